This design comes from an exercise in tuning for small area and a short achievable clock period on the open sky130 flow, not from production work.
Where RTL was checked, it was by simulation tests only, not by an equivalence proof against the original.
The runs stand in the order in which they began. Some may have run side by side, so a run need not build on the results above it, and the first need not be the original design.
Some runs may be left out. An edit can pass the tests and still lose a function that they never use.
Function not checked in runs 2 to 11, 13 to 15, 17, 20, 22, 24, 27, 28, 30 to 32, 38 and 41 to 43: the RTL went through the layout flow alone.

`flow/design.v`:
```
module CPU(clock,reset,MemData,MemOut,rd,wr,PC,IR,MBR,AC,MAR ,SR);
input clock;                    
input reset;                    
input signed [15:0]MemData;    
output reg signed [15:0]MemOut;       
output reg [10:0] PC,MAR;
output reg signed [15:0] IR,MBR,AC;     
output reg wr,rd;                      
output reg [3:0]SR;           
reg [2:0] state ;            
parameter Load = 4'b0001 , Store = 4'b0010 , Add = 4'b0011,Sub = 4'b0100 ,Mul = 4'b0101 , Div = 4'b0110 , Branch = 4'b0111 , BRZ = 4'b1000;
wire [16:0] sum  = {1'b0,AC} + {1'b0,MBR};
wire [16:0] diff = {1'b0,AC} - {1'b0,MBR};
wire signed [15:0] prod = AC * MBR;
wire signed [15:0] quot = (MBR == 16'sd0) ? 16'sd0 : AC / MBR;    
wire add_v = (AC[15] == MBR[15]) && (sum[15]  != AC[15]);
wire sub_v = (AC[15] != MBR[15]) && (diff[15] != AC[15]);
always@(posedge clock)begin
	if (reset) begin
PC <= 0; MAR <= 0; IR <= 0; MBR <= 0; AC <= 0; MemOut <= 0; SR <= 0;
rd <= 1 ; wr <= 0 ;
state <= 0;
	end
	else
	case (state)        
	0:begin           
rd <= 1 ; wr <= 0 ;      
MAR<=PC;              
state <= 1;           
  end 
1: begin           
rd <= 1 ;           
wr <= 0 ;
IR<= MemData ;      
PC<=PC+1;          
state <= 2;          
end 
2:begin 
if(IR[11] == 1)    
begin
MAR<=IR[10:0];      
end
state <= 3;          
end
3: begin 
state <= 4;
if(IR[11] == 1)     
		 begin
   case (IR[15:12])
	   Load : MBR <=MemData ;
	   Add  : MBR <= MemData;
	   Sub  : MBR <= MemData;
	   Mul  : MBR <= MemData;
	   Div  : MBR <= MemData;
	   Store: 
	   begin MBR <= AC;    
	   rd <= 0 ;
	   wr <= 1 ;
	   end   
	   Branch :         
	   begin
		 PC <= MAR;    
	   state <= 0;    
	   end
		 BRZ:
		 begin
		 if(SR[3] == 1'b1)    
		 begin
		  PC <= MAR;        
	   state <= 0;           
		 end
		 end
	   endcase 
	   end 
		 else      
		 begin
		  case (IR[15:12])
	   Load : MBR <=IR[10:0] ;
	   Add : MBR <=IR[10:0] ;
	   Sub : MBR <=IR[10:0] ;
	   Mul : MBR <=IR[10:0] ;
	   Div : MBR <=IR[10:0] ;
	   Store : begin MBR <= AC; rd <= 0 ; wr <= 1; end   
	   Branch :
		 begin
		 PC <= MAR;
	   state <= 0;
	   end
		 BRZ:
		 begin
		 if(SR[3] == 1'b1)
		 begin
		  PC <= MAR;
	   state <= 0;
		 end
		 end
	   endcase 
	   end  
		 end
 4:begin  
state <= 0;           
  if (IR[15:12]== 4'h1)begin
AC<=MBR;
SR<={MBR == 16'sd0, MBR[15], 2'b00};
end  
else if (IR[15:12]==4'h2)begin
MemOut<=MBR;
end
else if(IR[15:12]==4'h3)begin
AC<=sum[15:0];
SR<={sum[15:0] == 16'd0, sum[15], sum[16], add_v};
end     
else if(IR[15:12]==4'h4)begin
AC<=diff[15:0];
SR<={diff[15:0] == 16'd0, diff[15], diff[16], sub_v};
 end 
 else if(IR[15:12]==4'h5)begin
AC<= prod;
SR<={prod == 16'sd0, prod[15], 2'b00};
 end 
 else if(IR[15:12]==4'h6)begin
AC<=quot;
SR<={quot == 16'sd0, quot[15], 2'b00};
 end 
	end
	default: state <= 0;
	 endcase
	 end
	 endmodule
```
`flow/run.sh`:
```
#!/bin/bash
# synth_recipe.tcl (not shown) runs the flow's synth.tcl, then flattens the netlist and writes it again
# the make line also repeats each setting of config.mk as NAME=value (left out here)
make -C /OpenROAD-flow-scripts/flow DESIGN_CONFIG=/design/flow/config.mk WORK_HOME=/design/flow/orfs CLKGATE_MAP_FILE= SYNTH_SCRIPT=/design/flow/synth_recipe.tcl finish
```
`flow/config.mk`:
```
export PLATFORM = sky130hd
export DESIGN_NAME = CPU
export DESIGN_NICKNAME = CPU
export VERILOG_FILES = /design/flow/design.v
export SDC_FILE = /design/flow/constraint.sdc
export NUM_CORES = 4
export LEC_CHECK = 0
export CAP_MARGIN = 20
export CORE_MARGIN = 2
export CORE_UTILIZATION = 40
export SLEW_MARGIN = 20
```
`flow/constraint.sdc`:
```
create_clock -name core_clock -period 32.0 [get_ports {clock}]
set_input_delay 6.4000 -clock core_clock [delete_from_list [all_inputs] [get_ports {clock}]]
set_output_delay 6.4000 -clock core_clock [all_outputs]
set_load 0.01 [all_outputs]
```
==> results.toml, run 1 <==
[outcome]
status = "finished clean"

[floorplan]
fp.dieW_um = 219.4
top_level_ports = 110
coreArea_um2 = 45580
fp.dieArea_um2 = 48150
rows = 78
die_h_um = 219.4
initial_core_util_pct = 40.73

[timing]
tns_ps = 0
fin_skew_ps = 13.45
relSlewSlack_pct = 28.68
worst_pin_slew_ps = 1066
finalHoldViolCount = 0
setup_viol = 0
slew_violations = 0
finalCriticalPeriod_ps = 30490
fmax_mhz = 32.79
fin_crit_sh_pct = 95.29

[global_routing]
antenna_found_initial = 1
grt_usage_pct = 29.66
grt_pass1_wl_um = 111500
use_met1_pct = 38.16
grt_pass1_vias = 19490
top_usage_layer = "met2"
grt_overflow = 0
grt_use_met3_pct = 3.853
grt_max_degree = 73
grt_use_met2_pct = 50.19

[synthesis]
synthDistinctLibCells = 91
synth_top_family_by_area = "compound AO/OA/AOI/OAI gates"
yosys_warnings = 1
yosys-top-cells-area = "ha_1 16%, dfxtp_1 10%, fa_1 8.7%"
seq_area_frac_synth_pct = 10.14
synthArstFlopShare_pct = 0
synth_edf_count = 0
syn_avg_cell_area_um2 = 7.363
syn-instance-count = 2521
synth_seq_cells = 94
yosys_most_used_dff = "dfxtp_1"
synth.largest_area_cell = "ha_1"
synth_mux_area_share_pct = 3.316
synthSimpleGateAreaFrac_pct = 22.27
synth-adder-area-share_pct = 24.44
synth-xor-area-share_pct = 8.142
synth_compound_area_share_pct = 24.79
synthesis.nets = 2853
synth.top_cell.area_share_pct = 15.71
syn-cell-area_um2 = 18560

[finish]
regArea_um2 = 1882
fillCellCount = 4598
drive_gt1_share_pct = 11.15
fin_nets = 2991
diodes = 0
multi_input_area_um2 = 15730
area_delta_synth_final_pct = 16.85

[detailed_routing]
drc = 0
ant_nets = 0
vias_per_cell = 6.056
dr.pass1.iters = 6
dr.first_iter.drc_count = 1795
wirelength_um = 72620
wire_per_inst_um = 22.25
vias = 19770

[flow_run]
cap_violations = 0

[critical_path]
max_stage_delay_ps = 670
crit_type = "flip-flop to flip-flop"
worstPathRequired_ps = 32280
worstPathArrival_ps = 30770
crit_path_start_kind = "flip-flop"
cpMostUsedCell = "ha_1"
r2r_slack_ps = 1510
cp_slowest_cell = "or4b_2"
cp_max_fo = 12
end_kind = "flip-flop"

[placement]
port_buffers = 109
hpwl_um = 55490
routabilityCongestion = 0.9876

[clock_tree]
cts-hold-fix-buffers = 0
cts.clk_slew.worst_paths_ps = 80
htreeDepth = 3
cts_tree = "built"
cts_num_sinks = 94
cts_root_buf = "clkbuf_16"
cts_buffer_depth = 2
clock_latency_ps = 360
cts_made_buffers = 9

[hold_path]
hp-class = "flip-flop to flip-flop"
==> state kept, by name, summed over array words and instances, names as in the netlist <==
signal  flops
AC         15
IR         16
MAR        11
MBR        16
MemOut     16
PC         11
SR          4
rd          1
state       3
wr          1
==> placed cells by master, fill, tap and decap left out, drive strengths merged, types with 17 or more instances in the layout <==
master and count:
nand2 292, ha 233, nor2 223, inv 196
a21oi 190, buf 159, xnor2 117, clkdlybuf4s50 108
o21ai 105, dfxtp 94, fa 81, nor3 57
and2 56, a211oi 55, xor2 53, a21o 46
nand3 44, o21a 41, mux2 33, a31oi 32
o211ai 27, nand2b 27, mux2i 24, or3 23
o31ai 23, nor2b 22, nand4 20, o221ai 18
o22ai 18, nor4 17
==> synthesized netlist by cell type, types with 55 or more instances <==
library cell and instances:
inv_1 191, dfxtp_1 94, nand2_1 292, nor2_1 223, clkbuf_1 128, fa_1 81
a211oi_1 55, o21ai_0 105, a21oi_1 190, and2_1 55, nor3_1 55, xnor2_1 117
ha_1 233
==> per-stage QoR <==
step                setup slack, ps  util, %  hold WS [ps]  instance area, um2  std cells
floorplan                     574.9        -         476.2               18560       2521
global route                 -168.7    47.59         478.5               21690       3264
CTS                           24.61    46.59         458.1               21230       3241
detailed placement           -936.9    45.87         448.4               20910       3225
finish                         1507    47.59         458.7               21690       3264
global placement             -340.3    45.87         444.9               20910       3225
==> kinds of logic (layout without fill, tap and decap cells) <==
logic type / after synthesis / count (layout)
XOR/XNOR: 171 / 171
multiplexers: 57 / 57
flip-flops: 94 / 94
AO/OA/AOI/OAI: 687 / 687
AND/OR/NAND/NOR: 863 / 863
buffers and inverters: 335 / 478
adder cells (fa/ha/maj): 314 / 314
==> critical path, delay by kind of cell (launching register included) <==
kind,cells,cell delay (ps)
AND/OR/NAND/NOR,38,7820
adder cells (fa/ha/maj),17,5390
XOR/XNOR,2,350
flip-flops,1,340
buffers and inverters,11,1600
AO/OA/AOI/OAI,57,13510
multiplexers,4,1410
==> timing repair <==
item / 4_1_cts / 5_1_grt
pin swaps: 0 / 4
buffers inserted: 0 / 23
gates resized for setup: 8 / 69
endpoints found under the setup margin: 16 / 17
==> final timing paths <==
path             start         to  cells after the start
max reg2reg     MBR[1]      SR[3]                    129
min          MemOut[6]  MemOut[6]                      2
max             MBR[1]      SR[3]                    129
min reg2reg  MemOut[6]  MemOut[6]                      2
==> metal layers <==
metal | part of all wire, % | vias to the layer above
met4 | 4.6 | 0
met3 | 6.3 | 223
li1 | - | 9257
met5 | 0 | -
met2 | 47 | 841
met1 | 43 | 9446
==> cell type report <==
type                       count  area share [%]
clock buffer                   9           1.038
clock inverter                 7          0.3346
inverter                     195           3.398
multi-input combinational   2092           72.53
sequential                    94           8.676
tap                          600           3.461
timing repair buffer         267           10.56
Power of run 1 is left out: the tool's default activity adds up to more than one toggle a clock period on the data nets, which glitch-free logic cannot reach.
--- run 2: outline of the changes from run 1 ---
flow/design.v: 129 -> 597 lines; modules unchanged: 0
  CPU: edited, 129 -> 172 lines, not shown
  mul16lo: new, 425 lines, shown in part
==> module mul16lo as of run 2, first 79 of 425 lines <==
module mul16lo(input [15:0] a, input [15:0] b, output [15:0] p);
wire w1;
wire w2;
wire w3;
wire w4;
wire w5;
wire w6;
wire w7;
wire w8;
wire w9;
wire w10;
wire w11;
wire w12;
wire w13;
wire w14;
wire w15;
wire w16;
wire w17;
wire w18;
wire w19;
wire w20;
wire w21;
wire w22;
wire w23;
wire w24;
wire w25;
wire w26;
wire w27;
wire w28;
wire w29;
wire w30;
wire w31;
wire w32;
wire w33;
wire w34;
wire w35;
wire w36;
wire w37;
wire w38;
wire w39;
wire w40;
wire w41;
wire w42;
wire w43;
wire w44;
wire w45;
wire w46;
wire w47;
wire w48;
wire w49;
wire w50;
wire w51;
wire w52;
wire w53;
wire w54;
wire w55;
wire w56;
wire w57;
wire w58;
wire w59;
wire w60;
wire w61;
wire w62;
wire w63;
wire w64;
wire w65;
wire w66;
wire w67;
wire w68;
wire w69;
wire w70;
wire w71;
wire w72;
wire w73;
wire w74;
wire w75;
wire w76;
wire w77;
wire w78;
--- a/flow/config.mk
+++ b/flow/config.mk
@@ -7,2 +7,3 @@
 export LEC_CHECK = 0
+export ABC_AREA = 1
 export CAP_MARGIN = 20
==> run 2 against run 1 <==
Clock skew is 3.1 ps higher. Clock-buffer cell count is 8 higher. Worst setup slack better by 8800 ps. Utilization is 1.9 points lower. Routed wire length is 7.0% lower. Die area is 2.4% higher. Critical path type unchanged. Critical endpoint is now p2r[2]. Largest cell class unchanged. Highest routed layer is now met5.
==> results.toml, run 2 <==
[outcome]
status = "finished clean"

[synthesis]
seq_area_frac_synth_pct = 13.90
syn-cell-area_um2 = 19020
synthArstFlopShare_pct = 0
yosys-top-cells-count = "723 x nand2_1, 457 x inv_1, 231 x a21oi_1, 181 x ha_1, 181 x o21ai_0"
synth.largest_area_cell = "nand2_1"
synth_seq_cells = 132
synth_edf_count = 0
syn-instance-count = 2944
synthDistinctLibCells = 59
syn_avg_cell_area_um2 = 6.459
yosys.cell_count.top_type = "nand2_1"
yosys_warnings = 1
yosys-top-cells-area = "nand2_1 14%, dfxtp_1 14%, ha_1 12%"
synth.top_cell.area_share_pct = 14.27
yosys_most_used_dff = "dfxtp_1"
synthesis.nets = 3238

[hold_path]
hold_path_depth = 0
min_from = "p1q[1]"
hp-class = "flip-flop to flip-flop"
min_to = "p2q[11]"

[floorplan]
top_level_ports = 110
rows = 79
fp.dieW_um = 222.0
die_h_um = 222.0
coreArea_um2 = 46750
initial_core_util_pct = 40.67
fp.dieArea_um2 = 49300

[detailed_routing]
drc = 0
vias_per_cell = 5.469
ant_nets = 0
dr.pass1.iters = 8
dr.first_iter.drc_count = 1832
wire_per_inst_um = 18.64
wirelength_um = 67560
vias = 19830

[timing]
fmax_mhz = 46.15
slew_violations = 0
finalCriticalPeriod_ps = 21670
tns_ps = 0
fin_skew_ps = 16.50
worst_pin_slew_ps = 989.1
fin_crit_sh_pct = 67.71
rsz0062_at_grt = "no"
relSlewSlack_pct = 33.82
finalHoldViolCount = 0
setup_viol = 0

[placement]
port_buffers = 109
dpl_cell_area_um2 = 20710
hpwl_um = 51710
routabilityCongestion = 0.9480

[clock_tree]
cts_buffer_depth = 2
cts_num_sinks = 132
cts.clk_slew.worst_paths_ps = 70
cts_tree = "built"
cts_setup_buffers = 0
post_cts_resized = 0
cts_made_buffers = 17
cts-hold-fix-buffers = 0
clock_latency_ps = 470
cts_root_buf = "clkbuf_16"
htreeDepth = 4

[finish]
utilization_pct = 45.66
layout_commonest_cell = "nand2_1"
final_cell_mix = "723 x nand2_1, 457 x inv_1, 231 x a21oi_1"
area_delta_synth_final_pct = 12.26
fin_nets = 3299
drive_gt1_share_pct = 4.937
fin_area_um2 = 21350
diodes = 0

[critical_path]
ff2ff_path_depth = 110
crit_path_start_kind = "flip-flop"
worstPathRequired_ps = 32330
end_kind = "flip-flop"
worstPathArrival_ps = 22000
crit_type = "flip-flop to flip-flop"
worst-path-buf-inv = 16
regToRegEndpoint = "p2r[2]"
crit_family = "simple AND/OR/NAND/NOR gates"
cp_max_fo = 20
worstReg2RegStart = "MBR[15]"
r2r_slack_ps = 10330
cp_slowest_cell = "a2111oi_0"
max_stage_delay_ps = 730
cpMostUsedCell = "nand2_1"

[global_routing]
grt_overflow = 0
grt_pass1_vias = 19010
grt_pass1_wl_um = 105600
grt_usage_pct = 27.21
antenna_found_initial = 2
grt_max_degree = 52

[flow_run]
cap_violations = 0
run 2: cell count changes after synthesis, moves of 36 or more:
cell      before  now
inv_1        191  457
o21ai_0      105  181
a211oi_1      55   19
xnor2_1      117   51
clkbuf_1     128   77
a21oi_1      190  231
xor2_1        53  120
nand3_1       44  165
ha_1         233  181
nand2_1      292  723
dfxtp_1       94  132
nor2_1       223  169
run 2: layout make-up:
cell class / instances / area (um2)
Multi-Input combinational cell: 2230 / 14140
Sequential cell: 132 / 2643
Tap cell: 607 / 759.5
Inverter: 474 / 1779
Fill cell: 4879 / 25410
Clock inverter: 15 / 198.9
Clock buffer: 17 / 425.4
Timing Repair Buffer: 150 / 1403
run 2: routing by layer:
metal	GRT usage, %	vias up	part of all wire (%)
met4	8.261	4	2.9
li1	-	9622	-
met2	41.91	786	43
met3	5.155	130	8.5
met1	38.37	9283	46
met5	0	-	0.040
run 2: logic make-up (layout without fill, tap and decap cells):
kind of cell / Yosys count / in the layout / share of synthesized area (%)
AND/OR/NAND/NOR: 1202 / 1202 / 26.96
buffers and inverters: 582 / 656 / 11.87
AO/OA/AOI/OAI: 575 / 575 / 17.07
adder cells (fa/ha/maj): 276 / 276 / 21.91
XOR/XNOR: 174 / 174 / 8.133
flip-flops: 132 / 132 / 13.90
multiplexers: 3 / 3 / 0.1579
run 2: worst max path at each step:
stage	start	slack [ps]	cells past startpoint	to
2_1_floorplan	MBR[15]	14940	121	p2r[11]
3_5_place_dp	MBR[15]	10470	110	p2r[2]
6_report	MBR[15]	10330	110	p2r[2]
3_3_place_gp	MBR[15]	11460	108	p2r[2]
4_1_cts	MBR[15]	10440	110	p2r[2]
5_1_grt	MBR[15]	7760	107	p2r[2]
run 2: per-stage QoR:
stage / worst slack (ps) / hold slack [ps] / cells
2_1_floorplan: 14940 / 309.6 / 2944
3_3_place_gp: 11460 / 312.5 / 3592
3_5_place_dp: 10470 / 312.1 / 3593
4_1_cts: 10440 / 325.9 / 3625
5_1_grt: 7761 / 331.5 / 3625
6_report: 10330 / 325.4 / 3625
Power of run 2 is left out for the same reason.
==> run 3: changes to the inputs <==
==> flow/flow/run.sh (new file) <==
#!/bin/bash
set -euo pipefail
MARGIN=$(python3 -c "print(${FLOW_PERIOD_NS} - 16)")
bash standard.sh SETUP_SLACK_MARGIN=$MARGIN finish > standard_flow.log 2>&1
==> flow/standard.sh (new file) <==
#!/bin/bash
# synth_recipe.tcl (not shown) runs the flow's synth.tcl, then flattens the netlist and writes it again
# the make line also repeats each setting of config.mk as NAME=value (left out here)
make -C /OpenROAD-flow-scripts/flow DESIGN_CONFIG=/design/flow/config.mk WORK_HOME=/design/flow/orfs CLKGATE_MAP_FILE= SYNTH_SCRIPT=/design/flow/synth_recipe.tcl "${@:-finish}"
removed: flow/run.sh
==> run 3 against run 2 <==
Critical path depth grew 5. Flip-flop and latch count unchanged. Sequential share of layout area down 1.4 points. Final cell count increased by 3.9%. Synthesized cell count did not move. Non-clock buffer count increased by 131. Highest routed layer is now met4. Still clean on timing, DRC and antenna. Clock-buffer cell count unchanged.
==> results.toml, run 3 <==
[clock_tree]
cts_root_buf = "clkbuf_16"
clock_latency_ps = 470
cts_num_sinks = 132
cts.clk_slew.worst_paths_ps = 80
cts_made_buffers = 17
cts_tree = "built"
cts_buffer_depth = 2
htreeDepth = 4

[timing]
fin_skew_ps = 19.33
fmax_mhz = 61.87
relSlewSlack_pct = 36.24
worst_pin_slew_ps = 946.4
final.setup.worst_slack_ps = 15840
holdWs_ps = 317.9
slew_violations = 0
fin_crit_sh_pct = 50.51
tns_ps = 0
rsz0062_at_grt = "yes"
setup_viol = 0
finalCriticalPeriod_ps = 16160
finalHoldViolCount = 0

[global_routing]
antenna_found_initial = 2
grt_overflow = 0
grt_usage_pct = 28.13
grt_pass1_vias = 19670
grt_pass1_wl_um = 108700
grt_max_degree = 43

[placement]
pre_cts_ws_ps = 11710
routabilityCongestion = 0.9543
hpwl_um = 50850
port_buffers = 109
dpl_cell_area_um2 = 20810

[synthesis]
synthDistinctLibCells = 59
synthesis.nets = 3238
synth_edf_count = 0
syn-instance-count = 2944
seq_area_frac_synth_pct = 13.90
yosys.cell_count.top_type = "nand2_1"
synth.top_cell.area_share_pct = 14.27
yosys-top-cells-count = "723 x nand2_1, 457 x inv_1, 231 x a21oi_1, 181 x ha_1, 181 x o21ai_0"
synth_seq_cells = 132
yosys-top-cells-area = "nand2_1 14%, dfxtp_1 14%, ha_1 12%"
synthArstFlopShare_pct = 0
syn_avg_cell_area_um2 = 6.459
syn-cell-area_um2 = 19020
synth.largest_area_cell = "nand2_1"
yosys_warnings = 1
yosys_most_used_dff = "dfxtp_1"

[finish]
fin_area_um2 = 24350
regArea_um2 = 2669
layout_commonest_cell = "nand2_1"
fillCellCount = 4512
multi_input_area_um2 = 15780
final_cell_mix = "656 x nand2_1, 436 x inv_1, 202 x a21oi_1"
drive_gt1_share_pct = 17.76
diodes = 0
fin_nets = 3439
area_delta_synth_final_pct = 28.03

[flow_run]
cap_violations = 0

[detailed_routing]
dr.first_iter.drc_count = 1737
vias_per_cell = 5.547
vias = 20890
met1_length_um = 31460
drc = 0
ant_nets = 0
wl_met2_um = 32130
wl_met3_um = 6611
wirelength_um = 72600
wire_per_inst_um = 19.28
topRoutingLayerUsed = "met4"
dr.pass1.iters = 6

[outcome]
status = "finished clean"

[floorplan]
initial_core_util_pct = 40.67
rows = 79
coreArea_um2 = 46750
top_level_ports = 110
fp.dieArea_um2 = 49300
fp.dieW_um = 222.0
die_h_um = 222.0

[critical_path]
crit_path_start_kind = "flip-flop"
worstPathRequired_ps = 32370
max_stage_delay_ps = 410
cp_slowest_cell = "dfxtp_4"
end_kind = "flip-flop"
cpMostUsedCell = "nand2_2"
crit_type = "flip-flop to flip-flop"
cp_max_fo = 8
worstPathArrival_ps = 16530

[hold_path]
hp-class = "flip-flop to flip-flop"
[run 3: worst max-delay path: cells and delay by family, from the launching register on]
family                     cells  cell delay [ps]
DFF                            1              410
and+or+nand+nor               42             4940
muxes                          1              270
xor gates and xnor gates       1              150
adders and majority gates      9             2330
buffers and inverters         29             2990
AOI/OAI and AO/OA             33             4860
[run 3: worst paths after layout]
kind | from | end | slack, ps | cells past startpoint
max | MBR[15] | p2q[0] | 15840 | 115
min | p1q[3] | p2q[13] | 320 | 0
max reg2reg | MBR[15] | p2q[0] | 15840 | 115
min reg2reg | p1q[3] | p2q[13] | 320 | 0
[run 3: metal layers]
| layer | GRT usage (%) | vias to the layer above |
|---|---|---|
| li1 | - | 9918 |
| met1 | 38.15 | 9831 |
| met2 | 44.72 | 961 |
| met3 | 5.420 | 175 |
| met4 | 9.438 | 0 |
| met5 | 0 | - |
[run 3: final cells by class]
| cell class | count | area share [%] |
|---|---|---|
| repair buffers | 281 | 10.93 |
| clock inverters | 15 | 0.7555 |
| flip-flops and latches | 132 | 10.96 |
| multi-input cells | 2237 | 64.81 |
| inverters | 474 | 7.606 |
| repair inverters | 2 | 0.06681 |
| clock buffers | 17 | 1.747 |
| well taps | 607 | 3.120 |
[run 3: cells by family after synthesis]
logic type	after synthesis	synth area share, %
simple gates	1202	26.96
mux	3	0.1579
flops	132	13.90
compound gates	575	17.07
xor+xnor	174	8.133
fa+ha+maj	276	21.91
buf+inv	582	11.87
[run 3: timing repair]
item / in CTS / in global routing
resized for setup: 174 / 242
cloned: 11 / 1
hold buffers: 0 / 0
setup buffers: 76 / 46
endpoints found under the setup margin: 16 / 15
pin swaps: 49 / 137
[run 3: metrics by stage]
stage | cells | util [%]
5_1_grt | 3765 | 52.07
3_5_place_dp | 3598 | 44.50
4_1_cts | 3717 | 49.16
6_report | 3765 | 52.07
2_1_floorplan | 2944 | -
3_3_place_gp | 3598 | 44.50
Power of run 3 is left out for the same reason.
==> run 4: changes to the inputs <==
==> flow/flow/run.sh (replaced) <==
#!/bin/bash
set -euo pipefail
MARGIN=$(python3 -c "print(${FLOW_PERIOD_NS} - 13)")
bash standard.sh SETUP_SLACK_MARGIN=$MARGIN finish > standard_flow.log 2>&1
==> run 4 against run 3 <==
Still clean on timing, DRC and antenna. Clock skew fell by 1.9 ps. Synthesized cell count did not move. Flip-flop and latch count did not move. Design area rose by 4.4%. Via count rose by 3.6%. Synthesized area did not move. Worst setup slack got worse by 15 ps. Routed wire length rose by 6.2%. Die area did not move. Critical path depth fell by 9. Maximum frequency barely moved. Critical path type unchanged. Highest routed layer unchanged.
==> results.toml, run 4 <==
[clock_tree]
cts.clk_slew.worst_paths_ps = 70
htreeDepth = 4
clock_latency_ps = 470
cts_root_buf = "clkbuf_16"
cts-hold-fix-buffers = 0
cts_num_sinks = 132
cts_made_buffers = 17
cts_tree = "built"
cts_buffer_depth = 2

[synthesis]
seq_area_frac_synth_pct = 13.90
synth_seq_cells = 132
syn_avg_cell_area_um2 = 6.459
synthArstFlopShare_pct = 0
synthesis.nets = 3238
syn-instance-count = 2944
synth_edf_count = 0
synth.top_cell.area_share_pct = 14.27
yosys_most_used_dff = "dfxtp_1"
synthDistinctLibCells = 59
yosys-top-cells-area = "nand2_1 14%, dfxtp_1 14%, ha_1 12%"
synth.largest_area_cell = "nand2_1"
yosys-top-cells-count = "723 x nand2_1, 457 x inv_1, 231 x a21oi_1, 181 x ha_1, 181 x o21ai_0"
yosys_warnings = 1
yosys.cell_count.top_type = "nand2_1"
syn-cell-area_um2 = 19020

[detailed_routing]
wire_per_inst_um = 20.06
dr.first_iter.drc_count = 2232
dr.pass1.iters = 6
drc = 0
vias_per_cell = 5.628
ant_nets = 0
vias = 21630
wirelength_um = 77100

[timing]
tns_ps = 0
fmax_mhz = 61.81
finalHoldViolCount = 0
rsz0062_at_grt = "yes"
final.setup.worst_slack_ps = 15820
slew_violations = 0
fin_crit_sh_pct = 50.56
setup_viol = 0
finalCriticalPeriod_ps = 16180
worst_pin_slew_ps = 951.7
fin_skew_ps = 17.43
relSlewSlack_pct = 36.32

[floorplan]
rows = 79
initial_core_util_pct = 40.67
fp.dieArea_um2 = 49300
die_h_um = 222.0
top_level_ports = 110
fp.dieW_um = 222.0
coreArea_um2 = 46750

[critical_path]
crit_type = "flip-flop to flip-flop"
cp_slowest_cell = "dfxtp_2"
end_kind = "flip-flop"
cpMostUsedCell = "nand2_2"
max_stage_delay_ps = 560
worstPathRequired_ps = 32340
crit_path_start_kind = "flip-flop"
worstPathArrival_ps = 16520
cp_max_fo = 9

[finish]
fin_nets = 3518
final_cell_mix = "643 x nand2_1, 432 x inv_1, 220 x buf_4"
area_delta_synth_final_pct = 33.64
drive_gt1_share_pct = 21.32
diodes = 0
utilization_pct = 54.35
layout_commonest_cell = "nand2_1"

[global_routing]
grt_overflow = 0
grt_pass1_wl_um = 114800
grt_pass1_vias = 20490
antenna_found_initial = 1
grt_usage_pct = 29.81
grt_max_degree = 68

[placement]
routabilityCongestion = 0.9498
pre_cts_ws_ps = 13140
hpwl_um = 52030
port_buffers = 109

[flow_run]
cap_violations = 0

[outcome]
status = "finished clean"

[hold_path]
hp-class = "flip-flop to flip-flop"
run 4: cell counts after synthesis:
No cell type changed its count.
run 4: repair_timing:
item                                    in CTS  in global routing
cloned                                      14                  0
buffers inserted                           160                 48
endpoints found under the setup margin      35                 35
hold endpoints to repair                     0                  0
pin swaps                                  117                129
gates resized for setup                    231                171
run 4: layer usage:
layer / global-route usage [%] / routed length [um] / share of wire (%) / up-vias
met3: 5.910 / 7456 / 9.7 / 231
met1: 41.06 / 32970 / 43 / 10220
met2: 45.60 / 33260 / 43 / 1091
met5: 0 / 0 / 0 / -
li1: - / - / - / 10090
met4: 11.90 / 3419 / 4.4 / 0
run 4: cell type report:
class / instances / area [um2]
Clock buffer: 18 / 450.4
Sequential cell: 132 / 2676
Timing Repair Buffer: 360 / 3293
Fill cell: 4435 / 21340
Timing Repair inverter: 2 / 18.77
Tap cell: 607 / 759.5
Inverter: 474 / 1862
Multi-Input combinational cell: 2237 / 16220
Clock inverter: 13 / 136.4
run 4: worst max-delay path: cells and delay by family, from the launching register on:
family	cells	cell delay, ps
flops	1	560
compound gates	23	3080
xor+xnor	7	1250
fa+ha+maj	9	2830
simple gates	48	6020
buf+inv	19	2300
run 4: logic make-up after synthesis:
family	synth area share, %
multiplexers	0.1579
AND/OR/NAND/NOR	26.96
AO/OA/AOI/OAI	17.07
flip-flops	13.90
buffers and inverters	11.87
XOR/XNOR	8.133
adder cells (fa/ha/maj)	21.91
run 4: worst paths after layout:
| kind | startpoint | endpoint | slack (ps) | depth (start not counted) |
|---|---|---|---|---|
| setup reg to reg | MBR[13] | p2r[0] | 15820 | 106 |
| setup / recovery | MBR[13] | p2r[0] | 15820 | 106 |
| hold / removal | p1q[1] | p2q[11] | 330 | 0 |
| hold reg to reg | p1q[1] | p2q[11] | 330 | 0 |
run 4: per-stage QoR:
step,instance area (um2),hold slack (ps),std cells
2_1_floorplan,19520,309.6,2944
3_3_place_gp,21120,312.0,3590
3_5_place_dp,21120,314.4,3590
4_1_cts,24250,329.9,3795
5_1_grt,25410,331.7,3843
6_report,25410,328.7,3843
Power of run 4 is left out for the same reason.
==> run 5: changes to the inputs <==
--- a/flow/design.v
+++ b/flow/design.v
@@ -10,4 +10,4 @@
 output [3:0] SR;    
-parameter K1 = 4;           
-parameter K3 = 2;           
+parameter K1 = 6;           
+parameter K3 = 3;           
 localparam K12 = 16 - K3;   
@@ -112,8 +112,17 @@
 assign SR = accSel ? {quotz, quot[15], 2'b00} : SRr;
-wire [16:0] sum  = {1'b0,ACr} + {1'b0,MBR};
-wire [16:0] diff = {1'b0,ACr} - {1'b0,MBR};
+wire        sub  = (op == 4'h4);
+wire [15:0] bop  = MBR ^ {16{sub}};
+wire [16:0] sum  = {1'b0,ACr} + {1'b0,bop} + {16'd0,sub};
+wire        as_c = sum[16] ^ sub;                                   
+wire        as_v = (ACr[15] == bop[15]) && (sum[15] != ACr[15]);    
 wire [15:0] prod;
 mul16lo umul(.a(ACr), .b(MBR), .p(prod));
-wire add_v = (ACr[15] == MBR[15]) && (sum[15]  != ACr[15]);
-wire sub_v = (ACr[15] != MBR[15]) && (diff[15] != ACr[15]);
+reg [15:0] acn;
+always @(*)
+  case (op)
+    4'h1:       acn = MBR;
+    4'h3, 4'h4: acn = sum[15:0];
+    default:    acn = prod;
+  endcase
+wire [1:0] cv = (op == 4'h3 || op == 4'h4) ? {as_c, as_v} : 2'b00;
 always @(posedge clock) begin
@@ -159,7 +168,4 @@
     case (op)
-      4'h1: begin ACr <= MBR;       SRr <= {MBR == 16'd0, MBR[15], 2'b00}; end
+      4'h1, 4'h3, 4'h4, 4'h5: begin ACr <= acn; SRr <= {acn == 16'd0, acn[15], cv}; end
       4'h2: MemOut <= MBR;
-      4'h3: begin ACr <= sum[15:0];  SRr <= {sum[15:0] == 16'd0, sum[15], sum[16], add_v}; end
-      4'h4: begin ACr <= diff[15:0]; SRr <= {diff[15:0] == 16'd0, diff[15], diff[16], sub_v}; end
-      4'h5: begin ACr <= prod;       SRr <= {prod == 16'd0, prod[15], 2'b00}; end
       4'h6: accSel <= 1'b1;
==> flow/flow/run.sh (replaced) <==
#!/bin/bash
set -euo pipefail
MARGIN=$(python3 -c "print(round(${FLOW_PERIOD_NS} - 14.5, 3))")
bash standard.sh SETUP_SLACK_MARGIN=$MARGIN finish > standard_flow.log 2>&1
==> run 5 against run 4 <==
First-iteration DRC count is 23% lower. Utilization is 7.6 points lower. Flip-flop and latch count is 2 higher. Worst hold slack worse by 22 ps. Critical endpoint is now AC[14]. Non-clock buffer count is 168 lower. Synthesized area is 2.1% lower. Sequential share of layout area is 1.9 points higher. Worst setup slack better by 2100 ps. Clock skew is 2.1 ps higher. Final cell count is 5.2% lower. Routed wire length is 14% lower.
==> results.toml, run 5 <==
[timing]
rsz0062_at_grt = "no"
worst_pin_slew_ps = 1013
fin_crit_sh_pct = 43.95
slew_violations = 0
fmax_mhz = 71.11
finalHoldViolCount = 0
finalCriticalPeriod_ps = 14060
relSlewSlack_pct = 32.37
setup_viol = 0
tns_ps = 0
fin_skew_ps = 19.55

[clock_tree]
cts_made_buffers = 17
cts_tree = "built"
cts_num_sinks = 134
clock_latency_ps = 470
htreeDepth = 4
cts_buffer_depth = 2
cts.clk_slew.worst_paths_ps = 80
cts_root_buf = "clkbuf_16"

[critical_path]
max_stage_delay_ps = 580
worstPathRequired_ps = 25600
worstPathArrival_ps = 7660
cp_max_fo = 30
end_kind = "output port"
cp_slowest_cell = "clkdlybuf4s50_1"
crit_path_start_kind = "flip-flop"
cpMostUsedCell = "nand2_1"
crit_type = "flip-flop to output port"

[global_routing]
grt_overflow = 0
grt_pass1_vias = 18590
grt_max_degree = 39
grt_pass1_wl_um = 102000
antenna_found_initial = 1
grt_usage_pct = 27.22

[finish]
fillCellCount = 4846
drive_gt1_share_pct = 8.396
diodes = 0
area_delta_synth_final_pct = 16.08
fin_nets = 3301
layout_commonest_cell = "nand2_1"
final_cell_mix = "747 x nand2_1, 444 x inv_1, 198 x a21oi_1"
fin_cells = 3644

[detailed_routing]
dr.pass1.iters = 6
vias = 19600
ant_nets = 0
drc = 0
wirelength_um = 66160
wire_per_inst_um = 18.16
dr.first_iter.drc_count = 1724
vias_per_cell = 5.378

[flow_run]
cap_violations = 0

[floorplan]
initial_core_util_pct = 40.24
rows = 79
coreArea_um2 = 46260
fp.dieArea_um2 = 48280
top_level_ports = 110
die_h_um = 219.7
fp.dieW_um = 219.7

[synthesis]
syn-cell-area_um2 = 18620
synth.largest_area_cell = "nand2_1"
synthDistinctLibCells = 57
synthesis.nets = 3190
synthArstFlopShare_pct = 0
syn_avg_cell_area_um2 = 6.391
seq_area_frac_synth_pct = 14.41
synth_edf_count = 0
yosys_warnings = 1
synth_seq_cells = 134
yosys-top-cells-area = "nand2_1 15%, dfxtp_1 14%, ha_1 11%"
syn-instance-count = 2913
yosys.cell_count.top_type = "nand2_1"
yosys_most_used_dff = "dfxtp_1"
synth.top_cell.area_share_pct = 15.18
yosys-top-cells-count = "753 x nand2_1, 455 x inv_1, 201 x a21oi_1, 190 x o21ai_0, 179 x nand3_1"

[placement]
place_inst = 3561
routabilityCongestion = 0.9611
hpwl_um = 49120
port_buffers = 109

[hold_path]
hp-class = "flip-flop to flip-flop"

[outcome]
status = "finished clean"
==> run 5: cell count changes after synthesis, sizes merged, moves of 8 or more <==
cell	before	now
a21oi	232	203
nand3	173	186
xor2	121	95
nand2	730	767
o211ai	7	27
o21ai	210	221
ha	181	165
nor2	175	164
o22ai	15	7
==> run 5: logic make-up (layout without fill, tap and decap cells) <==
| kind of cell | after synthesis | in the layout | share of synthesized area (%) |
|---|---|---|---|
| AND/OR/NAND/NOR | 1234 | 1240 | 28.46 |
| buffers and inverters | 578 | 696 | 12.10 |
| AO/OA/AOI/OAI | 555 | 555 | 16.63 |
| adder cells (fa/ha/maj) | 259 | 259 | 21.20 |
| XOR/XNOR | 152 | 152 | 7.151 |
| flip-flops | 134 | 134 | 14.41 |
| multiplexers | 1 | 1 | 0.06048 |
==> run 5: critical path: cells and delay by family, from the launching register on <==
kind / cells / cell delay [ps]
multiplexers: 1 / 380
adder cells (fa/ha/maj): 4 / 1290
flip-flops: 1 / 350
AO/OA/AOI/OAI: 2 / 410
AND/OR/NAND/NOR: 34 / 3510
XOR/XNOR: 1 / 120
buffers and inverters: 6 / 1100
==> run 5: final cells by class <==
class / count / area (um2) / share of cell area (%)
multi-input cells: 2207 / 14020 / 64.90
flip-flops and latches: 134 / 2694 / 12.47
inverters: 472 / 1799 / 8.326
repair buffers: 192 / 1758 / 8.135
well taps: 607 / 759.5 / 3.514
clock buffers: 20 / 466.7 / 2.160
clock inverters: 12 / 108.9 / 0.5037
==> run 5: what timing repair did <==
item / in CTS / in global routing
gates resized for setup: 27 / 77
hold buffers: 0 / 0
setup buffers: 4 / 41
endpoints found under the setup margin: 39 / 39
pin swaps: 2 / 18
cloned: 0 / 6
==> run 5: final timing paths <==
check / cells past startpoint / slack (ps) / start / to
worst max-delay path: 48 / 17940 / ACr[1] / AC[14]
worst min-delay path: 0 / 310 / p1q[5] / p2q[12]
worst max register to register: 80 / 18510 / MBR[15] / p2r[12]
worst min register to register: 0 / 310 / p1q[5] / p2q[12]
==> run 5: metal layers <==
metal	share of wire, %	vias to the layer above	track usage [%]
li1	-	9604	-
met1	45	9126	37.27
met3	8.3	106	4.762
met4	2.6	0	9.038
met5	0	-	0
met2	44	762	43.17
==> run 5: per-stage QoR <==
step	setup slack, ps	hold WS, ps	utilization, %	area [um2]
2_1_floorplan	18830	309.6	-	18620
3_3_place_gp	15960	312.1	43.83	20270
3_5_place_dp	15510	313.2	43.83	20270
4_1_cts	17520	310.8	45.34	20980
5_1_grt	17390	330.0	46.72	21610
6_report	17940	307.1	46.72	21610
Power of run 5 is left out for the same reason.
==> run 6: changes to the inputs <==
==> flow/flow/run.sh (replaced) <==
#!/bin/bash
set -euo pipefail
MARGIN=$(python3 -c "print(round(${FLOW_PERIOD_NS} - 13, 3))")
bash standard.sh SETUP_SLACK_MARGIN=$MARGIN finish > standard_flow.log 2>&1
==> run 6 against run 5 <==
Still clean. Via count rose by 6.4%. Critical path depth fell by 2. Final cell count rose by 3.3%. Worst setup slack improved by 970 ps. Worst hold slack improved by 17 ps. Largest cell class unchanged. Highest routed layer is now met5.
==> results.toml, run 6 <==
[outcome]
status = "finished clean"

[synthesis]
synth.top_cell.area_share_pct = 15.18
synth.largest_area_cell = "nand2_1"
yosys-top-cells-area = "nand2_1 15%, dfxtp_1 14%, ha_1 11%"
syn_avg_cell_area_um2 = 6.391
synthDistinctLibCells = 57
synth_edf_count = 0
yosys_most_used_dff = "dfxtp_1"
syn-cell-area_um2 = 18620
seq_area_frac_synth_pct = 14.41
synthArstFlopShare_pct = 0
yosys-top-cells-count = "753 x nand2_1, 455 x inv_1, 201 x a21oi_1, 190 x o21ai_0, 179 x nand3_1"
synth_seq_cells = 134
syn-instance-count = 2913
yosys.cell_count.top_type = "nand2_1"
synthesis.nets = 3190
yosys_warnings = 1

[clock_tree]
cts_buffer_depth = 2
cts-hold-fix-buffers = 0
clock_latency_ps = 470
cts.clk_slew.worst_paths_ps = 80
cts_root_buf = "clkbuf_16"
htreeDepth = 4
cts_num_sinks = 134
cts_tree = "built"
cts_made_buffers = 17

[global_routing]
antenna_found_initial = 3
grt_max_degree = 42
grt_pass1_wl_um = 107600
grt_usage_pct = 28.62
grt_overflow = 0
grt_pass1_vias = 19500

[detailed_routing]
dr.first_iter.drc_count = 1706
dr.pass1.iters = 6
ant_nets = 0
vias = 20850
wire_per_inst_um = 18.97
drc = 0
vias_per_cell = 5.540
wirelength_um = 71400

[hold_path]
min_from = "p1q[5]"
hold_path_depth = 0
min_to = "p2q[12]"
hp-class = "flip-flop to flip-flop"

[timing]
fin_skew_ps = 14.63
slew_violations = 0
fmax_mhz = 76.37
tns_ps = 0
worst_pin_slew_ps = 1351
fin_crit_sh_pct = 40.92
final.setup.worst_slack_ps = 18910
setup_viol = 0
finalCriticalPeriod_ps = 13090
rsz0062_at_grt = "yes"
finalHoldViolCount = 0
relSlewSlack_pct = 9.832

[critical_path]
worstPathRequired_ps = 25600
cp_slowest_cell = "clkdlybuf4s50_1"
cpMostUsedCell = "nand2_1"
regToRegEndpoint = "p2r[2]"
crit_type = "flip-flop to output port"
ff2ff_path_depth = 86
crit_start = "ACr[1]"
worstReg2RegStart = "MBR[15]"
max_stage_delay_ps = 610
crit_path_start_kind = "flip-flop"
worstPathArrival_ps = 6690
cp_max_fo = 7
r2r_slack_ps = 19460
end_kind = "output port"

[floorplan]
die_h_um = 219.7
fp.dieArea_um2 = 48280
coreArea_um2 = 46260
fp.dieW_um = 219.7
rows = 79
initial_core_util_pct = 40.24
top_level_ports = 110

[flow_run]
cap_violations = 0

[finish]
final_cell_mix = "693 x nand2_1, 428 x inv_1, 170 x a21oi_1, 170 x buf_4, 154 x nand3_1"
fillCellCount = 4527
area_delta_synth_final_pct = 29.85
fin_nets = 3418
layout_commonest_cell = "nand2_1"
drive_gt1_share_pct = 19.63

[placement]
port_buffers = 109
routabilityCongestion = 0.9436
hpwl_um = 49500
pre_cts_ws_ps = 15680
run 6: cell counts after synthesis:
Identical to the previous run, type by type.
run 6: timing repair:
action                                  4_1_cts  5_1_grt
resized for setup                           243      308
pin swaps                                    65      132
endpoints found under the setup margin       40       39
buffers inserted                             74       86
cloned                                        7        4
run 6: worst max path at each step:
stage                     slack [ps]  cells past startpoint  endpoint
after floorplan                19010                     44    p1r[0]
after global placement         16210                     82   p2r[12]
after detailed placement       15680                     84    p2r[9]
after CTS                      18880                     86   p2r[11]
after global routing           18580                     87   p2r[12]
final                          18910                     46     AC[0]
run 6: layout make-up:
cell class,instances,area (um2),share of cell area (%)
repair buffers,309,2884,11.93
clock buffers,17,425.4,1.760
multi-input cells,2207,15410,63.76
flip-flops and latches,134,2713,11.22
inverters,472,1833,7.583
diodes,2,5.005,0.02070
well taps,607,759.5,3.142
clock inverters,15,141.4,0.5849
run 6: worst max-delay path: cells and delay by family, from the launching register on:
family | cells | cell delay [ps]
multiplexers | 1 | 360
AND/OR/NAND/NOR | 30 | 2600
flip-flops | 1 | 380
buffers and inverters | 8 | 1130
AO/OA/AOI/OAI | 2 | 440
adder cells (fa/ha/maj) | 4 | 1110
XOR/XNOR | 1 | 130
run 6: metrics by stage:
step	util, %	cells	hold slack, ps	instance area (um2)
finish	52.26	3763	323.8	24170
detailed placement	43.85	3558	312.1	20290
global route	52.24	3761	330.1	24170
floorplan	-	2913	309.6	18630
CTS	48.04	3671	318.2	22220
global placement	43.79	3557	310.7	20260
run 6: metal layers:
| layer | part of all wire (%) | vias up | routed length [um] | GRT usage (%) |
|---|---|---|---|---|
| li1 | - | 9837 | - | - |
| met1 | 42 | 9868 | 30020 | 38.20 |
| met2 | 45 | 971 | 32180 | 45.37 |
| met3 | 9.1 | 170 | 6499 | 5.742 |
| met4 | 3.8 | 2 | 2693 | 10.94 |
| met5 | 0.015 | - | 11 | 0 |
run 6: logic make-up after synthesis:
logic type | after synthesis | synth area share, %
compound gates | 555 | 16.63
xor+xnor | 152 | 7.151
fa+ha+maj | 259 | 21.20
buf+inv | 578 | 12.10
flops | 134 | 14.41
mux | 1 | 0.06048
simple gates | 1234 | 28.46
Power of run 6 is left out for the same reason.
==> run 7: changes to the inputs <==
==> flow/design.v (replaced) <==
module CPU(clock,reset,MemData,MemOut,rd,wr,PC,IR,MBR,AC,MAR,SR);
input clock;
input reset;
input signed [15:0] MemData;
output reg signed [15:0] MemOut;
output reg [10:0] PC,MAR;
output reg signed [15:0] IR,MBR;
output signed [15:0] AC;
output reg wr,rd;
output [3:0] SR;    
reg [2:0] state;
reg signed [15:0] ACr;      
reg [3:0] SRr;
reg accSel;                 
wire [3:0] op = IR[15:12];
wire       m  = IR[11];
wire        dv   = (op == 4'h6);            
wire        sa   = ACr[15];
wire [15:0] absa = dv ? (sa ? -ACr : ACr) : 16'd0;
wire [15:0] d1   = m ? MemData : {5'b0, IR[10:0]};    
wire        cin1 = dv & ~d1[15];
wire [15:0] B1c  = d1 ^ {16{cin1}};
wire [17:0] d3   = {{2{d1[15]}}, d1} + {d1[15], d1, 1'b0};
wire [17:0] B3c  = d3 ^ {18{cin1}};
reg [15:0] B1r;
reg [17:0] B3r;
reg        cinr, d1s;
always @(posedge clock)
  if (state == 3'd3) begin
    B1r <= B1c; B3r <= B3c; cinr <= cin1; d1s <= d1[15];
  end
wire [0:0] x1 = absa[15];
wire [17:0] b4 = {2'b11, B1c};
wire [1:0] t2 = {1'b0, x1} + {1'b0, b4[0:0]} + {1'd0, cin1};
wire g3 = t2[1] & (&b4[17:1]);
wire c6 = dv ? g3 : ACr[15];
wire [0:0] r5 = c6 ? t2[0:0] : x1;
wire [1:0] x7 = {r5, absa[14]};
wire [17:0] b10 = {2'b11, B1c};
wire [2:0] t8 = {1'b0, x7} + {1'b0, b10[1:0]} + {2'd0, cin1};
wire g9 = t8[2] & (&b10[17:2]);
wire c12 = dv ? g9 : ACr[14];
wire [1:0] r11 = c12 ? t8[1:0] : x7;
wire [2:0] x13 = {r11, absa[13]};
wire [17:0] b16 = {2'b11, B1c};
wire [3:0] t14 = {1'b0, x13} + {1'b0, b16[2:0]} + {3'd0, cin1};
wire g15 = t14[3] & (&b16[17:3]);
wire c18 = dv ? g15 : ACr[13];
wire [2:0] r17 = c18 ? t14[2:0] : x13;
wire [3:0] x19 = {r17, absa[12]};
wire [17:0] b22 = {2'b11, B1c};
wire [4:0] t20 = {1'b0, x19} + {1'b0, b22[3:0]} + {4'd0, cin1};
wire g21 = t20[4] & (&b22[17:4]);
wire c24 = dv ? g21 : ACr[12];
wire [3:0] r23 = c24 ? t20[3:0] : x19;
wire [4:0] x25 = {r23, absa[11]};
wire [17:0] b28 = {2'b11, B1c};
wire [5:0] t26 = {1'b0, x25} + {1'b0, b28[4:0]} + {5'd0, cin1};
wire g27 = t26[5] & (&b28[17:5]);
wire c30 = dv ? g27 : ACr[11];
wire [4:0] r29 = c30 ? t26[4:0] : x25;
wire [5:0] x31 = {r29, absa[10]};
wire [17:0] b34 = {2'b11, B1c};
wire [6:0] t32 = {1'b0, x31} + {1'b0, b34[5:0]} + {6'd0, cin1};
wire g33 = t32[6] & (&b34[17:6]);
wire c36 = dv ? g33 : ACr[10];
wire [5:0] r35 = c36 ? t32[5:0] : x31;
reg [5:0] p1r, p1q;
reg [9:0] p1a;
always @(posedge clock) begin
  p1r <= r35;
  p1q <= {g3, g9, g15, g21, g27, g33};
  p1a <= absa[9:0];
end
wire [6:0] x37 = {p1r, p1a[9]};
wire [17:0] b40 = {2'b11, B1r};
wire [7:0] t38 = {1'b0, x37} + {1'b0, b40[6:0]} + {7'd0, cinr};
wire g39 = t38[7] & (&b40[17:7]);
wire c42 = dv ? g39 : ACr[9];
wire [6:0] r41 = c42 ? t38[6:0] : x37;
wire [7:0] x43 = {r41, p1a[8]};
wire [17:0] b46 = {2'b11, B1r};
wire [8:0] t44 = {1'b0, x43} + {1'b0, b46[7:0]} + {8'd0, cinr};
wire g45 = t44[8] & (&b46[17:8]);
wire c48 = dv ? g45 : ACr[8];
wire [7:0] r47 = c48 ? t44[7:0] : x43;
wire [8:0] x49 = {r47, p1a[7]};
wire [17:0] b52 = {2'b11, B1r};
wire [9:0] t50 = {1'b0, x49} + {1'b0, b52[8:0]} + {9'd0, cinr};
wire g51 = t50[9] & (&b52[17:9]);
wire c54 = dv ? g51 : ACr[7];
wire [8:0] r53 = c54 ? t50[8:0] : x49;
wire [9:0] x55 = {r53, p1a[6]};
wire [17:0] b58 = {2'b11, B1r};
wire [10:0] t56 = {1'b0, x55} + {1'b0, b58[9:0]} + {10'd0, cinr};
wire g57 = t56[10] & (&b58[17:10]);
wire c60 = dv ? g57 : ACr[6];
wire [9:0] r59 = c60 ? t56[9:0] : x55;
wire [10:0] x61 = {r59, p1a[5]};
wire [17:0] b64 = {2'b11, B1r};
wire [11:0] t62 = {1'b0, x61} + {1'b0, b64[10:0]} + {11'd0, cinr};
wire g63 = t62[11] & (&b64[17:11]);
wire c66 = dv ? g63 : ACr[5];
wire [10:0] r65 = c66 ? t62[10:0] : x61;
wire [11:0] x67 = {r65, p1a[4]};
wire [17:0] b70 = {2'b11, B1r};
wire [12:0] t68 = {1'b0, x67} + {1'b0, b70[11:0]} + {12'd0, cinr};
wire g69 = t68[12] & (&b70[17:12]);
wire c72 = dv ? g69 : ACr[4];
wire [11:0] r71 = c72 ? t68[11:0] : x67;
wire [12:0] x73 = {r71, p1a[3]};
wire [17:0] b76 = {2'b11, B1r};
wire [13:0] t74 = {1'b0, x73} + {1'b0, b76[12:0]} + {13'd0, cinr};
wire g75 = t74[13] & (&b76[17:13]);
wire c78 = dv ? g75 : ACr[3];
wire [12:0] r77 = c78 ? t74[12:0] : x73;
reg [12:0] p2r;
reg [12:0] p2q;
reg [2:0] p2a;
always @(posedge clock) begin
  p2r <= r77;
  p2q <= {p1q, g39, g45, g51, g57, g63, g69, g75};
  p2a <= p1a[2:0];
end
wire [13:0] x79 = {p2r, p2a[2]};
wire [17:0] b82 = {2'b11, B1r};
wire [14:0] t80 = {1'b0, x79} + {1'b0, b82[13:0]} + {14'd0, cinr};
wire g81 = t80[14] & (&b82[17:14]);
wire c84 = dv ? g81 : ACr[2];
wire [13:0] r83 = c84 ? t80[13:0] : x79;
wire [14:0] x85 = {r83, p2a[1]};
wire [17:0] b88 = {2'b11, B1r};
wire [15:0] t86 = {1'b0, x85} + {1'b0, b88[14:0]} + {15'd0, cinr};
wire g87 = t86[15] & (&b88[17:15]);
wire c90 = dv ? g87 : ACr[1];
wire [14:0] r89 = c90 ? t86[14:0] : x85;
wire [15:0] x91 = {r89, p2a[0]};
wire [17:0] b94 = {2'b11, B1r};
wire [16:0] t92 = {1'b0, x91} + {1'b0, b94[15:0]} + {16'd0, cinr};
wire g93 = t92[16] & (&b94[17:16]);
wire c96 = dv ? g93 : ACr[0];
wire [15:0] r95 = c96 ? t92[15:0] : x91;
wire [15:0] qu = {p2q, g81, g87, g93};
wire [15:0] prod = r95;             
wire        dz   = cinr & (&B1r);           
wire        negq = sa ^ d1s;
wire [15:0] lowor;
assign lowor[0] = 1'b0;
genvar gi;
generate
  for (gi = 1; gi < 16; gi = gi + 1) begin : lo
    assign lowor[gi] = |qu[gi-1:0];
  end
endgenerate
wire [15:0] quot  = dz ? 16'd0 : (qu ^ ({16{negq}} & lowor));
wire [15:0] res   = dv ? quot : prod;
wire        resz  = dv ? (dz | ~|qu) : ~|prod;
assign AC = accSel ? res : ACr;
assign SR = accSel ? {resz, res[15], 2'b00} : SRr;
wire        sub  = (op == 4'h4);
wire [15:0] bop  = MBR ^ {16{sub}};
wire [16:0] sum  = {1'b0,ACr} + {1'b0,bop} + {16'd0,sub};
wire        as_c = sum[16] ^ sub;                                   
wire        as_v = (ACr[15] == bop[15]) && (sum[15] != ACr[15]);    
wire        ld  = (op == 4'h1);
wire [15:0] acn = ld ? MBR : sum[15:0];
wire [1:0]  cv  = ld ? 2'b00 : {as_c, as_v};
always @(posedge clock) begin
  if (reset) begin
    PC <= 0; MAR <= 0; IR <= 0; MBR <= 0; ACr <= 0; MemOut <= 0; SRr <= 0;
    rd <= 1; wr <= 0;
    accSel <= 0;
    state <= 0;
  end else
  case (state)
  0: begin
    rd <= 1; wr <= 0;
    MAR <= PC;
    if (accSel) begin
      ACr <= res;
      SRr <= {resz, res[15], 2'b00};
    end
    accSel <= 0;
    state <= 1;
  end
  1: begin
    rd <= 1; wr <= 0;
    IR <= MemData;
    PC <= PC + 1'b1;
    state <= 2;
  end
  2: begin
    if (m) MAR <= IR[10:0];
    state <= 3;
  end
  3: begin
    state <= 4;
    case (op)
      4'h1, 4'h3, 4'h4, 4'h5, 4'h6: MBR <= d1;
      4'h2: begin MBR <= ACr; rd <= 0; wr <= 1; end
      4'h7: begin PC <= MAR; state <= 0; end
      4'h8: if (SRr[3]) begin PC <= MAR; state <= 0; end
      default: ;
    endcase
  end
  4: begin
    state <= 0;
    case (op)
      4'h1, 4'h3, 4'h4: begin ACr <= acn; SRr <= {acn == 16'd0, acn[15], cv}; end
      4'h2: MemOut <= MBR;
      4'h5, 4'h6: accSel <= 1'b1;
      default: ;
    endcase
  end
  default: state <= 0;
  endcase
end
endmodule
==> flow/flow/run.sh (replaced) <==
#!/bin/bash
set -euo pipefail
MARGIN=$(python3 -c "print(round(${FLOW_PERIOD_NS} - 14, 3))")
bash standard.sh SETUP_SLACK_MARGIN=$MARGIN finish > standard_flow.log 2>&1
==> run 7 against run 6 <==
Die area is 8.7% lower. Utilization is 1.9 points lower. Via count is 11% lower. Final cell count is 8.2% lower. Flip-flop and latch count is 31 higher. Worst setup slack worse by 830 ps. Design area is 13% lower. Largest cell class unchanged.
==> results.toml, run 7 <==
[synthesis]
yosys_most_used_dff = "dfxtp_1"
yosys.cell_count.top_type = "nand2_1"
yosys-top-cells-count = "781 x nand2_1, 336 x inv_1, 243 x nand3_1, 190 x a21oi_1, 173 x nor2_1"
yosys_warnings = 1
synthesis.nets = 2879
synth_seq_cells = 165
synth.largest_area_cell = "dfxtp_1"
synth_edf_count = 18
synthArstFlopShare_pct = 0
synth.top_cell.area_share_pct = 17.33
synthDistinctLibCells = 64
seq_area_frac_synth_pct = 20.52
syn_avg_cell_area_um2 = 6.299
syn-cell-area_um2 = 16980
yosys-top-cells-area = "dfxtp_1 17%, nand2_1 17%, ha_1 10%"
syn-instance-count = 2695

[hold_path]
hold_path_depth = 0
min_from = "p1q[5]"
hp-class = "flip-flop to flip-flop"

[critical_path]
cpMostUsedCell = "nand2_2"
ff2ff_path_depth = 85
crit_start = "MemData[15]"
crit_path_start_kind = "input port"
crit_family = "simple AND/OR/NAND/NOR gates"
cp-endpoint = "p1r[1]"
crit_type = "input port to flip-flop"
max_stage_delay_ps = 380
cp_max_fo = 8
worst-path-buf-inv = 11
worstReg2RegStart = "B1r[0]"
worstPathArrival_ps = 14320
cp_slowest_cell = "fa_2"
cp.depth = 65
end_kind = "flip-flop"
worstPathRequired_ps = 32400
regToRegEndpoint = "p2r[11]"
r2r_slack_ps = 19030

[timing]
fmax_mhz = 71.82
fin_crit_sh_pct = 43.51
slew_violations = 0
finalCriticalPeriod_ps = 13920
relSlewSlack_pct = 26.22
fin_skew_ps = 19.31
worst_pin_slew_ps = 1106
setup_viol = 0
rsz0062_at_grt = "yes"
holdWs_ps = 329.1
tns_ps = 0
finalHoldViolCount = 0

[floorplan]
rows = 75
fp.dieW_um = 210.0
die_h_um = 210.0
coreArea_um2 = 41950
fp.dieArea_um2 = 44100
top_level_ports = 110
initial_core_util_pct = 40.47

[detailed_routing]
vias = 18570
wire_per_inst_um = 17.96
wirelength_um = 62060
dr.first_iter.drc_count = 1208
ant_nets = 0
vias_per_cell = 5.376
dr.pass1.iters = 6
drc = 0

[global_routing]
grt_pass1_wl_um = 95790
grt_usage_pct = 27.59
grt_pass1_vias = 17720
grt_overflow = 0
antenna_found_initial = 7
grt_max_degree = 66

[finish]
fillCellCount = 4278
area_delta_synth_final_pct = 24.51
layout_commonest_cell = "nand2_1"
final_cell_mix = "725 x nand2_1, 315 x inv_1, 230 x nand3_1"
utilization_pct = 50.39
drive_gt1_share_pct = 14.63
fin_nets = 3082

[placement]
routabilityCongestion = 0.9103
hpwl_um = 47070
port_buffers = 109

[clock_tree]
cts-hold-fix-buffers = 0
cts_made_buffers = 17
cts.clk_slew.worst_paths_ps = 70
clock_latency_ps = 460
cts_num_sinks = 165
cts_tree = "built"
cts_root_buf = "clkbuf_16"
cts_buffer_depth = 2
htreeDepth = 4

[flow_run]
cap_violations = 0

[outcome]
status = "finished clean"
run 7: cell types whose count changed after synthesis, moves of 26 or more:
cell,before,now
inv_1,455,336
fa_1,94,26
nand3_1,179,243
nand2_1,753,781
o21ai_0,190,164
run 7: cells by family after synthesis:
group,Yosys count,synth area share (%)
DFF,165,20.52
and+or+nand+nor,1354,34.34
buffers and inverters,422,9.707
AOI/OAI and AO/OA,470,15.52
adders and majority gates,166,13.38
xor gates and xnor gates,118,6.530
run 7: area by class of cell:
type,instances,area [um2],share of cell area [%]
repair buffers,256,2327,11.01
diodes,5,12.51,0.05920
clock buffers,17,425.4,2.013
flip-flops and latches,165,3483,16.48
clock inverters,15,166.4,0.7873
well taps,539,674.4,3.191
inverters,348,1341,6.346
multi-input cells,2109,12700,60.09
repair inverters,1,5.005,0.02368
run 7: timing repair:
item	4_1_cts	5_1_grt
resized for setup	75	184
cloned	1	1
pin swaps	24	89
buffers inserted	50	67
endpoints found under the hold margin	0	0
endpoints found under the setup margin	38	39
run 7: metrics by stage:
step	instance area (um2)	worst slack, ps	instances
after detailed placement	18640	15810	3299
after CTS	19950	17900	3382
after floorplan	16980	18190	2695
after global routing	21130	17590	3451
after global placement	18640	15780	3299
final	21140	18080	3455
run 7: worst min-delay path by stage:
stage                    to  slack (ps)
global placement     p2a[0]         310
detailed placement   p2a[0]         310
finish              p2q[12]         330
floorplan            p2a[0]         310
global route         p2a[0]         330
CTS                  p2a[0]         330
run 7: layer usage:
| metal | vias up | share of wire [%] | global-route usage, % |
|---|---|---|---|
| li1 | 9226 | - | - |
| met1 | 8614 | 43 | 34.42 |
| met2 | 588 | 48 | 48.57 |
| met3 | 140 | 5.3 | 3.963 |
| met4 | 6 | 3.6 | 9.636 |
| met5 | - | 0.066 | 0 |
run 7: worst reg2reg max path: cells and delay by family, from the launching register on:
family | cells | cell delay, ps
simple gates | 35 | 3870
compound gates | 26 | 3840
fa+ha+maj | 7 | 2480
buf+inv | 16 | 2110
flops | 1 | 440
xor+xnor | 1 | 150
Power of run 7 is not shown: the default activity estimate is doubtful for this run.
==> run 8: changes to the inputs <==
--- a/flow/design.v
+++ b/flow/design.v
@@ -18,3 +18,11 @@
 wire        sa   = ACr[15];
-wire [15:0] absa = dv ? (sa ? -ACr : ACr) : 16'd0;
+wire [15:0] lorA;
+assign lorA[0] = 1'b0;
+genvar ga;
+generate
+  for (ga = 1; ga < 16; ga = ga + 1) begin : la
+    assign lorA[ga] = |ACr[ga-1:0];
+  end
+endgenerate
+wire [15:0] absa = {16{dv}} & (ACr ^ ({16{sa}} & lorA));
 wire [15:0] d1   = m ? MemData : {5'b0, IR[10:0]};    
@@ -61,5 +69,10 @@
 wire [4:0] r29 = c30 ? t26[4:0] : x25;
-wire [5:0] x31 = {r29, absa[10]};
-wire [17:0] b34 = {2'b11, B1c};
-wire [6:0] t32 = {1'b0, x31} + {1'b0, b34[5:0]} + {6'd0, cin1};
+reg [4:0] p1r, p1q;
+always @(posedge clock) begin
+  p1r <= r29;
+  p1q <= {g3, g9, g15, g21, g27};
+end
+wire [5:0] x31 = {p1r, absa[10]};
+wire [17:0] b34 = {2'b11, B1r};
+wire [6:0] t32 = {1'b0, x31} + {1'b0, b34[5:0]} + {6'd0, cinr};
 wire g33 = t32[6] & (&b34[17:6]);
@@ -67,10 +80,3 @@
 wire [5:0] r35 = c36 ? t32[5:0] : x31;
-reg [5:0] p1r, p1q;
-reg [9:0] p1a;
-always @(posedge clock) begin
-  p1r <= r35;
-  p1q <= {g3, g9, g15, g21, g27, g33};
-  p1a <= absa[9:0];
-end
-wire [6:0] x37 = {p1r, p1a[9]};
+wire [6:0] x37 = {r35, absa[9]};
 wire [17:0] b40 = {2'b11, B1r};
@@ -80,3 +86,3 @@
 wire [6:0] r41 = c42 ? t38[6:0] : x37;
-wire [7:0] x43 = {r41, p1a[8]};
+wire [7:0] x43 = {r41, absa[8]};
 wire [17:0] b46 = {2'b11, B1r};
@@ -86,3 +92,3 @@
 wire [7:0] r47 = c48 ? t44[7:0] : x43;
-wire [8:0] x49 = {r47, p1a[7]};
+wire [8:0] x49 = {r47, absa[7]};
 wire [17:0] b52 = {2'b11, B1r};
@@ -92,3 +98,3 @@
 wire [8:0] r53 = c54 ? t50[8:0] : x49;
-wire [9:0] x55 = {r53, p1a[6]};
+wire [9:0] x55 = {r53, absa[6]};
 wire [17:0] b58 = {2'b11, B1r};
@@ -98,3 +104,3 @@
 wire [9:0] r59 = c60 ? t56[9:0] : x55;
-wire [10:0] x61 = {r59, p1a[5]};
+wire [10:0] x61 = {r59, absa[5]};
 wire [17:0] b64 = {2'b11, B1r};
@@ -104,3 +110,3 @@
 wire [10:0] r65 = c66 ? t62[10:0] : x61;
-wire [11:0] x67 = {r65, p1a[4]};
+wire [11:0] x67 = {r65, absa[4]};
 wire [17:0] b70 = {2'b11, B1r};
@@ -110,3 +116,3 @@
 wire [11:0] r71 = c72 ? t68[11:0] : x67;
-wire [12:0] x73 = {r71, p1a[3]};
+wire [12:0] x73 = {r71, absa[3]};
 wire [17:0] b76 = {2'b11, B1r};
@@ -118,9 +124,7 @@
 reg [12:0] p2q;
-reg [2:0] p2a;
 always @(posedge clock) begin
   p2r <= r77;
-  p2q <= {p1q, g39, g45, g51, g57, g63, g69, g75};
-  p2a <= p1a[2:0];
+  p2q <= {p1q, g33, g39, g45, g51, g57, g63, g69, g75};
 end
-wire [13:0] x79 = {p2r, p2a[2]};
+wire [13:0] x79 = {p2r, absa[2]};
 wire [17:0] b82 = {2'b11, B1r};
@@ -130,3 +134,3 @@
 wire [13:0] r83 = c84 ? t80[13:0] : x79;
-wire [14:0] x85 = {r83, p2a[1]};
+wire [14:0] x85 = {r83, absa[1]};
 wire [17:0] b88 = {2'b11, B1r};
@@ -136,3 +140,3 @@
 wire [14:0] r89 = c90 ? t86[14:0] : x85;
-wire [15:0] x91 = {r89, p2a[0]};
+wire [15:0] x91 = {r89, absa[0]};
 wire [17:0] b94 = {2'b11, B1r};
==> flow/flow/run.sh (replaced) <==
#!/bin/bash
set -euo pipefail
MARGIN=$(python3 -c "print(round(${FLOW_PERIOD_NS} - 14, 3))")
bash standard.sh SETUP_SLACK_MARGIN=$MARGIN "BUFFER_PORTS_ARGS=-buffer_cell sky130_fd_sc_hd__buf_1" finish > standard_flow.log 2>&1
==> run 8 against run 7 <==
Highest routed layer is now met4. First-iteration DRC count increased by 34%. Routed wire length is 1.1% higher. Critical endpoint is now SR[3]. Worst hold slack worse by 6.2 ps.
==> results.toml, run 8 <==
[outcome]
status = "finished clean"

[critical_path]
cpMostUsedCell = "nand2_1"
cp_slowest_cell = "fa_2"
end_kind = "output port"
crit_family = "simple AND/OR/NAND/NOR gates"
r2r_slack_ps = 18210
worstPathRequired_ps = 25600
worstPathArrival_ps = 7430
max_stage_delay_ps = 360
crit_type = "flip-flop to output port"
worst-path-buf-inv = 11
crit_path_start_kind = "flip-flop"
cp_max_fo = 9

[finish]
area_delta_synth_final_pct = 27.47
fin_cells = 3435
fin_nets = 3074
layout_commonest_cell = "nand2_1"
drive_gt1_share_pct = 18.29
final_cell_mix = "730 x nand2_1, 287 x inv_1, 214 x nand3_1"
diodes = 0

[clock_tree]
cts_num_sinks = 150
cts-hold-fix-buffers = 0
cts_root_buf = "clkbuf_16"
cts_tree = "built"
clock_latency_ps = 450
cts.clk_slew.worst_paths_ps = 70
cts_buffer_depth = 2
htreeDepth = 4
cts_made_buffers = 17

[global_routing]
grt_max_degree = 71
grt_usage_pct = 28.53
antenna_found_initial = 0
grt_pass1_vias = 17840
grt_overflow = 0
grt_pass1_wl_um = 95710

[synthesis]
synthesis.nets = 2854
seq_area_frac_synth_pct = 19.33
yosys_most_used_dff = "dfxtp_1"
syn_avg_cell_area_um2 = 6.167
syn-instance-count = 2670
synth.largest_area_cell = "nand2_1"
syn-cell-area_um2 = 16470
yosys-top-cells-count = "797 x nand2_1, 323 x inv_1, 248 x nand3_1, 185 x a21oi_1, 182 x o21ai_0"
yosys-top-cells-area = "nand2_1 18%, dfxtp_1 16%, ha_1 11%"
synth_edf_count = 18
synthDistinctLibCells = 57
yosys_warnings = 1
synthArstFlopShare_pct = 0
synth.top_cell.area_share_pct = 18.17
synth_seq_cells = 150
yosys.cell_count.top_type = "nand2_1"

[timing]
worst_pin_slew_ps = 1081
finalHoldViolCount = 0
fmax_mhz = 72.31
slew_violations = 0
setup_viol = 0
finalCriticalPeriod_ps = 13830
fin_crit_sh_pct = 43.22
tns_ps = 0
fin_skew_ps = 19.23
rsz0062_at_grt = "yes"
relSlewSlack_pct = 27.91

[placement]
routabilityCongestion = 0.9118
port_buffers = 109
hpwl_um = 44240
place_inst = 3267

[detailed_routing]
wire_per_inst_um = 18.27
drc = 0
ant_nets = 0
vias = 19050
dr.pass1.iters = 6
vias_per_cell = 5.545
wirelength_um = 62750
dr.first_iter.drc_count = 1616

[hold_path]
hp-class = "flip-flop to flip-flop"

[flow_run]
cap_violations = 0

[floorplan]
coreArea_um2 = 40740
die_h_um = 206.9
fp.dieW_um = 206.9
top_level_ports = 110
initial_core_util_pct = 40.42
fp.dieArea_um2 = 42810
rows = 74
[run 8: changes by cell type after synthesis, moves of 9 or more]
cell and delta:
dfxtp_1 -15, a31oi_1 +11, o211ai_1 -13, inv_1 -13, o21ai_0 +18, nand2_1 +16
nor2_1 -13, nand4_1 +9
[run 8: timing repair]
item / CTS / global route
setup endpoints to repair: 33 / 31
gates resized for setup: 152 / 266
setup buffers: 72 / 49
endpoints found under the hold margin: 0 / 0
pin swaps: 33 / 125
cloned: 14 / 1
[run 8: cell type report]
cell class	instances	area (um2)
inverters	333	1333
flip-flops and latches	150	3212
clock inverters	13	146.4
fillers	4115	19750
repair buffers	257	1635
repair inverters	6	43.79
clock buffers	19	475.5
multi-input cells	2125	13480
well taps	532	665.6
[run 8: worst paths after layout]
path	cells after the start	end	start
worst min register to register	0	p2q[12]	p1q[4]
worst max register to register	95	p2r[7]	ACr[1]
worst max-delay path	49	SR[3]	IR[15]
worst min-delay path	0	p2q[12]	p1q[4]
[run 8: routing by layer]
| layer | track usage [%] | up-vias | wire length (um) |
|---|---|---|---|
| met5 | 0 | - | 0 |
| met4 | 12.23 | 0 | 2625 |
| met3 | 4.301 | 162 | 4471 |
| met2 | 47.13 | 791 | 29130 |
| met1 | 36.96 | 8834 | 26530 |
| li1 | - | 9261 | - |
[run 8: cells by family after synthesis]
logic type	Yosys count	share of synthesized area [%]
DFF	150	19.33
AOI/OAI and AO/OA	479	16.06
xor gates and xnor gates	117	6.269
buffers and inverters	403	9.391
muxes	1	0.06079
and+or+nand+nor	1354	35.04
adders and majority gates	166	13.84
[run 8: stage by stage]
stage | cell area (um2) | setup slack [ps] | hold slack (ps) | utilization (%)
2_1_floorplan | 16520 | 18000 | 309.6 | -
3_3_place_gp | 17510 | 15360 | 311.4 | 42.98
3_5_place_dp | 17510 | 14740 | 312.1 | 42.98
4_1_cts | 19420 | 17990 | 326.3 | 47.68
5_1_grt | 20990 | 17460 | 331.7 | 51.52
6_report | 20990 | 18170 | 322.9 | 51.52
Power of run 8 is not shown: the default activity estimate is doubtful for this run.
==> run 9: changes to the inputs <==
--- a/flow/design.v
+++ b/flow/design.v
@@ -32,9 +32,6 @@
 wire [17:0] B3c  = d3 ^ {18{cin1}};
-reg [15:0] B1r;
-reg [17:0] B3r;
-reg        cinr, d1s;
-always @(posedge clock)
-  if (state == 3'd3) begin
-    B1r <= B1c; B3r <= B3c; cinr <= cin1; d1s <= d1[15];
-  end
+wire        d1s  = MBR[15];
+wire        cinr = dv & ~d1s;
+wire [15:0] B1r  = MBR ^ {16{cinr}};
+wire [17:0] B3r  = 18'd0;    
 wire [0:0] x1 = absa[15];
==> run 9 against run 8 <==
Still clean. Worst setup slack worse by 410 ps. First-iteration DRC count fell by 25%. Synthesized cell count is 2.6% lower. Critical path type is now flip-flop to flip-flop.
==> results.toml, run 9 <==
[synthesis]
synthesis.nets = 2770
synth_seq_cells = 132
syn-cell-area_um2 = 16240
seq_area_frac_synth_pct = 16.27
synth.largest_area_cell = "nand2_1"
yosys_warnings = 1
syn-instance-count = 2601
yosys-top-cells-area = "nand2_1 17%, dfxtp_1 16%, ha_1 10%"
syn_avg_cell_area_um2 = 6.245
yosys.cell_count.top_type = "nand2_1"
synthArstFlopShare_pct = 0
synth.top_cell.area_share_pct = 16.66
yosys_most_used_dff = "dfxtp_1"
yosys-top-cells-count = "721 x nand2_1, 297 x inv_1, 210 x nand3_1, 178 x a21oi_1, 152 x o21ai_0"
synth_edf_count = 0
synthDistinctLibCells = 65

[global_routing]
grt_overflow = 0
grt_max_degree = 67
grt_pass1_wl_um = 93970
antenna_found_initial = 0
grt_usage_pct = 28.51
grt_pass1_vias = 17360

[critical_path]
cp_max_fo = 7
cpMostUsedCell = "nand2_2"
crit_type = "flip-flop to flip-flop"
cp_slowest_cell = "fa_2"
crit_path_start_kind = "flip-flop"
worstPathArrival_ps = 14570
end_kind = "flip-flop"
max_stage_delay_ps = 440
worstPathRequired_ps = 32340

[floorplan]
coreArea_um2 = 39910
die_h_um = 205.5
fp.dieArea_um2 = 42240
top_level_ports = 110
rows = 73
initial_core_util_pct = 40.70
fp.dieW_um = 205.5

[clock_tree]
cts_buffer_depth = 2
cts_made_buffers = 17
clock_latency_ps = 450
htreeDepth = 4
cts_tree = "built"
cts_num_sinks = 132
cts.clk_slew.worst_paths_ps = 60
cts_root_buf = "clkbuf_16"
cts-hold-fix-buffers = 0

[timing]
finalHoldViolCount = 0
slew_violations = 0
fin_crit_sh_pct = 44.49
rsz0062_at_grt = "yes"
finalCriticalPeriod_ps = 14240
worst_pin_slew_ps = 1097
fmax_mhz = 70.24
tns_ps = 0
setup_viol = 0
fin_skew_ps = 10.86
relSlewSlack_pct = 26.90

[finish]
area_delta_synth_final_pct = 29.48
drive_gt1_share_pct = 23.48
final_cell_mix = "639 x nand2_1, 267 x inv_1, 184 x nand3_1"
layout_commonest_cell = "nand2_1"
fin_nets = 2995
diodes = 0

[flow_run]
cap_violations = 0

[detailed_routing]
vias = 18550
wire_per_inst_um = 18.75
vias_per_cell = 5.516
ant_nets = 0
dr.first_iter.drc_count = 1210
drc = 0
dr.pass1.iters = 5
wirelength_um = 63030

[placement]
routabilityCongestion = 0.9400
port_buffers = 109
hpwl_um = 44550

[outcome]
status = "finished clean"

[hold_path]
hp-class = "flip-flop to flip-flop"
[run 9: changes by cell type after synthesis, sizes merged, moves of 11 or more]
cell    previous run  this run
nand2            801       764
nor2             163       141
buf               17        36
xor2              73        92
edfxtp            18         0
o211ai             7        22
a31oi             35        23
o21ai            193       205
fa                27        16
nor3              32        21
[run 9: final timing paths]
path                            slack (ps)  cells after the start    from  endpoint
worst min-delay path                   330                      0  p1q[0]    p2q[8]
worst min register to register         330                      0  p1q[0]    p2q[8]
worst max-delay path                 17760                    115  ACr[1]    p2r[0]
worst max register to register       17760                    115  ACr[1]    p2r[0]
[run 9: critical path, delay by kind of cell (launching register included)]
kind / cells / cell delay (ps)
compound gates: 25 / 3540
fa+ha+maj: 8 / 2300
buf+inv: 14 / 1350
flops: 1 / 370
simple gates: 68 / 6520
[run 9: timing repair]
action | CTS | global route
resized for setup | 184 | 270
pin swaps | 45 | 114
endpoints found under the setup margin | 33 | 32
buffers inserted | 77 | 74
cloned | 7 | 0
[run 9: stage by stage]
stage / instance area, um2 / std cells / hold WS, ps / setup slack, ps / utilization [%]
4_1_cts: 19320 / 3288 / 332.4 / 18000 / 48.40
2_1_floorplan: 16290 / 2601 / 309.6 / 18000 / -
6_report: 21030 / 3362 / 329.3 / 17760 / 52.70
5_1_grt: 21030 / 3362 / 341.5 / 16900 / 52.70
3_3_place_gp: 17080 / 3174 / 315.7 / 15070 / 42.79
3_5_place_dp: 17080 / 3174 / 317.5 / 14490 / 42.79
[run 9: cells by family after synthesis]
group | share of synthesized area, %
fa+ha+maj | 12.37
buf+inv | 10.20
simple gates | 35.97
compound gates | 17.76
flops | 16.27
xor+xnor | 7.433
[run 9: routing by layer]
layer  vias up  track usage, %  wire length, um  share of wire, %
met3       195           4.625             3771               6.0
met1      8652           34.94            25910                41
li1       9035               -                -                 -
met5         -               0                0                 0
met4         0           13.28             3381               5.4
met2       664           48.69            29960                48
[run 9: cell type report]
| cell class | instances | area [um2] |
|---|---|---|
| fillers | 3890 | 18880 |
| multi-input cells | 2065 | 13760 |
| flip-flops and latches | 132 | 2695 |
| repair buffers | 283 | 2026 |
| inverters | 324 | 1303 |
| well taps | 525 | 656.9 |
| clock buffers | 20 | 436.7 |
| clock inverters | 10 | 126.4 |
| repair inverters | 3 | 26.28 |
Power of run 9 is not shown: the default activity estimate is doubtful for this run.
==> run 10: changes to the inputs <==
--- a/flow/design.v
+++ b/flow/design.v
@@ -32,6 +32,9 @@
 wire [17:0] B3c  = d3 ^ {18{cin1}};
-wire        d1s  = MBR[15];
-wire        cinr = dv & ~d1s;
-wire [15:0] B1r  = MBR ^ {16{cinr}};
-wire [17:0] B3r  = 18'd0;    
+reg [15:0] B1r;
+reg [17:0] B3r;
+reg        cinr, d1s;
+always @(posedge clock)
+  if (state == 3'd3) begin
+    B1r <= B1c; B3r <= B3c; cinr <= cin1; d1s <= d1[15];
+  end
 wire [0:0] x1 = absa[15];
--- a/flow/config.mk
+++ b/flow/config.mk
@@ -10,3 +10,4 @@
 export CORE_MARGIN = 2
-export CORE_UTILIZATION = 40
+export CORE_UTILIZATION = 65
+export PLACE_DENSITY = 0.75
 export SLEW_MARGIN = 20
==> run 10 against run 9 <==
Worst setup slack lost 120 ps. Non-clock buffer count down 29. Global-route usage grew 14 points. Clock skew rose by 8.9 ps. Critical path depth decreased by 17. Die area shrank 37%. Largest cell class unchanged. Still clean on timing, DRC and antenna. Design area shrank 1.8%. Synthesized cell count up 2.7%.
==> results.toml, run 10 <==
[global_routing]
grt_pass1_vias = 18030
grt_pass1_wl_um = 90140
grt_max_degree = 71
grt_overflow = 0
grt_usage_pct = 42.46
antenna_found_initial = 1

[flow_run]
cap_violations = 0

[synthesis]
syn_avg_cell_area_um2 = 6.167
yosys.cell_count.top_type = "nand2_1"
synth_mux_area_share_pct = 0.06079
synthSimpleGateAreaFrac_pct = 35.04
synth_compound_area_share_pct = 16.06
synth.top_cell.area_share_pct = 18.17
syn-instance-count = 2670
synthArstFlopShare_pct = 0
synth-xor-area-share_pct = 6.269
synth.largest_area_cell = "nand2_1"
synth-adder-area-share_pct = 13.84
synth_top_family_by_area = "simple AND/OR/NAND/NOR gates"
yosys_warnings = 1
synth_edf_count = 18
syn-cell-area_um2 = 16470
yosys-top-cells-area = "nand2_1 18%, dfxtp_1 16%, ha_1 11%"
yosys_most_used_dff = "dfxtp_1"
seq_area_frac_synth_pct = 19.33
synthesis.nets = 2854
yosys-top-cells-count = "797 x nand2_1, 323 x inv_1, 248 x nand3_1, 185 x a21oi_1, 182 x o21ai_0"
synth_seq_cells = 150
synthDistinctLibCells = 57

[floorplan]
fp.dieArea_um2 = 26620
die_h_um = 163.2
coreArea_um2 = 25040
top_level_ports = 110
rows = 58
fp.dieW_um = 163.2
initial_core_util_pct = 65.77

[timing]
fin_crit_sh_pct = 44.88
slew_violations = 0
rsz0062_at_grt = "yes"
finalCriticalPeriod_ps = 14360
finalHoldViolCount = 0
worst_pin_slew_ps = 907.8
relSlewSlack_pct = 39.40
fin_skew_ps = 19.72
fmax_mhz = 69.63
tns_ps = 0
holdWs_ps = 313.4
setup_viol = 0

[finish]
fillCellCount = 1643
final_cell_mix = "718 x nand2_1, 286 x inv_1, 216 x nand3_1"
area_delta_synth_final_pct = 25.39
layout_commonest_cell = "nand2_1"
utilization_pct = 82.47
fin_cells = 3228
drive_gt1_share_pct = 18.36
fin_nets = 3068

[critical_path]
ff2ff_path_depth = 98
max_stage_delay_ps = 380
cpMostUsedCell = "nand2_2"
end_kind = "flip-flop"
worstPathRequired_ps = 32350
cp_slowest_cell = "fa_2"
worstReg2RegStart = "ACr[1]"
r2r_slack_ps = 17640
crit_family = "simple AND/OR/NAND/NOR gates"
crit_type = "flip-flop to flip-flop"
crit_path_start_kind = "flip-flop"
worstPathArrival_ps = 14710
cp_max_fo = 8
regToRegEndpoint = "p2r[4]"
worst-path-buf-inv = 17

[hold_path]
min_from = "p1q[1]"
min_to = "p2q[9]"
hold_path_depth = 0
hp-class = "flip-flop to flip-flop"

[clock_tree]
cts_tree = "built"
cts_root_buf = "clkbuf_16"
clock_latency_ps = 450
cts.clk_slew.worst_paths_ps = 80
cts_num_sinks = 150
htreeDepth = 4
cts_made_buffers = 17
cts_buffer_depth = 2

[detailed_routing]
wirelength_um = 63000
dr.pass1.iters = 10
dr.first_iter.drc_count = 2510
ant_nets = 0
wire_per_inst_um = 19.52
vias = 20380
vias_per_cell = 6.312
drc = 0

[placement]
port_buffers = 109
place_inst = 3065
routabilityCongestion = 0.9842
hpwl_um = 40110

[outcome]
status = "finished clean"
## run 10: area by class of cell
type	instances	area, um2	share of cell area, %
multi-input combinational	2124	13510	65.43
sequential	150	3208	15.54
timing repair buffer	254	1597	7.732
inverter	333	1331	6.447
clock buffer	17	425.4	2.060
tap	330	412.9	2.000
clock inverter	15	131.4	0.6362
timing repair inverter	4	30.03	0.1454
antenna	1	2.502	0.01212
## run 10: metrics by stage
stage | worst slack [ps] | area (um2)
after CTS | 18010 | 18810
after global routing | 16960 | 20650
after floorplan | 18000 | 16520
final | 17640 | 20650
after detailed placement | 14980 | 17260
after global placement | 15450 | 17260
## run 10: how the worst max path moves through the flow
stage           start      to  slack [ps]  cells after the start
2_1_floorplan  ACr[0]  p2r[1]       18000                    107
3_3_place_gp   IR[13]  p2r[2]       15450                     96
3_5_place_dp   IR[13]  p2r[2]       14980                     97
4_1_cts        ACr[0]  p2r[2]       18010                    103
5_1_grt        ACr[1]  p2r[2]       16960                    102
6_report       ACr[1]  p2r[4]       17640                     98
## run 10: timing repair
action,4_1_cts,5_1_grt
hold buffers,0,0
endpoints found under the hold margin,0,0
cloned,8,4
pin swaps,27,132
endpoints found under the setup margin,32,35
resized for setup,122,307
setup buffers,58,60
## run 10: routing by layer
layer,up-vias,GRT usage (%),wire [um]
met1,9256,52.13,22880
met2,1406,69.29,27610
met5,-,0,0
met4,0,25.58,5559
met3,484,7.745,6955
li1,9230,-,-
## run 10: worst reg2reg max path: cells and delay by family (launching register included)
family	cells	cell delay, ps
AOI/OAI and AO/OA	28	4140
adders and majority gates	9	2660
xor gates and xnor gates	2	540
DFF	1	370
and+or+nand+nor	42	4420
buffers and inverters	17	2100
## run 10: kinds of logic (layout without fill, tap and decap cells)
family | Yosys count | count (layout)
muxes | 1 | 1
DFF | 150 | 150
buffers and inverters | 403 | 623
adders and majority gates | 166 | 166
xor gates and xnor gates | 117 | 117
and+or+nand+nor | 1354 | 1361
AOI/OAI and AO/OA | 479 | 479
other | 0 | 1
Power of run 10 is not shown: the default activity estimate is doubtful for this run.
==> run 11: changes to the inputs <==
--- a/flow/design.v
+++ b/flow/design.v
@@ -57,5 +57,10 @@
 wire [2:0] r17 = c18 ? t14[2:0] : x13;
-wire [3:0] x19 = {r17, absa[12]};
-wire [17:0] b22 = {2'b11, B1c};
-wire [4:0] t20 = {1'b0, x19} + {1'b0, b22[3:0]} + {4'd0, cin1};
+reg [2:0] p1r, p1q;
+always @(posedge clock) begin
+  p1r <= r17;
+  p1q <= {g3, g9, g15};
+end
+wire [3:0] x19 = {p1r, absa[12]};
+wire [17:0] b22 = {2'b11, B1r};
+wire [4:0] t20 = {1'b0, x19} + {1'b0, b22[3:0]} + {4'd0, cinr};
 wire g21 = t20[4] & (&b22[17:4]);
@@ -63,38 +68,33 @@
 wire [3:0] r23 = c24 ? t20[3:0] : x19;
-wire [4:0] x25 = {r23, absa[11]};
-wire [17:0] b28 = {2'b11, B1c};
-wire [5:0] t26 = {1'b0, x25} + {1'b0, b28[4:0]} + {5'd0, cin1};
-wire g27 = t26[5] & (&b28[17:5]);
-wire c30 = dv ? g27 : ACr[11];
-wire [4:0] r29 = c30 ? t26[4:0] : x25;
-reg [4:0] p1r, p1q;
-always @(posedge clock) begin
-  p1r <= r29;
-  p1q <= {g3, g9, g15, g21, g27};
-end
-wire [5:0] x31 = {p1r, absa[10]};
-wire [17:0] b34 = {2'b11, B1r};
-wire [6:0] t32 = {1'b0, x31} + {1'b0, b34[5:0]} + {6'd0, cinr};
+wire [5:0] x25 = {r23, absa[11], absa[10]};
+wire [17:0] b28 = {2'b11, B1r};
+wire [6:0] t26 = {1'b0, x25} + {1'b0, b28[5:0]} + {6'd0, cinr};
+wire g27 = t26[6] & (&b28[17:6]);
+wire [17:0] b31 = {1'b1, B1r, cinr};
+wire [6:0] t29 = {1'b0, x25} + {1'b0, b31[5:0]} + {6'd0, cinr};
+wire g30 = t29[6] & (&b31[17:6]);
+wire [17:0] b34 = B3r;
+wire [6:0] t32 = {1'b0, x25} + {1'b0, b34[5:0]} + {6'd0, cinr};
 wire g33 = t32[6] & (&b34[17:6]);
-wire c36 = dv ? g33 : ACr[10];
-wire [5:0] r35 = c36 ? t32[5:0] : x31;
-wire [6:0] x37 = {r35, absa[9]};
-wire [17:0] b40 = {2'b11, B1r};
-wire [7:0] t38 = {1'b0, x37} + {1'b0, b40[6:0]} + {7'd0, cinr};
-wire g39 = t38[7] & (&b40[17:7]);
-wire c42 = dv ? g39 : ACr[9];
-wire [6:0] r41 = c42 ? t38[6:0] : x37;
-wire [7:0] x43 = {r41, absa[8]};
-wire [17:0] b46 = {2'b11, B1r};
-wire [8:0] t44 = {1'b0, x43} + {1'b0, b46[7:0]} + {8'd0, cinr};
+wire q36 = g33 | (g27 & ~g30);
+wire c39 = dv ? g33 : (ACr[11] & ACr[10]);
+wire c38 = dv ? g30 : ACr[11];
+wire c37 = dv ? g27 : ACr[10];
+wire [5:0] r35 = c39 ? t32[5:0] : c38 ? t29[5:0] : c37 ? t26[5:0] : x25;
+wire [7:0] x40 = {r35, absa[9], absa[8]};
+wire [17:0] b43 = {2'b11, B1r};
+wire [8:0] t41 = {1'b0, x40} + {1'b0, b43[7:0]} + {8'd0, cinr};
+wire g42 = t41[8] & (&b43[17:8]);
+wire [17:0] b46 = {1'b1, B1r, cinr};
+wire [8:0] t44 = {1'b0, x40} + {1'b0, b46[7:0]} + {8'd0, cinr};
 wire g45 = t44[8] & (&b46[17:8]);
-wire c48 = dv ? g45 : ACr[8];
-wire [7:0] r47 = c48 ? t44[7:0] : x43;
-wire [8:0] x49 = {r47, absa[7]};
-wire [17:0] b52 = {2'b11, B1r};
-wire [9:0] t50 = {1'b0, x49} + {1'b0, b52[8:0]} + {9'd0, cinr};
-wire g51 = t50[9] & (&b52[17:9]);
-wire c54 = dv ? g51 : ACr[7];
-wire [8:0] r53 = c54 ? t50[8:0] : x49;
-wire [9:0] x55 = {r53, absa[6]};
+wire [17:0] b49 = B3r;
+wire [8:0] t47 = {1'b0, x40} + {1'b0, b49[7:0]} + {8'd0, cinr};
+wire g48 = t47[8] & (&b49[17:8]);
+wire q51 = g48 | (g42 & ~g45);
+wire c54 = dv ? g48 : (ACr[9] & ACr[8]);
+wire c53 = dv ? g45 : ACr[9];
+wire c52 = dv ? g42 : ACr[8];
+wire [7:0] r50 = c54 ? t47[7:0] : c53 ? t44[7:0] : c52 ? t41[7:0] : x40;
+wire [9:0] x55 = {r50, absa[7], absa[6]};
 wire [17:0] b58 = {2'b11, B1r};
@@ -102,48 +102,66 @@
 wire g57 = t56[10] & (&b58[17:10]);
-wire c60 = dv ? g57 : ACr[6];
-wire [9:0] r59 = c60 ? t56[9:0] : x55;
-wire [10:0] x61 = {r59, absa[5]};
-wire [17:0] b64 = {2'b11, B1r};
-wire [11:0] t62 = {1'b0, x61} + {1'b0, b64[10:0]} + {11'd0, cinr};
-wire g63 = t62[11] & (&b64[17:11]);
-wire c66 = dv ? g63 : ACr[5];
-wire [10:0] r65 = c66 ? t62[10:0] : x61;
-wire [11:0] x67 = {r65, absa[4]};
-wire [17:0] b70 = {2'b11, B1r};
-wire [12:0] t68 = {1'b0, x67} + {1'b0, b70[11:0]} + {12'd0, cinr};
-wire g69 = t68[12] & (&b70[17:12]);
-wire c72 = dv ? g69 : ACr[4];
-wire [11:0] r71 = c72 ? t68[11:0] : x67;
-wire [12:0] x73 = {r71, absa[3]};
-wire [17:0] b76 = {2'b11, B1r};
-wire [13:0] t74 = {1'b0, x73} + {1'b0, b76[12:0]} + {13'd0, cinr};
-wire g75 = t74[13] & (&b76[17:13]);
-wire c78 = dv ? g75 : ACr[3];
-wire [12:0] r77 = c78 ? t74[12:0] : x73;
-reg [12:0] p2r;
-reg [12:0] p2q;
+wire [17:0] b61 = {1'b1, B1r, cinr};
+wire [10:0] t59 = {1'b0, x55} + {1'b0, b61[9:0]} + {10'd0, cinr};
+wire g60 = t59[10] & (&b61[17:10]);
+wire [17:0] b64 = B3r;
+wire [10:0] t62 = {1'b0, x55} + {1'b0, b64[9:0]} + {10'd0, cinr};
+wire g63 = t62[10] & (&b64[17:10]);
+wire q66 = g63 | (g57 & ~g60);
+wire c69 = dv ? g63 : (ACr[7] & ACr[6]);
+wire c68 = dv ? g60 : ACr[7];
+wire c67 = dv ? g57 : ACr[6];
+wire [9:0] r65 = c69 ? t62[9:0] : c68 ? t59[9:0] : c67 ? t56[9:0] : x55;
+wire [11:0] x70 = {r65, absa[5], absa[4]};
+wire [17:0] b73 = {2'b11, B1r};
+wire [12:0] t71 = {1'b0, x70} + {1'b0, b73[11:0]} + {12'd0, cinr};
+wire g72 = t71[12] & (&b73[17:12]);
+wire [17:0] b76 = {1'b1, B1r, cinr};
+wire [12:0] t74 = {1'b0, x70} + {1'b0, b76[11:0]} + {12'd0, cinr};
+wire g75 = t74[12] & (&b76[17:12]);
+wire [17:0] b79 = B3r;
+wire [12:0] t77 = {1'b0, x70} + {1'b0, b79[11:0]} + {12'd0, cinr};
+wire g78 = t77[12] & (&b79[17:12]);
+wire q81 = g78 | (g72 & ~g75);
+wire c84 = dv ? g78 : (ACr[5] & ACr[4]);
+wire c83 = dv ? g75 : ACr[5];
+wire c82 = dv ? g72 : ACr[4];
+wire [11:0] r80 = c84 ? t77[11:0] : c83 ? t74[11:0] : c82 ? t71[11:0] : x70;
+wire [13:0] x85 = {r80, absa[3], absa[2]};
+wire [17:0] b88 = {2'b11, B1r};
+wire [14:0] t86 = {1'b0, x85} + {1'b0, b88[13:0]} + {14'd0, cinr};
+wire g87 = t86[14] & (&b88[17:14]);
+wire [17:0] b91 = {1'b1, B1r, cinr};
+wire [14:0] t89 = {1'b0, x85} + {1'b0, b91[13:0]} + {14'd0, cinr};
+wire g90 = t89[14] & (&b91[17:14]);
+wire [17:0] b94 = B3r;
+wire [14:0] t92 = {1'b0, x85} + {1'b0, b94[13:0]} + {14'd0, cinr};
+wire g93 = t92[14] & (&b94[17:14]);
+wire q96 = g93 | (g87 & ~g90);
+wire c99 = dv ? g93 : (ACr[3] & ACr[2]);
+wire c98 = dv ? g90 : ACr[3];
+wire c97 = dv ? g87 : ACr[2];
+wire [13:0] r95 = c99 ? t92[13:0] : c98 ? t89[13:0] : c97 ? t86[13:0] : x85;
+reg [13:0] p2r;
+reg [13:0] p2q;
 always @(posedge clock) begin
-  p2r <= r77;
-  p2q <= {p1q, g33, g39, g45, g51, g57, g63, g69, g75};
+  p2r <= r95;
+  p2q <= {p1q, g21, g30, q36, g45, q51, g60, q66, g75, q81, g90, q96};
 end
-wire [13:0] x79 = {p2r, absa[2]};
-wire [17:0] b82 = {2'b11, B1r};
-wire [14:0] t80 = {1'b0, x79} + {1'b0, b82[13:0]} + {14'd0, cinr};
-wire g81 = t80[14] & (&b82[17:14]);
-wire c84 = dv ? g81 : ACr[2];
-wire [13:0] r83 = c84 ? t80[13:0] : x79;
-wire [14:0] x85 = {r83, absa[1]};
-wire [17:0] b88 = {2'b11, B1r};
-wire [15:0] t86 = {1'b0, x85} + {1'b0, b88[14:0]} + {15'd0, cinr};
-wire g87 = t86[15] & (&b88[17:15]);
-wire c90 = dv ? g87 : ACr[1];
-wire [14:0] r89 = c90 ? t86[14:0] : x85;
-wire [15:0] x91 = {r89, absa[0]};
-wire [17:0] b94 = {2'b11, B1r};
-wire [16:0] t92 = {1'b0, x91} + {1'b0, b94[15:0]} + {16'd0, cinr};
-wire g93 = t92[16] & (&b94[17:16]);
-wire c96 = dv ? g93 : ACr[0];
-wire [15:0] r95 = c96 ? t92[15:0] : x91;
-wire [15:0] qu = {p2q, g81, g87, g93};
-wire [15:0] prod = r95;             
+wire [15:0] x100 = {p2r, absa[1], absa[0]};
+wire [17:0] b103 = {2'b11, B1r};
+wire [16:0] t101 = {1'b0, x100} + {1'b0, b103[15:0]} + {16'd0, cinr};
+wire g102 = t101[16] & (&b103[17:16]);
+wire [17:0] b106 = {1'b1, B1r, cinr};
+wire [16:0] t104 = {1'b0, x100} + {1'b0, b106[15:0]} + {16'd0, cinr};
+wire g105 = t104[16] & (&b106[17:16]);
+wire [17:0] b109 = B3r;
+wire [16:0] t107 = {1'b0, x100} + {1'b0, b109[15:0]} + {16'd0, cinr};
+wire g108 = t107[16] & (&b109[17:16]);
+wire q111 = g108 | (g102 & ~g105);
+wire c114 = dv ? g108 : (ACr[1] & ACr[0]);
+wire c113 = dv ? g105 : ACr[1];
+wire c112 = dv ? g102 : ACr[0];
+wire [15:0] r110 = c114 ? t107[15:0] : c113 ? t104[15:0] : c112 ? t101[15:0] : x100;
+wire [15:0] qu = {p2q, g105, q111};
+wire [15:0] prod = r110;             
 wire        dz   = cinr & (&B1r);           
==> flow/flow/run.sh (replaced) <==
#!/bin/bash
set -euo pipefail
MARGIN=$(python3 -c "print(round(${FLOW_PERIOD_NS} - 11, 3))")
bash standard.sh SETUP_SLACK_MARGIN=$MARGIN "BUFFER_PORTS_ARGS=-buffer_cell sky130_fd_sc_hd__buf_1" finish > standard_flow.log 2>&1
--- a/flow/config.mk
+++ b/flow/config.mk
@@ -10,4 +10,3 @@
 export CORE_MARGIN = 2
-export CORE_UTILIZATION = 65
-export PLACE_DENSITY = 0.75
+export CORE_UTILIZATION = 40
 export SLEW_MARGIN = 20
==> run 11 against run 10 <==
Still clean. Design area rose by 32%. Register-to-register slack better by 3000 ps. Worst hold slack gained 15 ps.
==> results.toml, run 11 <==
[synthesis]
synthDistinctLibCells = 57
synth.largest_area_cell = "nand2_1"
yosys_most_used_dff = "dfxtp_1"
yosys.cell_count.top_type = "nand2_1"
synthArstFlopShare_pct = 0
synth_edf_count = 34
synth.top_cell.area_share_pct = 14.78
synthesis.nets = 3558
yosys-top-cells-area = "nand2_1 15%, ha_1 14%, dfxtp_1 12%"
seq_area_frac_synth_pct = 17.30
synth_seq_cells = 164
syn-cell-area_um2 = 20950
yosys-top-cells-count = "825 x nand2_1, 410 x inv_1, 309 x a21oi_1, 262 x o21ai_0, 231 x ha_1"
syn-instance-count = 3279
yosys_warnings = 1
syn_avg_cell_area_um2 = 6.389

[hold_path]
hold_path_depth = 0
hp-class = "flip-flop to flip-flop"

[floorplan]
fp.dieW_um = 232.9
rows = 83
initial_core_util_pct = 40.67
die_h_um = 232.9
fp.dieArea_um2 = 54220
coreArea_um2 = 51510
top_level_ports = 110

[critical_path]
cpMostUsedCell = "nand2_1"
ff2ff_path_depth = 82
worst-path-buf-inv = 16
crit_path_start_kind = "flip-flop"
max_stage_delay_ps = 360
cp_max_fo = 11
cp.depth = 82
crit_type = "flip-flop to flip-flop"
cp_slowest_cell = "dfxtp_4"
worstPathRequired_ps = 32380
crit_family = "simple AND/OR/NAND/NOR gates"
worstPathArrival_ps = 11700
end_kind = "flip-flop"

[clock_tree]
cts_tree = "built"
cts_made_buffers = 17
cts_root_buf = "clkbuf_16"
htreeDepth = 4
cts_num_sinks = 164
cts_buffer_depth = 2
cts-hold-fix-buffers = 0
cts.clk_slew.worst_paths_ps = 80
clock_latency_ps = 460

[detailed_routing]
vias_per_cell = 5.618
vias = 23850
dr.first_iter.drc_count = 2315
wire_per_inst_um = 20.18
wirelength_um = 85680
dr.pass1.iters = 6
drc = 0
ant_nets = 0

[finish]
largest_reg_flops = 18
top_register = "B3r"
area_delta_synth_final_pct = 29.94
multi_input_area_um2 = 18180
fillCellCount = 5079
fin_area_um2 = 27220
final_cell_mix = "703 x nand2_1, 367 x inv_1, 269 x a21oi_1"
regArea_um2 = 3674
layout_commonest_cell = "nand2_1"
drive_gt1_share_pct = 21.69
fin_nets = 3830

[flow_run]
cap_violations = 0

[placement]
port_buffers = 109
pre_cts_ws_ps = 17340
routabilityCongestion = 0.9661
hpwl_um = 60010
dpl_cell_area_um2 = 22180

[timing]
final.setup.worst_slack_ps = 20680
fin_crit_sh_pct = 35.39
tns_ps = 0
finalHoldViolCount = 0
setup_viol = 0
worst_pin_slew_ps = 891.7
finalCriticalPeriod_ps = 11320
slew_violations = 0
rsz0062_at_grt = "yes"
fin_skew_ps = 16.87
fmax_mhz = 88.30
relSlewSlack_pct = 40.49
holdWs_ps = 328.5

[global_routing]
antenna_found_initial = 0
grt_usage_pct = 30.15
grt_overflow = 0
grt_max_degree = 60
grt_pass1_wl_um = 126000
grt_pass1_vias = 21660

[outcome]
status = "finished clean"
## run 11: cell type report
class,instances,area share [%]
repair buffers,327,8.508
clock inverters,12,0.3493
diodes,1,0.009192
multi-input cells,2620,66.78
inverters,420,6.095
clock buffers,20,1.604
well taps,680,3.125
repair inverters,1,0.03217
flip-flops and latches,164,13.49
## run 11: path summary, 6_finish.rpt
kind | from | to | slack, ps
worst max register to register | ACr[0] | p2r[9] | 20680
worst min register to register | p1q[2] | p2q[13] | 330
worst max-delay path | ACr[0] | p2r[9] | 20680
worst min-delay path | p1q[2] | p2q[13] | 330
## run 11: timing repair
item | in CTS | in global routing
pin swaps | 77 | 181
gates cloned | 10 | 3
setup endpoints to repair | 34 | 35
gates resized for setup | 370 | 343
setup buffers | 85 | 86
## run 11: worst reg2reg max path: cells and delay by family (launching register included)
kind                       cells  cell delay [ps]
adders and majority gates      7             1950
buffers and inverters         16             1680
DFF                            1              360
AOI/OAI and AO/OA             19             3300
and+or+nand+nor               40             3990
## run 11: routing by layer
layer  wire (um)  track usage, %  share of wire, %  vias up
met4        3453           11.37               4.0        0
met1       36500           40.79                43    11130
li1            -               -                 -    11520
met2       38580           47.53                45      999
met5           0               0                 0        -
met3        7151           5.478               8.3      196
## run 11: logic make-up after synthesis
group	synth area share, %
AO/OA/AOI/OAI	19.71
XOR/XNOR	9.353
adder cells (fa/ha/maj)	16.66
buffers and inverters	9.275
flip-flops	17.30
AND/OR/NAND/NOR	27.70
## run 11: metrics by stage
stage	std cells	util, %
2_1_floorplan	3279	-
3_3_place_gp	4028	43.06
3_5_place_dp	4028	43.06
4_1_cts	4155	48.91
5_1_grt	4244	52.84
6_report	4245	52.85
Power of run 11 is not shown: the default activity estimate is doubtful for this run.
==> run 12: changes to the inputs <==
==> flow/design.v (replaced) <==
module CPU(clock,reset,MemData,MemOut,rd,wr,PC,IR,MBR,AC,MAR,SR);
input clock;
input reset;
input signed [15:0] MemData;
output reg signed [15:0] MemOut;
output reg [10:0] PC,MAR;
output reg signed [15:0] IR,MBR;
output signed [15:0] AC;
output reg wr,rd;
output [3:0] SR;    
reg [2:0] state;
reg signed [15:0] ACr;      
reg [3:0] SRr;
reg accSel;                 
wire [3:0] op = IR[15:12];
wire       m  = IR[11];
wire        dv   = (op == 4'h6);            
wire        sa   = ACr[15];
wire [15:0] absa = dv ? (sa ? -ACr : ACr) : 16'd0;
wire [15:0] d1   = m ? MemData : {5'b0, IR[10:0]};    
wire        cin1 = dv & ~d1[15];
wire [15:0] B1c  = d1 ^ {16{cin1}};
wire [17:0] d3   = {{2{d1[15]}}, d1} + {d1[15], d1, 1'b0};
wire [17:0] B3c  = d3 ^ {18{cin1}};
reg [15:0] B1r;
reg [17:0] B3r;
reg        cinr, d1s;
always @(posedge clock)
  if (state == 3'd3) begin
    B1r <= B1c; B3r <= B3c; cinr <= cin1; d1s <= d1[15];
  end
wire [0:0] x1 = absa[15];
wire [17:0] b4 = {2'b11, B1c};
wire [1:0] t2 = {1'b0, x1} + {1'b0, b4[0:0]} + {1'd0, cin1};
wire g3 = t2[1] & (&b4[17:1]);
wire c6 = dv ? g3 : ACr[15];
wire [0:0] r5 = c6 ? t2[0:0] : x1;
wire [1:0] x7 = {r5, absa[14]};
wire [17:0] b10 = {2'b11, B1c};
wire [2:0] t8 = {1'b0, x7} + {1'b0, b10[1:0]} + {2'd0, cin1};
wire g9 = t8[2] & (&b10[17:2]);
wire c12 = dv ? g9 : ACr[14];
wire [1:0] r11 = c12 ? t8[1:0] : x7;
wire [2:0] x13 = {r11, absa[13]};
wire [17:0] b16 = {2'b11, B1c};
wire [3:0] t14 = {1'b0, x13} + {1'b0, b16[2:0]} + {3'd0, cin1};
wire g15 = t14[3] & (&b16[17:3]);
wire c18 = dv ? g15 : ACr[13];
wire [2:0] r17 = c18 ? t14[2:0] : x13;
wire [3:0] x19 = {r17, absa[12]};
wire [17:0] b22 = {2'b11, B1c};
wire [4:0] t20 = {1'b0, x19} + {1'b0, b22[3:0]} + {4'd0, cin1};
wire g21 = t20[4] & (&b22[17:4]);
wire c24 = dv ? g21 : ACr[12];
wire [3:0] r23 = c24 ? t20[3:0] : x19;
wire [4:0] x25 = {r23, absa[11]};
wire [17:0] b28 = {2'b11, B1c};
wire [5:0] t26 = {1'b0, x25} + {1'b0, b28[4:0]} + {5'd0, cin1};
wire g27 = t26[5] & (&b28[17:5]);
wire c30 = dv ? g27 : ACr[11];
wire [4:0] r29 = c30 ? t26[4:0] : x25;
reg [4:0] p1r, p1q;
reg [10:0] p1a;
always @(posedge clock) begin
  p1r <= r29;
  p1q <= {g3, g9, g15, g21, g27};
  p1a <= absa[10:0];
end
wire [5:0] x31 = {p1r, p1a[10]};
wire [17:0] b34 = {2'b11, B1r};
wire [6:0] t32 = {1'b0, x31} + {1'b0, b34[5:0]} + {6'd0, cinr};
wire g33 = t32[6] & (&b34[17:6]);
wire c36 = dv ? g33 : ACr[10];
wire [5:0] r35 = c36 ? t32[5:0] : x31;
wire [6:0] x37 = {r35, p1a[9]};
wire [17:0] b40 = {2'b11, B1r};
wire [7:0] t38 = {1'b0, x37} + {1'b0, b40[6:0]} + {7'd0, cinr};
wire g39 = t38[7] & (&b40[17:7]);
wire c42 = dv ? g39 : ACr[9];
wire [6:0] r41 = c42 ? t38[6:0] : x37;
wire [7:0] x43 = {r41, p1a[8]};
wire [17:0] b46 = {2'b11, B1r};
wire [8:0] t44 = {1'b0, x43} + {1'b0, b46[7:0]} + {8'd0, cinr};
wire g45 = t44[8] & (&b46[17:8]);
wire c48 = dv ? g45 : ACr[8];
wire [7:0] r47 = c48 ? t44[7:0] : x43;
wire [8:0] x49 = {r47, p1a[7]};
wire [17:0] b52 = {2'b11, B1r};
wire [9:0] t50 = {1'b0, x49} + {1'b0, b52[8:0]} + {9'd0, cinr};
wire g51 = t50[9] & (&b52[17:9]);
wire c54 = dv ? g51 : ACr[7];
wire [8:0] r53 = c54 ? t50[8:0] : x49;
wire [9:0] x55 = {r53, p1a[6]};
wire [17:0] b58 = {2'b11, B1r};
wire [10:0] t56 = {1'b0, x55} + {1'b0, b58[9:0]} + {10'd0, cinr};
wire g57 = t56[10] & (&b58[17:10]);
wire c60 = dv ? g57 : ACr[6];
wire [9:0] r59 = c60 ? t56[9:0] : x55;
wire [10:0] x61 = {r59, p1a[5]};
wire [17:0] b64 = {2'b11, B1r};
wire [11:0] t62 = {1'b0, x61} + {1'b0, b64[10:0]} + {11'd0, cinr};
wire g63 = t62[11] & (&b64[17:11]);
wire c66 = dv ? g63 : ACr[5];
wire [10:0] r65 = c66 ? t62[10:0] : x61;
wire [11:0] x67 = {r65, p1a[4]};
wire [17:0] b70 = {2'b11, B1r};
wire [12:0] t68 = {1'b0, x67} + {1'b0, b70[11:0]} + {12'd0, cinr};
wire g69 = t68[12] & (&b70[17:12]);
wire c72 = dv ? g69 : ACr[4];
wire [11:0] r71 = c72 ? t68[11:0] : x67;
wire [12:0] x73 = {r71, p1a[3]};
wire [17:0] b76 = {2'b11, B1r};
wire [13:0] t74 = {1'b0, x73} + {1'b0, b76[12:0]} + {13'd0, cinr};
wire g75 = t74[13] & (&b76[17:13]);
wire c78 = dv ? g75 : ACr[3];
wire [12:0] r77 = c78 ? t74[12:0] : x73;
reg [12:0] p2r;
reg [12:0] p2q;
reg [2:0] p2a;
always @(posedge clock) begin
  p2r <= r77;
  p2q <= {p1q, g33, g39, g45, g51, g57, g63, g69, g75};
  p2a <= p1a[2:0];
end
wire [13:0] x79 = {p2r, p2a[2]};
wire [17:0] b82 = {2'b11, B1r};
wire [14:0] t80 = {1'b0, x79} + {1'b0, b82[13:0]} + {14'd0, cinr};
wire g81 = t80[14] & (&b82[17:14]);
wire c84 = dv ? g81 : ACr[2];
wire [13:0] r83 = c84 ? t80[13:0] : x79;
wire [14:0] x85 = {r83, p2a[1]};
wire [17:0] b88 = {2'b11, B1r};
wire [15:0] t86 = {1'b0, x85} + {1'b0, b88[14:0]} + {15'd0, cinr};
wire g87 = t86[15] & (&b88[17:15]);
wire c90 = dv ? g87 : ACr[1];
wire [14:0] r89 = c90 ? t86[14:0] : x85;
wire [15:0] x91 = {r89, p2a[0]};
wire [17:0] b94 = {2'b11, B1r};
wire [16:0] t92 = {1'b0, x91} + {1'b0, b94[15:0]} + {16'd0, cinr};
wire g93 = t92[16] & (&b94[17:16]);
wire c96 = dv ? g93 : ACr[0];
wire [15:0] r95 = c96 ? t92[15:0] : x91;
wire [15:0] qu = {p2q, g81, g87, g93};
wire [15:0] prod = r95;             
wire        dz   = cinr & (&B1r);           
wire        negq = sa ^ d1s;
wire [15:0] lowor;
assign lowor[0] = 1'b0;
genvar gi;
generate
  for (gi = 1; gi < 16; gi = gi + 1) begin : lo
    assign lowor[gi] = |qu[gi-1:0];
  end
endgenerate
wire [15:0] quot  = dz ? 16'd0 : (qu ^ ({16{negq}} & lowor));
wire [15:0] res   = dv ? quot : prod;
wire        resz  = dv ? (dz | ~|qu) : ~|prod;
assign AC = accSel ? res : ACr;
assign SR = accSel ? {resz, res[15], 2'b00} : SRr;
wire        sub  = (op == 4'h4);
wire [15:0] bop  = MBR ^ {16{sub}};
wire [16:0] sum  = {1'b0,ACr} + {1'b0,bop} + {16'd0,sub};
wire        as_c = sum[16] ^ sub;                                   
wire        as_v = (ACr[15] == bop[15]) && (sum[15] != ACr[15]);    
wire        ld  = (op == 4'h1);
wire [15:0] acn = ld ? MBR : sum[15:0];
wire [1:0]  cv  = ld ? 2'b00 : {as_c, as_v};
always @(posedge clock) begin
  if (reset) begin
    PC <= 0; MAR <= 0; IR <= 0; MBR <= 0; ACr <= 0; MemOut <= 0; SRr <= 0;
    rd <= 1; wr <= 0;
    accSel <= 0;
    state <= 0;
  end else
  case (state)
  0: begin
    rd <= 1; wr <= 0;
    MAR <= PC;
    if (accSel) begin
      ACr <= res;
      SRr <= {resz, res[15], 2'b00};
    end
    accSel <= 0;
    state <= 1;
  end
  1: begin
    rd <= 1; wr <= 0;
    IR <= MemData;
    PC <= PC + 1'b1;
    state <= 2;
  end
  2: begin
    if (m) MAR <= IR[10:0];
    state <= 3;
  end
  3: begin
    state <= 4;
    case (op)
      4'h1, 4'h3, 4'h4, 4'h5, 4'h6: MBR <= d1;
      4'h2: begin MBR <= ACr; rd <= 0; wr <= 1; end
      4'h7: begin PC <= MAR; state <= 0; end
      4'h8: if (SRr[3]) begin PC <= MAR; state <= 0; end
      default: ;
    endcase
  end
  4: begin
    state <= 0;
    case (op)
      4'h1, 4'h3, 4'h4: begin ACr <= acn; SRr <= {acn == 16'd0, acn[15], cv}; end
      4'h2: MemOut <= MBR;
      4'h5, 4'h6: accSel <= 1'b1;
      default: ;
    endcase
  end
  default: state <= 0;
  endcase
end
endmodule
==> flow/flow/run.sh (replaced) <==
#!/bin/bash
set -euo pipefail
MARGIN=$(python3 -c "print(round(${FLOW_PERIOD_NS} - 14, 3))")
bash standard.sh SETUP_SLACK_MARGIN=$MARGIN finish > standard_flow.log 2>&1
==> run 12 against run 11 <==
Register-to-register slack got worse by 2300 ps. Still clean. Via count decreased by 23%. Non-clock buffer count decreased by 117. Design area decreased by 24%. Synthesized cell count decreased by 18%.
==> results.toml, run 12 <==
[critical_path]
cp_max_fo = 8
crit_type = "flip-flop to flip-flop"
crit_path_start_kind = "flip-flop"
cp_slowest_cell = "fa_1"
end_kind = "flip-flop"
max_stage_delay_ps = 440
worstPathArrival_ps = 14020
worstPathRequired_ps = 32350
cpMostUsedCell = "nand2_1"

[synthesis]
synth.largest_area_cell = "nand2_1"
yosys-top-cells-count = "781 x nand2_1, 330 x inv_1, 241 x nand3_1, 183 x a21oi_1, 178 x nor2_1"
synth-adder-area-share_pct = 13.59
synthSimpleGateAreaFrac_pct = 34.18
syn-instance-count = 2684
synth_compound_area_share_pct = 15.73
synthesis.nets = 2869
syn_avg_cell_area_um2 = 6.283
syn-cell-area_um2 = 16860
synth_seq_cells = 164
synth-xor-area-share_pct = 6.611
synth_edf_count = 18
synth_mux_area_share_pct = 0
synthArstFlopShare_pct = 0
yosys-top-cells-area = "nand2_1 17%, dfxtp_1 17%, ha_1 10%"
synthDistinctLibCells = 54
seq_area_frac_synth_pct = 20.54
synth_top_family_by_area = "simple AND/OR/NAND/NOR gates"
yosys_most_used_dff = "dfxtp_1"
yosys_warnings = 1
yosys.cell_count.top_type = "nand2_1"
synth.top_cell.area_share_pct = 17.39

[finish]
multi_input_area_um2 = 12780
area_delta_synth_final_pct = 23.07
diodes = 0
layout_commonest_cell = "nand2_1"
drive_gt1_share_pct = 12.34
regArea_um2 = 3463
fin_nets = 3033
fillCellCount = 4304
final_cell_mix = "749 x nand2_1, 319 x inv_1, 228 x nand3_1"

[clock_tree]
cts_buffer_depth = 2
cts_num_sinks = 164
cts_made_buffers = 17
clock_latency_ps = 450
cts.clk_slew.worst_paths_ps = 70
cts_root_buf = "clkbuf_16"
htreeDepth = 4
cts_tree = "built"

[timing]
final.setup.worst_slack_ps = 18330
finalHoldViolCount = 0
worst_pin_slew_ps = 1091
relSlewSlack_pct = 26.97
finalCriticalPeriod_ps = 13670
fin_crit_sh_pct = 42.73
rsz0062_at_grt = "yes"
setup_viol = 0
fmax_mhz = 73.14
fin_skew_ps = 12.95
tns_ps = 0
slew_violations = 0

[outcome]
status = "finished clean"

[global_routing]
antenna_found_initial = 0
grt_max_degree = 69
grt_pass1_vias = 17520
grt_use_met3_pct = 3.397
grt_overflow = 0
grt_pass1_wl_um = 93780
use_met1_pct = 34.30
grt_usage_pct = 27.05
grt_use_met2_pct = 47.14
top_usage_layer = "met2"

[floorplan]
rows = 75
fp.dieArea_um2 = 43810
initial_core_util_pct = 40.38
coreArea_um2 = 41760
die_h_um = 209.3
fp.dieW_um = 209.3
top_level_ports = 110

[detailed_routing]
wire_per_inst_um = 17.91
vias = 18440
dr.pass1.iters = 6
ant_nets = 0
vias_per_cell = 5.425
dr.first_iter.drc_count = 1282
wirelength_um = 60890
drc = 0

[hold_path]
hp-class = "flip-flop to flip-flop"

[placement]
routabilityCongestion = 0.9291
port_buffers = 109
pre_cts_ws_ps = 15590
hpwl_um = 45710

[flow_run]
cap_violations = 0
## run 12: worst paths after layout
kind | end | slack, ps | from | cells after the start
max | p2r[11] | 18330 | cinr | 94
min | p2a[2] | 330 | p1a[2] | 0
max reg2reg | p2r[11] | 18330 | cinr | 94
min reg2reg | p2a[2] | 330 | p1a[2] | 0
## run 12: stage by stage
stage	utilization (%)	instances	area, um2	hold slack, ps
final	49.70	3400	20750	328.7
after CTS	46.86	3349	19570	328.4
after global placement	44.49	3292	18580	311.4
after global routing	49.70	3400	20750	334.2
after floorplan	-	2684	16860	309.6
after detailed placement	44.49	3292	18580	312.1
## run 12: timing repair
| item | 4_1_cts | 5_1_grt |
|---|---|---|
| endpoints found under the setup margin | 32 | 32 |
| setup buffers | 22 | 46 |
| cloned | 3 | 5 |
| gates resized for setup | 64 | 170 |
| pin swaps | 3 | 32 |
| hold buffers | 0 | 0 |
## run 12: per-layer routing
| layer | wire [um] | share of wire, % |
|---|---|---|
| met5 | 0 | 0 |
| met4 | 2008 | 3.3 |
| met3 | 3546 | 5.8 |
| met2 | 29290 | 48 |
| met1 | 26050 | 43 |
## run 12: layout make-up
cell class / instances / area share [%]
Clock inverter: 10 / 0.4160
Sequential cell: 164 / 16.69
Timing Repair inverter: 4 / 0.1387
Inverter: 338 / 6.282
Tap cell: 539 / 3.250
Clock buffer: 22 / 2.388
Multi-Input combinational cell: 2113 / 61.59
Timing Repair Buffer: 210 / 9.243
## run 12: critical path: cells and delay by family (launching register included)
kind,cells,cell delay [ps]
compound gates,24,3480
buf+inv,19,1990
flops,1,420
fa+ha+maj,9,2810
xor+xnor,1,150
simple gates,41,4670
## run 12: kinds of logic (layout without fill, tap and decap cells)
logic type / after synthesis / count (layout)
compound gates: 470 / 471
buf+inv: 410 / 584
simple gates: 1350 / 1352
fa+ha+maj: 167 / 167
xor+xnor: 123 / 123
flops: 164 / 164
Power of run 12 is not shown: the default activity estimate is doubtful for this run.
==> run 13: changes to the inputs <==
--- a/flow/design.v
+++ b/flow/design.v
@@ -18,3 +18,11 @@
 wire        sa   = ACr[15];
-wire [15:0] absa = dv ? (sa ? -ACr : ACr) : 16'd0;
+wire [15:0] lorA;
+assign lorA[0] = 1'b0;
+genvar ga;
+generate
+  for (ga = 1; ga < 16; ga = ga + 1) begin : la
+    assign lorA[ga] = |ACr[ga-1:0];
+  end
+endgenerate
+wire [15:0] absa = {16{dv}} & (ACr ^ ({16{sa}} & lorA));
 wire [15:0] d1   = m ? MemData : {5'b0, IR[10:0]};    
@@ -62,3 +70,2 @@
 reg [4:0] p1r, p1q;
-reg [10:0] p1a;
 always @(posedge clock) begin
@@ -66,5 +73,4 @@
   p1q <= {g3, g9, g15, g21, g27};
-  p1a <= absa[10:0];
 end
-wire [5:0] x31 = {p1r, p1a[10]};
+wire [5:0] x31 = {p1r, absa[10]};
 wire [17:0] b34 = {2'b11, B1r};
@@ -74,3 +80,3 @@
 wire [5:0] r35 = c36 ? t32[5:0] : x31;
-wire [6:0] x37 = {r35, p1a[9]};
+wire [6:0] x37 = {r35, absa[9]};
 wire [17:0] b40 = {2'b11, B1r};
@@ -80,3 +86,3 @@
 wire [6:0] r41 = c42 ? t38[6:0] : x37;
-wire [7:0] x43 = {r41, p1a[8]};
+wire [7:0] x43 = {r41, absa[8]};
 wire [17:0] b46 = {2'b11, B1r};
@@ -86,3 +92,3 @@
 wire [7:0] r47 = c48 ? t44[7:0] : x43;
-wire [8:0] x49 = {r47, p1a[7]};
+wire [8:0] x49 = {r47, absa[7]};
 wire [17:0] b52 = {2'b11, B1r};
@@ -92,3 +98,3 @@
 wire [8:0] r53 = c54 ? t50[8:0] : x49;
-wire [9:0] x55 = {r53, p1a[6]};
+wire [9:0] x55 = {r53, absa[6]};
 wire [17:0] b58 = {2'b11, B1r};
@@ -98,3 +104,3 @@
 wire [9:0] r59 = c60 ? t56[9:0] : x55;
-wire [10:0] x61 = {r59, p1a[5]};
+wire [10:0] x61 = {r59, absa[5]};
 wire [17:0] b64 = {2'b11, B1r};
@@ -104,3 +110,3 @@
 wire [10:0] r65 = c66 ? t62[10:0] : x61;
-wire [11:0] x67 = {r65, p1a[4]};
+wire [11:0] x67 = {r65, absa[4]};
 wire [17:0] b70 = {2'b11, B1r};
@@ -110,3 +116,3 @@
 wire [11:0] r71 = c72 ? t68[11:0] : x67;
-wire [12:0] x73 = {r71, p1a[3]};
+wire [12:0] x73 = {r71, absa[3]};
 wire [17:0] b76 = {2'b11, B1r};
@@ -118,3 +124,2 @@
 reg [12:0] p2q;
-reg [2:0] p2a;
 always @(posedge clock) begin
@@ -122,5 +127,4 @@
   p2q <= {p1q, g33, g39, g45, g51, g57, g63, g69, g75};
-  p2a <= p1a[2:0];
 end
-wire [13:0] x79 = {p2r, p2a[2]};
+wire [13:0] x79 = {p2r, absa[2]};
 wire [17:0] b82 = {2'b11, B1r};
@@ -130,3 +134,3 @@
 wire [13:0] r83 = c84 ? t80[13:0] : x79;
-wire [14:0] x85 = {r83, p2a[1]};
+wire [14:0] x85 = {r83, absa[1]};
 wire [17:0] b88 = {2'b11, B1r};
@@ -136,3 +140,3 @@
 wire [14:0] r89 = c90 ? t86[14:0] : x85;
-wire [15:0] x91 = {r89, p2a[0]};
+wire [15:0] x91 = {r89, absa[0]};
 wire [17:0] b94 = {2'b11, B1r};
==> flow/flow/run.sh (replaced) <==
#!/bin/bash
set -euo pipefail
MARGIN=$(python3 -c "print(round(${FLOW_PERIOD_NS} - 15, 3))")
bash standard.sh SETUP_SLACK_MARGIN=$MARGIN "BUFFER_PORTS_ARGS=-buffer_cell sky130_fd_sc_hd__buf_1" finish > standard_flow.log 2>&1
==> run 13 against run 12 <==
Design area is 5.6% lower. Clock skew up 0.95 ps. Via count fell by 0.18%. Utilization fell by 1.6 points. First-iteration DRC count grew 17%. Synthesized cell count shrank 0.52%. Final cell count shrank 0.85%. Worst setup slack worse by 800 ps.
==> results.toml, run 13 <==
[timing]
fin_skew_ps = 13.90
setup_viol = 0
fmax_mhz = 69.09
fin_crit_sh_pct = 45.23
tns_ps = 0
holdWs_ps = 331.9
relSlewSlack_pct = 44.25
slew_violations = 0
finalHoldViolCount = 0
worst_pin_slew_ps = 835.4
finalCriticalPeriod_ps = 14470
rsz0062_at_grt = "yes"

[clock_tree]
htreeDepth = 4
cts.clk_slew.worst_paths_ps = 70
cts_tree = "built"
cts_root_buf = "clkbuf_16"
clock_latency_ps = 450
cts_num_sinks = 150
cts-hold-fix-buffers = 0
cts_buffer_depth = 2
cts_made_buffers = 17

[detailed_routing]
dr.pass1.iters = 8
wire_per_inst_um = 17.72
drc = 0
vias = 18410
ant_nets = 0
dr.first_iter.drc_count = 1503
wirelength_um = 59740
vias_per_cell = 5.461

[critical_path]
worst-path-buf-inv = 11
cpMostUsedCell = "nand2_1"
crit_path_start_kind = "flip-flop"
crit_type = "flip-flop to output port"
worstPathArrival_ps = 8070
cp_max_fo = 20
worstPathRequired_ps = 25600
crit_family = "simple AND/OR/NAND/NOR gates"
max_stage_delay_ps = 420
end_kind = "output port"
cp_slowest_cell = "fa_1"

[finish]
fillCellCount = 4206
regArea_um2 = 3191
area_delta_synth_final_pct = 18.96
diodes = 0
final_cell_mix = "773 x nand2_1, 307 x inv_1, 236 x nand3_1"
layout_commonest_cell = "nand2_1"
fin_nets = 3010
drive_gt1_share_pct = 11.31
multi_input_area_um2 = 12680

[floorplan]
initial_core_util_pct = 40.42
fp.dieW_um = 206.9
die_h_um = 206.9
top_level_ports = 110
coreArea_um2 = 40740
fp.dieArea_um2 = 42810
rows = 74

[synthesis]
synthSimpleGateAreaFrac_pct = 35.04
synth.top_cell.area_share_pct = 18.17
yosys-top-cells-area = "nand2_1 18%, dfxtp_1 16%, ha_1 11%"
seq_area_frac_synth_pct = 19.33
syn-cell-area_um2 = 16470
syn-instance-count = 2670
synthArstFlopShare_pct = 0
synth.largest_area_cell = "nand2_1"
synthDistinctLibCells = 57
synth_edf_count = 18
synthesis.nets = 2854
synth_compound_area_share_pct = 16.06
synth-adder-area-share_pct = 13.84
syn_avg_cell_area_um2 = 6.167
synth_seq_cells = 150
synth_top_family_by_area = "simple AND/OR/NAND/NOR gates"
yosys_warnings = 1
yosys.cell_count.top_type = "nand2_1"
synth_mux_area_share_pct = 0.06079
synth-xor-area-share_pct = 6.269
yosys_most_used_dff = "dfxtp_1"
yosys-top-cells-count = "797 x nand2_1, 323 x inv_1, 248 x nand3_1, 185 x a21oi_1, 182 x o21ai_0"

[placement]
hpwl_um = 43700
port_buffers = 109
routabilityCongestion = 0.9370

[flow_run]
cap_violations = 0

[hold_path]
hp-class = "flip-flop to flip-flop"

[global_routing]
grt_usage_pct = 27.34
top_usage_layer = "met2"
grt_use_met3_pct = 4.066
grt_pass1_wl_um = 92080
use_met1_pct = 36.02
antenna_found_initial = 0
grt_max_degree = 71
grt_overflow = 0
grt_pass1_vias = 17350
grt_use_met2_pct = 44.46

[outcome]
status = "finished clean"
## run 13: cell types whose count changed after synthesis, moves of 6 or more
cell      previous run  this run
o21ai_0            159       182
o21ai_2             10         4
nand2_2             10         2
dfxtp_1            146       132
inv_1              330       323
nor2_1             178       160
o21bai_1            15         8
nor3_1              37        31
nand3_1            241       248
o211ai_1            27         7
a211oi_1             5        11
nand2_1            781       797
## run 13: layout make-up
type / count / area share [%]
multi-input combinational: 2123 / 64.71
inverter: 333 / 6.700
clock buffer: 19 / 2.370
timing repair buffer: 198 / 5.646
sequential: 150 / 16.29
clock inverter: 13 / 0.7728
tap: 532 / 3.398
timing repair inverter: 3 / 0.1150
## run 13: worst paths after layout
check / slack (ps) / startpoint / cells past startpoint / end
hold reg to reg: 330 / p1q[3] / 0 / p2q[11]
setup / recovery: 17530 / IR[13] / 49 / SR[3]
setup reg to reg: 17880 / ACr[0] / 105 / p2r[3]
hold / removal: 330 / p1q[3] / 0 / p2q[11]
## run 13: timing repair
action                                  CTS  global route
endpoints found under the setup margin   32            31
resized for setup                        57           161
pin swaps                                 6            38
gates cloned                              3             6
setup buffers                            21            38
## run 13: cells by family after synthesis
group | after synthesis
flip-flops | 150
AND/OR/NAND/NOR | 1354
multiplexers | 1
XOR/XNOR | 117
AO/OA/AOI/OAI | 479
buffers and inverters | 403
adder cells (fa/ha/maj) | 166
## run 13: per-stage QoR
step                area (um2)  std cells  setup WS (ps)  util [%]
finish                   19590       3371          17530     48.09
global route             19590       3371          16780     48.09
CTS                      18500       3327          16990     45.41
detailed placement       17500       3271          14170     42.96
global placement         17500       3271          15000     42.96
floorplan                16470       2670          17030         -
## run 13: worst register-to-register path: cells and delay by family, from the launching register on
family / cells / cell delay, ps
buffers and inverters: 23 / 2290
AND/OR/NAND/NOR: 56 / 6440
AO/OA/AOI/OAI: 17 / 2250
flip-flops: 1 / 380
adder cells (fa/ha/maj): 9 / 2620
## run 13: layer usage
metal  up-vias  share of wire, %
met5         -                 0
met4         0               4.2
met3       140               6.2
met2       660                45
met1      8494                44
li1       9116                 -
Power of run 13 is not shown: the default activity estimate is doubtful for this run.
--- run 14: outline of the changes from run 13 ---
flow/design.v: 222 -> 1008 lines; modules unchanged: 0
  CPU: edited, 222 -> 1008 lines, not shown
==> flow/flow/run.sh (replaced) <==
#!/bin/bash
set -euo pipefail
MARGIN=$(python3 -c "print(round(${FLOW_PERIOD_NS} - 13, 3))")
bash standard.sh SETUP_SLACK_MARGIN=$MARGIN "BUFFER_PORTS_ARGS=-buffer_cell sky130_fd_sc_hd__buf_1" finish > standard_flow.log 2>&1
==> run 14 against run 13 <==
Still clean on timing, DRC and antenna. Global-route usage fell by 1.4 points. Design area fell by 0.47%. Non-clock buffer count rose by 62. Sequential share of layout area rose by 1.7 points. Worst setup slack got worse by 340 ps. Critical endpoint unchanged.
==> results.toml, run 14 <==
[outcome]
status = "finished clean"

[critical_path]
crit_path_start_kind = "flip-flop"
worstPathArrival_ps = 8420
cp_max_fo = 5
crit_type = "flip-flop to output port"
end_kind = "output port"
crit_start = "B1r[0]"
worstReg2RegStart = "B1r[0]"
worstPathRequired_ps = 25600
cp_slowest_cell = "fa_2"
max_stage_delay_ps = 520
ff2ff_path_depth = 96

[synthesis]
syn_avg_cell_area_um2 = 6.405
synth.largest_area_cell = "dfxtp_1"
yosys-top-cells-area = "dfxtp_1 18%, nand2_1 16%, inv_1 7.9%"
yosys.cell_count.top_type = "nand2_1"
synth_top_family_by_area = "simple AND/OR/NAND/NOR gates"
synth-xor-area-share_pct = 6.981
synth_seq_cells = 166
synthesis.nets = 2588
synth_mux_area_share_pct = 0.1325
synthSimpleGateAreaFrac_pct = 35.76
yosys_most_used_dff = "dfxtp_1"
synth_edf_count = 18
seq_area_frac_synth_pct = 21.82
yosys_warnings = 1
synthDistinctLibCells = 64
syn-cell-area_um2 = 16060
synth-adder-area-share_pct = 7.293
synthArstFlopShare_pct = 0
synth.top_cell.area_share_pct = 18.45
yosys-top-cells-count = "666 x nand2_1, 340 x inv_1, 206 x o21ai_0, 197 x nor2_1, 152 x nand3_1"
synth_compound_area_share_pct = 15.61
syn-instance-count = 2507

[floorplan]
top_level_ports = 110
fp.dieArea_um2 = 41760
coreArea_um2 = 39640
rows = 73
initial_core_util_pct = 40.51
die_h_um = 204.4
fp.dieW_um = 204.4

[detailed_routing]
topRoutingLayerUsed = "met4"
wire_per_inst_um = 16.95
drc = 0
wirelength_um = 54960
wl_met3_um = 2829
ant_nets = 0
wl_met2_um = 26130
dr.pass1.iters = 6
vias = 16850
dr.first_iter.drc_count = 1174
vias_per_cell = 5.194
met1_length_um = 23920

[global_routing]
grt_pass1_vias = 15830
antenna_found_initial = 0
grt_overflow = 0
grt_usage_pct = 25.92
grt_pass1_wl_um = 84920
grt_max_degree = 58

[clock_tree]
cts-hold-fix-buffers = 0
cts_num_sinks = 166
cts.clk_slew.worst_paths_ps = 70
cts_root_buf = "clkbuf_16"
htreeDepth = 4
cts_tree = "built"
cts_buffer_depth = 2
cts_made_buffers = 17
clock_latency_ps = 460

[hold_path]
min_from = "p1q[1]"
hold_path_depth = 0
hp-class = "flip-flop to flip-flop"

[finish]
area_delta_synth_final_pct = 21.42
multi_input_area_um2 = 11630
diodes = 0
fin_nets = 2786
final_cell_mix = "637 x nand2_1, 323 x inv_1, 186 x nor2_1"
layout_commonest_cell = "nand2_1"
fillCellCount = 4058
regArea_um2 = 3505
drive_gt1_share_pct = 21.08

[flow_run]
cap_violations = 0

[timing]
tns_ps = 0
rsz0062_at_grt = "yes"
fin_skew_ps = 18.36
finalCriticalPeriod_ps = 14820
relSlewSlack_pct = 27.58
fin_crit_sh_pct = 46.30
setup_viol = 0
fmax_mhz = 67.49
worst_pin_slew_ps = 1075
slew_violations = 0
finalHoldViolCount = 0

[placement]
port_buffers = 109
hpwl_um = 40090
routabilityCongestion = 0.9023
[run 14: layer usage]
metal	vias up	track usage, %
li1	8395	-
met1	7827	32.48
met2	517	44.99
met3	106	3.300
met4	0	10.33
met5	-	0
[run 14: logic make-up after synthesis]
group / after synthesis
xor gates and xnor gates: 128
muxes: 2
DFF: 166
AOI/OAI and AO/OA: 452
adders and majority gates: 66
buffers and inverters: 451
and+or+nand+nor: 1242
[run 14: stage by stage]
| step | instances | cell area, um2 | hold slack, ps | util, % | worst slack (ps) |
|---|---|---|---|---|---|
| after floorplan | 2507 | 16490 | 309.6 | - | 17220 |
| after CTS | 3197 | 18790 | 330.4 | 47.41 | 17390 |
| after global placement | 3081 | 17110 | 314.7 | 43.17 | 16080 |
| final | 3243 | 19500 | 330.0 | 49.19 | 17180 |
| after detailed placement | 3081 | 17110 | 314.3 | 43.17 | 15900 |
| after global routing | 3243 | 19500 | 331.0 | 49.19 | 16710 |
[run 14: layout make-up]
| cell class | instances | share of cell area [%] |
|---|---|---|
| flip-flops and latches | 166 | 17.97 |
| clock inverters | 10 | 0.6289 |
| multi-input cells | 1898 | 59.67 |
| inverters | 362 | 7.162 |
| clock buffers | 22 | 2.548 |
| repair buffers | 260 | 8.644 |
| well taps | 525 | 3.369 |
[run 14: worst paths after layout]
| path | endpoint | slack (ps) |
|---|---|---|
| setup / recovery | SR[3] | 17180 |
| hold / removal | p2q[9] | 330 |
| setup reg to reg | p2r[9] | 19880 |
| hold reg to reg | p2q[9] | 330 |
[run 14: what timing repair did]
| item | 4_1_cts | 5_1_grt |
|---|---|---|
| gates resized for setup | 109 | 77 |
| setup endpoints to repair | 24 | 38 |
| cloned | 3 | 5 |
| pin swaps | 78 | 45 |
| buffers inserted | 81 | 41 |
[run 14: critical path, delay by kind of cell, from the launching register on]
kind            cells  cell delay, ps
compound gates     22            2890
fa+ha+maj           5            1770
buf+inv             6             480
flops               1             450
mux                 1             310
simple gates       23            2060
Power of run 14 is not shown: the default activity estimate is doubtful for this run.
==> run 15: changes to the inputs <==
==> flow/design.v: back to that of run 8 <==
==> flow/flow/run.sh (replaced) <==
#!/bin/bash
set -euo pipefail
MARGIN=$(python3 -c "print(round(${FLOW_PERIOD_NS} - 16, 3))")
bash standard.sh SETUP_SLACK_MARGIN=$MARGIN "BUFFER_PORTS_ARGS=-buffer_cell sky130_fd_sc_hd__buf_1" finish > standard_flow.log 2>&1
==> run 15 against run 14 <==
Non-clock buffer count down 89. Design area fell by 4.2%. Critical endpoint is now AC[12]. Critical path depth decreased by 9. Routed wire length increased by 5.4%. Sequential share of layout area down 0.93 points. Flip-flop and latch count decreased by 16. Synthesized area increased by 2.5%. Clock skew grew 1.7 ps. Die area is 2.5% higher. Largest cell class unchanged. Worst hold slack worse by 2.9 ps. First-iteration DRC count up 32%.
==> results.toml, run 15 <==
[placement]
place_inst = 3271
hpwl_um = 44050
port_buffers = 109
routabilityCongestion = 0.9247

[flow_run]
cap_violations = 0

[finish]
final_cell_mix = "792 x nand2_1, 314 x inv_1, 246 x nand3_1"
drive_gt1_share_pct = 6.840
fin_cells = 3339
area_delta_synth_final_pct = 13.46
diodes = 0
layout_commonest_cell = "nand2_1"
fin_nets = 2978

[floorplan]
initial_core_util_pct = 40.42
die_h_um = 206.9
coreArea_um2 = 40740
rows = 74
top_level_ports = 110
fp.dieW_um = 206.9
fp.dieArea_um2 = 42810

[critical_path]
ff2ff_path_depth = 105
worstPathRequired_ps = 25600
crit_path_start_kind = "flip-flop"
worst-path-buf-inv = 8
crit_type = "flip-flop to output port"
max_stage_delay_ps = 440
cp_slowest_cell = "nor2_1"
end_kind = "output port"
regToRegEndpoint = "p2r[2]"
r2r_slack_ps = 17070
worstPathArrival_ps = 8810
cpMostUsedCell = "nand2_1"
cp_max_fo = 36
worstReg2RegStart = "ACr[0]"
crit_family = "simple AND/OR/NAND/NOR gates"

[detailed_routing]
wire_per_inst_um = 17.34
dr.pass1.iters = 6
vias = 18210
drc = 0
wirelength_um = 57910
vias_per_cell = 5.454
ant_nets = 0
dr.first_iter.drc_count = 1546

[timing]
tns_ps = 0
finalCriticalPeriod_ps = 15210
setup_viol = 0
fin_crit_sh_pct = 47.54
finalHoldViolCount = 0
relSlewSlack_pct = 40.60
rsz0062_at_grt = "yes"
slew_violations = 0
fin_skew_ps = 20.05
fmax_mhz = 65.74
worst_pin_slew_ps = 881.6

[clock_tree]
cts_buffer_depth = 2
cts_tree = "built"
cts_root_buf = "clkbuf_16"
cts.clk_slew.worst_paths_ps = 80
htreeDepth = 4
clock_latency_ps = 450
cts_num_sinks = 150
cts_made_buffers = 17
cts-hold-fix-buffers = 0

[outcome]
status = "finished clean"

[global_routing]
grt_usage_pct = 27.07
grt_pass1_wl_um = 91220
grt_pass1_vias = 17060
grt_overflow = 0
grt_max_degree = 71
antenna_found_initial = 0

[synthesis]
yosys-top-cells-count = "797 x nand2_1, 323 x inv_1, 248 x nand3_1, 185 x a21oi_1, 182 x o21ai_0"
synth_edf_count = 18
synth.top_cell.area_share_pct = 18.17
yosys-top-cells-area = "nand2_1 18%, dfxtp_1 16%, ha_1 11%"
synth_seq_cells = 150
synth.largest_area_cell = "nand2_1"
yosys_warnings = 1
synthDistinctLibCells = 57
synthesis.nets = 2854
seq_area_frac_synth_pct = 19.33
synthArstFlopShare_pct = 0
syn_avg_cell_area_um2 = 6.167
syn-cell-area_um2 = 16470
yosys_most_used_dff = "dfxtp_1"
yosys.cell_count.top_type = "nand2_1"
syn-instance-count = 2670

[hold_path]
min_to = "p2q[11]"
hold_path_depth = 0
hp-class = "flip-flop to flip-flop"
min_from = "p1q[3]"
## run 15: cell count changes in the layout (fill, tap and decap cells not counted), moves of 16 or more
cell     delta
a21oi_1    +67
and2_1     +32
buf_1      +17
buf_4      -80
dfxtp_1    -17
ha_1      +119
nand2_1   +155
nand2_2    -99
nand2_4    -16
nand3_1   +106
nand3_2    -40
nor2_1     -28
o21ai_1    -19
o21ai_2    -30
## run 15: final cells by class
class                           count  area [um2]
Fill cell                        4314       22050
Sequential cell                   150        3186
Multi-Input combinational cell   2118       12050
Clock buffer                       18       429.2
Clock inverter                     14       130.1
Inverter                          333        1309
Timing Repair inverter              3       18.77
Tap cell                          532       665.6
Timing Repair Buffer              171       897.1
## run 15: worst register-to-register path, delay by kind of cell, from the launching register on
kind,cells,cell delay (ps)
buf+inv,26,2840
simple gates,51,6000
compound gates,19,2870
flops,1,360
fa+ha+maj,9,2740
## run 15: routing by layer
| layer | track usage, % | share of wire [%] | vias to the layer above |
|---|---|---|---|
| li1 | - | - | 9055 |
| met3 | 3.752 | 6.4 | 110 |
| met4 | 9.625 | 3.3 | 0 |
| met5 | 0 | 0 | - |
| met2 | 45.01 | 46 | 674 |
| met1 | 35.78 | 44 | 8372 |
## run 15: timing repair
| item | 4_1_cts | 5_1_grt |
|---|---|---|
| pin swaps | 0 | 7 |
| buffers inserted | 6 | 26 |
| endpoints found under the setup margin | 31 | 31 |
| gates cloned | 0 | 4 |
| resized for setup | 23 | 68 |
## run 15: worst max path at each step
stage               endpoint  slack, ps    from  depth (start not counted)
floorplan             p2r[1]      16900  ACr[0]                        107
global placement      p2r[2]      14890  ACr[0]                        102
detailed placement    p2r[2]      14150  ACr[0]                        102
CTS                   p2r[2]      16040  ACr[0]                        104
global route          p2r[5]      15770  ACr[0]                        109
finish                AC[12]      16790  IR[13]                         48
## run 15: kinds of logic (layout without fill, tap and decap cells)
kind of cell	count (synthesis)	count (layout)	synth area share, %
AOI/OAI and AO/OA	479	479	16.06
xor gates and xnor gates	117	117	6.269
adders and majority gates	166	166	13.84
buffers and inverters	403	539	9.391
DFF	150	150	19.33
muxes	1	1	0.06079
and+or+nand+nor	1354	1355	35.04
## run 15: stage by stage
step	setup slack (ps)	utilization [%]	instance area (um2)	hold WS, ps
after detailed placement	14150	42.95	17500	313.6
final	16790	45.86	18680	327.1
after CTS	16040	44.57	18160	325.5
after global placement	14890	42.95	17500	314.3
after floorplan	16900	-	16470	309.6
after global routing	15770	45.86	18680	332.7
Power of run 15 is not shown: the default activity estimate is doubtful for this run.
==> run 16: too many edits to list; what changed since run 15 <==
flow/design.v: 222 -> 782 lines; modules unchanged: 0
  CPU: edited, 222 -> 782 lines, not shown
==> flow/flow/run.sh (replaced) <==
#!/bin/bash
set -euo pipefail
MARGIN=$(python3 -c "print(round(${FLOW_PERIOD_NS} - 13.5, 3))")
bash standard.sh SETUP_SLACK_MARGIN=$MARGIN "BUFFER_PORTS_ARGS=-buffer_cell sky130_fd_sc_hd__buf_1" finish > standard_flow.log 2>&1
==> run 16 against run 15 <==
Still clean. Synthesized area is 2.0% lower. Worst hold slack better by 4.1 ps. First-iteration DRC count is 27% lower. Critical path depth is 1 higher. Non-clock buffer count is 52 higher. Flip-flop and latch count is 18 higher. Die area is 2.0% lower. Highest routed layer unchanged.
==> results.toml, run 16 <==
[finish]
multi_input_area_um2 = 11490
drive_gt1_share_pct = 14.23
layout_commonest_cell = "nand2_1"
fin_area_um2 = 18860
final_cell_mix = "687 x nand2_1, 288 x inv_1, 191 x nor2_1"
area_delta_synth_final_pct = 16.92
fin_nets = 2799
regArea_um2 = 3543
fillCellCount = 4166

[critical_path]
max_stage_delay_ps = 560
worstPathArrival_ps = 7090
cp_max_fo = 7
crit_path_start_kind = "flip-flop"
end_kind = "output port"
cp_slowest_cell = "or4_4"
cpMostUsedCell = "nand2_2"
crit_type = "flip-flop to output port"
worstPathRequired_ps = 25600

[floorplan]
initial_core_util_pct = 40.60
rows = 73
fp.dieArea_um2 = 41950
fp.dieW_um = 204.8
die_h_um = 204.8
top_level_ports = 110
coreArea_um2 = 39730

[clock_tree]
cts_root_buf = "clkbuf_16"
cts_made_buffers = 17
clock_latency_ps = 450
cts.clk_slew.worst_paths_ps = 60
cts_buffer_depth = 2
cts-hold-fix-buffers = 0
htreeDepth = 4
cts_tree = "built"
cts_num_sinks = 168

[hold_path]
hp-class = "flip-flop to flip-flop"

[detailed_routing]
vias = 17170
vias_per_cell = 5.311
dr.pass1.iters = 6
dr.first_iter.drc_count = 1129
drc = 0
wirelength_um = 54300
wire_per_inst_um = 16.80
ant_nets = 0

[outcome]
status = "finished clean"

[synthesis]
syn_avg_cell_area_um2 = 6.371
syn-instance-count = 2532
synth_seq_cells = 168
synthesis.nets = 2638
yosys_most_used_dff = "dfxtp_1"
synthDistinctLibCells = 61
yosys-top-cells-area = "dfxtp_1 19%, nand2_1 16%, inv_1 6.8%"
synth.largest_area_cell = "dfxtp_1"
synthArstFlopShare_pct = 0
seq_area_frac_synth_pct = 21.97
yosys-top-cells-count = "701 x nand2_1, 292 x inv_1, 199 x nand3_1, 198 x nor2_1, 167 x o21ai_0"
yosys_warnings = 1
yosys.cell_count.top_type = "nand2_1"
syn-cell-area_um2 = 16130
synth.top_cell.area_share_pct = 18.61
synth_edf_count = 18

[timing]
setup_viol = 0
finalHoldViolCount = 0
holdWs_ps = 331.2
relSlewSlack_pct = 24.30
slew_violations = 0
fmax_mhz = 74.12
fin_skew_ps = 15.06
tns_ps = 0
fin_crit_sh_pct = 42.16
finalCriticalPeriod_ps = 13490
rsz0062_at_grt = "yes"
worst_pin_slew_ps = 1132

[global_routing]
antenna_found_initial = 0
grt_overflow = 0
grt_usage_pct = 25.44
grt_use_met3_pct = 3.754
grt_pass1_vias = 16160
grt_pass1_wl_um = 84260
use_met1_pct = 31.85
top_usage_layer = "met2"
grt_max_degree = 64
grt_use_met2_pct = 43.79

[flow_run]
cap_violations = 0

[placement]
dpl_cell_area_um2 = 16900
port_buffers = 109
routabilityCongestion = 0.9214
hpwl_um = 39630
[run 16: changes by cell type after synthesis, moves of 24 or more]
cell and delta:
o211ai_1 +24, and2_1 -27, a21oi_1 -41, nand3_1 -49, inv_1 -31, ha_1 -85
nor2_1 +38, nand2_2 +48, nand2_1 -96
[run 16: stage by stage]
| step | utilization, % | std cells | setup WS (ps) |
|---|---|---|---|
| 6_report | 47.47 | 3232 | 18510 |
| 4_1_cts | 45.20 | 3175 | 18480 |
| 5_1_grt | 47.46 | 3231 | 18020 |
| 3_5_place_dp | 42.53 | 3105 | 17210 |
| 2_1_floorplan | - | 2532 | 18640 |
| 3_3_place_gp | 42.53 | 3105 | 17370 |
[run 16: what timing repair did]
| item | in CTS | in global routing |
|---|---|---|
| buffers inserted | 36 | 50 |
| pin swaps | 23 | 51 |
| cloned | 2 | 5 |
| setup endpoints to repair | 39 | 38 |
| gates resized for setup | 48 | 100 |
[run 16: cell type report]
cell class | instances | share of cell area (%)
multi-input cells | 1962 | 60.93
flip-flops and latches | 168 | 18.79
repair buffers | 223 | 7.264
inverters | 321 | 6.521
well taps | 525 | 3.483
clock buffers | 22 | 2.567
clock inverters | 10 | 0.4312
diodes | 1 | 0.01327
[run 16: cell families after synthesis]
family	synth area share, %
and+or+nand+nor	35.52
AOI/OAI and AO/OA	15.43
buffers and inverters	10.79
DFF	21.97
xor gates and xnor gates	7.764
adders and majority gates	8.470
muxes	0.06205
[run 16: layer usage]
layer	wire [um]	share of wire, %
met5	0	0
met4	1804	3.3
met1	23410	43
met3	3132	5.8
met2	25950	48
[run 16: critical path: cells and delay by family (launching register included)]
kind                       cells  cell delay [ps]
buffers and inverters          4              560
AOI/OAI and AO/OA             17             2160
and+or+nand+nor               26             2760
DFF                            1              440
adders and majority gates      2              760
[run 16: worst paths after layout]
path,cells past startpoint,slack (ps),end,start
max,49,18510,SR[3],B1r[0]
min,0,330,p2q[11],p1q[2]
max reg2reg,99,19290,p2r[8],B1r[0]
min reg2reg,0,330,p2q[11],p1q[2]
Power of run 16 is not shown: the default activity estimate is doubtful for this run.
## Run 17: large edit since run 16, in outline
flow/design.v: 782 -> 1074 lines; modules unchanged: 0
  CPU: edited, 782 -> 1074 lines, shown in part
==> module CPU as of run 17, first 28 of 1074 lines <==
module CPU(clock,reset,MemData,MemOut,rd,wr,PC,IR,MBR,AC,MAR,SR);
input clock;
input reset;
input signed [15:0] MemData;
output reg signed [15:0] MemOut;
output reg [10:0] PC,MAR;
output reg signed [15:0] IR,MBR;
output signed [15:0] AC;
output reg wr,rd;
output [3:0] SR;    
reg [2:0] state;
reg signed [15:0] ACr;      
reg [3:0] SRr;
reg accSel;                 
wire [3:0] op = IR[15:12];
wire       m  = IR[11];
wire        dv   = (op == 4'h6);            
wire        sa   = ACr[15];
wire [15:0] lorA;
assign lorA[0] = 1'b0;
genvar ga;
generate
  for (ga = 1; ga < 16; ga = ga + 1) begin : la
    assign lorA[ga] = |ACr[ga-1:0];
  end
endgenerate
wire [15:0] absa = {16{dv}} & (ACr ^ ({16{sa}} & lorA));
reg  [15:0] absAr;
==> flow/flow/run.sh (replaced) <==
#!/bin/bash
set -euo pipefail
MARGIN=$(python3 -c "print(round(${FLOW_PERIOD_NS} - 14, 3))")
bash standard.sh SETUP_SLACK_MARGIN=$MARGIN "BUFFER_PORTS_ARGS=-buffer_cell sky130_fd_sc_hd__buf_1" finish > standard_flow.log 2>&1
==> run 17 against run 16 <==
Critical path type unchanged. Synthesized area grew 0.97%. Critical path depth rose by 3. Largest cell class unchanged. Maximum frequency decreased by 5.8%. Still clean. Clock-buffer cell count is 3 lower. Worst setup slack lost 820 ps.
==> results.toml, run 17 <==
[timing]
worst_pin_slew_ps = 1069
slew_violations = 0
setup_viol = 0
tns_ps = 0
relSlewSlack_pct = 26.89
fin_crit_sh_pct = 44.74
fin_skew_ps = 11.42
finalHoldViolCount = 0
rsz0062_at_grt = "yes"
fmax_mhz = 69.86
finalCriticalPeriod_ps = 14320

[critical_path]
crit_type = "flip-flop to output port"
worstPathRequired_ps = 25600
cp_max_fo = 7
cp_slowest_cell = "or4_4"
end_kind = "output port"
worstPathArrival_ps = 7920
crit_start = "cinr"
worstReg2RegStart = "B1r[12]"
max_stage_delay_ps = 550
crit_path_start_kind = "flip-flop"
cpMostUsedCell = "a21oi_2"

[detailed_routing]
dr.first_iter.drc_count = 1207
dr.pass1.iters = 5
vias_per_cell = 5.273
drc = 0
ant_nets = 0
wire_per_inst_um = 16.87
wirelength_um = 55060
vias = 17210

[placement]
hpwl_um = 40760
port_buffers = 109
routabilityCongestion = 0.9903
dpl_cell_area_um2 = 16980

[synthesis]
seq_area_frac_synth_pct = 21.51
synth.top_cell.area_share_pct = 18.19
yosys_most_used_dff = "dfxtp_1"
syn-instance-count = 2559
syn-cell-area_um2 = 16290
synthArstFlopShare_pct = 0
synth.largest_area_cell = "dfxtp_1"
syn_avg_cell_area_um2 = 6.365
yosys-top-cells-area = "dfxtp_1 18%, nand2_1 16%, inv_1 7.3%"
synth_seq_cells = 166
synthDistinctLibCells = 63
synth_edf_count = 18
synthesis.nets = 2634
yosys-top-cells-count = "707 x nand2_1, 315 x inv_1, 188 x o21ai_0, 187 x nand3_1, 185 x nor2_1"
yosys_warnings = 1
yosys.cell_count.top_type = "nand2_1"

[finish]
final_cell_mix = "692 x nand2_1, 312 x inv_1, 182 x nand3_1"
fin_area_um2 = 18970
multi_input_area_um2 = 11410
fillCellCount = 4216
fin_nets = 2800
layout_commonest_cell = "nand2_1"
regArea_um2 = 3505
drive_gt1_share_pct = 16.62
area_delta_synth_final_pct = 16.46

[floorplan]
fp.dieArea_um2 = 42350
coreArea_um2 = 40010
initial_core_util_pct = 40.71
fp.dieW_um = 205.8
rows = 73
die_h_um = 205.8
top_level_ports = 110

[hold_path]
min_from = "p1q[1]"
hp-class = "flip-flop to flip-flop"

[clock_tree]
cts_num_sinks = 166
htreeDepth = 4
cts.clk_slew.worst_paths_ps = 70
cts-hold-fix-buffers = 0
cts_tree = "built"
clock_latency_ps = 450
cts_root_buf = "clkbuf_16"
cts_buffer_depth = 2
cts_made_buffers = 17

[global_routing]
grt_pass1_vias = 16100
grt_pass1_wl_um = 87440
grt_usage_pct = 26.20
grt_overflow = 0
antenna_found_initial = 1
grt_max_degree = 67

[outcome]
status = "finished clean"

[flow_run]
cap_violations = 0
-- run 17: changes by cell type after synthesis, moves of 12 or more --
cell / before / now
nand3_2: 13 / 27
nand2_2: 50 / 68
nor2_1: 198 / 185
inv_1: 292 / 315
o21ai_0: 167 / 188
a21oi_1: 144 / 130
nand3_1: 199 / 187
ha_1: 54 / 16
-- run 17: critical path: cells and delay by family (launching register included) --
family	cells	cell delay (ps)
AOI/OAI and AO/OA	28	3690
adders and majority gates	2	580
buffers and inverters	12	1160
DFF	1	350
muxes	1	160
and+or+nand+nor	9	1520
-- run 17: final timing paths --
kind | endpoint | slack, ps | depth (start not counted)
worst max-delay path | SR[3] | 17680 | 52
worst min-delay path | p2q[11] | 330 | 0
worst max register to register | p2r[13] | 18380 | 107
worst min register to register | p2q[11] | 330 | 0
-- run 17: cells by family (layout without fill, tap and decap cells) --
family	Yosys count	count (layout)	synth area share [%]
other	0	1	0
adders and majority gates	58	58	6.330
AOI/OAI and AO/OA	451	451	15.62
xor gates and xnor gates	141	141	7.582
buffers and inverters	440	615	11.97
muxes	6	6	0.3841
DFF	166	166	21.51
and+or+nand+nor	1297	1301	36.61
-- run 17: timing repair --
action | in CTS | in global routing
pin swaps | 37 | 14
gates cloned | 4 | 1
resized for setup | 41 | 113
buffers inserted | 57 | 44
setup endpoints to repair | 33 | 34
hold endpoints to repair | 0 | 0
-- run 17: area by class of cell --
class / count / area share (%)
multi-input combinational: 1957 / 60.17
sequential: 166 / 18.48
timing repair buffer: 239 / 7.803
inverter: 344 / 6.906
tap: 525 / 3.463
clock buffer: 19 / 2.282
clock inverter: 13 / 0.8904
antenna: 1 / 0.01319
-- run 17: metrics by stage --
step                      setup slack [ps]  instances  utilization [%]  hold slack [ps]
after floorplan                      17840       2559                -            309.6
after global placement               16180       3125            42.45            317.7
after detailed placement             16080       3125            42.45            313.8
after CTS                            17840       3218            45.67            321.5
after global routing                 17060       3264            47.42            334.1
final                                17680       3264            47.42            325.8
-- run 17: layer usage --
layer  routed length [um]  vias up  track usage [%]
met1                24640     8046            34.34
met5                    0        -                0
met2                25860      501            44.06
li1                     -     8579                -
met3                 2747       86            2.898
met4                 1810        0            10.23
Power of run 17 is not shown: the default activity estimate is doubtful for this run.
==> run 18: changes to the inputs <==
==> flow/design.v: back to that of run 16 <==
==> flow/flow/run.sh (replaced) <==
#!/bin/bash
set -euo pipefail
MARGIN=$(python3 -c "print(round(${FLOW_PERIOD_NS} - 12.5, 3))")
bash standard.sh SETUP_SLACK_MARGIN=$MARGIN "BUFFER_PORTS_ARGS=-buffer_cell sky130_fd_sc_hd__buf_1" finish > standard_flow.log 2>&1
==> run 18 against run 17 <==
Still clean on timing, DRC and antenna. Die area decreased by 0.94%. Global-route usage shrank 0.086 points. Highest routed layer unchanged. Via count increased by 5.3%. Critical endpoint unchanged. Maximum frequency grew 4.4%. Sequential share of layout area down 1.9 points.
==> results.toml, run 18 <==
[synthesis]
synth.top_cell.area_share_pct = 18.61
synth_edf_count = 18
synthesis.nets = 2638
synthDistinctLibCells = 61
yosys_warnings = 1
syn-instance-count = 2532
syn_avg_cell_area_um2 = 6.371
yosys_most_used_dff = "dfxtp_1"
seq_area_frac_synth_pct = 21.97
yosys-top-cells-area = "dfxtp_1 19%, nand2_1 16%, inv_1 6.8%"
synth_seq_cells = 168
yosys.cell_count.top_type = "nand2_1"
syn-cell-area_um2 = 16130
synthArstFlopShare_pct = 0
synth.largest_area_cell = "dfxtp_1"
yosys-top-cells-count = "701 x nand2_1, 292 x inv_1, 199 x nand3_1, 198 x nor2_1, 167 x o21ai_0"

[detailed_routing]
vias = 18130
drc = 0
dr.pass1.iters = 6
wire_per_inst_um = 17.12
dr.first_iter.drc_count = 1204
vias_per_cell = 5.341
wirelength_um = 58130
ant_nets = 0

[floorplan]
fp.dieArea_um2 = 41950
top_level_ports = 110
fp.dieW_um = 204.8
die_h_um = 204.8
coreArea_um2 = 39730
initial_core_util_pct = 40.60
rows = 73

[timing]
worst_pin_slew_ps = 995.1
fmax_mhz = 72.91
rsz0062_at_grt = "yes"
fin_crit_sh_pct = 42.86
fin_skew_ps = 21.11
finalCriticalPeriod_ps = 13720
tns_ps = 0
slew_violations = 0
final.setup.worst_slack_ps = 18280
setup_viol = 0
relSlewSlack_pct = 33.61
finalHoldViolCount = 0

[global_routing]
grt_pass1_wl_um = 87550
grt_pass1_vias = 16870
grt_usage_pct = 26.12
grt_overflow = 0
antenna_found_initial = 0
grt_max_degree = 64

[critical_path]
cp_max_fo = 6
cpMostUsedCell = "buf_4"
max_stage_delay_ps = 420
end_kind = "output port"
worstPathRequired_ps = 25600
cp_slowest_cell = "edfxtp_1"
crit_path_start_kind = "flip-flop"
worst-path-buf-inv = 14
crit_type = "flip-flop to output port"
worstPathArrival_ps = 7320
crit_family = "compound AO/OA/AOI/OAI gates"

[clock_tree]
cts_made_buffers = 17
cts_num_sinks = 168
cts_buffer_depth = 2
cts_tree = "built"
cts.clk_slew.worst_paths_ps = 80
cts_root_buf = "clkbuf_16"
htreeDepth = 4
clock_latency_ps = 450

[finish]
area_delta_synth_final_pct = 32.73
diodes = 0
fin_area_um2 = 21410
fin_nets = 2963
final_cell_mix = "633 x nand2_1, 281 x inv_1, 235 x buf_4"
drive_gt1_share_pct = 25.47
layout_commonest_cell = "nand2_1"

[hold_path]
hp-class = "flip-flop to flip-flop"

[flow_run]
cap_violations = 0

[placement]
port_buffers = 109
pre_cts_ws_ps = 17530
dpl_cell_area_um2 = 16960
routabilityCongestion = 0.9433
hpwl_um = 39050

[outcome]
status = "finished clean"
## run 18: layer usage
metal	part of all wire [%]	wire length [um]	GRT usage, %	up-vias
li1	-	-	-	8885
met1	43	24870	32.40	8502
met2	47	27490	44.86	600
met3	5.9	3415	4.263	145
met4	4.1	2355	10.56	0
met5	0	0	0	-
## run 18: stage by stage
stage / cells / hold WS [ps] / util, %
5_1_grt: 3395 / 339.4 / 53.89
3_5_place_dp: 3102 / 322.6 / 42.69
6_report: 3395 / 329.0 / 53.89
3_3_place_gp: 3102 / 311.8 / 42.69
2_1_floorplan: 2532 / 309.6 / -
4_1_cts: 3263 / 336.5 / 48.24
## run 18: final timing paths
path	startpoint	end	slack [ps]	cells past startpoint
max	cinr	SR[3]	18280	50
min	p1q[2]	p2q[11]	330	0
max reg2reg	cinr	p2r[7]	19810	104
min reg2reg	p1q[2]	p2q[11]	330	0
## run 18: cell type report
cell class / count / area (um2)
Inverter: 321 / 1234
Clock inverter: 15 / 175.2
Fill cell: 3807 / 18320
Multi-Input combinational cell: 1964 / 12550
Sequential cell: 168 / 3543
Tap cell: 525 / 656.9
Timing Repair Buffer: 385 / 2828
Clock buffer: 17 / 425.4
## run 18: logic make-up after synthesis
family	Yosys count	synth area share [%]
AO/OA/AOI/OAI	442	15.43
XOR/XNOR	143	7.764
adder cells (fa/ha/maj)	89	8.470
buffers and inverters	408	10.79
flip-flops	168	21.97
multiplexers	1	0.06205
AND/OR/NAND/NOR	1281	35.52
## run 18: worst reg2reg max path, delay by kind of cell (launching register included)
kind	cells	cell delay [ps]
AO/OA/AOI/OAI	11	1140
XOR/XNOR	2	350
flip-flops	1	420
adder cells (fa/ha/maj)	5	1810
AND/OR/NAND/NOR	70	6700
buffers and inverters	16	1730
## run 18: repair_timing
action / CTS / global route
buffers inserted: 126 / 124
cloned: 3 / 8
pin swaps: 65 / 163
hold buffers: 0 / 0
gates resized for setup: 142 / 278
endpoints found under the setup margin: 40 / 40
Power of run 18 is not shown: the default activity estimate is doubtful for this run.
==> run 19: changes to the inputs <==
==> flow/flow/run.sh (replaced) <==
#!/bin/bash
# The standard layout (standard.sh, unchanged synthesis and steps) with two
# settings passed to ORFS:
#  - BUFFER_PORTS_ARGS: every port still gets its own buffer, a buf_1 instead
#    of the larger delay cell buffer_ports picks by default.
# The make output goes to standard_flow.log; ORFS keeps each step's log under
# orfs/logs/.
set -euo pipefail
MARGIN=$(python3 -c "print(round(${FLOW_PERIOD_NS} - 13.5, 3))")
bash standard.sh SETUP_SLACK_MARGIN=$MARGIN "BUFFER_PORTS_ARGS=-buffer_cell sky130_fd_sc_hd__buf_1" finish > standard_flow.log 2>&1
==> run 19 against run 18 <==
Worst hold slack improved by 2.2 ps. Non-clock buffer count fell by 162. Utilization fell by 6.4 points.
==> results.toml, run 19 <==
[floorplan]
initial_core_util_pct = 40.60
rows = 73
top_level_ports = 110
die_h_um = 204.8
fp.dieW_um = 204.8
fp.dieArea_um2 = 41950
coreArea_um2 = 39730

[detailed_routing]
met1_length_um = 23410
wire_per_inst_um = 16.80
dr.pass1.iters = 6
ant_nets = 0
dr.first_iter.drc_count = 1129
vias_per_cell = 5.311
vias = 17170
drc = 0
wirelength_um = 54300
topRoutingLayerUsed = "met4"
wl_met3_um = 3132
wl_met2_um = 25950

[synthesis]
yosys_warnings = 1
syn-instance-count = 2532
yosys-top-cells-area = "dfxtp_1 19%, nand2_1 16%, inv_1 6.8%"
yosys_most_used_dff = "dfxtp_1"
synth.top_cell.area_share_pct = 18.61
yosys.cell_count.top_type = "nand2_1"
syn-cell-area_um2 = 16130
yosys-top-cells-count = "701 x nand2_1, 292 x inv_1, 199 x nand3_1, 198 x nor2_1, 167 x o21ai_0"
synth.largest_area_cell = "dfxtp_1"
seq_area_frac_synth_pct = 21.97
synthDistinctLibCells = 61
synth_edf_count = 18
synth_seq_cells = 168
synthArstFlopShare_pct = 0
synthesis.nets = 2638
syn_avg_cell_area_um2 = 6.371

[finish]
layout_commonest_cell = "nand2_1"
drive_gt1_share_pct = 14.23
fin_nets = 2799
utilization_pct = 47.47
final_cell_mix = "687 x nand2_1, 288 x inv_1, 191 x nor2_1"
fin_area_um2 = 18860
area_delta_synth_final_pct = 16.92

[placement]
dpl_cell_area_um2 = 16900
routabilityCongestion = 0.9214
port_buffers = 109
hpwl_um = 39630

[hold_path]
min_from = "p1q[2]"
hp-class = "flip-flop to flip-flop"

[clock_tree]
cts_num_sinks = 168
cts.clk_slew.worst_paths_ps = 60
cts-hold-fix-buffers = 0
htreeDepth = 4
cts_root_buf = "clkbuf_16"
cts_tree = "built"
cts_buffer_depth = 2
cts_made_buffers = 17
clock_latency_ps = 450

[critical_path]
end_kind = "output port"
cpMostUsedCell = "nand2_2"
worstReg2RegStart = "B1r[0]"
cp_slowest_cell = "or4_4"
worstPathArrival_ps = 7090
cp_max_fo = 7
crit_start = "B1r[0]"
crit_path_start_kind = "flip-flop"
worstPathRequired_ps = 25600
crit_type = "flip-flop to output port"
max_stage_delay_ps = 560

[timing]
rsz0062_at_grt = "yes"
fin_crit_sh_pct = 42.16
finalHoldViolCount = 0
tns_ps = 0
holdWs_ps = 331.2
finalCriticalPeriod_ps = 13490
setup_viol = 0
relSlewSlack_pct = 24.30
fin_skew_ps = 15.06
slew_violations = 0
fmax_mhz = 74.12
worst_pin_slew_ps = 1132

[global_routing]
grt_pass1_wl_um = 84260
grt_pass1_vias = 16160
grt_overflow = 0
antenna_found_initial = 0
grt_usage_pct = 25.44
grt_max_degree = 64

[flow_run]
cap_violations = 0

[outcome]
status = "finished clean"
-- run 19: critical path, delay by kind of cell (launching register included) --
family / cells / cell delay, ps
AO/OA/AOI/OAI: 17 / 2160
adder cells (fa/ha/maj): 2 / 760
buffers and inverters: 4 / 560
flip-flops: 1 / 440
AND/OR/NAND/NOR: 26 / 2760
-- run 19: worst paths after layout --
path                                end  slack (ps)  cells past startpoint
worst min register to register  p2q[11]         330                      0
worst max register to register   p2r[8]       19290                     99
worst max-delay path              SR[3]       18510                     49
worst min-delay path            p2q[11]         330                      0
-- run 19: final cells by class --
cell class              count  area (um2)
multi-input cells        1962       11490
inverters                 321        1230
diodes                      1       2.502
repair buffers            223        1370
clock buffers              22       484.2
clock inverters            10       81.33
flip-flops and latches    168        3543
well taps                 525       656.9
fillers                  4166       20870
-- run 19: kinds of logic after synthesis --
kind of cell | Yosys count | synth area share (%)
simple gates | 1281 | 35.52
compound gates | 442 | 15.43
buf+inv | 408 | 10.79
flops | 168 | 21.97
xor+xnor | 143 | 7.764
fa+ha+maj | 89 | 8.470
mux | 1 | 0.06205
-- run 19: per-layer routing --
metal,vias up,GRT usage (%)
met3,102,3.754
li1,8546,-
met2,552,43.79
met1,7966,31.85
met4,0,10.02
met5,-,0
-- run 19: stage by stage --
stage | setup slack, ps | instances
4_1_cts | 18480 | 3175
3_3_place_gp | 17370 | 3105
2_1_floorplan | 18640 | 2532
5_1_grt | 18020 | 3231
6_report | 18510 | 3232
3_5_place_dp | 17210 | 3105
-- run 19: repair_timing --
action	CTS	global route
pin swaps	23	51
setup endpoints to repair	39	38
gates resized for setup	48	100
cloned	2	5
setup buffers	36	50
Power of run 19 is not shown: the default activity estimate is doubtful for this run.
==> run 20: too many edits to list; what changed since run 19 <==
flow/design.v: 782 -> 1186 lines; modules unchanged: 0
  CPU: edited, 782 -> 1186 lines, shown in part
==> module CPU as of run 20, first 28 of 1186 lines <==
module CPU(clock,reset,MemData,MemOut,rd,wr,PC,IR,MBR,AC,MAR,SR);
input clock;
input reset;
input signed [15:0] MemData;
output reg signed [15:0] MemOut;
output reg [10:0] PC,MAR;
output reg signed [15:0] IR,MBR;
output signed [15:0] AC;
output reg wr,rd;
output [3:0] SR;    
reg [2:0] state;
reg signed [15:0] ACr;      
reg [3:0] SRr;
reg accSel;                 
wire [3:0] op = IR[15:12];
wire       m  = IR[11];
wire        dv   = (op == 4'h6);            
wire        sa   = ACr[15];
wire [15:0] lorA;
assign lorA[0] = 1'b0;
genvar ga;
generate
  for (ga = 1; ga < 16; ga = ga + 1) begin : la
    assign lorA[ga] = |ACr[ga-1:0];
  end
endgenerate
wire [15:0] absa = {16{dv}} & (ACr ^ ({16{sa}} & lorA));
reg  [15:0] absAr;
==> flow/flow/run.sh (replaced) <==
#!/bin/bash
set -euo pipefail
MARGIN=$(python3 -c "print(round(${FLOW_PERIOD_NS} - 12.5, 3))")
bash standard.sh SETUP_SLACK_MARGIN=$MARGIN "BUFFER_PORTS_ARGS=-buffer_cell sky130_fd_sc_hd__buf_1" finish > standard_flow.log 2>&1
==> run 20 against run 19 <==
Still clean. Register-to-register slack lost 670 ps. Routed wire length grew 36%. Maximum frequency grew 0.80%. Non-clock buffer count grew 140. Flip-flop and latch count shrank 2. First-iteration DRC count grew 55%. Utilization grew 6.4 points. Final cell count grew 24%. Via count grew 29%. Synthesized cell count grew 22%. Worst hold slack gained 1.9 ps.
==> results.toml, run 20 <==
[synthesis]
syn-cell-area_um2 = 18110
seq_area_frac_synth_pct = 19.34
synthDistinctLibCells = 63
synth_seq_cells = 166
yosys-top-cells-area = "nand2_1 22%, dfxtp_1 16%, nand3_1 8.9%"
synth.largest_area_cell = "nand2_1"
yosys_most_used_dff = "dfxtp_1"
syn-instance-count = 3091
syn_avg_cell_area_um2 = 5.861
yosys.cell_count.top_type = "nand2_1"
synth_edf_count = 18
synthesis.nets = 3159
synth.top_cell.area_share_pct = 22.15
synthArstFlopShare_pct = 0
yosys-top-cells-count = "1069 x nand2_1, 321 x nand3_1, 302 x inv_1, 241 x nor2_1, 189 x o21ai_0"
yosys_warnings = 1

[global_routing]
grt_pass1_wl_um = 113000
grt_overflow = 0
antenna_found_initial = 0
grt_max_degree = 64
grt_pass1_vias = 21030
grt_usage_pct = 30.23

[floorplan]
fp.dieArea_um2 = 47000
initial_core_util_pct = 40.79
coreArea_um2 = 44410
rows = 77
top_level_ports = 110
die_h_um = 216.8
fp.dieW_um = 216.8

[timing]
fin_crit_sh_pct = 41.82
finalCriticalPeriod_ps = 13380
relSlewSlack_pct = 35.03
tns_ps = 0
final.setup.worst_slack_ps = 18620
fmax_mhz = 74.72
rsz0062_at_grt = "yes"
fin_skew_ps = 9.938
finalHoldViolCount = 0
setup_viol = 0
worst_pin_slew_ps = 972.3
slew_violations = 0

[clock_tree]
htreeDepth = 4
cts_made_buffers = 17
cts.clk_slew.worst_paths_ps = 70
cts-hold-fix-buffers = 0
cts_buffer_depth = 2
cts_num_sinks = 166
cts_root_buf = "clkbuf_16"
clock_latency_ps = 450
cts_tree = "built"

[critical_path]
max_stage_delay_ps = 430
cp_slowest_cell = "edfxtp_1"
crit_type = "flip-flop to flip-flop"
cpMostUsedCell = "nand2_2"
worstPathArrival_ps = 13720
r2r_slack_ps = 18620
end_kind = "flip-flop"
regToRegEndpoint = "p2r[10]"
crit_path_start_kind = "flip-flop"
worstPathRequired_ps = 32340
ff2ff_path_depth = 115
worstReg2RegStart = "B1r[0]"
cp_max_fo = 8

[detailed_routing]
ant_nets = 0
dr.pass1.iters = 6
dr.first_iter.drc_count = 1751
vias = 22130
vias_per_cell = 5.534
wire_per_inst_um = 18.54
wirelength_um = 74120
drc = 0

[hold_path]
min_from = "p1q[1]"
hp-class = "flip-flop to flip-flop"
hold_path_depth = 0
min_to = "p2q[13]"

[placement]
dpl_cell_area_um2 = 18910
hpwl_um = 51460
pre_cts_ws_ps = 17100
routabilityCongestion = 0.9733
port_buffers = 109

[finish]
final_cell_mix = "803 x nand2_1, 295 x inv_1, 221 x nand2_2"
area_delta_synth_final_pct = 32.06
fin_area_um2 = 23920
diodes = 0
fin_nets = 3461
drive_gt1_share_pct = 26.25
layout_commonest_cell = "nand2_1"

[outcome]
status = "finished clean"

[flow_run]
cap_violations = 0
[run 20: changes by cell type in the layout (fill, tap and decap cells not counted), moves of 27 or more]
cell      previous run  this run
buf_4               99       215
nand2_1            687       803
nand2_2             62       221
nand2_4              9        88
nand3_1            190       220
nand3_2             23       106
nand3_4              9        47
nand4_1             14        42
o211ai_1            31         4
o21ai_0            150       187
[run 20: worst max path at each step]
stage / startpoint / end / cells past startpoint
after detailed placement: B1r[1] / p2r[2] / 116
after floorplan: B1r[0] / p2r[1] / 116
after global placement: B1r[1] / p2r[1] / 116
final: B1r[0] / p2r[10] / 115
after global routing: B1r[0] / p2r[13] / 116
after CTS: cinr / p2r[7] / 115
[run 20: repair_timing]
action,CTS,global route
resized for setup,392,252
buffers inserted,160,57
pin swaps,114,158
endpoints found under the setup margin,17,17
gates cloned,18,1
hold endpoints to repair,0,0
[run 20: routing by layer]
metal | GRT usage (%) | share of wire [%] | up-vias
met5 | 0 | 0 | -
met4 | 12.83 | 4.6 | 0
met3 | 4.389 | 7.0 | 225
met2 | 50.94 | 47 | 953
met1 | 38.55 | 42 | 10280
li1 | - | - | 10670
[run 20: kinds of logic after synthesis]
| logic type | share of synthesized area, % |
|---|---|
| muxes | 0.2210 |
| DFF | 19.34 |
| buffers and inverters | 10.56 |
| and+or+nand+nor | 45.32 |
| adders and majority gates | 4.158 |
| AOI/OAI and AO/OA | 13.76 |
| xor gates and xnor gates | 6.645 |
[run 20: final cells by class]
| class | instances | area [um2] |
|---|---|---|
| Clock buffer | 17 | 425.4 |
| Clock inverter | 15 | 150.1 |
| Fill cell | 4336 | 20490 |
| Inverter | 345 | 1333 |
| Multi-Input combinational cell | 2500 | 15140 |
| Sequential cell | 166 | 3505 |
| Tap cell | 592 | 740.7 |
| Timing Repair Buffer | 363 | 2630 |
[run 20: critical path, delay by kind of cell (launching register included)]
| family | cells | cell delay (ps) |
|---|---|---|
| adder cells (fa/ha/maj) | 1 | 360 |
| XOR/XNOR | 1 | 160 |
| AO/OA/AOI/OAI | 4 | 580 |
| flip-flops | 1 | 430 |
| buffers and inverters | 23 | 2750 |
| AND/OR/NAND/NOR | 86 | 8930 |
[run 20: per-stage QoR]
stage	utilization [%]	cells	hold WS [ps]
global placement	42.57	3730	313.3
CTS	50.50	3940	335.5
detailed placement	42.57	3730	318.6
finish	53.86	3998	333.2
global route	53.86	3998	341.2
floorplan	-	3091	309.6
Power of run 20 is not shown: the default activity estimate is doubtful for this run.
==> run 21: changes to the inputs <==
==> flow/design.v: back to that of run 16 <==
==> flow/flow/run.sh (replaced) <==
#!/bin/bash
set -euo pipefail
MARGIN=$(python3 -c "print(round(${FLOW_PERIOD_NS} - 14, 3))")
bash standard.sh SETUP_SLACK_MARGIN=$MARGIN "BUFFER_PORTS_ARGS=-buffer_cell sky130_fd_sc_hd__buf_1" finish > standard_flow.log 2>&1
==> run 21 against run 20 <==
Still clean on timing, DRC and antenna. Utilization decreased by 7.4 points. Critical path depth down 66. Maximum frequency is 2.8% lower. Clock skew increased by 6.3 ps.
==> results.toml, run 21 <==
[placement]
routabilityCongestion = 0.9214
hpwl_um = 39630
port_buffers = 109

[detailed_routing]
vias = 16980
dr.pass1.iters = 6
dr.first_iter.drc_count = 1204
wirelength_um = 53880
wire_per_inst_um = 16.83
ant_nets = 0
drc = 0
vias_per_cell = 5.304

[floorplan]
coreArea_um2 = 39730
fp.dieArea_um2 = 41950
die_h_um = 204.8
fp.dieW_um = 204.8
initial_core_util_pct = 40.60
top_level_ports = 110
rows = 73

[flow_run]
cap_violations = 0

[clock_tree]
clock_latency_ps = 450
htreeDepth = 4
cts_buffer_depth = 2
cts.clk_slew.worst_paths_ps = 60
cts_made_buffers = 17
cts_num_sinks = 168
cts_tree = "built"
cts_root_buf = "clkbuf_16"

[synthesis]
syn-cell-area_um2 = 16130
yosys_most_used_dff = "dfxtp_1"
synth_edf_count = 18
synth.largest_area_cell = "dfxtp_1"
syn-instance-count = 2532
synthDistinctLibCells = 61
yosys.cell_count.top_type = "nand2_1"
syn_avg_cell_area_um2 = 6.371
yosys-top-cells-area = "dfxtp_1 19%, nand2_1 16%, inv_1 6.8%"
synth_seq_cells = 168
synthArstFlopShare_pct = 0
yosys-top-cells-count = "701 x nand2_1, 292 x inv_1, 199 x nand3_1, 198 x nor2_1, 167 x o21ai_0"
yosys_warnings = 1
synth.top_cell.area_share_pct = 18.61
synthesis.nets = 2638
seq_area_frac_synth_pct = 21.97

[critical_path]
crit_start = "B1r[0]"
regToRegEndpoint = "p2r[8]"
cpMostUsedCell = "nand2_2"
cp_slowest_cell = "or4_4"
worstPathRequired_ps = 25600
crit_type = "flip-flop to output port"
crit_family = "simple AND/OR/NAND/NOR gates"
r2r_slack_ps = 19170
worst-path-buf-inv = 4
worstPathArrival_ps = 7360
worstReg2RegStart = "cinr"
max_stage_delay_ps = 550
end_kind = "output port"
cp_max_fo = 8
cp.depth = 49
ff2ff_path_depth = 99
crit_path_start_kind = "flip-flop"

[global_routing]
grt_overflow = 0
grt_pass1_wl_um = 83720
grt_pass1_vias = 15950
antenna_found_initial = 0
grt_usage_pct = 25.27
grt_max_degree = 64

[finish]
layout_commonest_cell = "nand2_1"
drive_gt1_share_pct = 12.40
final_cell_mix = "691 x nand2_1, 289 x inv_1, 192 x nor2_1"
area_delta_synth_final_pct = 14.51
fin_nets = 2770
diodes = 0

[timing]
rsz0062_at_grt = "yes"
tns_ps = 0
setup_viol = 0
fmax_mhz = 72.65
slew_violations = 0
relSlewSlack_pct = 30.03
fin_crit_sh_pct = 43.01
finalHoldViolCount = 0
finalCriticalPeriod_ps = 13760
fin_skew_ps = 16.24
worst_pin_slew_ps = 1046

[outcome]
status = "finished clean"

[hold_path]
min_from = "p1q[3]"
hp-class = "flip-flop to flip-flop"
min_to = "p2q[12]"
hold_path_depth = 0
run 21: cell count changes in the layout (fill, tap and decap cells not counted), sizes merged, moves of 21 or more:
cell,delta
buf,-168
nor2,-42
inv,-22
nand2,-363
nand4,-28
nand3,-152
ha,+21
o211ai,+27
run 21: cells by family after synthesis:
family | after synthesis | synth area share, %
compound gates | 442 | 15.43
buf+inv | 408 | 10.79
mux | 1 | 0.06205
fa+ha+maj | 89 | 8.470
simple gates | 1281 | 35.52
flops | 168 | 21.97
xor+xnor | 143 | 7.764
run 21: what timing repair did:
action	in CTS	in global routing
setup buffers	6	52
setup endpoints to repair	37	39
pin swaps	0	44
hold buffers	0	0
resized for setup	17	99
gates cloned	1	6
run 21: worst max-delay path by stage:
stage             end  slack [ps]
2_1_floorplan  p1r[0]       18640
3_3_place_gp   p1r[0]       17370
3_5_place_dp   p1r[0]       17210
4_1_cts         SR[3]       17960
5_1_grt         SR[3]       17820
6_report        SR[3]       18240
run 21: area by class of cell:
class | instances | area, um2
fill | 4173 | 21260
timing repair buffer | 194 | 1114
inverter | 321 | 1227
clock inverter | 10 | 81.33
sequential | 168 | 3543
clock buffer | 22 | 484.2
multi-input combinational | 1962 | 11370
tap | 525 | 656.9
run 21: through the flow:
| step | hold WS [ps] | cells | util (%) | setup WS [ps] | cell area, um2 |
|---|---|---|---|---|---|
| 3_5_place_dp | 313.5 | 3105 | 42.53 | 17210 | 16900 |
| 6_report | 332.4 | 3202 | 46.49 | 18240 | 18470 |
| 2_1_floorplan | 309.6 | 2532 | - | 18640 | 16130 |
| 5_1_grt | 341.7 | 3202 | 46.49 | 17820 | 18470 |
| 4_1_cts | 331.3 | 3144 | 44.26 | 17960 | 17590 |
| 3_3_place_gp | 315.2 | 3105 | 42.53 | 17370 | 16900 |
run 21: layer usage:
layer  GRT usage [%]  vias up  wire length, um
li1                -     8477                -
met2           43.41      511            25550
met5               0        -                0
met1           31.95     7887            23430
met3           3.579      109             2958
met4           9.550        0             1939
Power of run 21 is not shown: the default activity estimate is doubtful for this run.
==> run 22: changes to the inputs <==
--- a/flow/design.v
+++ b/flow/design.v
@@ -27,4 +27,3 @@
 wire [15:0] absa = {16{dv}} & (ACr ^ ({16{sa}} & lorA));
-reg  [15:0] absAr;
-always @(posedge clock) absAr <= absa;
+wire [15:0] absAr = absa;
 wire [15:0] d1   = m ? MemData : {5'b0, IR[10:0]};    
==> flow/flow/run.sh (replaced) <==
#!/bin/bash
set -euo pipefail
MARGIN=$(python3 -c "print(round(${FLOW_PERIOD_NS} - 13.5, 3))")
bash standard.sh SETUP_SLACK_MARGIN=$MARGIN "BUFFER_PORTS_ARGS=-buffer_cell sky130_fd_sc_hd__buf_1" finish > standard_flow.log 2>&1
==> run 22 against run 21 <==
Synthesized cell count is 0.12% lower. Register-to-register slack better by 150 ps. Sequential share of layout area is 2.7 points lower. Clock skew is 3.9 ps lower. Worst setup slack worse by 310 ps. Synthesized area is 3.1% lower.
==> results.toml, run 22 <==
[outcome]
status = "finished clean"

[synthesis]
yosys_most_used_dff = "dfxtp_1"
yosys-top-cells-count = "710 x nand2_1, 306 x inv_1, 217 x nor2_1, 216 x nand3_1, 185 x o21ai_0"
yosys_warnings = 1
synth.top_cell.area_share_pct = 17.16
seq_area_frac_synth_pct = 20.62
synthArstFlopShare_pct = 0
syn_avg_cell_area_um2 = 6.180
yosys-top-cells-area = "dfxtp_1 17%, nand2_1 17%, inv_1 7.3%"
synth_seq_cells = 152
yosys.cell_count.top_type = "nand2_1"
synth_edf_count = 18
synthesis.nets = 2635
syn-instance-count = 2529
syn-cell-area_um2 = 15630
synth.largest_area_cell = "dfxtp_1"
synthDistinctLibCells = 54

[finish]
diodes = 0
fillCellCount = 3885
fin_area_um2 = 19690
drive_gt1_share_pct = 20.52
fin_nets = 2851
layout_commonest_cell = "nand2_1"
area_delta_synth_final_pct = 25.95
final_cell_mix = "631 x nand2_1, 284 x inv_1, 194 x nor2_1"

[global_routing]
grt_overflow = 0
antenna_found_initial = 0
grt_pass1_wl_um = 86080
grt_max_degree = 49
grt_usage_pct = 26.25
grt_pass1_vias = 16180

[critical_path]
worstPathArrival_ps = 7670
r2r_slack_ps = 19320
crit_family = "simple AND/OR/NAND/NOR gates"
worst-path-buf-inv = 12
worstPathRequired_ps = 25600
crit_path_start_kind = "flip-flop"
worstReg2RegStart = "ACr[1]"
cp_max_fo = 7
cpMostUsedCell = "nand2_2"
cp_slowest_cell = "dfxtp_2"
crit_type = "flip-flop to output port"
end_kind = "output port"
regToRegEndpoint = "p2r[8]"
ff2ff_path_depth = 105
max_stage_delay_ps = 370

[hold_path]
min_from = "p1q[0]"
hold_path_depth = 0
hp-class = "flip-flop to flip-flop"
min_to = "p2q[9]"

[timing]
fmax_mhz = 71.05
finalHoldViolCount = 0
final.setup.worst_slack_ps = 17930
setup_viol = 0
rsz0062_at_grt = "yes"
fin_crit_sh_pct = 43.98
fin_skew_ps = 12.35
relSlewSlack_pct = 27.62
slew_violations = 0
worst_pin_slew_ps = 1086
tns_ps = 0
finalCriticalPeriod_ps = 14070

[clock_tree]
cts_root_buf = "clkbuf_16"
cts-hold-fix-buffers = 0
clock_latency_ps = 450
cts.clk_slew.worst_paths_ps = 70
cts_tree = "built"
cts_buffer_depth = 2
htreeDepth = 4
cts_made_buffers = 17
cts_num_sinks = 152

[detailed_routing]
dr.pass1.iters = 7
wirelength_um = 55770
vias_per_cell = 5.346
drc = 0
dr.first_iter.drc_count = 1110
vias = 17520
wire_per_inst_um = 17.02
ant_nets = 0

[floorplan]
top_level_ports = 110
die_h_um = 201.7
rows = 72
coreArea_um2 = 38650
fp.dieW_um = 201.7
initial_core_util_pct = 40.44
fp.dieArea_um2 = 40670

[placement]
routabilityCongestion = 0.9267
dpl_cell_area_um2 = 16410
port_buffers = 109
hpwl_um = 39560
pre_cts_ws_ps = 16270

[flow_run]
cap_violations = 0
-- run 22: layout make-up --
| type | instances | area, um2 | share of cell area [%] |
|---|---|---|---|
| clock buffers | 20 | 467.9 | 2.377 |
| clock inverters | 12 | 130.1 | 0.6610 |
| inverters | 325 | 1266 | 6.432 |
| multi-input cells | 1973 | 12130 | 61.64 |
| flip-flops and latches | 152 | 3248 | 16.50 |
| well taps | 518 | 648.1 | 3.292 |
| repair buffers | 274 | 1774 | 9.013 |
| repair inverters | 2 | 16.27 | 0.08263 |
-- run 22: how the worst max path moves through the flow --
stage | startpoint | endpoint | slack, ps | cells past startpoint
global route | IR[13] | SR[2] | 17350 | 66
global placement | IR[14] | AC[15] | 16590 | 65
CTS | IR[14] | SR[2] | 17960 | 66
finish | IR[13] | SR[2] | 17930 | 66
detailed placement | IR[14] | AC[15] | 16270 | 65
floorplan | IR[14] | AC[15] | 18560 | 66
-- run 22: routing by layer --
layer	track usage, %	wire length [um]	vias to the layer above
li1	-	-	8644
met1	33.24	23680	8129
met2	44.15	26090	594
met3	4.163	3669	148
met4	11.34	2337	0
met5	0	0	-
-- run 22: stage by stage --
| step | std cells | util, % | hold slack, ps |
|---|---|---|---|
| 2_1_floorplan | 2529 | - | 309.6 |
| 3_3_place_gp | 3086 | 42.46 | 320.0 |
| 3_5_place_dp | 3086 | 42.46 | 314.7 |
| 4_1_cts | 3178 | 46.09 | 336.7 |
| 5_1_grt | 3276 | 50.94 | 350.1 |
| 6_report | 3276 | 50.94 | 335.3 |
-- run 22: repair_timing --
action	4_1_cts	5_1_grt
pin swaps	25	107
gates resized for setup	122	293
cloned	7	9
setup buffers	53	89
setup endpoints to repair	39	40
-- run 22: kinds of logic (layout without fill, tap and decap cells) --
family                     Yosys count  after routing  share of synthesized area [%]
muxes                                1              1                        0.06405
and+or+nand+nor                   1271           1283                          35.39
xor gates and xnor gates           146            146                          8.182
adders and majority gates           88             88                          8.678
AOI/OAI and AO/OA                  455            455                          16.25
DFF                                152            152                          20.62
buffers and inverters              416            633                          10.81
Power of run 22 is not shown: the default activity estimate is doubtful for this run.
==> run 23: changes to the inputs <==
--- a/flow/design.v
+++ b/flow/design.v
@@ -27,3 +27,4 @@
 wire [15:0] absa = {16{dv}} & (ACr ^ ({16{sa}} & lorA));
-wire [15:0] absAr = absa;
+reg  [15:0] absAr;
+always @(posedge clock) absAr <= absa;
 wire [15:0] d1   = m ? MemData : {5'b0, IR[10:0]};    
--- a/flow/config.mk
+++ b/flow/config.mk
@@ -11,2 +11,3 @@
 export CORE_UTILIZATION = 40
+export CTS_BUF_LIST = sky130_fd_sc_hd__clkbuf_4 sky130_fd_sc_hd__clkbuf_8
 export SLEW_MARGIN = 20
==> run 23 against run 22 <==
Maximum frequency increased by 3.5%. First-iteration DRC count increased by 7.5%. Via count decreased by 2.3%. Worst setup slack improved by 480 ps. Clock-buffer cell count increased by 2. Clock skew increased by 6.2 ps. Utilization decreased by 4.0 points. Synthesized cell count increased by 0.12%. Die area increased by 3.2%. Critical path depth decreased by 17. Synthesized area increased by 3.2%. Largest cell class unchanged.
==> results.toml, run 23 <==
[critical_path]
cp_slowest_cell = "or4_4"
worst-path-buf-inv = 4
end_kind = "output port"
crit_family = "simple AND/OR/NAND/NOR gates"
crit_path_start_kind = "flip-flop"
worstPathArrival_ps = 7200
crit_type = "flip-flop to output port"
worstPathRequired_ps = 25600
cpMostUsedCell = "nand2_2"
max_stage_delay_ps = 560
cp_max_fo = 7

[synthesis]
synth.top_cell.area_share_pct = 18.61
syn_avg_cell_area_um2 = 6.371
synth.largest_area_cell = "dfxtp_1"
yosys-top-cells-count = "701 x nand2_1, 292 x inv_1, 199 x nand3_1, 198 x nor2_1, 167 x o21ai_0"
yosys-top-cells-area = "dfxtp_1 19%, nand2_1 16%, inv_1 6.8%"
yosys_warnings = 1
yosys_most_used_dff = "dfxtp_1"
seq_area_frac_synth_pct = 21.97
syn-cell-area_um2 = 16130
synth_edf_count = 18
synth_seq_cells = 168
syn-instance-count = 2532
synthesis.nets = 2638
synthArstFlopShare_pct = 0
yosys.cell_count.top_type = "nand2_1"
synthDistinctLibCells = 61

[timing]
finalHoldViolCount = 0
rsz0062_at_grt = "yes"
fin_crit_sh_pct = 42.49
fmax_mhz = 73.55
tns_ps = 0
finalCriticalPeriod_ps = 13600
setup_viol = 0
slew_violations = 0
worst_pin_slew_ps = 1142
holdWs_ps = 335.4
fin_skew_ps = 18.59
relSlewSlack_pct = 23.62

[detailed_routing]
dr.pass1.iters = 6
drc = 0
vias_per_cell = 5.305
ant_nets = 0
wirelength_um = 53830
vias = 17110
dr.first_iter.drc_count = 1193
wire_per_inst_um = 16.69

[global_routing]
grt_pass1_vias = 16170
grt_usage_pct = 25.35
grt_pass1_wl_um = 84060
grt_overflow = 0
grt_max_degree = 64
antenna_found_initial = 0

[finish]
final_cell_mix = "689 x nand2_1, 287 x inv_1, 191 x nor2_1, 191 x nand3_1, 150 x dfxtp_1"
drive_gt1_share_pct = 14.14
fin_nets = 2794
fillCellCount = 4177
diodes = 0
area_delta_synth_final_pct = 15.67
layout_commonest_cell = "nand2_1"

[clock_tree]
cts_root_buf = "clkbuf_8"
cts_made_buffers = 17
clock_latency_ps = 490
cts_buffer_depth = 2
cts_num_sinks = 168
htreeDepth = 4
cts_tree = "built"
cts.clk_slew.worst_paths_ps = 80

[placement]
hpwl_um = 39630
routabilityCongestion = 0.9214
port_buffers = 109

[floorplan]
top_level_ports = 110
coreArea_um2 = 39730
rows = 73
initial_core_util_pct = 40.60
fp.dieArea_um2 = 41950
fp.dieW_um = 204.8
die_h_um = 204.8

[flow_run]
cap_violations = 0

[hold_path]
hp-class = "flip-flop to flip-flop"

[outcome]
status = "finished clean"
-- run 23: metal layers --
layer	vias to the layer above	global-route usage, %	share of wire (%)
met1	7989	31.77	44
met3	100	4.200	5.5
met2	510	43.65	48
met4	0	9.084	3.1
li1	8515	-	-
met5	-	0	0
-- run 23: metrics by stage --
step	utilization, %	std cells	area, um2	worst slack (ps)
after floorplan	-	2532	16130	18640
after global placement	42.53	3105	16900	17370
after detailed placement	42.53	3105	16900	17210
after CTS	44.71	3175	17770	18460
after global routing	46.96	3226	18660	17900
final	46.96	3226	18660	18400
-- run 23: timing repair --
item | CTS | global route
cloned | 2 | 2
setup buffers | 36 | 49
hold buffers | 0 | 0
resized for setup | 48 | 118
endpoints found under the hold margin | 0 | 0
setup endpoints to repair | 39 | 38
pin swaps | 22 | 52
-- run 23: worst paths after layout --
kind | startpoint | to | slack (ps) | depth (start not counted)
max reg2reg | B1r[0] | p2r[8] | 19310 | 98
min | p1q[4] | p2q[13] | 340 | 0
min reg2reg | p1q[4] | p2q[13] | 340 | 0
max | B1r[0] | SR[3] | 18400 | 49
-- run 23: kinds of logic after synthesis --
group	after synthesis	share of synthesized area [%]
multiplexers	1	0.06205
buffers and inverters	408	10.79
AO/OA/AOI/OAI	442	15.43
XOR/XNOR	143	7.764
adder cells (fa/ha/maj)	89	8.470
AND/OR/NAND/NOR	1281	35.52
flip-flops	168	21.97
-- run 23: final cells by class --
| class | instances | area [um2] | share of cell area [%] |
|---|---|---|---|
| Clock inverter | 10 | 81.33 | 0.4359 |
| Inverter | 321 | 1230 | 6.592 |
| Clock buffer | 22 | 296.5 | 1.589 |
| Multi-Input combinational cell | 1959 | 11500 | 61.65 |
| Sequential cell | 168 | 3543 | 18.99 |
| Tap cell | 525 | 656.9 | 3.520 |
| Timing Repair Buffer | 221 | 1348 | 7.222 |
Power of run 23 is not shown: the default activity estimate is doubtful for this run.
==> run 24: changes to the inputs <==
--- a/flow/design.v
+++ b/flow/design.v
@@ -16,2 +16,6 @@
 wire       m  = IR[11];
+wire        ld   = (op == 4'h1);
+wire        sub  = (op == 4'h4);
+wire        ls   = ld | (op == 4'h3) | sub;   
+wire        mul  = (op == 4'h5);
 wire        dv   = (op == 4'h6);            
@@ -30,3 +34,3 @@
 wire [15:0] d1   = m ? MemData : {5'b0, IR[10:0]};    
-wire        cin1 = dv & ~d1[15];
+wire        cin1 = (dv & ~d1[15]) | sub;
 wire [15:0] B1c  = d1 ^ {16{cin1}};
@@ -701,6 +705,7 @@
 wire [14:0] r559 = w558 ? t556[14:0] : x555;
-wire [15:0] x560 = {r559[14:0], absAr[0]};
+wire [15:0] x560 = ls ? ({16{~ld}} & ACr) : {r559[14:0], absAr[0]};
 wire [16:0] t561 = {1'b0, x560} + {1'b0, B1r[15:0]} + {16'd0, cinr};
 wire w562 = t561[16] & 1'b1;
-wire w563 = dv ? w562 : ACr[0];
+wire lastc = t561[16];     
+wire w563 = dv ? w562 : (~mul | ACr[0]);
 wire [15:0] r564 = w563 ? t561[15:0] : x560;
@@ -721,12 +726,8 @@
 wire        resz  = dv ? (dz | ~|qu) : ~|prod;
+wire        as_   = ls & ~ld;
+wire        resc  = as_ & (lastc ^ sub);
+wire        resv  = as_ & (ACr[15] == B1r[15]) & (prod[15] != ACr[15]);
+wire [3:0]  resf  = {resz, res[15], resc, resv};
 assign AC = accSel ? res : ACr;
-assign SR = accSel ? {resz, res[15], 2'b00} : SRr;
-wire        sub  = (op == 4'h4);
-wire [15:0] bop  = MBR ^ {16{sub}};
-wire [16:0] sum  = {1'b0,ACr} + {1'b0,bop} + {16'd0,sub};
-wire        as_c = sum[16] ^ sub;                                   
-wire        as_v = (ACr[15] == bop[15]) && (sum[15] != ACr[15]);    
-wire        ld  = (op == 4'h1);
-wire [15:0] acn = ld ? MBR : sum[15:0];
-wire [1:0]  cv  = ld ? 2'b00 : {as_c, as_v};
+assign SR = accSel ? resf : SRr;
 always @(posedge clock) begin
@@ -744,3 +745,3 @@
       ACr <= res;
-      SRr <= {resz, res[15], 2'b00};
+      SRr <= resf;
     end
@@ -772,5 +773,4 @@
     case (op)
-      4'h1, 4'h3, 4'h4: begin ACr <= acn; SRr <= {acn == 16'd0, acn[15], cv}; end
       4'h2: MemOut <= MBR;
-      4'h5, 4'h6: accSel <= 1'b1;
+      4'h1, 4'h3, 4'h4, 4'h5, 4'h6: accSel <= 1'b1;
       default: ;
--- a/flow/config.mk
+++ b/flow/config.mk
@@ -11,3 +11,2 @@
 export CORE_UTILIZATION = 40
-export CTS_BUF_LIST = sky130_fd_sc_hd__clkbuf_4 sky130_fd_sc_hd__clkbuf_8
 export SLEW_MARGIN = 20
==> run 24 against run 23 <==
Synthesized area fell by 5.7%. Synthesized cell count down 5.8%. Clock skew decreased by 5.6 ps. Design area shrank 4.8%. Routed wire length shrank 2.7%. Still clean. Critical endpoint is now AC[15].
==> results.toml, run 24 <==
[critical_path]
max_stage_delay_ps = 510
end_kind = "output port"
crit_path_start_kind = "flip-flop"
worst-path-buf-inv = 4
worstReg2RegStart = "B1r[0]"
crit_type = "flip-flop to output port"
worstPathArrival_ps = 7880
cpMostUsedCell = "o21bai_1"
crit_family = "compound AO/OA/AOI/OAI gates"
worstPathRequired_ps = 25600
cp_slowest_cell = "or4_4"
crit_start = "cinr"
cp_max_fo = 4
r2r_slack_ps = 19120

[finish]
layout_commonest_cell = "nand2_1"
multi_input_area_um2 = 10350
fillCellCount = 3910
diodes = 0
fin_cells = 3089
drive_gt1_share_pct = 14.93
regArea_um2 = 3543
utilization_pct = 47.27
area_delta_synth_final_pct = 16.80
final_cell_mix = "636 x nand2_1, 282 x inv_1, 198 x o21ai_0"
fin_nets = 2655

[synthesis]
synth_edf_count = 18
synth_compound_area_share_pct = 16.23
syn-instance-count = 2385
yosys-top-cells-count = "644 x nand2_1, 285 x inv_1, 225 x o21ai_0, 196 x nand3_1, 158 x nor2_1"
yosys.cell_count.top_type = "nand2_1"
synth-adder-area-share_pct = 7.618
synthArstFlopShare_pct = 0
synth.largest_area_cell = "dfxtp_1"
synthSimpleGateAreaFrac_pct = 35.46
synth_seq_cells = 168
synthesis.nets = 2475
seq_area_frac_synth_pct = 23.30
yosys-top-cells-area = "dfxtp_1 20%, nand2_1 16%, o21ai_0 7.4%"
synth-xor-area-share_pct = 6.104
synth_top_family_by_area = "simple AND/OR/NAND/NOR gates"
syn-cell-area_um2 = 15210
synthDistinctLibCells = 62
syn_avg_cell_area_um2 = 6.377
yosys_most_used_dff = "dfxtp_1"
synth.top_cell.area_share_pct = 19.74
yosys_warnings = 1
synth_mux_area_share_pct = 0.1316

[floorplan]
rows = 71
die_h_um = 199.0
fp.dieArea_um2 = 39600
top_level_ports = 110
coreArea_um2 = 37580
initial_core_util_pct = 40.48
fp.dieW_um = 199.0

[timing]
relSlewSlack_pct = 25.21
finalCriticalPeriod_ps = 14280
fmax_mhz = 70.05
finalHoldViolCount = 0
fin_crit_sh_pct = 44.61
holdWs_ps = 327.3
worst_pin_slew_ps = 1118
setup_viol = 0
tns_ps = 0
fin_skew_ps = 12.97
rsz0062_at_grt = "yes"
slew_violations = 0

[detailed_routing]
wl_met2_um = 24500
topRoutingLayerUsed = "met4"
drc = 0
met1_length_um = 22660
vias_per_cell = 5.287
vias = 16330
dr.first_iter.drc_count = 1009
ant_nets = 0
wire_per_inst_um = 16.96
dr.pass1.iters = 5
wl_met3_um = 2828
wirelength_um = 52390

[placement]
hpwl_um = 38830
place_inst = 2941
routabilityCongestion = 0.9461
port_buffers = 109

[clock_tree]
cts-hold-fix-buffers = 0
clock_latency_ps = 440
cts_num_sinks = 168
cts_buffer_depth = 2
cts_tree = "built"
cts_root_buf = "clkbuf_16"
cts_made_buffers = 17
cts.clk_slew.worst_paths_ps = 70
htreeDepth = 4

[hold_path]
hp-class = "flip-flop to flip-flop"
min_from = "p1q[2]"

[flow_run]
cap_violations = 0

[global_routing]
grt_usage_pct = 26.52
grt_max_degree = 74
grt_overflow = 0
grt_pass1_vias = 15560
grt_pass1_wl_um = 82040
antenna_found_initial = 0

[outcome]
status = "finished clean"
[run 24: cells by family after synthesis]
family,after synthesis
adder cells (fa/ha/maj),73
multiplexers,2
buffers and inverters,400
AND/OR/NAND/NOR,1182
XOR/XNOR,106
flip-flops,168
AO/OA/AOI/OAI,454
[run 24: per-stage QoR]
| step | setup slack [ps] | instance area, um2 |
|---|---|---|
| 3_5_place_dp | 16690 | 15920 |
| 3_3_place_gp | 16860 | 15920 |
| 4_1_cts | 17670 | 17280 |
| 2_1_floorplan | 18450 | 15230 |
| 6_report | 17720 | 17760 |
| 5_1_grt | 17190 | 17760 |
[run 24: path summary, 6_finish.rpt]
path                  end  cells past startpoint
hold reg to reg   p2q[11]                      0
setup reg to reg   p2r[8]                     98
setup / recovery   AC[15]                     52
hold / removal    p2q[11]                      0
[run 24: area by class of cell]
| type | instances | share of cell area (%) |
|---|---|---|
| timing repair inverter | 3 | 0.1268 |
| sequential | 168 | 19.95 |
| clock buffer | 24 | 2.768 |
| timing repair buffer | 235 | 8.001 |
| clock inverter | 8 | 0.4719 |
| inverter | 320 | 6.825 |
| tap | 511 | 3.599 |
| multi-input combinational | 1820 | 58.26 |
[run 24: worst reg2reg max path: cells and delay by family (launching register included)]
family          cells  cell delay [ps]
buf+inv            11             1210
fa+ha+maj           6             2110
mux                 1              130
flops               1              430
simple gates       69             7390
xor+xnor            4              750
compound gates      7              770
[run 24: layer usage]
layer,up-vias,global-route usage [%]
met1,7596,33.25
met4,0,12.44
met2,523,45.26
met3,103,3.272
met5,-,0
li1,8109,-
[run 24: timing repair]
item | in CTS | in global routing
pin swaps | 32 | 43
buffers inserted | 77 | 33
resized for setup | 65 | 45
setup endpoints to repair | 26 | 41
gates cloned | 4 | 2
Power of run 24 is not shown: the default activity estimate is doubtful for this run.
==> run 25: changes to the inputs <==
--- a/flow/design.v
+++ b/flow/design.v
@@ -20,3 +20,3 @@
 wire        mul  = (op == 4'h5);
-wire        dv   = (op == 4'h6);            
+wire        dv   = (op == 4'h6);
 wire        sa   = ACr[15];
@@ -33,9 +33,8 @@
 always @(posedge clock) absAr <= absa;
-wire [15:0] d1   = m ? MemData : {5'b0, IR[10:0]};    
-wire        cin1 = (dv & ~d1[15]) | sub;
-wire [15:0] B1c  = d1 ^ {16{cin1}};
-wire [17:0] d3   = {{2{d1[15]}}, d1} + {d1[15], d1, 1'b0};
-wire [17:0] B3c  = d3 ^ {18{cin1}};
+wire [15:0] d1, B1c;
+wire        cin1;
+wire [4:0] s3_r, s3_q;
+cpu_s3 u_s3(.MemData(MemData), .IRlo(IR[11:0]), .dv(dv), .sub(sub), .absAr(absAr),
+            .ACr(ACr), .d1(d1), .cin1(cin1), .B1c(B1c), .r_out(s3_r), .q_out(s3_q));
 reg [15:0] B1r;
-reg [17:0] B3r;
 reg        cinr, d1s;
@@ -43,4 +42,81 @@
   if (state == 3'd3) begin
-    B1r <= B1c; B3r <= B3c; cinr <= cin1; d1s <= d1[15];
+    B1r <= B1c; cinr <= cin1; d1s <= d1[15];
   end
+reg [4:0] p1r, p1q;
+always @(posedge clock) begin
+  p1r <= s3_r;
+  p1q <= s3_q;
+end
+wire [13:0] s4_r;
+wire [8:0] s4_q;
+cpu_s4 u_s4(.p1r(p1r), .absAr(absAr), .ACr(ACr), .B1r(B1r), .cinr(cinr), .dv(dv),
+            .r_out(s4_r), .q_out(s4_q));
+reg [13:0] p2r;
+reg [13:0] p2q;
+always @(posedge clock) begin
+  p2r <= s4_r;
+  p2q <= {p1q, s4_q};
+end
+wire [15:0] res;
+wire [3:0]  resf;
+cpu_s0 u_s0(.p2r(p2r), .p2q(p2q), .absAr(absAr), .ACr(ACr), .SRr(SRr), .accSel(accSel),
+            .B1r(B1r), .cinr(cinr), .d1s(d1s), .dv(dv), .mul(mul), .ls(ls), .ld(ld), .sub(sub),
+            .res(res), .resf(resf), .AC(AC), .SR(SR));
+always @(posedge clock) begin
+  if (reset) begin
+    PC <= 0; MAR <= 0; IR <= 0; MBR <= 0; ACr <= 0; MemOut <= 0; SRr <= 0;
+    rd <= 1; wr <= 0;
+    accSel <= 0;
+    state <= 0;
+  end else
+  case (state)
+  0: begin
+    rd <= 1; wr <= 0;
+    MAR <= PC;
+    if (accSel) begin
+      ACr <= res;
+      SRr <= resf;
+    end
+    accSel <= 0;
+    state <= 1;
+  end
+  1: begin
+    rd <= 1; wr <= 0;
+    IR <= MemData;
+    PC <= PC + 1'b1;
+    state <= 2;
+  end
+  2: begin
+    if (m) MAR <= IR[10:0];
+    state <= 3;
+  end
+  3: begin
+    state <= 4;
+    case (op)
+      4'h1, 4'h3, 4'h4, 4'h5, 4'h6: MBR <= d1;
+      4'h2: begin MBR <= ACr; rd <= 0; wr <= 1; end
+      4'h7: begin PC <= MAR; state <= 0; end
+      4'h8: if (SRr[3]) begin PC <= MAR; state <= 0; end
+      default: ;
+    endcase
+  end
+  4: begin
+    state <= 0;
+    case (op)
+      4'h2: MemOut <= MBR;
+      4'h1, 4'h3, 4'h4, 4'h5, 4'h6: accSel <= 1'b1;
+      default: ;
+    endcase
+  end
+  default: state <= 0;
+  endcase
+end
+endmodule
+module cpu_s3(input [15:0] MemData, input [11:0] IRlo, input dv, input sub,
+              input [15:0] absAr, input [15:0] ACr,
+              output [15:0] d1, output cin1, output [15:0] B1c,
+              output [4:0] r_out, output [4:0] q_out);
+assign d1   = IRlo[11] ? MemData : {5'b0, IRlo[10:0]};    
+assign cin1 = (dv & ~d1[15]) | sub;
+assign B1c  = d1 ^ {16{cin1}};
 wire [0:0] x1 = {absAr[15]};
@@ -70,7 +146,8 @@
 wire [4:0] r25 = w24 ? t22[4:0] : x21;
-reg [4:0] p1r, p1q;
-always @(posedge clock) begin
-  p1r <= r25;
-  p1q <= {w3, w8, w13, w18, w23};
-end
+assign r_out = r25;
+assign q_out = {w3, w8, w13, w18, w23};
+endmodule
+module cpu_s4(input [4:0] p1r, input [15:0] absAr, input [15:0] ACr,
+              input [15:0] B1r, input cinr, input dv,
+              output [13:0] r_out, output [8:0] q_out);
 wire w26 = absAr[10] & B1r[0];
@@ -694,8 +771,10 @@
 assign r554[13] = w553 ? (r467[12] ^ (B1r[13] ^ w548)) : r467[12];
-reg [13:0] p2r;
-reg [13:0] p2q;
-always @(posedge clock) begin
-  p2r <= r554;
-  p2q <= {p1q, w56, w97, w142, w193, w250, w315, w386, w465, w552};
-end
+assign r_out = r554;
+assign q_out = {w56, w97, w142, w193, w250, w315, w386, w465, w552};
+endmodule
+module cpu_s0(input [13:0] p2r, input [13:0] p2q, input [15:0] absAr,
+              input [15:0] ACr, input [3:0] SRr, input accSel,
+              input [15:0] B1r, input cinr, input d1s,
+              input dv, input mul, input ls, input ld, input sub,
+              output [15:0] res, output [3:0] resf, output [15:0] AC, output [3:0] SR);
 wire [14:0] x555 = {p2r[13:0], absAr[1]};
@@ -713,2 +792,3 @@
 wire [15:0] prod = r564;             
+wire        sa   = ACr[15];
 wire        dz   = cinr & (&B1r);           
@@ -724,3 +804,3 @@
 wire [15:0] quot  = dz ? 16'd0 : (qu ^ ({16{negq}} & lowor));
-wire [15:0] res   = dv ? quot : prod;
+assign      res   = dv ? quot : prod;
 wire        resz  = dv ? (dz | ~|qu) : ~|prod;
@@ -729,54 +809,5 @@
 wire        resv  = as_ & (ACr[15] == B1r[15]) & (prod[15] != ACr[15]);
-wire [3:0]  resf  = {resz, res[15], resc, resv};
+assign      resf  = {resz, res[15], resc, resv};
 assign AC = accSel ? res : ACr;
 assign SR = accSel ? resf : SRr;
-always @(posedge clock) begin
-  if (reset) begin
-    PC <= 0; MAR <= 0; IR <= 0; MBR <= 0; ACr <= 0; MemOut <= 0; SRr <= 0;
-    rd <= 1; wr <= 0;
-    accSel <= 0;
-    state <= 0;
-  end else
-  case (state)
-  0: begin
-    rd <= 1; wr <= 0;
-    MAR <= PC;
-    if (accSel) begin
-      ACr <= res;
-      SRr <= resf;
-    end
-    accSel <= 0;
-    state <= 1;
-  end
-  1: begin
-    rd <= 1; wr <= 0;
-    IR <= MemData;
-    PC <= PC + 1'b1;
-    state <= 2;
-  end
-  2: begin
-    if (m) MAR <= IR[10:0];
-    state <= 3;
-  end
-  3: begin
-    state <= 4;
-    case (op)
-      4'h1, 4'h3, 4'h4, 4'h5, 4'h6: MBR <= d1;
-      4'h2: begin MBR <= ACr; rd <= 0; wr <= 1; end
-      4'h7: begin PC <= MAR; state <= 0; end
-      4'h8: if (SRr[3]) begin PC <= MAR; state <= 0; end
-      default: ;
-    endcase
-  end
-  4: begin
-    state <= 0;
-    case (op)
-      4'h2: MemOut <= MBR;
-      4'h1, 4'h3, 4'h4, 4'h5, 4'h6: accSel <= 1'b1;
-      default: ;
-    endcase
-  end
-  default: state <= 0;
-  endcase
-end
 endmodule
==> flow/flow/run.sh (replaced) <==
#!/bin/bash
set -euo pipefail
MARGIN=$(python3 -c "print(round(${FLOW_PERIOD_NS} - 12.5, 3))")
bash standard.sh SETUP_SLACK_MARGIN=$MARGIN "BUFFER_PORTS_ARGS=-buffer_cell sky130_fd_sc_hd__buf_1" finish > standard_flow.log 2>&1
--- a/flow/config.mk
+++ b/flow/config.mk
@@ -12 +12,2 @@
 export SLEW_MARGIN = 20
+export SYNTH_HIERARCHICAL = 1
==> run 25 against run 24 <==
First-iteration DRC count is 33% higher. Sequential share of layout area is 2.0 points lower. Global-route usage is 0.24 points lower. Register-to-register slack better by 950 ps. Design area is 11% higher. Highest routed layer unchanged.
==> results.toml, run 25 <==
[outcome]
status = "finished clean"

[global_routing]
antenna_found_initial = 0
grt_max_degree = 51
grt_pass1_wl_um = 92000
grt_overflow = 0
grt_usage_pct = 26.28
grt_pass1_vias = 17370

[detailed_routing]
wirelength_um = 60430
vias_per_cell = 5.316
vias = 18740
ant_nets = 0
dr.first_iter.drc_count = 1339
drc = 0
dr.pass1.iters = 5
wire_per_inst_um = 17.14

[critical_path]
ff2ff_path_depth = 79
max_stage_delay_ps = 460
worstPathRequired_ps = 25600
worstReg2RegStart = "B1r[9]"
cp_slowest_cell = "fa_1"
regToRegEndpoint = "p2r[7]"
r2r_slack_ps = 20070
end_kind = "output port"
worstPathArrival_ps = 5710
crit_path_start_kind = "flip-flop"
cp_max_fo = 38
crit_type = "flip-flop to output port"
cpMostUsedCell = "nand2_1"

[clock_tree]
cts_num_sinks = 168
clock_latency_ps = 450
cts_buffer_depth = 2
cts-hold-fix-buffers = 0
cts_made_buffers = 17
cts_tree = "built"
htreeDepth = 4
cts.clk_slew.worst_paths_ps = 70
cts_root_buf = "clkbuf_16"

[floorplan]
fp.dieArea_um2 = 44040
fp.dieW_um = 209.9
coreArea_um2 = 41850
top_level_ports = 110
initial_core_util_pct = 40.51
rows = 75
die_h_um = 209.9

[timing]
worst_pin_slew_ps = 1087
fmax_mhz = 82.57
setup_viol = 0
fin_skew_ps = 17.46
tns_ps = 0
rsz0062_at_grt = "no"
fin_crit_sh_pct = 37.85
slew_violations = 0
relSlewSlack_pct = 27.31
finalCriticalPeriod_ps = 12110
finalHoldViolCount = 0
holdWs_ps = 334.1

[finish]
final_cell_mix = "895 x nand2_1, 323 x inv_1, 222 x nand3_1"
drive_gt1_share_pct = 16.64
diodes = 0
layout_commonest_cell = "nand2_1"
area_delta_synth_final_pct = 16.72
fin_nets = 3063

[synthesis]
syn-cell-area_um2 = 16950
synth.largest_area_cell = "nand2_1"
yosys_most_used_dff = "dfxtp_1"
syn-instance-count = 2842
yosys.cell_count.top_type = "nand2_1"
yosys-top-cells-count = "974 x nand2_1, 331 x inv_1, 278 x nand3_1, 206 x nor2_1, 150 x dfxtp_1"
seq_area_frac_synth_pct = 20.90
synthArstFlopShare_pct = 0
synthesis.nets = 2932
synth_seq_cells = 168
syn_avg_cell_area_um2 = 5.965
synthDistinctLibCells = 59
synth.top_cell.area_share_pct = 21.57
synth_edf_count = 18
yosys_warnings = 7
yosys-top-cells-area = "nand2_1 22%, dfxtp_1 18%, nand3_1 8.2%"

[hold_path]
min_to = "p2q[11]"
min_from = "p1q[2]"
hold_path_depth = 0
hp-class = "flip-flop to flip-flop"

[placement]
port_buffers = 109
hpwl_um = 44800
routabilityCongestion = 0.9779

[flow_run]
cap_violations = 0
## run 25: cell types whose count changed after synthesis, moves of 29 or more
| cell | before | now |
|---|---|---|
| a31oi_1 | 34 | 5 |
| inv_1 | 285 | 331 |
| nand2_1 | 644 | 974 |
| nand3_1 | 196 | 278 |
| nor2_1 | 158 | 206 |
| o21ai_0 | 225 | 127 |
| o21ai_1 | 10 | 41 |
## run 25: layout make-up
class	instances	area (um2)
fillers	4464	22060
multi-input cells	2211	12380
flip-flops and latches	168	3543
inverters	378	1453
repair buffers	197	1155
well taps	539	674.4
clock buffers	19	475.5
clock inverters	13	107.6
## run 25: per-stage QoR
stage | area, um2 | utilization, % | cells | setup WS, ps
2_1_floorplan | 16950 | - | 2842 | 20250
4_1_cts | 18260 | 43.62 | 3452 | 19530
6_report | 19790 | 47.28 | 3525 | 19890
5_1_grt | 19790 | 47.28 | 3525 | 19280
3_3_place_gp | 17520 | 41.87 | 3410 | 18850
3_5_place_dp | 17520 | 41.87 | 3410 | 18530
## run 25: how the worst max path moves through the flow
stage                           start       to  slack, ps  depth (start not counted)
after floorplan           MemData[15]   p1r[1]      20250                         48
after global routing             cinr  p2r[12]      19280                         97
final                          IR[13]    SR[3]      19890                         30
after global placement           cinr   p2r[8]      18850                         97
after CTS                        cinr   p2r[8]      19530                         95
after detailed placement       B1r[0]   p2r[8]      18530                         95
## run 25: kinds of logic (layout without fill, tap and decap cells)
group | Yosys count | after routing | synth area share [%]
and+or+nand+nor | 1665 | 1675 | 43.41
buffers and inverters | 474 | 607 | 12.17
AOI/OAI and AO/OA | 370 | 371 | 11.92
DFF | 168 | 168 | 20.90
xor gates and xnor gates | 91 | 91 | 4.701
adders and majority gates | 73 | 73 | 6.834
muxes | 1 | 1 | 0.05905
## run 25: what timing repair did
item                       CTS  global route
setup endpoints to repair   31            35
buffers inserted             9            63
pin swaps                    1            81
gates resized for setup     17           254
cloned                       1            10
## run 25: layer usage
layer | GRT usage (%) | routed length, um | vias up
li1 | - | - | 9305
met5 | 0 | 0 | -
met4 | 9.146 | 1995 | 0
met1 | 33.12 | 25980 | 8721
met2 | 45.90 | 28970 | 601
met3 | 3.651 | 3481 | 112
## run 25: worst max-delay path: cells and delay by family, from the launching register on
| kind | cells | cell delay (ps) |
|---|---|---|
| compound gates | 2 | 610 |
| fa+ha+maj | 1 | 460 |
| buf+inv | 8 | 1460 |
| flops | 1 | 430 |
| simple gates | 19 | 2210 |
## run 25: Yosys stat by module (local to each module, per instance)
module	copies in the design	cells inside
CPU	1	718
cpu_s0	1	645
cpu_s3	1	324
cpu_s4	1	1155
Power of run 25 is not shown: the default activity estimate is doubtful for this run.
==> run 26: changes to the inputs <==
==> flow/flow/run.sh (replaced) <==
#!/bin/bash
set -euo pipefail
MARGIN=$(python3 -c "print(round(${FLOW_PERIOD_NS} - 13, 3))")
bash standard.sh SETUP_SLACK_MARGIN=$MARGIN "BUFFER_PORTS_ARGS=-buffer_cell sky130_fd_sc_hd__buf_1" finish > standard_flow.log 2>&1
==> run 26 against run 25 <==
Still clean on timing, DRC and antenna. Synthesized area unchanged. Sequential share of layout area up 0.89 points. Clock skew up 2.0 ps. Global-route usage down 0.087 points. Routed wire length down 2.7%. Critical path type unchanged.
==> results.toml, run 26 <==
[outcome]
status = "finished clean"

[finish]
fin_cells = 3484
layout_commonest_cell = "nand2_1"
drive_gt1_share_pct = 11.10
final_cell_mix = "953 x nand2_1, 328 x inv_1, 254 x nand3_1"
fin_nets = 3022
area_delta_synth_final_pct = 11.22
diodes = 0

[critical_path]
cp-endpoint = "SR[3]"
cp_max_fo = 38
worstPathRequired_ps = 25600
crit_start = "IR[13]"
r2r_slack_ps = 19920
worstReg2RegStart = "B1r[11]"
max_stage_delay_ps = 560
cp.depth = 30
crit_type = "flip-flop to output port"
worstPathArrival_ps = 6220
crit_path_start_kind = "flip-flop"
cpMostUsedCell = "nand2_1"
crit_family = "simple AND/OR/NAND/NOR gates"
regToRegEndpoint = "p2r[8]"
cp_slowest_cell = "buf_4"
ff2ff_path_depth = 88
worst-path-buf-inv = 8
end_kind = "output port"

[placement]
routabilityCongestion = 0.9779
hpwl_um = 44800
port_buffers = 109
place_inst = 3410

[synthesis]
synth_edf_count = 18
syn_avg_cell_area_um2 = 5.965
syn-cell-area_um2 = 16950
synth.top_cell.area_share_pct = 21.57
seq_area_frac_synth_pct = 20.90
yosys_warnings = 7
yosys-top-cells-area = "nand2_1 22%, dfxtp_1 18%, nand3_1 8.2%"
yosys_most_used_dff = "dfxtp_1"
synthDistinctLibCells = 59
synthArstFlopShare_pct = 0
syn-instance-count = 2842
yosys-top-cells-count = "974 x nand2_1, 331 x inv_1, 278 x nand3_1, 206 x nor2_1, 150 x dfxtp_1"
synth.largest_area_cell = "nand2_1"
synthesis.nets = 2932
synth_seq_cells = 168
yosys.cell_count.top_type = "nand2_1"

[global_routing]
grt_pass1_wl_um = 91730
grt_pass1_vias = 17330
grt_overflow = 0
antenna_found_initial = 0
grt_max_degree = 51
grt_usage_pct = 26.20

[timing]
tns_ps = 0
setup_viol = 0
fin_skew_ps = 19.47
relSlewSlack_pct = 27.55
fmax_mhz = 79.24
worst_pin_slew_ps = 1083
finalHoldViolCount = 0
rsz0062_at_grt = "yes"
slew_violations = 0
finalCriticalPeriod_ps = 12620
fin_crit_sh_pct = 39.44

[clock_tree]
cts_made_buffers = 17
cts.clk_slew.worst_paths_ps = 70
cts_tree = "built"
htreeDepth = 4
cts_root_buf = "clkbuf_16"
cts_buffer_depth = 2
cts_num_sinks = 168
clock_latency_ps = 450

[detailed_routing]
dr.first_iter.drc_count = 1267
ant_nets = 0
vias = 18410
wirelength_um = 58790
dr.pass1.iters = 5
wire_per_inst_um = 16.87
drc = 0
vias_per_cell = 5.284

[floorplan]
fp.dieW_um = 209.9
rows = 75
die_h_um = 209.9
initial_core_util_pct = 40.51
fp.dieArea_um2 = 44040
coreArea_um2 = 41850
top_level_ports = 110

[hold_path]
hp-class = "flip-flop to flip-flop"

[flow_run]
cap_violations = 0
[run 26: cell counts after synthesis]
No cell type changed its count.
[run 26: layout make-up]
| cell class | count | area [um2] |
|---|---|---|
| clock buffers | 19 | 475.5 |
| repair buffers | 160 | 807.0 |
| well taps | 539 | 674.4 |
| fillers | 4553 | 23000 |
| flip-flops and latches | 168 | 3543 |
| multi-input cells | 2207 | 11800 |
| clock inverters | 13 | 107.6 |
| inverters | 378 | 1443 |
[run 26: logic make-up after synthesis]
logic type | after synthesis | share of synthesized area [%]
and+or+nand+nor | 1665 | 43.41
AOI/OAI and AO/OA | 370 | 11.92
xor gates and xnor gates | 91 | 4.701
DFF | 168 | 20.90
adders and majority gates | 73 | 6.834
muxes | 1 | 0.05905
buffers and inverters | 474 | 12.17
[run 26: worst register-to-register path, delay by kind of cell (launching register included)]
| kind | cells | cell delay (ps) |
|---|---|---|
| simple gates | 62 | 6690 |
| compound gates | 8 | 1060 |
| xor+xnor | 3 | 550 |
| buf+inv | 9 | 880 |
| flops | 1 | 800 |
| fa+ha+maj | 5 | 1910 |
| mux | 1 | 120 |
[run 26: timing repair]
action	CTS	global route
pin swaps	0	32
setup buffers	6	29
hold buffers	0	0
setup endpoints to repair	15	20
gates resized for setup	5	96
cloned	0	7
[run 26: per-layer routing]
layer | GRT usage (%) | vias to the layer above | part of all wire [%]
li1 | - | 9208 | -
met1 | 32.96 | 8589 | 43
met2 | 45.80 | 532 | 48
met3 | 3.651 | 80 | 6.0
met4 | 9.122 | 0 | 3.0
met5 | 0 | - | 0
[run 26: worst min path at each step]
stage                     cells past startpoint      end    from  slack [ps]
after floorplan                               0  p2q[10]  p1q[1]         310
after global placement                        0  p2q[11]  p1q[2]         320
after detailed placement                      0  p2q[10]  p1q[1]         310
after CTS                                     0  p2q[11]  p1q[2]         330
after global routing                          0  p2q[11]  p1q[2]         340
final                                         0  p2q[11]  p1q[2]         330
[run 26: stage by stage]
stage	util, %	setup slack [ps]	cell area (um2)	hold WS [ps]
2_1_floorplan	-	20250	16950	309.6
3_3_place_gp	41.87	18850	17520	316.2
3_5_place_dp	41.87	18530	17520	312.1
4_1_cts	43.42	19040	18170	332.0
5_1_grt	45.05	18920	18850	339.5
6_report	45.05	19380	18850	333.1
[run 26: Yosys stat by module (local to each module, per instance)]
module,times used,flops+latches,cells inside,cell area [um2]
cpu_s4,1,0,1155,5887
cpu_s3,1,0,324,1657
cpu_s0,1,0,645,3344
CPU,1,168,718,6065
Power of run 26 is not shown: the default activity estimate is doubtful for this run.
## Run 27: large edit since run 26, in outline
flow/design.v: 813 -> 1104 lines; modules unchanged: 1
  cpu_s3: edited, 35 -> 108 lines, not shown
  cpu_s4: edited, 625 -> 625 lines, shown in part
  cpu_s0: edited, 39 -> 257 lines, not shown
==> module cpu_s4 as of run 27, first 29 of 625 lines <==
module cpu_s4(input [4:0] p1r, input [15:0] absAr, input [15:0] ACr,
              input [15:0] B1r, input cinr, input dv,
              output [13:0] r_out, output [8:0] q_out);
wire w84 = absAr[10] & B1r[0];
wire w85 = absAr[10] | B1r[0];
wire w86 = p1r[0] & B1r[1];
wire w87 = p1r[0] | B1r[1];
wire w88 = p1r[1] & B1r[2];
wire w89 = p1r[1] | B1r[2];
wire w90 = p1r[2] & B1r[3];
wire w91 = p1r[2] | B1r[3];
wire w92 = p1r[3] & B1r[4];
wire w93 = p1r[3] | B1r[4];
wire w94 = p1r[4] & B1r[5];
wire w95 = p1r[4] | B1r[5];
wire w96 = w84 | (w85 & cinr);
wire w97 = w85 & 1'b0;
wire w98 = w88 | (w89 & w86);
wire w99 = w89 & w87;
wire w100 = w92 | (w93 & w90);
wire w101 = w93 & w91;
wire w102 = w86 | (w87 & w96);
wire w103 = w87 & w97;
wire w104 = w98 | (w99 & w96);
wire w105 = w99 & w97;
wire w106 = w94 | (w95 & w100);
wire w107 = w95 & w101;
wire w108 = w90 | (w91 & w104);
wire w109 = w91 & w105;
==> run 27 against run 26 <==
Global-route usage fell by 1.2 points. Critical endpoint unchanged. Still clean. Critical path type unchanged. Flip-flop and latch count did not move. Critical path depth rose by 11. Die area fell by 1.0%. Largest cell class unchanged. Worst hold slack got worse by 4.2 ps. Worst setup slack improved by 60 ps. Clock skew fell by 8.3 ps. Routed wire length fell by 4.4%. First-iteration DRC count rose by 6.7%.
==> results.toml, run 27 <==
[timing]
finalHoldViolCount = 0
worst_pin_slew_ps = 1085
fmax_mhz = 79.62
holdWs_ps = 328.9
slew_violations = 0
final.setup.worst_slack_ps = 19440
finalCriticalPeriod_ps = 12560
rsz0062_at_grt = "yes"
setup_viol = 0
tns_ps = 0
relSlewSlack_pct = 27.58
fin_skew_ps = 11.18
fin_crit_sh_pct = 39.25

[finish]
multi_input_area_um2 = 11640
diodes = 0
final_cell_mix = "928 x nand2_1, 320 x inv_1, 269 x nand3_1"
layout_commonest_cell = "nand2_1"
fillCellCount = 4480
fin_area_um2 = 18900
drive_gt1_share_pct = 14.41
area_delta_synth_final_pct = 12.65
fin_nets = 2973
regArea_um2 = 3543

[synthesis]
synthesis.nets = 2869
yosys_warnings = 10
syn-instance-count = 2812
syn_avg_cell_area_um2 = 5.967
syn-cell-area_um2 = 16780

[placement]
dpl_cell_area_um2 = 17320
port_buffers = 109
pre_cts_ws_ps = 18470
routabilityCongestion = 0.9423
hpwl_um = 42450

[detailed_routing]
topRoutingLayerUsed = "met4"
dr.first_iter.drc_count = 1352
wire_per_inst_um = 16.21
dr.pass1.iters = 7
drc = 0
wl_met2_um = 26500
ant_nets = 0
wl_met3_um = 2840
wirelength_um = 56210
met1_length_um = 24930
vias = 18120
vias_per_cell = 5.226

[floorplan]
initial_core_util_pct = 40.27
coreArea_um2 = 41670
die_h_um = 208.8
rows = 75
top_level_ports = 110
fp.dieArea_um2 = 43600
fp.dieW_um = 208.8

[clock_tree]
cts_root_buf = "clkbuf_16"
cts_made_buffers = 17
cts_tree = "built"
htreeDepth = 4
clock_latency_ps = 450
cts_buffer_depth = 2
cts.clk_slew.worst_paths_ps = 70
cts_num_sinks = 168

[critical_path]
worstPathArrival_ps = 6160
cp_slowest_cell = "edfxtp_1"
crit_path_start_kind = "flip-flop"
worst-path-buf-inv = 8
worstPathRequired_ps = 25600
end_kind = "output port"
crit_type = "flip-flop to output port"
cpMostUsedCell = "nand2_1"
max_stage_delay_ps = 480
crit_family = "simple AND/OR/NAND/NOR gates"
cp_max_fo = 10

[global_routing]
grt_usage_pct = 25.03
grt_max_degree = 51
grt_pass1_wl_um = 87730
grt_pass1_vias = 16590
grt_overflow = 0
antenna_found_initial = 0

[outcome]
status = "finished clean"

[flow_run]
cap_violations = 0

[hold_path]
hp-class = "flip-flop to flip-flop"
-- run 27: cell types whose count changed in the layout (fill, tap and decap cells not counted), sizes merged, moves of 6 or more --
cell   change
xor2       +8
inv        +8
buf       +14
a21oi     -18
nand3     +27
nor2      +10
nand2      +6
xnor2      -9
ha        -38
-- run 27: final cells by class --
cell class | count | area share [%]
clock inverters | 15 | 1.072
multi-input cells | 2170 | 61.58
inverters | 384 | 7.778
repair buffers | 175 | 5.004
clock buffers | 17 | 2.251
flip-flops and latches | 168 | 18.75
well taps | 539 | 3.568
-- run 27: final timing paths --
kind / startpoint / endpoint / slack (ps) / cells after the start
setup / recovery: B1r[0] / SR[3] / 19440 / 41
setup reg to reg: B1r[13] / p2r[8] / 19740 / 90
hold reg to reg: p1q[3] / p2q[12] / 330 / 0
hold / removal: p1q[3] / p2q[12] / 330 / 0
-- run 27: timing repair --
action	CTS	global route
pin swaps	0	24
gates cloned	0	8
hold buffers	0	0
setup endpoints to repair	28	21
gates resized for setup	8	108
setup buffers	6	46
-- run 27: worst register-to-register path, delay by kind of cell (launching register included) --
family          cells  cell delay (ps)
simple gates       69             7840
fa+ha+maj           4             1390
flops               1              570
buf+inv             7              750
xor+xnor            2              380
compound gates      7              990
mux                 1              220
-- run 27: through the flow --
| stage | util, % | instances |
|---|---|---|
| 2_1_floorplan | - | 2812 |
| 3_3_place_gp | 41.58 | 3376 |
| 3_5_place_dp | 41.58 | 3376 |
| 4_1_cts | 43.26 | 3414 |
| 5_1_grt | 45.37 | 3468 |
| 6_report | 45.37 | 3468 |
-- run 27: metal layers --
metal  global-route usage, %  vias up
met5                       0        -
met4                   8.596        0
met3                   2.855      104
met2                   42.97      554
met1                   32.59     8389
li1                        -     9077
Power of run 27 is not shown: the default activity estimate is doubtful for this run.
==> run 28: changes to the inputs <==
==> flow/flow/run.sh (replaced) <==
#!/bin/bash
set -euo pipefail
MARGIN=$(python3 -c "print(round(${FLOW_PERIOD_NS} - 12.5, 3))")
bash standard.sh SETUP_SLACK_MARGIN=$MARGIN "BUFFER_PORTS_ARGS=-buffer_cell sky130_fd_sc_hd__buf_1" finish > standard_flow.log 2>&1
==> run 28 against run 27 <==
Still clean. Clock skew rose by 1.9 ps. Via count increased by 1.8%. Worst hold slack improved by 0.61 ps. Design area up 4.9%. Clock-buffer cell count did not move. Register-to-register slack improved by 320 ps. Global-route usage grew 0.14 points. Maximum frequency rose by 1.9%.
==> results.toml, run 28 <==
[detailed_routing]
ant_nets = 0
vias = 18460
wirelength_um = 57620
vias_per_cell = 5.255
drc = 0
dr.first_iter.drc_count = 1396
dr.pass1.iters = 6
wire_per_inst_um = 16.41

[floorplan]
fp.dieW_um = 208.8
fp.dieArea_um2 = 43600
rows = 75
coreArea_um2 = 41670
die_h_um = 208.8
top_level_ports = 110
initial_core_util_pct = 40.27

[clock_tree]
cts_buffer_depth = 2
cts.clk_slew.worst_paths_ps = 70
cts_made_buffers = 17
htreeDepth = 4
cts_num_sinks = 168
clock_latency_ps = 450
cts_root_buf = "clkbuf_16"
cts-hold-fix-buffers = 0
cts_tree = "built"

[critical_path]
worstPathArrival_ps = 5930
crit_path_start_kind = "flip-flop"
max_stage_delay_ps = 560
cp_max_fo = 5
end_kind = "output port"
crit_type = "flip-flop to output port"
cp_slowest_cell = "fa_2"
worstPathRequired_ps = 25600
cpMostUsedCell = "nand2_2"

[placement]
hpwl_um = 42450
port_buffers = 109
routabilityCongestion = 0.9423

[finish]
fin_nets = 3017
drive_gt1_share_pct = 19.31
utilization_pct = 47.60
diodes = 0
layout_commonest_cell = "nand2_1"
final_cell_mix = "876 x nand2_1, 319 x inv_1, 239 x nand3_1"
area_delta_synth_final_pct = 18.20

[global_routing]
grt_pass1_vias = 16690
grt_usage_pct = 25.18
grt_pass1_wl_um = 88220
antenna_found_initial = 0
grt_overflow = 0
grt_max_degree = 51

[synthesis]
syn-cell-area_um2 = 16780
synthesis.nets = 2869
yosys_warnings = 10
syn-instance-count = 2812
syn_avg_cell_area_um2 = 5.967

[timing]
fin_skew_ps = 13.10
setup_viol = 0
fin_crit_sh_pct = 38.53
fmax_mhz = 81.11
finalCriticalPeriod_ps = 12330
slew_violations = 0
rsz0062_at_grt = "yes"
worst_pin_slew_ps = 1119
relSlewSlack_pct = 25.32
finalHoldViolCount = 0
tns_ps = 0

[hold_path]
hp-class = "flip-flop to flip-flop"

[flow_run]
cap_violations = 0

[outcome]
status = "finished clean"
[run 28: layer usage]
metal  part of all wire, %  global-route usage, %
met4                   3.7                  9.039
met5                     0                      0
met3                   4.8                  2.961
met1                    44                  32.63
met2                    48                  43.14
[run 28: worst paths after layout]
path	startpoint	end	slack (ps)	depth (start not counted)
max	B1r[0]	SR[3]	19670	42
min	p1q[3]	p2q[12]	330	0
max reg2reg	B1r[4]	p2r[7]	20060	94
min reg2reg	p1q[3]	p2q[12]	330	0
[run 28: repair_timing]
item / in CTS / in global routing
pin swaps: 2 / 90
resized for setup: 34 / 230
setup endpoints to repair: 34 / 24
gates cloned: 0 / 9
setup buffers: 20 / 75
[run 28: worst max-delay path: cells and delay by family (launching register included)]
kind            cells  cell delay, ps
buf+inv            10            1130
fa+ha+maj           3            1280
flops               1             430
compound gates      2             130
simple gates       27            2490
[run 28: per-stage QoR]
| step | setup slack [ps] | hold slack, ps | instance area (um2) | instances |
|---|---|---|---|---|
| finish | 19670 | 329.5 | 19830 | 3512 |
| global route | 19250 | 343.6 | 19830 | 3512 |
| CTS | 19500 | 331.3 | 18250 | 3428 |
| detailed placement | 18470 | 313.6 | 17320 | 3376 |
| global placement | 18610 | 313.0 | 17320 | 3376 |
| floorplan | 20600 | 309.6 | 16780 | 2812 |
[run 28: layout make-up]
class	instances	area, um2
flip-flops and latches	168	3543
clock inverters	15	202.7
inverters	384	1470
multi-input cells	2171	12170
clock buffers	17	425.4
well taps	539	674.4
repair buffers	218	1341
fillers	4394	21830
Power of run 28 is not shown: the default activity estimate is doubtful for this run.
==> run 29: changes to the inputs <==
==> flow/design.v: back to that of run 25 <==
==> flow/flow/run.sh (replaced) <==
#!/bin/bash
# The standard layout (standard.sh: unchanged synthesis and steps) with two
# settings passed to ORFS:
set -euo pipefail
MARGIN=$(python3 -c "print(round(${FLOW_PERIOD_NS} - 13, 3))")
bash standard.sh SETUP_SLACK_MARGIN=$MARGIN "BUFFER_PORTS_ARGS=-buffer_cell sky130_fd_sc_hd__buf_1" finish > standard_flow.log 2>&1
==> run 29 against run 28 <==
Sequential share of layout area is 0.93 points higher. Still clean. Design area is 4.9% lower. Via count is 0.26% lower. Worst setup slack worse by 290 ps. Clock-buffer cell count is 2 higher. First-iteration DRC count is 9.2% lower. Register-to-register slack worse by 140 ps. Highest routed layer unchanged. Synthesized area is 1.0% higher. Non-clock buffer count is 58 lower. Final cell count is 0.80% lower.
==> results.toml, run 29 <==
[outcome]
status = "finished clean"

[detailed_routing]
vias_per_cell = 5.284
dr.first_iter.drc_count = 1267
dr.pass1.iters = 5
wirelength_um = 58790
ant_nets = 0
wire_per_inst_um = 16.87
vias = 18410
drc = 0

[timing]
slew_violations = 0
setup_viol = 0
finalHoldViolCount = 0
finalCriticalPeriod_ps = 12620
worst_pin_slew_ps = 1083
fmax_mhz = 79.24
fin_skew_ps = 19.47
fin_crit_sh_pct = 39.44
holdWs_ps = 333.1
tns_ps = 0
rsz0062_at_grt = "yes"
relSlewSlack_pct = 27.55

[floorplan]
rows = 75
fp.dieW_um = 209.9
top_level_ports = 110
fp.dieArea_um2 = 44040
coreArea_um2 = 41850
die_h_um = 209.9
initial_core_util_pct = 40.51

[clock_tree]
cts_made_buffers = 17
clock_latency_ps = 450
cts_buffer_depth = 2
cts-hold-fix-buffers = 0
cts_root_buf = "clkbuf_16"
cts_tree = "built"
htreeDepth = 4
cts_num_sinks = 168
cts.clk_slew.worst_paths_ps = 70

[placement]
routabilityCongestion = 0.9779
hpwl_um = 44800
port_buffers = 109
dpl_cell_area_um2 = 17520

[global_routing]
antenna_found_initial = 0
grt_overflow = 0
grt_usage_pct = 26.20
grt_pass1_wl_um = 91730
grt_max_degree = 51
grt_pass1_vias = 17330

[synthesis]
syn-cell-area_um2 = 16950
yosys_warnings = 7
synth_seq_cells = 168
seq_area_frac_synth_pct = 20.90
synth_edf_count = 18
yosys-top-cells-area = "nand2_1 22%, dfxtp_1 18%, nand3_1 8.2%"
yosys-top-cells-count = "974 x nand2_1, 331 x inv_1, 278 x nand3_1, 206 x nor2_1, 150 x dfxtp_1"
yosys.cell_count.top_type = "nand2_1"
synth.top_cell.area_share_pct = 21.57
syn_avg_cell_area_um2 = 5.965
yosys_most_used_dff = "dfxtp_1"
syn-instance-count = 2842
synthDistinctLibCells = 59
synth.largest_area_cell = "nand2_1"
synthesis.nets = 2932
synthArstFlopShare_pct = 0

[finish]
diodes = 0
fin_nets = 3022
layout_commonest_cell = "nand2_1"
utilization_pct = 45.05
area_delta_synth_final_pct = 11.22
drive_gt1_share_pct = 11.10
fin_area_um2 = 18850
final_cell_mix = "953 x nand2_1, 328 x inv_1, 254 x nand3_1"

[critical_path]
worstPathRequired_ps = 25600
cp_slowest_cell = "buf_4"
cp_max_fo = 38
worstPathArrival_ps = 6220
crit_family = "simple AND/OR/NAND/NOR gates"
end_kind = "output port"
cpMostUsedCell = "nand2_1"
crit_type = "flip-flop to output port"
worst-path-buf-inv = 8
crit_path_start_kind = "flip-flop"
max_stage_delay_ps = 560

[flow_run]
cap_violations = 0

[hold_path]
hp-class = "flip-flop to flip-flop"
run 29: changes by cell type in the layout (fill, tap and decap cells not counted), sizes merged, moves of 5 or more:
cell,delta
ha,+38
fa,-5
nor3,+5
nand2,-7
buf,-57
inv,-8
xor2,-8
nand3,-27
nor2,-10
a21oi,+18
xnor2,+9
clkinv,+5
run 29: path summary, 6_finish.rpt:
kind	from	end	slack [ps]	depth (start not counted)
max	IR[13]	SR[3]	19380	30
min	p1q[2]	p2q[11]	330	0
max reg2reg	B1r[11]	p2r[8]	19920	88
min reg2reg	p1q[2]	p2q[11]	330	0
run 29: per-stage QoR:
| stage | setup slack [ps] | cells |
|---|---|---|
| CTS | 19040 | 3448 |
| finish | 19380 | 3484 |
| global placement | 18850 | 3410 |
| detailed placement | 18530 | 3410 |
| global route | 18920 | 3484 |
| floorplan | 20250 | 2842 |
run 29: logic make-up (layout without fill, tap and decap cells):
kind of cell / count (synthesis) / count (layout) / share of synthesized area (%)
flip-flops: 168 / 168 / 20.90
XOR/XNOR: 91 / 91 / 4.701
adder cells (fa/ha/maj): 73 / 73 / 6.834
buffers and inverters: 474 / 570 / 12.17
AND/OR/NAND/NOR: 1665 / 1671 / 43.41
AO/OA/AOI/OAI: 370 / 371 / 11.92
multiplexers: 1 / 1 / 0.05905
run 29: timing repair:
item,in CTS,in global routing
gates cloned,0,7
gates resized for setup,5,96
buffers inserted,6,29
setup endpoints to repair,15,20
pin swaps,0,32
run 29: Yosys stat by module, one instance, submodules excluded:
module  cells inside  times used
CPU              718           1
cpu_s0           645           1
cpu_s3           324           1
cpu_s4          1155           1
run 29: layout make-up:
type                    count  area [um2]
inverters                 378        1443
well taps                 539       674.4
multi-input cells        2207       11800
flip-flops and latches    168        3543
fillers                  4553       23000
clock buffers              19       475.5
clock inverters            13       107.6
repair buffers            160       807.0
run 29: per-layer routing:
layer	up-vias	routed length, um	global-route usage, %
met2	532	28190	45.80
met1	8589	25330	32.96
met5	-	0	0
li1	9208	-	-
met4	0	1751	9.122
met3	80	3509	3.651
run 29: worst reg2reg max path, delay by kind of cell, from the launching register on:
family,cells,cell delay [ps]
AOI/OAI and AO/OA,8,1060
xor gates and xnor gates,3,550
adders and majority gates,5,1910
buffers and inverters,9,880
DFF,1,800
muxes,1,120
and+or+nand+nor,62,6690
Power of run 29 is not shown: the default activity estimate is doubtful for this run.
==> run 30: too many edits to list; what changed since run 29 <==
flow/design.v: 813 -> 1121 lines; modules unchanged: 1
  cpu_s3: edited, 35 -> 108 lines, not shown
  cpu_s4: edited, 625 -> 625 lines, shown in part
  cpu_s0: edited, 39 -> 274 lines, not shown
==> module cpu_s4 as of run 30, first 23 of 625 lines <==
module cpu_s4(input [4:0] p1r, input [15:0] absAr, input [15:0] ACr,
              input [15:0] B1r, input cinr, input dv,
              output [13:0] r_out, output [8:0] q_out);
wire w84 = absAr[10] & B1r[0];
wire w85 = absAr[10] | B1r[0];
wire w86 = p1r[0] & B1r[1];
wire w87 = p1r[0] | B1r[1];
wire w88 = p1r[1] & B1r[2];
wire w89 = p1r[1] | B1r[2];
wire w90 = p1r[2] & B1r[3];
wire w91 = p1r[2] | B1r[3];
wire w92 = p1r[3] & B1r[4];
wire w93 = p1r[3] | B1r[4];
wire w94 = p1r[4] & B1r[5];
wire w95 = p1r[4] | B1r[5];
wire w96 = w84 | (w85 & cinr);
wire w97 = w85 & 1'b0;
wire w98 = w88 | (w89 & w86);
wire w99 = w89 & w87;
wire w100 = w92 | (w93 & w90);
wire w101 = w93 & w91;
wire w102 = w86 | (w87 & w96);
wire w103 = w87 & w97;
--- a/flow/flow/run.sh
+++ b/flow/flow/run.sh
@@ -1,4 +1,2 @@
 #!/bin/bash
-# The standard layout (standard.sh: unchanged synthesis and steps) with two
-# settings passed to ORFS:
 set -euo pipefail
==> run 30 against run 29 <==
First-iteration DRC count increased by 5.1%. Clock-buffer cell count decreased by 1. Utilization increased by 0.22 points. Synthesized area decreased by 0.18%. Critical path type unchanged. Register-to-register slack got worse by 80 ps. Final cell count increased by 0.17%. Synthesized cell count decreased by 0.14%. Worst hold slack got worse by 2.8 ps.
==> results.toml, run 30 <==
[floorplan]
initial_core_util_pct = 40.43
die_h_um = 209.7
top_level_ports = 110
fp.dieW_um = 209.7
coreArea_um2 = 41850
fp.dieArea_um2 = 43970
rows = 75

[detailed_routing]
drc = 0
wirelength_um = 57020
wire_per_inst_um = 16.34
ant_nets = 0
dr.pass1.iters = 8
vias_per_cell = 5.261
dr.first_iter.drc_count = 1331
vias = 18360

[synthesis]
synth.top_cell.area_share_pct = 21.32
yosys.cell_count.top_type = "nand2_1"
synthDistinctLibCells = 56
yosys_warnings = 7
synth.largest_area_cell = "nand2_1"
synthesis.nets = 2895
seq_area_frac_synth_pct = 20.94
yosys-top-cells-count = "961 x nand2_1, 316 x inv_1, 302 x nand3_1, 207 x nor2_1, 150 x dfxtp_1"
yosys_most_used_dff = "dfxtp_1"
synth_seq_cells = 168
synth_edf_count = 18
yosys-top-cells-area = "nand2_1 21%, dfxtp_1 18%, nand3_1 8.9%"
syn-cell-area_um2 = 16920
synthArstFlopShare_pct = 0
syn_avg_cell_area_um2 = 5.963
syn-instance-count = 2838

[finish]
fin_nets = 2995
diodes = 0
regArea_um2 = 3543
layout_commonest_cell = "nand2_1"
final_cell_mix = "947 x nand2_1, 313 x inv_1, 285 x nand3_1"
fillCellCount = 4515
fin_area_um2 = 18940
multi_input_area_um2 = 11640
drive_gt1_share_pct = 14.10
area_delta_synth_final_pct = 11.95

[critical_path]
cp_slowest_cell = "fa_1"
cpMostUsedCell = "nand2_1"
worstPathArrival_ps = 6140
worstPathRequired_ps = 25600
max_stage_delay_ps = 500
end_kind = "output port"
cp_max_fo = 15
crit_path_start_kind = "flip-flop"
crit_type = "flip-flop to output port"

[global_routing]
grt_pass1_vias = 16790
grt_usage_pct = 25.42
grt_pass1_wl_um = 88550
antenna_found_initial = 0
grt_max_degree = 61
grt_overflow = 0

[placement]
dpl_cell_area_um2 = 17480
port_buffers = 109
pre_cts_ws_ps = 18390
hpwl_um = 43600
routabilityCongestion = 0.9602

[clock_tree]
cts.clk_slew.worst_paths_ps = 70
cts_num_sinks = 168
htreeDepth = 4
cts-hold-fix-buffers = 0
cts_made_buffers = 17
cts_root_buf = "clkbuf_16"
clock_latency_ps = 460
cts_tree = "built"
cts_buffer_depth = 2

[timing]
fin_crit_sh_pct = 39.18
fin_skew_ps = 14.72
slew_violations = 0
worst_pin_slew_ps = 1021
finalCriticalPeriod_ps = 12540
rsz0062_at_grt = "no"
tns_ps = 0
setup_viol = 0
fmax_mhz = 79.77
final.setup.worst_slack_ps = 19460
finalHoldViolCount = 0
relSlewSlack_pct = 31.69

[outcome]
status = "finished clean"

[flow_run]
cap_violations = 0

[hold_path]
hp-class = "flip-flop to flip-flop"
==> run 30: changes by cell type after synthesis, moves of 8 or more <==
| cell | change |
|---|---|
| ha_1 | -38 |
| a21oi_1 | -24 |
| nand3_1 | +24 |
| inv_2 | +19 |
| nand2_2 | +16 |
| inv_1 | -15 |
| nand2_1 | -13 |
| nand2_4 | +12 |
| nand3_2 | +12 |
| nor2_2 | +12 |
| o21ai_0 | -8 |
| xnor2_1 | -8 |
==> run 30: modules after synthesis (local to each module, per instance) <==
module | times used | area [um2] | flip-flops and latches
CPU | 1 | 6065 | 168
cpu_s0 | 1 | 3098 | 0
cpu_s3 | 1 | 1873 | 0
cpu_s4 | 1 | 5887 | 0
==> run 30: layout make-up <==
class	instances	area share (%)
Sequential cell	168	18.70
Clock inverter	14	0.8586
Timing Repair Buffer	176	5.343
Inverter	385	7.760
Clock buffer	18	2.318
Multi-Input combinational cell	2190	61.46
Tap cell	539	3.560
==> run 30: final timing paths <==
| kind | slack (ps) | endpoint | startpoint | cells after the start |
|---|---|---|---|---|
| setup / recovery | 19460 | SR[3] | B1r[0] | 41 |
| hold reg to reg | 330 | p2q[10] | p1q[1] | 0 |
| hold / removal | 330 | p2q[10] | p1q[1] | 0 |
| setup reg to reg | 19840 | p2r[8] | B1r[13] | 89 |
==> run 30: stage by stage <==
step | instances | util, % | hold slack (ps)
floorplan | 2838 | - | 309.6
global placement | 3402 | 41.77 | 315.2
detailed placement | 3402 | 41.77 | 314.4
CTS | 3437 | 43.31 | 331.8
global route | 3490 | 45.26 | 334.7
finish | 3490 | 45.26 | 330.3
==> run 30: cell families after synthesis <==
kind of cell	Yosys count	share of synthesized area, %
simple gates	1717	46.26
xor+xnor	87	4.503
mux	1	0.05915
compound gates	341	11.22
flops	168	20.94
buf+inv	484	12.38
fa+ha+maj	40	4.628
==> run 30: layer usage <==
metal | wire length, um | part of all wire (%) | track usage [%]
met5 | 0 | 0 | 0
met4 | 1945 | 3.4 | 9.562
met3 | 2937 | 5.2 | 3.307
met2 | 26970 | 47 | 43.13
met1 | 25160 | 44 | 32.94
==> run 30: what timing repair did <==
item / in CTS / in global routing
endpoints found under the hold margin: 0 / 0
pin swaps: 0 / 16
endpoints found under the setup margin: 33 / 22
resized for setup: 9 / 91
setup buffers: 3 / 49
cloned: 0 / 4
==> run 30: critical path: cells and delay by family, from the launching register on <==
family                   cells  cell delay [ps]
flip-flops                   1              410
AND/OR/NAND/NOR             29             2830
adder cells (fa/ha/maj)      3             1330
AO/OA/AOI/OAI                2              200
buffers and inverters        7              910
Power of run 30 is not shown: the default activity estimate is doubtful for this run.
==> run 31: changes to the inputs <==
--- a/flow/design.v
+++ b/flow/design.v
@@ -125,3 +125,3 @@
 wire w4 = w2 & 1'b0;
-wire w5 = w3 & (&B1c[15:1]);
+wire w5 = w3 & (d1[15] ? (&d1[15:1]) : ~(|d1[15:1]));
 wire w6 = dv ? w5 : ACr[15];
@@ -137,3 +137,3 @@
 wire w15 = w11 & w13;
-wire w16 = w14 & (&B1c[15:2]);
+wire w16 = w14 & (d1[15] ? (&d1[15:2]) : ~(|d1[15:2]));
 wire w17 = dv ? w16 : ACr[14];
@@ -156,3 +156,3 @@
 wire w32 = w28 & w26;
-wire w33 = w31 & (&B1c[15:3]);
+wire w33 = w31 & (d1[15] ? (&d1[15:3]) : ~(|d1[15:3]));
 wire w34 = dv ? w33 : ACr[13];
@@ -180,3 +180,3 @@
 wire w53 = w43 & w51;
-wire w54 = w52 & (&B1c[15:4]);
+wire w54 = w52 & (d1[15] ? (&d1[15:4]) : ~(|d1[15:4]));
 wire w55 = dv ? w54 : ACr[12];
@@ -211,3 +211,3 @@
 wire w80 = w72 & w76;
-wire w81 = w79 & (&B1c[15:5]);
+wire w81 = w79 & (d1[15] ? (&d1[15:5]) : ~(|d1[15:5]));
 wire w82 = dv ? w81 : ACr[11];
--- a/flow/config.mk
+++ b/flow/config.mk
@@ -11,2 +11,3 @@
 export CORE_UTILIZATION = 40
+export CTS_BUF_LIST = sky130_fd_sc_hd__clkbuf_4 sky130_fd_sc_hd__clkbuf_8
 export SLEW_MARGIN = 20
==> run 31 against run 30 <==
Still clean on timing, DRC and antenna. First-iteration DRC count fell by 10%. Design area decreased by 0.90%. Maximum frequency is 0.25% lower. Synthesized area shrank 0.57%. Largest cell class unchanged.
==> results.toml, run 31 <==
[detailed_routing]
dr.pass1.iters = 6
dr.first_iter.drc_count = 1198
drc = 0
vias = 18220
wirelength_um = 57150
wire_per_inst_um = 16.58
ant_nets = 0
vias_per_cell = 5.288

[critical_path]
worst-path-buf-inv = 7
crit_path_start_kind = "flip-flop"
cpMostUsedCell = "nand2_1"
cp_slowest_cell = "fa_1"
crit_family = "simple AND/OR/NAND/NOR gates"
r2r_slack_ps = 19910
worstPathRequired_ps = 25600
cp_max_fo = 14
end_kind = "output port"
crit_type = "flip-flop to output port"
worstPathArrival_ps = 6170
max_stage_delay_ps = 510

[placement]
routabilityCongestion = 0.9476
port_buffers = 109
hpwl_um = 43760

[floorplan]
fp.dieW_um = 209.1
rows = 75
fp.dieArea_um2 = 43720
coreArea_um2 = 41760
initial_core_util_pct = 40.29
die_h_um = 209.1
top_level_ports = 110

[timing]
tns_ps = 0
rsz0062_at_grt = "yes"
fmax_mhz = 79.57
setup_viol = 0
slew_violations = 0
finalHoldViolCount = 0
worst_pin_slew_ps = 959.8
fin_skew_ps = 21.67
fin_crit_sh_pct = 39.27
relSlewSlack_pct = 35.78
finalCriticalPeriod_ps = 12570

[clock_tree]
clock_latency_ps = 490
cts_tree = "built"
cts_buffer_depth = 2
cts_root_buf = "clkbuf_8"
htreeDepth = 4
cts_made_buffers = 17
cts_num_sinks = 168
cts.clk_slew.worst_paths_ps = 100

[finish]
layout_commonest_cell = "nand2_1"
area_delta_synth_final_pct = 11.57
final_cell_mix = "891 x nand2_1, 294 x inv_1, 290 x nand3_1"
fin_nets = 2952
diodes = 0
drive_gt1_share_pct = 14.59

[global_routing]
antenna_found_initial = 0
grt_overflow = 0
grt_usage_pct = 25.60
grt_pass1_vias = 16670
grt_pass1_wl_um = 88890
grt_max_degree = 55

[synthesis]
yosys_most_used_dff = "dfxtp_1"
synth.largest_area_cell = "nand2_1"
yosys-top-cells-count = "910 x nand2_1, 304 x nand3_1, 298 x inv_1, 198 x nor2_1, 150 x dfxtp_1"
yosys-top-cells-area = "nand2_1 20%, dfxtp_1 18%, nand3_1 9.0%"
synth_seq_cells = 168
synthArstFlopShare_pct = 0
synthesis.nets = 2844
syn_avg_cell_area_um2 = 6.040
syn-cell-area_um2 = 16830
seq_area_frac_synth_pct = 21.06
synth_edf_count = 18
syn-instance-count = 2786
synth.top_cell.area_share_pct = 20.30
yosys.cell_count.top_type = "nand2_1"
synthDistinctLibCells = 63
yosys_warnings = 7

[outcome]
status = "finished clean"

[hold_path]
hp-class = "flip-flop to flip-flop"

[flow_run]
cap_violations = 0
-- run 31: changes by cell type after synthesis, moves of 4 or more --
cell | before | now
buf_6 | 15 | 11
inv_1 | 316 | 298
nand2_1 | 961 | 910
nand3_2 | 31 | 25
nand3b_1 | 30 | 34
nor2_1 | 207 | 198
o21ai_2 | 15 | 9
xor2_1 | 60 | 74
-- run 31: area by class of cell --
type	count	area [um2]
clock buffer	20	269.0
tap	539	674.4
sequential	168	3545
inverter	367	1401
timing repair buffer	176	983.4
multi-input combinational	2164	11750
clock inverter	12	153.9
fill	4490	22990
-- run 31: path summary, 6_finish.rpt --
| check | from | end | cells after the start |
|---|---|---|---|
| setup / recovery | B1r[0] | SR[3] | 41 |
| hold / removal | p1q[0] | p2q[9] | 0 |
| setup reg to reg | B1r[14] | p2r[8] | 89 |
| hold reg to reg | p1q[0] | p2q[9] | 0 |
-- run 31: logic make-up after synthesis --
family	synth area share [%]
AND/OR/NAND/NOR	45.84
buffers and inverters	11.85
AO/OA/AOI/OAI	11.11
flip-flops	21.06
XOR/XNOR	5.302
adder cells (fa/ha/maj)	4.774
multiplexers	0.05949
-- run 31: stage by stage --
stage	instances	setup WS [ps]	hold slack (ps)	instance area (um2)	utilization, %
CTS	3387	19020	341.2	17880	42.83
detailed placement	3352	18500	319.7	17420	41.71
global route	3446	18880	346.4	18770	44.96
global placement	3352	18720	312.8	17420	41.71
floorplan	2786	20390	309.6	16830	-
finish	3446	19430	336.5	18770	44.96
-- run 31: layer usage --
layer / vias up / routed length (um) / share of wire (%) / GRT usage [%]
met3: 92 / 2959 / 5.2 / 3.021
met5: - / 0 / 0 / 0
met4: 0 / 1625 / 2.8 / 7.956
li1: 9068 / - / - / -
met2: 532 / 27230 / 48 / 44.72
met1: 8531 / 25330 / 44 / 32.93
-- run 31: Yosys stat by module, one instance, submodules excluded --
module	area [um2]	cells inside	copies in the design
CPU	6065	718	1
cpu_s0	3098	619	1
cpu_s4	5887	1155	1
cpu_s3	1777	294	1
-- run 31: timing repair --
item	CTS	global route
gates resized for setup	9	92
gates cloned	0	10
setup endpoints to repair	33	20
setup buffers	3	49
hold buffers	0	0
pin swaps	0	26
Power of run 31 is not shown: the default activity estimate is doubtful for this run.
==> run 32: changes to the inputs <==
--- a/flow/config.mk
+++ b/flow/config.mk
@@ -11,3 +11,2 @@
 export CORE_UTILIZATION = 40
-export CTS_BUF_LIST = sky130_fd_sc_hd__clkbuf_4 sky130_fd_sc_hd__clkbuf_8
 export SLEW_MARGIN = 20
==> run 32 against run 31 <==
Still clean on timing, DRC and antenna. Clock skew is 3.6 ps lower. Global-route usage is 0.081 points higher. Via count hardly changed. Largest cell class unchanged.
==> results.toml, run 32 <==
[critical_path]
worstPathArrival_ps = 6120
end_kind = "output port"
crit_path_start_kind = "flip-flop"
max_stage_delay_ps = 510
crit_type = "flip-flop to output port"
cp_slowest_cell = "fa_1"
cp_max_fo = 14
r2r_slack_ps = 19820
cp-endpoint = "SR[3]"
crit_start = "B1r[0]"
worstReg2RegStart = "B1r[9]"
cpMostUsedCell = "nand2_1"
worstPathRequired_ps = 25600
regToRegEndpoint = "p2r[6]"
ff2ff_path_depth = 82

[timing]
setup_viol = 0
rsz0062_at_grt = "no"
relSlewSlack_pct = 30.60
finalCriticalPeriod_ps = 12520
worst_pin_slew_ps = 1037
slew_violations = 0
final.setup.worst_slack_ps = 19480
finalHoldViolCount = 0
fmax_mhz = 79.88
fin_skew_ps = 18.08
fin_crit_sh_pct = 39.12
tns_ps = 0

[clock_tree]
cts_tree = "built"
cts_made_buffers = 17
htreeDepth = 4
cts_root_buf = "clkbuf_16"
cts-hold-fix-buffers = 0
cts_buffer_depth = 2
cts_num_sinks = 168
clock_latency_ps = 460
cts.clk_slew.worst_paths_ps = 70

[synthesis]
synth.largest_area_cell = "nand2_1"
synth.top_cell.area_share_pct = 20.30
seq_area_frac_synth_pct = 21.06
synth_mux_area_share_pct = 0.05949
yosys.cell_count.top_type = "nand2_1"
synth-adder-area-share_pct = 4.774
yosys_warnings = 7
yosys-top-cells-count = "910 x nand2_1, 304 x nand3_1, 298 x inv_1, 198 x nor2_1, 150 x dfxtp_1"
synthArstFlopShare_pct = 0
synth-xor-area-share_pct = 5.302
yosys-top-cells-area = "nand2_1 20%, dfxtp_1 18%, nand3_1 9.0%"
synthDistinctLibCells = 63
syn-cell-area_um2 = 16830
syn_avg_cell_area_um2 = 6.040
synth_edf_count = 18
synthesis.nets = 2844
synth_seq_cells = 168
synthSimpleGateAreaFrac_pct = 45.84
synth_compound_area_share_pct = 11.11
syn-instance-count = 2786
yosys_most_used_dff = "dfxtp_1"
synth_top_family_by_area = "simple AND/OR/NAND/NOR gates"

[placement]
pre_cts_ws_ps = 18500
place_inst = 3352
dpl_cell_area_um2 = 17420
port_buffers = 109
hpwl_um = 43760
routabilityCongestion = 0.9476

[global_routing]
antenna_found_initial = 0
grt_pass1_vias = 16710
grt_overflow = 0
grt_usage_pct = 25.68
grt_pass1_wl_um = 89080
grt_max_degree = 55

[floorplan]
fp.dieArea_um2 = 43720
top_level_ports = 110
fp.dieW_um = 209.1
coreArea_um2 = 41760
initial_core_util_pct = 40.29
rows = 75
die_h_um = 209.1

[finish]
fin_area_um2 = 18840
fin_cells = 3441
area_delta_synth_final_pct = 11.98
layout_commonest_cell = "nand2_1"
diodes = 0
final_cell_mix = "892 x nand2_1, 295 x inv_1, 291 x nand3_1"
fin_nets = 2947
drive_gt1_share_pct = 14.23

[detailed_routing]
met1_length_um = 25370
vias_per_cell = 5.295
dr.first_iter.drc_count = 1226
wl_met2_um = 27100
vias = 18220
ant_nets = 0
wire_per_inst_um = 16.65
wirelength_um = 57300
dr.pass1.iters = 6
drc = 0
wl_met3_um = 2996
topRoutingLayerUsed = "met4"

[hold_path]
hp-class = "flip-flop to flip-flop"

[flow_run]
cap_violations = 0

[outcome]
status = "finished clean"
[run 32: timing repair]
action,4_1_cts,5_1_grt
gates resized for setup,8,80
cloned,0,9
hold endpoints to repair,0,0
pin swaps,0,24
setup buffers,3,45
endpoints found under the setup margin,33,20
[run 32: cell families after synthesis]
logic type / after synthesis
xor+xnor: 101
simple gates: 1674
mux: 1
compound gates: 337
buf+inv: 464
fa+ha+maj: 41
flops: 168
[run 32: cell type report]
| cell class | count | area [um2] |
|---|---|---|
| clock inverters | 12 | 153.9 |
| fillers | 4456 | 22920 |
| repair buffers | 172 | 920.9 |
| clock buffers | 20 | 456.7 |
| flip-flops and latches | 168 | 3545 |
| well taps | 539 | 674.4 |
| multi-input cells | 2163 | 11690 |
| inverters | 367 | 1401 |
[run 32: how the worst min path moves through the flow]
| stage | cells past startpoint | endpoint | slack, ps | startpoint |
|---|---|---|---|---|
| 3_3_place_gp | 0 | p2q[10] | 310 | p1q[1] |
| 4_1_cts | 0 | p2q[9] | 340 | p1q[0] |
| 2_1_floorplan | 0 | p2q[10] | 310 | p1q[1] |
| 5_1_grt | 0 | p2q[11] | 340 | p1q[2] |
| 3_5_place_dp | 0 | p2q[10] | 320 | p1q[1] |
| 6_report | 0 | p2q[9] | 340 | p1q[0] |
[run 32: per-stage QoR]
step	hold WS, ps	util [%]
floorplan	309.6	-
global placement	312.8	41.71
detailed placement	319.7	41.71
CTS	337.7	43.27
global route	340.1	45.12
finish	338.8	45.12
[run 32: layer usage]
metal  vias to the layer above  GRT usage (%)
met3                       108          3.156
met5                         -              0
met1                      8504          32.85
met4                         0          9.089
met2                       536          44.47
li1                       9072              -
[run 32: per-module statistics from Yosys (local to each module, per instance)]
module,flops+latches,times used,area [um2],cells
CPU,168,1,6065,718
cpu_s4,0,1,5887,1155
cpu_s0,0,1,3098,619
cpu_s3,0,1,1777,294
[run 32: critical path, delay by kind of cell, from the launching register on]
kind | cells | cell delay (ps)
adder cells (fa/ha/maj) | 3 | 1340
AO/OA/AOI/OAI | 2 | 200
buffers and inverters | 7 | 950
flip-flops | 1 | 410
AND/OR/NAND/NOR | 29 | 2730
Power of run 32 is not shown: the default activity estimate is doubtful for this run.
## Run 33: large edit since run 32, in outline
flow/design.v: 1121 -> 1121 lines; modules unchanged: 1
  cpu_s3: edited, 108 -> 108 lines, not shown
  cpu_s4: edited, 625 -> 625 lines, not shown
  cpu_s0: edited, 274 -> 274 lines, not shown
==> flow/flow/run.sh (replaced) <==
#!/bin/bash
set -euo pipefail
MARGIN=$(python3 -c "print(round(${FLOW_PERIOD_NS} - 11, 3))")
bash standard.sh SETUP_SLACK_MARGIN=$MARGIN "BUFFER_PORTS_ARGS=-buffer_cell sky130_fd_sc_hd__buf_1" finish > standard_flow.log 2>&1
==> run 33 against run 32 <==
Synthesized cell count is 9.0% higher. Via count is 12% higher. Register-to-register slack better by 1600 ps. Non-clock buffer count is 124 higher. Design area is 19% higher. Die area is 2.7% higher. First-iteration DRC count is 25% higher. Flip-flop and latch count stayed put. Still clean. Utilization is 7.2 points higher. Highest routed layer unchanged.
==> results.toml, run 33 <==
[synthesis]
synth_edf_count = 18
synth.top_cell.area_share_pct = 23.75
synth.largest_area_cell = "nand2_1"
yosys.cell_count.top_type = "nand2_1"
yosys-top-cells-area = "nand2_1 24%, dfxtp_1 17%, nand3_1 9.8%"
yosys-top-cells-count = "1094 x nand2_1, 366 x inv_1, 339 x nand3_1, 214 x nor2_1, 150 x dfxtp_1"
synthArstFlopShare_pct = 0
syn-instance-count = 3037
synth_seq_cells = 168
synthDistinctLibCells = 54
syn_avg_cell_area_um2 = 5.693
synthesis.nets = 3056
yosys_warnings = 7
syn-cell-area_um2 = 17290
yosys_most_used_dff = "dfxtp_1"
seq_area_frac_synth_pct = 20.49

[finish]
layout_commonest_cell = "nand2_1"
drive_gt1_share_pct = 27.08
area_delta_synth_final_pct = 29.73
final_cell_mix = "874 x nand2_1, 347 x inv_1, 275 x nand3_1"
diodes = 0
fin_nets = 3282
fillCellCount = 4351
multi_input_area_um2 = 13790
regArea_um2 = 3543

[clock_tree]
cts.clk_slew.worst_paths_ps = 70
cts_root_buf = "clkbuf_16"
clock_latency_ps = 460
cts-hold-fix-buffers = 0
cts_made_buffers = 17
cts_buffer_depth = 2
htreeDepth = 4
cts_tree = "built"
cts_num_sinks = 168

[timing]
worst_pin_slew_ps = 938.6
fin_crit_sh_pct = 34.22
finalCriticalPeriod_ps = 10950
setup_viol = 0
relSlewSlack_pct = 36.85
rsz0062_at_grt = "yes"
finalHoldViolCount = 0
slew_violations = 0
fmax_mhz = 91.32
fin_skew_ps = 20.12
tns_ps = 0

[global_routing]
grt_pass1_vias = 17860
grt_usage_pct = 26.89
grt_max_degree = 38
antenna_found_initial = 0
grt_overflow = 0
grt_pass1_wl_um = 94950

[floorplan]
initial_core_util_pct = 40.32
rows = 76
die_h_um = 211.9
fp.dieW_um = 211.9
fp.dieArea_um2 = 44910
top_level_ports = 110
coreArea_um2 = 42890

[hold_path]
hp-class = "flip-flop to flip-flop"
min_from = "p1q[0]"
hold_path_depth = 0
min_to = "p2q[9]"

[detailed_routing]
dr.pass1.iters = 6
wirelength_um = 65230
vias = 20330
wire_per_inst_um = 16.89
vias_per_cell = 5.266
dr.first_iter.drc_count = 1534
ant_nets = 0
drc = 0

[outcome]
status = "finished clean"

[placement]
routabilityCongestion = 0.9604
port_buffers = 109
hpwl_um = 44390

[critical_path]
worstPathArrival_ps = 4550
worstPathRequired_ps = 25600
crit_type = "flip-flop to output port"
crit_path_start_kind = "flip-flop"
end_kind = "output port"
cp_max_fo = 8
cp_slowest_cell = "edfxtp_1"
regToRegEndpoint = "p2r[4]"
worstReg2RegStart = "cinr"
r2r_slack_ps = 21390
max_stage_delay_ps = 440
ff2ff_path_depth = 95

[flow_run]
cap_violations = 0
==> run 33: cell count changes after synthesis, moves of 11 or more <==
cell	previous run	this run
xnor2_1	26	6
xor2_1	74	92
nand3b_1	34	23
fa_1	39	0
clkbuf_1	33	19
nor2_1	198	214
nand3_1	304	339
a21oi_1	111	126
buf_6	11	23
inv_1	298	366
nand2_1	910	1094
nand3_2	25	56
inv_2	55	42
==> run 33: metal layers <==
layer	wire (um)	vias up	global-route usage, %
li1	-	10020	-
met1	27000	9378	34.10
met4	3607	0	14.04
met2	31170	748	45.52
met5	0	-	0
met3	3454	186	2.136
==> run 33: logic make-up after synthesis <==
group | share of synthesized area, %
DFF | 20.49
AOI/OAI and AO/OA | 10.23
and+or+nand+nor | 49.53
adders and majority gates | 0.07235
xor gates and xnor gates | 5.435
buffers and inverters | 14.23
==> run 33: critical path: cells and delay by family, from the launching register on <==
kind	cells	cell delay, ps
flops	1	440
buf+inv	4	630
compound gates	3	720
simple gates	23	2300
==> run 33: repair_timing <==
item                       4_1_cts  5_1_grt
buffers inserted                44      119
cloned                          19        8
pin swaps                       27      171
setup endpoints to repair       35       34
resized for setup               95      550
==> run 33: area by class of cell <==
type / count / share of cell area, %
Tap cell: 585 / 3.263
Timing Repair Buffer: 296 / 9.444
Inverter: 419 / 7.296
Clock inverter: 14 / 0.7419
Clock buffer: 18 / 1.958
Multi-Input combinational cell: 2361 / 61.50
Sequential cell: 168 / 15.80
==> run 33: worst max-delay path by stage <==
stage / end / startpoint / slack, ps / cells past startpoint
floorplan: SR[3] / IR[13] / 22220 / 33
global placement: p2r[9] / B1r[14] / 19680 / 91
detailed placement: p2r[2] / B1r[15] / 19420 / 91
CTS: p2r[1] / B1r[0] / 20970 / 89
global route: p2r[10] / cinr / 20640 / 99
finish: AC[2] / B1r[2] / 21050 / 30
==> run 33: modules after synthesis (local to each module, per instance) <==
| module | cells | copies in the design |
|---|---|---|
| cpu_s0 | 691 | 1 |
| cpu_s3 | 334 | 1 |
| cpu_s4 | 1294 | 1 |
| CPU | 718 | 1 |
==> run 33: through the flow <==
step           cells  instance area (um2)  worst slack [ps]  util [%]  hold WS (ps)
2_1_floorplan   3037                17290             22220         -         309.6
6_report        3861                22430             21050     52.30         320.4
4_1_cts         3734                19290             20970     44.99         320.4
5_1_grt         3861                22430             20640     52.30         341.6
3_5_place_dp    3639                17700             19420     41.27         314.3
3_3_place_gp    3639                17700             19680     41.27         315.1
Power of run 33 is not shown: the default activity estimate is doubtful for this run.
==> run 34: changes to the inputs <==
==> flow/flow/run.sh (replaced) <==
#!/bin/bash
set -euo pipefail
MARGIN=$(python3 -c "print(round(${FLOW_PERIOD_NS} - 12, 3))")
bash standard.sh SETUP_SLACK_MARGIN=$MARGIN "BUFFER_PORTS_ARGS=-buffer_cell sky130_fd_sc_hd__buf_1" finish > standard_flow.log 2>&1
==> run 34 against run 33 <==
Still clean on timing, DRC and antenna. Maximum frequency decreased by 6.0%. First-iteration DRC count down 7.4%. Critical path depth is the same. Non-clock buffer count decreased by 120. Critical path type unchanged. Largest cell class unchanged.
==> results.toml, run 34 <==
[outcome]
status = "finished clean"

[critical_path]
worst-path-buf-inv = 7
worstPathRequired_ps = 25600
cp_max_fo = 37
cpMostUsedCell = "nand2_1"
crit_family = "simple AND/OR/NAND/NOR gates"
crit_path_start_kind = "flip-flop"
crit_type = "flip-flop to output port"
end_kind = "output port"
worstPathArrival_ps = 5250
max_stage_delay_ps = 450
cp_slowest_cell = "a31oi_1"

[synthesis]
yosys.cell_count.top_type = "nand2_1"
synthArstFlopShare_pct = 0
yosys_most_used_dff = "dfxtp_1"
syn-cell-area_um2 = 17290
syn_avg_cell_area_um2 = 5.693
seq_area_frac_synth_pct = 20.49
yosys-top-cells-count = "1094 x nand2_1, 366 x inv_1, 339 x nand3_1, 214 x nor2_1, 150 x dfxtp_1"
synth_seq_cells = 168
synthesis.nets = 3056
synth.largest_area_cell = "nand2_1"
synth_edf_count = 18
synthDistinctLibCells = 54
syn-instance-count = 3037
yosys_warnings = 7
yosys-top-cells-area = "nand2_1 24%, dfxtp_1 17%, nand3_1 9.8%"
synth.top_cell.area_share_pct = 23.75

[timing]
fmax_mhz = 85.86
tns_ps = 0
fin_crit_sh_pct = 36.40
finalCriticalPeriod_ps = 11650
relSlewSlack_pct = 37.48
holdWs_ps = 320.1
finalHoldViolCount = 0
slew_violations = 0
worst_pin_slew_ps = 934.4
rsz0062_at_grt = "yes"
fin_skew_ps = 21.48
setup_viol = 0

[clock_tree]
cts_buffer_depth = 2
htreeDepth = 4
cts_tree = "built"
cts_root_buf = "clkbuf_16"
clock_latency_ps = 460
cts_num_sinks = 168
cts.clk_slew.worst_paths_ps = 70
cts_made_buffers = 17

[floorplan]
rows = 76
coreArea_um2 = 42890
top_level_ports = 110
fp.dieW_um = 211.9
die_h_um = 211.9
initial_core_util_pct = 40.32
fp.dieArea_um2 = 44910

[detailed_routing]
dr.pass1.iters = 7
vias_per_cell = 5.158
wirelength_um = 59120
wire_per_inst_um = 15.85
drc = 0
vias = 19250
ant_nets = 0
dr.first_iter.drc_count = 1421

[finish]
fillCellCount = 4682
area_delta_synth_final_pct = 11.51
diodes = 0
drive_gt1_share_pct = 13.00
layout_commonest_cell = "nand2_1"
final_cell_mix = "1075 x nand2_1, 364 x inv_1, 331 x nand3_1"
fin_nets = 3152

[hold_path]
hp-class = "flip-flop to flip-flop"

[global_routing]
grt_usage_pct = 25.16
grt_pass1_wl_um = 89520
grt_max_degree = 38
grt_overflow = 0
grt_pass1_vias = 17200
antenna_found_initial = 0

[placement]
port_buffers = 109
hpwl_um = 44390
routabilityCongestion = 0.9604

[flow_run]
cap_violations = 0
[run 34: cells by family (layout without fill, tap and decap cells)]
kind of cell / after synthesis / count (layout) / synth area share, %
AOI/OAI and AO/OA: 332 / 332 / 10.23
xor gates and xnor gates: 103 / 103 / 5.435
and+or+nand+nor: 1902 / 1915 / 49.53
buffers and inverters: 531 / 627 / 14.23
DFF: 168 / 168 / 20.49
adders and majority gates: 1 / 1 / 0.07235
[run 34: cell type report]
type	instances	area (um2)	area share, %
clock buffers	18	439.2	2.278
well taps	585	732.0	3.796
repair buffers	176	989.7	5.133
flip-flops and latches	168	3543	18.38
multi-input cells	2351	11800	61.22
inverters	419	1607	8.332
clock inverters	14	166.4	0.8631
[run 34: through the flow]
step                      area, um2  cells  util, %  setup WS (ps)
final                         19280   3731    44.96          20350
after global routing          19280   3731    44.96          19900
after CTS                     18400   3679    42.89          20000
after detailed placement      17700   3639    41.27          19420
after global placement        17700   3639    41.27          19680
after floorplan               17290   3037        -          22220
[run 34: layer usage]
metal	up-vias	share of wire (%)	global-route usage, %
met4	0	5.0	13.53
met1	8815	44	31.62
met2	564	46	42.69
li1	9727	-	-
met5	-	0	0
met3	140	4.8	2.092
[run 34: worst reg2reg max path: cells and delay by family, from the launching register on]
kind | cells | cell delay (ps)
AOI/OAI and AO/OA | 1 | 170
DFF | 1 | 390
and+or+nand+nor | 87 | 9670
buffers and inverters | 7 | 800
[run 34: repair_timing]
item,in CTS,in global routing
hold buffers,0,0
gates resized for setup,7,97
endpoints found under the setup margin,34,34
cloned,0,13
buffers inserted,8,39
endpoints found under the hold margin,0,0
pin swaps,0,24
[run 34: path summary, 6_finish.rpt]
check,from,endpoint,slack (ps),cells past startpoint
worst max-delay path,IR[13],AC[6],20350,30
worst min-delay path,p1q[0],p2q[9],320,0
worst max register to register,B1r[10],p2r[9],20900,95
worst min register to register,p1q[0],p2q[9],320,0
[run 34: modules after synthesis, one instance, submodules excluded]
module | copies in the design | cell area, um2
CPU | 1 | 6065
cpu_s0 | 1 | 3293
cpu_s3 | 1 | 1673
cpu_s4 | 1 | 6260
Power of run 34 is not shown: the default activity estimate is doubtful for this run.
==> run 35: changes to the inputs <==
==> flow/flow/run.sh (replaced) <==
#!/bin/bash
set -euo pipefail
MARGIN=$(python3 -c "print(round(${FLOW_PERIOD_NS} - 12.5, 3))")
bash standard.sh SETUP_SLACK_MARGIN=$MARGIN "BUFFER_PORTS_ARGS=-buffer_cell sky130_fd_sc_hd__buf_1" finish > standard_flow.log 2>&1
==> run 35 against run 34 <==
First-iteration DRC count is 8.2% lower. Worst hold slack worse by 1.3 ps. Highest routed layer unchanged. Flip-flop and latch count stayed put. Synthesized cell count stayed put. Register-to-register slack worse by 250 ps. Worst setup slack worse by 290 ps. Via count is 1.6% lower. Sequential share of layout area is 0.52 points higher.
==> results.toml, run 35 <==
[timing]
fin_crit_sh_pct = 37.31
fin_skew_ps = 20.24
relSlewSlack_pct = 37.85
finalHoldViolCount = 0
rsz0062_at_grt = "yes"
tns_ps = 0
finalCriticalPeriod_ps = 11940
slew_violations = 0
final.setup.worst_slack_ps = 20060
worst_pin_slew_ps = 928.8
fmax_mhz = 83.75
setup_viol = 0

[hold_path]
hp-class = "flip-flop to flip-flop"

[global_routing]
grt_pass1_wl_um = 89450
grt_pass1_vias = 17180
grt_use_met3_pct = 2.018
grt_max_degree = 38
grt_overflow = 0
top_usage_layer = "met2"
grt_use_met2_pct = 42.61
grt_usage_pct = 25.14
use_met1_pct = 31.74
antenna_found_initial = 0

[finish]
diodes = 0
layout_commonest_cell = "nand2_1"
fillCellCount = 4734
fin_nets = 3121
drive_gt1_share_pct = 11.27
area_delta_synth_final_pct = 8.431
final_cell_mix = "1090 x nand2_1, 366 x inv_1, 335 x nand3_1"
multi_input_area_um2 = 11550
regArea_um2 = 3543
fin_area_um2 = 18750

[floorplan]
initial_core_util_pct = 40.32
die_h_um = 211.9
fp.dieArea_um2 = 44910
fp.dieW_um = 211.9
top_level_ports = 110
coreArea_um2 = 42890
rows = 76

[synthesis]
syn-instance-count = 3037
synth_edf_count = 18
synth_mux_area_share_pct = 0
synthesis.nets = 3056
synthArstFlopShare_pct = 0
synthDistinctLibCells = 54
yosys_warnings = 7
synth-adder-area-share_pct = 0.07236
yosys.cell_count.top_type = "nand2_1"
yosys-top-cells-count = "1094 x nand2_1, 366 x inv_1, 339 x nand3_1, 214 x nor2_1, 150 x dfxtp_1"
synth_top_family_by_area = "simple AND/OR/NAND/NOR gates"
synthSimpleGateAreaFrac_pct = 49.53
synth-xor-area-share_pct = 5.435
synth_seq_cells = 168
synth.largest_area_cell = "nand2_1"
syn-cell-area_um2 = 17290
yosys_most_used_dff = "dfxtp_1"
syn_avg_cell_area_um2 = 5.693
seq_area_frac_synth_pct = 20.49
synth_compound_area_share_pct = 10.23
synth.top_cell.area_share_pct = 23.75
yosys-top-cells-area = "nand2_1 24%, dfxtp_1 17%, nand3_1 9.8%"

[critical_path]
worstPathArrival_ps = 5540
cp_max_fo = 37
end_kind = "output port"
cpMostUsedCell = "nand2_1"
max_stage_delay_ps = 420
worstPathRequired_ps = 25600
crit_path_start_kind = "flip-flop"
cp_slowest_cell = "dfxtp_1"
crit_type = "flip-flop to output port"

[detailed_routing]
dr.pass1.iters = 6
drc = 0
ant_nets = 0
vias_per_cell = 5.121
vias = 18950
dr.first_iter.drc_count = 1305
wire_per_inst_um = 15.66
wirelength_um = 57960

[clock_tree]
htreeDepth = 4
cts_buffer_depth = 2
cts-hold-fix-buffers = 0
cts_made_buffers = 17
cts_tree = "built"
cts_num_sinks = 168
cts_root_buf = "clkbuf_16"
cts.clk_slew.worst_paths_ps = 70
clock_latency_ps = 460

[outcome]
status = "finished clean"

[flow_run]
cap_violations = 0

[placement]
routabilityCongestion = 0.9604
port_buffers = 109
dpl_cell_area_um2 = 17700
pre_cts_ws_ps = 19420
hpwl_um = 44390
## run 35: cell count changes in the layout (fill, tap and decap cells not counted), moves of 3 or more
cell	delta
a21oi_1	+3
buf_4	-16
nand2_4	-5
buf_6	-3
nand2_1	+15
nand3_4	-7
nand3_2	+3
nand2_2	-12
nand2_8	-3
buf_12	-3
nand3_1	+4
## run 35: metrics by stage
stage	hold WS [ps]	std cells	utilization (%)
6_report	318.9	3700	43.72
5_1_grt	341.2	3700	43.72
4_1_cts	320.4	3671	42.69
3_5_place_dp	314.3	3639	41.27
3_3_place_gp	315.1	3639	41.27
2_1_floorplan	309.6	3037	-
## run 35: worst paths after layout
path / startpoint / endpoint / slack, ps / cells after the start
worst max-delay path: IR[13] / SR[3] / 20060 / 30
worst min-delay path: p1q[0] / p2q[9] / 320 / 0
worst max register to register: IR[13] / p2r[9] / 20650 / 93
worst min register to register: p1q[0] / p2q[9] / 320 / 0
## run 35: modules after synthesis (local to each module, per instance)
module	flip-flops and latches	cell area (um2)
CPU	168	6065
cpu_s0	0	3293
cpu_s3	0	1673
cpu_s4	0	6260
## run 35: layout make-up
cell class	count	area share, %
clock buffer	18	2.342
clock inverter	14	0.8876
inverter	419	8.509
multi-input combinational	2346	61.59
sequential	168	18.90
tap	585	3.904
timing repair buffer	150	3.864
## run 35: cell families (layout without fill, tap and decap cells)
kind of cell,Yosys count,in the layout
simple gates,1902,1910
buf+inv,531,601
compound gates,332,332
flops,168,168
xor+xnor,103,103
fa+ha+maj,1,1
## run 35: what timing repair did
item / 4_1_cts / 5_1_grt
endpoints found under the setup margin: 14 / 34
pin swaps: 0 / 8
gates cloned: 0 / 8
buffers inserted: 0 / 21
gates resized for setup: 1 / 40
## run 35: routing by layer
layer	wire length, um	up-vias
li1	-	9660
met3	2565	132
met4	2914	0
met1	25510	8609
met5	0	-
met2	26960	546
## run 35: worst max-delay path, delay by kind of cell, from the launching register on
family | cells | cell delay (ps)
DFF | 1 | 420
and+or+nand+nor | 25 | 3470
buffers and inverters | 5 | 1160
Power of run 35 is not shown: the default activity estimate is doubtful for this run.
==> run 36: changes to the inputs <==
--- a/flow/flow/run.sh
+++ b/flow/flow/run.sh
@@ -1,2 +1,4 @@
 #!/bin/bash
+# The standard layout (standard.sh: unchanged synthesis and steps) with two
+# settings passed to ORFS:
 set -euo pipefail
==> run 36 against run 35 <==
Critical path depth unchanged. Worst setup slack is the same. Critical path type unchanged. Sequential share of layout area unchanged. First-iteration DRC count did not move. Non-clock buffer count stayed put. Largest cell class unchanged. Design area did not move. Global-route usage unchanged. Worst hold slack stayed put. Final cell count is the same.
==> results.toml, run 36 <==
[detailed_routing]
dr.pass1.iters = 6
vias = 18950
wl_met3_um = 2565
ant_nets = 0
wl_met2_um = 26960
vias_per_cell = 5.121
wire_per_inst_um = 15.66
met1_length_um = 25510
dr.first_iter.drc_count = 1305
topRoutingLayerUsed = "met4"
wirelength_um = 57960
drc = 0

[placement]
port_buffers = 109
hpwl_um = 44390
routabilityCongestion = 0.9604
place_inst = 3639

[clock_tree]
cts_made_buffers = 17
cts.clk_slew.worst_paths_ps = 70
htreeDepth = 4
cts_num_sinks = 168
cts_root_buf = "clkbuf_16"
cts_tree = "built"
cts_buffer_depth = 2
cts-hold-fix-buffers = 0
clock_latency_ps = 460

[timing]
setup_viol = 0
finalHoldViolCount = 0
fin_crit_sh_pct = 37.31
worst_pin_slew_ps = 928.8
rsz0062_at_grt = "yes"
fmax_mhz = 83.75
fin_skew_ps = 20.24
holdWs_ps = 318.9
slew_violations = 0
relSlewSlack_pct = 37.85
tns_ps = 0
finalCriticalPeriod_ps = 11940

[synthesis]
synth_edf_count = 18
synth_seq_cells = 168
synthArstFlopShare_pct = 0
yosys-top-cells-count = "1094 x nand2_1, 366 x inv_1, 339 x nand3_1, 214 x nor2_1, 150 x dfxtp_1"
syn_avg_cell_area_um2 = 5.693
synth.top_cell.area_share_pct = 23.75
yosys.cell_count.top_type = "nand2_1"
synthesis.nets = 3056
yosys-top-cells-area = "nand2_1 24%, dfxtp_1 17%, nand3_1 9.8%"
yosys_most_used_dff = "dfxtp_1"
synth.largest_area_cell = "nand2_1"
syn-cell-area_um2 = 17290
syn-instance-count = 3037
yosys_warnings = 7
synthDistinctLibCells = 54
seq_area_frac_synth_pct = 20.49

[flow_run]
cap_violations = 0

[critical_path]
worstReg2RegStart = "IR[13]"
crit_family = "simple AND/OR/NAND/NOR gates"
worstPathRequired_ps = 25600
crit_type = "flip-flop to output port"
cp_slowest_cell = "dfxtp_1"
cp_max_fo = 37
cpMostUsedCell = "nand2_1"
crit_path_start_kind = "flip-flop"
worstPathArrival_ps = 5540
end_kind = "output port"
ff2ff_path_depth = 93
r2r_slack_ps = 20650
regToRegEndpoint = "p2r[9]"
worst-path-buf-inv = 5
max_stage_delay_ps = 420

[global_routing]
grt_max_degree = 38
grt_overflow = 0
antenna_found_initial = 0
grt_usage_pct = 25.14
grt_pass1_wl_um = 89450
grt_pass1_vias = 17180

[floorplan]
fp.dieArea_um2 = 44910
die_h_um = 211.9
coreArea_um2 = 42890
top_level_ports = 110
fp.dieW_um = 211.9
rows = 76
initial_core_util_pct = 40.32

[finish]
final_cell_mix = "1090 x nand2_1, 366 x inv_1, 335 x nand3_1"
drive_gt1_share_pct = 11.27
diodes = 0
fin_cells = 3700
fillCellCount = 4734
regArea_um2 = 3543
layout_commonest_cell = "nand2_1"
multi_input_area_um2 = 11550
area_delta_synth_final_pct = 8.431
fin_nets = 3121

[hold_path]
min_from = "p1q[0]"
hp-class = "flip-flop to flip-flop"
hold_path_depth = 0
min_to = "p2q[9]"

[outcome]
status = "finished clean"
==> run 36: kinds of logic (layout without fill, tap and decap cells) <==
group                    Yosys count  in the layout  synth area share [%]
AO/OA/AOI/OAI                    332            332                 10.23
XOR/XNOR                         103            103                 5.435
adder cells (fa/ha/maj)            1              1               0.07235
buffers and inverters            531            601                 14.23
flip-flops                       168            168                 20.49
AND/OR/NAND/NOR                 1902           1910                 49.53
==> run 36: layout make-up <==
| class | instances | area share, % |
|---|---|---|
| Clock buffer | 18 | 2.342 |
| Clock inverter | 14 | 0.8876 |
| Inverter | 419 | 8.509 |
| Multi-Input combinational cell | 2346 | 61.59 |
| Sequential cell | 168 | 18.90 |
| Tap cell | 585 | 3.904 |
| Timing Repair Buffer | 150 | 3.864 |
==> run 36: worst max path at each step <==
stage,from,endpoint,cells past startpoint
after floorplan,IR[13],SR[3],33
after global placement,B1r[14],p2r[9],91
after detailed placement,B1r[15],p2r[2],91
after CTS,IR[14],SR[3],29
after global routing,B1r[9],p2r[10],97
final,IR[13],SR[3],30
==> run 36: what timing repair did <==
action | 4_1_cts | 5_1_grt
buffers inserted | 0 | 21
gates cloned | 0 | 8
resized for setup | 1 | 40
endpoints found under the setup margin | 14 | 34
pin swaps | 0 | 8
==> run 36: through the flow <==
stage / area, um2 / worst slack [ps] / utilization (%)
2_1_floorplan: 17290 / 22220 / -
3_3_place_gp: 17700 / 19680 / 41.27
3_5_place_dp: 17700 / 19420 / 41.27
4_1_cts: 18310 / 19570 / 42.69
5_1_grt: 18750 / 19420 / 43.72
6_report: 18750 / 20060 / 43.72
==> run 36: Yosys stat by module (local to each module, per instance) <==
module,times used,cells,flip-flops and latches
cpu_s4,1,1294,0
CPU,1,718,168
cpu_s0,1,691,0
cpu_s3,1,334,0
==> run 36: layer usage <==
layer	up-vias	GRT usage [%]
met1	8609	31.74
met2	546	42.61
met4	0	13.38
li1	9660	-
met3	132	2.018
met5	-	0
Power of run 36 is not shown: the default activity estimate is doubtful for this run.
==> run 37: changes to the inputs <==
--- a/flow/design.v
+++ b/flow/design.v
@@ -33,2 +33,6 @@
 always @(posedge clock) absAr <= absa;
+reg ldq, subq, lsq, mulq, dvq;
+always @(posedge clock) begin
+  ldq <= ld; subq <= sub; lsq <= ls; mulq <= mul; dvq <= dv;
+end
 wire [15:0] d1, B1c;
@@ -36,3 +40,3 @@
 wire [4:0] s3_r, s3_q;
-cpu_s3 u_s3(.MemData(MemData), .IRlo(IR[11:0]), .dv(dv), .sub(sub), .absAr(absAr),
+cpu_s3 u_s3(.MemData(MemData), .IRlo(IR[11:0]), .dv(dvq), .sub(subq), .absAr(absAr),
             .ACr(ACr), .d1(d1), .cin1(cin1), .B1c(B1c), .r_out(s3_r), .q_out(s3_q));
@@ -51,3 +55,3 @@
 wire [8:0] s4_q;
-cpu_s4 u_s4(.p1r(p1r), .absAr(absAr), .ACr(ACr), .B1r(B1r), .cinr(cinr), .dv(dv),
+cpu_s4 u_s4(.p1r(p1r), .absAr(absAr), .ACr(ACr), .B1r(B1r), .cinr(cinr), .dv(dvq),
             .r_out(s4_r), .q_out(s4_q));
@@ -62,3 +66,3 @@
 cpu_s0 u_s0(.p2r(p2r), .p2q(p2q), .absAr(absAr), .ACr(ACr), .SRr(SRr), .accSel(accSel),
-            .B1r(B1r), .cinr(cinr), .d1s(d1s), .dv(dv), .mul(mul), .ls(ls), .ld(ld), .sub(sub),
+            .B1r(B1r), .cinr(cinr), .d1s(d1s), .dv(dvq), .mul(mulq), .ls(lsq), .ld(ldq), .sub(subq),
             .res(res), .resf(resf), .AC(AC), .SR(SR));
--- a/flow/flow/run.sh
+++ b/flow/flow/run.sh
@@ -1,4 +1,2 @@
 #!/bin/bash
-# The standard layout (standard.sh: unchanged synthesis and steps) with two
-# settings passed to ORFS:
 set -euo pipefail
==> run 37 against run 36 <==
Still clean. Flip-flop and latch count grew 5. Design area grew 0.24%. Worst hold slack gained 11 ps. Final cell count grew 0.24%. Sequential share of layout area grew 0.49 points. Worst setup slack gained 84 ps. Maximum frequency grew 0.71%. Via count shrank 0.54%. Routed wire length shrank 3.0%. Clock skew shrank 11 ps. Die area grew 1.1%. Non-clock buffer count shrank 2.
==> results.toml, run 37 <==
[placement]
port_buffers = 109
routabilityCongestion = 0.9377
hpwl_um = 42980

[detailed_routing]
dr.first_iter.drc_count = 1178
vias = 18850
vias_per_cell = 5.081
wire_per_inst_um = 15.16
ant_nets = 0
wirelength_um = 56240
drc = 0
dr.pass1.iters = 8

[finish]
area_delta_synth_final_pct = 7.493
drive_gt1_share_pct = 10.85
layout_commonest_cell = "nand2_1"
fillCellCount = 4691
final_cell_mix = "1089 x nand2_1, 375 x inv_1, 328 x nand3_1"
diodes = 0
fin_nets = 3130

[synthesis]
synth_top_family_by_area = "simple AND/OR/NAND/NOR gates"
yosys_warnings = 7
synth_seq_cells = 173
synth_edf_count = 18
synth_compound_area_share_pct = 10.23
syn-cell-area_um2 = 17480
yosys-top-cells-area = "nand2_1 23%, dfxtp_1 18%, nand3_1 9.4%"
synth-xor-area-share_pct = 5.375
synth.top_cell.area_share_pct = 23.42
seq_area_frac_synth_pct = 20.84
synth-adder-area-share_pct = 0.07157
yosys.cell_count.top_type = "nand2_1"
synthDistinctLibCells = 56
syn-instance-count = 3049
synthArstFlopShare_pct = 0
yosys_most_used_dff = "dfxtp_1"
syn_avg_cell_area_um2 = 5.734
synthesis.nets = 3068
synth_mux_area_share_pct = 0
synth.largest_area_cell = "nand2_1"
yosys-top-cells-count = "1091 x nand2_1, 376 x inv_1, 329 x nand3_1, 248 x nor2_1, 155 x dfxtp_1"
synthSimpleGateAreaFrac_pct = 49.22

[timing]
relSlewSlack_pct = 32.36
finalHoldViolCount = 0
worst_pin_slew_ps = 1015
fin_skew_ps = 9.632
finalCriticalPeriod_ps = 11860
tns_ps = 0
holdWs_ps = 329.5
setup_viol = 0
slew_violations = 0
fin_crit_sh_pct = 37.05
fmax_mhz = 84.34
rsz0062_at_grt = "no"

[hold_path]
min_to = "p2q[9]"
min_from = "p1q[0]"
hold_path_depth = 0
hp-class = "flip-flop to flip-flop"

[clock_tree]
cts.clk_slew.worst_paths_ps = 70
cts_root_buf = "clkbuf_16"
cts_num_sinks = 173
cts_made_buffers = 17
cts_tree = "built"
cts_buffer_depth = 2
htreeDepth = 4
clock_latency_ps = 450

[global_routing]
grt_overflow = 0
grt_pass1_wl_um = 89530
grt_max_degree = 80
grt_pass1_vias = 17370
grt_usage_pct = 24.87
antenna_found_initial = 0

[critical_path]
crit_type = "flip-flop to output port"
r2r_slack_ps = 20840
max_stage_delay_ps = 490
end_kind = "output port"
ff2ff_path_depth = 95
cp_max_fo = 31
cp_slowest_cell = "nand2_2"
worstPathArrival_ps = 5460
worstPathRequired_ps = 25600
cpMostUsedCell = "nand2_1"
regToRegEndpoint = "p2r[10]"
crit_path_start_kind = "flip-flop"
worstReg2RegStart = "B1r[11]"

[floorplan]
die_h_um = 213.1
coreArea_um2 = 43080
fp.dieW_um = 213.1
fp.dieArea_um2 = 45400
rows = 76
top_level_ports = 110
initial_core_util_pct = 40.59

[flow_run]
cap_violations = 0

[outcome]
status = "finished clean"
==> run 37: cell types whose count changed in the layout (fill, tap and decap cells not counted), moves of 4 or more <==
cell and delta:
o21ai_1 -7, nor2_2 -10, inv_8 -5, nor2_1 +34, dfxtp_1 +5, a21oi_1 -28, inv_1 +9, a21oi_2 +8
nand2_2 +6, clkinv_8 -4, nand3_1 -7, o21ai_0 +4, o211ai_1 +18, o22ai_1 -9
==> run 37: layout make-up <==
class	count	area, um2	share of cell area, %
Multi-Input combinational cell	2345	11510	61.26
Clock buffer	23	509.2	2.710
Timing Repair Buffer	148	714.4	3.802
Tap cell	585	732.0	3.895
Sequential cell	173	3643	19.39
Clock inverter	9	73.82	0.3928
Inverter	426	1608	8.555
==> run 37: routing by layer <==
metal | part of all wire, % | up-vias | GRT usage (%)
li1 | - | 9671 | -
met1 | 45 | 8576 | 31.80
met2 | 46 | 486 | 42.05
met3 | 4.9 | 112 | 3.471
met4 | 3.6 | 0 | 10.08
met5 | 0 | - | 0
==> run 37: worst max path at each step <==
stage,startpoint,to,slack (ps)
floorplan,B1r[12],SR[3],22390
detailed placement,B1r[4],p2r[7],19590
global route,B1r[11],p2r[5],19480
CTS,B1r[4],p2r[10],19570
global placement,B1r[4],p2r[0],20070
finish,B1r[8],SR[3],20140
==> run 37: kinds of logic after synthesis <==
| group | count (synthesis) |
|---|---|
| AND/OR/NAND/NOR | 1915 |
| XOR/XNOR | 103 |
| adder cells (fa/ha/maj) | 1 |
| buffers and inverters | 537 |
| flip-flops | 173 |
| AO/OA/AOI/OAI | 320 |
==> run 37: Yosys stat by module (local to each module, per instance) <==
| module | cell area (um2) | flops+latches | copies in the design |
|---|---|---|---|
| cpu_s0 | 3293 | 0 | 1 |
| cpu_s3 | 1673 | 0 | 1 |
| CPU | 6257 | 173 | 1 |
| cpu_s4 | 6260 | 0 | 1 |
==> run 37: worst max-delay path, delay by kind of cell, from the launching register on <==
family                 cells  cell delay [ps]
buffers and inverters      4              630
AO/OA/AOI/OAI              2              440
flip-flops                 1              330
AND/OR/NAND/NOR           25             3580
==> run 37: per-stage QoR <==
stage	setup slack [ps]	util [%]	area, um2	std cells
after floorplan	22390	-	17480	3049
after global placement	20070	41.52	17880	3652
after detailed placement	19590	41.52	17880	3652
after CTS	19570	42.87	18470	3684
after global routing	19480	43.63	18790	3709
final	20140	43.63	18790	3709
==> run 37: timing repair <==
item	CTS	global route
setup buffers	0	19
hold buffers	0	0
setup endpoints to repair	0	18
resized for setup	0	20
Power of run 37 is not shown: the default activity estimate is doubtful for this run.
==> run 38: changes to the inputs <==
--- a/flow/design.v
+++ b/flow/design.v
@@ -39,3 +39,3 @@
 wire        cin1;
-wire [4:0] s3_r, s3_q;
+wire [5:0] s3_r, s3_q;
 cpu_s3 u_s3(.MemData(MemData), .IRlo(IR[11:0]), .dv(dvq), .sub(subq), .absAr(absAr),
@@ -48,3 +48,3 @@
   end
-reg [4:0] p1r, p1q;
+reg [5:0] p1r, p1q;
 always @(posedge clock) begin
@@ -54,3 +54,3 @@
 wire [13:0] s4_r;
-wire [8:0] s4_q;
+wire [7:0] s4_q;
 cpu_s4 u_s4(.p1r(p1r), .absAr(absAr), .ACr(ACr), .B1r(B1r), .cinr(cinr), .dv(dvq),
@@ -121,3 +121,3 @@
               output [15:0] d1, output cin1, output [15:0] B1c,
-              output [4:0] r_out, output [4:0] q_out);
+              output [5:0] r_out, output [5:0] q_out);
 assign d1   = IRlo[11] ? MemData : {5'b0, IRlo[10:0]};    
@@ -223,21 +223,15 @@
 assign r83[4] = r56[3] ^ (w82 & (B1c[4] ^ w77));
-assign r_out = r83;
-assign q_out = {w5, w16, w33, w54, w81};
-endmodule
-module cpu_s4(input [4:0] p1r, input [15:0] absAr, input [15:0] ACr,
-              input [15:0] B1r, input cinr, input dv,
-              output [13:0] r_out, output [8:0] q_out);
-wire w84 = absAr[10] & B1r[0];
-wire w85 = absAr[10] | B1r[0];
-wire w86 = p1r[0] & B1r[1];
-wire w87 = p1r[0] | B1r[1];
-wire w88 = p1r[1] & B1r[2];
-wire w89 = p1r[1] | B1r[2];
-wire w90 = p1r[2] & B1r[3];
-wire w91 = p1r[2] | B1r[3];
-wire w92 = p1r[3] & B1r[4];
-wire w93 = p1r[3] | B1r[4];
-wire w94 = p1r[4] & B1r[5];
-wire w95 = p1r[4] | B1r[5];
-wire w96 = w84 | (w85 & cinr);
+wire w84 = absAr[10] & B1c[0];
+wire w85 = absAr[10] | B1c[0];
+wire w86 = r83[0] & B1c[1];
+wire w87 = r83[0] | B1c[1];
+wire w88 = r83[1] & B1c[2];
+wire w89 = r83[1] | B1c[2];
+wire w90 = r83[2] & B1c[3];
+wire w91 = r83[2] | B1c[3];
+wire w92 = r83[3] & B1c[4];
+wire w93 = r83[3] | B1c[4];
+wire w94 = r83[4] & B1c[5];
+wire w95 = r83[4] | B1c[5];
+wire w96 = w84 | (w85 & cin1);
 wire w97 = w85 & 1'b0;
@@ -259,25 +253,31 @@
 wire w113 = w107 & w105;
-wire w114 = w112 & (&B1r[15:6]);
+wire w114 = w112 & (d1[15] ? (&d1[15:6]) : ~(|d1[15:6]));
 wire w115 = dv ? w114 : ACr[10];
 wire [5:0] r116;
-assign r116[0] = absAr[10] ^ (w115 & (B1r[0] ^ cinr));
-assign r116[1] = p1r[0] ^ (w115 & (B1r[1] ^ w96));
-assign r116[2] = p1r[1] ^ (w115 & (B1r[2] ^ w102));
-assign r116[3] = p1r[2] ^ (w115 & (B1r[3] ^ w104));
-assign r116[4] = p1r[3] ^ (w115 & (B1r[4] ^ w108));
-assign r116[5] = p1r[4] ^ (w115 & (B1r[5] ^ w110));
+assign r116[0] = absAr[10] ^ (w115 & (B1c[0] ^ cin1));
+assign r116[1] = r83[0] ^ (w115 & (B1c[1] ^ w96));
+assign r116[2] = r83[1] ^ (w115 & (B1c[2] ^ w102));
+assign r116[3] = r83[2] ^ (w115 & (B1c[3] ^ w104));
+assign r116[4] = r83[3] ^ (w115 & (B1c[4] ^ w108));
+assign r116[5] = r83[4] ^ (w115 & (B1c[5] ^ w110));
+assign r_out = r116;
+assign q_out = {w5, w16, w33, w54, w81, w114};
+endmodule
+module cpu_s4(input [5:0] p1r, input [15:0] absAr, input [15:0] ACr,
+              input [15:0] B1r, input cinr, input dv,
+              output [13:0] r_out, output [7:0] q_out);
 wire w117 = absAr[9] & B1r[0];
 wire w118 = absAr[9] | B1r[0];
-wire w119 = r116[0] & B1r[1];
-wire w120 = r116[0] | B1r[1];
-wire w121 = r116[1] & B1r[2];
-wire w122 = r116[1] | B1r[2];
-wire w123 = r116[2] & B1r[3];
-wire w124 = r116[2] | B1r[3];
-wire w125 = r116[3] & B1r[4];
-wire w126 = r116[3] | B1r[4];
-wire w127 = r116[4] & B1r[5];
-wire w128 = r116[4] | B1r[5];
-wire w129 = r116[5] & B1r[6];
-wire w130 = r116[5] | B1r[6];
+wire w119 = p1r[0] & B1r[1];
+wire w120 = p1r[0] | B1r[1];
+wire w121 = p1r[1] & B1r[2];
+wire w122 = p1r[1] | B1r[2];
+wire w123 = p1r[2] & B1r[3];
+wire w124 = p1r[2] | B1r[3];
+wire w125 = p1r[3] & B1r[4];
+wire w126 = p1r[3] | B1r[4];
+wire w127 = p1r[4] & B1r[5];
+wire w128 = p1r[4] | B1r[5];
+wire w129 = p1r[5] & B1r[6];
+wire w130 = p1r[5] | B1r[6];
 wire w131 = w117 | (w118 & cinr);
@@ -310,8 +310,8 @@
 assign r157[0] = absAr[9] ^ (w156 & (B1r[0] ^ cinr));
-assign r157[1] = r116[0] ^ (w156 & (B1r[1] ^ w131));
-assign r157[2] = r116[1] ^ (w156 & (B1r[2] ^ w139));
-assign r157[3] = r116[2] ^ (w156 & (B1r[3] ^ w141));
-assign r157[4] = r116[3] ^ (w156 & (B1r[4] ^ w147));
-assign r157[5] = r116[4] ^ (w156 & (B1r[5] ^ w149));
-assign r157[6] = r116[5] ^ (w156 & (B1r[6] ^ w151));
+assign r157[1] = p1r[0] ^ (w156 & (B1r[1] ^ w131));
+assign r157[2] = p1r[1] ^ (w156 & (B1r[2] ^ w139));
+assign r157[3] = p1r[2] ^ (w156 & (B1r[3] ^ w141));
+assign r157[4] = p1r[3] ^ (w156 & (B1r[4] ^ w147));
+assign r157[5] = p1r[4] ^ (w156 & (B1r[5] ^ w149));
+assign r157[6] = p1r[5] ^ (w156 & (B1r[6] ^ w151));
 wire w158 = absAr[8] & B1r[0];
@@ -849,3 +849,3 @@
 assign r_out = r612;
-assign q_out = {w114, w155, w200, w251, w308, w373, w444, w523, w610};
+assign q_out = {w155, w200, w251, w308, w373, w444, w523, w610};
 endmodule
==> run 38 against run 37 <==
Utilization shrank 0.77 points. Worst hold slack gained 5.5 ps. Flip-flop and latch count grew 2. Design area grew 0.63%. Clock skew grew 0.89 ps. Register-to-register slack gained 110 ps. Highest routed layer is now met5. Via count grew 0.10%. Worst setup slack lost 13 ps. First-iteration DRC count grew 17%. Die area grew 2.2%. Still clean on timing, DRC and antenna. Critical path type unchanged.
==> results.toml, run 38 <==
[synthesis]
synth_top_family_by_area = "simple AND/OR/NAND/NOR gates"
yosys-top-cells-area = "nand2_1 22%, dfxtp_1 18%, nand3_1 8.3%"
syn_avg_cell_area_um2 = 5.893
syn-cell-area_um2 = 17870
yosys-top-cells-count = "1028 x nand2_1, 372 x inv_1, 296 x nand3_1, 209 x nor2_1, 157 x dfxtp_1"
synth.largest_area_cell = "nand2_1"
synth-xor-area-share_pct = 5.061
synthDistinctLibCells = 60
synth_edf_count = 18
yosys.cell_count.top_type = "nand2_1"
yosys_warnings = 7
synth.top_cell.area_share_pct = 21.59
syn-instance-count = 3033
synthArstFlopShare_pct = 0
synth-adder-area-share_pct = 0.07000
seq_area_frac_synth_pct = 20.61
synthesis.nets = 3052
synth_seq_cells = 175
synthSimpleGateAreaFrac_pct = 49.42
synth_mux_area_share_pct = 0
yosys_most_used_dff = "dfxtp_1"
synth_compound_area_share_pct = 10.36

[finish]
utilization_pct = 42.86
area_delta_synth_final_pct = 5.810
final_cell_mix = "1028 x nand2_1, 372 x inv_1, 296 x nand3_1"
diodes = 0
fin_nets = 3101
drive_gt1_share_pct = 13.05
layout_commonest_cell = "nand2_1"

[clock_tree]
cts-hold-fix-buffers = 0
cts_tree = "built"
cts_num_sinks = 175
cts.clk_slew.worst_paths_ps = 70
htreeDepth = 4
cts_buffer_depth = 2
cts_root_buf = "clkbuf_16"
clock_latency_ps = 450
cts_made_buffers = 17

[timing]
fin_crit_sh_pct = 37.09
slew_violations = 0
tns_ps = 0
relSlewSlack_pct = 33.28
finalHoldViolCount = 0
setup_viol = 0
rsz0062_at_grt = "no"
finalCriticalPeriod_ps = 11870
fmax_mhz = 84.25
fin_skew_ps = 10.53
worst_pin_slew_ps = 997.1

[global_routing]
antenna_found_initial = 2
grt_overflow = 0
grt_max_degree = 38
grt_usage_pct = 23.52
grt_pass1_vias = 17290
grt_pass1_wl_um = 88810

[flow_run]
cap_violations = 0

[detailed_routing]
vias_per_cell = 5.116
vias = 18860
wire_per_inst_um = 15.00
dr.first_iter.drc_count = 1380
wirelength_um = 55300
ant_nets = 0
drc = 0
dr.pass1.iters = 6

[hold_path]
hp-class = "flip-flop to flip-flop"

[critical_path]
cpMostUsedCell = "nand2_2"
cp_slowest_cell = "edfxtp_1"
worstPathArrival_ps = 5470
max_stage_delay_ps = 670
worstPathRequired_ps = 25600
crit_path_start_kind = "flip-flop"
crit_type = "flip-flop to output port"
end_kind = "output port"
cp_max_fo = 29

[floorplan]
die_h_um = 215.4
coreArea_um2 = 44120
fp.dieW_um = 215.4
top_level_ports = 110
fp.dieArea_um2 = 46390
rows = 77
initial_core_util_pct = 40.51

[placement]
port_buffers = 109
hpwl_um = 42980
routabilityCongestion = 0.9272

[outcome]
status = "finished clean"
[run 38: cell count changes after synthesis, sizes merged, moves of 6 or more]
cell,change
clkbuf,+10
o22ai,+6
o21ai,+12
nand2,-18
nor2,-26
nand3,-11
o211ai,-18
nor3,+7
a21oi,+23
buf,-14
[run 38: cells by family after synthesis]
logic type                 after synthesis
and+or+nand+nor                       1873
AOI/OAI and AO/OA                      344
buffers and inverters                  541
xor gates and xnor gates                99
adders and majority gates                1
DFF                                    175
[run 38: routing by layer]
layer  GRT usage [%]  share of wire, %  up-vias  routed length [um]
met5               0             0.024        -                  13
li1                -                 -     9601                   -
met2           39.83                46      503               25340
met1           31.00                46     8679               25550
met3           3.044               5.3       79                2951
met4           7.448               2.6        2                1445
[run 38: worst paths after layout]
kind	startpoint	endpoint	depth (start not counted)	slack, ps
max reg2reg	B1r[15]	p2r[6]	87	20950
min reg2reg	p1q[1]	p2q[9]	0	340
min	p1q[1]	p2q[9]	0	340
max	B1r[1]	AC[12]	31	20130
[run 38: stage by stage]
stage / cells / instance area [um2] / setup slack (ps) / hold slack, ps
after floorplan: 3033 / 17870 / 21650 / 309.6
after global placement: 3643 / 18190 / 20350 / 316.2
after detailed placement: 3643 / 18190 / 20320 / 315.0
after CTS: 3675 / 18770 / 20000 / 332.0
after global routing: 3687 / 18910 / 19540 / 337.8
final: 3687 / 18910 / 20130 / 335.0
[run 38: what timing repair did]
item / CTS / global route
setup buffers: 0 / 12
resized for setup: 0 / 2
setup endpoints to repair: 0 / 16
[run 38: critical path: cells and delay by family, from the launching register on]
family | cells | cell delay, ps
AND/OR/NAND/NOR | 24 | 3020
AO/OA/AOI/OAI | 5 | 1110
flip-flops | 1 | 670
buffers and inverters | 2 | 210
[run 38: layout make-up]
| cell class | instances | area, um2 |
|---|---|---|
| Multi-Input combinational cell | 2317 | 11610 |
| Fill cell | 4846 | 25210 |
| Tap cell | 592 | 740.7 |
| Clock buffer | 19 | 454.2 |
| Timing Repair Buffer | 137 | 663.1 |
| Clock inverter | 13 | 121.4 |
| Sequential cell | 175 | 3684 |
| Inverter | 434 | 1639 |
[run 38: per-module statistics from Yosys (local to each module, per instance)]
module | cells | flip-flops and latches | times used | cell area (um2)
cpu_s3 | 411 | 0 | 1 | 2004
CPU | 730 | 175 | 1 | 6178
cpu_s0 | 691 | 0 | 1 | 3293
cpu_s4 | 1201 | 0 | 1 | 6397
Power of run 38 is not shown: the default activity estimate is doubtful for this run.
==> run 39: changes to the inputs <==
==> flow/design.v: back to that of run 37 <==
==> flow/flow/run.sh (replaced) <==
#!/bin/bash
set -euo pipefail
MARGIN=$(python3 -c "print(round(${FLOW_PERIOD_NS} - 11.5, 3))")
bash standard.sh SETUP_SLACK_MARGIN=$MARGIN "BUFFER_PORTS_ARGS=-buffer_cell sky130_fd_sc_hd__buf_1" finish > standard_flow.log 2>&1
==> run 39 against run 38 <==
Critical path type unchanged. Via count rose by 2.4%. Utilization increased by 3.5 points. Non-clock buffer count increased by 54. Critical endpoint is now SR[3].
==> results.toml, run 39 <==
[finish]
drive_gt1_share_pct = 15.63
utilization_pct = 46.38
fin_nets = 3186
final_cell_mix = "1035 x nand2_1, 373 x inv_1, 309 x nand3_1"
layout_commonest_cell = "nand2_1"
area_delta_synth_final_pct = 14.28
fin_cells = 3765
diodes = 0

[timing]
relSlewSlack_pct = 30.92
setup_viol = 0
fin_skew_ps = 12.58
fmax_mhz = 89.45
slew_violations = 0
finalHoldViolCount = 0
tns_ps = 0
final.setup.worst_slack_ps = 20820
rsz0062_at_grt = "yes"
finalCriticalPeriod_ps = 11180
fin_crit_sh_pct = 34.94
worst_pin_slew_ps = 1036

[placement]
place_inst = 3652
port_buffers = 109
hpwl_um = 42980
pre_cts_ws_ps = 19590
routabilityCongestion = 0.9377

[detailed_routing]
wire_per_inst_um = 15.59
vias = 19320
dr.pass1.iters = 5
wirelength_um = 58680
vias_per_cell = 5.133
drc = 0
dr.first_iter.drc_count = 1319
ant_nets = 0

[critical_path]
cp_slowest_cell = "edfxtp_1"
cpMostUsedCell = "nand2_1"
cp_max_fo = 8
worstPathRequired_ps = 25600
worstPathArrival_ps = 4780
crit_type = "flip-flop to output port"
max_stage_delay_ps = 450
r2r_slack_ps = 21270
end_kind = "output port"
crit_path_start_kind = "flip-flop"

[synthesis]
synthArstFlopShare_pct = 0
synthDistinctLibCells = 56
yosys_warnings = 7
synth.top_cell.area_share_pct = 23.42
seq_area_frac_synth_pct = 20.84
synth_edf_count = 18
synth_seq_cells = 173
yosys-top-cells-area = "nand2_1 23%, dfxtp_1 18%, nand3_1 9.4%"
syn-cell-area_um2 = 17480
yosys-top-cells-count = "1091 x nand2_1, 376 x inv_1, 329 x nand3_1, 248 x nor2_1, 155 x dfxtp_1"
yosys.cell_count.top_type = "nand2_1"
syn_avg_cell_area_um2 = 5.734
synth.largest_area_cell = "nand2_1"
syn-instance-count = 3049
synthesis.nets = 3068
yosys_most_used_dff = "dfxtp_1"

[floorplan]
top_level_ports = 110
fp.dieArea_um2 = 45400
fp.dieW_um = 213.1
initial_core_util_pct = 40.59
rows = 76
die_h_um = 213.1
coreArea_um2 = 43080

[global_routing]
grt_usage_pct = 24.96
grt_pass1_vias = 17440
grt_pass1_wl_um = 89850
grt_max_degree = 80
antenna_found_initial = 0
grt_overflow = 0

[clock_tree]
cts_root_buf = "clkbuf_16"
cts_num_sinks = 173
htreeDepth = 4
cts_tree = "built"
cts-hold-fix-buffers = 0
clock_latency_ps = 450
cts_buffer_depth = 2
cts_made_buffers = 17
cts.clk_slew.worst_paths_ps = 70

[outcome]
status = "finished clean"

[hold_path]
hp-class = "flip-flop to flip-flop"

[flow_run]
cap_violations = 0
[run 39: changes by cell type after synthesis, moves of 16 or more]
cell and change:
a21oi_1 -30, nand3_2 -22, nand2_1 +63, nand3_1 +33
o21ai_0 -16, nand2_2 -29, o211ai_1 +18, nor2_1 +39
[run 39: kinds of logic after synthesis]
| group | after synthesis | share of synthesized area, % |
|---|---|---|
| flip-flops | 173 | 20.84 |
| AO/OA/AOI/OAI | 320 | 10.23 |
| adder cells (fa/ha/maj) | 1 | 0.07156 |
| AND/OR/NAND/NOR | 1915 | 49.22 |
| buffers and inverters | 537 | 14.26 |
| XOR/XNOR | 103 | 5.375 |
[run 39: worst max-delay path, delay by kind of cell, from the launching register on]
family / cells / cell delay (ps)
buffers and inverters: 3 / 380
AO/OA/AOI/OAI: 1 / 190
flip-flops: 1 / 450
AND/OR/NAND/NOR: 30 / 3300
[run 39: timing repair]
item	CTS	global route
setup endpoints to repair	34	34
buffers inserted	8	53
pin swaps	0	57
gates resized for setup	8	176
gates cloned	0	20
hold endpoints to repair	0	0
[run 39: area by class of cell]
class	count	area [um2]
clock buffers	23	509.2
clock inverters	9	73.82
fillers	4579	23100
inverters	426	1623
multi-input cells	2358	12230
flip-flops and latches	173	3645
well taps	585	732.0
repair buffers	191	1172
[run 39: per-stage QoR]
| step | area [um2] | hold WS [ps] |
|---|---|---|
| global placement | 17880 | 318.3 |
| floorplan | 17480 | 309.6 |
| finish | 19980 | 327.8 |
| detailed placement | 17880 | 313.8 |
| global route | 19980 | 333.9 |
| CTS | 18590 | 329.8 |
[run 39: worst paths after layout]
kind | start | end | cells past startpoint
max | B1r[0] | SR[3] | 34
min | p1q[4] | p2q[13] | 0
max reg2reg | B1r[10] | p2r[10] | 96
min reg2reg | p1q[4] | p2q[13] | 0
[run 39: per-module statistics from Yosys (local to each module, per instance)]
module  cells inside  cell area [um2]  flip-flops and latches  copies in the design
cpu_s4          1294             6260                       0                     1
cpu_s3           334             1673                       0                     1
cpu_s0           691             3293                       0                     1
CPU              730             6257                     173                     1
[run 39: metal layers]
| layer | routed length [um] | vias up | global-route usage, % |
|---|---|---|---|
| met5 | 0 | - | 0 |
| met4 | 2386 | 0 | 10.34 |
| met2 | 27020 | 561 | 42.11 |
| li1 | - | 9820 | - |
| met1 | 26120 | 8816 | 31.90 |
| met3 | 3154 | 127 | 3.501 |
Power of run 39 is not shown: the default activity estimate is doubtful for this run.
==> run 40: changes to the inputs <==
==> flow/flow/run.sh (replaced) <==
#!/bin/bash
set -euo pipefail
MARGIN=$(python3 -c "print(round(${FLOW_PERIOD_NS} - 12, 3))")
bash standard.sh SETUP_SLACK_MARGIN=$MARGIN "BUFFER_PORTS_ARGS=-buffer_cell sky130_fd_sc_hd__buf_1" finish > standard_flow.log 2>&1
==> run 40 against run 39 <==
First-iteration DRC count shrank 9.6%. Via count fell by 1.1%. Die area unchanged. Critical path depth decreased by 11. Synthesized cell count did not move. Sequential share of layout area up 0.59 points. Maximum frequency fell by 3.4%. Non-clock buffer count is 22 lower. Worst hold slack is essentially flat. Routed wire length decreased by 2.0%.
==> results.toml, run 40 <==
[detailed_routing]
ant_nets = 0
dr.first_iter.drc_count = 1192
vias = 19110
wire_per_inst_um = 15.39
vias_per_cell = 5.114
drc = 0
dr.pass1.iters = 6
wirelength_um = 57500

[clock_tree]
cts_buffer_depth = 2
cts.clk_slew.worst_paths_ps = 60
cts_num_sinks = 173
htreeDepth = 4
cts_tree = "built"
cts_root_buf = "clkbuf_16"
clock_latency_ps = 450
cts_made_buffers = 17

[floorplan]
top_level_ports = 110
coreArea_um2 = 43080
die_h_um = 213.1
initial_core_util_pct = 40.59
fp.dieArea_um2 = 45400
fp.dieW_um = 213.1
rows = 76

[global_routing]
grt_pass1_wl_um = 89770
antenna_found_initial = 0
grt_pass1_vias = 17410
grt_overflow = 0
grt_max_degree = 80
grt_usage_pct = 24.95

[timing]
final.setup.worst_slack_ps = 20430
fin_crit_sh_pct = 36.16
finalHoldViolCount = 0
fin_skew_ps = 11.95
worst_pin_slew_ps = 1016
setup_viol = 0
relSlewSlack_pct = 32.30
tns_ps = 0
slew_violations = 0
fmax_mhz = 86.41
rsz0062_at_grt = "yes"
finalCriticalPeriod_ps = 11570

[finish]
drive_gt1_share_pct = 12.63
regArea_um2 = 3643
fin_nets = 3157
layout_commonest_cell = "nand2_1"
diodes = 0
fillCellCount = 4637
final_cell_mix = "1076 x nand2_1, 374 x inv_1, 320 x nand3_1"
area_delta_synth_final_pct = 10.65
multi_input_area_um2 = 11830

[synthesis]
seq_area_frac_synth_pct = 20.84
synthesis.nets = 3068
yosys-top-cells-area = "nand2_1 23%, dfxtp_1 18%, nand3_1 9.4%"
synth_seq_cells = 173
synthArstFlopShare_pct = 0
yosys_warnings = 7
syn_avg_cell_area_um2 = 5.734
synth.top_cell.area_share_pct = 23.42
yosys.cell_count.top_type = "nand2_1"
syn-instance-count = 3049
synthDistinctLibCells = 56
synth.largest_area_cell = "nand2_1"
yosys-top-cells-count = "1091 x nand2_1, 376 x inv_1, 329 x nand3_1, 248 x nor2_1, 155 x dfxtp_1"
synth_edf_count = 18
yosys_most_used_dff = "dfxtp_1"
syn-cell-area_um2 = 17480

[placement]
routabilityCongestion = 0.9377
pre_cts_ws_ps = 19590
port_buffers = 109
hpwl_um = 42980

[critical_path]
crit_type = "flip-flop to output port"
cp_max_fo = 31
end_kind = "output port"
worstPathRequired_ps = 25600
worstPathArrival_ps = 5170
crit_path_start_kind = "flip-flop"

[flow_run]
cap_violations = 0

[outcome]
status = "finished clean"

[hold_path]
hp-class = "flip-flop to flip-flop"
[run 40: layout make-up]
class	count	area share (%)
Clock buffer	23	2.632
Timing Repair Buffer	169	4.819
Clock inverter	9	0.3816
Multi-Input combinational cell	2351	61.17
Inverter	426	8.376
Sequential cell	173	18.83
Tap cell	585	3.784
[run 40: Yosys stat by module (local to each module, per instance)]
module  cell area (um2)  flip-flops and latches  copies in the design
cpu_s4             6260                       0                     1
CPU                6257                     173                     1
cpu_s0             3293                       0                     1
cpu_s3             1673                       0                     1
[run 40: through the flow]
| step | cells | area, um2 | utilization [%] | hold WS (ps) |
|---|---|---|---|---|
| floorplan | 3049 | 17480 | - | 309.6 |
| detailed placement | 3652 | 17880 | 41.52 | 313.8 |
| finish | 3736 | 19340 | 44.91 | 327.6 |
| CTS | 3689 | 18520 | 42.99 | 329.8 |
| global placement | 3652 | 17880 | 41.52 | 318.3 |
| global route | 3736 | 19340 | 44.91 | 333.6 |
[run 40: repair_timing]
| item | in CTS | in global routing |
|---|---|---|
| hold buffers | 0 | 0 |
| endpoints found under the setup margin | 16 | 34 |
| setup buffers | 5 | 35 |
| cloned | 0 | 12 |
| gates resized for setup | 1 | 91 |
| pin swaps | 0 | 24 |
[run 40: kinds of logic (layout without fill, tap and decap cells)]
kind of cell / Yosys count / count (layout) / share of synthesized area [%]
AO/OA/AOI/OAI: 320 / 320 / 10.23
XOR/XNOR: 103 / 103 / 5.375
adder cells (fa/ha/maj): 1 / 1 / 0.07156
buffers and inverters: 537 / 627 / 14.26
flip-flops: 173 / 173 / 20.84
AND/OR/NAND/NOR: 1915 / 1927 / 49.22
[run 40: routing by layer]
layer / wire length, um / global-route usage [%]
met2: 26470 / 42.05
met4: 2332 / 10.34
met5: 0 / 0
met3: 2949 / 3.486
met1: 25750 / 31.91
[run 40: worst paths after layout]
check             cells after the start  startpoint  slack [ps]      end
setup / recovery                     23         lsq       20430    SR[3]
hold reg to reg                       0      p1q[4]         330  p2q[13]
setup reg to reg                     94     B1r[15]       20920  p2r[10]
hold / removal                        0      p1q[4]         330  p2q[13]
[run 40: worst max-delay path, cell delays in order, from the launching register on]
cell and delay (ps):
dfxtp_1 330, clkinv_1 550, nor2_2 760, inv_1 270, o21ai_0 320, o21ai_0 190
inv_1 80, nand2_1 60, nand3_1 130, nand3_2 100, nand2_4 140, nand2_2 70
nand3_1 100, nand3_2 100, nand2_4 330, nand3_1 120, nand2_1 250, nand3_1 110
nor2_1 140, nand3_1 90, nand2_1 160, nand2_1 80, nand2_1 80, buf_1 150
Power of run 40 is not shown: the default activity estimate is doubtful for this run.
## Run 41: large edit since run 40, in outline
flow/design.v: 1125 -> 1125 lines; modules unchanged: 0
  CPU: edited, 118 -> 118 lines, not shown
  cpu_s3: edited, 108 -> 147 lines, not shown
  cpu_s4: edited, 625 -> 698 lines, shown in part
  cpu_s0: edited, 274 -> 162 lines, not shown
==> module cpu_s4, changes in run 41, first 26 of 206 lines <==
@@ -1,57 +1,18 @@
-module cpu_s4(input [4:0] p1r, input [15:0] absAr, input [15:0] ACr,
+module cpu_s4(input [5:0] p1r, input [15:0] absAr, input [15:0] ACr,
               input [15:0] B1r, input cinr, input dv,
-              output [13:0] r_out, output [8:0] q_out);
-wire w84 = absAr[10] & B1r[0];
-wire w85 = absAr[10] | B1r[0];
-wire w86 = p1r[0] & B1r[1];
-wire w87 = p1r[0] | B1r[1];
-wire w88 = p1r[1] & B1r[2];
-wire w89 = p1r[1] | B1r[2];
-wire w90 = p1r[2] & B1r[3];
-wire w91 = p1r[2] | B1r[3];
-wire w92 = p1r[3] & B1r[4];
-wire w93 = p1r[3] | B1r[4];
-wire w94 = p1r[4] & B1r[5];
-wire w95 = p1r[4] | B1r[5];
-wire w96 = w84 | (w85 & cinr);
-wire w97 = w85 & 1'b0;
-wire w98 = w88 | (w89 & w86);
-wire w99 = w89 & w87;
-wire w100 = w92 | (w93 & w90);
-wire w101 = w93 & w91;
-wire w102 = w86 | (w87 & w96);
-wire w103 = w87 & w97;
-wire w104 = w98 | (w99 & w96);
==> run 41 against run 40 <==
Still clean. Utilization is 1.3 points higher. Via count up 1.9%. Non-clock buffer count up 20. Critical path type is now input port to flip-flop.
==> results.toml, run 41 <==
[hold_path]
min_to = "p2q[9]"
hp-class = "flip-flop to flip-flop"
min_from = "p1q[0]"
hold_path_depth = 0

[global_routing]
grt_max_degree = 85
grt_pass1_vias = 17150
grt_overflow = 0
antenna_found_initial = 0
grt_usage_pct = 24.59
grt_pass1_wl_um = 88700

[floorplan]
fp.dieW_um = 212.6
initial_core_util_pct = 40.51
coreArea_um2 = 42980
top_level_ports = 110
rows = 76
die_h_um = 212.6
fp.dieArea_um2 = 45220

[critical_path]
worstReg2RegStart = "B1r[9]"
crit_path_start_kind = "input port"
crit_type = "input port to flip-flop"
regToRegEndpoint = "p2r[7]"
ff2ff_path_depth = 99
r2r_slack_ps = 20740
end_kind = "flip-flop"
cpMostUsedCell = "nand2_1"
cp_slowest_cell = "nor2_1"
worstPathRequired_ps = 32340
worstPathArrival_ps = 11620
cp_max_fo = 18
max_stage_delay_ps = 390

[synthesis]
syn_avg_cell_area_um2 = 5.650
synthArstFlopShare_pct = 0
syn-instance-count = 3082
synthesis.nets = 3101
synth.top_cell.area_share_pct = 24.42
yosys-top-cells-area = "nand2_1 24%, dfxtp_1 18%, nand3_1 10%"
seq_area_frac_synth_pct = 21.38
yosys_most_used_dff = "dfxtp_1"
synth.largest_area_cell = "nand2_1"
yosys.cell_count.top_type = "nand2_1"
synth_edf_count = 18
yosys_warnings = 7
syn-cell-area_um2 = 17410
synthDistinctLibCells = 58
synth_seq_cells = 177
yosys-top-cells-count = "1133 x nand2_1, 366 x inv_1, 358 x nand3_1, 249 x nor2_1, 159 x dfxtp_1"

[finish]
layout_commonest_cell = "nand2_1"
fillCellCount = 4676
fin_cells = 3791
diodes = 0
area_delta_synth_final_pct = 14.10
fin_nets = 3212
drive_gt1_share_pct = 14.57
final_cell_mix = "1067 x nand2_1, 362 x inv_1, 341 x nand3_1"

[timing]
worst_pin_slew_ps = 1023
fmax_mhz = 88.71
tns_ps = 0
fin_crit_sh_pct = 35.23
relSlewSlack_pct = 31.71
slew_violations = 0
setup_viol = 0
finalCriticalPeriod_ps = 11270
rsz0062_at_grt = "yes"
fin_skew_ps = 17.08
finalHoldViolCount = 0
final.setup.worst_slack_ps = 20730

[clock_tree]
clock_latency_ps = 470
cts_root_buf = "clkbuf_16"
cts-hold-fix-buffers = 0
cts_num_sinks = 177
cts_made_buffers = 17
cts.clk_slew.worst_paths_ps = 70
cts_buffer_depth = 2
htreeDepth = 4
cts_tree = "built"

[detailed_routing]
ant_nets = 0
dr.pass1.iters = 6
dr.first_iter.drc_count = 1561
wirelength_um = 58370
vias = 19470
vias_per_cell = 5.135
drc = 0
wire_per_inst_um = 15.40

[placement]
pre_cts_ws_ps = 19380
routabilityCongestion = 0.9100
place_inst = 3670
port_buffers = 109
hpwl_um = 42730

[outcome]
status = "finished clean"

[flow_run]
cap_violations = 0
-- run 41: how the worst max path moves through the flow --
stage	startpoint	endpoint	slack, ps	cells past startpoint
CTS	B1r[8]	p2r[1]	20050	94
global placement	B1r[4]	p2r[7]	19720	97
floorplan	MemData[15]	p1r[2]	21650	51
finish	MemData[15]	p1r[4]	20730	48
detailed placement	B1r[4]	p2r[5]	19380	97
global route	B1r[9]	p2r[4]	19790	99
-- run 41: cell type report --
cell class	instances	area (um2)	area share, %
repair inverters	2	10.01	0.05038
multi-input cells	2383	12070	60.76
well taps	585	732.0	3.684
clock buffers	19	454.2	2.286
clock inverters	13	155.1	0.7809
repair buffers	189	1099	5.529
inverters	423	1622	8.162
flip-flops and latches	177	3725	18.75
-- run 41: modules after synthesis, one instance, submodules excluded --
module  times used  cell area, um2
cpu_s3           1            2004
cpu_s4           1            6874
cpu_s0           1            2328
CPU              1            6206
-- run 41: through the flow --
step           util (%)  hold WS (ps)  cell area [um2]
2_1_floorplan         -         309.6            17410
3_3_place_gp      41.36         313.8            17780
3_5_place_dp      41.36         314.7            17780
4_1_cts           42.98         331.5            18480
5_1_grt           46.22         335.3            19870
6_report          46.22         331.7            19870
-- run 41: repair_timing --
action | in CTS | in global routing
resized for setup | 2 | 187
buffers inserted | 10 | 57
setup endpoints to repair | 16 | 18
cloned | 1 | 21
pin swaps | 0 | 61
endpoints found under the hold margin | 0 | 0
-- run 41: cells by family after synthesis --
family          Yosys count  share of synthesized area, %
compound gates          310                         9.801
xor+xnor                 99                         5.195
fa+ha+maj                 1                       0.07184
buf+inv                 541                         14.15
flops                   177                         21.38
simple gates           1954                         49.40
-- run 41: critical path: cells and delay by family --
family,cells,cell delay [ps]
and+or+nand+nor,40,4300
xor gates and xnor gates,1,190
buffers and inverters,5,450
AOI/OAI and AO/OA,2,230
-- run 41: metal layers --
| metal | track usage, % | vias to the layer above | routed length, um |
|---|---|---|---|
| li1 | - | 9898 | - |
| met1 | 31.86 | 8922 | 25820 |
| met2 | 41.76 | 548 | 27690 |
| met3 | 2.851 | 97 | 3062 |
| met4 | 9.356 | 0 | 1797 |
| met5 | 0 | - | 0 |
Power of run 41 is not shown: the default activity estimate is doubtful for this run.
## Run 42: large edit since run 41, in outline
flow/design.v: 1125 -> 1178 lines; modules unchanged: 0
  CPU: edited, 118 -> 117 lines
  cpu_s3: edited, 147 -> 165 lines, not shown
  cpu_s4: edited, 698 -> 716 lines, not shown
  cpu_s0: edited, 162 -> 180 lines, not shown
==> module CPU, changes in run 42 <==
@@ -31,4 +31,3 @@
 wire [15:0] absa = {16{dv}} & (ACr ^ ({16{sa}} & lorA));
-reg  [15:0] absAr;
-always @(posedge clock) absAr <= absa;
+wire [15:0] absAr = 16'd0;    
 reg ldq, subq, lsq, mulq, dvq;
==> flow/flow/run.sh (replaced) <==
#!/bin/bash
set -euo pipefail
MARGIN=$(python3 -c "print(round(${FLOW_PERIOD_NS} - 12.5, 3))")
bash standard.sh SETUP_SLACK_MARGIN=$MARGIN "BUFFER_PORTS_ARGS=-buffer_cell sky130_fd_sc_hd__buf_1" finish > standard_flow.log 2>&1
==> run 42 against run 41 <==
Worst hold slack got worse by 2.2 ps. First-iteration DRC count rose by 14%. Synthesized cell count fell by 0.97%. Maximum frequency fell by 5.4%. Global-route usage barely moved. Utilization fell by 0.32 points. Sequential share of layout area fell by 1.0 points. Final cell count fell by 2.5%. Worst setup slack got worse by 640 ps. Clock skew fell by 2.8 ps.
==> results.toml, run 42 <==
[clock_tree]
cts_tree = "built"
htreeDepth = 4
cts_num_sinks = 161
cts.clk_slew.worst_paths_ps = 70
cts_made_buffers = 17
cts_root_buf = "clkbuf_16"
cts_buffer_depth = 2
clock_latency_ps = 450

[critical_path]
cp_slowest_cell = "edfxtp_1"
regToRegEndpoint = "p2r[5]"
ff2ff_path_depth = 99
worstReg2RegStart = "B1r[14]"
cpMostUsedCell = "nand2_2"
r2r_slack_ps = 20080
cp_max_fo = 8
max_stage_delay_ps = 530
crit_start = "B1r[14]"
crit_path_start_kind = "flip-flop"
crit_type = "flip-flop to flip-flop"
worstPathRequired_ps = 32330
end_kind = "flip-flop"
worstPathArrival_ps = 12250
cp-endpoint = "p2r[5]"

[synthesis]
syn_avg_cell_area_um2 = 5.571
yosys_warnings = 7
syn-instance-count = 3052
synthesis.nets = 3071
syn-cell-area_um2 = 17000

[finish]
final_cell_mix = "1039 x nand2_1, 386 x inv_1, 325 x nand3_1"
layout_commonest_cell = "nand2_1"
fin_nets = 3165
area_delta_synth_final_pct = 13.25
diodes = 0
utilization_pct = 45.90
drive_gt1_share_pct = 14.97

[outcome]
status = "finished clean"

[flow_run]
cap_violations = 0

[timing]
finalHoldViolCount = 0
fmax_mhz = 83.92
setup_viol = 0
tns_ps = 0
relSlewSlack_pct = 27.32
finalCriticalPeriod_ps = 11920
worst_pin_slew_ps = 1088
fin_crit_sh_pct = 37.24
fin_skew_ps = 14.23
rsz0062_at_grt = "no"
slew_violations = 0

[detailed_routing]
drc = 0
ant_nets = 0
vias_per_cell = 5.205
vias = 19250
wirelength_um = 57490
dr.first_iter.drc_count = 1777
wire_per_inst_um = 15.55
dr.pass1.iters = 5

[hold_path]
hp-class = "flip-flop to flip-flop"

[floorplan]
rows = 75
die_h_um = 210.2
coreArea_um2 = 41950
top_level_ports = 110
fp.dieArea_um2 = 44170
initial_core_util_pct = 40.53
fp.dieW_um = 210.2

[global_routing]
grt_pass1_wl_um = 87380
grt_pass1_vias = 16800
grt_max_degree = 52
antenna_found_initial = 2
grt_overflow = 0
grt_usage_pct = 24.62

[placement]
hpwl_um = 41810
port_buffers = 109
routabilityCongestion = 0.9087
==> run 42: cell types whose count changed in the layout (fill, tap and decap cells not counted), moves of 7 or more <==
cell and change:
o21ai_0 +7, o21ai_1 -8, nand3b_1 -7, inv_1 +24
nand2_4 +12, nand2_2 +22, dfxtp_1 -20, nand3_1 -16
a21oi_2 -7, nand2_1 -28, a21oi_1 +12, nor2_1 -13
==> run 42: cell type report <==
cell class | instances | area [um2]
flip-flops and latches | 161 | 3410
repair buffers | 175 | 912.1
multi-input cells | 2358 | 12040
fillers | 4422 | 22690
inverters | 432 | 1642
repair inverters | 1 | 5.005
clock inverters | 15 | 148.9
clock buffers | 17 | 425.4
well taps | 539 | 674.4
==> run 42: worst min-delay path by stage <==
stage / start / to / slack [ps] / cells past startpoint
2_1_floorplan: p1q[1] / p2q[10] / 310 / 0
3_3_place_gp: p1q[3] / p2q[12] / 310 / 0
3_5_place_dp: p1q[5] / p2q[14] / 310 / 0
4_1_cts: p1q[5] / p2q[14] / 330 / 0
5_1_grt: p1q[0] / p2q[9] / 340 / 0
6_report: p1q[3] / p2q[12] / 330 / 0
==> run 42: timing repair <==
action,in CTS,in global routing
hold buffers,0,0
resized for setup,9,187
pin swaps,0,76
gates cloned,1,19
setup endpoints to repair,16,17
setup buffers,2,52
==> run 42: worst max-delay path: cells and delay by family, from the launching register on <==
family                 cells  cell delay, ps
AND/OR/NAND/NOR           88            9870
buffers and inverters      8             800
XOR/XNOR                   1             240
AO/OA/AOI/OAI              2             280
flip-flops                 1             530
==> run 42: layer usage <==
metal,vias up,GRT usage (%),wire [um]
li1,9731,-,-
met1,8817,32.91,25490
met2,605,40.68,26560
met3,96,3.576,3895
met4,0,8.168,1545
met5,-,0,0
==> run 42: stage by stage <==
step / std cells / hold slack (ps) / instance area [um2] / worst slack [ps]
after floorplan: 3052 / 309.6 / 17000 / 21730
after global placement: 3592 / 313.6 / 17350 / 19100
after detailed placement: 3592 / 314.3 / 17350 / 18610
after CTS: 3627 / 330.1 / 17990 / 19530
after global routing: 3698 / 341.3 / 19250 / 19260
final: 3698 / 329.5 / 19250 / 20080
Power of run 42 is not shown: the default activity estimate is doubtful for this run.
==> run 43: changes to the inputs <==
==> flow/design.v: back to that of run 41 <==
==> run 43 against run 42 <==
Still clean on timing, DRC and antenna. Maximum frequency up 3.3%. Worst setup slack better by 380 ps. Flip-flop and latch count up 16. Worst hold slack better by 2.2 ps. Non-clock buffer count down 5. Design area up 0.25%. Utilization down 0.99 points. Synthesized cell count up 0.98%. Largest cell class unchanged.
==> results.toml, run 43 <==
[detailed_routing]
dr.first_iter.drc_count = 1648
vias = 19230
vias_per_cell = 5.101
drc = 0
wirelength_um = 57240
wire_per_inst_um = 15.19
ant_nets = 0
dr.pass1.iters = 6

[synthesis]
synthDistinctLibCells = 58
synth_edf_count = 18
synth_seq_cells = 177
synth.top_cell.area_share_pct = 24.42
synth.largest_area_cell = "nand2_1"
yosys-top-cells-count = "1133 x nand2_1, 366 x inv_1, 358 x nand3_1, 249 x nor2_1, 159 x dfxtp_1"
synthArstFlopShare_pct = 0
syn-cell-area_um2 = 17410
yosys.cell_count.top_type = "nand2_1"
yosys-top-cells-area = "nand2_1 24%, dfxtp_1 18%, nand3_1 10%"
yosys_most_used_dff = "dfxtp_1"
syn-instance-count = 3082
syn_avg_cell_area_um2 = 5.650
synthesis.nets = 3101
yosys_warnings = 7
seq_area_frac_synth_pct = 21.38

[timing]
relSlewSlack_pct = 30.41
tns_ps = 0
fin_crit_sh_pct = 36.06
rsz0062_at_grt = "no"
finalCriticalPeriod_ps = 11540
finalHoldViolCount = 0
worst_pin_slew_ps = 1042
fmax_mhz = 86.66
fin_skew_ps = 16.19
setup_viol = 0
slew_violations = 0

[placement]
place_inst = 3670
routabilityCongestion = 0.9100
port_buffers = 109
hpwl_um = 42730

[critical_path]
cpMostUsedCell = "nand2_1"
crit_start = "B1r[12]"
cp_max_fo = 15
crit_path_start_kind = "flip-flop"
worstReg2RegStart = "B1r[12]"
crit_type = "flip-flop to flip-flop"
worstPathRequired_ps = 32350
end_kind = "flip-flop"
r2r_slack_ps = 20460
cp_slowest_cell = "edfxtp_1"
max_stage_delay_ps = 350
worstPathArrival_ps = 11890

[global_routing]
antenna_found_initial = 0
grt_overflow = 0
grt_pass1_wl_um = 88340
grt_max_degree = 85
grt_use_met3_pct = 2.969
top_usage_layer = "met2"
grt_usage_pct = 24.47
grt_pass1_vias = 17110
grt_use_met2_pct = 41.66
use_met1_pct = 31.51

[finish]
fillCellCount = 4718
area_delta_synth_final_pct = 10.86
final_cell_mix = "1122 x nand2_1, 363 x inv_1, 356 x nand3_1"
fin_nets = 3190
fin_cells = 3769
layout_commonest_cell = "nand2_1"
multi_input_area_um2 = 11710
drive_gt1_share_pct = 11.24
regArea_um2 = 3725
diodes = 0

[flow_run]
cap_violations = 0

[outcome]
status = "finished clean"

[hold_path]
hp-class = "flip-flop to flip-flop"
min_from = "p1q[0]"

[floorplan]
coreArea_um2 = 42980
die_h_um = 212.6
initial_core_util_pct = 40.51
fp.dieW_um = 212.6
rows = 76
fp.dieArea_um2 = 45220
top_level_ports = 110

[clock_tree]
clock_latency_ps = 460
cts_num_sinks = 177
cts_tree = "built"
cts_buffer_depth = 2
cts_root_buf = "clkbuf_16"
cts.clk_slew.worst_paths_ps = 70
htreeDepth = 4
cts_made_buffers = 17
## run 43: cell count changes in the layout (fill, tap and decap cells not counted), sizes merged, moves of 6 or more
cell	delta
a21oi	-6
clkinv	+9
dfxtp	+16
inv	-17
nand3b	+8
nor2	+13
## run 43: Yosys stat by module (local to each module, per instance)
| module | copies in the design | area (um2) | flops+latches | cells inside |
|---|---|---|---|---|
| CPU | 1 | 6206 | 177 | 728 |
| cpu_s0 | 1 | 2328 | 0 | 492 |
| cpu_s3 | 1 | 2004 | 0 | 411 |
| cpu_s4 | 1 | 6874 | 0 | 1451 |
## run 43: cell type report
class / count / share of cell area (%)
inverter: 423 / 8.387
sequential: 177 / 19.30
clock inverter: 13 / 0.8037
timing repair buffer: 170 / 4.673
multi-input combinational: 2380 / 60.64
timing repair inverter: 2 / 0.05185
tap: 585 / 3.792
clock buffer: 19 / 2.353
## run 43: worst paths after layout
kind         endpoint  depth (start not counted)
max            p2r[7]                        102
max reg2reg    p2r[7]                        102
min            p2q[9]                          0
min reg2reg    p2q[9]                          0
## run 43: routing by layer
metal,wire length (um),vias to the layer above
met5,0,-
met1,25610,8736
met2,27040,538
met4,1816,0
li1,-,9850
met3,2775,101
## run 43: what timing repair did
action                     4_1_cts  5_1_grt
gates resized for setup          0       81
buffers inserted                 3       46
pin swaps                        0       24
cloned                           0       18
setup endpoints to repair       15       16
hold buffers                     0        0
## run 43: kinds of logic after synthesis
kind of cell | synth area share, %
fa+ha+maj | 0.07184
xor+xnor | 5.195
flops | 21.38
simple gates | 49.40
compound gates | 9.801
buf+inv | 14.15
## run 43: critical path: cells and delay by family, from the launching register on
family                    cells  cell delay (ps)
DFF                           1              350
and+or+nand+nor              88             9250
xor gates and xnor gates      1              240
AOI/OAI and AO/OA             3              460
buffers and inverters        10             1140
## run 43: per-stage QoR
stage | hold WS (ps) | area, um2 | worst slack (ps) | util, %
finish | 331.7 | 19300 | 20460 | 44.91
global placement | 313.8 | 17780 | 19720 | 41.36
detailed placement | 314.7 | 17780 | 19380 | 41.36
floorplan | 309.6 | 17410 | 21650 | -
CTS | 331.5 | 18410 | 19630 | 42.83
global route | 335.3 | 19300 | 19370 | 44.91
Power of run 43 is not shown: the default activity estimate is doubtful for this run.
==> run 44: changes to the inputs <==
==> flow/design.v: back to that of run 37 <==
--- a/flow/flow/run.sh
+++ b/flow/flow/run.sh
@@ -1,2 +1,4 @@
 #!/bin/bash
+# The standard layout (standard.sh: unchanged synthesis and steps) with two
+# settings passed to ORFS:
 set -euo pipefail
==> run 44 against run 43 <==
Sequential share of layout area grew 0.091 points. Utilization shrank 1.3 points. Synthesized cell count shrank 1.1%.
==> results.toml, run 44 <==
[critical_path]
worstPathRequired_ps = 25600
end_kind = "output port"
crit_type = "flip-flop to output port"
r2r_slack_ps = 20840
crit_path_start_kind = "flip-flop"
cp_slowest_cell = "nand2_2"
crit_start = "B1r[8]"
worstPathArrival_ps = 5460
worstReg2RegStart = "B1r[11]"
cp_max_fo = 31
cpMostUsedCell = "nand2_1"
max_stage_delay_ps = 490
regToRegEndpoint = "p2r[10]"
ff2ff_path_depth = 95

[synthesis]
yosys_warnings = 7
synth-adder-area-share_pct = 0.07157
synth_top_family_by_area = "simple AND/OR/NAND/NOR gates"
yosys_most_used_dff = "dfxtp_1"
synthArstFlopShare_pct = 0
yosys-top-cells-area = "nand2_1 23%, dfxtp_1 18%, nand3_1 9.4%"
synth.largest_area_cell = "nand2_1"
synthesis.nets = 3068
synth_seq_cells = 173
yosys.cell_count.top_type = "nand2_1"
synthDistinctLibCells = 56
synth_mux_area_share_pct = 0
seq_area_frac_synth_pct = 20.84
synth_edf_count = 18
synth.top_cell.area_share_pct = 23.42
yosys-top-cells-count = "1091 x nand2_1, 376 x inv_1, 329 x nand3_1, 248 x nor2_1, 155 x dfxtp_1"
synth-xor-area-share_pct = 5.375
synth_compound_area_share_pct = 10.23
syn_avg_cell_area_um2 = 5.734
synthSimpleGateAreaFrac_pct = 49.22
syn-cell-area_um2 = 17480
syn-instance-count = 3049

[clock_tree]
cts_tree = "built"
cts.clk_slew.worst_paths_ps = 70
clock_latency_ps = 450
cts_buffer_depth = 2
cts-hold-fix-buffers = 0
htreeDepth = 4
cts_made_buffers = 17
cts_num_sinks = 173
cts_root_buf = "clkbuf_16"

[global_routing]
grt_usage_pct = 24.87
grt_overflow = 0
grt_pass1_vias = 17370
antenna_found_initial = 0
grt_pass1_wl_um = 89530
grt_max_degree = 80

[hold_path]
min_to = "p2q[9]"
hold_path_depth = 0
hp-class = "flip-flop to flip-flop"
min_from = "p1q[0]"

[finish]
drive_gt1_share_pct = 10.85
final_cell_mix = "1089 x nand2_1, 375 x inv_1, 328 x nand3_1"
fillCellCount = 4691
layout_commonest_cell = "nand2_1"
area_delta_synth_final_pct = 7.493
diodes = 0
fin_nets = 3130

[floorplan]
top_level_ports = 110
fp.dieArea_um2 = 45400
coreArea_um2 = 43080
initial_core_util_pct = 40.59
fp.dieW_um = 213.1
rows = 76
die_h_um = 213.1

[timing]
fmax_mhz = 84.34
relSlewSlack_pct = 32.36
fin_skew_ps = 9.632
setup_viol = 0
slew_violations = 0
tns_ps = 0
finalCriticalPeriod_ps = 11860
worst_pin_slew_ps = 1015
finalHoldViolCount = 0
rsz0062_at_grt = "no"
fin_crit_sh_pct = 37.05

[placement]
routabilityCongestion = 0.9377
port_buffers = 109
hpwl_um = 42980

[detailed_routing]
ant_nets = 0
wirelength_um = 56240
vias = 18850
dr.first_iter.drc_count = 1178
drc = 0
wire_per_inst_um = 15.16
vias_per_cell = 5.081
dr.pass1.iters = 8

[outcome]
status = "finished clean"

[flow_run]
cap_violations = 0
-- run 44: Yosys stat by module, one instance, submodules excluded --
module / flip-flops and latches / cell area (um2) / cells inside
cpu_s0: 0 / 3293 / 691
CPU: 173 / 6257 / 730
cpu_s4: 0 / 6260 / 1294
cpu_s3: 0 / 1673 / 334
-- run 44: cell type report --
class                   count  area (um2)  share of cell area, %
multi-input cells        2345       11510                  61.26
flip-flops and latches    173        3643                  19.39
inverters                 426        1608                  8.555
well taps                 585       732.0                  3.895
repair buffers            148       714.4                  3.802
clock buffers              23       509.2                  2.710
clock inverters             9       73.82                 0.3928
-- run 44: metrics by stage --
stage	std cells	area [um2]	hold WS (ps)	util, %	worst slack, ps
final	3709	18790	329.5	43.63	20140
after floorplan	3049	17480	309.6	-	22390
after global placement	3652	17880	318.3	41.52	20070
after detailed placement	3652	17880	313.8	41.52	19590
after CTS	3684	18470	329.8	42.87	19570
after global routing	3709	18790	333.6	43.63	19480
-- run 44: kinds of logic (layout without fill, tap and decap cells) --
logic type | count (synthesis) | after routing
AOI/OAI and AO/OA | 320 | 320
xor gates and xnor gates | 103 | 103
adders and majority gates | 1 | 1
buffers and inverters | 537 | 606
DFF | 173 | 173
and+or+nand+nor | 1915 | 1921
-- run 44: per-layer routing --
| layer | vias up | global-route usage [%] | wire length (um) |
|---|---|---|---|
| li1 | 9671 | - | - |
| met1 | 8576 | 31.80 | 25460 |
| met2 | 486 | 42.05 | 26000 |
| met3 | 112 | 3.471 | 2739 |
| met4 | 0 | 10.08 | 2038 |
| met5 | - | 0 | 0 |
-- run 44: critical path: cells and delay by family, from the launching register on --
| kind | cells | cell delay [ps] |
|---|---|---|
| AOI/OAI and AO/OA | 2 | 440 |
| buffers and inverters | 4 | 630 |
| DFF | 1 | 330 |
| and+or+nand+nor | 25 | 3580 |
-- run 44: timing repair --
item                                   CTS  global route
endpoints found under the hold margin    0             0
setup buffers                            0            19
gates resized for setup                  0            20
setup endpoints to repair                0            18
-- run 44: worst max-delay path by stage --
stage | end | cells past startpoint
2_1_floorplan | SR[3] | 32
3_3_place_gp | p2r[0] | 91
3_5_place_dp | p2r[7] | 91
4_1_cts | p2r[10] | 91
5_1_grt | p2r[5] | 99
6_report | SR[3] | 31
Power of run 44 is not shown: the default activity estimate is doubtful for this run.
==> run 45: changes to the inputs <==
--- a/flow/flow/run.sh
+++ b/flow/flow/run.sh
@@ -1,4 +1,2 @@
 #!/bin/bash
-# The standard layout (standard.sh: unchanged synthesis and steps) with two
-# settings passed to ORFS:
 set -euo pipefail
--- a/flow/config.mk
+++ b/flow/config.mk
@@ -11,2 +11,3 @@
 export CORE_UTILIZATION = 40
+export GPL_ROUTABILITY_DRIVEN = 0
 export SLEW_MARGIN = 20
==> run 45 against run 44 <==
Non-clock buffer count decreased by 1. Utilization is 0.25 points lower. Maximum frequency is 0.13% lower. Design area down 0.57%. Critical path type unchanged. Register-to-register slack got worse by 60 ps. Routed wire length shrank 2.6%. Synthesized cell count unchanged. Sequential share of layout area up 0.11 points. Synthesized area did not move. Worst setup slack worse by 15 ps. Worst hold slack about the same. Clock skew up 4.8 ps.
==> results.toml, run 45 <==
[floorplan]
die_h_um = 213.1
fp.dieW_um = 213.1
top_level_ports = 110
initial_core_util_pct = 40.59
rows = 76
coreArea_um2 = 43080
fp.dieArea_um2 = 45400

[timing]
slew_violations = 0
worst_pin_slew_ps = 992.2
tns_ps = 0
finalHoldViolCount = 0
rsz0062_at_grt = "no"
setup_viol = 0
fmax_mhz = 84.23
finalCriticalPeriod_ps = 11870
fin_skew_ps = 14.43
fin_crit_sh_pct = 37.10
relSlewSlack_pct = 33.76

[global_routing]
top_usage_layer = "met2"
grt_use_met2_pct = 40.78
use_met1_pct = 30.93
grt_use_met3_pct = 2.956
antenna_found_initial = 1
grt_usage_pct = 23.97
grt_pass1_wl_um = 86540
grt_pass1_vias = 16910
grt_overflow = 0
grt_max_degree = 80

[synthesis]
synthDistinctLibCells = 56
syn_avg_cell_area_um2 = 5.734
yosys_most_used_dff = "dfxtp_1"
synthesis.nets = 3068
yosys_warnings = 7
syn-cell-area_um2 = 17480
syn-instance-count = 3049
synthArstFlopShare_pct = 0
yosys.cell_count.top_type = "nand2_1"
yosys-top-cells-area = "nand2_1 23%, dfxtp_1 18%, nand3_1 9.4%"
yosys-top-cells-count = "1091 x nand2_1, 376 x inv_1, 329 x nand3_1, 248 x nor2_1, 155 x dfxtp_1"
synth_edf_count = 18
synth_seq_cells = 173
synth.top_cell.area_share_pct = 23.42
synth.largest_area_cell = "nand2_1"
seq_area_frac_synth_pct = 20.84

[hold_path]
hp-class = "flip-flop to flip-flop"

[critical_path]
cpMostUsedCell = "nand2_1"
worstPathRequired_ps = 25600
cp_max_fo = 31
worstPathArrival_ps = 5470
worst-path-buf-inv = 2
crit_path_start_kind = "flip-flop"
crit_family = "simple AND/OR/NAND/NOR gates"
end_kind = "output port"
cp_slowest_cell = "nand2_2"
max_stage_delay_ps = 480
crit_type = "flip-flop to output port"

[finish]
final_cell_mix = "1089 x nand2_1, 375 x inv_1, 329 x nand3_1"
multi_input_area_um2 = 11430
layout_commonest_cell = "nand2_1"
diodes = 0
drive_gt1_share_pct = 10.54
fin_nets = 3126
regArea_um2 = 3643
fillCellCount = 4637
area_delta_synth_final_pct = 6.885
fin_cells = 3705

[detailed_routing]
drc = 0
wirelength_um = 54800
dr.pass1.iters = 9
vias_per_cell = 5.106
vias = 18920
ant_nets = 0
dr.first_iter.drc_count = 1319
wire_per_inst_um = 14.79

[placement]
hpwl_um = 42340
place_inst = 3655
port_buffers = 109

[clock_tree]
cts.clk_slew.worst_paths_ps = 70
cts_buffer_depth = 2
cts_root_buf = "clkbuf_16"
clock_latency_ps = 450
cts-hold-fix-buffers = 0
cts_num_sinks = 173
cts_made_buffers = 17
htreeDepth = 4
cts_tree = "built"

[outcome]
status = "finished clean"

[flow_run]
cap_violations = 0
## run 45: repair_timing
item | CTS | global route
resized for setup | 0 | 16
buffers inserted | 0 | 15
setup endpoints to repair | 0 | 19
## run 45: final timing paths
check                 to    start  slack (ps)  cells after the start
setup / recovery   SR[3]   B1r[7]       20130                     32
hold / removal    p2q[9]   p1q[0]         330                      0
setup reg to reg  p2r[7]  B1r[11]       20780                     98
hold reg to reg   p2q[9]   p1q[0]         330                      0
## run 45: worst register-to-register path: cells and delay by family (launching register included)
| family | cells | cell delay (ps) |
|---|---|---|
| and+or+nand+nor | 89 | 9610 |
| buffers and inverters | 7 | 750 |
| AOI/OAI and AO/OA | 2 | 420 |
| DFF | 1 | 330 |
## run 45: cells by family after synthesis
logic type / Yosys count / synth area share [%]
simple gates: 1915 / 49.22
flops: 173 / 20.84
fa+ha+maj: 1 / 0.07156
buf+inv: 537 / 14.26
compound gates: 320 / 10.23
xor+xnor: 103 / 5.375
## run 45: final cells by class
cell class                 count  share of cell area, %
timing repair buffer         147                  3.890
multi-input combinational   2342                  61.19
sequential                   173                  19.50
clock inverter                10                 0.4285
inverter                     426                  8.597
clock buffer                  22                  2.484
tap                          585                  3.917
## run 45: per-stage QoR
step	setup slack (ps)	hold slack (ps)	area, um2	utilization, %
floorplan	22390	309.6	17480	-
global placement	20240	313.1	17910	41.57
detailed placement	19900	313.5	17910	41.57
CTS	19880	329.4	18450	42.83
global route	19490	336.3	18690	43.38
finish	20130	329.9	18690	43.38
## run 45: per-layer routing
| metal | share of wire, % | vias up |
|---|---|---|
| met5 | 0.020 | - |
| met4 | 3.1 | 2 |
| met3 | 5.4 | 97 |
| met2 | 47 | 546 |
| met1 | 45 | 8636 |
| li1 | - | 9637 |
## run 45: per-module statistics from Yosys (local to each module, per instance)
module	flops+latches	cell area [um2]
CPU	173	6257
cpu_s3	0	1673
cpu_s4	0	6260
cpu_s0	0	3293
Power of run 45 is not shown: the default activity estimate is doubtful for this run.
==> run 46: changes to the inputs <==
==> flow/flow/run.sh (replaced) <==
#!/bin/bash
set -euo pipefail
MARGIN=$(python3 -c "print(round(${FLOW_PERIOD_NS} - 12, 3))")
bash standard.sh SETUP_SLACK_MARGIN=$MARGIN "BUFFER_PORTS_ARGS=-buffer_cell sky130_fd_sc_hd__buf_1" finish > standard_flow.log 2>&1
==> run 46 against run 45 <==
Still clean on timing, DRC and antenna. Global-route usage barely moved. Synthesized cell count did not move. Utilization rose by 1.2 points. Synthesized area did not move. Final cell count rose by 0.76%. Critical path depth rose by 1. Flip-flop and latch count did not move. Largest cell class unchanged.
==> results.toml, run 46 <==
[timing]
fmax_mhz = 87.22
fin_skew_ps = 13.34
relSlewSlack_pct = 32.71
worst_pin_slew_ps = 1008
finalCriticalPeriod_ps = 11460
slew_violations = 0
fin_crit_sh_pct = 35.83
tns_ps = 0
finalHoldViolCount = 0
setup_viol = 0
rsz0062_at_grt = "no"

[global_routing]
grt_overflow = 0
grt_usage_pct = 24.01
grt_max_degree = 80
grt_pass1_vias = 16910
grt_pass1_wl_um = 86620
antenna_found_initial = 1

[finish]
diodes = 0
area_delta_synth_final_pct = 9.805
drive_gt1_share_pct = 11.88
final_cell_mix = "1081 x nand2_1, 375 x inv_1, 324 x nand3_1"
fillCellCount = 4596
layout_commonest_cell = "nand2_1"
fin_nets = 3154

[detailed_routing]
wire_per_inst_um = 15.03
drc = 0
dr.first_iter.drc_count = 1233
dr.pass1.iters = 8
ant_nets = 0
vias = 19080
vias_per_cell = 5.112
wirelength_um = 56100

[floorplan]
die_h_um = 213.1
coreArea_um2 = 43080
initial_core_util_pct = 40.59
fp.dieArea_um2 = 45400
top_level_ports = 110
rows = 76
fp.dieW_um = 213.1

[critical_path]
crit_type = "flip-flop to output port"
crit_family = "simple AND/OR/NAND/NOR gates"
max_stage_delay_ps = 330
worst-path-buf-inv = 4
cp_slowest_cell = "o21ai_1"
crit_path_start_kind = "flip-flop"
worstPathArrival_ps = 5060
cpMostUsedCell = "nand2_1"
cp.depth = 33
end_kind = "output port"
ff2ff_path_depth = 97
worstPathRequired_ps = 25600
cp_max_fo = 31

[clock_tree]
cts.clk_slew.worst_paths_ps = 70
cts_num_sinks = 173
cts_buffer_depth = 2
cts_root_buf = "clkbuf_16"
cts_made_buffers = 17
clock_latency_ps = 450
htreeDepth = 4
cts_tree = "built"
cts-hold-fix-buffers = 0

[synthesis]
seq_area_frac_synth_pct = 20.84
syn_avg_cell_area_um2 = 5.734
synthesis.nets = 3068
yosys-top-cells-area = "nand2_1 23%, dfxtp_1 18%, nand3_1 9.4%"
yosys_warnings = 7
syn-instance-count = 3049
yosys-top-cells-count = "1091 x nand2_1, 376 x inv_1, 329 x nand3_1, 248 x nor2_1, 155 x dfxtp_1"
yosys_most_used_dff = "dfxtp_1"
yosys.cell_count.top_type = "nand2_1"
synth_edf_count = 18
synth.largest_area_cell = "nand2_1"
syn-cell-area_um2 = 17480
synth_seq_cells = 173
synthArstFlopShare_pct = 0
synthDistinctLibCells = 56
synth.top_cell.area_share_pct = 23.42

[outcome]
status = "finished clean"

[hold_path]
hp-class = "flip-flop to flip-flop"
hold_path_depth = 0

[flow_run]
cap_violations = 0

[placement]
hpwl_um = 42340
port_buffers = 109
run 46: cell families (layout without fill, tap and decap cells):
logic type	count (synthesis)	count (layout)	synth area share (%)
and+or+nand+nor	1915	1926	49.22
buffers and inverters	537	625	14.26
AOI/OAI and AO/OA	320	320	10.23
xor gates and xnor gates	103	103	5.375
DFF	173	173	20.84
adders and majority gates	1	1	0.07156
run 46: stage by stage:
stage               setup WS (ps)  instance area, um2  util [%]  instances  hold WS, ps
floorplan                   22390               17480         -       3049        309.6
CTS                         19940               18460     42.86       3688        329.4
finish                      20540               19200     44.57       3733        330.0
global route                19890               19200     44.57       3733        336.3
detailed placement          19900               17910     41.57       3655        313.5
global placement            20240               17910     41.57       3655        313.1
run 46: worst register-to-register path, delay by kind of cell, from the launching register on:
family	cells	cell delay (ps)
XOR/XNOR	1	240
AND/OR/NAND/NOR	84	8800
flip-flops	1	530
buffers and inverters	11	1230
AO/OA/AOI/OAI	1	180
run 46: area by class of cell:
cell class	count	area [um2]	share of cell area [%]
multi-input cells	2350	11720	61.06
clock buffers	22	464.2	2.418
clock inverters	10	80.08	0.4171
repair buffers	167	944.7	4.921
flip-flops and latches	173	3643	18.98
well taps	585	732.0	3.813
inverters	426	1612	8.395
run 46: Yosys stat by module (local to each module, per instance):
module / area (um2) / flops+latches / cells / times used
CPU: 6257 / 173 / 730 / 1
cpu_s0: 3293 / 0 / 691 / 1
cpu_s3: 1673 / 0 / 334 / 1
cpu_s4: 6260 / 0 / 1294 / 1
run 46: final timing paths:
path | from | end | slack, ps
max reg2reg | B1r[13] | p2r[7] | 20910
min reg2reg | p1q[0] | p2q[9] | 330
min | p1q[0] | p2q[9] | 330
max | B1r[8] | SR[3] | 20540
run 46: timing repair:
action                                  CTS  global route
resized for setup                         1            74
setup buffers                             1            34
hold endpoints to repair                  0             0
cloned                                    0            11
pin swaps                                 0            20
endpoints found under the setup margin   15            34
run 46: per-layer routing:
metal	part of all wire [%]	vias to the layer above	global-route usage (%)
met1	45	8706	31.00
met5	0.020	-	0
met3	5.4	100	2.956
li1	-	9706	-
met2	47	569	40.82
met4	3.4	2	9.043
Power of run 46 is not shown: the default activity estimate is doubtful for this run.
==> run 47: changes to the inputs <==
==> flow/flow/run.sh (replaced) <==
#!/bin/bash
set -euo pipefail
MARGIN=$(python3 -c "print(round(${FLOW_PERIOD_NS} - 12.5, 3))")
bash standard.sh SETUP_SLACK_MARGIN=$MARGIN "BUFFER_PORTS_ARGS=-buffer_cell sky130_fd_sc_hd__buf_1" finish > standard_flow.log 2>&1
--- a/flow/config.mk
+++ b/flow/config.mk
@@ -12,2 +12,3 @@
 export GPL_ROUTABILITY_DRIVEN = 0
+export GPL_TIMING_DRIVEN = 0
 export SLEW_MARGIN = 20
==> run 47 against run 46 <==
Clock-buffer cell count shrank 5. Still clean on timing, DRC and antenna. Maximum frequency shrank 0.46%. Critical path depth shrank 2. Sequential share of layout area shrank 0.18 points. Die area is the same.
==> results.toml, run 47 <==
[finish]
area_delta_synth_final_pct = 10.89
fin_nets = 3211
final_cell_mix = "1090 x nand2_1, 376 x inv_1, 329 x nand3_1"
drive_gt1_share_pct = 12.48
multi_input_area_um2 = 11380
diodes = 0
regArea_um2 = 3643
fillCellCount = 4636
layout_commonest_cell = "nand2_1"

[floorplan]
coreArea_um2 = 43080
fp.dieW_um = 213.1
die_h_um = 213.1
rows = 76
fp.dieArea_um2 = 45400
top_level_ports = 110
initial_core_util_pct = 40.59

[synthesis]
syn-cell-area_um2 = 17480
synth_mux_area_share_pct = 0
syn-instance-count = 3049
synthDistinctLibCells = 56
synthArstFlopShare_pct = 0
synth_top_family_by_area = "simple AND/OR/NAND/NOR gates"
synth-xor-area-share_pct = 5.375
synthesis.nets = 3068
synth.largest_area_cell = "nand2_1"
yosys-top-cells-area = "nand2_1 23%, dfxtp_1 18%, nand3_1 9.4%"
syn_avg_cell_area_um2 = 5.734
yosys-top-cells-count = "1091 x nand2_1, 376 x inv_1, 329 x nand3_1, 248 x nor2_1, 155 x dfxtp_1"
synth.top_cell.area_share_pct = 23.42
seq_area_frac_synth_pct = 20.84
yosys_most_used_dff = "dfxtp_1"
synth_edf_count = 18
yosys_warnings = 7
synthSimpleGateAreaFrac_pct = 49.22
synth-adder-area-share_pct = 0.07157
synth_compound_area_share_pct = 10.23
synth_seq_cells = 173
yosys.cell_count.top_type = "nand2_1"

[timing]
fin_skew_ps = 18.97
tns_ps = 0
slew_violations = 0
fin_crit_sh_pct = 35.99
finalCriticalPeriod_ps = 11520
rsz0062_at_grt = "no"
holdWs_ps = 327.5
setup_viol = 0
finalHoldViolCount = 0
worst_pin_slew_ps = 861.0
relSlewSlack_pct = 42.07
fmax_mhz = 86.82

[global_routing]
grt_pass1_vias = 17590
grt_overflow = 0
use_met1_pct = 32.04
grt_use_met3_pct = 2.897
grt_use_met2_pct = 41.49
antenna_found_initial = 0
top_usage_layer = "met2"
grt_usage_pct = 24.99
grt_max_degree = 28
grt_pass1_wl_um = 90060

[flow_run]
cap_violations = 0

[critical_path]
end_kind = "output port"
cp_max_fo = 10
crit_type = "flip-flop to output port"
cpMostUsedCell = "nand2_1"
crit_path_start_kind = "flip-flop"
cp_slowest_cell = "edfxtp_1"
max_stage_delay_ps = 550
worstPathRequired_ps = 25600
worstPathArrival_ps = 5120

[clock_tree]
cts_buffer_depth = 2
cts_num_sinks = 173
cts.clk_slew.worst_paths_ps = 70
htreeDepth = 4
cts-hold-fix-buffers = 0
cts_made_buffers = 17
cts_tree = "built"
cts_root_buf = "clkbuf_16"
clock_latency_ps = 460

[placement]
port_buffers = 108
hpwl_um = 45520

[outcome]
status = "finished clean"

[detailed_routing]
vias = 19240
vias_per_cell = 5.075
wirelength_um = 56670
dr.first_iter.drc_count = 1399
wire_per_inst_um = 14.95
drc = 0
dr.pass1.iters = 5
ant_nets = 0

[hold_path]
hp-class = "flip-flop to flip-flop"
## run 47: cell counts after synthesis
No cell type changed its count.
## run 47: logic make-up after synthesis
| family | Yosys count |
|---|---|
| flops | 173 |
| simple gates | 1915 |
| compound gates | 320 |
| buf+inv | 537 |
| fa+ha+maj | 1 |
| xor+xnor | 103 |
## run 47: per-layer routing
layer	part of all wire, %	vias to the layer above
met5	0	-
met4	4.5	0
met3	5.2	134
met2	45	597
met1	45	8683
li1	-	9821
## run 47: cell type report
class | count | area share (%)
buffer | 111 | 4.653
clock buffer | 17 | 2.194
clock inverter | 15 | 0.7680
inverter | 426 | 8.274
multi-input combinational | 2339 | 58.70
sequential | 173 | 18.79
tap | 585 | 3.776
timing repair buffer | 124 | 2.840
## run 47: metrics by stage
step	std cells	area, um2	worst slack, ps	util, %
3_3_place_gp	3742	18620	20580	43.23
2_1_floorplan	3049	17480	22390	-
6_report	3790	19390	20480	45.00
5_1_grt	3790	19390	19510	45.00
4_1_cts	3774	19190	20380	44.56
3_5_place_dp	3742	18620	20430	43.23
## run 47: path summary, 6_finish.rpt
kind         startpoint      end  slack [ps]  cells after the start
min              p1q[2]  p2q[11]         330                      0
max              B1r[9]    AC[6]       20480                     31
max reg2reg     B1r[15]   p2r[2]       20810                     97
min reg2reg      p1q[2]  p2q[11]         330                      0
## run 47: modules after synthesis, one instance, submodules excluded
module  cell area (um2)  cells
cpu_s3             1673    334
CPU                6257    730
cpu_s4             6260   1294
cpu_s0             3293    691
## run 47: critical path: cells and delay by family (launching register included)
kind / cells / cell delay [ps]
AOI/OAI and AO/OA: 5 / 1100
and+or+nand+nor: 19 / 2090
buffers and inverters: 7 / 880
DFF: 1 / 550
## run 47: what timing repair did
item / in CTS / in global routing
setup buffers: 0 / 16
resized for setup: 0 / 12
setup endpoints to repair: 0 / 15
Power of run 47 is not shown: the default activity estimate is doubtful for this run.
==> run 48: changes to the inputs <==
==> flow/flow/run.sh (replaced) <==
#!/bin/bash
# The standard layout (standard.sh: unchanged synthesis and steps) with two
# settings passed to ORFS:
set -euo pipefail
MARGIN=$(python3 -c "print(round(${FLOW_PERIOD_NS} - 12, 3))")
bash standard.sh SETUP_SLACK_MARGIN=$MARGIN "BUFFER_PORTS_ARGS=-buffer_cell sky130_fd_sc_hd__buf_1" finish > standard_flow.log 2>&1
--- a/flow/config.mk
+++ b/flow/config.mk
@@ -12,3 +12,2 @@
 export GPL_ROUTABILITY_DRIVEN = 0
-export GPL_TIMING_DRIVEN = 0
 export SLEW_MARGIN = 20
==> run 48 against run 47 <==
Highest routed layer is now met5. Still clean. First-iteration DRC count fell by 12%. Worst setup slack improved by 53 ps. Clock skew fell by 5.6 ps. Utilization fell by 0.44 points. Largest cell class unchanged. Flip-flop and latch count did not move. Critical path type unchanged. Design area fell by 0.97%. Routed wire length fell by 0.99%. Die area did not move.
==> results.toml, run 48 <==
[clock_tree]
cts_buffer_depth = 2
cts_root_buf = "clkbuf_16"
htreeDepth = 4
clock_latency_ps = 450
cts_made_buffers = 17
cts_num_sinks = 173
cts-hold-fix-buffers = 0
cts.clk_slew.worst_paths_ps = 70
cts_tree = "built"

[timing]
fmax_mhz = 87.22
worst_pin_slew_ps = 1008
fin_crit_sh_pct = 35.83
finalCriticalPeriod_ps = 11460
tns_ps = 0
relSlewSlack_pct = 32.71
setup_viol = 0
fin_skew_ps = 13.34
finalHoldViolCount = 0
slew_violations = 0
rsz0062_at_grt = "no"

[detailed_routing]
drc = 0
dr.first_iter.drc_count = 1233
wire_per_inst_um = 15.03
vias = 19080
dr.pass1.iters = 8
ant_nets = 0
wirelength_um = 56100
vias_per_cell = 5.112

[critical_path]
worstReg2RegStart = "B1r[13]"
max_stage_delay_ps = 330
crit_start = "B1r[8]"
ff2ff_path_depth = 97
crit_type = "flip-flop to output port"
cpMostUsedCell = "nand2_1"
crit_path_start_kind = "flip-flop"
worstPathRequired_ps = 25600
regToRegEndpoint = "p2r[7]"
end_kind = "output port"
cp_max_fo = 31
cp_slowest_cell = "o21ai_1"
r2r_slack_ps = 20910
worstPathArrival_ps = 5060

[floorplan]
fp.dieW_um = 213.1
rows = 76
fp.dieArea_um2 = 45400
coreArea_um2 = 43080
initial_core_util_pct = 40.59
die_h_um = 213.1
top_level_ports = 110

[finish]
fin_area_um2 = 19200
fillCellCount = 4596
final_cell_mix = "1081 x nand2_1, 375 x inv_1, 324 x nand3_1"
diodes = 0
area_delta_synth_final_pct = 9.805
regArea_um2 = 3643
drive_gt1_share_pct = 11.88
fin_nets = 3154
multi_input_area_um2 = 11720
fin_cells = 3733
layout_commonest_cell = "nand2_1"
utilization_pct = 44.57

[synthesis]
synth_edf_count = 18
synthDistinctLibCells = 56
yosys_warnings = 7
synthArstFlopShare_pct = 0
syn-instance-count = 3049
syn-cell-area_um2 = 17480
synth_seq_cells = 173
synth.largest_area_cell = "nand2_1"
synth.top_cell.area_share_pct = 23.42
synthesis.nets = 3068
yosys-top-cells-count = "1091 x nand2_1, 376 x inv_1, 329 x nand3_1, 248 x nor2_1, 155 x dfxtp_1"
syn_avg_cell_area_um2 = 5.734
seq_area_frac_synth_pct = 20.84
yosys_most_used_dff = "dfxtp_1"
yosys.cell_count.top_type = "nand2_1"
yosys-top-cells-area = "nand2_1 23%, dfxtp_1 18%, nand3_1 9.4%"

[hold_path]
min_from = "p1q[0]"
min_to = "p2q[9]"
hold_path_depth = 0
hp-class = "flip-flop to flip-flop"

[global_routing]
antenna_found_initial = 1
grt_overflow = 0
grt_pass1_vias = 16910
grt_max_degree = 80
grt_usage_pct = 24.01
grt_pass1_wl_um = 86620

[flow_run]
cap_violations = 0

[placement]
place_inst = 3655
hpwl_um = 42340
dpl_cell_area_um2 = 17910
port_buffers = 109

[outcome]
status = "finished clean"
==> run 48: what timing repair did <==
item | in CTS | in global routing
setup buffers | 1 | 34
pin swaps | 0 | 20
endpoints found under the setup margin | 15 | 34
gates resized for setup | 1 | 74
cloned | 0 | 11
==> run 48: worst max path at each step <==
stage | cells after the start | to | slack (ps)
4_1_cts | 35 | SR[3] | 19940
6_report | 33 | SR[3] | 20540
2_1_floorplan | 32 | SR[3] | 22390
5_1_grt | 99 | p2r[7] | 19890
3_3_place_gp | 93 | p2r[1] | 20240
3_5_place_dp | 95 | p2r[2] | 19900
==> run 48: metal layers <==
metal | global-route usage [%] | share of wire, % | wire length [um] | up-vias
met2 | 40.82 | 47 | 26150 | 569
met1 | 31.00 | 45 | 25010 | 8706
li1 | - | - | - | 9706
met3 | 2.956 | 5.4 | 3049 | 100
met5 | 0 | 0.020 | 11 | -
met4 | 9.043 | 3.4 | 1881 | 2
==> run 48: cell families (layout without fill, tap and decap cells) <==
family                     count (synthesis)  in the layout  synth area share, %
xor gates and xnor gates                 103            103                5.375
AOI/OAI and AO/OA                        320            320                10.23
DFF                                      173            173                20.84
buffers and inverters                    537            625                14.26
and+or+nand+nor                         1915           1926                49.22
adders and majority gates                  1              1              0.07156
==> run 48: area by class of cell <==
cell class	instances	share of cell area, %
inverters	426	8.395
well taps	585	3.813
clock inverters	10	0.4171
multi-input cells	2350	61.06
repair buffers	167	4.921
clock buffers	22	2.418
flip-flops and latches	173	18.98
==> run 48: critical path: cells and delay by family (launching register included) <==
| family | cells | cell delay [ps] |
|---|---|---|
| buffers and inverters | 4 | 640 |
| AND/OR/NAND/NOR | 27 | 3170 |
| AO/OA/AOI/OAI | 2 | 460 |
| flip-flops | 1 | 320 |
==> run 48: per-module statistics from Yosys, one instance, submodules excluded <==
| module | copies in the design | cells inside |
|---|---|---|
| CPU | 1 | 730 |
| cpu_s0 | 1 | 691 |
| cpu_s3 | 1 | 334 |
| cpu_s4 | 1 | 1294 |
==> run 48: through the flow <==
step / setup WS, ps / hold WS, ps
final: 20540 / 330.0
after global routing: 19890 / 336.3
after CTS: 19940 / 329.4
after detailed placement: 19900 / 313.5
after global placement: 20240 / 313.1
after floorplan: 22390 / 309.6
Power of run 48 is not shown: the default activity estimate is doubtful for this run.

[port drivers added, routing unchanged]
In the flow no input, the clock included, has a driving cell. The finished layouts below were timed again as built, in two steps.
Step 1 sets driving cells, clkbuf_16 on the clock port and buf_2 on the other inputs (assumed; they add their load-dependent delay and slew).
Step 2 also shifts input and output timing later by t, the mid clock arrival at the registers, as if the neighbouring blocks saw the same clock.
Three values: ideal, step 1, step 2; two values: the first two.
run	shift t [ns]	setup slack, ns	worst setup path at the end	cell pins on the clock port's net
run 1	0.396	1.507 / 1.507 / 1.507	register to register	1
run 2	0.516	10.333 / 10.333 / 10.333	register to register	1
run 3	0.518	15.837 / 15.837 / 15.837	register to register	1
run 4	0.512	15.822 / 15.822 / 15.822	register to register	1
run 5	0.516	17.937 / 17.881 / 17.630	input to register	1
run 6	0.512	18.905 / 18.853 / 18.636	input to register	1
run 7	0.507	18.076 / 18.094 / 17.587	input to register	1
run 8	0.494	18.171 / 18.117 / 18.214	register to register	1
run 9	0.496	17.762 / 17.762 / 17.762	register to register	1
run 10	0.494	17.638 / 17.638 / 17.638	register to register	1
run 11	0.504	20.675 / 20.675 / 20.675	register to register	1
run 12	0.498	18.328 / 18.286 / 18.215	input to register	1
run 13	0.498	17.527 / 17.473 / 17.876	register to register	1
run 14	0.504	17.183 / 17.129 / 17.460	input to register	1
run 15	0.497	16.788 / 16.732 / 17.075	register to register	1
run 16	0.489	18.509 / 18.458 / 18.266	input to register	1
run 17	0.504	17.685 / 17.630 / 18.134	register to output	1
run 18	0.492	18.285 / 18.234 / 18.726	register to output	1
run 19	0.489	18.509 / 18.458 / 18.266	input to register	1
run 20	0.502	18.616 / 18.616 / 18.616	register to register	1
run 21	0.496	18.236 / 18.184 / 18.225	input to register	1
run 22	0.496	17.926 / 17.875 / 18.371	register to output	1
run 23	0.534	18.404 / 18.354 / 18.341	input to register	1
run 24	0.480	17.724 / 17.674 / 17.933	input to register	1
run 25	0.498	19.889 / 19.832 / 19.528	input to register	1
run 26	0.493	19.380 / 19.324 / 19.248	input to register	1
run 27	0.504	19.440 / 19.385 / 19.503	input to register	1
run 28	0.501	19.671 / 19.614 / 19.574	input to register	1
run 29	0.493	19.380 / 19.324 / 19.248	input to register	1
run 30	0.506	19.463 / 19.407 / 19.639	input to register	1
run 31	0.536	19.432 / 19.380 / 19.626	input to register	1
run 32	0.506	19.482 / 19.428 / 19.591	input to register	1
run 33	0.504	21.049 / 20.997 / 21.387	register to register	1
run 34	0.507	20.353 / 20.298 / 20.805	register to output	1
run 35	0.501	20.060 / 20.007 / 20.508	register to output	1
run 36	0.501	20.060 / 20.007 / 20.508	register to output	1
run 37	0.499	20.143 / 20.090 / 20.589	register to output	1
run 38	0.500	20.130 / 20.075 / 20.215	input to register	1
run 39	0.499	20.821 / 20.768 / 21.267	register to output	1
run 40	0.502	20.428 / 20.374 / 20.876	register to output	1
run 41	0.514	20.727 / 20.729 / 20.215	input to register	1
run 42	0.495	20.084 / 20.084 / 19.907	input to register	1
run 43	0.512	20.460 / 20.460 / 20.167	input to register	1
run 44	0.499	20.143 / 20.090 / 20.589	register to output	1
run 45	0.502	20.128 / 20.073 / 20.575	register to output	1
run 46	0.500	20.535 / 20.480 / 20.910	register to register	1
run 47	0.510	20.482 / 20.427 / 20.806	register to register	1
run 48	0.500	20.535 / 20.480 / 20.910	register to register	1
After both steps every run listed still meets setup and hold. The setup slack of run 41, which loses most, moves by +0.002 ns with the drivers and by -0.512 ns with both steps.
